Context: an optimization exercise on an open-source flow, tuned for small area. The choices shown serve that exercise and are no tape-out recipe.
RTL that was checked went through simulation tests only; none was proved equivalent to the original.
The runs stand in the order in which they began. Some may have run side by side, so a run need not build on the results above it, and the first need not be the original design.
Some runs may be left out. An edit can pass the tests and still lose a function that they never use.
The RTL of runs 7 and 8 was laid out without a check of its function.

`flow/config.mk`:
```
export PLATFORM = sky130hd
export DESIGN_NAME = foc_svpwm
export DESIGN_NICKNAME = foc_svpwm
export VERILOG_FILES = /design/flow/design.v
export SDC_FILE = /design/flow/constraint.sdc
export NUM_CORES = 4
export LEC_CHECK = 0
export CAP_MARGIN = 20
export CORE_MARGIN = 2
export CORE_UTILIZATION = 40
export SLEW_MARGIN = 20
```
`flow/constraint.sdc`:
```
create_clock -name core_clock -period 10.0 [get_ports {clk}]
set_input_delay 2.0000 -clock core_clock [delete_from_list [all_inputs] [get_ports {clk}]]
set_output_delay 2.0000 -clock core_clock [all_outputs]
set_load 0.01 [all_outputs]
```
`flow/design.v`:
```
`timescale 1ns / 1ps
module CORDIC_Top (
        input clk,
        input rst,
        input [16:0] x_i,
        input [16:0] y_i,
        input [16:0] theta_i,
        output [16:0] x_o,
        output [16:0] y_o,
        output [16:0] theta_o
    );
    localparam ITERATIONS = 16;
    function [16:0] tanangle;
        input [3:0] i;
        begin
            case (i)
                4'b0000: tanangle = 17'd25736;  
                4'b0001: tanangle = 17'd15193;  
                4'b0010: tanangle = 17'd8027;  
                4'b0011: tanangle = 17'd4075;  
                4'b0100: tanangle = 17'd2045;  
                4'b0101: tanangle = 17'd1024;  
                4'b0110: tanangle = 17'd512;  
                4'b0111: tanangle = 17'd256;  
                4'b1000: tanangle = 17'd128;  
                4'b1001: tanangle = 17'd64;  
                4'b1010: tanangle = 17'd32;  
                4'b1011: tanangle = 17'd16;  
                4'b1100: tanangle = 17'd8;  
                4'b1101: tanangle = 17'd4;  
                4'b1110: tanangle = 17'd2;  
                default: tanangle = 17'd1;  
            endcase
        end
    endfunction
    reg signed [16:0] x [ITERATIONS:1];
    reg signed [16:0] y [ITERATIONS:1];
    reg signed [16:0] z [ITERATIONS:1];
    wire signed [16:0] x_in [ITERATIONS-1:0];
    wire signed [16:0] y_in [ITERATIONS-1:0];
    wire signed [16:0] z_in [ITERATIONS-1:0];
    assign x_in[0] = x_i;
    assign y_in[0] = y_i;
    assign z_in[0] = theta_i;
    genvar gi;
    generate
        for (gi = 1; gi < ITERATIONS; gi = gi + 1) begin: link_genloop
            assign x_in[gi] = x[gi];
            assign y_in[gi] = y[gi];
            assign z_in[gi] = z[gi];
        end
        for (gi = 0; gi < ITERATIONS; gi = gi + 1) begin: stage_genloop
            wire signed [16:0] x_sh = x_in[gi] >>> gi;
            wire signed [16:0] y_sh = y_in[gi] >>> gi;
            wire neg = z_in[gi][16];
            always @(posedge clk or posedge rst) begin
                if (rst) begin
                    x[gi+1] <= 0;
                    y[gi+1] <= 0;
                    z[gi+1] <= 0;
                end
                else begin
                    if (neg) begin
                        x[gi+1] <= x_in[gi] + y_sh;
                        y[gi+1] <= y_in[gi] - x_sh;
                        z[gi+1] <= z_in[gi] + tanangle(gi);
                    end
                    else begin
                        x[gi+1] <= x_in[gi] - y_sh;
                        y[gi+1] <= y_in[gi] + x_sh;
                        z[gi+1] <= z_in[gi] - tanangle(gi);
                    end
                end
            end
        end
    endgenerate
    assign x_o = x[ITERATIONS];
    assign y_o = y[ITERATIONS];
    assign theta_o = z[ITERATIONS];
endmodule
`timescale 1ns / 1ps
module sin_cos (
        input clk,
        input rstn,
        input signed [17:0] theta_tdata,
        input theta_tvalid,
        output [17*2-1:0] sin_cos_tdata,
        output sin_cos_tvalid
    );
    localparam ITERATION = 17;
    localparam FARCTIONAL_BITS = 15;
    localparam FARCTIONAL_SHIFT = (2 ** FARCTIONAL_BITS);
    localparam [16:0] x_i = 19898;  
    localparam [16:0] y_i = 0;
    localparam signed [17:0] PI_BY_2 = 51471;  
    localparam signed [17:0] PI = 102943;  
    reg [ITERATION-1:0] tvalid_delay;
    wire signed [16:0] sin_o;
    wire signed [16:0] cos_o;
    reg [ITERATION-1:0] quadrant;
    reg [16:0] cordic_core_thera_in;
    assign sin_cos_tvalid = tvalid_delay[ITERATION-1];
    assign sin_cos_tdata = {sin_o, quadrant[ITERATION-1] ? -cos_o : cos_o};
    always @(posedge clk or negedge rstn) begin
        if (!rstn) begin
            tvalid_delay <= 0;
            cordic_core_thera_in <= 0;
            quadrant <= 0;
        end
        else begin
            tvalid_delay <= tvalid_delay << 1 | theta_tvalid;
            if (theta_tvalid) begin
                if (theta_tdata > PI_BY_2) begin
                    cordic_core_thera_in <= -theta_tdata + PI;
                    quadrant <= quadrant << 1 | 1'b1;
                end
                else if (theta_tdata < -PI_BY_2) begin
                    cordic_core_thera_in <= -theta_tdata - PI;
                    quadrant <= quadrant << 1 | 1'b1;
                end
                else begin
                    cordic_core_thera_in <= theta_tdata;
                    quadrant <= quadrant << 1;
                end
            end else begin
                cordic_core_thera_in <= 0;
                quadrant <= quadrant << 1;
            end
        end
    end
    CORDIC_Top cordic_core (
                   .clk(clk),   
                   .rst(~rstn),   
                   .x_i(x_i),   
                   .y_i(y_i),   
                   .theta_i(cordic_core_thera_in),   
                   .x_o(cos_o),   
                   .y_o(sin_o)   
               );
endmodule
`timescale 1ns / 1ps
module SVPWM #(
        parameter integer PWM_WIDTH = 16
    ) (
        input clk,
        input rstn,
        input [PWM_WIDTH*2-1:0] alpha_beat_tdata,
        input alpha_beat_tvalid,
        output [PWM_WIDTH*3-1:0] pwm_out_tdata,
        output pwm_out_tvalid
    );
    localparam signed [PWM_WIDTH/2+1:0] SQRT3_BY_2 = 221;  
    reg signed [PWM_WIDTH:0] alpha_tmp;
    reg signed [PWM_WIDTH:0] va[2:0];
    reg signed [PWM_WIDTH:0] vb[2:0];
    reg signed [PWM_WIDTH:0] vc[2:0];
    reg signed [PWM_WIDTH:0] mux;
    reg signed [PWM_WIDTH:0] vmax;
    reg signed [PWM_WIDTH:0] vmin;
    reg signed [PWM_WIDTH:0] vcom;
    reg [PWM_WIDTH-1:0] pwm_u;
    reg [PWM_WIDTH-1:0] pwm_v;
    reg [PWM_WIDTH-1:0] pwm_w;
    reg [4:0] valid_delay;
    wire signed [PWM_WIDTH:0] alpha = {
             alpha_beat_tdata[PWM_WIDTH*2-1], alpha_beat_tdata[PWM_WIDTH*2-1:PWM_WIDTH]
         };
    wire signed [PWM_WIDTH/2-1:0] beta = {alpha_beat_tdata[PWM_WIDTH-1:PWM_WIDTH/2]};
    assign pwm_out_tdata  = {pwm_u, pwm_v, pwm_w};
    assign pwm_out_tvalid = valid_delay[4];
    function signed [PWM_WIDTH:0] MAX;
        input signed [PWM_WIDTH:0] a;
        input signed [PWM_WIDTH:0] b;
        begin
            if (a > b)
                MAX = a;
            else
                MAX = b;
        end
    endfunction
    function signed [PWM_WIDTH:0] MIN;
        input signed [PWM_WIDTH:0] a;
        input signed [PWM_WIDTH:0] b;
        begin
            if (a < b)
                MIN = a;
            else
                MIN = b;
        end
    endfunction
    always @(posedge clk) begin
        if (!rstn) begin
            alpha_tmp <= 0;
            va[0] <= 0;
            vb[0] <= 0;
            vc[0] <= 0;
            va[1] <= 0;
            vb[1] <= 0;
            vc[1] <= 0;
            va[2] <= 0;
            vb[2] <= 0;
            vc[2] <= 0;
            mux <= 0;
            vmax <= 0;
            vmin <= 0;
            vcom <= 0;
            pwm_u <= 0;
            pwm_v <= 0;
            pwm_w <= 0;
            valid_delay <= 0;
        end
        else begin
            valid_delay <= valid_delay << 1 | alpha_beat_tvalid;
            mux <= beta * SQRT3_BY_2;
            alpha_tmp <= alpha;
            va[0] <= alpha_tmp;
            vb[0] <= -alpha_tmp / $signed(3'd2) + mux;
            vc[0] <= -alpha_tmp / $signed(3'd2) - mux;
            vmax <= MAX(va[0], MAX(vb[0], vc[0]));
            vmin <= MIN(va[0], MIN(vb[0], vc[0]));
            va[1] <= va[0] * $signed(3'd2);
            vb[1] <= vb[0] * $signed(3'd2);
            vc[1] <= vc[0] * $signed(3'd2);
            vcom <= vmax + vmin;
            va[2] <= va[1] + (2'd2 ** (PWM_WIDTH - 1));
            vb[2] <= vb[1] + (2'd2 ** (PWM_WIDTH - 1));
            vc[2] <= vc[1] + (2'd2 ** (PWM_WIDTH - 1));
            pwm_u <= vcom - va[2];
            pwm_v <= vcom - vb[2];
            pwm_w <= vcom - vc[2];
        end
    end
endmodule
`timescale 1ns / 1ps
module PWM_Conv #(
        parameter integer PWM_CHANNEL_NUM = 3,
        parameter integer PWM_WIDTH = 16,
        parameter [PWM_WIDTH-1:0] PWM_RELOAD = 5000
    ) (
        input clk,
        input rstn,
        input [PWM_CHANNEL_NUM*PWM_WIDTH-1:0] axis_tdata,
        input axis_tvalid,
        output [PWM_CHANNEL_NUM*PWM_WIDTH-1:0] comp1,
        output [PWM_CHANNEL_NUM*PWM_WIDTH-1:0] comp2
    );
    localparam signed [PWM_WIDTH-1:0] RESIZE =  PWM_RELOAD / 4;  
    integer i;
    function [PWM_WIDTH-1:0] perunit_to_unsigned;
        input [PWM_WIDTH-1:0] D;
        begin
            perunit_to_unsigned = D * RESIZE / (2 ** (PWM_WIDTH - 1));
        end
    endfunction
    reg  [PWM_WIDTH-1:0] comp1_array[PWM_CHANNEL_NUM-1:0];
    reg  [PWM_WIDTH-1:0] comp2_array[PWM_CHANNEL_NUM-1:0];
    wire [PWM_WIDTH-1:0] pwm_array  [PWM_CHANNEL_NUM-1:0];
    genvar gi;
    generate
        for (gi = 0; gi < PWM_CHANNEL_NUM; gi = gi + 1) begin: comp_genloop
            assign pwm_array[gi] = perunit_to_unsigned(axis_tdata[(gi+1)*PWM_WIDTH-1:gi*PWM_WIDTH]);
            assign comp1[(gi+1)*PWM_WIDTH-1:gi*PWM_WIDTH] = comp1_array[gi];
            assign comp2[(gi+1)*PWM_WIDTH-1:gi*PWM_WIDTH] = comp2_array[gi];
        end
    endgenerate
    always @(posedge clk) begin
        if (!rstn) begin
            for (i = 0; i < PWM_CHANNEL_NUM; i = i + 1) begin
                comp1_array[i] <= 0;
                comp2_array[i] <= 0;
            end
        end
        else begin
            if (axis_tvalid) begin
                for (i = 0; i < PWM_CHANNEL_NUM; i = i + 1) begin
                    comp1_array[i] <= (PWM_RELOAD / $signed(3'd2)) - pwm_array[i];  
                    comp2_array[i] <= (PWM_RELOAD / $signed(3'd2)) + pwm_array[i];  
                end
            end
        end
    end
endmodule
`timescale 1ns / 1ps
module foc_svpwm (
        input clk,
        input rst,
        input [17:0] theta,
        input theta_valid,
        output [47:0] comp1,
        output [47:0] comp2,
        output comp_valid
    );
    wire rstn = ~rst;
    wire [33:0] sin_cos_tdata;
    wire sin_cos_tvalid;
    wire [47:0] pwm_out_tdata;
    wire pwm_out_tvalid;
    reg comp_valid_reg;
    sin_cos sin_cos_i (
                .clk(clk),
                .rstn(rstn),
                .theta_tdata(theta),
                .theta_tvalid(theta_valid),
                .sin_cos_tdata(sin_cos_tdata),
                .sin_cos_tvalid(sin_cos_tvalid)
            );
    wire [15:0] alpha = sin_cos_tdata[33:33-15];
    wire [15:0] beat = sin_cos_tdata[16:1];
    wire alpha_beat_tvalid = sin_cos_tvalid;
    SVPWM svpwm(
              .clk(clk),
              .rstn(rstn),
              .alpha_beat_tdata({alpha, beat}),
              .alpha_beat_tvalid(alpha_beat_tvalid),
              .pwm_out_tdata(pwm_out_tdata),
              .pwm_out_tvalid(pwm_out_tvalid)
          );
    PWM_Conv #(
                 .PWM_CHANNEL_NUM(3),
                 .PWM_WIDTH(16),
                 .PWM_RELOAD(4999)  
             ) pwm_conv_0 (
                 .clk(clk),
                 .rstn(rstn),
                 .axis_tdata(pwm_out_tdata),
                 .axis_tvalid(pwm_out_tvalid),
                 .comp1(comp1),
                 .comp2(comp2)
             );
    always @(posedge clk) begin
        if (!rstn)
            comp_valid_reg <= 0;
        else
            comp_valid_reg <= pwm_out_tvalid;
    end
    assign comp_valid = comp_valid_reg;
endmodule
```
`flow/run.sh`:
```
#!/bin/bash
# synth_recipe.tcl (not shown) runs the flow's synth.tcl, then flattens the netlist and writes it again
# the make line also repeats each setting of config.mk as NAME=value (left out here)
make -C /OpenROAD-flow-scripts/flow DESIGN_CONFIG=/design/flow/config.mk WORK_HOME=/design/flow/orfs CLKGATE_MAP_FILE= SYNTH_SCRIPT=/design/flow/synth_recipe.tcl finish
```
==> results of run 1 <==
[worst min path at each step]
stage | slack (ns) | cells past startpoint | end
2_1_floorplan | 0.33 | 0 | sin_cos_i.cordic_core.z[10][1]$_DFF_PP0_
6_report | 0.31 | 0 | sin_cos_i.quadrant[8]$_DFF_PP0_
5_1_grt | 0.32 | 0 | sin_cos_i.quadrant[8]$_DFF_PP0_
4_1_cts | 0.31 | 0 | sin_cos_i.quadrant[8]$_DFF_PP0_
3_3_place_gp | 0.33 | 0 | sin_cos_i.tvalid_delay[15]$_DFF_PP0_
3_5_place_dp | 0.33 | 0 | sin_cos_i.cordic_core.z[14][1]$_DFF_PP0_
[layout make-up]
cell class	count	area (um2)
fillers	18900	110000
multi-input cells	6202	48400
flip-flops and latches	1135	26700
clock buffers	193	3840
inverters	926	3480
well taps	2640	3300
repair buffers	134	1320
clock inverters	54	698
diodes	1	2.50
[layout by cell type (no fill, tap or decap), drive strengths merged, types with 193 or more instances in the layout]
master,instances
clkbuf,193
nor2b,193
xor2,283
o21ai,279
a21oi,627
nand3,231
inv,931
dfxtp,344
ha,1095
nor2,700
xnor2,641
nor3,270
nand2,304
dfrtp,791
[logic make-up (layout without fill, tap and decap cells)]
family	Yosys count	in the layout	share of synthesized area, %
AND/OR/NAND/NOR	2062	2062	12.6
AO/OA/AOI/OAI	1842	1842	15.2
flip-flops	1135	1135	33.6
XOR/XNOR	925	925	10.3
multiplexers	98	98	1.28
adder cells (fa/ha/maj)	1265	1265	21.6
buffers and inverters	1123	1307	5.46
other	2	11	0.00947
[metrics by stage]
step / hold slack (ns) / TNS (ns) / util (%) / worst slack [ns] / instances
after floorplan: 0.331 / -2324.16 / - / -6.26 / 8460
after global placement: 0.333 / 0 / 42.2 / 3.52 / 11000
after detailed placement: 0.335 / 0 / 42.2 / 3.51 / 11000
after CTS: 0.310 / 0 / 44.5 / 3.47 / 11300
after global routing: 0.323 / 0 / 44.5 / 2.96 / 11300
final: 0.310 / 0 / 44.5 / 3.51 / 11300
[metal layers]
metal / share of wire, % / track usage (%) / up-vias
li1: - / - / 29400
met5: 0.017 / 0 / -
met1: 45 / 22.9 / 27900
met4: 4.1 / 7.29 / 6
met3: 3.5 / 2.51 / 357
met2: 47 / 30.0 / 943
==> results.txt, run 1 <==
status timing/DRC/antenna clean; Worst Tran Pin Value between 1 and 1.5 ns; total CTS buffers ~140; crit-path cells nor4_1 -> nand3_1 -> or3_1 -> o31ai_1 -> xnor2_1 -> inv_1 -> fa_1 -> inv_1 -> ha_1 -> inv_1 -> fa_1 -> fa_1 -> inv_1 -> ha_1 -> a21oi_1 -> o21bai_1 -> a21oi_1 -> o21bai_1 -> a21oi_1 -> o21bai_1 -> a2111oi_0 -> o21ai_0 -> nor3b_1; CTS tree done; gr usage total roughly 18%; CTS Sinks approximately 1100; R2R depth 23; Syn Inst Count ~8500; top cells by count, synth ha_1, inv_1, dfrtp_1; reg2reg start sin_cos_i.cordic_core.x[16][5]$_DFF_PP0_; largest net degree at the start of global routing roughly 180; Largest regs sin_cos_i.cordic_core.y: 256 flops, sin_cos_i.cordic_core.x: 255 flops, sin_cos_i.cordic_core.z: 229 flops; Vias just under 60000; Clock transition at path regs 0.06 ns; Nets between 9000 and 10000; initial antenna violation count 4; most common cell in the netlist ha_1; asr flop ratio synth 69.7%; WP depth 23; register area share after synthesis ~34%; Max Fclk roughly 150 MHz; clock latency on the worst-skew pair ~0.78 ns; Post-Syn Area between 70000 and 80000 um2; leading area contributor after synthesis dfrtp_1; Syn Area/Cell approximately 9.4 um2; post-CTS setup buffer count 0; hold_sp sin_cos_i.quadrant[7]$_DFF_PP0_; Cell Rows between 150 and 200; Clock Path Buffers 3; RSZ-0062 raised after global routing no; first-pass GRT wire length 298000 um; number of global-route vias before repair between 50000 and 60000; Data required, critical path around 11 ns; hpwl dp 142000 um; Max stage delay on crit path about 0.57 ns; EDFF count, synth 0; Worst Hold Class reg2reg; ys flop type dfrtp_1; Congestion Overflow GR 0; Syn. warnings 13; Root Driver clkbuf_16; post-route cell area roughly 90000 um2; remaining antenna violation count 0; max-cap viol count 0; critical path fanouts, max 4; placed cell area 83200 um2; WL final 180000 um; initial drt markers between 2000 and 3000; top cells by area, synth dfrtp_1, ha_1, dfxtp_1, xnor2_1, inv_1; Die Y-Extent between 400 and 500 um; R2R Path End svpwm.mux[15]$_SDFF_PP0_; slew margin rel. around a quarter; CP max stage cell a2111oi_0; Final setup violation count 0; DRC viols 0; Die ar. between 200000 and 250000 um2; Critical Path Source sin_cos_i.cordic_core.x[16][5]$_DFF_PP0_; Synth cell types between 100 and 150; drt first pass iters 6; Final period util between 60% and 70%; Slew Limit Fails 0; Final Hold Viols 0; number of port buffers 108; H-tree levels 4; Setup crit end kind register; Final Wtd Congestion approximately 0.86; Critical Path AT 7.10 ns; Area growth syn-to-layout 10.5%; most used cell, CP inv_1; post_cts resized 0; Tmin final roughly 6.5 ns; startpoint types register; max FFs per register ~260; Top delay family on crit path adder cells; post-synth top area share 24.9%; clock skew 0.0466 ns; Largest Register sin_cos_i.cordic_core.y; CORE AREA between 150000 and 200000 um2; DR vias/cell 5.19; R2R Setup Slk roughly 3.5 ns; hold_buf cts 0; Crit Path Category reg2reg; CP Capture Point svpwm.mux[15]$_SDFF_PP0_; Yosys reg bits 1135; WP buf/inv 4; boundary pin count between 100 and 150; layout cells sized above 1 a little over 4%; WL/cell about 16 um; Initial Util around two fifths; die width 449 um
Power of run 1 is not shown: default switching activity piles up to over one toggle a cycle in this logic, so the estimate is an artifact.
==> run 2: changes to the inputs <==
==> flow/design.v (replaced) <==
`timescale 1ns / 1ps
module foc_svpwm (
        input clk,
        input rst,
        input [17:0] theta,
        input theta_valid,
        output [47:0] comp1,
        output [47:0] comp2,
        output comp_valid
    );
    wire signed [17:0] th = theta;
    wire qa = th > 18'sd51471;
    wire qb = th < -18'sd51471;
    wire [16:0] z0 = qa ? (17'd102943 - theta[16:0]) : qb ? (-theta[16:0] - 17'd102943) : theta[16:0];
    wire n0 = z0[16];
    wire [15:0] z1 = n0 ? z0[15:0] + 16'd25736 : z0[15:0] - 16'd25736;
    wire n1 = z1[15];
    wire [14:0] z2 = n1 ? z1[14:0] + 15'd15193 : z1[14:0] - 15'd15193;
    reg qA; reg [1:0] pA; reg [14:0] z2A;
    always @(posedge clk) begin qA <= qa | qb; pA <= {n0, n1}; z2A <= z2; end
    wire n2 = z2A[14];
    wire [13:0] z3 = n2 ? z2A[13:0] + 14'd8027 : z2A[13:0] - 14'd8027;
    wire n3 = z3[13];
    wire [12:0] z4 = n3 ? z3[12:0] + 13'd4075 : z3[12:0] - 13'd4075;
    wire n4 = z4[12];
    wire [11:0] z5 = n4 ? z4[11:0] + 12'd2045 : z4[11:0] - 12'd2045;
    reg [16:0] x5t, y5t;
    always @(*) begin
        case ({pA, n2, n3, n4})
            5'd1: begin x5t = 17'd487; y5t = 17'd32743; end
            5'd2: begin x5t = 17'd4528; y5t = 17'd32431; end
            5'd3: begin x5t = 17'd8530; y5t = 17'd31615; end
            5'd4: begin x5t = 17'd12144; y5t = 17'd30410; end
            5'd5: begin x5t = 17'd15836; y5t = 17'd28662; end
            5'd6: begin x5t = 17'd19256; y5t = 17'd26485; end
            5'd7: begin x5t = 17'd22404; y5t = 17'd23883; end
            5'd8: begin x5t = 17'd23883; y5t = 17'd22404; end
            5'd9: begin x5t = 17'd26485; y5t = 17'd19256; end
            5'd10: begin x5t = 17'd28662; y5t = 17'd15836; end
            5'd11: begin x5t = 17'd30410; y5t = 17'd12144; end
            5'd12: begin x5t = 17'd31615; y5t = 17'd8530; end
            5'd13: begin x5t = 17'd32431; y5t = 17'd4528; end
            5'd14: begin x5t = 17'd32743; y5t = 17'd487; end
            5'd17: begin x5t = 17'd32743; y5t = 17'd130585; end
            5'd18: begin x5t = 17'd32433; y5t = 17'd126544; end
            5'd19: begin x5t = 17'd31615; y5t = 17'd122542; end
            5'd20: begin x5t = 17'd30411; y5t = 17'd118927; end
            5'd21: begin x5t = 17'd28661; y5t = 17'd115235; end
            5'd22: begin x5t = 17'd26484; y5t = 17'd111816; end
            5'd23: begin x5t = 17'd23880; y5t = 17'd108670; end
            5'd24: begin x5t = 17'd22405; y5t = 17'd107189; end
            5'd25: begin x5t = 17'd19257; y5t = 17'd104587; end
            5'd26: begin x5t = 17'd15837; y5t = 17'd102410; end
            5'd27: begin x5t = 17'd12145; y5t = 17'd100662; end
            5'd28: begin x5t = 17'd8531; y5t = 17'd99456; end
            5'd29: begin x5t = 17'd4527; y5t = 17'd98640; end
            5'd30: begin x5t = 17'd486; y5t = 17'd98330; end
            default: begin x5t = 17'bx; y5t = 17'bx; end
        endcase
    end
    reg qS0; reg [10:0] bS0; reg [16:0] x5, y5;
    always @(posedge clk) begin qS0 <= qA; bS0 <= {~z5[11], z5[10:1]}; x5 <= x5t; y5 <= y5t; end
    wire u5 = bS0[10];
    wire d5 = ~bS0[10];
    wire [16:0] tx5 = $signed(x5) >>> 5;
    wire [16:0] ty5 = $signed(y5) >>> 5;
    wire [16:0] x6w, y6w;
    rca #(17) ax5 (x5, ~(ty5 ^ {17{d5}}), u5, x6w);
    rca #(17) ay5 (y5, ~(tx5 ^ {17{u5}}), d5, y6w);
    reg qS1; reg [16:0] x6r, y6r; reg [10:0] bS1;
    always @(posedge clk) begin qS1 <= qS0; x6r <= x6w; y6r <= y6w; bS1 <= bS0; end
    wire u6 = bS1[9];
    wire d6 = ~bS1[9];
    wire [16:0] tx6 = $signed(x6r) >>> 6;
    wire [16:0] ty6 = $signed(y6r) >>> 6;
    wire [16:0] x7w, y7w;
    rca #(17) ax6 (x6r, ~(ty6 ^ {17{d6}}), u6, x7w);
    rca #(17) ay6 (y6r, ~(tx6 ^ {17{u6}}), d6, y7w);
    reg qS2; reg [16:0] x7r, y7r; reg [10:0] bS2;
    always @(posedge clk) begin qS2 <= qS1; x7r <= x7w; y7r <= y7w; bS2 <= bS1; end
    wire u7 = bS2[8];
    wire d7 = ~bS2[8];
    wire [16:0] tx7 = $signed(x7r) >>> 7;
    wire [16:0] ty7 = $signed(y7r) >>> 7;
    wire [16:0] x8w, y8w;
    rca #(17) ax7 (x7r, ~(ty7 ^ {17{d7}}), u7, x8w);
    rca #(17) ay7 (y7r, ~(tx7 ^ {17{u7}}), d7, y8w);
    reg qS3; reg [16:0] x8r, y8r; reg [10:0] bS3;
    always @(posedge clk) begin qS3 <= qS2; x8r <= x8w; y8r <= y8w; bS3 <= bS2; end
    wire u8 = bS3[7];
    wire d8 = ~bS3[7];
    wire [16:0] tx8 = $signed(x8r) >>> 8;
    wire [16:0] ty8 = $signed(y8r) >>> 8;
    wire [16:0] x9w, y9w;
    rca #(17) ax8 (x8r, ~(ty8 ^ {17{d8}}), u8, x9w);
    rca #(17) ay8 (y8r, ~(tx8 ^ {17{u8}}), d8, y9w);
    reg qS4; reg [16:0] x9r, y9r; reg [10:0] bS4;
    always @(posedge clk) begin qS4 <= qS3; x9r <= x9w; y9r <= y9w; bS4 <= bS3; end
    wire u9 = bS4[6];
    wire d9 = ~bS4[6];
    wire [16:0] tx9 = $signed(x9r) >>> 9;
    wire [16:0] ty9 = $signed(y9r) >>> 9;
    wire [16:0] x10w, y10w;
    rca #(17) ax9 (x9r, ~(ty9 ^ {17{d9}}), u9, x10w);
    rca #(17) ay9 (y9r, ~(tx9 ^ {17{u9}}), d9, y10w);
    reg qS5; reg [16:0] x10r, y10r; reg [10:0] bS5;
    always @(posedge clk) begin qS5 <= qS4; x10r <= x10w; y10r <= y10w; bS5 <= bS4; end
    wire u10 = bS5[5];
    wire d10 = ~bS5[5];
    wire [16:0] tx10 = $signed(x10r) >>> 10;
    wire [16:0] ty10 = $signed(y10r) >>> 10;
    wire [16:0] x11w, y11w;
    rca #(17) ax10 (x10r, ~(ty10 ^ {17{d10}}), u10, x11w);
    rca #(17) ay10 (y10r, ~(tx10 ^ {17{u10}}), d10, y11w);
    reg qS6; reg [16:0] x11r, y11r; reg [10:0] bS6;
    always @(posedge clk) begin qS6 <= qS5; x11r <= x11w; y11r <= y11w; bS6 <= bS5; end
    wire u11 = bS6[4];
    wire d11 = ~bS6[4];
    wire [16:0] tx11 = $signed(x11r) >>> 11;
    wire [16:0] ty11 = $signed(y11r) >>> 11;
    wire [16:0] x12w, y12w;
    rca #(17) ax11 (x11r, ~(ty11 ^ {17{d11}}), u11, x12w);
    rca #(17) ay11 (y11r, ~(tx11 ^ {17{u11}}), d11, y12w);
    reg qS7; reg [16:0] x12r, y12r; reg [10:0] bS7;
    always @(posedge clk) begin qS7 <= qS6; x12r <= x12w; y12r <= y12w; bS7 <= bS6; end
    wire u12 = bS7[3];
    wire d12 = ~bS7[3];
    wire [16:0] tx12 = $signed(x12r) >>> 12;
    wire [16:0] ty12 = $signed(y12r) >>> 12;
    wire [16:0] x13w, y13w;
    rca #(17) ax12 (x12r, ~(ty12 ^ {17{d12}}), u12, x13w);
    rca #(17) ay12 (y12r, ~(tx12 ^ {17{u12}}), d12, y13w);
    reg qS8; reg [16:0] x13r, y13r; reg [10:0] bS8;
    always @(posedge clk) begin qS8 <= qS7; x13r <= x13w; y13r <= y13w; bS8 <= bS7; end
    wire u13 = bS8[2];
    wire d13 = ~bS8[2];
    wire [16:0] tx13 = $signed(x13r) >>> 13;
    wire [16:0] ty13 = $signed(y13r) >>> 13;
    wire [16:0] x14w, y14w;
    rca #(17) ax13 (x13r, ~(ty13 ^ {17{d13}}), u13, x14w);
    rca #(17) ay13 (y13r, ~(tx13 ^ {17{u13}}), d13, y14w);
    reg qS9; reg [16:0] x14r, y14r; reg [10:0] bS9;
    always @(posedge clk) begin qS9 <= qS8; x14r <= x14w; y14r <= y14w; bS9 <= bS8; end
    wire u14 = bS9[1];
    wire d14 = ~bS9[1];
    wire [16:0] tx14 = $signed(x14r) >>> 14;
    wire [16:0] ty14 = $signed(y14r) >>> 14;
    wire [16:0] x15w, y15w;
    rca #(17) ax14 (x14r, ~(ty14 ^ {17{d14}}), u14, x15w);
    rca #(17) ay14 (y14r, ~(tx14 ^ {17{u14}}), d14, y15w);
    reg qS10; reg [16:0] x15r, y15r; reg [10:0] bS10;
    always @(posedge clk) begin qS10 <= qS9; x15r <= x15w; y15r <= y15w; bS10 <= bS9; end
    wire u15 = bS10[0];
    wire d15 = ~bS10[0];
    wire [16:0] tx15 = $signed(x15r) >>> 15;
    wire [16:0] ty15 = $signed(y15r) >>> 15;
    wire [16:0] x16w, y16w;
    rca #(17) ax15 (x15r, ~(ty15 ^ {17{d15}}), u15, x16w);
    rca #(17) ay15 (y15r, ~(tx15 ^ {17{u15}}), d15, y16w);
    wire x16z = ~|x16w[8:0];
    wire [7:0] cneg;
    rca #(8) acn (~x16w[16:9], 8'd0, x16z, cneg);
    reg [15:0] alS; reg [7:0] beS;
    always @(posedge clk) begin alS <= y16w[16:1]; beS <= qS10 ? cneg : x16w[16:9]; end
    wire [16:0] a = {alS[15], alS};
    wire [17:0] a3;
    rca #(18) aa3 ({a[16], a}, {a, 1'b0}, a[16], a3);
    wire [16:0] g = a3[17:1];
    wire [16:0] b = {{9{beS[7]}}, beS};
    wire [16:0] mt1, mt2, m, m3;
    rca #(17) am1 ({b[8:0], 8'd0}, ~{b[11:0], 5'd0}, 1'b1, mt1);
    rca #(17) am2 (mt1, ~{b[14:0], 2'd0}, 1'b1, mt2);
    rca #(17) am3 (mt2, b, 1'b0, m);
    rca #(17) am4 (m, {m[15:0], 1'b0}, 1'b0, m3);
    reg [16:0] gS, mS, m3S;
    always @(posedge clk) begin gS <= g; mS <= m; m3S <= m3; end
    wire [16:0] s1, s2, gm3, gp3;
    rca #(17) as1 (gS, mS, 1'b0, s1);          
    rca #(17) as2 (gS, ~mS, 1'b1, s2);         
    rca #(17) ag1 (m3S, ~gS, 1'b1, gm3);       
    rca #(17) ag2 (gS, m3S, 1'b0, gp3);        
    wire amid = s2[16] ^ s1[16];
    wire bmid = ~amid & ~(s2[16] ^ mS[16]);
    wire cmid = ~amid & ~bmid;
    reg [16:0] nuS, nvS, swS;
    reg nviS;
    always @(posedge clk) begin
        nuS <= amid ? {gS[15:0], 1'b0} : bmid ? s1 : s2;
        nvS <= amid ? {mS[15:0], 1'b0} : bmid ? gm3 : ~s2;
        nviS <= cmid;
        swS <= amid ? {mS[15:0], 1'b0} : bmid ? s1 : gp3;
    end
    wire [11:0] cu, cv, cw;
    cmul mu (nuS, 1'b0, cu);
    cmul mv (nvS, nviS, cv);
    cmul mw (~swS, 1'b1, cw);
    reg [11:0] cuS, cvS, cwS;
    always @(posedge clk) begin cuS <= cu; cvS <= cv; cwS <= cw; end
    wire [12:0] du, dv, dw;
    rca #(13) adu (13'd4998, ~{1'b0, cuS}, 1'b1, du);
    rca #(13) adv (13'd4998, ~{1'b0, cvS}, 1'b1, dv);
    rca #(13) adw (13'd4998, ~{1'b0, cwS}, 1'b1, dw);
    assign comp1 = {4'd0, cuS, 4'd0, cvS, 4'd0, cwS};
    assign comp2 = {3'd0, du, 3'd0, dv, 3'd0, dw};
    reg [15:0] vS;
    always @(posedge clk or posedge rst)
        if (rst) vS <= 16'd0;
        else vS <= {vS[14:0], theta_valid};
    assign comp_valid = vS[15];
endmodule
module rca #(parameter W = 8) (
        input [W-1:0] a,
        input [W-1:0] b,
        input ci,
        output [W-1:0] s
    );
    wire [W:0] c;
    assign c[0] = ci;
    genvar j;
    generate
        for (j = 0; j < W; j = j + 1) begin : bit_
            assign s[j] = a[j] ^ b[j] ^ c[j];
            assign c[j+1] = (a[j] & b[j]) | (c[j] & (a[j] ^ b[j]));
        end
    endgenerate
endmodule
module cmul (
        input [16:0] w,
        input inc,
        output [11:0] c
    );
    wire [16:0] wo = w ^ 17'h10000;
    wire [26:0] p0 = {wo, 10'd0};
    wire [26:0] p1 = {2'd0, wo, 8'd0};
    wire [26:0] p2 = {5'd0, ~wo, 5'd0};
    wire [26:0] p3 = {10'd0, wo};
    wire [26:0] k = inc ? 27'd89163008 : 27'd89161759;
    wire [26:0] sa = p0 ^ p1 ^ p2;
    wire [26:0] ca = {(p0[25:0] & p1[25:0]) | (p0[25:0] & p2[25:0]) | (p1[25:0] & p2[25:0]), 1'b0};
    wire [26:0] sb = sa ^ ca ^ p3;
    wire [26:0] cb = {(sa[25:0] & ca[25:0]) | (sa[25:0] & p3[25:0]) | (ca[25:0] & p3[25:0]), 1'b0};
    wire [26:0] sc = sb ^ cb ^ k;
    wire [26:0] cc = {(sb[25:0] & cb[25:0]) | (sb[25:0] & k[25:0]) | (cb[25:0] & k[25:0]), 1'b0};
    wire [26:0] t;
    rca #(27) af (sc, cc, 1'b0, t);
    assign c = t[26:15];
endmodule
==> run 2 against run 1 <==
Against the previous run:
- setup slack lost 2.4 ns
- critical path type unchanged
- clock skew shrank 0.030 ns
- worst hold slack gained 0.011 ns
- still clean
- flip-flop and latch count shrank 492
- critical path depth shrank 1
==> results.txt, run 2 <==
status timing/DRC/antenna clean; Clock Path Buffers 3; Final setup violation count 0; largest net degree at the start of global routing 56; Final Hold Viols 0; post-synth top area share approximately a third; hpwl dp a little over 50000 um; leading area contributor after synthesis dfxtp_1; Congestion Overflow GR 0; clock skew 0.0162 ns; CTS tree done; Setup crit end kind register; Crit Path Category reg2reg; first-pass GRT wire length 106000 um; compound-gate portion of the synthesized area around 7.5%; Critical Path AT 9.35 ns; H-tree levels 3; CORE AREA around 90000 um2; Syn Inst Count slightly below 3000; slew margin rel. approximately a third; total CTS buffers 73; simple-gate share of the synthesized area 4.21%; commonest non-fill, non-tap cell in the layout dfxtp_1; post-CTS setup buffer count 0; remaining antenna violation count 0; RSZ-0062 raised after global routing no; post_cts resized 0; Slew Limit Fails 0; top cells by area, synth dfxtp_1, fa_1, ha_1, inv_1, xnor2_1; DRC viols 0; number of global-route vias before repair around 21000; critical path fanouts, max 26; Area growth syn-to-layout 13.5%; # fillers around 8200; Synth Area in XOR/XNOR between 6 and 7%; Post-Syn Area approximately 36000 um2; Cell Rows 110; asr flop ratio synth around 2.5%; Initial Util 40.2%; drt first pass iters 6; WL/cell between 10 and 15 um; Data required, critical path between 10 and 15 ns; die width a little over 300 um; Worst Hold Class reg2reg; max-cap viol count 0; DR vias/cell ~4.6; Tmin final between 8 and 9 ns; Vias about 20000; ys flop type dfxtp_1; Die Y-Extent around 300 um; Root Driver clkbuf_16; Nets slightly below 4000; layout cells sized above 1 approximately 6.4%; most frequent cells in the layout dfxtp_1, fa_1, inv_1; initial antenna violation count 0; register area share after synthesis between 30% and 40%; Yosys reg bits 643; Antenna Cells 0; most common cell in the netlist dfxtp_1; boundary pin count about 120; hold_buf cts 0; clock latency on the worst-skew pair between 0.6 and 0.7 ns; Worst Hold Slack 0.321 ns; Final Wtd Congestion ~0.9; mux share of post-synthesis cell area less than 1%; Syn Area/Cell between 10 and 15 um2; setup TNS 0 ns; adder-cell share of the synthesized area around two fifths; gr usage total roughly 14%; Synth cell types 95; main combinational cell family by area after synthesis adder cells; Syn. warnings 1; Worst Tran Pin Value about 0.99 ns; startpoint types register; WL final 62300 um; Max Fclk 113 MHz; CTS Sinks ~640; Clock transition at path regs 0.06 ns; initial drt markers 880; number of port buffers between 90 and 100; EDFF count, synth 0; Die ar. just over 90000 um2; top cells by count, synth dfxtp_1, fa_1, inv_1; Final period util between 80% and 90%
==> run 2: critical path: stages, from the launching register on <==
cell,delay (ns)
dfxtp_1,0.33
ha_1,0.20
inv_1,0.10
fa_1,0.18
inv_1,0.05
fa_1,0.40
fa_1,0.39
fa_1,0.39
fa_1,0.40
fa_1,0.39
fa_1,0.39
fa_1,0.40
fa_1,0.39
fa_1,0.40
fa_1,0.39
fa_1,0.40
fa_1,0.39
fa_1,0.39
fa_1,0.74
nand2_1,0.44
o21a_1,0.69
clkinv_1,0.50
a221oi_1,0.41
==> run 2: kinds of logic (layout without fill, tap and decap cells) <==
kind of cell               count (synthesis)  in the layout
xor gates and xnor gates                 262            262
other                                      1             21
muxes                                     19             19
buffers and inverters                    496            659
AOI/OAI and AO/OA                        404            404
and+or+nand+nor                          329            329
DFF                                      643            643
adders and majority gates                817            817
==> run 2: worst paths after layout <==
kind                                start               end  slack (ns)  cells after the start
min in group asynchronous             rst   vS[5]$_DFF_PP0_        1.76                      2
hold / removal             bS1[6]$_DFF_P_    bS2[6]$_DFF_P_        0.32                      0
setup / recovery           m3S[0]$_DFF_P_    nvS[2]$_DFF_P_        1.15                     22
max in group asynchronous             rst  vS[14]$_DFF_PP0_        7.85                      2
hold reg to reg            bS1[6]$_DFF_P_    bS2[6]$_DFF_P_        0.32                      0
setup reg to reg           m3S[0]$_DFF_P_    nvS[2]$_DFF_P_        1.15                     22
==> run 2: layout make-up <==
type / count / area [um2] / area share, %
flip-flops and latches: 643 / 13000 / 31.7
clock inverters: 34 / 420 / 1.03
multi-input cells: 1852 / 21200 / 51.8
well taps: 1176 / 1470 / 3.60
inverters: 402 / 1510 / 3.69
clock buffers: 98 / 2150 / 5.25
repair buffers: 125 / 1180 / 2.89
==> run 2: per-stage QoR <==
step	cell area [um2]	util [%]	worst slack, ns	cells
2_1_floorplan	36100	-	2.03	2991
3_3_place_gp	38300	42.7	1.32	4198
3_5_place_dp	38300	42.7	1.20	4198
4_1_cts	40800	45.6	1.18	4330
5_1_grt	40800	45.6	0.619	4330
6_report	40800	45.6	1.15	4330
==> run 2: per-layer routing <==
metal  wire, um  vias to the layer above  GRT usage (%)
met5          0                        -              0
met4       1460                        0           4.15
met3       2170                       94           2.20
met2      33300                      344           26.5
met1      25400                     9916           16.7
li1           -                     9771              -
Power of run 2 is left out for the same reason.
==> run 3: changes to the inputs <==
--- a/flow/config.mk
+++ b/flow/config.mk
@@ -7,5 +7,6 @@
 export LEC_CHECK = 0
 export CAP_MARGIN = 20
 export CORE_MARGIN = 2
-export CORE_UTILIZATION = 40
+export CORE_UTILIZATION = 70
+export CTS_BUF_LIST = sky130_fd_sc_hd__clkbuf_4
 export SLEW_MARGIN = 20
==> run 3 against run 2 <==
Against the previous run:
- sequential share of layout area grew 0.94 points
- critical endpoint is now nuS[15]$_DFF_P_
- critical path depth grew 2
- worst hold slack lost 0.026 ns
- still clean
==> results.txt, run 3 <==
H-tree levels 4; most frequent cells in the layout dfxtp_1, fa_1, inv_1; Critical Path AT between 9 and 10 ns; Clock Path Buffers 3; hpwl dp between 50000 and 60000 um; EDFF count, synth 0; WL final between 70000 and 80000 um; boundary pin count 118; final setup margin approximately 0.93 ns; status timing/DRC/antenna clean; Syn Area/Cell roughly 12 um2; Data required, critical path 10.91 ns; clock skew between 0.07 and 0.08 ns; Area growth syn-to-layout 10.2%; Root Driver clkbuf_4; Congestion Overflow GR 0; register area share after synthesis a little over a third; hold_buf cts 0; WL/cell 18.1 um; most common cell in the netlist dfxtp_1; Max Fclk 110 MHz; Initial Util ~70%; DRC viols 0; number of global-route vias before repair approximately 24000; Worst Hold Slack ~0.30 ns; drt first pass iters 5; initial antenna violation count 2; Die ar. 53300 um2; DR vias/cell 5.38; layout cells sized above 1 under 10%; initial drt markers between 1000 and 1500; CTS Sinks between 600 and 700; commonest non-fill, non-tap cell in the layout dfxtp_1; Yosys reg bits about 640; asr flop ratio synth under 10%; Nets 4019; RSZ-0062 raised after global routing no; Final period util roughly 91%; Crit Path Category reg2reg; Vias between 20000 and 25000; Tmin final 9.07 ns; Syn Inst Count around 3000; Clock transition at path regs ~0.07 ns; Slew Limit Fails 0; remaining antenna violation count 0; largest net degree at the start of global routing 56; post-synth top area share 34.9%; Synth cell types 95; Post-Syn Area 36000 um2; CORE AREA between 50000 and 60000 um2; startpoint types register; gr usage total around 29%; CTS tree done; leading area contributor after synthesis dfxtp_1; Cell Rows 83; die width between 200 and 250 um; top cells by count, synth dfxtp_1, fa_1, inv_1; Setup crit end kind register; clock latency on the worst-skew pair 1.03 ns; Syn. warnings 1; dpl ws approximately 1 ns; Final setup violation count 0; Worst Tran Pin Value ~0.94 ns; first-pass GRT wire length 119000 um; top cells by area, synth dfxtp_1, fa_1, ha_1, inv_1, xnor2_1; setup TNS 0 ns; post-CTS setup buffer count 0; Final Wtd Congestion slightly above 0.9; slew margin rel. ~37%; max-cap viol count 0; number of port buffers 96; ys flop type dfxtp_1; critical path fanouts, max 26; post_cts resized 0; Die Y-Extent 231 um; Final Hold Viols 0; total CTS buffers 159; Worst Hold Class reg2reg
[run 3: changes by cell type in the layout (fill, tap and decap cells not counted), moves of 2 or more]
cell / delta
clkbuf_8: -14
diode_2: +4
xnor2_2: -2
clkinvlp_4: -3
clkinv_1: +31
inv_8: +3
bufinv_16: -3
clkbuf_1: -7
clkbuf_4: +212
clkbuf_16: -77
[run 3: area by class of cell]
cell class / count / area [um2]
clock buffer: 212 / 1590
timing repair buffer: 124 / 1170
clock inverter: 60 / 414
sequential: 643 / 13000
inverter: 402 / 1510
fill: 3088 / 11400
multi-input combinational: 1852 / 21200
antenna: 4 / 10.0
tap: 680 / 851
[run 3: worst paths after layout]
kind	from	end	slack [ns]	depth (start not counted)
min in group asynchronous	rst	vS[0]$_DFF_PP0_	1.37	2
max in group asynchronous	rst	vS[6]$_DFF_PP0_	8.24	2
min reg2reg	bS4[2]$_DFF_P_	bS5[2]$_DFF_P_	0.30	0
max reg2reg	m3S[0]$_DFF_P_	nuS[15]$_DFF_P_	0.93	24
min	bS4[2]$_DFF_P_	bS5[2]$_DFF_P_	0.30	0
max	m3S[0]$_DFF_P_	nuS[15]$_DFF_P_	0.93	24
[run 3: per-layer routing]
metal  up-vias  GRT usage, %  wire length (um)
li1      10000             -                 -
met1     10700          33.4             28100
met2       499          52.2             38700
met3       176          5.50              2900
met4         0          11.7              2410
met5         -             0                 0
[run 3: worst max-delay path: stages (launching register included)]
cell      delay [ns]
dfxtp_1         0.35
ha_1            0.22
inv_1           0.11
fa_1            0.19
inv_1           0.05
fa_1            0.40
fa_1            0.41
fa_1            0.39
fa_1            0.39
fa_1            0.39
fa_1            0.38
fa_1            0.38
fa_1            0.39
fa_1            0.38
fa_1            0.39
fa_1            0.39
fa_1            0.38
fa_1            0.38
fa_1            0.75
nand2_1         0.45
o21a_1          0.77
clkinv_1        0.59
nand2_1         0.22
o21ai_0         0.13
nor2_1          0.12
[run 3: stage by stage]
| stage | instance area (um2) | cells | util (%) |
|---|---|---|---|
| global route | 39700 | 3977 | 77.7 |
| global placement | 37600 | 3701 | 73.7 |
| floorplan | 36100 | 2991 | - |
| CTS | 39700 | 3973 | 77.6 |
| finish | 39700 | 3977 | 77.7 |
| detailed placement | 37600 | 3701 | 73.7 |
[run 3: logic make-up after synthesis]
logic type | share of synthesized area (%)
other cells | 0.0104
fa+ha+maj | 39.8
flops | 36.0
compound gates | 7.47
buf+inv | 5.47
xor+xnor | 6.48
mux | 0.594
simple gates | 4.21
Power of run 3 is left out for the same reason.
==> run 4: changes to the inputs <==
--- a/flow/config.mk
+++ b/flow/config.mk
@@ -7,6 +7,6 @@
 export LEC_CHECK = 0
 export CAP_MARGIN = 20
 export CORE_MARGIN = 2
-export CORE_UTILIZATION = 70
-export CTS_BUF_LIST = sky130_fd_sc_hd__clkbuf_4
+export CORE_UTILIZATION = 60
+export CTS_BUF_LIST = sky130_fd_sc_hd__clkbuf_2 sky130_fd_sc_hd__clkbuf_4 sky130_fd_sc_hd__clkbuf_8
 export SLEW_MARGIN = 20
==> run 4 against run 3 <==
Against the previous run:
- final cell count grew 0.18%
- clock skew down 0.017 ns
- critical endpoint is now nvS[5]$_DFF_P_
- maximum frequency rose by 6.3%
- critical path depth fell by 1
- wire length decreased by 9.9%
- register-to-register slack better by 0.54 ns
- largest cell class unchanged
- still clean
- first-iteration DRC count is 28% lower
==> results.txt, run 4 <==
R2R Setup Slk around 1.5 ns; crit-path cells ha_1 -> inv_1 -> fa_1 -> inv_1 -> fa_1 -> fa_1 -> fa_1 -> fa_1 -> fa_1 -> fa_1 -> fa_1 -> fa_1 -> fa_1 -> fa_1 -> fa_1 -> fa_1 -> fa_1 -> fa_1 -> nand2_1 -> o21a_1 -> buf_4 -> clkinv_1 -> a221oi_1; DR vias/cell 5.12; max-cap viol count 0; Data required, critical path around 11 ns; hpwl dp around 53000 um; Area growth syn-to-layout 11.5%; Synth cell types between 90 and 100; final setup margin 1.47 ns; H-tree levels 3; RSZ-0062 raised after global routing no; drt first pass iters 5; ys flop type dfxtp_1; WP buf/inv 4; Slew Limit Fails 0; Root Driver clkbuf_8; Hold Path Stages 0; CP max stage cell fa_1; remaining antenna violation count 0; Crit Path Category reg2reg; post-route cell area 40100 um2; Worst Tran Pin Value between 0.9 and 1 ns; reg2reg start m3S[0]$_DFF_P_; clock skew 0.0622 ns; asr flop ratio synth between 2 and 2.5%; dpl cells roughly 3800; Setup crit end kind register; commonest non-fill, non-tap cell in the layout dfxtp_1; Congestion Overflow GR 0; Max stage delay on crit path roughly 0.75 ns; hold_sp bS3[0]$_DFF_P_; Final period util 85.3%; clock latency on the worst-skew pair about 0.7 ns; CTS Sinks 643; Syn Inst Count just under 3000; die width roughly 250 um; Post-Syn Area about 36000 um2; gr usage total ~22%; Initial Util between 60 and 70%; critical path fanouts, max 26; Die Y-Extent approximately 250 um; Top delay family on crit path adder cells; Clock Path Buffers 3; CTS tree done; startpoint types register; post-synth top area share 34.9%; Critical Path AT ~9.1 ns; post-CTS setup buffer count 0; # fillers between 4000 and 5000; top cells by area, synth dfxtp_1, fa_1, ha_1, inv_1, xnor2_1; Nets 3962; total CTS buffers between 100 and 150; hold_buf cts 0; first-pass GRT wire length ~110000 um; setup TNS 0 ns; Final Wtd Congestion roughly 0.90; Yosys reg bits about 640; register area share after synthesis about 36%; Tmin final 8.53 ns; largest net degree at the start of global routing 56; status timing/DRC/antenna clean; dpl ws 1.26 ns; Max Fclk ~120 MHz; hold endpoint bS4[0]$_DFF_P_; Die ar. 62000 um2; Syn Area/Cell between 10 and 15 um2; Final setup violation count 0; WL final 65000 um; WP depth 23; most used cell, CP fa_1; DRC viols 0; most frequent cells in the layout dfxtp_1, fa_1, inv_1; WL/cell ~16 um; Vias between 20000 and 25000; Syn. warnings 1; post_cts resized 0; R2R depth 23; most common cell in the netlist dfxtp_1; layout cells sized above 1 under 10%; CORE AREA between 50000 and 60000 um2; Final Hold Viols 0; EDFF count, synth 0; Clock transition at path regs ~0.06 ns; initial drt markers between 800 and 900; number of port buffers 96; placed cell area ~38000 um2; boundary pin count 118; Worst Hold Class reg2reg; initial antenna violation count 1; R2R Path End nvS[5]$_DFF_P_; leading area contributor after synthesis dfxtp_1; Cell Rows between 80 and 90; fin cells roughly 4000; slew margin rel. 35.1%; number of global-route vias before repair ~23000; top cells by count, synth dfxtp_1, fa_1, inv_1
## run 4: cell counts after synthesis
No cell type changed its count.
## run 4: layout make-up
| cell class | count | area, um2 | share of cell area (%) |
|---|---|---|---|
| Clock inverter | 36 | 482 | 1.20 |
| Multi-Input combinational cell | 1852 | 21200 | 52.8 |
| Timing Repair Buffer | 124 | 1170 | 2.92 |
| Sequential cell | 643 | 13000 | 32.3 |
| Clock buffer | 148 | 1870 | 4.65 |
| Inverter | 402 | 1510 | 3.76 |
| Tap cell | 773 | 967 | 2.41 |
| Antenna cell | 6 | 15.0 | 0.0374 |
## run 4: worst register-to-register path, delay by kind of cell, from the launching register on
kind	cells	cell delay [ns]
adders and majority gates	16	6.20
DFF	1	0.34
AOI/OAI and AO/OA	2	0.58
buffers and inverters	4	0.81
and+or+nand+nor	1	0.47
## run 4: layer usage
metal  vias to the layer above  share of wire, %  track usage [%]  wire length (um)
met5                         -                 0                0                 0
met4                         0               2.5             6.96              1640
met3                       123               3.0             3.40              1930
met2                       315                51             39.3             33300
met1                     10100                43             28.2             28200
li1                       9843                 -                -                 -
## run 4: worst max path at each step
stage	start	end	slack, ns
finish	m3S[0]$_DFF_P_	nvS[5]$_DFF_P_	1.47
global route	m3S[0]$_DFF_P_	nuS[15]$_DFF_P_	1.02
CTS	m3S[0]$_DFF_P_	nvS[5]$_DFF_P_	1.48
detailed placement	theta[6]	z2A[14]$_DFF_P_	1.26
global placement	theta[3]	z2A[14]$_DFF_P_	1.45
floorplan	bS2[8]$_DFF_P_	y8r[16]$_DFF_P_	2.03
## run 4: per-stage QoR
step	hold WS [ns]	utilization (%)
3_3_place_gp	0.312	63.9
5_1_grt	0.293	67.9
6_report	0.282	67.9
2_1_floorplan	0.310	-
3_5_place_dp	0.312	63.9
4_1_cts	0.262	67.9
## run 4: kinds of logic (layout without fill, tap and decap cells)
logic type	after synthesis	in the layout	share of synthesized area, %
flip-flops	643	643	36.0
other	1	27	0.0104
multiplexers	19	19	0.594
adder cells (fa/ha/maj)	817	817	39.8
buffers and inverters	496	710	5.47
AND/OR/NAND/NOR	329	329	4.21
XOR/XNOR	262	262	6.48
AO/OA/AOI/OAI	404	404	7.47
Power of run 4 is left out for the same reason.
==> run 5: changes to the inputs <==
==> flow/design.v (replaced) <==
`timescale 1ns / 1ps
module foc_svpwm (
        input clk,
        input rst,
        input [17:0] theta,
        input theta_valid,
        output [47:0] comp1,
        output [47:0] comp2,
        output comp_valid
    );
    wire signed [17:0] th = theta;
    wire qa = th > 18'sd51471;
    wire qb = th < -18'sd51471;
    wire [16:0] z0 = qa ? (17'd102943 - theta[16:0]) : qb ? (-theta[16:0] - 17'd102943) : theta[16:0];
    wire n0 = z0[16];
    wire [15:0] z1 = n0 ? z0[15:0] + 16'd25736 : z0[15:0] - 16'd25736;
    wire n1 = z1[15];
    wire [14:0] z2 = n1 ? z1[14:0] + 15'd15193 : z1[14:0] - 15'd15193;
    reg qA; reg [1:0] pA; reg [14:0] z2A;
    always @(posedge clk) begin qA <= qa | qb; pA <= {n0, n1}; z2A <= z2; end
    wire n2 = z2A[14];
    wire [13:0] z3 = n2 ? z2A[13:0] + 14'd8027 : z2A[13:0] - 14'd8027;
    wire n3 = z3[13];
    wire [12:0] z4 = n3 ? z3[12:0] + 13'd4075 : z3[12:0] - 13'd4075;
    wire n4 = z4[12];
    wire [11:0] z5 = n4 ? z4[11:0] + 12'd2045 : z4[11:0] - 12'd2045;
    reg [16:0] x5t, y5t;
    always @(*) begin
        case ({pA, n2, n3, n4})
            5'd1: begin x5t = 17'd487; y5t = 17'd32743; end
            5'd2: begin x5t = 17'd4528; y5t = 17'd32431; end
            5'd3: begin x5t = 17'd8530; y5t = 17'd31615; end
            5'd4: begin x5t = 17'd12144; y5t = 17'd30410; end
            5'd5: begin x5t = 17'd15836; y5t = 17'd28662; end
            5'd6: begin x5t = 17'd19256; y5t = 17'd26485; end
            5'd7: begin x5t = 17'd22404; y5t = 17'd23883; end
            5'd8: begin x5t = 17'd23883; y5t = 17'd22404; end
            5'd9: begin x5t = 17'd26485; y5t = 17'd19256; end
            5'd10: begin x5t = 17'd28662; y5t = 17'd15836; end
            5'd11: begin x5t = 17'd30410; y5t = 17'd12144; end
            5'd12: begin x5t = 17'd31615; y5t = 17'd8530; end
            5'd13: begin x5t = 17'd32431; y5t = 17'd4528; end
            5'd14: begin x5t = 17'd32743; y5t = 17'd487; end
            5'd17: begin x5t = 17'd32743; y5t = 17'd130585; end
            5'd18: begin x5t = 17'd32433; y5t = 17'd126544; end
            5'd19: begin x5t = 17'd31615; y5t = 17'd122542; end
            5'd20: begin x5t = 17'd30411; y5t = 17'd118927; end
            5'd21: begin x5t = 17'd28661; y5t = 17'd115235; end
            5'd22: begin x5t = 17'd26484; y5t = 17'd111816; end
            5'd23: begin x5t = 17'd23880; y5t = 17'd108670; end
            5'd24: begin x5t = 17'd22405; y5t = 17'd107189; end
            5'd25: begin x5t = 17'd19257; y5t = 17'd104587; end
            5'd26: begin x5t = 17'd15837; y5t = 17'd102410; end
            5'd27: begin x5t = 17'd12145; y5t = 17'd100662; end
            5'd28: begin x5t = 17'd8531; y5t = 17'd99456; end
            5'd29: begin x5t = 17'd4527; y5t = 17'd98640; end
            5'd30: begin x5t = 17'd486; y5t = 17'd98330; end
            default: begin x5t = 17'bx; y5t = 17'bx; end
        endcase
    end
    reg qS0; reg [10:0] bS0; reg [16:0] x5, y5;
    always @(posedge clk) begin qS0 <= qA; bS0 <= {~z5[11], z5[10:1]}; x5 <= x5t; y5 <= y5t; end
    wire w_x5_0 = x5[0];
    wire w_y5_0 = y5[0];
    wire w_x5_1 = x5[1];
    wire w_y5_1 = y5[1];
    wire w_x5_2 = x5[2];
    wire w_y5_2 = y5[2];
    wire w_x5_3 = x5[3];
    wire w_y5_3 = y5[3];
    wire w_x5_4 = x5[4];
    wire w_y5_4 = y5[4];
    wire w_x5_5 = x5[5];
    wire w_y5_5 = y5[5];
    wire w_x5_6 = x5[6];
    wire w_y5_6 = y5[6];
    wire w_x5_7 = x5[7];
    wire w_y5_7 = y5[7];
    wire w_x5_8 = x5[8];
    wire w_y5_8 = y5[8];
    wire w_x5_9 = x5[9];
    wire w_y5_9 = y5[9];
    wire w_x5_10 = x5[10];
    wire w_y5_10 = y5[10];
    wire w_x5_11 = x5[11];
    wire w_y5_11 = y5[11];
    wire w_x5_12 = x5[12];
    wire w_y5_12 = y5[12];
    wire w_x5_13 = x5[13];
    wire w_y5_13 = y5[13];
    wire w_x5_14 = x5[14];
    wire w_y5_14 = y5[14];
    wire w_x5_15 = x5[15];
    wire w_y5_15 = y5[15];
    wire w_x5_16 = x5[16];
    wire w_y5_16 = y5[16];
    wire w_u5 = bS0[10];
    wire w_u6 = bS0[9];
    wire w_u7 = bS0[8];
    wire w_u8 = bS0[7];
    wire w_u9 = bS0[6];
    wire w_u10 = bS0[5];
    wire w_u11 = bS0[4];
    wire w_u12 = bS0[3];
    wire w_u13 = bS0[2];
    wire w_u14 = bS0[1];
    wire w_u15 = bS0[0];
    wire w_q = qS0;
    wire w_x6_0, w_cx5_1; fa f_x5_0 (w_x5_0, ~(w_y5_5 ^ ~w_u5), w_u5, w_x6_0, w_cx5_1);   
    wire w_x6_1, w_cx5_2; fa f_x5_1 (w_x5_1, ~(w_y5_6 ^ ~w_u5), w_cx5_1, w_x6_1, w_cx5_2);   
    wire w_x6_2, w_cx5_3; fa f_x5_2 (w_x5_2, ~(w_y5_7 ^ ~w_u5), w_cx5_2, w_x6_2, w_cx5_3);   
    wire w_x6_3, w_cx5_4; fa f_x5_3 (w_x5_3, ~(w_y5_8 ^ ~w_u5), w_cx5_3, w_x6_3, w_cx5_4);   
    wire w_x6_4, w_cx5_5; fa f_x5_4 (w_x5_4, ~(w_y5_9 ^ ~w_u5), w_cx5_4, w_x6_4, w_cx5_5);   
    wire w_x6_5, w_cx5_6; fa f_x5_5 (w_x5_5, ~(w_y5_10 ^ ~w_u5), w_cx5_5, w_x6_5, w_cx5_6);   
    wire w_x6_6, w_cx5_7; fa f_x5_6 (w_x5_6, ~(w_y5_11 ^ ~w_u5), w_cx5_6, w_x6_6, w_cx5_7);   
    wire w_x6_7, w_cx5_8; fa f_x5_7 (w_x5_7, ~(w_y5_12 ^ ~w_u5), w_cx5_7, w_x6_7, w_cx5_8);   
    wire w_x6_8, w_cx5_9; fa f_x5_8 (w_x5_8, ~(w_y5_13 ^ ~w_u5), w_cx5_8, w_x6_8, w_cx5_9);   
    wire w_x6_9, w_cx5_10; fa f_x5_9 (w_x5_9, ~(w_y5_14 ^ ~w_u5), w_cx5_9, w_x6_9, w_cx5_10);   
    wire w_x6_10, w_cx5_11; fa f_x5_10 (w_x5_10, ~(w_y5_15 ^ ~w_u5), w_cx5_10, w_x6_10, w_cx5_11);   
    wire w_x6_11, w_cx5_12; fa f_x5_11 (w_x5_11, ~(w_y5_16 ^ ~w_u5), w_cx5_11, w_x6_11, w_cx5_12);   
    wire w_x6_12, w_cx5_13; fa f_x5_12 (w_x5_12, ~(w_y5_16 ^ ~w_u5), w_cx5_12, w_x6_12, w_cx5_13);   
    wire w_x6_13, w_cx5_14; fa f_x5_13 (w_x5_13, ~(w_y5_16 ^ ~w_u5), w_cx5_13, w_x6_13, w_cx5_14);   
    wire w_x6_14, w_cx5_15; fa f_x5_14 (w_x5_14, ~(w_y5_16 ^ ~w_u5), w_cx5_14, w_x6_14, w_cx5_15);   
    wire w_x6_15, w_cx5_16; fa f_x5_15 (w_x5_15, ~(w_y5_16 ^ ~w_u5), w_cx5_15, w_x6_15, w_cx5_16);   
    wire w_x6_16, w_cx5_17; fa f_x5_16 (w_x5_16, ~(w_y5_16 ^ ~w_u5), w_cx5_16, w_x6_16, w_cx5_17);   
    wire w_y6_0, w_cy5_1; fa f_y5_0 (w_y5_0, ~(w_x5_5 ^ w_u5), ~w_u5, w_y6_0, w_cy5_1);   
    wire w_y6_1, w_cy5_2; fa f_y5_1 (w_y5_1, ~(w_x5_6 ^ w_u5), w_cy5_1, w_y6_1, w_cy5_2);   
    wire w_y6_2, w_cy5_3; fa f_y5_2 (w_y5_2, ~(w_x5_7 ^ w_u5), w_cy5_2, w_y6_2, w_cy5_3);   
    wire w_y6_3, w_cy5_4; fa f_y5_3 (w_y5_3, ~(w_x5_8 ^ w_u5), w_cy5_3, w_y6_3, w_cy5_4);   
    wire w_y6_4, w_cy5_5; fa f_y5_4 (w_y5_4, ~(w_x5_9 ^ w_u5), w_cy5_4, w_y6_4, w_cy5_5);   
    wire w_y6_5, w_cy5_6; fa f_y5_5 (w_y5_5, ~(w_x5_10 ^ w_u5), w_cy5_5, w_y6_5, w_cy5_6);   
    wire w_y6_6, w_cy5_7; fa f_y5_6 (w_y5_6, ~(w_x5_11 ^ w_u5), w_cy5_6, w_y6_6, w_cy5_7);   
    wire w_y6_7, w_cy5_8; fa f_y5_7 (w_y5_7, ~(w_x5_12 ^ w_u5), w_cy5_7, w_y6_7, w_cy5_8);   
    wire w_y6_8, w_cy5_9; fa f_y5_8 (w_y5_8, ~(w_x5_13 ^ w_u5), w_cy5_8, w_y6_8, w_cy5_9);   
    wire w_y6_9, w_cy5_10; fa f_y5_9 (w_y5_9, ~(w_x5_14 ^ w_u5), w_cy5_9, w_y6_9, w_cy5_10);   
    wire w_y6_10, w_cy5_11; fa f_y5_10 (w_y5_10, ~(w_x5_15 ^ w_u5), w_cy5_10, w_y6_10, w_cy5_11);   
    wire w_y6_11, w_cy5_12; fa f_y5_11 (w_y5_11, ~(w_x5_16 ^ w_u5), w_cy5_11, w_y6_11, w_cy5_12);   
    wire w_y6_12, w_cy5_13; fa f_y5_12 (w_y5_12, ~(w_x5_16 ^ w_u5), w_cy5_12, w_y6_12, w_cy5_13);   
    wire w_y6_13, w_cy5_14; fa f_y5_13 (w_y5_13, ~(w_x5_16 ^ w_u5), w_cy5_13, w_y6_13, w_cy5_14);   
    wire w_y6_14, w_cy5_15; fa f_y5_14 (w_y5_14, ~(w_x5_16 ^ w_u5), w_cy5_14, w_y6_14, w_cy5_15);   
    wire w_y6_15, w_cy5_16; fa f_y5_15 (w_y5_15, ~(w_x5_16 ^ w_u5), w_cy5_15, w_y6_15, w_cy5_16);   
    wire w_y6_16, w_cy5_17; fa f_y5_16 (w_y5_16, ~(w_x5_16 ^ w_u5), w_cy5_16, w_y6_16, w_cy5_17);   
    wire w_x7_0, w_cx6_1; fa f_x6_0 (w_x6_0, ~(w_y6_6 ^ ~w_u6), w_u6, w_x7_0, w_cx6_1);   
    wire w_x7_1, w_cx6_2; fa f_x6_1 (w_x6_1, ~(w_y6_7 ^ ~w_u6), w_cx6_1, w_x7_1, w_cx6_2);   
    wire w_x7_2, w_cx6_3; fa f_x6_2 (w_x6_2, ~(w_y6_8 ^ ~w_u6), w_cx6_2, w_x7_2, w_cx6_3);   
    wire w_x7_3, w_cx6_4; fa f_x6_3 (w_x6_3, ~(w_y6_9 ^ ~w_u6), w_cx6_3, w_x7_3, w_cx6_4);   
    wire w_x7_4, w_cx6_5; fa f_x6_4 (w_x6_4, ~(w_y6_10 ^ ~w_u6), w_cx6_4, w_x7_4, w_cx6_5);   
    wire w_x7_5, w_cx6_6; fa f_x6_5 (w_x6_5, ~(w_y6_11 ^ ~w_u6), w_cx6_5, w_x7_5, w_cx6_6);   
    wire w_x7_6, w_cx6_7; fa f_x6_6 (w_x6_6, ~(w_y6_12 ^ ~w_u6), w_cx6_6, w_x7_6, w_cx6_7);   
    wire w_x7_7, w_cx6_8; fa f_x6_7 (w_x6_7, ~(w_y6_13 ^ ~w_u6), w_cx6_7, w_x7_7, w_cx6_8);   
    wire w_x7_8, w_cx6_9; fa f_x6_8 (w_x6_8, ~(w_y6_14 ^ ~w_u6), w_cx6_8, w_x7_8, w_cx6_9);   
    wire w_x7_9, w_cx6_10; fa f_x6_9 (w_x6_9, ~(w_y6_15 ^ ~w_u6), w_cx6_9, w_x7_9, w_cx6_10);   
    wire w_x7_10, w_cx6_11; fa f_x6_10 (r1_x6_10, ~(r1_y6_16 ^ ~r1_u6), r1_cx6_10, w_x7_10, w_cx6_11);   
    wire w_x7_11, w_cx6_12; fa f_x6_11 (r1_x6_11, ~(r1_y6_16 ^ ~r1_u6), w_cx6_11, w_x7_11, w_cx6_12);   
    wire w_x7_12, w_cx6_13; fa f_x6_12 (r1_x6_12, ~(r1_y6_16 ^ ~r1_u6), w_cx6_12, w_x7_12, w_cx6_13);   
    wire w_x7_13, w_cx6_14; fa f_x6_13 (r1_x6_13, ~(r1_y6_16 ^ ~r1_u6), w_cx6_13, w_x7_13, w_cx6_14);   
    wire w_x7_14, w_cx6_15; fa f_x6_14 (r1_x6_14, ~(r1_y6_16 ^ ~r1_u6), w_cx6_14, w_x7_14, w_cx6_15);   
    wire w_x7_15, w_cx6_16; fa f_x6_15 (r1_x6_15, ~(r1_y6_16 ^ ~r1_u6), w_cx6_15, w_x7_15, w_cx6_16);   
    wire w_x7_16, w_cx6_17; fa f_x6_16 (r1_x6_16, ~(r1_y6_16 ^ ~r1_u6), w_cx6_16, w_x7_16, w_cx6_17);   
    wire w_y7_0, w_cy6_1; fa f_y6_0 (w_y6_0, ~(w_x6_6 ^ w_u6), ~w_u6, w_y7_0, w_cy6_1);   
    wire w_y7_1, w_cy6_2; fa f_y6_1 (w_y6_1, ~(w_x6_7 ^ w_u6), w_cy6_1, w_y7_1, w_cy6_2);   
    wire w_y7_2, w_cy6_3; fa f_y6_2 (w_y6_2, ~(w_x6_8 ^ w_u6), w_cy6_2, w_y7_2, w_cy6_3);   
    wire w_y7_3, w_cy6_4; fa f_y6_3 (w_y6_3, ~(w_x6_9 ^ w_u6), w_cy6_3, w_y7_3, w_cy6_4);   
    wire w_y7_4, w_cy6_5; fa f_y6_4 (w_y6_4, ~(w_x6_10 ^ w_u6), w_cy6_4, w_y7_4, w_cy6_5);   
    wire w_y7_5, w_cy6_6; fa f_y6_5 (w_y6_5, ~(w_x6_11 ^ w_u6), w_cy6_5, w_y7_5, w_cy6_6);   
    wire w_y7_6, w_cy6_7; fa f_y6_6 (w_y6_6, ~(w_x6_12 ^ w_u6), w_cy6_6, w_y7_6, w_cy6_7);   
    wire w_y7_7, w_cy6_8; fa f_y6_7 (w_y6_7, ~(w_x6_13 ^ w_u6), w_cy6_7, w_y7_7, w_cy6_8);   
    wire w_y7_8, w_cy6_9; fa f_y6_8 (w_y6_8, ~(w_x6_14 ^ w_u6), w_cy6_8, w_y7_8, w_cy6_9);   
    wire w_y7_9, w_cy6_10; fa f_y6_9 (w_y6_9, ~(w_x6_15 ^ w_u6), w_cy6_9, w_y7_9, w_cy6_10);   
    wire w_y7_10, w_cy6_11; fa f_y6_10 (r1_y6_10, ~(r1_x6_16 ^ r1_u6), r1_cy6_10, w_y7_10, w_cy6_11);   
    wire w_y7_11, w_cy6_12; fa f_y6_11 (r1_y6_11, ~(r1_x6_16 ^ r1_u6), w_cy6_11, w_y7_11, w_cy6_12);   
    wire w_y7_12, w_cy6_13; fa f_y6_12 (r1_y6_12, ~(r1_x6_16 ^ r1_u6), w_cy6_12, w_y7_12, w_cy6_13);   
    wire w_y7_13, w_cy6_14; fa f_y6_13 (r1_y6_13, ~(r1_x6_16 ^ r1_u6), w_cy6_13, w_y7_13, w_cy6_14);   
    wire w_y7_14, w_cy6_15; fa f_y6_14 (r1_y6_14, ~(r1_x6_16 ^ r1_u6), w_cy6_14, w_y7_14, w_cy6_15);   
    wire w_y7_15, w_cy6_16; fa f_y6_15 (r1_y6_15, ~(r1_x6_16 ^ r1_u6), w_cy6_15, w_y7_15, w_cy6_16);   
    wire w_y7_16, w_cy6_17; fa f_y6_16 (r1_y6_16, ~(r1_x6_16 ^ r1_u6), w_cy6_16, w_y7_16, w_cy6_17);   
    wire w_x8_0, w_cx7_1; fa f_x7_0 (w_x7_0, ~(w_y7_7 ^ ~w_u7), w_u7, w_x8_0, w_cx7_1);   
    wire w_x8_1, w_cx7_2; fa f_x7_1 (r1_x7_1, ~(r1_y7_8 ^ ~r1_u7), r1_cx7_1, w_x8_1, w_cx7_2);   
    wire w_x8_2, w_cx7_3; fa f_x7_2 (r1_x7_2, ~(r1_y7_9 ^ ~r1_u7), w_cx7_2, w_x8_2, w_cx7_3);   
    wire w_x8_3, w_cx7_4; fa f_x7_3 (r1_x7_3, ~(w_y7_10 ^ ~r1_u7), w_cx7_3, w_x8_3, w_cx7_4);   
    wire w_x8_4, w_cx7_5; fa f_x7_4 (r1_x7_4, ~(w_y7_11 ^ ~r1_u7), w_cx7_4, w_x8_4, w_cx7_5);   
    wire w_x8_5, w_cx7_6; fa f_x7_5 (r1_x7_5, ~(w_y7_12 ^ ~r1_u7), w_cx7_5, w_x8_5, w_cx7_6);   
    wire w_x8_6, w_cx7_7; fa f_x7_6 (r1_x7_6, ~(w_y7_13 ^ ~r1_u7), w_cx7_6, w_x8_6, w_cx7_7);   
    wire w_x8_7, w_cx7_8; fa f_x7_7 (r1_x7_7, ~(w_y7_14 ^ ~r1_u7), w_cx7_7, w_x8_7, w_cx7_8);   
    wire w_x8_8, w_cx7_9; fa f_x7_8 (r1_x7_8, ~(w_y7_15 ^ ~r1_u7), w_cx7_8, w_x8_8, w_cx7_9);   
    wire w_x8_9, w_cx7_10; fa f_x7_9 (r1_x7_9, ~(w_y7_16 ^ ~r1_u7), w_cx7_9, w_x8_9, w_cx7_10);   
    wire w_x8_10, w_cx7_11; fa f_x7_10 (w_x7_10, ~(w_y7_16 ^ ~r1_u7), w_cx7_10, w_x8_10, w_cx7_11);   
    wire w_x8_11, w_cx7_12; fa f_x7_11 (w_x7_11, ~(w_y7_16 ^ ~r1_u7), w_cx7_11, w_x8_11, w_cx7_12);   
    wire w_x8_12, w_cx7_13; fa f_x7_12 (w_x7_12, ~(w_y7_16 ^ ~r1_u7), w_cx7_12, w_x8_12, w_cx7_13);   
    wire w_x8_13, w_cx7_14; fa f_x7_13 (w_x7_13, ~(w_y7_16 ^ ~r1_u7), w_cx7_13, w_x8_13, w_cx7_14);   
    wire w_x8_14, w_cx7_15; fa f_x7_14 (w_x7_14, ~(w_y7_16 ^ ~r1_u7), w_cx7_14, w_x8_14, w_cx7_15);   
    wire w_x8_15, w_cx7_16; fa f_x7_15 (w_x7_15, ~(w_y7_16 ^ ~r1_u7), w_cx7_15, w_x8_15, w_cx7_16);   
    wire w_x8_16, w_cx7_17; fa f_x7_16 (w_x7_16, ~(w_y7_16 ^ ~r1_u7), w_cx7_16, w_x8_16, w_cx7_17);   
    wire w_y8_0, w_cy7_1; fa f_y7_0 (w_y7_0, ~(w_x7_7 ^ w_u7), ~w_u7, w_y8_0, w_cy7_1);   
    wire w_y8_1, w_cy7_2; fa f_y7_1 (r1_y7_1, ~(r1_x7_8 ^ r1_u7), r1_cy7_1, w_y8_1, w_cy7_2);   
    wire w_y8_2, w_cy7_3; fa f_y7_2 (r1_y7_2, ~(r1_x7_9 ^ r1_u7), w_cy7_2, w_y8_2, w_cy7_3);   
    wire w_y8_3, w_cy7_4; fa f_y7_3 (r1_y7_3, ~(w_x7_10 ^ r1_u7), w_cy7_3, w_y8_3, w_cy7_4);   
    wire w_y8_4, w_cy7_5; fa f_y7_4 (r1_y7_4, ~(w_x7_11 ^ r1_u7), w_cy7_4, w_y8_4, w_cy7_5);   
    wire w_y8_5, w_cy7_6; fa f_y7_5 (r1_y7_5, ~(w_x7_12 ^ r1_u7), w_cy7_5, w_y8_5, w_cy7_6);   
    wire w_y8_6, w_cy7_7; fa f_y7_6 (r1_y7_6, ~(w_x7_13 ^ r1_u7), w_cy7_6, w_y8_6, w_cy7_7);   
    wire w_y8_7, w_cy7_8; fa f_y7_7 (r1_y7_7, ~(w_x7_14 ^ r1_u7), w_cy7_7, w_y8_7, w_cy7_8);   
    wire w_y8_8, w_cy7_9; fa f_y7_8 (r1_y7_8, ~(w_x7_15 ^ r1_u7), w_cy7_8, w_y8_8, w_cy7_9);   
    wire w_y8_9, w_cy7_10; fa f_y7_9 (r1_y7_9, ~(w_x7_16 ^ r1_u7), w_cy7_9, w_y8_9, w_cy7_10);   
    wire w_y8_10, w_cy7_11; fa f_y7_10 (w_y7_10, ~(w_x7_16 ^ r1_u7), w_cy7_10, w_y8_10, w_cy7_11);   
    wire w_y8_11, w_cy7_12; fa f_y7_11 (w_y7_11, ~(w_x7_16 ^ r1_u7), w_cy7_11, w_y8_11, w_cy7_12);   
    wire w_y8_12, w_cy7_13; fa f_y7_12 (w_y7_12, ~(w_x7_16 ^ r1_u7), w_cy7_12, w_y8_12, w_cy7_13);   
    wire w_y8_13, w_cy7_14; fa f_y7_13 (w_y7_13, ~(w_x7_16 ^ r1_u7), w_cy7_13, w_y8_13, w_cy7_14);   
    wire w_y8_14, w_cy7_15; fa f_y7_14 (w_y7_14, ~(w_x7_16 ^ r1_u7), w_cy7_14, w_y8_14, w_cy7_15);   
    wire w_y8_15, w_cy7_16; fa f_y7_15 (w_y7_15, ~(w_x7_16 ^ r1_u7), w_cy7_15, w_y8_15, w_cy7_16);   
    wire w_y8_16, w_cy7_17; fa f_y7_16 (w_y7_16, ~(w_x7_16 ^ r1_u7), w_cy7_16, w_y8_16, w_cy7_17);   
    wire w_x9_0, w_cx8_1; fa f_x8_0 (r1_x8_0, ~(w_y8_8 ^ ~r1_u8), r1_u8, w_x9_0, w_cx8_1);   
    wire w_x9_1, w_cx8_2; fa f_x8_1 (w_x8_1, ~(w_y8_9 ^ ~r1_u8), w_cx8_1, w_x9_1, w_cx8_2);   
    wire w_x9_2, w_cx8_3; fa f_x8_2 (w_x8_2, ~(w_y8_10 ^ ~r1_u8), w_cx8_2, w_x9_2, w_cx8_3);   
    wire w_x9_3, w_cx8_4; fa f_x8_3 (w_x8_3, ~(w_y8_11 ^ ~r1_u8), w_cx8_3, w_x9_3, w_cx8_4);   
    wire w_x9_4, w_cx8_5; fa f_x8_4 (w_x8_4, ~(w_y8_12 ^ ~r1_u8), w_cx8_4, w_x9_4, w_cx8_5);   
    wire w_x9_5, w_cx8_6; fa f_x8_5 (w_x8_5, ~(w_y8_13 ^ ~r1_u8), w_cx8_5, w_x9_5, w_cx8_6);   
    wire w_x9_6, w_cx8_7; fa f_x8_6 (w_x8_6, ~(w_y8_14 ^ ~r1_u8), w_cx8_6, w_x9_6, w_cx8_7);   
    wire w_x9_7, w_cx8_8; fa f_x8_7 (w_x8_7, ~(w_y8_15 ^ ~r1_u8), w_cx8_7, w_x9_7, w_cx8_8);   
    wire w_x9_8, w_cx8_9; fa f_x8_8 (w_x8_8, ~(w_y8_16 ^ ~r1_u8), w_cx8_8, w_x9_8, w_cx8_9);   
    wire w_x9_9, w_cx8_10; fa f_x8_9 (r2_x8_9, ~(r2_y8_16 ^ ~r2_u8), r2_cx8_9, w_x9_9, w_cx8_10);   
    wire w_x9_10, w_cx8_11; fa f_x8_10 (r2_x8_10, ~(r2_y8_16 ^ ~r2_u8), w_cx8_10, w_x9_10, w_cx8_11);   
    wire w_x9_11, w_cx8_12; fa f_x8_11 (r2_x8_11, ~(r2_y8_16 ^ ~r2_u8), w_cx8_11, w_x9_11, w_cx8_12);   
    wire w_x9_12, w_cx8_13; fa f_x8_12 (r2_x8_12, ~(r2_y8_16 ^ ~r2_u8), w_cx8_12, w_x9_12, w_cx8_13);   
    wire w_x9_13, w_cx8_14; fa f_x8_13 (r2_x8_13, ~(r2_y8_16 ^ ~r2_u8), w_cx8_13, w_x9_13, w_cx8_14);   
    wire w_x9_14, w_cx8_15; fa f_x8_14 (r2_x8_14, ~(r2_y8_16 ^ ~r2_u8), w_cx8_14, w_x9_14, w_cx8_15);   
    wire w_x9_15, w_cx8_16; fa f_x8_15 (r2_x8_15, ~(r2_y8_16 ^ ~r2_u8), w_cx8_15, w_x9_15, w_cx8_16);   
    wire w_x9_16, w_cx8_17; fa f_x8_16 (r2_x8_16, ~(r2_y8_16 ^ ~r2_u8), w_cx8_16, w_x9_16, w_cx8_17);   
    wire w_y9_0, w_cy8_1; fa f_y8_0 (r1_y8_0, ~(w_x8_8 ^ r1_u8), ~r1_u8, w_y9_0, w_cy8_1);   
    wire w_y9_1, w_cy8_2; fa f_y8_1 (w_y8_1, ~(w_x8_9 ^ r1_u8), w_cy8_1, w_y9_1, w_cy8_2);   
    wire w_y9_2, w_cy8_3; fa f_y8_2 (w_y8_2, ~(w_x8_10 ^ r1_u8), w_cy8_2, w_y9_2, w_cy8_3);   
    wire w_y9_3, w_cy8_4; fa f_y8_3 (w_y8_3, ~(w_x8_11 ^ r1_u8), w_cy8_3, w_y9_3, w_cy8_4);   
    wire w_y9_4, w_cy8_5; fa f_y8_4 (w_y8_4, ~(w_x8_12 ^ r1_u8), w_cy8_4, w_y9_4, w_cy8_5);   
    wire w_y9_5, w_cy8_6; fa f_y8_5 (w_y8_5, ~(w_x8_13 ^ r1_u8), w_cy8_5, w_y9_5, w_cy8_6);   
    wire w_y9_6, w_cy8_7; fa f_y8_6 (w_y8_6, ~(w_x8_14 ^ r1_u8), w_cy8_6, w_y9_6, w_cy8_7);   
    wire w_y9_7, w_cy8_8; fa f_y8_7 (w_y8_7, ~(w_x8_15 ^ r1_u8), w_cy8_7, w_y9_7, w_cy8_8);   
    wire w_y9_8, w_cy8_9; fa f_y8_8 (w_y8_8, ~(w_x8_16 ^ r1_u8), w_cy8_8, w_y9_8, w_cy8_9);   
    wire w_y9_9, w_cy8_10; fa f_y8_9 (r2_y8_9, ~(r2_x8_16 ^ r2_u8), r2_cy8_9, w_y9_9, w_cy8_10);   
    wire w_y9_10, w_cy8_11; fa f_y8_10 (r2_y8_10, ~(r2_x8_16 ^ r2_u8), w_cy8_10, w_y9_10, w_cy8_11);   
    wire w_y9_11, w_cy8_12; fa f_y8_11 (r2_y8_11, ~(r2_x8_16 ^ r2_u8), w_cy8_11, w_y9_11, w_cy8_12);   
    wire w_y9_12, w_cy8_13; fa f_y8_12 (r2_y8_12, ~(r2_x8_16 ^ r2_u8), w_cy8_12, w_y9_12, w_cy8_13);   
    wire w_y9_13, w_cy8_14; fa f_y8_13 (r2_y8_13, ~(r2_x8_16 ^ r2_u8), w_cy8_13, w_y9_13, w_cy8_14);   
    wire w_y9_14, w_cy8_15; fa f_y8_14 (r2_y8_14, ~(r2_x8_16 ^ r2_u8), w_cy8_14, w_y9_14, w_cy8_15);   
    wire w_y9_15, w_cy8_16; fa f_y8_15 (r2_y8_15, ~(r2_x8_16 ^ r2_u8), w_cy8_15, w_y9_15, w_cy8_16);   
    wire w_y9_16, w_cy8_17; fa f_y8_16 (r2_y8_16, ~(r2_x8_16 ^ r2_u8), w_cy8_16, w_y9_16, w_cy8_17);   
    wire w_x10_0, w_cx9_1; fa f_x9_0 (r2_x9_0, ~(w_y9_9 ^ ~r2_u9), r2_u9, w_x10_0, w_cx9_1);   
    wire w_x10_1, w_cx9_2; fa f_x9_1 (r2_x9_1, ~(w_y9_10 ^ ~r2_u9), w_cx9_1, w_x10_1, w_cx9_2);   
    wire w_x10_2, w_cx9_3; fa f_x9_2 (r2_x9_2, ~(w_y9_11 ^ ~r2_u9), w_cx9_2, w_x10_2, w_cx9_3);   
    wire w_x10_3, w_cx9_4; fa f_x9_3 (r2_x9_3, ~(w_y9_12 ^ ~r2_u9), w_cx9_3, w_x10_3, w_cx9_4);   
    wire w_x10_4, w_cx9_5; fa f_x9_4 (r2_x9_4, ~(w_y9_13 ^ ~r2_u9), w_cx9_4, w_x10_4, w_cx9_5);   
    wire w_x10_5, w_cx9_6; fa f_x9_5 (r2_x9_5, ~(w_y9_14 ^ ~r2_u9), w_cx9_5, w_x10_5, w_cx9_6);   
    wire w_x10_6, w_cx9_7; fa f_x9_6 (r2_x9_6, ~(w_y9_15 ^ ~r2_u9), w_cx9_6, w_x10_6, w_cx9_7);   
    wire w_x10_7, w_cx9_8; fa f_x9_7 (r2_x9_7, ~(w_y9_16 ^ ~r2_u9), w_cx9_7, w_x10_7, w_cx9_8);   
    wire w_x10_8, w_cx9_9; fa f_x9_8 (r2_x9_8, ~(w_y9_16 ^ ~r2_u9), w_cx9_8, w_x10_8, w_cx9_9);   
    wire w_x10_9, w_cx9_10; fa f_x9_9 (w_x9_9, ~(w_y9_16 ^ ~r2_u9), w_cx9_9, w_x10_9, w_cx9_10);   
    wire w_x10_10, w_cx9_11; fa f_x9_10 (w_x9_10, ~(w_y9_16 ^ ~r2_u9), w_cx9_10, w_x10_10, w_cx9_11);   
    wire w_x10_11, w_cx9_12; fa f_x9_11 (w_x9_11, ~(w_y9_16 ^ ~r2_u9), w_cx9_11, w_x10_11, w_cx9_12);   
    wire w_x10_12, w_cx9_13; fa f_x9_12 (w_x9_12, ~(w_y9_16 ^ ~r2_u9), w_cx9_12, w_x10_12, w_cx9_13);   
    wire w_x10_13, w_cx9_14; fa f_x9_13 (w_x9_13, ~(w_y9_16 ^ ~r2_u9), w_cx9_13, w_x10_13, w_cx9_14);   
    wire w_x10_14, w_cx9_15; fa f_x9_14 (w_x9_14, ~(w_y9_16 ^ ~r2_u9), w_cx9_14, w_x10_14, w_cx9_15);   
    wire w_x10_15, w_cx9_16; fa f_x9_15 (w_x9_15, ~(w_y9_16 ^ ~r2_u9), w_cx9_15, w_x10_15, w_cx9_16);   
    wire w_x10_16, w_cx9_17; fa f_x9_16 (r3_x9_16, ~(r3_y9_16 ^ ~r3_u9), r3_cx9_16, w_x10_16, w_cx9_17);   
    wire w_y10_0, w_cy9_1; fa f_y9_0 (r2_y9_0, ~(w_x9_9 ^ r2_u9), ~r2_u9, w_y10_0, w_cy9_1);   
    wire w_y10_1, w_cy9_2; fa f_y9_1 (r2_y9_1, ~(w_x9_10 ^ r2_u9), w_cy9_1, w_y10_1, w_cy9_2);   
    wire w_y10_2, w_cy9_3; fa f_y9_2 (r2_y9_2, ~(w_x9_11 ^ r2_u9), w_cy9_2, w_y10_2, w_cy9_3);   
    wire w_y10_3, w_cy9_4; fa f_y9_3 (r2_y9_3, ~(w_x9_12 ^ r2_u9), w_cy9_3, w_y10_3, w_cy9_4);   
    wire w_y10_4, w_cy9_5; fa f_y9_4 (r2_y9_4, ~(w_x9_13 ^ r2_u9), w_cy9_4, w_y10_4, w_cy9_5);   
    wire w_y10_5, w_cy9_6; fa f_y9_5 (r2_y9_5, ~(w_x9_14 ^ r2_u9), w_cy9_5, w_y10_5, w_cy9_6);   
    wire w_y10_6, w_cy9_7; fa f_y9_6 (r2_y9_6, ~(w_x9_15 ^ r2_u9), w_cy9_6, w_y10_6, w_cy9_7);   
    wire w_y10_7, w_cy9_8; fa f_y9_7 (r2_y9_7, ~(w_x9_16 ^ r2_u9), w_cy9_7, w_y10_7, w_cy9_8);   
    wire w_y10_8, w_cy9_9; fa f_y9_8 (r2_y9_8, ~(w_x9_16 ^ r2_u9), w_cy9_8, w_y10_8, w_cy9_9);   
    wire w_y10_9, w_cy9_10; fa f_y9_9 (w_y9_9, ~(w_x9_16 ^ r2_u9), w_cy9_9, w_y10_9, w_cy9_10);   
    wire w_y10_10, w_cy9_11; fa f_y9_10 (w_y9_10, ~(w_x9_16 ^ r2_u9), w_cy9_10, w_y10_10, w_cy9_11);   
    wire w_y10_11, w_cy9_12; fa f_y9_11 (w_y9_11, ~(w_x9_16 ^ r2_u9), w_cy9_11, w_y10_11, w_cy9_12);   
    wire w_y10_12, w_cy9_13; fa f_y9_12 (w_y9_12, ~(w_x9_16 ^ r2_u9), w_cy9_12, w_y10_12, w_cy9_13);   
    wire w_y10_13, w_cy9_14; fa f_y9_13 (w_y9_13, ~(w_x9_16 ^ r2_u9), w_cy9_13, w_y10_13, w_cy9_14);   
    wire w_y10_14, w_cy9_15; fa f_y9_14 (w_y9_14, ~(w_x9_16 ^ r2_u9), w_cy9_14, w_y10_14, w_cy9_15);   
    wire w_y10_15, w_cy9_16; fa f_y9_15 (w_y9_15, ~(w_x9_16 ^ r2_u9), w_cy9_15, w_y10_15, w_cy9_16);   
    wire w_y10_16, w_cy9_17; fa f_y9_16 (r3_y9_16, ~(r3_x9_16 ^ r3_u9), r3_cy9_16, w_y10_16, w_cy9_17);   
    wire w_x11_0, w_cx10_1; fa f_x10_0 (w_x10_0, ~(w_y10_10 ^ ~r2_u10), r2_u10, w_x11_0, w_cx10_1);   
    wire w_x11_1, w_cx10_2; fa f_x10_1 (w_x10_1, ~(w_y10_11 ^ ~r2_u10), w_cx10_1, w_x11_1, w_cx10_2);   
    wire w_x11_2, w_cx10_3; fa f_x10_2 (w_x10_2, ~(w_y10_12 ^ ~r2_u10), w_cx10_2, w_x11_2, w_cx10_3);   
    wire w_x11_3, w_cx10_4; fa f_x10_3 (w_x10_3, ~(w_y10_13 ^ ~r2_u10), w_cx10_3, w_x11_3, w_cx10_4);   
    wire w_x11_4, w_cx10_5; fa f_x10_4 (r3_x10_4, ~(r3_y10_14 ^ ~r3_u10), r3_cx10_4, w_x11_4, w_cx10_5);   
    wire w_x11_5, w_cx10_6; fa f_x10_5 (r3_x10_5, ~(r3_y10_15 ^ ~r3_u10), w_cx10_5, w_x11_5, w_cx10_6);   
    wire w_x11_6, w_cx10_7; fa f_x10_6 (r3_x10_6, ~(w_y10_16 ^ ~r3_u10), w_cx10_6, w_x11_6, w_cx10_7);   
    wire w_x11_7, w_cx10_8; fa f_x10_7 (r3_x10_7, ~(w_y10_16 ^ ~r3_u10), w_cx10_7, w_x11_7, w_cx10_8);   
    wire w_x11_8, w_cx10_9; fa f_x10_8 (r3_x10_8, ~(w_y10_16 ^ ~r3_u10), w_cx10_8, w_x11_8, w_cx10_9);   
    wire w_x11_9, w_cx10_10; fa f_x10_9 (r3_x10_9, ~(w_y10_16 ^ ~r3_u10), w_cx10_9, w_x11_9, w_cx10_10);   
    wire w_x11_10, w_cx10_11; fa f_x10_10 (r3_x10_10, ~(w_y10_16 ^ ~r3_u10), w_cx10_10, w_x11_10, w_cx10_11);   
    wire w_x11_11, w_cx10_12; fa f_x10_11 (r3_x10_11, ~(w_y10_16 ^ ~r3_u10), w_cx10_11, w_x11_11, w_cx10_12);   
    wire w_x11_12, w_cx10_13; fa f_x10_12 (r3_x10_12, ~(w_y10_16 ^ ~r3_u10), w_cx10_12, w_x11_12, w_cx10_13);   
    wire w_x11_13, w_cx10_14; fa f_x10_13 (r3_x10_13, ~(w_y10_16 ^ ~r3_u10), w_cx10_13, w_x11_13, w_cx10_14);   
    wire w_x11_14, w_cx10_15; fa f_x10_14 (r3_x10_14, ~(w_y10_16 ^ ~r3_u10), w_cx10_14, w_x11_14, w_cx10_15);   
    wire w_x11_15, w_cx10_16; fa f_x10_15 (r3_x10_15, ~(w_y10_16 ^ ~r3_u10), w_cx10_15, w_x11_15, w_cx10_16);   
    wire w_x11_16, w_cx10_17; fa f_x10_16 (w_x10_16, ~(w_y10_16 ^ ~r3_u10), w_cx10_16, w_x11_16, w_cx10_17);   
    wire w_y11_0, w_cy10_1; fa f_y10_0 (w_y10_0, ~(w_x10_10 ^ r2_u10), ~r2_u10, w_y11_0, w_cy10_1);   
    wire w_y11_1, w_cy10_2; fa f_y10_1 (w_y10_1, ~(w_x10_11 ^ r2_u10), w_cy10_1, w_y11_1, w_cy10_2);   
    wire w_y11_2, w_cy10_3; fa f_y10_2 (w_y10_2, ~(w_x10_12 ^ r2_u10), w_cy10_2, w_y11_2, w_cy10_3);   
    wire w_y11_3, w_cy10_4; fa f_y10_3 (w_y10_3, ~(w_x10_13 ^ r2_u10), w_cy10_3, w_y11_3, w_cy10_4);   
    wire w_y11_4, w_cy10_5; fa f_y10_4 (r3_y10_4, ~(r3_x10_14 ^ r3_u10), r3_cy10_4, w_y11_4, w_cy10_5);   
    wire w_y11_5, w_cy10_6; fa f_y10_5 (r3_y10_5, ~(r3_x10_15 ^ r3_u10), w_cy10_5, w_y11_5, w_cy10_6);   
    wire w_y11_6, w_cy10_7; fa f_y10_6 (r3_y10_6, ~(w_x10_16 ^ r3_u10), w_cy10_6, w_y11_6, w_cy10_7);   
    wire w_y11_7, w_cy10_8; fa f_y10_7 (r3_y10_7, ~(w_x10_16 ^ r3_u10), w_cy10_7, w_y11_7, w_cy10_8);   
    wire w_y11_8, w_cy10_9; fa f_y10_8 (r3_y10_8, ~(w_x10_16 ^ r3_u10), w_cy10_8, w_y11_8, w_cy10_9);   
    wire w_y11_9, w_cy10_10; fa f_y10_9 (r3_y10_9, ~(w_x10_16 ^ r3_u10), w_cy10_9, w_y11_9, w_cy10_10);   
    wire w_y11_10, w_cy10_11; fa f_y10_10 (r3_y10_10, ~(w_x10_16 ^ r3_u10), w_cy10_10, w_y11_10, w_cy10_11);   
    wire w_y11_11, w_cy10_12; fa f_y10_11 (r3_y10_11, ~(w_x10_16 ^ r3_u10), w_cy10_11, w_y11_11, w_cy10_12);   
    wire w_y11_12, w_cy10_13; fa f_y10_12 (r3_y10_12, ~(w_x10_16 ^ r3_u10), w_cy10_12, w_y11_12, w_cy10_13);   
    wire w_y11_13, w_cy10_14; fa f_y10_13 (r3_y10_13, ~(w_x10_16 ^ r3_u10), w_cy10_13, w_y11_13, w_cy10_14);   
    wire w_y11_14, w_cy10_15; fa f_y10_14 (r3_y10_14, ~(w_x10_16 ^ r3_u10), w_cy10_14, w_y11_14, w_cy10_15);   
    wire w_y11_15, w_cy10_16; fa f_y10_15 (r3_y10_15, ~(w_x10_16 ^ r3_u10), w_cy10_15, w_y11_15, w_cy10_16);   
    wire w_y11_16, w_cy10_17; fa f_y10_16 (w_y10_16, ~(w_x10_16 ^ r3_u10), w_cy10_16, w_y11_16, w_cy10_17);   
    wire w_x12_0, w_cx11_1; fa f_x11_0 (r3_x11_0, ~(w_y11_11 ^ ~r3_u11), r3_u11, w_x12_0, w_cx11_1);   
    wire w_x12_1, w_cx11_2; fa f_x11_1 (r3_x11_1, ~(w_y11_12 ^ ~r3_u11), w_cx11_1, w_x12_1, w_cx11_2);   
    wire w_x12_2, w_cx11_3; fa f_x11_2 (r3_x11_2, ~(w_y11_13 ^ ~r3_u11), w_cx11_2, w_x12_2, w_cx11_3);   
    wire w_x12_3, w_cx11_4; fa f_x11_3 (r3_x11_3, ~(w_y11_14 ^ ~r3_u11), w_cx11_3, w_x12_3, w_cx11_4);   
    wire w_x12_4, w_cx11_5; fa f_x11_4 (w_x11_4, ~(w_y11_15 ^ ~r3_u11), w_cx11_4, w_x12_4, w_cx11_5);   
    wire w_x12_5, w_cx11_6; fa f_x11_5 (w_x11_5, ~(w_y11_16 ^ ~r3_u11), w_cx11_5, w_x12_5, w_cx11_6);   
    wire w_x12_6, w_cx11_7; fa f_x11_6 (w_x11_6, ~(w_y11_16 ^ ~r3_u11), w_cx11_6, w_x12_6, w_cx11_7);   
    wire w_x12_7, w_cx11_8; fa f_x11_7 (w_x11_7, ~(w_y11_16 ^ ~r3_u11), w_cx11_7, w_x12_7, w_cx11_8);   
    wire w_x12_8, w_cx11_9; fa f_x11_8 (w_x11_8, ~(w_y11_16 ^ ~r3_u11), w_cx11_8, w_x12_8, w_cx11_9);   
    wire w_x12_9, w_cx11_10; fa f_x11_9 (r4_x11_9, ~(r4_y11_16 ^ ~r4_u11), r4_cx11_9, w_x12_9, w_cx11_10);   
    wire w_x12_10, w_cx11_11; fa f_x11_10 (r4_x11_10, ~(r4_y11_16 ^ ~r4_u11), w_cx11_10, w_x12_10, w_cx11_11);   
    wire w_x12_11, w_cx11_12; fa f_x11_11 (r4_x11_11, ~(r4_y11_16 ^ ~r4_u11), w_cx11_11, w_x12_11, w_cx11_12);   
    wire w_x12_12, w_cx11_13; fa f_x11_12 (r4_x11_12, ~(r4_y11_16 ^ ~r4_u11), w_cx11_12, w_x12_12, w_cx11_13);   
    wire w_x12_13, w_cx11_14; fa f_x11_13 (r4_x11_13, ~(r4_y11_16 ^ ~r4_u11), w_cx11_13, w_x12_13, w_cx11_14);   
    wire w_x12_14, w_cx11_15; fa f_x11_14 (r4_x11_14, ~(r4_y11_16 ^ ~r4_u11), w_cx11_14, w_x12_14, w_cx11_15);   
    wire w_x12_15, w_cx11_16; fa f_x11_15 (r4_x11_15, ~(r4_y11_16 ^ ~r4_u11), w_cx11_15, w_x12_15, w_cx11_16);   
    wire w_x12_16, w_cx11_17; fa f_x11_16 (r4_x11_16, ~(r4_y11_16 ^ ~r4_u11), w_cx11_16, w_x12_16, w_cx11_17);   
    wire w_y12_0, w_cy11_1; fa f_y11_0 (r3_y11_0, ~(w_x11_11 ^ r3_u11), ~r3_u11, w_y12_0, w_cy11_1);   
    wire w_y12_1, w_cy11_2; fa f_y11_1 (r3_y11_1, ~(w_x11_12 ^ r3_u11), w_cy11_1, w_y12_1, w_cy11_2);   
    wire w_y12_2, w_cy11_3; fa f_y11_2 (r3_y11_2, ~(w_x11_13 ^ r3_u11), w_cy11_2, w_y12_2, w_cy11_3);   
    wire w_y12_3, w_cy11_4; fa f_y11_3 (r3_y11_3, ~(w_x11_14 ^ r3_u11), w_cy11_3, w_y12_3, w_cy11_4);   
    wire w_y12_4, w_cy11_5; fa f_y11_4 (w_y11_4, ~(w_x11_15 ^ r3_u11), w_cy11_4, w_y12_4, w_cy11_5);   
    wire w_y12_5, w_cy11_6; fa f_y11_5 (w_y11_5, ~(w_x11_16 ^ r3_u11), w_cy11_5, w_y12_5, w_cy11_6);   
    wire w_y12_6, w_cy11_7; fa f_y11_6 (w_y11_6, ~(w_x11_16 ^ r3_u11), w_cy11_6, w_y12_6, w_cy11_7);   
    wire w_y12_7, w_cy11_8; fa f_y11_7 (w_y11_7, ~(w_x11_16 ^ r3_u11), w_cy11_7, w_y12_7, w_cy11_8);   
    wire w_y12_8, w_cy11_9; fa f_y11_8 (w_y11_8, ~(w_x11_16 ^ r3_u11), w_cy11_8, w_y12_8, w_cy11_9);   
    wire w_y12_9, w_cy11_10; fa f_y11_9 (r4_y11_9, ~(r4_x11_16 ^ r4_u11), r4_cy11_9, w_y12_9, w_cy11_10);   
    wire w_y12_10, w_cy11_11; fa f_y11_10 (r4_y11_10, ~(r4_x11_16 ^ r4_u11), w_cy11_10, w_y12_10, w_cy11_11);   
    wire w_y12_11, w_cy11_12; fa f_y11_11 (r4_y11_11, ~(r4_x11_16 ^ r4_u11), w_cy11_11, w_y12_11, w_cy11_12);   
    wire w_y12_12, w_cy11_13; fa f_y11_12 (r4_y11_12, ~(r4_x11_16 ^ r4_u11), w_cy11_12, w_y12_12, w_cy11_13);   
    wire w_y12_13, w_cy11_14; fa f_y11_13 (r4_y11_13, ~(r4_x11_16 ^ r4_u11), w_cy11_13, w_y12_13, w_cy11_14);   
    wire w_y12_14, w_cy11_15; fa f_y11_14 (r4_y11_14, ~(r4_x11_16 ^ r4_u11), w_cy11_14, w_y12_14, w_cy11_15);   
    wire w_y12_15, w_cy11_16; fa f_y11_15 (r4_y11_15, ~(r4_x11_16 ^ r4_u11), w_cy11_15, w_y12_15, w_cy11_16);   
    wire w_y12_16, w_cy11_17; fa f_y11_16 (r4_y11_16, ~(r4_x11_16 ^ r4_u11), w_cy11_16, w_y12_16, w_cy11_17);   
    wire w_x13_0, w_cx12_1; fa f_x12_0 (r4_x12_0, ~(w_y12_12 ^ ~r4_u12), r4_u12, w_x13_0, w_cx12_1);   
    wire w_x13_1, w_cx12_2; fa f_x12_1 (r4_x12_1, ~(w_y12_13 ^ ~r4_u12), w_cx12_1, w_x13_1, w_cx12_2);   
    wire w_x13_2, w_cx12_3; fa f_x12_2 (r4_x12_2, ~(w_y12_14 ^ ~r4_u12), w_cx12_2, w_x13_2, w_cx12_3);   
    wire w_x13_3, w_cx12_4; fa f_x12_3 (r4_x12_3, ~(w_y12_15 ^ ~r4_u12), w_cx12_3, w_x13_3, w_cx12_4);   
    wire w_x13_4, w_cx12_5; fa f_x12_4 (r4_x12_4, ~(w_y12_16 ^ ~r4_u12), w_cx12_4, w_x13_4, w_cx12_5);   
    wire w_x13_5, w_cx12_6; fa f_x12_5 (r4_x12_5, ~(w_y12_16 ^ ~r4_u12), w_cx12_5, w_x13_5, w_cx12_6);   
    wire w_x13_6, w_cx12_7; fa f_x12_6 (r4_x12_6, ~(w_y12_16 ^ ~r4_u12), w_cx12_6, w_x13_6, w_cx12_7);   
    wire w_x13_7, w_cx12_8; fa f_x12_7 (r4_x12_7, ~(w_y12_16 ^ ~r4_u12), w_cx12_7, w_x13_7, w_cx12_8);   
    wire w_x13_8, w_cx12_9; fa f_x12_8 (r4_x12_8, ~(w_y12_16 ^ ~r4_u12), w_cx12_8, w_x13_8, w_cx12_9);   
    wire w_x13_9, w_cx12_10; fa f_x12_9 (w_x12_9, ~(w_y12_16 ^ ~r4_u12), w_cx12_9, w_x13_9, w_cx12_10);   
    wire w_x13_10, w_cx12_11; fa f_x12_10 (w_x12_10, ~(w_y12_16 ^ ~r4_u12), w_cx12_10, w_x13_10, w_cx12_11);   
    wire w_x13_11, w_cx12_12; fa f_x12_11 (w_x12_11, ~(w_y12_16 ^ ~r4_u12), w_cx12_11, w_x13_11, w_cx12_12);   
    wire w_x13_12, w_cx12_13; fa f_x12_12 (w_x12_12, ~(w_y12_16 ^ ~r4_u12), w_cx12_12, w_x13_12, w_cx12_13);   
    wire w_x13_13, w_cx12_14; fa f_x12_13 (r5_x12_13, ~(r5_y12_16 ^ ~r5_u12), r5_cx12_13, w_x13_13, w_cx12_14);   
    wire w_x13_14, w_cx12_15; fa f_x12_14 (r5_x12_14, ~(r5_y12_16 ^ ~r5_u12), w_cx12_14, w_x13_14, w_cx12_15);   
    wire w_x13_15, w_cx12_16; fa f_x12_15 (r5_x12_15, ~(r5_y12_16 ^ ~r5_u12), w_cx12_15, w_x13_15, w_cx12_16);   
    wire w_x13_16, w_cx12_17; fa f_x12_16 (r5_x12_16, ~(r5_y12_16 ^ ~r5_u12), w_cx12_16, w_x13_16, w_cx12_17);   
    wire w_y13_0, w_cy12_1; fa f_y12_0 (r4_y12_0, ~(w_x12_12 ^ r4_u12), ~r4_u12, w_y13_0, w_cy12_1);   
    wire w_y13_1, w_cy12_2; fa f_y12_1 (r4_y12_1, ~(w_x12_13 ^ r4_u12), w_cy12_1, w_y13_1, w_cy12_2);   
    wire w_y13_2, w_cy12_3; fa f_y12_2 (r4_y12_2, ~(w_x12_14 ^ r4_u12), w_cy12_2, w_y13_2, w_cy12_3);   
    wire w_y13_3, w_cy12_4; fa f_y12_3 (r4_y12_3, ~(w_x12_15 ^ r4_u12), w_cy12_3, w_y13_3, w_cy12_4);   
    wire w_y13_4, w_cy12_5; fa f_y12_4 (r4_y12_4, ~(w_x12_16 ^ r4_u12), w_cy12_4, w_y13_4, w_cy12_5);   
    wire w_y13_5, w_cy12_6; fa f_y12_5 (r4_y12_5, ~(w_x12_16 ^ r4_u12), w_cy12_5, w_y13_5, w_cy12_6);   
    wire w_y13_6, w_cy12_7; fa f_y12_6 (r4_y12_6, ~(w_x12_16 ^ r4_u12), w_cy12_6, w_y13_6, w_cy12_7);   
    wire w_y13_7, w_cy12_8; fa f_y12_7 (r4_y12_7, ~(w_x12_16 ^ r4_u12), w_cy12_7, w_y13_7, w_cy12_8);   
    wire w_y13_8, w_cy12_9; fa f_y12_8 (r4_y12_8, ~(w_x12_16 ^ r4_u12), w_cy12_8, w_y13_8, w_cy12_9);   
    wire w_y13_9, w_cy12_10; fa f_y12_9 (w_y12_9, ~(w_x12_16 ^ r4_u12), w_cy12_9, w_y13_9, w_cy12_10);   
    wire w_y13_10, w_cy12_11; fa f_y12_10 (w_y12_10, ~(w_x12_16 ^ r4_u12), w_cy12_10, w_y13_10, w_cy12_11);   
    wire w_y13_11, w_cy12_12; fa f_y12_11 (w_y12_11, ~(w_x12_16 ^ r4_u12), w_cy12_11, w_y13_11, w_cy12_12);   
    wire w_y13_12, w_cy12_13; fa f_y12_12 (w_y12_12, ~(w_x12_16 ^ r4_u12), w_cy12_12, w_y13_12, w_cy12_13);   
    wire w_y13_13, w_cy12_14; fa f_y12_13 (r5_y12_13, ~(r5_x12_16 ^ r5_u12), r5_cy12_13, w_y13_13, w_cy12_14);   
    wire w_y13_14, w_cy12_15; fa f_y12_14 (r5_y12_14, ~(r5_x12_16 ^ r5_u12), w_cy12_14, w_y13_14, w_cy12_15);   
    wire w_y13_15, w_cy12_16; fa f_y12_15 (r5_y12_15, ~(r5_x12_16 ^ r5_u12), w_cy12_15, w_y13_15, w_cy12_16);   
    wire w_y13_16, w_cy12_17; fa f_y12_16 (r5_y12_16, ~(r5_x12_16 ^ r5_u12), w_cy12_16, w_y13_16, w_cy12_17);   
    wire w_x14_0, w_cx13_1; fa f_x13_0 (r5_x13_0, ~(w_y13_13 ^ ~r5_u13), r5_u13, w_x14_0, w_cx13_1);   
    wire w_x14_1, w_cx13_2; fa f_x13_1 (r5_x13_1, ~(w_y13_14 ^ ~r5_u13), w_cx13_1, w_x14_1, w_cx13_2);   
    wire w_x14_2, w_cx13_3; fa f_x13_2 (r5_x13_2, ~(w_y13_15 ^ ~r5_u13), w_cx13_2, w_x14_2, w_cx13_3);   
    wire w_x14_3, w_cx13_4; fa f_x13_3 (r5_x13_3, ~(w_y13_16 ^ ~r5_u13), w_cx13_3, w_x14_3, w_cx13_4);   
    wire w_x14_4, w_cx13_5; fa f_x13_4 (r5_x13_4, ~(w_y13_16 ^ ~r5_u13), w_cx13_4, w_x14_4, w_cx13_5);   
    wire w_x14_5, w_cx13_6; fa f_x13_5 (r5_x13_5, ~(w_y13_16 ^ ~r5_u13), w_cx13_5, w_x14_5, w_cx13_6);   
    wire w_x14_6, w_cx13_7; fa f_x13_6 (r5_x13_6, ~(w_y13_16 ^ ~r5_u13), w_cx13_6, w_x14_6, w_cx13_7);   
    wire w_x14_7, w_cx13_8; fa f_x13_7 (r5_x13_7, ~(w_y13_16 ^ ~r5_u13), w_cx13_7, w_x14_7, w_cx13_8);   
    wire w_x14_8, w_cx13_9; fa f_x13_8 (r5_x13_8, ~(w_y13_16 ^ ~r5_u13), w_cx13_8, w_x14_8, w_cx13_9);   
    wire w_x14_9, w_cx13_10; fa f_x13_9 (r5_x13_9, ~(w_y13_16 ^ ~r5_u13), w_cx13_9, w_x14_9, w_cx13_10);   
    wire w_x14_10, w_cx13_11; fa f_x13_10 (r5_x13_10, ~(w_y13_16 ^ ~r5_u13), w_cx13_10, w_x14_10, w_cx13_11);   
    wire w_x14_11, w_cx13_12; fa f_x13_11 (r5_x13_11, ~(w_y13_16 ^ ~r5_u13), w_cx13_11, w_x14_11, w_cx13_12);   
    wire w_x14_12, w_cx13_13; fa f_x13_12 (r5_x13_12, ~(w_y13_16 ^ ~r5_u13), w_cx13_12, w_x14_12, w_cx13_13);   
    wire w_x14_13, w_cx13_14; fa f_x13_13 (w_x13_13, ~(w_y13_16 ^ ~r5_u13), w_cx13_13, w_x14_13, w_cx13_14);   
    wire w_x14_14, w_cx13_15; fa f_x13_14 (w_x13_14, ~(w_y13_16 ^ ~r5_u13), w_cx13_14, w_x14_14, w_cx13_15);   
    wire w_x14_15, w_cx13_16; fa f_x13_15 (w_x13_15, ~(w_y13_16 ^ ~r5_u13), w_cx13_15, w_x14_15, w_cx13_16);   
    wire w_x14_16, w_cx13_17; fa f_x13_16 (r6_x13_16, ~(r6_y13_16 ^ ~r6_u13), r6_cx13_16, w_x14_16, w_cx13_17);   
    wire w_y14_0, w_cy13_1; fa f_y13_0 (r5_y13_0, ~(w_x13_13 ^ r5_u13), ~r5_u13, w_y14_0, w_cy13_1);   
    wire w_y14_1, w_cy13_2; fa f_y13_1 (r5_y13_1, ~(w_x13_14 ^ r5_u13), w_cy13_1, w_y14_1, w_cy13_2);   
    wire w_y14_2, w_cy13_3; fa f_y13_2 (r5_y13_2, ~(w_x13_15 ^ r5_u13), w_cy13_2, w_y14_2, w_cy13_3);   
    wire w_y14_3, w_cy13_4; fa f_y13_3 (r5_y13_3, ~(w_x13_16 ^ r5_u13), w_cy13_3, w_y14_3, w_cy13_4);   
    wire w_y14_4, w_cy13_5; fa f_y13_4 (r5_y13_4, ~(w_x13_16 ^ r5_u13), w_cy13_4, w_y14_4, w_cy13_5);   
    wire w_y14_5, w_cy13_6; fa f_y13_5 (r5_y13_5, ~(w_x13_16 ^ r5_u13), w_cy13_5, w_y14_5, w_cy13_6);   
    wire w_y14_6, w_cy13_7; fa f_y13_6 (r5_y13_6, ~(w_x13_16 ^ r5_u13), w_cy13_6, w_y14_6, w_cy13_7);   
    wire w_y14_7, w_cy13_8; fa f_y13_7 (r5_y13_7, ~(w_x13_16 ^ r5_u13), w_cy13_7, w_y14_7, w_cy13_8);   
    wire w_y14_8, w_cy13_9; fa f_y13_8 (r5_y13_8, ~(w_x13_16 ^ r5_u13), w_cy13_8, w_y14_8, w_cy13_9);   
    wire w_y14_9, w_cy13_10; fa f_y13_9 (r5_y13_9, ~(w_x13_16 ^ r5_u13), w_cy13_9, w_y14_9, w_cy13_10);   
    wire w_y14_10, w_cy13_11; fa f_y13_10 (r5_y13_10, ~(w_x13_16 ^ r5_u13), w_cy13_10, w_y14_10, w_cy13_11);   
    wire w_y14_11, w_cy13_12; fa f_y13_11 (r5_y13_11, ~(w_x13_16 ^ r5_u13), w_cy13_11, w_y14_11, w_cy13_12);   
    wire w_y14_12, w_cy13_13; fa f_y13_12 (r5_y13_12, ~(w_x13_16 ^ r5_u13), w_cy13_12, w_y14_12, w_cy13_13);   
    wire w_y14_13, w_cy13_14; fa f_y13_13 (w_y13_13, ~(w_x13_16 ^ r5_u13), w_cy13_13, w_y14_13, w_cy13_14);   
    wire w_y14_14, w_cy13_15; fa f_y13_14 (w_y13_14, ~(w_x13_16 ^ r5_u13), w_cy13_14, w_y14_14, w_cy13_15);   
    wire w_y14_15, w_cy13_16; fa f_y13_15 (w_y13_15, ~(w_x13_16 ^ r5_u13), w_cy13_15, w_y14_15, w_cy13_16);   
    wire w_y14_16, w_cy13_17; fa f_y13_16 (r6_y13_16, ~(r6_x13_16 ^ r6_u13), r6_cy13_16, w_y14_16, w_cy13_17);   
    wire w_x15_0, w_cx14_1; fa f_x14_0 (r6_x14_0, ~(r6_y14_14 ^ ~r6_u14), r6_u14, w_x15_0, w_cx14_1);   
    wire w_x15_1, w_cx14_2; fa f_x14_1 (r6_x14_1, ~(r6_y14_15 ^ ~r6_u14), w_cx14_1, w_x15_1, w_cx14_2);   
    wire w_x15_2, w_cx14_3; fa f_x14_2 (r6_x14_2, ~(w_y14_16 ^ ~r6_u14), w_cx14_2, w_x15_2, w_cx14_3);   
    wire w_x15_3, w_cx14_4; fa f_x14_3 (r6_x14_3, ~(w_y14_16 ^ ~r6_u14), w_cx14_3, w_x15_3, w_cx14_4);   
    wire w_x15_4, w_cx14_5; fa f_x14_4 (r6_x14_4, ~(w_y14_16 ^ ~r6_u14), w_cx14_4, w_x15_4, w_cx14_5);   
    wire w_x15_5, w_cx14_6; fa f_x14_5 (r6_x14_5, ~(w_y14_16 ^ ~r6_u14), w_cx14_5, w_x15_5, w_cx14_6);   
    wire w_x15_6, w_cx14_7; fa f_x14_6 (r6_x14_6, ~(w_y14_16 ^ ~r6_u14), w_cx14_6, w_x15_6, w_cx14_7);   
    wire w_x15_7, w_cx14_8; fa f_x14_7 (r6_x14_7, ~(w_y14_16 ^ ~r6_u14), w_cx14_7, w_x15_7, w_cx14_8);   
    wire w_x15_8, w_cx14_9; fa f_x14_8 (r6_x14_8, ~(w_y14_16 ^ ~r6_u14), w_cx14_8, w_x15_8, w_cx14_9);   
    wire w_x15_9, w_cx14_10; fa f_x14_9 (r6_x14_9, ~(w_y14_16 ^ ~r6_u14), w_cx14_9, w_x15_9, w_cx14_10);   
    wire w_x15_10, w_cx14_11; fa f_x14_10 (r6_x14_10, ~(w_y14_16 ^ ~r6_u14), w_cx14_10, w_x15_10, w_cx14_11);   
    wire w_x15_11, w_cx14_12; fa f_x14_11 (r6_x14_11, ~(w_y14_16 ^ ~r6_u14), w_cx14_11, w_x15_11, w_cx14_12);   
    wire w_x15_12, w_cx14_13; fa f_x14_12 (r6_x14_12, ~(w_y14_16 ^ ~r6_u14), w_cx14_12, w_x15_12, w_cx14_13);   
    wire w_x15_13, w_cx14_14; fa f_x14_13 (r6_x14_13, ~(w_y14_16 ^ ~r6_u14), w_cx14_13, w_x15_13, w_cx14_14);   
    wire w_x15_14, w_cx14_15; fa f_x14_14 (r6_x14_14, ~(w_y14_16 ^ ~r6_u14), w_cx14_14, w_x15_14, w_cx14_15);   
    wire w_x15_15, w_cx14_16; fa f_x14_15 (r6_x14_15, ~(w_y14_16 ^ ~r6_u14), w_cx14_15, w_x15_15, w_cx14_16);   
    wire w_x15_16, w_cx14_17; fa f_x14_16 (w_x14_16, ~(w_y14_16 ^ ~r6_u14), w_cx14_16, w_x15_16, w_cx14_17);   
    wire w_y15_0, w_cy14_1; fa f_y14_0 (r6_y14_0, ~(r6_x14_14 ^ r6_u14), ~r6_u14, w_y15_0, w_cy14_1);   
    wire w_y15_1, w_cy14_2; fa f_y14_1 (r6_y14_1, ~(r6_x14_15 ^ r6_u14), w_cy14_1, w_y15_1, w_cy14_2);   
    wire w_y15_2, w_cy14_3; fa f_y14_2 (r6_y14_2, ~(w_x14_16 ^ r6_u14), w_cy14_2, w_y15_2, w_cy14_3);   
    wire w_y15_3, w_cy14_4; fa f_y14_3 (r6_y14_3, ~(w_x14_16 ^ r6_u14), w_cy14_3, w_y15_3, w_cy14_4);   
    wire w_y15_4, w_cy14_5; fa f_y14_4 (r6_y14_4, ~(w_x14_16 ^ r6_u14), w_cy14_4, w_y15_4, w_cy14_5);   
    wire w_y15_5, w_cy14_6; fa f_y14_5 (r6_y14_5, ~(w_x14_16 ^ r6_u14), w_cy14_5, w_y15_5, w_cy14_6);   
    wire w_y15_6, w_cy14_7; fa f_y14_6 (r6_y14_6, ~(w_x14_16 ^ r6_u14), w_cy14_6, w_y15_6, w_cy14_7);   
    wire w_y15_7, w_cy14_8; fa f_y14_7 (r6_y14_7, ~(w_x14_16 ^ r6_u14), w_cy14_7, w_y15_7, w_cy14_8);   
    wire w_y15_8, w_cy14_9; fa f_y14_8 (r6_y14_8, ~(w_x14_16 ^ r6_u14), w_cy14_8, w_y15_8, w_cy14_9);   
    wire w_y15_9, w_cy14_10; fa f_y14_9 (r6_y14_9, ~(w_x14_16 ^ r6_u14), w_cy14_9, w_y15_9, w_cy14_10);   
    wire w_y15_10, w_cy14_11; fa f_y14_10 (r6_y14_10, ~(w_x14_16 ^ r6_u14), w_cy14_10, w_y15_10, w_cy14_11);   
    wire w_y15_11, w_cy14_12; fa f_y14_11 (r6_y14_11, ~(w_x14_16 ^ r6_u14), w_cy14_11, w_y15_11, w_cy14_12);   
    wire w_y15_12, w_cy14_13; fa f_y14_12 (r6_y14_12, ~(w_x14_16 ^ r6_u14), w_cy14_12, w_y15_12, w_cy14_13);   
    wire w_y15_13, w_cy14_14; fa f_y14_13 (r6_y14_13, ~(w_x14_16 ^ r6_u14), w_cy14_13, w_y15_13, w_cy14_14);   
    wire w_y15_14, w_cy14_15; fa f_y14_14 (r6_y14_14, ~(w_x14_16 ^ r6_u14), w_cy14_14, w_y15_14, w_cy14_15);   
    wire w_y15_15, w_cy14_16; fa f_y14_15 (r6_y14_15, ~(w_x14_16 ^ r6_u14), w_cy14_15, w_y15_15, w_cy14_16);   
    wire w_y15_16, w_cy14_17; fa f_y14_16 (w_y14_16, ~(w_x14_16 ^ r6_u14), w_cy14_16, w_y15_16, w_cy14_17);   
    wire w_x16_0, w_cx15_1; fa f_x15_0 (w_x15_0, ~(w_y15_15 ^ ~r6_u15), r6_u15, w_x16_0, w_cx15_1);   
    wire w_x16_1, w_cx15_2; fa f_x15_1 (r7_x15_1, ~(r7_y15_16 ^ ~r7_u15), r7_cx15_1, w_x16_1, w_cx15_2);   
    wire w_x16_2, w_cx15_3; fa f_x15_2 (r7_x15_2, ~(r7_y15_16 ^ ~r7_u15), w_cx15_2, w_x16_2, w_cx15_3);   
    wire w_x16_3, w_cx15_4; fa f_x15_3 (r7_x15_3, ~(r7_y15_16 ^ ~r7_u15), w_cx15_3, w_x16_3, w_cx15_4);   
    wire w_x16_4, w_cx15_5; fa f_x15_4 (r7_x15_4, ~(r7_y15_16 ^ ~r7_u15), w_cx15_4, w_x16_4, w_cx15_5);   
    wire w_x16_5, w_cx15_6; fa f_x15_5 (r7_x15_5, ~(r7_y15_16 ^ ~r7_u15), w_cx15_5, w_x16_5, w_cx15_6);   
    wire w_x16_6, w_cx15_7; fa f_x15_6 (r7_x15_6, ~(r7_y15_16 ^ ~r7_u15), w_cx15_6, w_x16_6, w_cx15_7);   
    wire w_x16_7, w_cx15_8; fa f_x15_7 (r7_x15_7, ~(r7_y15_16 ^ ~r7_u15), w_cx15_7, w_x16_7, w_cx15_8);   
    wire w_x16_8, w_cx15_9; fa f_x15_8 (r7_x15_8, ~(r7_y15_16 ^ ~r7_u15), w_cx15_8, w_x16_8, w_cx15_9);   
    wire w_x16_9, w_cx15_10; fa f_x15_9 (r7_x15_9, ~(r7_y15_16 ^ ~r7_u15), w_cx15_9, w_x16_9, w_cx15_10);   
    wire w_x16_10, w_cx15_11; fa f_x15_10 (r7_x15_10, ~(r7_y15_16 ^ ~r7_u15), w_cx15_10, w_x16_10, w_cx15_11);   
    wire w_x16_11, w_cx15_12; fa f_x15_11 (r7_x15_11, ~(r7_y15_16 ^ ~r7_u15), w_cx15_11, w_x16_11, w_cx15_12);   
    wire w_x16_12, w_cx15_13; fa f_x15_12 (r7_x15_12, ~(r7_y15_16 ^ ~r7_u15), w_cx15_12, w_x16_12, w_cx15_13);   
    wire w_x16_13, w_cx15_14; fa f_x15_13 (r7_x15_13, ~(r7_y15_16 ^ ~r7_u15), w_cx15_13, w_x16_13, w_cx15_14);   
    wire w_x16_14, w_cx15_15; fa f_x15_14 (r7_x15_14, ~(r7_y15_16 ^ ~r7_u15), w_cx15_14, w_x16_14, w_cx15_15);   
    wire w_x16_15, w_cx15_16; fa f_x15_15 (r7_x15_15, ~(r7_y15_16 ^ ~r7_u15), w_cx15_15, w_x16_15, w_cx15_16);   
    wire w_x16_16, w_cx15_17; fa f_x15_16 (r7_x15_16, ~(r7_y15_16 ^ ~r7_u15), w_cx15_16, w_x16_16, w_cx15_17);   
    wire w_y16_0, w_cy15_1; fa f_y15_0 (w_y15_0, ~(w_x15_15 ^ r6_u15), ~r6_u15, w_y16_0, w_cy15_1);   
    wire w_y16_1, w_cy15_2; fa f_y15_1 (r7_y15_1, ~(r7_x15_16 ^ r7_u15), r7_cy15_1, w_y16_1, w_cy15_2);   
    wire w_y16_2, w_cy15_3; fa f_y15_2 (r7_y15_2, ~(r7_x15_16 ^ r7_u15), w_cy15_2, w_y16_2, w_cy15_3);   
    wire w_y16_3, w_cy15_4; fa f_y15_3 (r7_y15_3, ~(r7_x15_16 ^ r7_u15), w_cy15_3, w_y16_3, w_cy15_4);   
    wire w_y16_4, w_cy15_5; fa f_y15_4 (r7_y15_4, ~(r7_x15_16 ^ r7_u15), w_cy15_4, w_y16_4, w_cy15_5);   
    wire w_y16_5, w_cy15_6; fa f_y15_5 (r7_y15_5, ~(r7_x15_16 ^ r7_u15), w_cy15_5, w_y16_5, w_cy15_6);   
    wire w_y16_6, w_cy15_7; fa f_y15_6 (r7_y15_6, ~(r7_x15_16 ^ r7_u15), w_cy15_6, w_y16_6, w_cy15_7);   
    wire w_y16_7, w_cy15_8; fa f_y15_7 (r7_y15_7, ~(r7_x15_16 ^ r7_u15), w_cy15_7, w_y16_7, w_cy15_8);   
    wire w_y16_8, w_cy15_9; fa f_y15_8 (r7_y15_8, ~(r7_x15_16 ^ r7_u15), w_cy15_8, w_y16_8, w_cy15_9);   
    wire w_y16_9, w_cy15_10; fa f_y15_9 (r7_y15_9, ~(r7_x15_16 ^ r7_u15), w_cy15_9, w_y16_9, w_cy15_10);   
    wire w_y16_10, w_cy15_11; fa f_y15_10 (r7_y15_10, ~(r7_x15_16 ^ r7_u15), w_cy15_10, w_y16_10, w_cy15_11);   
    wire w_y16_11, w_cy15_12; fa f_y15_11 (r7_y15_11, ~(r7_x15_16 ^ r7_u15), w_cy15_11, w_y16_11, w_cy15_12);   
    wire w_y16_12, w_cy15_13; fa f_y15_12 (r7_y15_12, ~(r7_x15_16 ^ r7_u15), w_cy15_12, w_y16_12, w_cy15_13);   
    wire w_y16_13, w_cy15_14; fa f_y15_13 (r7_y15_13, ~(r7_x15_16 ^ r7_u15), w_cy15_13, w_y16_13, w_cy15_14);   
    wire w_y16_14, w_cy15_15; fa f_y15_14 (r7_y15_14, ~(r7_x15_16 ^ r7_u15), w_cy15_14, w_y16_14, w_cy15_15);   
    wire w_y16_15, w_cy15_16; fa f_y15_15 (r7_y15_15, ~(r7_x15_16 ^ r7_u15), w_cy15_15, w_y16_15, w_cy15_16);   
    wire w_y16_16, w_cy15_17; fa f_y15_16 (r7_y15_16, ~(r7_x15_16 ^ r7_u15), w_cy15_16, w_y16_16, w_cy15_17);   
    wire w_zz = ~|{r7_x16_0, w_x16_1, w_x16_2, w_x16_3, w_x16_4, w_x16_5, w_x16_6, w_x16_7, w_x16_8};
    reg r1_u6, r1_u7, r1_u8, r2_u8, r1_u9, r2_u9, r3_u9, r1_u10, r2_u10, r3_u10, r1_u11, r2_u11, r3_u11, r4_u11, r1_u12, r2_u12, r3_u12, r4_u12, r5_u12, r1_u13, r2_u13, r3_u13, r4_u13, r5_u13, r6_u13, r1_u14, r2_u14, r3_u14, r4_u14, r5_u14, r6_u14, r1_u15, r2_u15, r3_u15, r4_u15, r5_u15, r6_u15, r7_u15, r1_q, r2_q, r3_q, r4_q, r5_q, r6_q, r7_q, r8_q, r1_x6_10, r1_x6_11, r1_x6_12, r1_x6_13, r1_x6_14, r1_x6_15, r1_x6_16, r1_y6_10, r1_y6_11, r1_y6_12, r1_y6_13, r1_y6_14, r1_y6_15, r1_y6_16, r1_x7_1, r1_x7_2, r1_x7_3, r1_x7_4, r1_x7_5, r1_x7_6, r1_x7_7, r1_x7_8, r1_x7_9, r1_cx6_10, r1_y7_1, r1_y7_2, r1_y7_3, r1_y7_4, r1_y7_5, r1_y7_6, r1_y7_7, r1_y7_8, r1_y7_9, r1_cy6_10, r1_x8_0, r1_cx7_1, r2_x8_9, r2_x8_10, r2_x8_11, r2_x8_12, r2_x8_13, r2_x8_14, r2_x8_15, r2_x8_16, r1_y8_0, r1_cy7_1, r2_y8_9, r2_y8_10, r2_y8_11, r2_y8_12, r2_y8_13, r2_y8_14, r2_y8_15, r2_y8_16, r2_x9_0, r2_x9_1, r2_x9_2, r2_x9_3, r2_x9_4, r2_x9_5, r2_x9_6, r2_x9_7, r2_x9_8, r2_cx8_9, r3_x9_16, r2_y9_0, r2_y9_1, r2_y9_2, r2_y9_3, r2_y9_4, r2_y9_5, r2_y9_6, r2_y9_7, r2_y9_8, r2_cy8_9, r3_y9_16, r3_x10_4, r3_x10_5, r3_x10_6, r3_x10_7, r3_x10_8, r3_x10_9, r3_x10_10, r3_x10_11, r3_x10_12, r3_x10_13, r3_x10_14, r3_x10_15, r3_cx9_16, r3_y10_4, r3_y10_5, r3_y10_6, r3_y10_7, r3_y10_8, r3_y10_9, r3_y10_10, r3_y10_11, r3_y10_12, r3_y10_13, r3_y10_14, r3_y10_15, r3_cy9_16, r3_x11_0, r3_x11_1, r3_x11_2, r3_x11_3, r3_cx10_4, r4_x11_9, r4_x11_10, r4_x11_11, r4_x11_12, r4_x11_13, r4_x11_14, r4_x11_15, r4_x11_16, r3_y11_0, r3_y11_1, r3_y11_2, r3_y11_3, r3_cy10_4, r4_y11_9, r4_y11_10, r4_y11_11, r4_y11_12, r4_y11_13, r4_y11_14, r4_y11_15, r4_y11_16, r4_x12_0, r4_x12_1, r4_x12_2, r4_x12_3, r4_x12_4, r4_x12_5, r4_x12_6, r4_x12_7, r4_x12_8, r4_cx11_9, r5_x12_13, r5_x12_14, r5_x12_15, r5_x12_16, r4_y12_0, r4_y12_1, r4_y12_2, r4_y12_3, r4_y12_4, r4_y12_5, r4_y12_6, r4_y12_7, r4_y12_8, r4_cy11_9, r5_y12_13, r5_y12_14, r5_y12_15, r5_y12_16, r5_x13_0, r5_x13_1, r5_x13_2, r5_x13_3, r5_x13_4, r5_x13_5, r5_x13_6, r5_x13_7, r5_x13_8, r5_x13_9, r5_x13_10, r5_x13_11, r5_x13_12, r5_cx12_13, r6_x13_16, r5_y13_0, r5_y13_1, r5_y13_2, r5_y13_3, r5_y13_4, r5_y13_5, r5_y13_6, r5_y13_7, r5_y13_8, r5_y13_9, r5_y13_10, r5_y13_11, r5_y13_12, r5_cy12_13, r6_y13_16, r6_x14_0, r6_x14_1, r6_x14_2, r6_x14_3, r6_x14_4, r6_x14_5, r6_x14_6, r6_x14_7, r6_x14_8, r6_x14_9, r6_x14_10, r6_x14_11, r6_x14_12, r6_x14_13, r6_x14_14, r6_x14_15, r6_cx13_16, r6_y14_0, r6_y14_1, r6_y14_2, r6_y14_3, r6_y14_4, r6_y14_5, r6_y14_6, r6_y14_7, r6_y14_8, r6_y14_9, r6_y14_10, r6_y14_11, r6_y14_12, r6_y14_13, r6_y14_14, r6_y14_15, r6_cy13_16, r7_x15_1, r7_x15_2, r7_x15_3, r7_x15_4, r7_x15_5, r7_x15_6, r7_x15_7, r7_x15_8, r7_x15_9, r7_x15_10, r7_x15_11, r7_x15_12, r7_x15_13, r7_x15_14, r7_x15_15, r7_x15_16, r7_y15_1, r7_y15_2, r7_y15_3, r7_y15_4, r7_y15_5, r7_y15_6, r7_y15_7, r7_y15_8, r7_y15_9, r7_y15_10, r7_y15_11, r7_y15_12, r7_y15_13, r7_y15_14, r7_y15_15, r7_y15_16, r7_x16_0, r7_cx15_1, r8_x16_9, r8_x16_10, r8_x16_11, r8_x16_12, r8_x16_13, r8_x16_14, r8_x16_15, r8_x16_16, r7_cy15_1, r8_y16_1, r8_y16_2, r8_y16_3, r8_y16_4, r8_y16_5, r8_y16_6, r8_y16_7, r8_y16_8, r8_y16_9, r8_y16_10, r8_y16_11, r8_y16_12, r8_y16_13, r8_y16_14, r8_y16_15, r8_y16_16, r8_zz;
    always @(posedge clk) begin
        r1_u6 <= w_u6;
        r1_u7 <= w_u7;
        r1_u8 <= w_u8;
        r2_u8 <= r1_u8;
        r1_u9 <= w_u9;
        r2_u9 <= r1_u9;
        r3_u9 <= r2_u9;
        r1_u10 <= w_u10;
        r2_u10 <= r1_u10;
        r3_u10 <= r2_u10;
        r1_u11 <= w_u11;
        r2_u11 <= r1_u11;
        r3_u11 <= r2_u11;
        r4_u11 <= r3_u11;
        r1_u12 <= w_u12;
        r2_u12 <= r1_u12;
        r3_u12 <= r2_u12;
        r4_u12 <= r3_u12;
        r5_u12 <= r4_u12;
        r1_u13 <= w_u13;
        r2_u13 <= r1_u13;
        r3_u13 <= r2_u13;
        r4_u13 <= r3_u13;
        r5_u13 <= r4_u13;
        r6_u13 <= r5_u13;
        r1_u14 <= w_u14;
        r2_u14 <= r1_u14;
        r3_u14 <= r2_u14;
        r4_u14 <= r3_u14;
        r5_u14 <= r4_u14;
        r6_u14 <= r5_u14;
        r1_u15 <= w_u15;
        r2_u15 <= r1_u15;
        r3_u15 <= r2_u15;
        r4_u15 <= r3_u15;
        r5_u15 <= r4_u15;
        r6_u15 <= r5_u15;
        r7_u15 <= r6_u15;
        r1_q <= w_q;
        r2_q <= r1_q;
        r3_q <= r2_q;
        r4_q <= r3_q;
        r5_q <= r4_q;
        r6_q <= r5_q;
        r7_q <= r6_q;
        r8_q <= r7_q;
        r1_x6_10 <= w_x6_10;
        r1_x6_11 <= w_x6_11;
        r1_x6_12 <= w_x6_12;
        r1_x6_13 <= w_x6_13;
        r1_x6_14 <= w_x6_14;
        r1_x6_15 <= w_x6_15;
        r1_x6_16 <= w_x6_16;
        r1_y6_10 <= w_y6_10;
        r1_y6_11 <= w_y6_11;
        r1_y6_12 <= w_y6_12;
        r1_y6_13 <= w_y6_13;
        r1_y6_14 <= w_y6_14;
        r1_y6_15 <= w_y6_15;
        r1_y6_16 <= w_y6_16;
        r1_x7_1 <= w_x7_1;
        r1_x7_2 <= w_x7_2;
        r1_x7_3 <= w_x7_3;
        r1_x7_4 <= w_x7_4;
        r1_x7_5 <= w_x7_5;
        r1_x7_6 <= w_x7_6;
        r1_x7_7 <= w_x7_7;
        r1_x7_8 <= w_x7_8;
        r1_x7_9 <= w_x7_9;
        r1_cx6_10 <= w_cx6_10;
        r1_y7_1 <= w_y7_1;
        r1_y7_2 <= w_y7_2;
        r1_y7_3 <= w_y7_3;
        r1_y7_4 <= w_y7_4;
        r1_y7_5 <= w_y7_5;
        r1_y7_6 <= w_y7_6;
        r1_y7_7 <= w_y7_7;
        r1_y7_8 <= w_y7_8;
        r1_y7_9 <= w_y7_9;
        r1_cy6_10 <= w_cy6_10;
        r1_x8_0 <= w_x8_0;
        r1_cx7_1 <= w_cx7_1;
        r2_x8_9 <= w_x8_9;
        r2_x8_10 <= w_x8_10;
        r2_x8_11 <= w_x8_11;
        r2_x8_12 <= w_x8_12;
        r2_x8_13 <= w_x8_13;
        r2_x8_14 <= w_x8_14;
        r2_x8_15 <= w_x8_15;
        r2_x8_16 <= w_x8_16;
        r1_y8_0 <= w_y8_0;
        r1_cy7_1 <= w_cy7_1;
        r2_y8_9 <= w_y8_9;
        r2_y8_10 <= w_y8_10;
        r2_y8_11 <= w_y8_11;
        r2_y8_12 <= w_y8_12;
        r2_y8_13 <= w_y8_13;
        r2_y8_14 <= w_y8_14;
        r2_y8_15 <= w_y8_15;
        r2_y8_16 <= w_y8_16;
        r2_x9_0 <= w_x9_0;
        r2_x9_1 <= w_x9_1;
        r2_x9_2 <= w_x9_2;
        r2_x9_3 <= w_x9_3;
        r2_x9_4 <= w_x9_4;
        r2_x9_5 <= w_x9_5;
        r2_x9_6 <= w_x9_6;
        r2_x9_7 <= w_x9_7;
        r2_x9_8 <= w_x9_8;
        r2_cx8_9 <= w_cx8_9;
        r3_x9_16 <= w_x9_16;
        r2_y9_0 <= w_y9_0;
        r2_y9_1 <= w_y9_1;
        r2_y9_2 <= w_y9_2;
        r2_y9_3 <= w_y9_3;
        r2_y9_4 <= w_y9_4;
        r2_y9_5 <= w_y9_5;
        r2_y9_6 <= w_y9_6;
        r2_y9_7 <= w_y9_7;
        r2_y9_8 <= w_y9_8;
        r2_cy8_9 <= w_cy8_9;
        r3_y9_16 <= w_y9_16;
        r3_x10_4 <= w_x10_4;
        r3_x10_5 <= w_x10_5;
        r3_x10_6 <= w_x10_6;
        r3_x10_7 <= w_x10_7;
        r3_x10_8 <= w_x10_8;
        r3_x10_9 <= w_x10_9;
        r3_x10_10 <= w_x10_10;
        r3_x10_11 <= w_x10_11;
        r3_x10_12 <= w_x10_12;
        r3_x10_13 <= w_x10_13;
        r3_x10_14 <= w_x10_14;
        r3_x10_15 <= w_x10_15;
        r3_cx9_16 <= w_cx9_16;
        r3_y10_4 <= w_y10_4;
        r3_y10_5 <= w_y10_5;
        r3_y10_6 <= w_y10_6;
        r3_y10_7 <= w_y10_7;
        r3_y10_8 <= w_y10_8;
        r3_y10_9 <= w_y10_9;
        r3_y10_10 <= w_y10_10;
        r3_y10_11 <= w_y10_11;
        r3_y10_12 <= w_y10_12;
        r3_y10_13 <= w_y10_13;
        r3_y10_14 <= w_y10_14;
        r3_y10_15 <= w_y10_15;
        r3_cy9_16 <= w_cy9_16;
        r3_x11_0 <= w_x11_0;
        r3_x11_1 <= w_x11_1;
        r3_x11_2 <= w_x11_2;
        r3_x11_3 <= w_x11_3;
        r3_cx10_4 <= w_cx10_4;
        r4_x11_9 <= w_x11_9;
        r4_x11_10 <= w_x11_10;
        r4_x11_11 <= w_x11_11;
        r4_x11_12 <= w_x11_12;
        r4_x11_13 <= w_x11_13;
        r4_x11_14 <= w_x11_14;
        r4_x11_15 <= w_x11_15;
        r4_x11_16 <= w_x11_16;
        r3_y11_0 <= w_y11_0;
        r3_y11_1 <= w_y11_1;
        r3_y11_2 <= w_y11_2;
        r3_y11_3 <= w_y11_3;
        r3_cy10_4 <= w_cy10_4;
        r4_y11_9 <= w_y11_9;
        r4_y11_10 <= w_y11_10;
        r4_y11_11 <= w_y11_11;
        r4_y11_12 <= w_y11_12;
        r4_y11_13 <= w_y11_13;
        r4_y11_14 <= w_y11_14;
        r4_y11_15 <= w_y11_15;
        r4_y11_16 <= w_y11_16;
        r4_x12_0 <= w_x12_0;
        r4_x12_1 <= w_x12_1;
        r4_x12_2 <= w_x12_2;
        r4_x12_3 <= w_x12_3;
        r4_x12_4 <= w_x12_4;
        r4_x12_5 <= w_x12_5;
        r4_x12_6 <= w_x12_6;
        r4_x12_7 <= w_x12_7;
        r4_x12_8 <= w_x12_8;
        r4_cx11_9 <= w_cx11_9;
        r5_x12_13 <= w_x12_13;
        r5_x12_14 <= w_x12_14;
        r5_x12_15 <= w_x12_15;
        r5_x12_16 <= w_x12_16;
        r4_y12_0 <= w_y12_0;
        r4_y12_1 <= w_y12_1;
        r4_y12_2 <= w_y12_2;
        r4_y12_3 <= w_y12_3;
        r4_y12_4 <= w_y12_4;
        r4_y12_5 <= w_y12_5;
        r4_y12_6 <= w_y12_6;
        r4_y12_7 <= w_y12_7;
        r4_y12_8 <= w_y12_8;
        r4_cy11_9 <= w_cy11_9;
        r5_y12_13 <= w_y12_13;
        r5_y12_14 <= w_y12_14;
        r5_y12_15 <= w_y12_15;
        r5_y12_16 <= w_y12_16;
        r5_x13_0 <= w_x13_0;
        r5_x13_1 <= w_x13_1;
        r5_x13_2 <= w_x13_2;
        r5_x13_3 <= w_x13_3;
        r5_x13_4 <= w_x13_4;
        r5_x13_5 <= w_x13_5;
        r5_x13_6 <= w_x13_6;
        r5_x13_7 <= w_x13_7;
        r5_x13_8 <= w_x13_8;
        r5_x13_9 <= w_x13_9;
        r5_x13_10 <= w_x13_10;
        r5_x13_11 <= w_x13_11;
        r5_x13_12 <= w_x13_12;
        r5_cx12_13 <= w_cx12_13;
        r6_x13_16 <= w_x13_16;
        r5_y13_0 <= w_y13_0;
        r5_y13_1 <= w_y13_1;
        r5_y13_2 <= w_y13_2;
        r5_y13_3 <= w_y13_3;
        r5_y13_4 <= w_y13_4;
        r5_y13_5 <= w_y13_5;
        r5_y13_6 <= w_y13_6;
        r5_y13_7 <= w_y13_7;
        r5_y13_8 <= w_y13_8;
        r5_y13_9 <= w_y13_9;
        r5_y13_10 <= w_y13_10;
        r5_y13_11 <= w_y13_11;
        r5_y13_12 <= w_y13_12;
        r5_cy12_13 <= w_cy12_13;
        r6_y13_16 <= w_y13_16;
        r6_x14_0 <= w_x14_0;
        r6_x14_1 <= w_x14_1;
        r6_x14_2 <= w_x14_2;
        r6_x14_3 <= w_x14_3;
        r6_x14_4 <= w_x14_4;
        r6_x14_5 <= w_x14_5;
        r6_x14_6 <= w_x14_6;
        r6_x14_7 <= w_x14_7;
        r6_x14_8 <= w_x14_8;
        r6_x14_9 <= w_x14_9;
        r6_x14_10 <= w_x14_10;
        r6_x14_11 <= w_x14_11;
        r6_x14_12 <= w_x14_12;
        r6_x14_13 <= w_x14_13;
        r6_x14_14 <= w_x14_14;
        r6_x14_15 <= w_x14_15;
        r6_cx13_16 <= w_cx13_16;
        r6_y14_0 <= w_y14_0;
        r6_y14_1 <= w_y14_1;
        r6_y14_2 <= w_y14_2;
        r6_y14_3 <= w_y14_3;
        r6_y14_4 <= w_y14_4;
        r6_y14_5 <= w_y14_5;
        r6_y14_6 <= w_y14_6;
        r6_y14_7 <= w_y14_7;
        r6_y14_8 <= w_y14_8;
        r6_y14_9 <= w_y14_9;
        r6_y14_10 <= w_y14_10;
        r6_y14_11 <= w_y14_11;
        r6_y14_12 <= w_y14_12;
        r6_y14_13 <= w_y14_13;
        r6_y14_14 <= w_y14_14;
        r6_y14_15 <= w_y14_15;
        r6_cy13_16 <= w_cy13_16;
        r7_x15_1 <= w_x15_1;
        r7_x15_2 <= w_x15_2;
        r7_x15_3 <= w_x15_3;
        r7_x15_4 <= w_x15_4;
        r7_x15_5 <= w_x15_5;
        r7_x15_6 <= w_x15_6;
        r7_x15_7 <= w_x15_7;
        r7_x15_8 <= w_x15_8;
        r7_x15_9 <= w_x15_9;
        r7_x15_10 <= w_x15_10;
        r7_x15_11 <= w_x15_11;
        r7_x15_12 <= w_x15_12;
        r7_x15_13 <= w_x15_13;
        r7_x15_14 <= w_x15_14;
        r7_x15_15 <= w_x15_15;
        r7_x15_16 <= w_x15_16;
        r7_y15_1 <= w_y15_1;
        r7_y15_2 <= w_y15_2;
        r7_y15_3 <= w_y15_3;
        r7_y15_4 <= w_y15_4;
        r7_y15_5 <= w_y15_5;
        r7_y15_6 <= w_y15_6;
        r7_y15_7 <= w_y15_7;
        r7_y15_8 <= w_y15_8;
        r7_y15_9 <= w_y15_9;
        r7_y15_10 <= w_y15_10;
        r7_y15_11 <= w_y15_11;
        r7_y15_12 <= w_y15_12;
        r7_y15_13 <= w_y15_13;
        r7_y15_14 <= w_y15_14;
        r7_y15_15 <= w_y15_15;
        r7_y15_16 <= w_y15_16;
        r7_x16_0 <= w_x16_0;
        r7_cx15_1 <= w_cx15_1;
        r8_x16_9 <= w_x16_9;
        r8_x16_10 <= w_x16_10;
        r8_x16_11 <= w_x16_11;
        r8_x16_12 <= w_x16_12;
        r8_x16_13 <= w_x16_13;
        r8_x16_14 <= w_x16_14;
        r8_x16_15 <= w_x16_15;
        r8_x16_16 <= w_x16_16;
        r7_cy15_1 <= w_cy15_1;
        r8_y16_1 <= w_y16_1;
        r8_y16_2 <= w_y16_2;
        r8_y16_3 <= w_y16_3;
        r8_y16_4 <= w_y16_4;
        r8_y16_5 <= w_y16_5;
        r8_y16_6 <= w_y16_6;
        r8_y16_7 <= w_y16_7;
        r8_y16_8 <= w_y16_8;
        r8_y16_9 <= w_y16_9;
        r8_y16_10 <= w_y16_10;
        r8_y16_11 <= w_y16_11;
        r8_y16_12 <= w_y16_12;
        r8_y16_13 <= w_y16_13;
        r8_y16_14 <= w_y16_14;
        r8_y16_15 <= w_y16_15;
        r8_y16_16 <= w_y16_16;
        r8_zz <= w_zz;
    end
    wire [15:0] alS = {r8_y16_16, r8_y16_15, r8_y16_14, r8_y16_13, r8_y16_12, r8_y16_11, r8_y16_10, r8_y16_9, r8_y16_8, r8_y16_7, r8_y16_6, r8_y16_5, r8_y16_4, r8_y16_3, r8_y16_2, r8_y16_1};
    wire [7:0] bxS = {r8_x16_16, r8_x16_15, r8_x16_14, r8_x16_13, r8_x16_12, r8_x16_11, r8_x16_10, r8_x16_9};
    wire zzS = r8_zz;
    wire qF = r8_q;
    wire [7:0] beS;
    rca #(8) abe (bxS ^ {8{qF}}, 8'd0, qF & zzS, beS);
    wire [16:0] b = {{9{beS[7]}}, beS};
    wire [16:0] mt1, mt2, m, m3;
    rca #(17) am1 ({b[8:0], 8'd0}, ~{b[11:0], 5'd0}, 1'b1, mt1);
    rca #(17) am2 (mt1, ~{b[14:0], 2'd0}, 1'b1, mt2);
    rca #(17) am3 (mt2, b, 1'b0, m);
    rca #(17) am4 (m, {m[15:0], 1'b0}, 1'b0, m3);
    wire [16:0] a = {alS[15], alS};
    wire [17:0] a3;
    rca #(18) aa3 ({a[16], a}, {a, 1'b0}, a[16], a3);
    wire [16:0] g = a3[17:1];
    reg [16:0] gS, mS, m3S;
    always @(posedge clk) begin gS <= g; mS <= m; m3S <= m3; end
    wire [16:0] s1, s2, gm3, gp3;
    rca #(17) as1 (gS, mS, 1'b0, s1);          
    rca #(17) as2 (gS, ~mS, 1'b1, s2);         
    rca #(17) ag1 (m3S, ~gS, 1'b1, gm3);       
    rca #(17) ag2 (gS, m3S, 1'b0, gp3);        
    wire amid = s2[16] ^ s1[16];
    wire bmid = ~amid & ~(s2[16] ^ mS[16]);
    wire cmid = ~amid & ~bmid;
    reg [16:0] sS, nwS;
    reg nwiS, amidS, bmidS, cmidS;
    always @(posedge clk) begin
        sS <= amid ? {mS[15:0], 1'b0} : bmid ? s1 : s2;
        nwS <= amid ? {gS[15:0], 1'b0} : bmid ? gm3 : ~gp3;
        nwiS <= cmid;
        amidS <= amid; bmidS <= bmid; cmidS <= cmid;
    end
    wire [11:0] yn, ym;
    cmul ms (sS, 1'b0, yn);
    cmul mm (nwS, nwiS, ym);
    reg [11:0] ynS, ymS;
    reg amidT, bmidT, cmidT;
    always @(posedge clk) begin ynS <= yn; ymS <= ym; amidT <= amidS; bmidT <= bmidS; cmidT <= cmidS; end
    wire [11:0] yp;
    rca #(12) ayp (12'd2501, ~ynS, 1'b1, yp);
    wire [11:0] cu = amidT ? ymS : ynS;
    wire [11:0] cv = amidT ? ynS : bmidT ? ymS : yp;
    wire [11:0] cw = cmidT ? ymS : yp;
    wire [12:0] du, dv, dw;
    rca #(13) adu (13'd4998, ~{1'b0, cu}, 1'b1, du);
    rca #(13) adv (13'd4998, ~{1'b0, cv}, 1'b1, dv);
    rca #(13) adw (13'd4998, ~{1'b0, cw}, 1'b1, dw);
    assign comp1 = {4'd0, cu, 4'd0, cv, 4'd0, cw};
    assign comp2 = {3'd0, du, 3'd0, dv, 3'd0, dw};
    reg [12:0] vS;
    always @(posedge clk or posedge rst)
        if (rst) vS <= 13'd0;
        else vS <= {vS[11:0], theta_valid};
    assign comp_valid = vS[12];
endmodule
module fa (
        input a,
        input b,
        input c,
        output s,
        output co
    );
    assign s = a ^ b ^ c;
    assign co = (a & b) | (c & (a ^ b));
endmodule
module rca #(parameter W = 8) (
        input [W-1:0] a,
        input [W-1:0] b,
        input ci,
        output [W-1:0] s
    );
    wire [W:0] c;
    assign c[0] = ci;
    genvar j;
    generate
        for (j = 0; j < W; j = j + 1) begin : bit_
            assign s[j] = a[j] ^ b[j] ^ c[j];
            assign c[j+1] = (a[j] & b[j]) | (c[j] & (a[j] ^ b[j]));
        end
    endgenerate
endmodule
module cmul (
        input [16:0] w,
        input inc,
        output [11:0] c
    );
    wire [16:0] wo = w ^ 17'h10000;
    wire [26:0] p0 = {wo, 10'd0};
    wire [26:0] p1 = {2'd0, wo, 8'd0};
    wire [26:0] p2 = {5'd0, ~wo, 5'd0};
    wire [26:0] p3 = {10'd0, wo};
    wire [26:0] k = inc ? 27'd89163008 : 27'd89161759;
    wire [26:0] sa = p0 ^ p1 ^ p2;
    wire [26:0] ca = {(p0[25:0] & p1[25:0]) | (p0[25:0] & p2[25:0]) | (p1[25:0] & p2[25:0]), 1'b0};
    wire [26:0] sb = sa ^ ca ^ p3;
    wire [26:0] cb = {(sa[25:0] & ca[25:0]) | (sa[25:0] & p3[25:0]) | (ca[25:0] & p3[25:0]), 1'b0};
    wire [26:0] sc = sb ^ cb ^ k;
    wire [26:0] cc = {(sb[25:0] & cb[25:0]) | (sb[25:0] & k[25:0]) | (cb[25:0] & k[25:0]), 1'b0};
    wire [26:0] t;
    rca #(27) af (sc, cc, 1'b0, t);
    assign c = t[26:15];
endmodule
--- a/flow/config.mk
+++ b/flow/config.mk
@@ -7,6 +7,7 @@
 export LEC_CHECK = 0
 export CAP_MARGIN = 20
 export CORE_MARGIN = 2
-export CORE_UTILIZATION = 60
-export CTS_BUF_LIST = sky130_fd_sc_hd__clkbuf_2 sky130_fd_sc_hd__clkbuf_4 sky130_fd_sc_hd__clkbuf_8
+export CORE_UTILIZATION = 75
+export CTS_BUF_LIST = sky130_fd_sc_hd__clkbuf_8
+export CTS_CLUSTER_SIZE = 20
 export SLEW_MARGIN = 20
==> run 5 against run 4 <==
Against the previous run:
- wire length increased by 14%
- non-clock buffer count decreased by 5
- count of clock-buffer cells in the layout decreased by 53
- flip-flop and latch count decreased by 129
- final cell count decreased by 4.6%
- utilization increased by 15 points
- die area decreased by 26%
- global-route usage increased by 12 points
- register-to-register slack got worse by 0.42 ns
- synthesized area decreased by 7.6%
- clock skew decreased by 0.028 ns
- maximum frequency decreased by 4.7%
- critical endpoint is now m3S[16]$_DFF_P_
==> results.txt, run 5 <==
Clock Path Buffers 3; CTS tree done; WL final ~74000 um; first-pass GRT wire length about 120000 um; ys flop type dfxtp_1; Die ar. between 40000 and 50000 um2; Final Hold Viols 0; R2R Path End m3S[16]$_DFF_P_; Critical Path AT roughly 9.6 ns; layout cells sized above 1 roughly 6.1%; DR vias/cell about 5.6; drt first pass iters 5; Clock transition at path regs 0.07 ns; Worst Tran Pin Value between 1 and 1.5 ns; number of global-route vias before repair about 24000; Yosys reg bits between 500 and 600; Die Y-Extent about 210 um; Data required, critical path between 10 and 15 ns; Area growth syn-to-layout 9.77%; Nets roughly 3900; post-CTS setup buffer count 0; remaining antenna violation count 0; hold_buf cts 0; Post-Syn Area ~33000 um2; boundary pin count roughly 120; reg2reg start r8_q$_DFF_P_; Crit Path Category reg2reg; Root Driver clkbuf_8; CTS Sinks 514; initial drt markers about 1300; Setup crit end kind register; Hold Path Stages 0; Syn Area/Cell approximately 11 um2; largest net degree at the start of global routing 51; top cells by count, synth inv_1, fa_1, dfxtp_1; hpwl dp ~56000 um; Initial Util 75.6%; WL/cell roughly 20 um; startpoint types register; hold endpoint r5_u15$_DFF_P_; Worst Hold Class reg2reg; Congestion Overflow GR 0; max-cap viol count 0; top cells by area, synth fa_1, dfxtp_1, ha_1, inv_1, xnor2_1; H-tree levels 3; initial antenna violation count 1; slew margin rel. a little over a quarter; critical path fanouts, max 9; setup TNS 0 ns; CORE AREA around 44000 um2; Cell Rows 77; Final Wtd Congestion approximately 0.89; leading area contributor after synthesis fa_1; post-synth top area share 31.0%; Vias approximately 21000; R2R depth 21; Syn. warnings 1; gr usage total 34.3%; EDFF count, synth 0; Max Fclk ~110 MHz; total CTS buffers 83; clock skew approximately 0.034 ns; Final period util between 80 and 90%; Syn Inst Count 3020; commonest non-fill, non-tap cell in the layout inv_1; Slew Limit Fails 0; number of port buffers 96; Synth cell types just over 80; asr flop ratio synth under 10%; status timing/DRC/antenna clean; die width 215 um; post_cts resized 0; Final setup violation count 0; most frequent cells in the layout inv_1, fa_1, dfxtp_1; DRC viols 0; R2R Setup Slk approximately 1.1 ns; Tmin final 8.95 ns; hold_sp r4_u15$_DFF_P_; register area share after synthesis between 30% and 40%; RSZ-0062 raised after global routing no; clock latency on the worst-skew pair about 0.67 ns; most common cell in the netlist inv_1
[run 5: changes by cell type after synthesis, sizes merged, moves of 9 or more]
cell	change
o221ai	-16
dfxtp	-126
nor2	-11
a211oi	+14
nand2	+43
inv	+212
nand3	-9
fa	-31
o21ai	+19
o22ai	-33
ha	-36
mux2	+18
[run 5: worst max-delay path: stages (launching register included)]
cell and delay (ns):
dfxtp_1 0.63, xor2_1 0.14, ha_1 0.22, ha_1 0.19, ha_1 0.36, ha_1 0.25
fa_1 0.57, fa_1 0.47, fa_1 0.48, fa_1 0.47, fa_1 0.48, fa_1 0.48
fa_1 0.47, fa_1 0.46, fa_1 0.46, fa_1 0.46, fa_1 0.48, fa_1 0.48
fa_1 0.47, fa_1 0.45, xor2_1 0.25, xnor2_1 0.15
[run 5: worst max-delay path by stage]
stage                 endpoint  cells after the start  slack (ns)     startpoint
2_1_floorplan  m3S[16]$_DFF_P_                     24        1.34   r8_q$_DFF_P_
3_3_place_gp   m3S[16]$_DFF_P_                     21        1.40   r8_q$_DFF_P_
3_5_place_dp   r2_y9_8$_DFF_P_                     22        1.17  r1_u6$_DFF_P_
4_1_cts        m3S[16]$_DFF_P_                     21        1.03   r8_q$_DFF_P_
5_1_grt        m3S[16]$_DFF_P_                     21        0.75   r8_q$_DFF_P_
6_report       m3S[16]$_DFF_P_                     21        1.05   r8_q$_DFF_P_
[run 5: routing by layer]
layer	vias to the layer above	wire length (um)	GRT usage [%]
met5	-	0	0
met4	0	3170	15.3
met3	248	3940	5.59
met2	750	39300	62.1
met1	10700	27700	40.1
li1	9609	-	-
[run 5: logic make-up (layout without fill, tap and decap cells)]
group,after synthesis,after routing,synth area share [%]
AND/OR/NAND/NOR,341,341,4.58
AO/OA/AOI/OAI,390,390,7.48
flip-flops,514,514,31.1
XOR/XNOR,275,275,7.33
other,1,22,0.0113
adder cells (fa/ha/maj),749,749,39.8
multiplexers,41,41,1.34
buffers and inverters,709,877,8.34
[run 5: area by class of cell]
type / instances / area, um2
timing repair buffer: 119 / 1130
fill: 2374 / 7510
antenna: 1 / 2.50
sequential: 514 / 10400
clock buffer: 95 / 1310
tap: 592 / 741
clock inverter: 50 / 448
inverter: 613 / 2300
multi-input combinational: 1817 / 20200
[run 5: stage by stage]
step	cell area, um2	setup WS, ns	utilization, %	hold WS, ns	cells
3_5_place_dp	34800	1.17	78.9	0.312	3655
4_1_cts	36500	1.03	82.9	0.308	3800
6_report	36500	1.05	82.9	0.315	3801
5_1_grt	36500	0.752	82.9	0.321	3800
3_3_place_gp	34800	1.40	78.9	0.310	3655
2_1_floorplan	33300	1.34	-	0.310	3040
Power of run 5 is left out for the same reason.
==> run 6: changes to the inputs <==
--- a/flow/config.mk
+++ b/flow/config.mk
@@ -8,6 +8,7 @@
 export CAP_MARGIN = 20
 export CORE_MARGIN = 2
 export CORE_UTILIZATION = 75
-export CTS_BUF_LIST = sky130_fd_sc_hd__clkbuf_8
-export CTS_CLUSTER_SIZE = 20
+export CTS_BUF_LIST = sky130_fd_sc_hd__clkbuf_4 sky130_fd_sc_hd__clkbuf_8
+export CTS_CLUSTER_DIAMETER = 50
+export CTS_CLUSTER_SIZE = 16
 export SLEW_MARGIN = 20
==> run 6 against run 5 <==
Against the previous run:
- still clean on timing, DRC and antenna
- maximum frequency increased by 1.0%
- wire length shrank 6.1%
- synthesized cell count did not move
- setup slack improved by 0.091 ns
- die area unchanged
- synthesized area is the same
- design area fell by 1.6%
- worst hold slack gained 0.0010 ns
- largest cell class unchanged
- highest routed layer is now met5
==> results.txt, run 6 <==
hold_buf cts 0; top cells by area, synth fa_1, dfxtp_1, ha_1, inv_1, xnor2_1; commonest non-fill, non-tap cell in the layout inv_1; DRC viols 0; initial drt markers between 1000 and 1500; DR vias/cell 5.54; WP buf/inv 3; Final setup violation count 0; most common cell in the netlist inv_1; Hold Path Stages 0; R2R Path End r2_y9_8$_DFF_P_; number of global-route vias before repair around 23000; post-CTS setup buffer count 0; Setup crit end kind register; Yosys reg bits slightly above 500; CTS tree done; compound-gate portion of the synthesized area 7.48%; layout cells sized above 1 5.01%; remaining antenna violation count 0; main combinational cell family by area after synthesis adder cells; Clock Path Buffers 3; Root Driver clkbuf_8; WL final between 60000 and 70000 um; R2R depth 22; Initial Util about three quarters; critical path fanouts, max 5; clock latency on the worst-skew pair ~0.66 ns; Max stage delay on crit path around 0.69 ns; simple-gate share of the synthesized area under 10%; Slew Limit Fails 0; max-cap viol count 0; CP max stage cell fa_1; EDFF count, synth 0; Congestion Overflow GR 0; RSZ-0062 raised after global routing no; Synth cell types 81; Synth Area in XOR/XNOR 7.33%; Die ar. about 46000 um2; CTS Sinks about 500; Final period util ~89%; CORE AREA between 40000 and 50000 um2; Max Fclk approximately 110 MHz; initial antenna violation count 2; WP depth 22; Crit Path Category reg2reg; drt first pass iters 5; WL/cell ~19 um; Syn Inst Count between 3000 and 4000; post_cts resized 0; boundary pin count between 100 and 150; leading area contributor after synthesis fa_1; reg2reg start r1_u6$_DFF_P_; largest net degree at the start of global routing 51; adder-cell share of the synthesized area approximately two fifths; post-route cell area between 30000 and 40000 um2; Vias between 20000 and 25000; hpwl dp ~56000 um; first-pass GRT wire length between 100000 and 150000 um; most used cell, CP fa_1; Final Wtd Congestion 0.887; top cells by count, synth inv_1, fa_1, dfxtp_1; Syn. warnings 1; number of port buffers 96; Final Hold Viols 0; Data required, critical path between 10 and 15 ns; hold endpoint r5_u15$_DFF_P_; Cell Rows 77; Critical Path AT 9.40 ns; Worst Hold Class reg2reg; Area growth syn-to-layout 7.98%; ys flop type dfxtp_1; crit-path cells xor2_1 -> inv_1 -> fa_1 -> xnor2_1 -> fa_1 -> fa_1 -> fa_1 -> fa_1 -> fa_1 -> fa_1 -> inv_1 -> fa_1 -> xor2_1 -> fa_1 -> fa_1 -> fa_1 -> fa_1 -> fa_1 -> fa_1 -> fa_1 -> inv_1 -> fa_1; post-synth top area share between 30% and 40%; gr usage total 32.0%; placed cell area ~35000 um2; hold_sp r4_u15$_DFF_P_; Clock transition at path regs ~0.090 ns; register area share after synthesis ~31%; most frequent cells in the layout inv_1, fa_1, dfxtp_1; Worst Tran Pin Value just over 1 ns; Post-Syn Area roughly 33000 um2; Nets roughly 3900; R2R Setup Slk about 1.1 ns; asr flop ratio synth 2.53%; status timing/DRC/antenna clean; setup TNS 0 ns; slew margin rel. between 30% and 40%; Syn Area/Cell between 10 and 15 um2; startpoint types register; total CTS buffers between 50 and 60; Die Y-Extent ~210 um; H-tree levels 2; Top delay family on crit path adder cells; Tmin final approximately 9 ns; clock skew ~0.031 ns; mux share of post-synthesis cell area about 1.3%; die width roughly 210 um
-- run 6: how the worst max path moves through the flow --
stage	slack [ns]	startpoint	endpoint
final	1.15	r1_u6$_DFF_P_	r2_y9_8$_DFF_P_
after global routing	0.74	r5_u12$_DFF_P_	r6_x14_15$_DFF_P_
after CTS	1.10	r5_u12$_DFF_P_	r6_x14_15$_DFF_P_
after detailed placement	1.17	r1_u6$_DFF_P_	r2_y9_8$_DFF_P_
after global placement	1.40	r8_q$_DFF_P_	m3S[16]$_DFF_P_
after floorplan	1.34	r8_q$_DFF_P_	m3S[16]$_DFF_P_
-- run 6: final cells by class --
| cell class | instances | area, um2 |
|---|---|---|
| tap | 592 | 741 |
| antenna | 1 | 2.50 |
| clock inverter | 28 | 373 |
| multi-input combinational | 1817 | 20200 |
| timing repair buffer | 119 | 1130 |
| inverter | 613 | 2300 |
| fill | 2505 | 8110 |
| clock buffer | 60 | 788 |
| sequential | 514 | 10400 |
-- run 6: stage by stage --
stage               instances  setup slack (ns)  hold slack [ns]  utilization, %
detailed placement       3655              1.17            0.312            78.9
CTS                      3743              1.10            0.320            81.6
floorplan                3040              1.34            0.310               -
global placement         3655              1.40            0.310            78.9
global route             3744             0.740            0.319            81.6
finish                   3744              1.15            0.316            81.6
-- run 6: layer usage --
metal  vias up  GRT usage [%]  routed length, um
met2       608           57.7              36900
li1       9527              -                  -
met1     10400           39.0              26800
met3       183           4.89               3170
met5         -              0                 13
met4         2           12.2               2770
-- run 6: logic make-up (layout without fill, tap and decap cells) --
group | count (synthesis) | in the layout
AO/OA/AOI/OAI | 390 | 390
XOR/XNOR | 275 | 275
adder cells (fa/ha/maj) | 749 | 749
buffers and inverters | 709 | 820
flip-flops | 514 | 514
multiplexers | 41 | 41
other | 1 | 22
AND/OR/NAND/NOR | 341 | 341
Power of run 6 is left out for the same reason.
==> run 7: changes to the inputs <==
==> flow/design.v (replaced) <==
`timescale 1ns / 1ps
module foc_svpwm (
        input clk,
        input rst,
        input [17:0] theta,
        input theta_valid,
        output [47:0] comp1,
        output [47:0] comp2,
        output comp_valid
    );
    wire signed [17:0] th = theta;
    wire qa = th > 18'sd51471;
    wire qb = th < -18'sd51471;
    wire [16:0] z0 = qa ? (17'd102943 - theta[16:0]) : qb ? (-theta[16:0] - 17'd102943) : theta[16:0];
    wire n0 = z0[16];
    wire [15:0] z1 = n0 ? z0[15:0] + 16'd25736 : z0[15:0] - 16'd25736;
    wire n1 = z1[15];
    wire [14:0] z2 = n1 ? z1[14:0] + 15'd15193 : z1[14:0] - 15'd15193;
    reg qA; reg [1:0] pA; reg [14:0] z2A;
    always @(posedge clk) begin qA <= qa | qb; pA <= {n0, n1}; z2A <= z2; end
    wire n2 = z2A[14];
    wire [13:0] z3 = n2 ? z2A[13:0] + 14'd8027 : z2A[13:0] - 14'd8027;
    wire n3 = z3[13];
    wire [12:0] z4 = n3 ? z3[12:0] + 13'd4075 : z3[12:0] - 13'd4075;
    wire n4 = z4[12];
    wire [11:0] z5 = n4 ? z4[11:0] + 12'd2045 : z4[11:0] - 12'd2045;
    reg [16:0] x5t, y5t;
    always @(*) begin
        case ({pA, n2, n3, n4})
            5'd1: begin x5t = 17'd487; y5t = 17'd32743; end
            5'd2: begin x5t = 17'd4528; y5t = 17'd32431; end
            5'd3: begin x5t = 17'd8530; y5t = 17'd31615; end
            5'd4: begin x5t = 17'd12144; y5t = 17'd30410; end
            5'd5: begin x5t = 17'd15836; y5t = 17'd28662; end
            5'd6: begin x5t = 17'd19256; y5t = 17'd26485; end
            5'd7: begin x5t = 17'd22404; y5t = 17'd23883; end
            5'd8: begin x5t = 17'd23883; y5t = 17'd22404; end
            5'd9: begin x5t = 17'd26485; y5t = 17'd19256; end
            5'd10: begin x5t = 17'd28662; y5t = 17'd15836; end
            5'd11: begin x5t = 17'd30410; y5t = 17'd12144; end
            5'd12: begin x5t = 17'd31615; y5t = 17'd8530; end
            5'd13: begin x5t = 17'd32431; y5t = 17'd4528; end
            5'd14: begin x5t = 17'd32743; y5t = 17'd487; end
            5'd17: begin x5t = 17'd32743; y5t = 17'd130585; end
            5'd18: begin x5t = 17'd32433; y5t = 17'd126544; end
            5'd19: begin x5t = 17'd31615; y5t = 17'd122542; end
            5'd20: begin x5t = 17'd30411; y5t = 17'd118927; end
            5'd21: begin x5t = 17'd28661; y5t = 17'd115235; end
            5'd22: begin x5t = 17'd26484; y5t = 17'd111816; end
            5'd23: begin x5t = 17'd23880; y5t = 17'd108670; end
            5'd24: begin x5t = 17'd22405; y5t = 17'd107189; end
            5'd25: begin x5t = 17'd19257; y5t = 17'd104587; end
            5'd26: begin x5t = 17'd15837; y5t = 17'd102410; end
            5'd27: begin x5t = 17'd12145; y5t = 17'd100662; end
            5'd28: begin x5t = 17'd8531; y5t = 17'd99456; end
            5'd29: begin x5t = 17'd4527; y5t = 17'd98640; end
            5'd30: begin x5t = 17'd486; y5t = 17'd98330; end
            default: begin x5t = 17'bx; y5t = 17'bx; end
        endcase
    end
    wire [10:0] bS0 = {~z5[11], z5[10:1]};
    wire [16:0] x5 = x5t, y5 = y5t;
    wire qS0 = qA;
    wire w_x5_0 = x5[0];
    wire w_y5_0 = y5[0];
    wire w_x5_1 = x5[1];
    wire w_y5_1 = y5[1];
    wire w_x5_2 = x5[2];
    wire w_y5_2 = y5[2];
    wire w_x5_3 = x5[3];
    wire w_y5_3 = y5[3];
    wire w_x5_4 = x5[4];
    wire w_y5_4 = y5[4];
    wire w_x5_5 = x5[5];
    wire w_y5_5 = y5[5];
    wire w_x5_6 = x5[6];
    wire w_y5_6 = y5[6];
    wire w_x5_7 = x5[7];
    wire w_y5_7 = y5[7];
    wire w_x5_8 = x5[8];
    wire w_y5_8 = y5[8];
    wire w_x5_9 = x5[9];
    wire w_y5_9 = y5[9];
    wire w_x5_10 = x5[10];
    wire w_y5_10 = y5[10];
    wire w_x5_11 = x5[11];
    wire w_y5_11 = y5[11];
    wire w_x5_12 = x5[12];
    wire w_y5_12 = y5[12];
    wire w_x5_13 = x5[13];
    wire w_y5_13 = y5[13];
    wire w_x5_14 = x5[14];
    wire w_y5_14 = y5[14];
    wire w_x5_15 = x5[15];
    wire w_y5_15 = y5[15];
    wire w_x5_16 = x5[16];
    wire w_y5_16 = y5[16];
    wire w_u5 = bS0[10];
    wire w_u6 = bS0[9];
    wire w_u7 = bS0[8];
    wire w_u8 = bS0[7];
    wire w_u9 = bS0[6];
    wire w_u10 = bS0[5];
    wire w_u11 = bS0[4];
    wire w_u12 = bS0[3];
    wire w_u13 = bS0[2];
    wire w_u14 = bS0[1];
    wire w_u15 = bS0[0];
    wire w_q = qS0;
    wire w_x6_0, w_cx5_1; fa f_x5_0 (w_x5_0, ~(w_y5_5 ^ ~w_u5), w_u5, w_x6_0, w_cx5_1);   
    wire w_x6_1, w_cx5_2; fa f_x5_1 (w_x5_1, ~(w_y5_6 ^ ~w_u5), w_cx5_1, w_x6_1, w_cx5_2);   
    wire w_x6_2, w_cx5_3; fa f_x5_2 (w_x5_2, ~(w_y5_7 ^ ~w_u5), w_cx5_2, w_x6_2, w_cx5_3);   
    wire w_x6_3, w_cx5_4; fa f_x5_3 (w_x5_3, ~(w_y5_8 ^ ~w_u5), w_cx5_3, w_x6_3, w_cx5_4);   
    wire w_x6_4, w_cx5_5; fa f_x5_4 (r1_x5_4, ~(r1_y5_9 ^ ~r1_u5), r1_cx5_4, w_x6_4, w_cx5_5);   
    wire w_x6_5, w_cx5_6; fa f_x5_5 (r1_x5_5, ~(r1_y5_10 ^ ~r1_u5), w_cx5_5, w_x6_5, w_cx5_6);   
    wire w_x6_6, w_cx5_7; fa f_x5_6 (r1_x5_6, ~(r1_y5_11 ^ ~r1_u5), w_cx5_6, w_x6_6, w_cx5_7);   
    wire w_x6_7, w_cx5_8; fa f_x5_7 (r1_x5_7, ~(r1_y5_12 ^ ~r1_u5), w_cx5_7, w_x6_7, w_cx5_8);   
    wire w_x6_8, w_cx5_9; fa f_x5_8 (r1_x5_8, ~(r1_y5_13 ^ ~r1_u5), w_cx5_8, w_x6_8, w_cx5_9);   
    wire w_x6_9, w_cx5_10; fa f_x5_9 (r1_x5_9, ~(r1_y5_14 ^ ~r1_u5), w_cx5_9, w_x6_9, w_cx5_10);   
    wire w_x6_10, w_cx5_11; fa f_x5_10 (r1_x5_10, ~(r1_y5_15 ^ ~r1_u5), w_cx5_10, w_x6_10, w_cx5_11);   
    wire w_x6_11, w_cx5_12; fa f_x5_11 (r1_x5_11, ~(r1_y5_16 ^ ~r1_u5), w_cx5_11, w_x6_11, w_cx5_12);   
    wire w_x6_12, w_cx5_13; fa f_x5_12 (r1_x5_12, ~(r1_y5_16 ^ ~r1_u5), w_cx5_12, w_x6_12, w_cx5_13);   
    wire w_x6_13, w_cx5_14; fa f_x5_13 (r1_x5_13, ~(r1_y5_16 ^ ~r1_u5), w_cx5_13, w_x6_13, w_cx5_14);   
    wire w_x6_14, w_cx5_15; fa f_x5_14 (r1_x5_14, ~(r1_y5_16 ^ ~r1_u5), w_cx5_14, w_x6_14, w_cx5_15);   
    wire w_x6_15, w_cx5_16; fa f_x5_15 (r1_x5_15, ~(r1_y5_16 ^ ~r1_u5), w_cx5_15, w_x6_15, w_cx5_16);   
    wire w_x6_16, w_cx5_17; fa f_x5_16 (r1_x5_16, ~(r1_y5_16 ^ ~r1_u5), w_cx5_16, w_x6_16, w_cx5_17);   
    wire w_y6_0, w_cy5_1; fa f_y5_0 (w_y5_0, ~(w_x5_5 ^ w_u5), ~w_u5, w_y6_0, w_cy5_1);   
    wire w_y6_1, w_cy5_2; fa f_y5_1 (w_y5_1, ~(w_x5_6 ^ w_u5), w_cy5_1, w_y6_1, w_cy5_2);   
    wire w_y6_2, w_cy5_3; fa f_y5_2 (w_y5_2, ~(w_x5_7 ^ w_u5), w_cy5_2, w_y6_2, w_cy5_3);   
    wire w_y6_3, w_cy5_4; fa f_y5_3 (w_y5_3, ~(w_x5_8 ^ w_u5), w_cy5_3, w_y6_3, w_cy5_4);   
    wire w_y6_4, w_cy5_5; fa f_y5_4 (r1_y5_4, ~(r1_x5_9 ^ r1_u5), r1_cy5_4, w_y6_4, w_cy5_5);   
    wire w_y6_5, w_cy5_6; fa f_y5_5 (r1_y5_5, ~(r1_x5_10 ^ r1_u5), w_cy5_5, w_y6_5, w_cy5_6);   
    wire w_y6_6, w_cy5_7; fa f_y5_6 (r1_y5_6, ~(r1_x5_11 ^ r1_u5), w_cy5_6, w_y6_6, w_cy5_7);   
    wire w_y6_7, w_cy5_8; fa f_y5_7 (r1_y5_7, ~(r1_x5_12 ^ r1_u5), w_cy5_7, w_y6_7, w_cy5_8);   
    wire w_y6_8, w_cy5_9; fa f_y5_8 (r1_y5_8, ~(r1_x5_13 ^ r1_u5), w_cy5_8, w_y6_8, w_cy5_9);   
    wire w_y6_9, w_cy5_10; fa f_y5_9 (r1_y5_9, ~(r1_x5_14 ^ r1_u5), w_cy5_9, w_y6_9, w_cy5_10);   
    wire w_y6_10, w_cy5_11; fa f_y5_10 (r1_y5_10, ~(r1_x5_15 ^ r1_u5), w_cy5_10, w_y6_10, w_cy5_11);   
    wire w_y6_11, w_cy5_12; fa f_y5_11 (r1_y5_11, ~(r1_x5_16 ^ r1_u5), w_cy5_11, w_y6_11, w_cy5_12);   
    wire w_y6_12, w_cy5_13; fa f_y5_12 (r1_y5_12, ~(r1_x5_16 ^ r1_u5), w_cy5_12, w_y6_12, w_cy5_13);   
    wire w_y6_13, w_cy5_14; fa f_y5_13 (r1_y5_13, ~(r1_x5_16 ^ r1_u5), w_cy5_13, w_y6_13, w_cy5_14);   
    wire w_y6_14, w_cy5_15; fa f_y5_14 (r1_y5_14, ~(r1_x5_16 ^ r1_u5), w_cy5_14, w_y6_14, w_cy5_15);   
    wire w_y6_15, w_cy5_16; fa f_y5_15 (r1_y5_15, ~(r1_x5_16 ^ r1_u5), w_cy5_15, w_y6_15, w_cy5_16);   
    wire w_y6_16, w_cy5_17; fa f_y5_16 (r1_y5_16, ~(r1_x5_16 ^ r1_u5), w_cy5_16, w_y6_16, w_cy5_17);   
    wire w_x7_0, w_cx6_1; fa f_x6_0 (r1_x6_0, ~(w_y6_6 ^ ~r1_u6), r1_u6, w_x7_0, w_cx6_1);   
    wire w_x7_1, w_cx6_2; fa f_x6_1 (r1_x6_1, ~(w_y6_7 ^ ~r1_u6), w_cx6_1, w_x7_1, w_cx6_2);   
    wire w_x7_2, w_cx6_3; fa f_x6_2 (r1_x6_2, ~(w_y6_8 ^ ~r1_u6), w_cx6_2, w_x7_2, w_cx6_3);   
    wire w_x7_3, w_cx6_4; fa f_x6_3 (r1_x6_3, ~(w_y6_9 ^ ~r1_u6), w_cx6_3, w_x7_3, w_cx6_4);   
    wire w_x7_4, w_cx6_5; fa f_x6_4 (w_x6_4, ~(w_y6_10 ^ ~r1_u6), w_cx6_4, w_x7_4, w_cx6_5);   
    wire w_x7_5, w_cx6_6; fa f_x6_5 (w_x6_5, ~(w_y6_11 ^ ~r1_u6), w_cx6_5, w_x7_5, w_cx6_6);   
    wire w_x7_6, w_cx6_7; fa f_x6_6 (w_x6_6, ~(w_y6_12 ^ ~r1_u6), w_cx6_6, w_x7_6, w_cx6_7);   
    wire w_x7_7, w_cx6_8; fa f_x6_7 (w_x6_7, ~(w_y6_13 ^ ~r1_u6), w_cx6_7, w_x7_7, w_cx6_8);   
    wire w_x7_8, w_cx6_9; fa f_x6_8 (w_x6_8, ~(w_y6_14 ^ ~r1_u6), w_cx6_8, w_x7_8, w_cx6_9);   
    wire w_x7_9, w_cx6_10; fa f_x6_9 (w_x6_9, ~(w_y6_15 ^ ~r1_u6), w_cx6_9, w_x7_9, w_cx6_10);   
    wire w_x7_10, w_cx6_11; fa f_x6_10 (w_x6_10, ~(w_y6_16 ^ ~r1_u6), w_cx6_10, w_x7_10, w_cx6_11);   
    wire w_x7_11, w_cx6_12; fa f_x6_11 (w_x6_11, ~(w_y6_16 ^ ~r1_u6), w_cx6_11, w_x7_11, w_cx6_12);   
    wire w_x7_12, w_cx6_13; fa f_x6_12 (w_x6_12, ~(w_y6_16 ^ ~r1_u6), w_cx6_12, w_x7_12, w_cx6_13);   
    wire w_x7_13, w_cx6_14; fa f_x6_13 (w_x6_13, ~(w_y6_16 ^ ~r1_u6), w_cx6_13, w_x7_13, w_cx6_14);   
    wire w_x7_14, w_cx6_15; fa f_x6_14 (w_x6_14, ~(w_y6_16 ^ ~r1_u6), w_cx6_14, w_x7_14, w_cx6_15);   
    wire w_x7_15, w_cx6_16; fa f_x6_15 (w_x6_15, ~(w_y6_16 ^ ~r1_u6), w_cx6_15, w_x7_15, w_cx6_16);   
    wire w_x7_16, w_cx6_17; fa f_x6_16 (r2_x6_16, ~(r2_y6_16 ^ ~r2_u6), r2_cx6_16, w_x7_16, w_cx6_17);   
    wire w_y7_0, w_cy6_1; fa f_y6_0 (r1_y6_0, ~(w_x6_6 ^ r1_u6), ~r1_u6, w_y7_0, w_cy6_1);   
    wire w_y7_1, w_cy6_2; fa f_y6_1 (r1_y6_1, ~(w_x6_7 ^ r1_u6), w_cy6_1, w_y7_1, w_cy6_2);   
    wire w_y7_2, w_cy6_3; fa f_y6_2 (r1_y6_2, ~(w_x6_8 ^ r1_u6), w_cy6_2, w_y7_2, w_cy6_3);   
    wire w_y7_3, w_cy6_4; fa f_y6_3 (r1_y6_3, ~(w_x6_9 ^ r1_u6), w_cy6_3, w_y7_3, w_cy6_4);   
    wire w_y7_4, w_cy6_5; fa f_y6_4 (w_y6_4, ~(w_x6_10 ^ r1_u6), w_cy6_4, w_y7_4, w_cy6_5);   
    wire w_y7_5, w_cy6_6; fa f_y6_5 (w_y6_5, ~(w_x6_11 ^ r1_u6), w_cy6_5, w_y7_5, w_cy6_6);   
    wire w_y7_6, w_cy6_7; fa f_y6_6 (w_y6_6, ~(w_x6_12 ^ r1_u6), w_cy6_6, w_y7_6, w_cy6_7);   
    wire w_y7_7, w_cy6_8; fa f_y6_7 (w_y6_7, ~(w_x6_13 ^ r1_u6), w_cy6_7, w_y7_7, w_cy6_8);   
    wire w_y7_8, w_cy6_9; fa f_y6_8 (w_y6_8, ~(w_x6_14 ^ r1_u6), w_cy6_8, w_y7_8, w_cy6_9);   
    wire w_y7_9, w_cy6_10; fa f_y6_9 (w_y6_9, ~(w_x6_15 ^ r1_u6), w_cy6_9, w_y7_9, w_cy6_10);   
    wire w_y7_10, w_cy6_11; fa f_y6_10 (w_y6_10, ~(w_x6_16 ^ r1_u6), w_cy6_10, w_y7_10, w_cy6_11);   
    wire w_y7_11, w_cy6_12; fa f_y6_11 (w_y6_11, ~(w_x6_16 ^ r1_u6), w_cy6_11, w_y7_11, w_cy6_12);   
    wire w_y7_12, w_cy6_13; fa f_y6_12 (w_y6_12, ~(w_x6_16 ^ r1_u6), w_cy6_12, w_y7_12, w_cy6_13);   
    wire w_y7_13, w_cy6_14; fa f_y6_13 (w_y6_13, ~(w_x6_16 ^ r1_u6), w_cy6_13, w_y7_13, w_cy6_14);   
    wire w_y7_14, w_cy6_15; fa f_y6_14 (w_y6_14, ~(w_x6_16 ^ r1_u6), w_cy6_14, w_y7_14, w_cy6_15);   
    wire w_y7_15, w_cy6_16; fa f_y6_15 (w_y6_15, ~(w_x6_16 ^ r1_u6), w_cy6_15, w_y7_15, w_cy6_16);   
    wire w_y7_16, w_cy6_17; fa f_y6_16 (r2_y6_16, ~(r2_x6_16 ^ r2_u6), r2_cy6_16, w_y7_16, w_cy6_17);   
    wire w_x8_0, w_cx7_1; fa f_x7_0 (w_x7_0, ~(w_y7_7 ^ ~r1_u7), r1_u7, w_x8_0, w_cx7_1);   
    wire w_x8_1, w_cx7_2; fa f_x7_1 (w_x7_1, ~(w_y7_8 ^ ~r1_u7), w_cx7_1, w_x8_1, w_cx7_2);   
    wire w_x8_2, w_cx7_3; fa f_x7_2 (w_x7_2, ~(w_y7_9 ^ ~r1_u7), w_cx7_2, w_x8_2, w_cx7_3);   
    wire w_x8_3, w_cx7_4; fa f_x7_3 (w_x7_3, ~(w_y7_10 ^ ~r1_u7), w_cx7_3, w_x8_3, w_cx7_4);   
    wire w_x8_4, w_cx7_5; fa f_x7_4 (w_x7_4, ~(w_y7_11 ^ ~r1_u7), w_cx7_4, w_x8_4, w_cx7_5);   
    wire w_x8_5, w_cx7_6; fa f_x7_5 (w_x7_5, ~(w_y7_12 ^ ~r1_u7), w_cx7_5, w_x8_5, w_cx7_6);   
    wire w_x8_6, w_cx7_7; fa f_x7_6 (w_x7_6, ~(w_y7_13 ^ ~r1_u7), w_cx7_6, w_x8_6, w_cx7_7);   
    wire w_x8_7, w_cx7_8; fa f_x7_7 (r2_x7_7, ~(r2_y7_14 ^ ~r2_u7), r2_cx7_7, w_x8_7, w_cx7_8);   
    wire w_x8_8, w_cx7_9; fa f_x7_8 (r2_x7_8, ~(r2_y7_15 ^ ~r2_u7), w_cx7_8, w_x8_8, w_cx7_9);   
    wire w_x8_9, w_cx7_10; fa f_x7_9 (r2_x7_9, ~(w_y7_16 ^ ~r2_u7), w_cx7_9, w_x8_9, w_cx7_10);   
    wire w_x8_10, w_cx7_11; fa f_x7_10 (r2_x7_10, ~(w_y7_16 ^ ~r2_u7), w_cx7_10, w_x8_10, w_cx7_11);   
    wire w_x8_11, w_cx7_12; fa f_x7_11 (r2_x7_11, ~(w_y7_16 ^ ~r2_u7), w_cx7_11, w_x8_11, w_cx7_12);   
    wire w_x8_12, w_cx7_13; fa f_x7_12 (r2_x7_12, ~(w_y7_16 ^ ~r2_u7), w_cx7_12, w_x8_12, w_cx7_13);   
    wire w_x8_13, w_cx7_14; fa f_x7_13 (r2_x7_13, ~(w_y7_16 ^ ~r2_u7), w_cx7_13, w_x8_13, w_cx7_14);   
    wire w_x8_14, w_cx7_15; fa f_x7_14 (r2_x7_14, ~(w_y7_16 ^ ~r2_u7), w_cx7_14, w_x8_14, w_cx7_15);   
    wire w_x8_15, w_cx7_16; fa f_x7_15 (r2_x7_15, ~(w_y7_16 ^ ~r2_u7), w_cx7_15, w_x8_15, w_cx7_16);   
    wire w_x8_16, w_cx7_17; fa f_x7_16 (w_x7_16, ~(w_y7_16 ^ ~r2_u7), w_cx7_16, w_x8_16, w_cx7_17);   
    wire w_y8_0, w_cy7_1; fa f_y7_0 (w_y7_0, ~(w_x7_7 ^ r1_u7), ~r1_u7, w_y8_0, w_cy7_1);   
    wire w_y8_1, w_cy7_2; fa f_y7_1 (w_y7_1, ~(w_x7_8 ^ r1_u7), w_cy7_1, w_y8_1, w_cy7_2);   
    wire w_y8_2, w_cy7_3; fa f_y7_2 (w_y7_2, ~(w_x7_9 ^ r1_u7), w_cy7_2, w_y8_2, w_cy7_3);   
    wire w_y8_3, w_cy7_4; fa f_y7_3 (w_y7_3, ~(w_x7_10 ^ r1_u7), w_cy7_3, w_y8_3, w_cy7_4);   
    wire w_y8_4, w_cy7_5; fa f_y7_4 (w_y7_4, ~(w_x7_11 ^ r1_u7), w_cy7_4, w_y8_4, w_cy7_5);   
    wire w_y8_5, w_cy7_6; fa f_y7_5 (w_y7_5, ~(w_x7_12 ^ r1_u7), w_cy7_5, w_y8_5, w_cy7_6);   
    wire w_y8_6, w_cy7_7; fa f_y7_6 (w_y7_6, ~(w_x7_13 ^ r1_u7), w_cy7_6, w_y8_6, w_cy7_7);   
    wire w_y8_7, w_cy7_8; fa f_y7_7 (r2_y7_7, ~(r2_x7_14 ^ r2_u7), r2_cy7_7, w_y8_7, w_cy7_8);   
    wire w_y8_8, w_cy7_9; fa f_y7_8 (r2_y7_8, ~(r2_x7_15 ^ r2_u7), w_cy7_8, w_y8_8, w_cy7_9);   
    wire w_y8_9, w_cy7_10; fa f_y7_9 (r2_y7_9, ~(w_x7_16 ^ r2_u7), w_cy7_9, w_y8_9, w_cy7_10);   
    wire w_y8_10, w_cy7_11; fa f_y7_10 (r2_y7_10, ~(w_x7_16 ^ r2_u7), w_cy7_10, w_y8_10, w_cy7_11);   
    wire w_y8_11, w_cy7_12; fa f_y7_11 (r2_y7_11, ~(w_x7_16 ^ r2_u7), w_cy7_11, w_y8_11, w_cy7_12);   
    wire w_y8_12, w_cy7_13; fa f_y7_12 (r2_y7_12, ~(w_x7_16 ^ r2_u7), w_cy7_12, w_y8_12, w_cy7_13);   
    wire w_y8_13, w_cy7_14; fa f_y7_13 (r2_y7_13, ~(w_x7_16 ^ r2_u7), w_cy7_13, w_y8_13, w_cy7_14);   
    wire w_y8_14, w_cy7_15; fa f_y7_14 (r2_y7_14, ~(w_x7_16 ^ r2_u7), w_cy7_14, w_y8_14, w_cy7_15);   
    wire w_y8_15, w_cy7_16; fa f_y7_15 (r2_y7_15, ~(w_x7_16 ^ r2_u7), w_cy7_15, w_y8_15, w_cy7_16);   
    wire w_y8_16, w_cy7_17; fa f_y7_16 (w_y7_16, ~(w_x7_16 ^ r2_u7), w_cy7_16, w_y8_16, w_cy7_17);   
    wire w_x9_0, w_cx8_1; fa f_x8_0 (r2_x8_0, ~(w_y8_8 ^ ~r2_u8), r2_u8, w_x9_0, w_cx8_1);   
    wire w_x9_1, w_cx8_2; fa f_x8_1 (r2_x8_1, ~(w_y8_9 ^ ~r2_u8), w_cx8_1, w_x9_1, w_cx8_2);   
    wire w_x9_2, w_cx8_3; fa f_x8_2 (r2_x8_2, ~(w_y8_10 ^ ~r2_u8), w_cx8_2, w_x9_2, w_cx8_3);   
    wire w_x9_3, w_cx8_4; fa f_x8_3 (r2_x8_3, ~(w_y8_11 ^ ~r2_u8), w_cx8_3, w_x9_3, w_cx8_4);   
    wire w_x9_4, w_cx8_5; fa f_x8_4 (r2_x8_4, ~(w_y8_12 ^ ~r2_u8), w_cx8_4, w_x9_4, w_cx8_5);   
    wire w_x9_5, w_cx8_6; fa f_x8_5 (r2_x8_5, ~(w_y8_13 ^ ~r2_u8), w_cx8_5, w_x9_5, w_cx8_6);   
    wire w_x9_6, w_cx8_7; fa f_x8_6 (r2_x8_6, ~(w_y8_14 ^ ~r2_u8), w_cx8_6, w_x9_6, w_cx8_7);   
    wire w_x9_7, w_cx8_8; fa f_x8_7 (w_x8_7, ~(w_y8_15 ^ ~r2_u8), w_cx8_7, w_x9_7, w_cx8_8);   
    wire w_x9_8, w_cx8_9; fa f_x8_8 (w_x8_8, ~(w_y8_16 ^ ~r2_u8), w_cx8_8, w_x9_8, w_cx8_9);   
    wire w_x9_9, w_cx8_10; fa f_x8_9 (w_x8_9, ~(w_y8_16 ^ ~r2_u8), w_cx8_9, w_x9_9, w_cx8_10);   
    wire w_x9_10, w_cx8_11; fa f_x8_10 (w_x8_10, ~(w_y8_16 ^ ~r2_u8), w_cx8_10, w_x9_10, w_cx8_11);   
    wire w_x9_11, w_cx8_12; fa f_x8_11 (w_x8_11, ~(w_y8_16 ^ ~r2_u8), w_cx8_11, w_x9_11, w_cx8_12);   
    wire w_x9_12, w_cx8_13; fa f_x8_12 (w_x8_12, ~(w_y8_16 ^ ~r2_u8), w_cx8_12, w_x9_12, w_cx8_13);   
    wire w_x9_13, w_cx8_14; fa f_x8_13 (w_x8_13, ~(w_y8_16 ^ ~r2_u8), w_cx8_13, w_x9_13, w_cx8_14);   
    wire w_x9_14, w_cx8_15; fa f_x8_14 (w_x8_14, ~(w_y8_16 ^ ~r2_u8), w_cx8_14, w_x9_14, w_cx8_15);   
    wire w_x9_15, w_cx8_16; fa f_x8_15 (w_x8_15, ~(w_y8_16 ^ ~r2_u8), w_cx8_15, w_x9_15, w_cx8_16);   
    wire w_x9_16, w_cx8_17; fa f_x8_16 (w_x8_16, ~(w_y8_16 ^ ~r2_u8), w_cx8_16, w_x9_16, w_cx8_17);   
    wire w_y9_0, w_cy8_1; fa f_y8_0 (r2_y8_0, ~(w_x8_8 ^ r2_u8), ~r2_u8, w_y9_0, w_cy8_1);   
    wire w_y9_1, w_cy8_2; fa f_y8_1 (r2_y8_1, ~(w_x8_9 ^ r2_u8), w_cy8_1, w_y9_1, w_cy8_2);   
    wire w_y9_2, w_cy8_3; fa f_y8_2 (r2_y8_2, ~(w_x8_10 ^ r2_u8), w_cy8_2, w_y9_2, w_cy8_3);   
    wire w_y9_3, w_cy8_4; fa f_y8_3 (r2_y8_3, ~(w_x8_11 ^ r2_u8), w_cy8_3, w_y9_3, w_cy8_4);   
    wire w_y9_4, w_cy8_5; fa f_y8_4 (r2_y8_4, ~(w_x8_12 ^ r2_u8), w_cy8_4, w_y9_4, w_cy8_5);   
    wire w_y9_5, w_cy8_6; fa f_y8_5 (r2_y8_5, ~(w_x8_13 ^ r2_u8), w_cy8_5, w_y9_5, w_cy8_6);   
    wire w_y9_6, w_cy8_7; fa f_y8_6 (r2_y8_6, ~(w_x8_14 ^ r2_u8), w_cy8_6, w_y9_6, w_cy8_7);   
    wire w_y9_7, w_cy8_8; fa f_y8_7 (w_y8_7, ~(w_x8_15 ^ r2_u8), w_cy8_7, w_y9_7, w_cy8_8);   
    wire w_y9_8, w_cy8_9; fa f_y8_8 (w_y8_8, ~(w_x8_16 ^ r2_u8), w_cy8_8, w_y9_8, w_cy8_9);   
    wire w_y9_9, w_cy8_10; fa f_y8_9 (w_y8_9, ~(w_x8_16 ^ r2_u8), w_cy8_9, w_y9_9, w_cy8_10);   
    wire w_y9_10, w_cy8_11; fa f_y8_10 (w_y8_10, ~(w_x8_16 ^ r2_u8), w_cy8_10, w_y9_10, w_cy8_11);   
    wire w_y9_11, w_cy8_12; fa f_y8_11 (w_y8_11, ~(w_x8_16 ^ r2_u8), w_cy8_11, w_y9_11, w_cy8_12);   
    wire w_y9_12, w_cy8_13; fa f_y8_12 (w_y8_12, ~(w_x8_16 ^ r2_u8), w_cy8_12, w_y9_12, w_cy8_13);   
    wire w_y9_13, w_cy8_14; fa f_y8_13 (w_y8_13, ~(w_x8_16 ^ r2_u8), w_cy8_13, w_y9_13, w_cy8_14);   
    wire w_y9_14, w_cy8_15; fa f_y8_14 (w_y8_14, ~(w_x8_16 ^ r2_u8), w_cy8_14, w_y9_14, w_cy8_15);   
    wire w_y9_15, w_cy8_16; fa f_y8_15 (w_y8_15, ~(w_x8_16 ^ r2_u8), w_cy8_15, w_y9_15, w_cy8_16);   
    wire w_y9_16, w_cy8_17; fa f_y8_16 (w_y8_16, ~(w_x8_16 ^ r2_u8), w_cy8_16, w_y9_16, w_cy8_17);   
    wire w_x10_0, w_cx9_1; fa f_x9_0 (w_x9_0, ~(w_y9_9 ^ ~r2_u9), r2_u9, w_x10_0, w_cx9_1);   
    wire w_x10_1, w_cx9_2; fa f_x9_1 (w_x9_1, ~(w_y9_10 ^ ~r2_u9), w_cx9_1, w_x10_1, w_cx9_2);   
    wire w_x10_2, w_cx9_3; fa f_x9_2 (w_x9_2, ~(w_y9_11 ^ ~r2_u9), w_cx9_2, w_x10_2, w_cx9_3);   
    wire w_x10_3, w_cx9_4; fa f_x9_3 (w_x9_3, ~(w_y9_12 ^ ~r2_u9), w_cx9_3, w_x10_3, w_cx9_4);   
    wire w_x10_4, w_cx9_5; fa f_x9_4 (w_x9_4, ~(w_y9_13 ^ ~r2_u9), w_cx9_4, w_x10_4, w_cx9_5);   
    wire w_x10_5, w_cx9_6; fa f_x9_5 (w_x9_5, ~(w_y9_14 ^ ~r2_u9), w_cx9_5, w_x10_5, w_cx9_6);   
    wire w_x10_6, w_cx9_7; fa f_x9_6 (r3_x9_6, ~(r3_y9_15 ^ ~r3_u9), r3_cx9_6, w_x10_6, w_cx9_7);   
    wire w_x10_7, w_cx9_8; fa f_x9_7 (r3_x9_7, ~(r3_y9_16 ^ ~r3_u9), w_cx9_7, w_x10_7, w_cx9_8);   
    wire w_x10_8, w_cx9_9; fa f_x9_8 (r3_x9_8, ~(r3_y9_16 ^ ~r3_u9), w_cx9_8, w_x10_8, w_cx9_9);   
    wire w_x10_9, w_cx9_10; fa f_x9_9 (r3_x9_9, ~(r3_y9_16 ^ ~r3_u9), w_cx9_9, w_x10_9, w_cx9_10);   
    wire w_x10_10, w_cx9_11; fa f_x9_10 (r3_x9_10, ~(r3_y9_16 ^ ~r3_u9), w_cx9_10, w_x10_10, w_cx9_11);   
    wire w_x10_11, w_cx9_12; fa f_x9_11 (r3_x9_11, ~(r3_y9_16 ^ ~r3_u9), w_cx9_11, w_x10_11, w_cx9_12);   
    wire w_x10_12, w_cx9_13; fa f_x9_12 (r3_x9_12, ~(r3_y9_16 ^ ~r3_u9), w_cx9_12, w_x10_12, w_cx9_13);   
    wire w_x10_13, w_cx9_14; fa f_x9_13 (r3_x9_13, ~(r3_y9_16 ^ ~r3_u9), w_cx9_13, w_x10_13, w_cx9_14);   
    wire w_x10_14, w_cx9_15; fa f_x9_14 (r3_x9_14, ~(r3_y9_16 ^ ~r3_u9), w_cx9_14, w_x10_14, w_cx9_15);   
    wire w_x10_15, w_cx9_16; fa f_x9_15 (r3_x9_15, ~(r3_y9_16 ^ ~r3_u9), w_cx9_15, w_x10_15, w_cx9_16);   
    wire w_x10_16, w_cx9_17; fa f_x9_16 (r3_x9_16, ~(r3_y9_16 ^ ~r3_u9), w_cx9_16, w_x10_16, w_cx9_17);   
    wire w_y10_0, w_cy9_1; fa f_y9_0 (w_y9_0, ~(w_x9_9 ^ r2_u9), ~r2_u9, w_y10_0, w_cy9_1);   
    wire w_y10_1, w_cy9_2; fa f_y9_1 (w_y9_1, ~(w_x9_10 ^ r2_u9), w_cy9_1, w_y10_1, w_cy9_2);   
    wire w_y10_2, w_cy9_3; fa f_y9_2 (w_y9_2, ~(w_x9_11 ^ r2_u9), w_cy9_2, w_y10_2, w_cy9_3);   
    wire w_y10_3, w_cy9_4; fa f_y9_3 (w_y9_3, ~(w_x9_12 ^ r2_u9), w_cy9_3, w_y10_3, w_cy9_4);   
    wire w_y10_4, w_cy9_5; fa f_y9_4 (w_y9_4, ~(w_x9_13 ^ r2_u9), w_cy9_4, w_y10_4, w_cy9_5);   
    wire w_y10_5, w_cy9_6; fa f_y9_5 (w_y9_5, ~(w_x9_14 ^ r2_u9), w_cy9_5, w_y10_5, w_cy9_6);   
    wire w_y10_6, w_cy9_7; fa f_y9_6 (r3_y9_6, ~(r3_x9_15 ^ r3_u9), r3_cy9_6, w_y10_6, w_cy9_7);   
    wire w_y10_7, w_cy9_8; fa f_y9_7 (r3_y9_7, ~(r3_x9_16 ^ r3_u9), w_cy9_7, w_y10_7, w_cy9_8);   
    wire w_y10_8, w_cy9_9; fa f_y9_8 (r3_y9_8, ~(r3_x9_16 ^ r3_u9), w_cy9_8, w_y10_8, w_cy9_9);   
    wire w_y10_9, w_cy9_10; fa f_y9_9 (r3_y9_9, ~(r3_x9_16 ^ r3_u9), w_cy9_9, w_y10_9, w_cy9_10);   
    wire w_y10_10, w_cy9_11; fa f_y9_10 (r3_y9_10, ~(r3_x9_16 ^ r3_u9), w_cy9_10, w_y10_10, w_cy9_11);   
    wire w_y10_11, w_cy9_12; fa f_y9_11 (r3_y9_11, ~(r3_x9_16 ^ r3_u9), w_cy9_11, w_y10_11, w_cy9_12);   
    wire w_y10_12, w_cy9_13; fa f_y9_12 (r3_y9_12, ~(r3_x9_16 ^ r3_u9), w_cy9_12, w_y10_12, w_cy9_13);   
    wire w_y10_13, w_cy9_14; fa f_y9_13 (r3_y9_13, ~(r3_x9_16 ^ r3_u9), w_cy9_13, w_y10_13, w_cy9_14);   
    wire w_y10_14, w_cy9_15; fa f_y9_14 (r3_y9_14, ~(r3_x9_16 ^ r3_u9), w_cy9_14, w_y10_14, w_cy9_15);   
    wire w_y10_15, w_cy9_16; fa f_y9_15 (r3_y9_15, ~(r3_x9_16 ^ r3_u9), w_cy9_15, w_y10_15, w_cy9_16);   
    wire w_y10_16, w_cy9_17; fa f_y9_16 (r3_y9_16, ~(r3_x9_16 ^ r3_u9), w_cy9_16, w_y10_16, w_cy9_17);   
    wire w_x11_0, w_cx10_1; fa f_x10_0 (r3_x10_0, ~(w_y10_10 ^ ~r3_u10), r3_u10, w_x11_0, w_cx10_1);   
    wire w_x11_1, w_cx10_2; fa f_x10_1 (r3_x10_1, ~(w_y10_11 ^ ~r3_u10), w_cx10_1, w_x11_1, w_cx10_2);   
    wire w_x11_2, w_cx10_3; fa f_x10_2 (r3_x10_2, ~(w_y10_12 ^ ~r3_u10), w_cx10_2, w_x11_2, w_cx10_3);   
    wire w_x11_3, w_cx10_4; fa f_x10_3 (r3_x10_3, ~(w_y10_13 ^ ~r3_u10), w_cx10_3, w_x11_3, w_cx10_4);   
    wire w_x11_4, w_cx10_5; fa f_x10_4 (r3_x10_4, ~(w_y10_14 ^ ~r3_u10), w_cx10_4, w_x11_4, w_cx10_5);   
    wire w_x11_5, w_cx10_6; fa f_x10_5 (r3_x10_5, ~(w_y10_15 ^ ~r3_u10), w_cx10_5, w_x11_5, w_cx10_6);   
    wire w_x11_6, w_cx10_7; fa f_x10_6 (w_x10_6, ~(w_y10_16 ^ ~r3_u10), w_cx10_6, w_x11_6, w_cx10_7);   
    wire w_x11_7, w_cx10_8; fa f_x10_7 (w_x10_7, ~(w_y10_16 ^ ~r3_u10), w_cx10_7, w_x11_7, w_cx10_8);   
    wire w_x11_8, w_cx10_9; fa f_x10_8 (w_x10_8, ~(w_y10_16 ^ ~r3_u10), w_cx10_8, w_x11_8, w_cx10_9);   
    wire w_x11_9, w_cx10_10; fa f_x10_9 (w_x10_9, ~(w_y10_16 ^ ~r3_u10), w_cx10_9, w_x11_9, w_cx10_10);   
    wire w_x11_10, w_cx10_11; fa f_x10_10 (w_x10_10, ~(w_y10_16 ^ ~r3_u10), w_cx10_10, w_x11_10, w_cx10_11);   
    wire w_x11_11, w_cx10_12; fa f_x10_11 (w_x10_11, ~(w_y10_16 ^ ~r3_u10), w_cx10_11, w_x11_11, w_cx10_12);   
    wire w_x11_12, w_cx10_13; fa f_x10_12 (w_x10_12, ~(w_y10_16 ^ ~r3_u10), w_cx10_12, w_x11_12, w_cx10_13);   
    wire w_x11_13, w_cx10_14; fa f_x10_13 (w_x10_13, ~(w_y10_16 ^ ~r3_u10), w_cx10_13, w_x11_13, w_cx10_14);   
    wire w_x11_14, w_cx10_15; fa f_x10_14 (r4_x10_14, ~(r4_y10_16 ^ ~r4_u10), r4_cx10_14, w_x11_14, w_cx10_15);   
    wire w_x11_15, w_cx10_16; fa f_x10_15 (r4_x10_15, ~(r4_y10_16 ^ ~r4_u10), w_cx10_15, w_x11_15, w_cx10_16);   
    wire w_x11_16, w_cx10_17; fa f_x10_16 (r4_x10_16, ~(r4_y10_16 ^ ~r4_u10), w_cx10_16, w_x11_16, w_cx10_17);   
    wire w_y11_0, w_cy10_1; fa f_y10_0 (r3_y10_0, ~(w_x10_10 ^ r3_u10), ~r3_u10, w_y11_0, w_cy10_1);   
    wire w_y11_1, w_cy10_2; fa f_y10_1 (r3_y10_1, ~(w_x10_11 ^ r3_u10), w_cy10_1, w_y11_1, w_cy10_2);   
    wire w_y11_2, w_cy10_3; fa f_y10_2 (r3_y10_2, ~(w_x10_12 ^ r3_u10), w_cy10_2, w_y11_2, w_cy10_3);   
    wire w_y11_3, w_cy10_4; fa f_y10_3 (r3_y10_3, ~(w_x10_13 ^ r3_u10), w_cy10_3, w_y11_3, w_cy10_4);   
    wire w_y11_4, w_cy10_5; fa f_y10_4 (r3_y10_4, ~(w_x10_14 ^ r3_u10), w_cy10_4, w_y11_4, w_cy10_5);   
    wire w_y11_5, w_cy10_6; fa f_y10_5 (r3_y10_5, ~(w_x10_15 ^ r3_u10), w_cy10_5, w_y11_5, w_cy10_6);   
    wire w_y11_6, w_cy10_7; fa f_y10_6 (w_y10_6, ~(w_x10_16 ^ r3_u10), w_cy10_6, w_y11_6, w_cy10_7);   
    wire w_y11_7, w_cy10_8; fa f_y10_7 (w_y10_7, ~(w_x10_16 ^ r3_u10), w_cy10_7, w_y11_7, w_cy10_8);   
    wire w_y11_8, w_cy10_9; fa f_y10_8 (w_y10_8, ~(w_x10_16 ^ r3_u10), w_cy10_8, w_y11_8, w_cy10_9);   
    wire w_y11_9, w_cy10_10; fa f_y10_9 (w_y10_9, ~(w_x10_16 ^ r3_u10), w_cy10_9, w_y11_9, w_cy10_10);   
    wire w_y11_10, w_cy10_11; fa f_y10_10 (w_y10_10, ~(w_x10_16 ^ r3_u10), w_cy10_10, w_y11_10, w_cy10_11);   
    wire w_y11_11, w_cy10_12; fa f_y10_11 (w_y10_11, ~(w_x10_16 ^ r3_u10), w_cy10_11, w_y11_11, w_cy10_12);   
    wire w_y11_12, w_cy10_13; fa f_y10_12 (w_y10_12, ~(w_x10_16 ^ r3_u10), w_cy10_12, w_y11_12, w_cy10_13);   
    wire w_y11_13, w_cy10_14; fa f_y10_13 (w_y10_13, ~(w_x10_16 ^ r3_u10), w_cy10_13, w_y11_13, w_cy10_14);   
    wire w_y11_14, w_cy10_15; fa f_y10_14 (r4_y10_14, ~(r4_x10_16 ^ r4_u10), r4_cy10_14, w_y11_14, w_cy10_15);   
    wire w_y11_15, w_cy10_16; fa f_y10_15 (r4_y10_15, ~(r4_x10_16 ^ r4_u10), w_cy10_15, w_y11_15, w_cy10_16);   
    wire w_y11_16, w_cy10_17; fa f_y10_16 (r4_y10_16, ~(r4_x10_16 ^ r4_u10), w_cy10_16, w_y11_16, w_cy10_17);   
    wire w_x12_0, w_cx11_1; fa f_x11_0 (w_x11_0, ~(w_y11_11 ^ ~r3_u11), r3_u11, w_x12_0, w_cx11_1);   
    wire w_x12_1, w_cx11_2; fa f_x11_1 (r4_x11_1, ~(r4_y11_12 ^ ~r4_u11), r4_cx11_1, w_x12_1, w_cx11_2);   
    wire w_x12_2, w_cx11_3; fa f_x11_2 (r4_x11_2, ~(r4_y11_13 ^ ~r4_u11), w_cx11_2, w_x12_2, w_cx11_3);   
    wire w_x12_3, w_cx11_4; fa f_x11_3 (r4_x11_3, ~(w_y11_14 ^ ~r4_u11), w_cx11_3, w_x12_3, w_cx11_4);   
    wire w_x12_4, w_cx11_5; fa f_x11_4 (r4_x11_4, ~(w_y11_15 ^ ~r4_u11), w_cx11_4, w_x12_4, w_cx11_5);   
    wire w_x12_5, w_cx11_6; fa f_x11_5 (r4_x11_5, ~(w_y11_16 ^ ~r4_u11), w_cx11_5, w_x12_5, w_cx11_6);   
    wire w_x12_6, w_cx11_7; fa f_x11_6 (r4_x11_6, ~(w_y11_16 ^ ~r4_u11), w_cx11_6, w_x12_6, w_cx11_7);   
    wire w_x12_7, w_cx11_8; fa f_x11_7 (r4_x11_7, ~(w_y11_16 ^ ~r4_u11), w_cx11_7, w_x12_7, w_cx11_8);   
    wire w_x12_8, w_cx11_9; fa f_x11_8 (r4_x11_8, ~(w_y11_16 ^ ~r4_u11), w_cx11_8, w_x12_8, w_cx11_9);   
    wire w_x12_9, w_cx11_10; fa f_x11_9 (r4_x11_9, ~(w_y11_16 ^ ~r4_u11), w_cx11_9, w_x12_9, w_cx11_10);   
    wire w_x12_10, w_cx11_11; fa f_x11_10 (r4_x11_10, ~(w_y11_16 ^ ~r4_u11), w_cx11_10, w_x12_10, w_cx11_11);   
    wire w_x12_11, w_cx11_12; fa f_x11_11 (r4_x11_11, ~(w_y11_16 ^ ~r4_u11), w_cx11_11, w_x12_11, w_cx11_12);   
    wire w_x12_12, w_cx11_13; fa f_x11_12 (r4_x11_12, ~(w_y11_16 ^ ~r4_u11), w_cx11_12, w_x12_12, w_cx11_13);   
    wire w_x12_13, w_cx11_14; fa f_x11_13 (r4_x11_13, ~(w_y11_16 ^ ~r4_u11), w_cx11_13, w_x12_13, w_cx11_14);   
    wire w_x12_14, w_cx11_15; fa f_x11_14 (w_x11_14, ~(w_y11_16 ^ ~r4_u11), w_cx11_14, w_x12_14, w_cx11_15);   
    wire w_x12_15, w_cx11_16; fa f_x11_15 (w_x11_15, ~(w_y11_16 ^ ~r4_u11), w_cx11_15, w_x12_15, w_cx11_16);   
    wire w_x12_16, w_cx11_17; fa f_x11_16 (w_x11_16, ~(w_y11_16 ^ ~r4_u11), w_cx11_16, w_x12_16, w_cx11_17);   
    wire w_y12_0, w_cy11_1; fa f_y11_0 (w_y11_0, ~(w_x11_11 ^ r3_u11), ~r3_u11, w_y12_0, w_cy11_1);   
    wire w_y12_1, w_cy11_2; fa f_y11_1 (r4_y11_1, ~(r4_x11_12 ^ r4_u11), r4_cy11_1, w_y12_1, w_cy11_2);   
    wire w_y12_2, w_cy11_3; fa f_y11_2 (r4_y11_2, ~(r4_x11_13 ^ r4_u11), w_cy11_2, w_y12_2, w_cy11_3);   
    wire w_y12_3, w_cy11_4; fa f_y11_3 (r4_y11_3, ~(w_x11_14 ^ r4_u11), w_cy11_3, w_y12_3, w_cy11_4);   
    wire w_y12_4, w_cy11_5; fa f_y11_4 (r4_y11_4, ~(w_x11_15 ^ r4_u11), w_cy11_4, w_y12_4, w_cy11_5);   
    wire w_y12_5, w_cy11_6; fa f_y11_5 (r4_y11_5, ~(w_x11_16 ^ r4_u11), w_cy11_5, w_y12_5, w_cy11_6);   
    wire w_y12_6, w_cy11_7; fa f_y11_6 (r4_y11_6, ~(w_x11_16 ^ r4_u11), w_cy11_6, w_y12_6, w_cy11_7);   
    wire w_y12_7, w_cy11_8; fa f_y11_7 (r4_y11_7, ~(w_x11_16 ^ r4_u11), w_cy11_7, w_y12_7, w_cy11_8);   
    wire w_y12_8, w_cy11_9; fa f_y11_8 (r4_y11_8, ~(w_x11_16 ^ r4_u11), w_cy11_8, w_y12_8, w_cy11_9);   
    wire w_y12_9, w_cy11_10; fa f_y11_9 (r4_y11_9, ~(w_x11_16 ^ r4_u11), w_cy11_9, w_y12_9, w_cy11_10);   
    wire w_y12_10, w_cy11_11; fa f_y11_10 (r4_y11_10, ~(w_x11_16 ^ r4_u11), w_cy11_10, w_y12_10, w_cy11_11);   
    wire w_y12_11, w_cy11_12; fa f_y11_11 (r4_y11_11, ~(w_x11_16 ^ r4_u11), w_cy11_11, w_y12_11, w_cy11_12);   
    wire w_y12_12, w_cy11_13; fa f_y11_12 (r4_y11_12, ~(w_x11_16 ^ r4_u11), w_cy11_12, w_y12_12, w_cy11_13);   
    wire w_y12_13, w_cy11_14; fa f_y11_13 (r4_y11_13, ~(w_x11_16 ^ r4_u11), w_cy11_13, w_y12_13, w_cy11_14);   
    wire w_y12_14, w_cy11_15; fa f_y11_14 (w_y11_14, ~(w_x11_16 ^ r4_u11), w_cy11_14, w_y12_14, w_cy11_15);   
    wire w_y12_15, w_cy11_16; fa f_y11_15 (w_y11_15, ~(w_x11_16 ^ r4_u11), w_cy11_15, w_y12_15, w_cy11_16);   
    wire w_y12_16, w_cy11_17; fa f_y11_16 (w_y11_16, ~(w_x11_16 ^ r4_u11), w_cy11_16, w_y12_16, w_cy11_17);   
    wire w_x13_0, w_cx12_1; fa f_x12_0 (r4_x12_0, ~(w_y12_12 ^ ~r4_u12), r4_u12, w_x13_0, w_cx12_1);   
    wire w_x13_1, w_cx12_2; fa f_x12_1 (w_x12_1, ~(w_y12_13 ^ ~r4_u12), w_cx12_1, w_x13_1, w_cx12_2);   
    wire w_x13_2, w_cx12_3; fa f_x12_2 (w_x12_2, ~(w_y12_14 ^ ~r4_u12), w_cx12_2, w_x13_2, w_cx12_3);   
    wire w_x13_3, w_cx12_4; fa f_x12_3 (w_x12_3, ~(w_y12_15 ^ ~r4_u12), w_cx12_3, w_x13_3, w_cx12_4);   
    wire w_x13_4, w_cx12_5; fa f_x12_4 (w_x12_4, ~(w_y12_16 ^ ~r4_u12), w_cx12_4, w_x13_4, w_cx12_5);   
    wire w_x13_5, w_cx12_6; fa f_x12_5 (w_x12_5, ~(w_y12_16 ^ ~r4_u12), w_cx12_5, w_x13_5, w_cx12_6);   
    wire w_x13_6, w_cx12_7; fa f_x12_6 (w_x12_6, ~(w_y12_16 ^ ~r4_u12), w_cx12_6, w_x13_6, w_cx12_7);   
    wire w_x13_7, w_cx12_8; fa f_x12_7 (r5_x12_7, ~(r5_y12_16 ^ ~r5_u12), r5_cx12_7, w_x13_7, w_cx12_8);   
    wire w_x13_8, w_cx12_9; fa f_x12_8 (r5_x12_8, ~(r5_y12_16 ^ ~r5_u12), w_cx12_8, w_x13_8, w_cx12_9);   
    wire w_x13_9, w_cx12_10; fa f_x12_9 (r5_x12_9, ~(r5_y12_16 ^ ~r5_u12), w_cx12_9, w_x13_9, w_cx12_10);   
    wire w_x13_10, w_cx12_11; fa f_x12_10 (r5_x12_10, ~(r5_y12_16 ^ ~r5_u12), w_cx12_10, w_x13_10, w_cx12_11);   
    wire w_x13_11, w_cx12_12; fa f_x12_11 (r5_x12_11, ~(r5_y12_16 ^ ~r5_u12), w_cx12_11, w_x13_11, w_cx12_12);   
    wire w_x13_12, w_cx12_13; fa f_x12_12 (r5_x12_12, ~(r5_y12_16 ^ ~r5_u12), w_cx12_12, w_x13_12, w_cx12_13);   
    wire w_x13_13, w_cx12_14; fa f_x12_13 (r5_x12_13, ~(r5_y12_16 ^ ~r5_u12), w_cx12_13, w_x13_13, w_cx12_14);   
    wire w_x13_14, w_cx12_15; fa f_x12_14 (r5_x12_14, ~(r5_y12_16 ^ ~r5_u12), w_cx12_14, w_x13_14, w_cx12_15);   
    wire w_x13_15, w_cx12_16; fa f_x12_15 (r5_x12_15, ~(r5_y12_16 ^ ~r5_u12), w_cx12_15, w_x13_15, w_cx12_16);   
    wire w_x13_16, w_cx12_17; fa f_x12_16 (r5_x12_16, ~(r5_y12_16 ^ ~r5_u12), w_cx12_16, w_x13_16, w_cx12_17);   
    wire w_y13_0, w_cy12_1; fa f_y12_0 (r4_y12_0, ~(w_x12_12 ^ r4_u12), ~r4_u12, w_y13_0, w_cy12_1);   
    wire w_y13_1, w_cy12_2; fa f_y12_1 (w_y12_1, ~(w_x12_13 ^ r4_u12), w_cy12_1, w_y13_1, w_cy12_2);   
    wire w_y13_2, w_cy12_3; fa f_y12_2 (w_y12_2, ~(w_x12_14 ^ r4_u12), w_cy12_2, w_y13_2, w_cy12_3);   
    wire w_y13_3, w_cy12_4; fa f_y12_3 (w_y12_3, ~(w_x12_15 ^ r4_u12), w_cy12_3, w_y13_3, w_cy12_4);   
    wire w_y13_4, w_cy12_5; fa f_y12_4 (w_y12_4, ~(w_x12_16 ^ r4_u12), w_cy12_4, w_y13_4, w_cy12_5);   
    wire w_y13_5, w_cy12_6; fa f_y12_5 (w_y12_5, ~(w_x12_16 ^ r4_u12), w_cy12_5, w_y13_5, w_cy12_6);   
    wire w_y13_6, w_cy12_7; fa f_y12_6 (w_y12_6, ~(w_x12_16 ^ r4_u12), w_cy12_6, w_y13_6, w_cy12_7);   
    wire w_y13_7, w_cy12_8; fa f_y12_7 (r5_y12_7, ~(r5_x12_16 ^ r5_u12), r5_cy12_7, w_y13_7, w_cy12_8);   
    wire w_y13_8, w_cy12_9; fa f_y12_8 (r5_y12_8, ~(r5_x12_16 ^ r5_u12), w_cy12_8, w_y13_8, w_cy12_9);   
    wire w_y13_9, w_cy12_10; fa f_y12_9 (r5_y12_9, ~(r5_x12_16 ^ r5_u12), w_cy12_9, w_y13_9, w_cy12_10);   
    wire w_y13_10, w_cy12_11; fa f_y12_10 (r5_y12_10, ~(r5_x12_16 ^ r5_u12), w_cy12_10, w_y13_10, w_cy12_11);   
    wire w_y13_11, w_cy12_12; fa f_y12_11 (r5_y12_11, ~(r5_x12_16 ^ r5_u12), w_cy12_11, w_y13_11, w_cy12_12);   
    wire w_y13_12, w_cy12_13; fa f_y12_12 (r5_y12_12, ~(r5_x12_16 ^ r5_u12), w_cy12_12, w_y13_12, w_cy12_13);   
    wire w_y13_13, w_cy12_14; fa f_y12_13 (r5_y12_13, ~(r5_x12_16 ^ r5_u12), w_cy12_13, w_y13_13, w_cy12_14);   
    wire w_y13_14, w_cy12_15; fa f_y12_14 (r5_y12_14, ~(r5_x12_16 ^ r5_u12), w_cy12_14, w_y13_14, w_cy12_15);   
    wire w_y13_15, w_cy12_16; fa f_y12_15 (r5_y12_15, ~(r5_x12_16 ^ r5_u12), w_cy12_15, w_y13_15, w_cy12_16);   
    wire w_y13_16, w_cy12_17; fa f_y12_16 (r5_y12_16, ~(r5_x12_16 ^ r5_u12), w_cy12_16, w_y13_16, w_cy12_17);   
    wire w_x14_0, w_cx13_1; fa f_x13_0 (r5_x13_0, ~(w_y13_13 ^ ~r5_u13), r5_u13, w_x14_0, w_cx13_1);   
    wire w_x14_1, w_cx13_2; fa f_x13_1 (r5_x13_1, ~(w_y13_14 ^ ~r5_u13), w_cx13_1, w_x14_1, w_cx13_2);   
    wire w_x14_2, w_cx13_3; fa f_x13_2 (r5_x13_2, ~(w_y13_15 ^ ~r5_u13), w_cx13_2, w_x14_2, w_cx13_3);   
    wire w_x14_3, w_cx13_4; fa f_x13_3 (r5_x13_3, ~(w_y13_16 ^ ~r5_u13), w_cx13_3, w_x14_3, w_cx13_4);   
    wire w_x14_4, w_cx13_5; fa f_x13_4 (r5_x13_4, ~(w_y13_16 ^ ~r5_u13), w_cx13_4, w_x14_4, w_cx13_5);   
    wire w_x14_5, w_cx13_6; fa f_x13_5 (r5_x13_5, ~(w_y13_16 ^ ~r5_u13), w_cx13_5, w_x14_5, w_cx13_6);   
    wire w_x14_6, w_cx13_7; fa f_x13_6 (r5_x13_6, ~(w_y13_16 ^ ~r5_u13), w_cx13_6, w_x14_6, w_cx13_7);   
    wire w_x14_7, w_cx13_8; fa f_x13_7 (w_x13_7, ~(w_y13_16 ^ ~r5_u13), w_cx13_7, w_x14_7, w_cx13_8);   
    wire w_x14_8, w_cx13_9; fa f_x13_8 (w_x13_8, ~(w_y13_16 ^ ~r5_u13), w_cx13_8, w_x14_8, w_cx13_9);   
    wire w_x14_9, w_cx13_10; fa f_x13_9 (w_x13_9, ~(w_y13_16 ^ ~r5_u13), w_cx13_9, w_x14_9, w_cx13_10);   
    wire w_x14_10, w_cx13_11; fa f_x13_10 (w_x13_10, ~(w_y13_16 ^ ~r5_u13), w_cx13_10, w_x14_10, w_cx13_11);   
    wire w_x14_11, w_cx13_12; fa f_x13_11 (w_x13_11, ~(w_y13_16 ^ ~r5_u13), w_cx13_11, w_x14_11, w_cx13_12);   
    wire w_x14_12, w_cx13_13; fa f_x13_12 (r6_x13_12, ~(r6_y13_16 ^ ~r6_u13), r6_cx13_12, w_x14_12, w_cx13_13);   
    wire w_x14_13, w_cx13_14; fa f_x13_13 (r6_x13_13, ~(r6_y13_16 ^ ~r6_u13), w_cx13_13, w_x14_13, w_cx13_14);   
    wire w_x14_14, w_cx13_15; fa f_x13_14 (r6_x13_14, ~(r6_y13_16 ^ ~r6_u13), w_cx13_14, w_x14_14, w_cx13_15);   
    wire w_x14_15, w_cx13_16; fa f_x13_15 (r6_x13_15, ~(r6_y13_16 ^ ~r6_u13), w_cx13_15, w_x14_15, w_cx13_16);   
    wire w_x14_16, w_cx13_17; fa f_x13_16 (r6_x13_16, ~(r6_y13_16 ^ ~r6_u13), w_cx13_16, w_x14_16, w_cx13_17);   
    wire w_y14_0, w_cy13_1; fa f_y13_0 (r5_y13_0, ~(w_x13_13 ^ r5_u13), ~r5_u13, w_y14_0, w_cy13_1);   
    wire w_y14_1, w_cy13_2; fa f_y13_1 (r5_y13_1, ~(w_x13_14 ^ r5_u13), w_cy13_1, w_y14_1, w_cy13_2);   
    wire w_y14_2, w_cy13_3; fa f_y13_2 (r5_y13_2, ~(w_x13_15 ^ r5_u13), w_cy13_2, w_y14_2, w_cy13_3);   
    wire w_y14_3, w_cy13_4; fa f_y13_3 (r5_y13_3, ~(w_x13_16 ^ r5_u13), w_cy13_3, w_y14_3, w_cy13_4);   
    wire w_y14_4, w_cy13_5; fa f_y13_4 (r5_y13_4, ~(w_x13_16 ^ r5_u13), w_cy13_4, w_y14_4, w_cy13_5);   
    wire w_y14_5, w_cy13_6; fa f_y13_5 (r5_y13_5, ~(w_x13_16 ^ r5_u13), w_cy13_5, w_y14_5, w_cy13_6);   
    wire w_y14_6, w_cy13_7; fa f_y13_6 (r5_y13_6, ~(w_x13_16 ^ r5_u13), w_cy13_6, w_y14_6, w_cy13_7);   
    wire w_y14_7, w_cy13_8; fa f_y13_7 (w_y13_7, ~(w_x13_16 ^ r5_u13), w_cy13_7, w_y14_7, w_cy13_8);   
    wire w_y14_8, w_cy13_9; fa f_y13_8 (w_y13_8, ~(w_x13_16 ^ r5_u13), w_cy13_8, w_y14_8, w_cy13_9);   
    wire w_y14_9, w_cy13_10; fa f_y13_9 (w_y13_9, ~(w_x13_16 ^ r5_u13), w_cy13_9, w_y14_9, w_cy13_10);   
    wire w_y14_10, w_cy13_11; fa f_y13_10 (w_y13_10, ~(w_x13_16 ^ r5_u13), w_cy13_10, w_y14_10, w_cy13_11);   
    wire w_y14_11, w_cy13_12; fa f_y13_11 (w_y13_11, ~(w_x13_16 ^ r5_u13), w_cy13_11, w_y14_11, w_cy13_12);   
    wire w_y14_12, w_cy13_13; fa f_y13_12 (r6_y13_12, ~(r6_x13_16 ^ r6_u13), r6_cy13_12, w_y14_12, w_cy13_13);   
    wire w_y14_13, w_cy13_14; fa f_y13_13 (r6_y13_13, ~(r6_x13_16 ^ r6_u13), w_cy13_13, w_y14_13, w_cy13_14);   
    wire w_y14_14, w_cy13_15; fa f_y13_14 (r6_y13_14, ~(r6_x13_16 ^ r6_u13), w_cy13_14, w_y14_14, w_cy13_15);   
    wire w_y14_15, w_cy13_16; fa f_y13_15 (r6_y13_15, ~(r6_x13_16 ^ r6_u13), w_cy13_15, w_y14_15, w_cy13_16);   
    wire w_y14_16, w_cy13_17; fa f_y13_16 (r6_y13_16, ~(r6_x13_16 ^ r6_u13), w_cy13_16, w_y14_16, w_cy13_17);   
    wire w_x15_0, w_cx14_1; fa f_x14_0 (r6_x14_0, ~(w_y14_14 ^ ~r6_u14), r6_u14, w_x15_0, w_cx14_1);   
    wire w_x15_1, w_cx14_2; fa f_x14_1 (r6_x14_1, ~(w_y14_15 ^ ~r6_u14), w_cx14_1, w_x15_1, w_cx14_2);   
    wire w_x15_2, w_cx14_3; fa f_x14_2 (r6_x14_2, ~(w_y14_16 ^ ~r6_u14), w_cx14_2, w_x15_2, w_cx14_3);   
    wire w_x15_3, w_cx14_4; fa f_x14_3 (r6_x14_3, ~(w_y14_16 ^ ~r6_u14), w_cx14_3, w_x15_3, w_cx14_4);   
    wire w_x15_4, w_cx14_5; fa f_x14_4 (r6_x14_4, ~(w_y14_16 ^ ~r6_u14), w_cx14_4, w_x15_4, w_cx14_5);   
    wire w_x15_5, w_cx14_6; fa f_x14_5 (r6_x14_5, ~(w_y14_16 ^ ~r6_u14), w_cx14_5, w_x15_5, w_cx14_6);   
    wire w_x15_6, w_cx14_7; fa f_x14_6 (r6_x14_6, ~(w_y14_16 ^ ~r6_u14), w_cx14_6, w_x15_6, w_cx14_7);   
    wire w_x15_7, w_cx14_8; fa f_x14_7 (r6_x14_7, ~(w_y14_16 ^ ~r6_u14), w_cx14_7, w_x15_7, w_cx14_8);   
    wire w_x15_8, w_cx14_9; fa f_x14_8 (r6_x14_8, ~(w_y14_16 ^ ~r6_u14), w_cx14_8, w_x15_8, w_cx14_9);   
    wire w_x15_9, w_cx14_10; fa f_x14_9 (r6_x14_9, ~(w_y14_16 ^ ~r6_u14), w_cx14_9, w_x15_9, w_cx14_10);   
    wire w_x15_10, w_cx14_11; fa f_x14_10 (r6_x14_10, ~(w_y14_16 ^ ~r6_u14), w_cx14_10, w_x15_10, w_cx14_11);   
    wire w_x15_11, w_cx14_12; fa f_x14_11 (r6_x14_11, ~(w_y14_16 ^ ~r6_u14), w_cx14_11, w_x15_11, w_cx14_12);   
    wire w_x15_12, w_cx14_13; fa f_x14_12 (w_x14_12, ~(w_y14_16 ^ ~r6_u14), w_cx14_12, w_x15_12, w_cx14_13);   
    wire w_x15_13, w_cx14_14; fa f_x14_13 (w_x14_13, ~(w_y14_16 ^ ~r6_u14), w_cx14_13, w_x15_13, w_cx14_14);   
    wire w_x15_14, w_cx14_15; fa f_x14_14 (w_x14_14, ~(w_y14_16 ^ ~r6_u14), w_cx14_14, w_x15_14, w_cx14_15);   
    wire w_x15_15, w_cx14_16; fa f_x14_15 (w_x14_15, ~(w_y14_16 ^ ~r6_u14), w_cx14_15, w_x15_15, w_cx14_16);   
    wire w_x15_16, w_cx14_17; fa f_x14_16 (r7_x14_16, ~(r7_y14_16 ^ ~r7_u14), r7_cx14_16, w_x15_16, w_cx14_17);   
    wire w_y15_0, w_cy14_1; fa f_y14_0 (r6_y14_0, ~(w_x14_14 ^ r6_u14), ~r6_u14, w_y15_0, w_cy14_1);   
    wire w_y15_1, w_cy14_2; fa f_y14_1 (r6_y14_1, ~(w_x14_15 ^ r6_u14), w_cy14_1, w_y15_1, w_cy14_2);   
    wire w_y15_2, w_cy14_3; fa f_y14_2 (r6_y14_2, ~(w_x14_16 ^ r6_u14), w_cy14_2, w_y15_2, w_cy14_3);   
    wire w_y15_3, w_cy14_4; fa f_y14_3 (r6_y14_3, ~(w_x14_16 ^ r6_u14), w_cy14_3, w_y15_3, w_cy14_4);   
    wire w_y15_4, w_cy14_5; fa f_y14_4 (r6_y14_4, ~(w_x14_16 ^ r6_u14), w_cy14_4, w_y15_4, w_cy14_5);   
    wire w_y15_5, w_cy14_6; fa f_y14_5 (r6_y14_5, ~(w_x14_16 ^ r6_u14), w_cy14_5, w_y15_5, w_cy14_6);   
    wire w_y15_6, w_cy14_7; fa f_y14_6 (r6_y14_6, ~(w_x14_16 ^ r6_u14), w_cy14_6, w_y15_6, w_cy14_7);   
    wire w_y15_7, w_cy14_8; fa f_y14_7 (r6_y14_7, ~(w_x14_16 ^ r6_u14), w_cy14_7, w_y15_7, w_cy14_8);   
    wire w_y15_8, w_cy14_9; fa f_y14_8 (r6_y14_8, ~(w_x14_16 ^ r6_u14), w_cy14_8, w_y15_8, w_cy14_9);   
    wire w_y15_9, w_cy14_10; fa f_y14_9 (r6_y14_9, ~(w_x14_16 ^ r6_u14), w_cy14_9, w_y15_9, w_cy14_10);   
    wire w_y15_10, w_cy14_11; fa f_y14_10 (r6_y14_10, ~(w_x14_16 ^ r6_u14), w_cy14_10, w_y15_10, w_cy14_11);   
    wire w_y15_11, w_cy14_12; fa f_y14_11 (r6_y14_11, ~(w_x14_16 ^ r6_u14), w_cy14_11, w_y15_11, w_cy14_12);   
    wire w_y15_12, w_cy14_13; fa f_y14_12 (w_y14_12, ~(w_x14_16 ^ r6_u14), w_cy14_12, w_y15_12, w_cy14_13);   
    wire w_y15_13, w_cy14_14; fa f_y14_13 (w_y14_13, ~(w_x14_16 ^ r6_u14), w_cy14_13, w_y15_13, w_cy14_14);   
    wire w_y15_14, w_cy14_15; fa f_y14_14 (w_y14_14, ~(w_x14_16 ^ r6_u14), w_cy14_14, w_y15_14, w_cy14_15);   
    wire w_y15_15, w_cy14_16; fa f_y14_15 (w_y14_15, ~(w_x14_16 ^ r6_u14), w_cy14_15, w_y15_15, w_cy14_16);   
    wire w_y15_16, w_cy14_17; fa f_y14_16 (r7_y14_16, ~(r7_x14_16 ^ r7_u14), r7_cy14_16, w_y15_16, w_cy14_17);   
    wire w_x16_0, w_cx15_1; fa f_x15_0 (r7_x15_0, ~(r7_y15_15 ^ ~r7_u15), r7_u15, w_x16_0, w_cx15_1);   
    wire w_x16_1, w_cx15_2; fa f_x15_1 (r7_x15_1, ~(w_y15_16 ^ ~r7_u15), w_cx15_1, w_x16_1, w_cx15_2);   
    wire w_x16_2, w_cx15_3; fa f_x15_2 (r7_x15_2, ~(w_y15_16 ^ ~r7_u15), w_cx15_2, w_x16_2, w_cx15_3);   
    wire w_x16_3, w_cx15_4; fa f_x15_3 (r7_x15_3, ~(w_y15_16 ^ ~r7_u15), w_cx15_3, w_x16_3, w_cx15_4);   
    wire w_x16_4, w_cx15_5; fa f_x15_4 (r7_x15_4, ~(w_y15_16 ^ ~r7_u15), w_cx15_4, w_x16_4, w_cx15_5);   
    wire w_x16_5, w_cx15_6; fa f_x15_5 (r7_x15_5, ~(w_y15_16 ^ ~r7_u15), w_cx15_5, w_x16_5, w_cx15_6);   
    wire w_x16_6, w_cx15_7; fa f_x15_6 (r7_x15_6, ~(w_y15_16 ^ ~r7_u15), w_cx15_6, w_x16_6, w_cx15_7);   
    wire w_x16_7, w_cx15_8; fa f_x15_7 (r7_x15_7, ~(w_y15_16 ^ ~r7_u15), w_cx15_7, w_x16_7, w_cx15_8);   
    wire w_x16_8, w_cx15_9; fa f_x15_8 (r7_x15_8, ~(w_y15_16 ^ ~r7_u15), w_cx15_8, w_x16_8, w_cx15_9);   
    wire w_x16_9, w_cx15_10; fa f_x15_9 (r7_x15_9, ~(w_y15_16 ^ ~r7_u15), w_cx15_9, w_x16_9, w_cx15_10);   
    wire w_x16_10, w_cx15_11; fa f_x15_10 (r7_x15_10, ~(w_y15_16 ^ ~r7_u15), w_cx15_10, w_x16_10, w_cx15_11);   
    wire w_x16_11, w_cx15_12; fa f_x15_11 (r7_x15_11, ~(w_y15_16 ^ ~r7_u15), w_cx15_11, w_x16_11, w_cx15_12);   
    wire w_x16_12, w_cx15_13; fa f_x15_12 (r7_x15_12, ~(w_y15_16 ^ ~r7_u15), w_cx15_12, w_x16_12, w_cx15_13);   
    wire w_x16_13, w_cx15_14; fa f_x15_13 (r7_x15_13, ~(w_y15_16 ^ ~r7_u15), w_cx15_13, w_x16_13, w_cx15_14);   
    wire w_x16_14, w_cx15_15; fa f_x15_14 (r7_x15_14, ~(w_y15_16 ^ ~r7_u15), w_cx15_14, w_x16_14, w_cx15_15);   
    wire w_x16_15, w_cx15_16; fa f_x15_15 (r7_x15_15, ~(w_y15_16 ^ ~r7_u15), w_cx15_15, w_x16_15, w_cx15_16);   
    wire w_x16_16, w_cx15_17; fa f_x15_16 (w_x15_16, ~(w_y15_16 ^ ~r7_u15), w_cx15_16, w_x16_16, w_cx15_17);   
    wire w_y16_0, w_cy15_1; fa f_y15_0 (r7_y15_0, ~(r7_x15_15 ^ r7_u15), ~r7_u15, w_y16_0, w_cy15_1);   
    wire w_y16_1, w_cy15_2; fa f_y15_1 (r7_y15_1, ~(w_x15_16 ^ r7_u15), w_cy15_1, w_y16_1, w_cy15_2);   
    wire w_y16_2, w_cy15_3; fa f_y15_2 (r7_y15_2, ~(w_x15_16 ^ r7_u15), w_cy15_2, w_y16_2, w_cy15_3);   
    wire w_y16_3, w_cy15_4; fa f_y15_3 (r7_y15_3, ~(w_x15_16 ^ r7_u15), w_cy15_3, w_y16_3, w_cy15_4);   
    wire w_y16_4, w_cy15_5; fa f_y15_4 (r7_y15_4, ~(w_x15_16 ^ r7_u15), w_cy15_4, w_y16_4, w_cy15_5);   
    wire w_y16_5, w_cy15_6; fa f_y15_5 (r7_y15_5, ~(w_x15_16 ^ r7_u15), w_cy15_5, w_y16_5, w_cy15_6);   
    wire w_y16_6, w_cy15_7; fa f_y15_6 (r7_y15_6, ~(w_x15_16 ^ r7_u15), w_cy15_6, w_y16_6, w_cy15_7);   
    wire w_y16_7, w_cy15_8; fa f_y15_7 (r7_y15_7, ~(w_x15_16 ^ r7_u15), w_cy15_7, w_y16_7, w_cy15_8);   
    wire w_y16_8, w_cy15_9; fa f_y15_8 (r7_y15_8, ~(w_x15_16 ^ r7_u15), w_cy15_8, w_y16_8, w_cy15_9);   
    wire w_y16_9, w_cy15_10; fa f_y15_9 (r7_y15_9, ~(w_x15_16 ^ r7_u15), w_cy15_9, w_y16_9, w_cy15_10);   
    wire w_y16_10, w_cy15_11; fa f_y15_10 (r7_y15_10, ~(w_x15_16 ^ r7_u15), w_cy15_10, w_y16_10, w_cy15_11);   
    wire w_y16_11, w_cy15_12; fa f_y15_11 (r7_y15_11, ~(w_x15_16 ^ r7_u15), w_cy15_11, w_y16_11, w_cy15_12);   
    wire w_y16_12, w_cy15_13; fa f_y15_12 (r7_y15_12, ~(w_x15_16 ^ r7_u15), w_cy15_12, w_y16_12, w_cy15_13);   
    wire w_y16_13, w_cy15_14; fa f_y15_13 (r7_y15_13, ~(w_x15_16 ^ r7_u15), w_cy15_13, w_y16_13, w_cy15_14);   
    wire w_y16_14, w_cy15_15; fa f_y15_14 (r7_y15_14, ~(w_x15_16 ^ r7_u15), w_cy15_14, w_y16_14, w_cy15_15);   
    wire w_y16_15, w_cy15_16; fa f_y15_15 (r7_y15_15, ~(w_x15_16 ^ r7_u15), w_cy15_15, w_y16_15, w_cy15_16);   
    wire w_y16_16, w_cy15_17; fa f_y15_16 (w_y15_16, ~(w_x15_16 ^ r7_u15), w_cy15_16, w_y16_16, w_cy15_17);   
    wire w_zz = ~|{w_x16_0, w_x16_1, w_x16_2, w_x16_3, w_x16_4, w_x16_5, w_x16_6, w_x16_7, w_x16_8};
    reg r1_x5_4, r1_y5_4, r1_x5_5, r1_y5_5, r1_x5_6, r1_y5_6, r1_x5_7, r1_y5_7, r1_x5_8, r1_y5_8, r1_x5_9, r1_y5_9, r1_x5_10, r1_y5_10, r1_x5_11, r1_y5_11, r1_x5_12, r1_y5_12, r1_x5_13, r1_y5_13, r1_x5_14, r1_y5_14, r1_x5_15, r1_y5_15, r1_x5_16, r1_y5_16, r1_u5, r1_u6, r2_u6, r1_u7, r2_u7, r1_u8, r2_u8, r1_u9, r2_u9, r3_u9, r1_u10, r2_u10, r3_u10, r4_u10, r1_u11, r2_u11, r3_u11, r4_u11, r1_u12, r2_u12, r3_u12, r4_u12, r5_u12, r1_u13, r2_u13, r3_u13, r4_u13, r5_u13, r6_u13, r1_u14, r2_u14, r3_u14, r4_u14, r5_u14, r6_u14, r7_u14, r1_u15, r2_u15, r3_u15, r4_u15, r5_u15, r6_u15, r7_u15, r1_q, r2_q, r3_q, r4_q, r5_q, r6_q, r7_q, r8_q, r1_x6_0, r1_x6_1, r1_x6_2, r1_x6_3, r1_cx5_4, r2_x6_16, r1_y6_0, r1_y6_1, r1_y6_2, r1_y6_3, r1_cy5_4, r2_y6_16, r2_x7_7, r2_x7_8, r2_x7_9, r2_x7_10, r2_x7_11, r2_x7_12, r2_x7_13, r2_x7_14, r2_x7_15, r2_cx6_16, r2_y7_7, r2_y7_8, r2_y7_9, r2_y7_10, r2_y7_11, r2_y7_12, r2_y7_13, r2_y7_14, r2_y7_15, r2_cy6_16, r2_x8_0, r2_x8_1, r2_x8_2, r2_x8_3, r2_x8_4, r2_x8_5, r2_x8_6, r2_cx7_7, r2_y8_0, r2_y8_1, r2_y8_2, r2_y8_3, r2_y8_4, r2_y8_5, r2_y8_6, r2_cy7_7, r3_x9_6, r3_x9_7, r3_x9_8, r3_x9_9, r3_x9_10, r3_x9_11, r3_x9_12, r3_x9_13, r3_x9_14, r3_x9_15, r3_x9_16, r3_y9_6, r3_y9_7, r3_y9_8, r3_y9_9, r3_y9_10, r3_y9_11, r3_y9_12, r3_y9_13, r3_y9_14, r3_y9_15, r3_y9_16, r3_x10_0, r3_x10_1, r3_x10_2, r3_x10_3, r3_x10_4, r3_x10_5, r3_cx9_6, r4_x10_14, r4_x10_15, r4_x10_16, r3_y10_0, r3_y10_1, r3_y10_2, r3_y10_3, r3_y10_4, r3_y10_5, r3_cy9_6, r4_y10_14, r4_y10_15, r4_y10_16, r4_x11_1, r4_x11_2, r4_x11_3, r4_x11_4, r4_x11_5, r4_x11_6, r4_x11_7, r4_x11_8, r4_x11_9, r4_x11_10, r4_x11_11, r4_x11_12, r4_x11_13, r4_cx10_14, r4_y11_1, r4_y11_2, r4_y11_3, r4_y11_4, r4_y11_5, r4_y11_6, r4_y11_7, r4_y11_8, r4_y11_9, r4_y11_10, r4_y11_11, r4_y11_12, r4_y11_13, r4_cy10_14, r4_x12_0, r4_cx11_1, r5_x12_7, r5_x12_8, r5_x12_9, r5_x12_10, r5_x12_11, r5_x12_12, r5_x12_13, r5_x12_14, r5_x12_15, r5_x12_16, r4_y12_0, r4_cy11_1, r5_y12_7, r5_y12_8, r5_y12_9, r5_y12_10, r5_y12_11, r5_y12_12, r5_y12_13, r5_y12_14, r5_y12_15, r5_y12_16, r5_x13_0, r5_x13_1, r5_x13_2, r5_x13_3, r5_x13_4, r5_x13_5, r5_x13_6, r5_cx12_7, r6_x13_12, r6_x13_13, r6_x13_14, r6_x13_15, r6_x13_16, r5_y13_0, r5_y13_1, r5_y13_2, r5_y13_3, r5_y13_4, r5_y13_5, r5_y13_6, r5_cy12_7, r6_y13_12, r6_y13_13, r6_y13_14, r6_y13_15, r6_y13_16, r6_x14_0, r6_x14_1, r6_x14_2, r6_x14_3, r6_x14_4, r6_x14_5, r6_x14_6, r6_x14_7, r6_x14_8, r6_x14_9, r6_x14_10, r6_x14_11, r6_cx13_12, r7_x14_16, r6_y14_0, r6_y14_1, r6_y14_2, r6_y14_3, r6_y14_4, r6_y14_5, r6_y14_6, r6_y14_7, r6_y14_8, r6_y14_9, r6_y14_10, r6_y14_11, r6_cy13_12, r7_y14_16, r7_x15_0, r7_x15_1, r7_x15_2, r7_x15_3, r7_x15_4, r7_x15_5, r7_x15_6, r7_x15_7, r7_x15_8, r7_x15_9, r7_x15_10, r7_x15_11, r7_x15_12, r7_x15_13, r7_x15_14, r7_x15_15, r7_cx14_16, r7_y15_0, r7_y15_1, r7_y15_2, r7_y15_3, r7_y15_4, r7_y15_5, r7_y15_6, r7_y15_7, r7_y15_8, r7_y15_9, r7_y15_10, r7_y15_11, r7_y15_12, r7_y15_13, r7_y15_14, r7_y15_15, r7_cy14_16, r8_x16_9, r8_x16_10, r8_x16_11, r8_x16_12, r8_x16_13, r8_x16_14, r8_x16_15, r8_x16_16, r8_y16_1, r8_y16_2, r8_y16_3, r8_y16_4, r8_y16_5, r8_y16_6, r8_y16_7, r8_y16_8, r8_y16_9, r8_y16_10, r8_y16_11, r8_y16_12, r8_y16_13, r8_y16_14, r8_y16_15, r8_y16_16, r8_zz;
    always @(posedge clk) begin
        r1_x5_4 <= w_x5_4;
        r1_y5_4 <= w_y5_4;
        r1_x5_5 <= w_x5_5;
        r1_y5_5 <= w_y5_5;
        r1_x5_6 <= w_x5_6;
        r1_y5_6 <= w_y5_6;
        r1_x5_7 <= w_x5_7;
        r1_y5_7 <= w_y5_7;
        r1_x5_8 <= w_x5_8;
        r1_y5_8 <= w_y5_8;
        r1_x5_9 <= w_x5_9;
        r1_y5_9 <= w_y5_9;
        r1_x5_10 <= w_x5_10;
        r1_y5_10 <= w_y5_10;
        r1_x5_11 <= w_x5_11;
        r1_y5_11 <= w_y5_11;
        r1_x5_12 <= w_x5_12;
        r1_y5_12 <= w_y5_12;
        r1_x5_13 <= w_x5_13;
        r1_y5_13 <= w_y5_13;
        r1_x5_14 <= w_x5_14;
        r1_y5_14 <= w_y5_14;
        r1_x5_15 <= w_x5_15;
        r1_y5_15 <= w_y5_15;
        r1_x5_16 <= w_x5_16;
        r1_y5_16 <= w_y5_16;
        r1_u5 <= w_u5;
        r1_u6 <= w_u6;
        r2_u6 <= r1_u6;
        r1_u7 <= w_u7;
        r2_u7 <= r1_u7;
        r1_u8 <= w_u8;
        r2_u8 <= r1_u8;
        r1_u9 <= w_u9;
        r2_u9 <= r1_u9;
        r3_u9 <= r2_u9;
        r1_u10 <= w_u10;
        r2_u10 <= r1_u10;
        r3_u10 <= r2_u10;
        r4_u10 <= r3_u10;
        r1_u11 <= w_u11;
        r2_u11 <= r1_u11;
        r3_u11 <= r2_u11;
        r4_u11 <= r3_u11;
        r1_u12 <= w_u12;
        r2_u12 <= r1_u12;
        r3_u12 <= r2_u12;
        r4_u12 <= r3_u12;
        r5_u12 <= r4_u12;
        r1_u13 <= w_u13;
        r2_u13 <= r1_u13;
        r3_u13 <= r2_u13;
        r4_u13 <= r3_u13;
        r5_u13 <= r4_u13;
        r6_u13 <= r5_u13;
        r1_u14 <= w_u14;
        r2_u14 <= r1_u14;
        r3_u14 <= r2_u14;
        r4_u14 <= r3_u14;
        r5_u14 <= r4_u14;
        r6_u14 <= r5_u14;
        r7_u14 <= r6_u14;
        r1_u15 <= w_u15;
        r2_u15 <= r1_u15;
        r3_u15 <= r2_u15;
        r4_u15 <= r3_u15;
        r5_u15 <= r4_u15;
        r6_u15 <= r5_u15;
        r7_u15 <= r6_u15;
        r1_q <= w_q;
        r2_q <= r1_q;
        r3_q <= r2_q;
        r4_q <= r3_q;
        r5_q <= r4_q;
        r6_q <= r5_q;
        r7_q <= r6_q;
        r8_q <= r7_q;
        r1_x6_0 <= w_x6_0;
        r1_x6_1 <= w_x6_1;
        r1_x6_2 <= w_x6_2;
        r1_x6_3 <= w_x6_3;
        r1_cx5_4 <= w_cx5_4;
        r2_x6_16 <= w_x6_16;
        r1_y6_0 <= w_y6_0;
        r1_y6_1 <= w_y6_1;
        r1_y6_2 <= w_y6_2;
        r1_y6_3 <= w_y6_3;
        r1_cy5_4 <= w_cy5_4;
        r2_y6_16 <= w_y6_16;
        r2_x7_7 <= w_x7_7;
        r2_x7_8 <= w_x7_8;
        r2_x7_9 <= w_x7_9;
        r2_x7_10 <= w_x7_10;
        r2_x7_11 <= w_x7_11;
        r2_x7_12 <= w_x7_12;
        r2_x7_13 <= w_x7_13;
        r2_x7_14 <= w_x7_14;
        r2_x7_15 <= w_x7_15;
        r2_cx6_16 <= w_cx6_16;
        r2_y7_7 <= w_y7_7;
        r2_y7_8 <= w_y7_8;
        r2_y7_9 <= w_y7_9;
        r2_y7_10 <= w_y7_10;
        r2_y7_11 <= w_y7_11;
        r2_y7_12 <= w_y7_12;
        r2_y7_13 <= w_y7_13;
        r2_y7_14 <= w_y7_14;
        r2_y7_15 <= w_y7_15;
        r2_cy6_16 <= w_cy6_16;
        r2_x8_0 <= w_x8_0;
        r2_x8_1 <= w_x8_1;
        r2_x8_2 <= w_x8_2;
        r2_x8_3 <= w_x8_3;
        r2_x8_4 <= w_x8_4;
        r2_x8_5 <= w_x8_5;
        r2_x8_6 <= w_x8_6;
        r2_cx7_7 <= w_cx7_7;
        r2_y8_0 <= w_y8_0;
        r2_y8_1 <= w_y8_1;
        r2_y8_2 <= w_y8_2;
        r2_y8_3 <= w_y8_3;
        r2_y8_4 <= w_y8_4;
        r2_y8_5 <= w_y8_5;
        r2_y8_6 <= w_y8_6;
        r2_cy7_7 <= w_cy7_7;
        r3_x9_6 <= w_x9_6;
        r3_x9_7 <= w_x9_7;
        r3_x9_8 <= w_x9_8;
        r3_x9_9 <= w_x9_9;
        r3_x9_10 <= w_x9_10;
        r3_x9_11 <= w_x9_11;
        r3_x9_12 <= w_x9_12;
        r3_x9_13 <= w_x9_13;
        r3_x9_14 <= w_x9_14;
        r3_x9_15 <= w_x9_15;
        r3_x9_16 <= w_x9_16;
        r3_y9_6 <= w_y9_6;
        r3_y9_7 <= w_y9_7;
        r3_y9_8 <= w_y9_8;
        r3_y9_9 <= w_y9_9;
        r3_y9_10 <= w_y9_10;
        r3_y9_11 <= w_y9_11;
        r3_y9_12 <= w_y9_12;
        r3_y9_13 <= w_y9_13;
        r3_y9_14 <= w_y9_14;
        r3_y9_15 <= w_y9_15;
        r3_y9_16 <= w_y9_16;
        r3_x10_0 <= w_x10_0;
        r3_x10_1 <= w_x10_1;
        r3_x10_2 <= w_x10_2;
        r3_x10_3 <= w_x10_3;
        r3_x10_4 <= w_x10_4;
        r3_x10_5 <= w_x10_5;
        r3_cx9_6 <= w_cx9_6;
        r4_x10_14 <= w_x10_14;
        r4_x10_15 <= w_x10_15;
        r4_x10_16 <= w_x10_16;
        r3_y10_0 <= w_y10_0;
        r3_y10_1 <= w_y10_1;
        r3_y10_2 <= w_y10_2;
        r3_y10_3 <= w_y10_3;
        r3_y10_4 <= w_y10_4;
        r3_y10_5 <= w_y10_5;
        r3_cy9_6 <= w_cy9_6;
        r4_y10_14 <= w_y10_14;
        r4_y10_15 <= w_y10_15;
        r4_y10_16 <= w_y10_16;
        r4_x11_1 <= w_x11_1;
        r4_x11_2 <= w_x11_2;
        r4_x11_3 <= w_x11_3;
        r4_x11_4 <= w_x11_4;
        r4_x11_5 <= w_x11_5;
        r4_x11_6 <= w_x11_6;
        r4_x11_7 <= w_x11_7;
        r4_x11_8 <= w_x11_8;
        r4_x11_9 <= w_x11_9;
        r4_x11_10 <= w_x11_10;
        r4_x11_11 <= w_x11_11;
        r4_x11_12 <= w_x11_12;
        r4_x11_13 <= w_x11_13;
        r4_cx10_14 <= w_cx10_14;
        r4_y11_1 <= w_y11_1;
        r4_y11_2 <= w_y11_2;
        r4_y11_3 <= w_y11_3;
        r4_y11_4 <= w_y11_4;
        r4_y11_5 <= w_y11_5;
        r4_y11_6 <= w_y11_6;
        r4_y11_7 <= w_y11_7;
        r4_y11_8 <= w_y11_8;
        r4_y11_9 <= w_y11_9;
        r4_y11_10 <= w_y11_10;
        r4_y11_11 <= w_y11_11;
        r4_y11_12 <= w_y11_12;
        r4_y11_13 <= w_y11_13;
        r4_cy10_14 <= w_cy10_14;
        r4_x12_0 <= w_x12_0;
        r4_cx11_1 <= w_cx11_1;
        r5_x12_7 <= w_x12_7;
        r5_x12_8 <= w_x12_8;
        r5_x12_9 <= w_x12_9;
        r5_x12_10 <= w_x12_10;
        r5_x12_11 <= w_x12_11;
        r5_x12_12 <= w_x12_12;
        r5_x12_13 <= w_x12_13;
        r5_x12_14 <= w_x12_14;
        r5_x12_15 <= w_x12_15;
        r5_x12_16 <= w_x12_16;
        r4_y12_0 <= w_y12_0;
        r4_cy11_1 <= w_cy11_1;
        r5_y12_7 <= w_y12_7;
        r5_y12_8 <= w_y12_8;
        r5_y12_9 <= w_y12_9;
        r5_y12_10 <= w_y12_10;
        r5_y12_11 <= w_y12_11;
        r5_y12_12 <= w_y12_12;
        r5_y12_13 <= w_y12_13;
        r5_y12_14 <= w_y12_14;
        r5_y12_15 <= w_y12_15;
        r5_y12_16 <= w_y12_16;
        r5_x13_0 <= w_x13_0;
        r5_x13_1 <= w_x13_1;
        r5_x13_2 <= w_x13_2;
        r5_x13_3 <= w_x13_3;
        r5_x13_4 <= w_x13_4;
        r5_x13_5 <= w_x13_5;
        r5_x13_6 <= w_x13_6;
        r5_cx12_7 <= w_cx12_7;
        r6_x13_12 <= w_x13_12;
        r6_x13_13 <= w_x13_13;
        r6_x13_14 <= w_x13_14;
        r6_x13_15 <= w_x13_15;
        r6_x13_16 <= w_x13_16;
        r5_y13_0 <= w_y13_0;
        r5_y13_1 <= w_y13_1;
        r5_y13_2 <= w_y13_2;
        r5_y13_3 <= w_y13_3;
        r5_y13_4 <= w_y13_4;
        r5_y13_5 <= w_y13_5;
        r5_y13_6 <= w_y13_6;
        r5_cy12_7 <= w_cy12_7;
        r6_y13_12 <= w_y13_12;
        r6_y13_13 <= w_y13_13;
        r6_y13_14 <= w_y13_14;
        r6_y13_15 <= w_y13_15;
        r6_y13_16 <= w_y13_16;
        r6_x14_0 <= w_x14_0;
        r6_x14_1 <= w_x14_1;
        r6_x14_2 <= w_x14_2;
        r6_x14_3 <= w_x14_3;
        r6_x14_4 <= w_x14_4;
        r6_x14_5 <= w_x14_5;
        r6_x14_6 <= w_x14_6;
        r6_x14_7 <= w_x14_7;
        r6_x14_8 <= w_x14_8;
        r6_x14_9 <= w_x14_9;
        r6_x14_10 <= w_x14_10;
        r6_x14_11 <= w_x14_11;
        r6_cx13_12 <= w_cx13_12;
        r7_x14_16 <= w_x14_16;
        r6_y14_0 <= w_y14_0;
        r6_y14_1 <= w_y14_1;
        r6_y14_2 <= w_y14_2;
        r6_y14_3 <= w_y14_3;
        r6_y14_4 <= w_y14_4;
        r6_y14_5 <= w_y14_5;
        r6_y14_6 <= w_y14_6;
        r6_y14_7 <= w_y14_7;
        r6_y14_8 <= w_y14_8;
        r6_y14_9 <= w_y14_9;
        r6_y14_10 <= w_y14_10;
        r6_y14_11 <= w_y14_11;
        r6_cy13_12 <= w_cy13_12;
        r7_y14_16 <= w_y14_16;
        r7_x15_0 <= w_x15_0;
        r7_x15_1 <= w_x15_1;
        r7_x15_2 <= w_x15_2;
        r7_x15_3 <= w_x15_3;
        r7_x15_4 <= w_x15_4;
        r7_x15_5 <= w_x15_5;
        r7_x15_6 <= w_x15_6;
        r7_x15_7 <= w_x15_7;
        r7_x15_8 <= w_x15_8;
        r7_x15_9 <= w_x15_9;
        r7_x15_10 <= w_x15_10;
        r7_x15_11 <= w_x15_11;
        r7_x15_12 <= w_x15_12;
        r7_x15_13 <= w_x15_13;
        r7_x15_14 <= w_x15_14;
        r7_x15_15 <= w_x15_15;
        r7_cx14_16 <= w_cx14_16;
        r7_y15_0 <= w_y15_0;
        r7_y15_1 <= w_y15_1;
        r7_y15_2 <= w_y15_2;
        r7_y15_3 <= w_y15_3;
        r7_y15_4 <= w_y15_4;
        r7_y15_5 <= w_y15_5;
        r7_y15_6 <= w_y15_6;
        r7_y15_7 <= w_y15_7;
        r7_y15_8 <= w_y15_8;
        r7_y15_9 <= w_y15_9;
        r7_y15_10 <= w_y15_10;
        r7_y15_11 <= w_y15_11;
        r7_y15_12 <= w_y15_12;
        r7_y15_13 <= w_y15_13;
        r7_y15_14 <= w_y15_14;
        r7_y15_15 <= w_y15_15;
        r7_cy14_16 <= w_cy14_16;
        r8_x16_9 <= w_x16_9;
        r8_x16_10 <= w_x16_10;
        r8_x16_11 <= w_x16_11;
        r8_x16_12 <= w_x16_12;
        r8_x16_13 <= w_x16_13;
        r8_x16_14 <= w_x16_14;
        r8_x16_15 <= w_x16_15;
        r8_x16_16 <= w_x16_16;
        r8_y16_1 <= w_y16_1;
        r8_y16_2 <= w_y16_2;
        r8_y16_3 <= w_y16_3;
        r8_y16_4 <= w_y16_4;
        r8_y16_5 <= w_y16_5;
        r8_y16_6 <= w_y16_6;
        r8_y16_7 <= w_y16_7;
        r8_y16_8 <= w_y16_8;
        r8_y16_9 <= w_y16_9;
        r8_y16_10 <= w_y16_10;
        r8_y16_11 <= w_y16_11;
        r8_y16_12 <= w_y16_12;
        r8_y16_13 <= w_y16_13;
        r8_y16_14 <= w_y16_14;
        r8_y16_15 <= w_y16_15;
        r8_y16_16 <= w_y16_16;
        r8_zz <= w_zz;
    end
    wire [15:0] alS = {r8_y16_16, r8_y16_15, r8_y16_14, r8_y16_13, r8_y16_12, r8_y16_11, r8_y16_10, r8_y16_9, r8_y16_8, r8_y16_7, r8_y16_6, r8_y16_5, r8_y16_4, r8_y16_3, r8_y16_2, r8_y16_1};
    wire [7:0] bxS = {r8_x16_16, r8_x16_15, r8_x16_14, r8_x16_13, r8_x16_12, r8_x16_11, r8_x16_10, r8_x16_9};
    wire zzS = r8_zz;
    wire qF = r8_q;
    wire [7:0] beS;
    rca #(8) abe (bxS ^ {8{qF}}, 8'd0, qF & zzS, beS);
    wire [15:0] b = {{8{beS[7]}}, beS};
    wire [15:0] mt1, mt2, m;
    rca #(16) am1 ({b[7:0], 8'd0}, ~{b[10:0], 5'd0}, 1'b1, mt1);
    rca #(16) am2 (mt1, ~{b[13:0], 2'd0}, 1'b1, mt2);
    rca #(16) am3 (mt2, b, 1'b0, m);
    wire [15:0] a = alS;
    wire [16:0] a3;
    rca #(17) aa3 ({a[15], a}, {a, 1'b0}, a[15], a3);
    wire [15:0] g = a3[16:1];
    reg [15:0] gS, mS;
    always @(posedge clk) begin gS <= g; mS <= m; end
    wire [15:0] m3S, s1, s2, gm3, gp3;
    rca #(16) am4 (mS, {mS[14:0], 1'b0}, 1'b0, m3S);
    rca #(16) as1 (gS, mS, 1'b0, s1);          
    rca #(16) as2 (gS, ~mS, 1'b1, s2);         
    rca #(16) ag1 (m3S, ~gS, 1'b1, gm3);       
    rca #(16) ag2 (gS, m3S, 1'b0, gp3);        
    wire amid = s2[15] ^ s1[15];
    wire bmid = ~amid & ~(s2[15] ^ mS[15]);
    reg [15:0] sS, nwS;
    reg amidS, bmidS;
    always @(posedge clk) begin
        sS <= amid ? {mS[14:0], 1'b0} : bmid ? s1 : s2;
        nwS <= amid ? {gS[14:0], 1'b0} : bmid ? gm3 : ~gp3;
        amidS <= amid; bmidS <= bmid;
    end
    wire cmidS = ~amidS & ~bmidS;
    wire [11:0] yn, ym;
    cmuln ms (sS, 1'b0, yn);
    cmuli mm (nwS, cmidS, ym);
    reg [11:0] ynS, ymS;
    reg amidT, bmidT;
    always @(posedge clk) begin ynS <= yn; ymS <= ym; amidT <= amidS; bmidT <= bmidS; end
    wire cmidT = ~amidT & ~bmidT;
    wire [11:0] yp;
    rca #(12) ayp (12'd2501, ~ynS, 1'b1, yp);
    wire [11:0] cu = amidT ? ymS : ynS;
    wire [11:0] cv = amidT ? ynS : bmidT ? ymS : yp;
    wire [11:0] cw = cmidT ? ymS : yp;
    wire [12:0] du, dv, dw;
    rca #(13) adu (13'd4998, ~{1'b0, cu}, 1'b1, du);
    rca #(13) adv (13'd4998, ~{1'b0, cv}, 1'b1, dv);
    rca #(13) adw (13'd4998, ~{1'b0, cw}, 1'b1, dw);
    assign comp1 = {4'd0, cu, 4'd0, cv, 4'd0, cw};
    assign comp2 = {3'd0, du, 3'd0, dv, 3'd0, dw};
    reg [11:0] vS;
    always @(posedge clk or posedge rst)
        if (rst) vS <= 12'd0;
        else vS <= {vS[10:0], theta_valid};
    assign comp_valid = vS[11];
endmodule
module fa (
        input a,
        input b,
        input c,
        output s,
        output co
    );
    assign s = a ^ b ^ c;
    assign co = (a & b) | (c & (a ^ b));
endmodule
module rca #(parameter W = 8) (
        input [W-1:0] a,
        input [W-1:0] b,
        input ci,
        output [W-1:0] s
    );
    wire [W:0] c;
    assign c[0] = ci;
    genvar j;
    generate
        for (j = 0; j < W; j = j + 1) begin : bit_
            assign s[j] = a[j] ^ b[j] ^ c[j];
            assign c[j+1] = (a[j] & b[j]) | (c[j] & (a[j] ^ b[j]));
        end
    endgenerate
endmodule
module cmuln (
        input [15:0] w,
        input unused,
        output [11:0] c
    );
    wire [15:0] wo = w ^ 16'h8000;
    wire [26:0] p0 = {1'b1, wo, 5'd0, 5'b11111};
    wire [26:0] p1 = {3'd0, wo, 8'd0};
    wire [26:0] p2 = {6'd0, ~wo, 5'd0};
    wire [26:0] p3 = {1'b0, 5'b11111, 4'd0, 1'b1, wo};
    wire [26:0] sa = p0 ^ p1 ^ p2;
    wire [26:0] ca = {(p0[25:0] & p1[25:0]) | (p0[25:0] & p2[25:0]) | (p1[25:0] & p2[25:0]), 1'b0};
    wire [26:0] sb = sa ^ ca ^ p3;
    wire [26:0] cb = {(sa[25:0] & ca[25:0]) | (sa[25:0] & p3[25:0]) | (ca[25:0] & p3[25:0]), 1'b0};
    wire [26:0] t;
    rca #(27) af (sb, cb, 1'b0, t);
    assign c = t[26:15];
endmodule
module cmuli (
        input [15:0] w,
        input inc,
        output [11:0] c
    );
    wire [15:0] wo = w ^ 16'h8000;
    wire [26:0] p0 = {1'b0, wo, 10'd0};
    wire [26:0] p1 = {3'd0, wo, 8'd0};
    wire [26:0] p2 = {6'd0, ~wo, 5'd0};
    wire [26:0] p3 = {11'd0, wo};
    wire [26:0] k = inc ? 27'd132187392 : 27'd132186143;
    wire [26:0] sa = p0 ^ p1 ^ p2;
    wire [26:0] ca = {(p0[25:0] & p1[25:0]) | (p0[25:0] & p2[25:0]) | (p1[25:0] & p2[25:0]), 1'b0};
    wire [26:0] sb = sa ^ ca ^ p3;
    wire [26:0] cb = {(sa[25:0] & ca[25:0]) | (sa[25:0] & p3[25:0]) | (ca[25:0] & p3[25:0]), 1'b0};
    wire [26:0] sc = sb ^ cb ^ k;
    wire [26:0] cc = {(sb[25:0] & cb[25:0]) | (sb[25:0] & k[25:0]) | (cb[25:0] & k[25:0]), 1'b0};
    wire [26:0] t;
    rca #(27) af (sc, cc, 1'b0, t);
    assign c = t[26:15];
endmodule
==> run 7 against run 6 <==
Against the previous run:
- non-clock buffer count is 3 lower
- register-to-register slack worse by 0.35 ns
- maximum frequency shrank 3.8%
- via count fell by 5.2%
- wire length is 6.1% lower
- final cell count fell by 4.6%
- setup slack got worse by 0.35 ns
- global-route usage shrank 0.35 points
- synthesized area shrank 5.3%
==> results.txt, run 7 <==
Antenna Cells 0; most common cell in the netlist inv_1; Area growth syn-to-layout 7.62%; Clock transition at path regs approximately 0.09 ns; Root Driver clkbuf_8; final setup margin 0.794 ns; clock skew slightly below 0.05 ns; startpoint types register; Yosys reg bits 451; hold endpoint r5_q$_DFF_P_; Data required, critical path 10.51 ns; Tmin final slightly above 9 ns; Slew Limit Fails 0; die width about 210 um; Multi-input gate area 19700 um2; reg2reg start r1_u5$_DFF_P_; top cells by area, synth fa_1, dfxtp_1, ha_1, inv_1, xnor2_1; layout cells sized above 1 under 10%; Die ar. 43700 um2; R2R Path End r2_x8_6$_DFF_P_; Syn. warnings 1; post_cts resized 0; Worst Tran Pin Value ~0.94 ns; initial drt markers roughly 1300; Critical Path AT a little under 10 ns; Die Y-Extent around 210 um; largest net degree at the start of global routing 64; most used cell, CP fa_1; Setup crit end kind register; gr usage total 31.7%; top cells by count, synth inv_1, fa_1, dfxtp_1; initial antenna violation count 0; hold_sp r4_q$_DFF_P_; Max stage delay on crit path 0.59 ns; boundary pin count between 100 and 150; Post-Syn Area roughly 32000 um2; Syn Inst Count between 2000 and 3000; crit-path cells inv_1 -> ha_1 -> inv_1 -> fa_1 -> inv_1 -> fa_1 -> fa_1 -> fa_1 -> fa_1 -> fa_1 -> fa_1 -> fa_1 -> fa_1 -> fa_1 -> xor2_1 -> fa_1 -> xnor2_1 -> fa_1 -> fa_1 -> fa_1 -> fa_1 -> fa_1 -> inv_1 -> fa_1; post-synth top area share 32.0%; CP max stage cell fa_1; R2R Setup Slk between 0.7 and 0.8 ns; RSZ-0062 raised after global routing no; CTS tree done; remaining antenna violation count 0; Congestion Overflow GR 0; Clock Path Buffers 3; Syn Area/Cell about 11 um2; # fillers ~2400; commonest non-fill, non-tap cell in the layout inv_1; DR vias/cell 5.51; ys flop type dfxtp_1; hold_buf cts 0; number of global-route vias before repair between 20000 and 25000; hpwl dp 51800 um; Crit Path Category reg2reg; total CTS buffers between 40 and 50; Hold Path Stages 0; register area between 9000 and 10000 um2; status timing/DRC/antenna clean; first-pass GRT wire length roughly 110000 um; Cell Rows 75; CTS Sinks approximately 450; Final Hold Viols 0; WL/cell ~18 um; critical path fanouts, max 12; DRC viols 0; asr flop ratio synth 2.66%; H-tree levels 2; max-cap viol count 0; Worst Hold Class reg2reg; leading area contributor after synthesis fa_1; drt first pass iters 7; Final period util slightly above 90%; Max Fclk about 110 MHz; Final setup violation count 0; R2R depth 24; most frequent cells in the layout inv_1, fa_1, dfxtp_1; dpl ws ~0.77 ns; Final Wtd Congestion approximately 0.88; register area share after synthesis 28.8%; CORE AREA around 42000 um2; WL final approximately 65000 um; setup TNS 0 ns; Initial Util around three quarters; EDFF count, synth 0; post-CTS setup buffer count 0; Nets 3752; number of port buffers 96; Vias between 15000 and 20000; Synth cell types 82; clock latency on the worst-skew pair 0.66 ns; slew margin rel. between 30 and 40%
[run 7: cell count changes in the layout (fill, tap and decap cells not counted), sizes merged, moves of 14 or more]
cell,delta
inv,+16
xor2,-16
nand2,-43
dfxtp,-62
nor2,+24
o21ai,-39
a211oi,-14
a21oi,+38
[run 7: how the worst max path moves through the flow]
stage / startpoint / endpoint / cells after the start / slack, ns
after global placement: theta[8] / z2A[14]$_DFF_P_ / 27 / 1.02
after global routing: r6_u13$_DFF_P_ / r7_x15_15$_DFF_P_ / 26 / 0.31
after detailed placement: theta[8] / z2A[14]$_DFF_P_ / 27 / 0.77
after floorplan: r1_u5$_DFF_P_ / r2_x8_6$_DFF_P_ / 25 / 1.16
final: r1_u5$_DFF_P_ / r2_x8_6$_DFF_P_ / 24 / 0.79
after CTS: r1_u5$_DFF_P_ / r2_x8_6$_DFF_P_ / 24 / 0.74
[run 7: final cells by class]
class / count / share of cell area [%]
clock buffer: 47 / 1.85
clock inverter: 23 / 0.944
inverter: 630 / 6.97
multi-input combinational: 1765 / 58.2
sequential: 451 / 26.8
tap: 539 / 1.99
timing repair buffer: 116 / 3.28
[run 7: per-stage QoR]
step                cells  utilization [%]  hold WS (ns)  instance area, um2
floorplan            2942                -         0.310               31600
global placement     3501             78.9         0.311               32900
detailed placement   3501             78.9         0.312               32900
CTS                  3571             81.2         0.312               33900
global route         3571             81.2         0.311               33900
finish               3571             81.2         0.311               33900
[run 7: kinds of logic (layout without fill, tap and decap cells)]
group | count (synthesis) | count (layout) | synth area share [%]
buf+inv | 726 | 816 | 9.00
fa+ha+maj | 725 | 725 | 40.8
flops | 451 | 451 | 28.8
compound gates | 366 | 366 | 7.50
simple gates | 338 | 338 | 4.81
xor+xnor | 271 | 271 | 7.55
mux | 44 | 44 | 1.50
other cells | 1 | 21 | 0.0119
[run 7: critical path: cells and delay by family, from the launching register on]
kind / cells / cell delay [ns]
flip-flops: 1 / 0.57
adder cells (fa/ha/maj): 18 / 7.55
XOR/XNOR: 2 / 0.38
buffers and inverters: 4 / 0.59
[run 7: routing by layer]
layer,track usage [%],share of wire [%],up-vias
met2,59.9,56,496
met3,3.89,3.4,169
li1,-,-,9128
met4,11.8,3.8,0
met5,0,0,-
met1,36.8,37,9874
Power of run 7 is left out for the same reason.
==> run 8: changes to the inputs <==
--- a/flow/design.v
+++ b/flow/design.v
@@ -13,20 +13,51 @@
     wire qb = th < -18'sd51471;
     wire [16:0] z0 = qa ? (17'd102943 - theta[16:0]) : qb ? (-theta[16:0] - 17'd102943) : theta[16:0];
     wire n0 = z0[16];
-    wire [15:0] z1 = n0 ? z0[15:0] + 16'd25736 : z0[15:0] - 16'd25736;
-    wire n1 = z1[15];
-    wire [14:0] z2 = n1 ? z1[14:0] + 15'd15193 : z1[14:0] - 15'd15193;
-    reg qA; reg [1:0] pA; reg [14:0] z2A;
-    always @(posedge clk) begin qA <= qa | qb; pA <= {n0, n1}; z2A <= z2; end
-    wire n2 = z2A[14];
-    wire [13:0] z3 = n2 ? z2A[13:0] + 14'd8027 : z2A[13:0] - 14'd8027;
-    wire n3 = z3[13];
-    wire [12:0] z4 = n3 ? z3[12:0] + 13'd4075 : z3[12:0] - 13'd4075;
-    wire n4 = z4[12];
-    wire [11:0] z5 = n4 ? z4[11:0] + 12'd2045 : z4[11:0] - 12'd2045;
+    wire signed [16:0] z0s = z0;
+    wire n1 = n0 ? (z0s < -17'sd25736) : (z0s < 17'sd25736);
+    reg signed [16:0] t2;
+    always @(*) begin
+        case ({n0, n1})
+            2'b00: t2 = 17'sd40929;
+            2'b01: t2 = 17'sd10543;
+            2'b10: t2 = -17'sd10543;
+            default: t2 = -17'sd40929;
+        endcase
+    end
+    wire n2 = z0s < t2;
+    wire [14:0] z2 = z0[14:0] - t2[14:0];
+    reg qA; reg [2:0] pA; reg [14:0] z2A;
+    always @(posedge clk) begin qA <= qa | qb; pA <= {n0, n1, n2}; z2A <= z2; end
+    wire signed [14:0] z2s = z2A;
+    wire n3 = pA[0] ? (z2s < -15'sd8027) : (z2s < 15'sd8027);
+    reg signed [14:0] t4;
+    always @(*) begin
+        case ({pA[0], n3})
+            2'b00: t4 = 15'sd12102;
+            2'b01: t4 = 15'sd3952;
+            2'b10: t4 = -15'sd3952;
+            default: t4 = -15'sd12102;
+        endcase
+    end
+    wire n4 = z2s < t4;
+    reg [11:0] t5;
+    always @(*) begin
+        case ({pA[0], n3, n4})
+            3'b000: t5 = 12'd1859;
+            3'b001: t5 = 12'd1865;
+            3'b010: t5 = 12'd1901;
+            3'b011: t5 = 12'd1907;
+            3'b100: t5 = 12'd2189;
+            3'b101: t5 = 12'd2195;
+            3'b110: t5 = 12'd2231;
+            3'b111: t5 = 12'd2237;
+            default: t5 = 12'd0;
+        endcase
+    end
+    wire [11:0] z5 = z2A[11:0] - t5;
     reg [16:0] x5t, y5t;
     always @(*) begin
-        case ({pA, n2, n3, n4})
+        case ({pA, n3, n4})
             5'd1: begin x5t = 17'd487; y5t = 17'd32743; end
             5'd2: begin x5t = 17'd4528; y5t = 17'd32431; end
             5'd3: begin x5t = 17'd8530; y5t = 17'd31615; end
--- a/flow/config.mk
+++ b/flow/config.mk
@@ -5,6 +5,7 @@
 export SDC_FILE = /design/flow/constraint.sdc
 export NUM_CORES = 4
 export LEC_CHECK = 0
+export ABC_AREA = 1
 export CAP_MARGIN = 20
 export CORE_MARGIN = 2
 export CORE_UTILIZATION = 75
==> run 8 against run 7 <==
Against the previous run:
- maximum frequency shrank 1.5%
- critical path type unchanged
- register-to-register slack worse by 0.14 ns
- critical path depth increased by 2
- synthesized area is 2.9% lower
- highest routed layer unchanged
- still clean
==> results.txt, run 8 <==
RSZ-0062 raised after global routing no; max-cap viol count 0; Vias ~19000; CORE AREA 40600 um2; CTS Sinks roughly 450; asr flop ratio synth about 2.7%; layout cells sized above 1 around 4.4%; met3 Use GR around 5%; WL/cell around 18 um; remaining antenna violation count 0; Syn. warnings 1; Tmin final 9.34 ns; Cell Rows 74; Synth cell types 58; Setup crit end kind register; critical path fanouts, max 7; Max stage delay on crit path between 0.8 and 0.9 ns; Yosys reg bits approximately 450; Die Y-Extent around 210 um; # fillers 2319; Final Wtd Congestion 0.923; ys flop type dfxtp_1; Congestion Overflow GR 0; hold endpoint r8_q$_DFF_P_; Worst Tran Pin Value between 1 and 1.5 ns; post-route cell area about 33000 um2; Max Fclk approximately 110 MHz; CP max stage cell xor2_1; clock latency on the worst-skew pair approximately 0.65 ns; Critical Path AT 9.88 ns; hpwl dp between 50000 and 60000 um; total CTS buffers 43; Final setup violation count 0; leading area contributor after synthesis fa_1; setup TNS 0 ns; most used cell, CP fa_1; Hold Path Stages 0; DRC viols 0; most frequent cells in the layout inv_1, fa_1, dfxtp_1; largest net degree at the start of global routing 57; top cells by count, synth inv_1, fa_1, dfxtp_1; drt first pass iters 7; EDFF count, synth 0; initial antenna violation count 0; Slew Limit Fails 0; Data required, critical path roughly 11 ns; WL final between 60000 and 70000 um; Final Hold Viols 0; final core occ a little over 80%; Syn Inst Count about 3000; DR vias/cell between 5 and 6; R2R Setup Slk ~0.66 ns; Worst Hold Class reg2reg; die width approximately 200 um; post_cts resized 0; Clock transition at path regs 0.10 ns; Crit Path Category reg2reg; R2R depth 26; hold_sp r7_q$_DFF_P_; Post-Syn Area 30600 um2; status timing/DRC/antenna clean; startpoint types register; initial drt markers roughly 1100; reg2reg start r2_u7$_DFF_P_; commonest non-fill, non-tap cell in the layout inv_1; Die ar. between 40000 and 50000 um2; Root Driver clkbuf_8; clock skew ~0.021 ns; most common cell in the netlist inv_1; CTS tree done; top cells by area, synth fa_1, dfxtp_1, inv_1, ha_1, xor2_1; Antenna Cells 0; gr usage total between 30% and 40%; Clock Path Buffers 3; number of port buffers 96; number of global-route vias before repair about 22000; Most Crowded Layer GR met2; slew margin rel. between 30% and 40%; met1 GRT Util between 30% and 40%; placed cell area between 30000 and 40000 um2; Initial Util between 70 and 80%; first-pass GRT wire length 105000 um; boundary pin count around 120; Final period util between 90% and 100%; register area share after synthesis between 20% and 30%; Nets roughly 3800; Area growth syn-to-layout 7.77%; M2 GR Usage 59.7%; hold_buf cts 0; R2R Path End r3_x10_5$_DFF_P_; post-CTS setup buffer count 0; Syn Area/Cell 10.3 um2; H-tree levels 2; post-synth top area share 33.0%
[run 8: changes by cell type after synthesis, moves of 30 or more]
cell,before,now
nand2_1,101,300
inv_1,627,736
nor2_1,129,73
a21oi_1,115,64
xnor2_1,153,103
nand3_1,14,57
o21ai_0,82,118
ha_1,221,191
[run 8: cell type report]
cell class | instances | area [um2] | share of cell area, %
Inverter | 745 | 2800 | 8.48
Sequential cell | 452 | 9110 | 27.6
Tap cell | 532 | 666 | 2.02
Multi-Input combinational cell | 1710 | 18400 | 55.6
Clock buffer | 52 | 697 | 2.11
Clock inverter | 22 | 312 | 0.944
Timing Repair Buffer | 109 | 1060 | 3.21
[run 8: how the worst max path moves through the flow]
stage	start	end	depth (start not counted)
after floorplan	r1_u5$_DFF_P_	r2_x8_6$_DFF_P_	24
after global placement	r1_u5$_DFF_P_	r2_x8_6$_DFF_P_	24
after detailed placement	r1_u5$_DFF_P_	r2_x8_6$_DFF_P_	24
after CTS	r2_u7$_DFF_P_	r3_x10_5$_DFF_P_	26
after global routing	r2_u7$_DFF_P_	r3_x10_5$_DFF_P_	26
final	r2_u7$_DFF_P_	r3_x10_5$_DFF_P_	26
[run 8: cell families after synthesis]
kind of cell | after synthesis | share of synthesized area, %
compound gates | 272 | 5.09
mux | 4 | 0.139
buf+inv | 830 | 10.6
flops | 452 | 29.8
fa+ha+maj | 696 | 40.8
simple gates | 476 | 6.62
xor+xnor | 241 | 6.92
other cells | 1 | 0.0122
[run 8: worst max-delay path: cells and delay by family, from the launching register on]
| kind | cells | cell delay, ns |
|---|---|---|
| xor gates and xnor gates | 4 | 1.35 |
| adders and majority gates | 17 | 6.78 |
| buffers and inverters | 5 | 0.59 |
| DFF | 1 | 0.51 |
[run 8: stage by stage]
stage                     setup WS, ns  instances  hold WS [ns]
after global placement            1.05       3548         0.311
after detailed placement         0.753       3548         0.313
after floorplan                   1.15       2992         0.310
after CTS                        0.578       3622         0.324
after global routing             0.208       3622         0.328
final                            0.656       3622         0.322
[run 8: per-layer routing]
| layer | up-vias | part of all wire [%] |
|---|---|---|
| met4 | 0 | 5.1 |
| li1 | 8929 | - |
| met2 | 466 | 55 |
| met3 | 217 | 4.0 |
| met1 | 9577 | 36 |
| met5 | - | 0 |
Power of run 8 is left out for the same reason.
==> run 9: changes to the inputs <==
--- a/flow/design.v
+++ b/flow/design.v
@@ -853,24 +853,124 @@
     wire zzS = r8_zz;
     wire qF = r8_q;
     wire [7:0] beS;
-    rca #(8) abe (bxS ^ {8{qF}}, 8'd0, qF & zzS, beS);
+    wire [7:0] abe_a = bxS ^ {8{qF}};
+    wire [7:0] abe_b = 8'd0;
+    wire [8:0] abe_c;
+    assign abe_c[0] = qF & zzS;
+    genvar abe_j;
+    generate
+        for (abe_j = 0; abe_j < 8; abe_j = abe_j + 1) begin : abe_bit
+            assign beS[abe_j] = abe_a[abe_j] ^ abe_b[abe_j] ^ abe_c[abe_j];
+            assign abe_c[abe_j+1] = (abe_a[abe_j] & abe_b[abe_j]) | (abe_c[abe_j] & (abe_a[abe_j] ^ abe_b[abe_j]));
+        end
+    endgenerate
     wire [15:0] b = {{8{beS[7]}}, beS};
     wire [15:0] mt1, mt2, m;
-    rca #(16) am1 ({b[7:0], 8'd0}, ~{b[10:0], 5'd0}, 1'b1, mt1);
-    rca #(16) am2 (mt1, ~{b[13:0], 2'd0}, 1'b1, mt2);
-    rca #(16) am3 (mt2, b, 1'b0, m);
+    wire [15:0] am1_a = {b[7:0], 8'd0};
+    wire [15:0] am1_b = ~{b[10:0], 5'd0};
+    wire [16:0] am1_c;
+    assign am1_c[0] = 1'b1;
+    genvar am1_j;
+    generate
+        for (am1_j = 0; am1_j < 16; am1_j = am1_j + 1) begin : am1_bit
+            assign mt1[am1_j] = am1_a[am1_j] ^ am1_b[am1_j] ^ am1_c[am1_j];
+            assign am1_c[am1_j+1] = (am1_a[am1_j] & am1_b[am1_j]) | (am1_c[am1_j] & (am1_a[am1_j] ^ am1_b[am1_j]));
+        end
+    endgenerate
+    wire [15:0] am2_a = mt1;
+    wire [15:0] am2_b = ~{b[13:0], 2'd0};
+    wire [16:0] am2_c;
+    assign am2_c[0] = 1'b1;
+    genvar am2_j;
+    generate
+        for (am2_j = 0; am2_j < 16; am2_j = am2_j + 1) begin : am2_bit
+            assign mt2[am2_j] = am2_a[am2_j] ^ am2_b[am2_j] ^ am2_c[am2_j];
+            assign am2_c[am2_j+1] = (am2_a[am2_j] & am2_b[am2_j]) | (am2_c[am2_j] & (am2_a[am2_j] ^ am2_b[am2_j]));
+        end
+    endgenerate
+    wire [15:0] am3_a = mt2;
+    wire [15:0] am3_b = b;
+    wire [16:0] am3_c;
+    assign am3_c[0] = 1'b0;
+    genvar am3_j;
+    generate
+        for (am3_j = 0; am3_j < 16; am3_j = am3_j + 1) begin : am3_bit
+            assign m[am3_j] = am3_a[am3_j] ^ am3_b[am3_j] ^ am3_c[am3_j];
+            assign am3_c[am3_j+1] = (am3_a[am3_j] & am3_b[am3_j]) | (am3_c[am3_j] & (am3_a[am3_j] ^ am3_b[am3_j]));
+        end
+    endgenerate
     wire [15:0] a = alS;
     wire [16:0] a3;
-    rca #(17) aa3 ({a[15], a}, {a, 1'b0}, a[15], a3);
+    wire [16:0] aa3_a = {a[15], a};
+    wire [16:0] aa3_b = {a, 1'b0};
+    wire [17:0] aa3_c;
+    assign aa3_c[0] = a[15];
+    genvar aa3_j;
+    generate
+        for (aa3_j = 0; aa3_j < 17; aa3_j = aa3_j + 1) begin : aa3_bit
+            assign a3[aa3_j] = aa3_a[aa3_j] ^ aa3_b[aa3_j] ^ aa3_c[aa3_j];
+            assign aa3_c[aa3_j+1] = (aa3_a[aa3_j] & aa3_b[aa3_j]) | (aa3_c[aa3_j] & (aa3_a[aa3_j] ^ aa3_b[aa3_j]));
+        end
+    endgenerate
     wire [15:0] g = a3[16:1];
     reg [15:0] gS, mS;
     always @(posedge clk) begin gS <= g; mS <= m; end
     wire [15:0] m3S, s1, s2, gm3, gp3;
-    rca #(16) am4 (mS, {mS[14:0], 1'b0}, 1'b0, m3S);
-    rca #(16) as1 (gS, mS, 1'b0, s1);          
-    rca #(16) as2 (gS, ~mS, 1'b1, s2);         
-    rca #(16) ag1 (m3S, ~gS, 1'b1, gm3);       
-    rca #(16) ag2 (gS, m3S, 1'b0, gp3);        
+    wire [15:0] am4_a = mS;
+    wire [15:0] am4_b = {mS[14:0], 1'b0};
+    wire [16:0] am4_c;
+    assign am4_c[0] = 1'b0;
+    genvar am4_j;
+    generate
+        for (am4_j = 0; am4_j < 16; am4_j = am4_j + 1) begin : am4_bit
+            assign m3S[am4_j] = am4_a[am4_j] ^ am4_b[am4_j] ^ am4_c[am4_j];
+            assign am4_c[am4_j+1] = (am4_a[am4_j] & am4_b[am4_j]) | (am4_c[am4_j] & (am4_a[am4_j] ^ am4_b[am4_j]));
+        end
+    endgenerate
+    wire [15:0] as1_a = gS;
+    wire [15:0] as1_b = mS;
+    wire [16:0] as1_c;
+    assign as1_c[0] = 1'b0;
+    genvar as1_j;
+    generate
+        for (as1_j = 0; as1_j < 16; as1_j = as1_j + 1) begin : as1_bit
+            assign s1[as1_j] = as1_a[as1_j] ^ as1_b[as1_j] ^ as1_c[as1_j];
+            assign as1_c[as1_j+1] = (as1_a[as1_j] & as1_b[as1_j]) | (as1_c[as1_j] & (as1_a[as1_j] ^ as1_b[as1_j]));
+        end
+    endgenerate
+    wire [15:0] as2_a = gS;
+    wire [15:0] as2_b = ~mS;
+    wire [16:0] as2_c;
+    assign as2_c[0] = 1'b1;
+    genvar as2_j;
+    generate
+        for (as2_j = 0; as2_j < 16; as2_j = as2_j + 1) begin : as2_bit
+            assign s2[as2_j] = as2_a[as2_j] ^ as2_b[as2_j] ^ as2_c[as2_j];
+            assign as2_c[as2_j+1] = (as2_a[as2_j] & as2_b[as2_j]) | (as2_c[as2_j] & (as2_a[as2_j] ^ as2_b[as2_j]));
+        end
+    endgenerate
+    wire [15:0] ag1_a = m3S;
+    wire [15:0] ag1_b = ~gS;
+    wire [16:0] ag1_c;
+    assign ag1_c[0] = 1'b1;
+    genvar ag1_j;
+    generate
+        for (ag1_j = 0; ag1_j < 16; ag1_j = ag1_j + 1) begin : ag1_bit
+            assign gm3[ag1_j] = ag1_a[ag1_j] ^ ag1_b[ag1_j] ^ ag1_c[ag1_j];
+            assign ag1_c[ag1_j+1] = (ag1_a[ag1_j] & ag1_b[ag1_j]) | (ag1_c[ag1_j] & (ag1_a[ag1_j] ^ ag1_b[ag1_j]));
+        end
+    endgenerate
+    wire [15:0] ag2_a = gS;
+    wire [15:0] ag2_b = m3S;
+    wire [16:0] ag2_c;
+    assign ag2_c[0] = 1'b0;
+    genvar ag2_j;
+    generate
+        for (ag2_j = 0; ag2_j < 16; ag2_j = ag2_j + 1) begin : ag2_bit
+            assign gp3[ag2_j] = ag2_a[ag2_j] ^ ag2_b[ag2_j] ^ ag2_c[ag2_j];
+            assign ag2_c[ag2_j+1] = (ag2_a[ag2_j] & ag2_b[ag2_j]) | (ag2_c[ag2_j] & (ag2_a[ag2_j] ^ ag2_b[ag2_j]));
+        end
+    endgenerate
     wire amid = s2[15] ^ s1[15];
     wire bmid = ~amid & ~(s2[15] ^ mS[15]);
     reg [15:0] sS, nwS;
@@ -882,21 +982,116 @@
     end
     wire cmidS = ~amidS & ~bmidS;
     wire [11:0] yn, ym;
-    cmuln ms (sS, 1'b0, yn);
-    cmuli mm (nwS, cmidS, ym);
+    wire [15:0] ms_w = sS;
+    wire ms_inc = 1'b0;
+    wire ms_unused = 1'b0;
+    wire [11:0] ms_c;
+    wire [15:0] ms_wo = ms_w ^ 16'h8000;
+    wire [26:0] ms_p0 = {1'b1, ms_wo, 5'd0, 5'b11111};
+    wire [26:0] ms_p1 = {3'd0, ms_wo, 8'd0};
+    wire [26:0] ms_p2 = {6'd0, ~ms_wo, 5'd0};
+    wire [26:0] ms_p3 = {1'b0, 5'b11111, 4'd0, 1'b1, ms_wo};
+    wire [26:0] ms_sa = ms_p0 ^ ms_p1 ^ ms_p2;
+    wire [26:0] ms_ca = {(ms_p0[25:0] & ms_p1[25:0]) | (ms_p0[25:0] & ms_p2[25:0]) | (ms_p1[25:0] & ms_p2[25:0]), 1'b0};
+    wire [26:0] ms_sb = ms_sa ^ ms_ca ^ ms_p3;
+    wire [26:0] ms_cb = {(ms_sa[25:0] & ms_ca[25:0]) | (ms_sa[25:0] & ms_p3[25:0]) | (ms_ca[25:0] & ms_p3[25:0]), 1'b0};
+    wire [26:0] ms_t;
+    wire [26:0] ms_af_a = ms_sb;
+    wire [26:0] ms_af_b = ms_cb;
+    wire [27:0] ms_af_c;
+    assign ms_af_c[0] = 1'b0;
+    genvar ms_af_j;
+    generate
+        for (ms_af_j = 0; ms_af_j < 27; ms_af_j = ms_af_j + 1) begin : ms_af_bit
+            assign ms_t[ms_af_j] = ms_af_a[ms_af_j] ^ ms_af_b[ms_af_j] ^ ms_af_c[ms_af_j];
+            assign ms_af_c[ms_af_j+1] = (ms_af_a[ms_af_j] & ms_af_b[ms_af_j]) | (ms_af_c[ms_af_j] & (ms_af_a[ms_af_j] ^ ms_af_b[ms_af_j]));
+        end
+    endgenerate
+    assign ms_c = ms_t[26:15];
+    assign yn = ms_c;
+    wire [15:0] mm_w = nwS;
+    wire mm_inc = cmidS;
+    wire mm_unused = 1'b0;
+    wire [11:0] mm_c;
+    wire [15:0] mm_wo = mm_w ^ 16'h8000;
+    wire [26:0] mm_p0 = {1'b0, mm_wo, 10'd0};
+    wire [26:0] mm_p1 = {3'd0, mm_wo, 8'd0};
+    wire [26:0] mm_p2 = {6'd0, ~mm_wo, 5'd0};
+    wire [26:0] mm_p3 = {11'd0, mm_wo};
+    wire [26:0] mm_k = mm_inc ? 27'd132187392 : 27'd132186143;
+    wire [26:0] mm_sa = mm_p0 ^ mm_p1 ^ mm_p2;
+    wire [26:0] mm_ca = {(mm_p0[25:0] & mm_p1[25:0]) | (mm_p0[25:0] & mm_p2[25:0]) | (mm_p1[25:0] & mm_p2[25:0]), 1'b0};
+    wire [26:0] mm_sb = mm_sa ^ mm_ca ^ mm_p3;
+    wire [26:0] mm_cb = {(mm_sa[25:0] & mm_ca[25:0]) | (mm_sa[25:0] & mm_p3[25:0]) | (mm_ca[25:0] & mm_p3[25:0]), 1'b0};
+    wire [26:0] mm_sc = mm_sb ^ mm_cb ^ mm_k;
+    wire [26:0] mm_cc = {(mm_sb[25:0] & mm_cb[25:0]) | (mm_sb[25:0] & mm_k[25:0]) | (mm_cb[25:0] & mm_k[25:0]), 1'b0};
+    wire [26:0] mm_t;
+    wire [26:0] mm_af_a = mm_sc;
+    wire [26:0] mm_af_b = mm_cc;
+    wire [27:0] mm_af_c;
+    assign mm_af_c[0] = 1'b0;
+    genvar mm_af_j;
+    generate
+        for (mm_af_j = 0; mm_af_j < 27; mm_af_j = mm_af_j + 1) begin : mm_af_bit
+            assign mm_t[mm_af_j] = mm_af_a[mm_af_j] ^ mm_af_b[mm_af_j] ^ mm_af_c[mm_af_j];
+            assign mm_af_c[mm_af_j+1] = (mm_af_a[mm_af_j] & mm_af_b[mm_af_j]) | (mm_af_c[mm_af_j] & (mm_af_a[mm_af_j] ^ mm_af_b[mm_af_j]));
+        end
+    endgenerate
+    assign mm_c = mm_t[26:15];
+    assign ym = mm_c;
     reg [11:0] ynS, ymS;
     reg amidT, bmidT;
     always @(posedge clk) begin ynS <= yn; ymS <= ym; amidT <= amidS; bmidT <= bmidS; end
     wire cmidT = ~amidT & ~bmidT;
     wire [11:0] yp;
-    rca #(12) ayp (12'd2501, ~ynS, 1'b1, yp);
+    wire [11:0] ayp_a = 12'd2501;
+    wire [11:0] ayp_b = ~ynS;
+    wire [12:0] ayp_c;
+    assign ayp_c[0] = 1'b1;
+    genvar ayp_j;
+    generate
+        for (ayp_j = 0; ayp_j < 12; ayp_j = ayp_j + 1) begin : ayp_bit
+            assign yp[ayp_j] = ayp_a[ayp_j] ^ ayp_b[ayp_j] ^ ayp_c[ayp_j];
+            assign ayp_c[ayp_j+1] = (ayp_a[ayp_j] & ayp_b[ayp_j]) | (ayp_c[ayp_j] & (ayp_a[ayp_j] ^ ayp_b[ayp_j]));
+        end
+    endgenerate
     wire [11:0] cu = amidT ? ymS : ynS;
     wire [11:0] cv = amidT ? ynS : bmidT ? ymS : yp;
     wire [11:0] cw = cmidT ? ymS : yp;
     wire [12:0] du, dv, dw;
-    rca #(13) adu (13'd4998, ~{1'b0, cu}, 1'b1, du);
-    rca #(13) adv (13'd4998, ~{1'b0, cv}, 1'b1, dv);
-    rca #(13) adw (13'd4998, ~{1'b0, cw}, 1'b1, dw);
+    wire [12:0] adu_a = 13'd4998;
+    wire [12:0] adu_b = ~{1'b0, cu};
+    wire [13:0] adu_c;
+    assign adu_c[0] = 1'b1;
+    genvar adu_j;
+    generate
+        for (adu_j = 0; adu_j < 13; adu_j = adu_j + 1) begin : adu_bit
+            assign du[adu_j] = adu_a[adu_j] ^ adu_b[adu_j] ^ adu_c[adu_j];
+            assign adu_c[adu_j+1] = (adu_a[adu_j] & adu_b[adu_j]) | (adu_c[adu_j] & (adu_a[adu_j] ^ adu_b[adu_j]));
+        end
+    endgenerate
+    wire [12:0] adv_a = 13'd4998;
+    wire [12:0] adv_b = ~{1'b0, cv};
+    wire [13:0] adv_c;
+    assign adv_c[0] = 1'b1;
+    genvar adv_j;
+    generate
+        for (adv_j = 0; adv_j < 13; adv_j = adv_j + 1) begin : adv_bit
+            assign dv[adv_j] = adv_a[adv_j] ^ adv_b[adv_j] ^ adv_c[adv_j];
+            assign adv_c[adv_j+1] = (adv_a[adv_j] & adv_b[adv_j]) | (adv_c[adv_j] & (adv_a[adv_j] ^ adv_b[adv_j]));
+        end
+    endgenerate
+    wire [12:0] adw_a = 13'd4998;
+    wire [12:0] adw_b = ~{1'b0, cw};
+    wire [13:0] adw_c;
+    assign adw_c[0] = 1'b1;
+    genvar adw_j;
+    generate
+        for (adw_j = 0; adw_j < 13; adw_j = adw_j + 1) begin : adw_bit
+            assign dw[adw_j] = adw_a[adw_j] ^ adw_b[adw_j] ^ adw_c[adw_j];
+            assign adw_c[adw_j+1] = (adw_a[adw_j] & adw_b[adw_j]) | (adw_c[adw_j] & (adw_a[adw_j] ^ adw_b[adw_j]));
+        end
+    endgenerate
     assign comp1 = {4'd0, cu, 4'd0, cv, 4'd0, cw};
     assign comp2 = {3'd0, du, 3'd0, dv, 3'd0, dw};
     reg [11:0] vS;
@@ -915,58 +1110,3 @@
     assign s = a ^ b ^ c;
     assign co = (a & b) | (c & (a ^ b));
 endmodule
-module rca #(parameter W = 8) (
-        input [W-1:0] a,
-        input [W-1:0] b,
-        input ci,
-        output [W-1:0] s
-    );
-    wire [W:0] c;
-    assign c[0] = ci;
-    genvar j;
-    generate
-        for (j = 0; j < W; j = j + 1) begin : bit_
-            assign s[j] = a[j] ^ b[j] ^ c[j];
-            assign c[j+1] = (a[j] & b[j]) | (c[j] & (a[j] ^ b[j]));
-        end
-    endgenerate
-endmodule
-module cmuln (
-        input [15:0] w,
-        input unused,
-        output [11:0] c
-    );
-    wire [15:0] wo = w ^ 16'h8000;
-    wire [26:0] p0 = {1'b1, wo, 5'd0, 5'b11111};
-    wire [26:0] p1 = {3'd0, wo, 8'd0};
-    wire [26:0] p2 = {6'd0, ~wo, 5'd0};
-    wire [26:0] p3 = {1'b0, 5'b11111, 4'd0, 1'b1, wo};
-    wire [26:0] sa = p0 ^ p1 ^ p2;
-    wire [26:0] ca = {(p0[25:0] & p1[25:0]) | (p0[25:0] & p2[25:0]) | (p1[25:0] & p2[25:0]), 1'b0};
-    wire [26:0] sb = sa ^ ca ^ p3;
-    wire [26:0] cb = {(sa[25:0] & ca[25:0]) | (sa[25:0] & p3[25:0]) | (ca[25:0] & p3[25:0]), 1'b0};
-    wire [26:0] t;
-    rca #(27) af (sb, cb, 1'b0, t);
-    assign c = t[26:15];
-endmodule
-module cmuli (
-        input [15:0] w,
-        input inc,
-        output [11:0] c
-    );
-    wire [15:0] wo = w ^ 16'h8000;
-    wire [26:0] p0 = {1'b0, wo, 10'd0};
-    wire [26:0] p1 = {3'd0, wo, 8'd0};
-    wire [26:0] p2 = {6'd0, ~wo, 5'd0};
-    wire [26:0] p3 = {11'd0, wo};
-    wire [26:0] k = inc ? 27'd132187392 : 27'd132186143;
-    wire [26:0] sa = p0 ^ p1 ^ p2;
-    wire [26:0] ca = {(p0[25:0] & p1[25:0]) | (p0[25:0] & p2[25:0]) | (p1[25:0] & p2[25:0]), 1'b0};
-    wire [26:0] sb = sa ^ ca ^ p3;
-    wire [26:0] cb = {(sa[25:0] & ca[25:0]) | (sa[25:0] & p3[25:0]) | (ca[25:0] & p3[25:0]), 1'b0};
-    wire [26:0] sc = sb ^ cb ^ k;
-    wire [26:0] cc = {(sb[25:0] & cb[25:0]) | (sb[25:0] & k[25:0]) | (cb[25:0] & k[25:0]), 1'b0};
-    wire [26:0] t;
-    rca #(27) af (sc, cc, 1'b0, t);
-    assign c = t[26:15];
-endmodule
--- a/flow/config.mk
+++ b/flow/config.mk
@@ -13,3 +13,5 @@
 export CTS_CLUSTER_DIAMETER = 50
 export CTS_CLUSTER_SIZE = 16
 export SLEW_MARGIN = 20
+export SYNTH_HIERARCHICAL = 1
+export SYNTH_MINIMUM_KEEP_SIZE = 0
==> run 9 against run 8 <==
Against the previous run:
- critical path depth fell by 5
- first-iteration DRC count up 6.1%
- maximum frequency down 1.7%
- still clean on timing, DRC and antenna
- global-route usage rose by 1.6 points
- highest routed layer unchanged
- final cell count decreased by 9.7%
- clock skew grew 0.055 ns
- design area decreased by 2.1%
- die area down 2.6%
- synthesized area is 2.7% lower
- flip-flop and latch count is the same
- wire length increased by 3.5%
==> results.txt, run 9 <==
Final Wtd Congestion approximately 0.9; most frequent cells in the layout fa_1, dfxtp_1, inv_1; Worst Hold Class reg2reg; Yosys reg bits between 400 and 500; hold_buf cts 0; Vias 18200; RSZ-0062 raised after global routing no; commonest non-fill, non-tap cell in the layout fa_1; first-pass GRT wire length approximately 110000 um; leading area contributor after synthesis fa_1; slew margin rel. about 33%; DRC viols 0; Slew Limit Fails 0; # fillers 2068; Die ar. approximately 41000 um2; Tmin final between 9 and 10 ns; Initial Util roughly 76%; clock skew 0.0768 ns; post_cts resized 0; Clock Path Buffers 3; Setup crit end kind register; ys flop type dfxtp_1; post-CTS setup buffer count 0; initial antenna violation count 1; Final setup violation count 0; CTS tree done; WL/cell 20.3 um; Worst Hold Slack 0.273 ns; Nets 3477; CTS Sinks ~450; remaining antenna violation count 0; Multi-input gate area approximately 19000 um2; Root Driver clkbuf_8; gr usage total between 30% and 40%; die width 203 um; H-tree levels 2; boundary pin count about 120; clock latency on the worst-skew pair between 0.6 and 0.7 ns; WL final roughly 66000 um; layout cells sized above 1 under 10%; Cell Rows 73; DR vias/cell around 5.6; status timing/DRC/antenna clean; Final period util between 90% and 100%; Critical Path AT about 10 ns; Crit Path Category reg2reg; top cells by count, synth fa_1, dfxtp_1, inv_1; number of port buffers 96; asr flop ratio synth under 10%; Area growth syn-to-layout 8.39%; startpoint types register; max-cap viol count 0; initial drt markers 1145; register area between 9000 and 10000 um2; register area share after synthesis between 30% and 40%; EDFF count, synth 0; number of global-route vias before repair roughly 21000; Clock transition at path regs ~0.1 ns; Congestion Overflow GR 0; post-synth top area share 36.9%; Die Y-Extent roughly 200 um; Syn Inst Count 2608; critical path fanouts, max 12; Max Fclk between 100 and 150 MHz; top cells by area, synth fa_1, dfxtp_1, ha_1, inv_1, nand2_1; Post-Syn Area 29800 um2; setup TNS 0 ns; most common cell in the netlist fa_1; CORE AREA 39500 um2; Syn. warnings 7; Antenna Cells 0; Syn Area/Cell 11.4 um2; Synth cell types 59; final core occ approximately four fifths; Final Hold Viols 0; Worst Tran Pin Value just over 1 ns; largest net degree at the start of global routing 33; total CTS buffers between 40 and 50; Data required, critical path between 10 and 15 ns; hpwl dp 52600 um; drt first pass iters 8
-- run 9: path summary, 6_finish.rpt --
path,endpoint,startpoint,slack [ns],cells past startpoint
worst min-delay path,r2_u15$_DFF_P_,r1_u15$_DFF_P_,0.27,0
worst max-delay path,r5_y13_6$_DFF_P_,r4_x10_16$_DFF_P_,0.50,21
max in group asynchronous,vS[0]$_DFF_PP0_,rst,8.00,2
worst max register to register,r5_y13_6$_DFF_P_,r4_x10_16$_DFF_P_,0.50,21
worst min register to register,r2_u15$_DFF_P_,r1_u15$_DFF_P_,0.27,0
min in group asynchronous,vS[8]$_DFF_PP0_,rst,1.69,2
-- run 9: final cells by class --
class	count	share of cell area [%]
clock inverter	20	0.767
multi-input combinational	1670	58.2
tap	525	2.03
clock buffer	55	2.27
timing repair buffer	123	3.60
inverter	427	4.96
sequential	452	28.2
-- run 9: critical path, cell delays in order, from the launching register on --
cell     delay, ns
dfxtp_1       0.36
xnor2_1       0.29
fa_1          0.49
fa_1          0.46
fa_1          0.68
xor2_2        0.36
fa_1          0.55
fa_1          0.43
fa_1          0.41
fa_1          0.39
fa_1          0.43
fa_1          0.40
fa_1          0.39
fa_1          0.41
fa_1          0.40
fa_1          0.40
fa_1          0.39
fa_1          0.49
xnor2_1       0.25
fa_1          0.51
fa_1          0.40
fa_1          0.44
-- run 9: stage by stage --
step                      worst slack [ns]  cell area (um2)  std cells
after floorplan                      0.725            29900       2630
after global placement               0.996            31300       3197
after detailed placement             0.654            31300       3197
after CTS                            0.595            32300       3272
after global routing                 0.211            32300       3272
final                                0.497            32300       3272
-- run 9: cells by family (layout without fill, tap and decap cells) --
logic type | Yosys count | after routing | share of synthesized area [%]
XOR/XNOR | 212 | 212 | 6.26
AO/OA/AOI/OAI | 247 | 247 | 4.93
flip-flops | 452 | 452 | 30.6
adder cells (fa/ha/maj) | 738 | 738 | 44.8
other | 1 | 23 | 0.0126
multiplexers | 2 | 2 | 0.109
AND/OR/NAND/NOR | 448 | 448 | 6.41
buffers and inverters | 508 | 625 | 6.88
-- run 9: per-module statistics from Yosys (local to each module, per instance) --
| module | flip-flops and latches | cells | copies in the design |
|---|---|---|---|
| fa | 0 | 1 | 374 |
| foc_svpwm | 452 | 2234 | 1 |
-- run 9: layer usage --
metal / share of wire, % / vias to the layer above / GRT usage, %
met5: 0 / - / 0
met4: 4.6 / 0 / 15.2
met3: 4.3 / 231 / 4.73
met2: 55 / 586 / 62.3
met1: 36 / 9213 / 39.0
li1: - / 8137 / -
Power of run 9 is left out for the same reason.
==> run 10: changes to the inputs <==
==> flow/config.mk (replaced) <==
export PLATFORM = sky130hd
export DESIGN_NAME = foc_svpwm
export DESIGN_NICKNAME = foc_svpwm
export VERILOG_FILES = /design/flow/design.v
export SDC_FILE = /design/flow/constraint.sdc
export NUM_CORES = 4
export LEC_CHECK = 0
export CAP_MARGIN = 20
export CORE_MARGIN = 2
export CORE_UTILIZATION = 75
export CTS_BUF_LIST = sky130_fd_sc_hd__clkbuf_2 sky130_fd_sc_hd__clkbuf_4 sky130_fd_sc_hd__clkbuf_8
export CTS_CLUSTER_DIAMETER = 40
export CTS_CLUSTER_SIZE = 12
export SLEW_MARGIN = 20
export SYNTH_HIERARCHICAL = 1
export SYNTH_MINIMUM_KEEP_SIZE = 0
==> run 10 against run 9 <==
Against the previous run:
- global-route usage is 1.6 points higher
- utilization up 1.7 points
- design area grew 0.50%
- still clean
==> results.txt, run 10 <==
number of port buffers between 90 and 100; clock skew ~0.045 ns; Max Fclk 102 MHz; Worst Hold Class reg2reg; Post-Syn Area between 20000 and 30000 um2; Initial Util approximately 76%; Final Wtd Congestion 0.907; layout cells sized above 1 under 10%; remaining antenna violation count 0; Die ar. just over 40000 um2; status timing/DRC/antenna clean; DRC viols 0; Die Y-Extent 203 um; register area share after synthesis roughly 31%; Vias 17900; Cell Rows 72; fin cells 3117; largest net degree at the start of global routing 55; commonest non-fill, non-tap cell in the layout fa_1; hpwl dp between 50000 and 60000 um; Slew Limit Fails 0; Final period util 98.1%; Area growth syn-to-layout 9.29%; Yosys reg bits 452; Multi-input gate area approximately 19000 um2; Syn. warnings 7; Data required, critical path around 11 ns; Crit Path Category reg2reg; setup TNS 0 ns; CTS tree done; Nets approximately 3300; Clock Path Buffers 3; register area between 9000 and 10000 um2; Congestion Overflow GR 0; Critical Path AT a little over 10 ns; most frequent cells in the layout fa_1, dfxtp_1, inv_1; critical path fanouts, max 10; post-CTS setup buffer count 0; Worst Hold Slack around 0.30 ns; WL final between 60000 and 70000 um; top cells by area, synth fa_1, dfxtp_1, ha_1, inv_1, xnor2_1; dpl cells about 3000; Tmin final ~9.8 ns; Clock transition at path regs 0.08 ns; H-tree levels 2; CORE AREA around 39000 um2; boundary pin count about 120; CTS Sinks 452; total CTS buffers 56; post-synth top area share ~37%; most common cell in the netlist fa_1; asr flop ratio synth between 2 and 3%; R2R depth 21; initial drt markers roughly 1100; final core occ between 80% and 90%; gr usage total a little over a third; first-pass GRT wire length 110000 um; DR vias/cell 5.76; Syn Inst Count about 2500; clock latency on the worst-skew pair ~0.67 ns; Antenna Cells 0; # fillers between 2000 and 2500; initial antenna violation count 0; ys flop type dfxtp_1; Root Driver clkbuf_8; Worst Tran Pin Value around 1.1 ns; max-cap viol count 0; Synth cell types between 80 and 90; hold_buf cts 0; die width around 200 um; RSZ-0062 raised after global routing no; slew margin rel. between 20% and 30%; Hold Path Stages 0; leading area contributor after synthesis fa_1; Final Hold Viols 0; post_cts resized 0; drt first pass iters 5; EDFF count, synth 0; number of global-route vias before repair between 20000 and 25000; Setup crit end kind register; Final setup violation count 0; WL/cell 21.7 um; Syn Area/Cell 12.1 um2; top cells by count, synth fa_1, dfxtp_1, inv_1; startpoint types register
## run 10: cell count changes after synthesis, moves of 15 or more
cell,before,now
a21oi_1,50,73
inv_1,413,322
mux2i_1,1,16
nand2_1,285,134
nand3_1,39,9
o211ai_1,33,7
o21ai_0,100,117
xnor2_1,91,123
xor2_1,120,90
## run 10: cell families after synthesis
| family | synth area share [%] |
|---|---|
| adders and majority gates | 45.0 |
| DFF | 30.7 |
| buffers and inverters | 5.84 |
| AOI/OAI and AO/OA | 6.63 |
| and+or+nand+nor | 4.39 |
| xor gates and xnor gates | 6.28 |
| muxes | 1.18 |
| other | 0.0126 |
## run 10: per-module statistics from Yosys, one instance, submodules excluded
module / cells inside / area, um2 / times used / flip-flops and latches
fa: 1 / 20.0 / 374 / 0
foc_svpwm: 2082 / 22200 / 1 / 452
## run 10: routing by layer
layer | wire, um | global-route usage [%] | share of wire, % | up-vias
met5 | 0 | 0 | 0 | -
met1 | 24200 | 40.8 | 36 | 9171
met2 | 36100 | 64.3 | 53 | 641
met3 | 3610 | 5.01 | 5.3 | 234
met4 | 3880 | 18.3 | 5.7 | 0
li1 | - | - | - | 7901
## run 10: final cells by class
cell class | count | area share (%)
Inverter | 324 | 3.75
Tap cell | 518 | 2.00
Clock inverter | 26 | 1.12
Clock buffer | 67 | 2.78
Timing Repair Buffer | 127 | 3.68
Multi-Input combinational cell | 1603 | 58.6
Sequential cell | 452 | 28.1
## run 10: path summary, 6_finish.rpt
| check | from | slack (ns) | endpoint |
|---|---|---|---|
| max in group asynchronous | rst | 7.99 | vS[0]$_DFF_PP0_ |
| worst min register to register | r1_u12$_DFF_P_ | 0.30 | r2_u12$_DFF_P_ |
| worst max-delay path | r4_u11$_DFF_P_ | 0.19 | r5_y13_6$_DFF_P_ |
| worst min-delay path | r1_u12$_DFF_P_ | 0.30 | r2_u12$_DFF_P_ |
| worst max register to register | r4_u11$_DFF_P_ | 0.19 | r5_y13_6$_DFF_P_ |
| min in group asynchronous | rst | 1.69 | vS[11]$_DFF_PP0_ |
## run 10: through the flow
step / setup WS (ns) / area, um2
after floorplan: 0.725 / 29800
after global placement: 1.11 / 31200
after global routing: 0.00880 / 32500
final: 0.193 / 32500
after CTS: 0.227 / 32400
after detailed placement: 0.625 / 31200
## run 10: worst max-delay path: stages, from the launching register on
cell     delay, ns
dfxtp_1       0.76
xor2_1        0.23
fa_1          0.48
fa_1          0.42
fa_1          0.44
fa_1          0.46
fa_1          0.40
fa_1          0.39
fa_1          0.41
fa_1          0.41
fa_1          0.45
fa_1          0.44
fa_1          0.43
fa_1          0.45
fa_1          0.44
fa_1          0.45
fa_1          0.41
fa_1          0.53
xnor2_1       0.29
fa_1          0.50
fa_1          0.42
fa_1          0.46
Power of run 10 is left out for the same reason.
==> run 11: changes to the inputs <==
==> flow/config.mk (replaced) <==
export PLATFORM = sky130hd
export DESIGN_NAME = foc_svpwm
export DESIGN_NICKNAME = foc_svpwm
export VERILOG_FILES = /design/flow/design.v
export SDC_FILE = /design/flow/constraint.sdc
export NUM_CORES = 4
export LEC_CHECK = 0
export CAP_MARGIN = 20
export CORE_MARGIN = 2
export CORE_UTILIZATION = 75
export CTS_BUF_LIST = sky130_fd_sc_hd__clkbuf_8
export CTS_CLUSTER_DIAMETER = 50
export CTS_CLUSTER_SIZE = 16
export SLEW_MARGIN = 20
export SYNTH_HIERARCHICAL = 1
export SYNTH_MINIMUM_KEEP_SIZE = 0
==> run 11 against run 10 <==
Against the previous run:
- design area fell by 1.1%
- critical path depth did not move
- wire length down 7.2%
- critical endpoint is now r2_x8_6$_DFF_P_
- largest cell class unchanged
- highest routed layer unchanged
==> results.txt, run 11 <==
status timing/DRC/antenna clean; top cells by area, synth fa_1, dfxtp_1, ha_1, inv_1, xnor2_1; hold_buf cts 0; critical path fanouts, max 6; largest net degree at the start of global routing 55; Tmin final roughly 9.4 ns; post-CTS setup buffer count 0; EDFF count, synth 0; Multi-input gate area ~19000 um2; Clock transition at path regs 0.09 ns; most common cell in the netlist fa_1; Synth cell types between 80 and 90; clock skew between 0.06 and 0.07 ns; CP max stage cell xnor2_1; Final Wtd Congestion about 0.9; Final Hold Viols 0; Final period util between 90% and 100%; post_cts resized 0; register area share after synthesis between 30% and 40%; placed cell area around 31000 um2; asr flop ratio synth about 2.7%; initial drt markers ~1000; CORE AREA between 30000 and 40000 um2; leading area contributor after synthesis fa_1; reg2reg start r1_y5_9$_DFF_P_; H-tree levels 2; initial antenna violation count 0; total CTS buffers between 40 and 50; final core occ 82.7%; RSZ-0062 raised after global routing no; WL/cell a little over 20 um; commonest non-fill, non-tap cell in the layout fa_1; Antenna Cells 0; setup TNS 0 ns; most used cell, CP fa_1; Post-Syn Area 29700 um2; Syn Inst Count 2456; Worst Hold Class reg2reg; Nets 3310; Critical Path Source r1_y5_9$_DFF_P_; crit-path cells xor2_1 -> fa_1 -> fa_1 -> fa_1 -> fa_1 -> fa_1 -> fa_1 -> fa_1 -> fa_1 -> fa_1 -> fa_1 -> fa_1 -> fa_1 -> fa_1 -> xnor2_1 -> fa_1 -> xor2_1 -> fa_1 -> fa_1 -> fa_1 -> fa_1; Final setup violation count 0; layout cells sized above 1 5.59%; # fillers 2140; Die ar. 41200 um2; top cells by count, synth fa_1, dfxtp_1, inv_1; DR vias/cell ~5.7; slew margin rel. 33.1%; Max stage delay on crit path approximately 0.79 ns; hpwl dp between 50000 and 60000 um; WL final between 60000 and 70000 um; Crit Path Category reg2reg; Root Driver clkbuf_8; number of port buffers 96; startpoint types register; most frequent cells in the layout fa_1, dfxtp_1, inv_1; first-pass GRT wire length ~100000 um; Setup crit end kind register; gr usage total roughly a third; die width 203 um; Yosys reg bits about 450; max-cap viol count 0; Data required, critical path between 10 and 15 ns; Congestion Overflow GR 0; boundary pin count about 120; Slew Limit Fails 0; register area a little over 9000 um2; Cell Rows between 70 and 80; Syn Area/Cell 12.1 um2; remaining antenna violation count 0; hold_sp r1_u12$_DFF_P_; Area growth syn-to-layout 8.10%; Syn. warnings 7; Die Y-Extent between 200 and 250 um; Critical Path AT between 9 and 10 ns; post-synth top area share 37.1%; Vias roughly 18000; Worst Tran Pin Value ~1.0 ns; DRC viols 0; Max Fclk about 110 MHz; Initial Util 76.5%; clock latency on the worst-skew pair 0.65 ns; drt first pass iters 5; ys flop type dfxtp_1; CTS Sinks 452; post-route cell area roughly 32000 um2; Clock Path Buffers 3; number of global-route vias before repair 19600; CTS tree done
-- run 11: layout make-up --
| class | instances | area share [%] |
|---|---|---|
| Inverter | 324 | 3.79 |
| Tap cell | 518 | 2.02 |
| Timing Repair Buffer | 127 | 3.72 |
| Clock inverter | 27 | 0.955 |
| Multi-Input combinational cell | 1603 | 59.3 |
| Sequential cell | 452 | 28.4 |
| Clock buffer | 44 | 1.89 |
-- run 11: metrics by stage --
| step | std cells | hold slack [ns] | worst slack (ns) |
|---|---|---|---|
| 3_5_place_dp | 3024 | 0.312 | 0.625 |
| 5_1_grt | 3095 | 0.312 | 0.333 |
| 6_report | 3095 | 0.304 | 0.583 |
| 4_1_cts | 3095 | 0.298 | 0.590 |
| 3_3_place_gp | 3024 | 0.310 | 1.11 |
| 2_1_floorplan | 2478 | 0.310 | 0.725 |
-- run 11: Yosys stat by module (local to each module, per instance) --
module     copies in the design  cell area [um2]  cells
foc_svpwm                     1            22200   2082
fa                          374             20.0      1
-- run 11: logic make-up after synthesis --
logic type	Yosys count	synth area share, %
AND/OR/NAND/NOR	292	4.39
AO/OA/AOI/OAI	308	6.63
flip-flops	452	30.7
other	1	0.0126
buffers and inverters	423	5.84
XOR/XNOR	213	6.28
adder cells (fa/ha/maj)	738	45.0
multiplexers	29	1.18
-- run 11: final timing paths --
kind                       slack (ns)              end  depth (start not counted)
setup / recovery                 0.58  r2_x8_6$_DFF_P_                         21
hold / removal                   0.30   r2_u12$_DFF_P_                          0
setup reg to reg                 0.58  r2_x8_6$_DFF_P_                         21
hold reg to reg                  0.30   r2_u12$_DFF_P_                          0
max in group asynchronous        7.98  vS[0]$_DFF_PP0_                          2
min in group asynchronous        1.69  vS[6]$_DFF_PP0_                          2
-- run 11: layer usage --
layer	wire length, um	track usage [%]	up-vias	share of wire (%)
met5	0	0	-	0
met4	2810	14.2	0	4.5
met3	2490	3.93	157	4.0
met2	33600	59.7	506	53
met1	24000	39.5	8995	38
li1	-	-	7859	-
-- run 11: worst max-delay path: cells and delay by family (launching register included) --
kind / cells / cell delay [ns]
adder cells (fa/ha/maj): 18 / 7.79
XOR/XNOR: 3 / 1.15
flip-flops: 1 / 0.35
Power of run 11 is left out for the same reason.
==> run 12: changes to the inputs <==
--- a/flow/config.mk
+++ b/flow/config.mk
@@ -9,8 +9,8 @@
 export CORE_MARGIN = 2
 export CORE_UTILIZATION = 75
 export CTS_BUF_LIST = sky130_fd_sc_hd__clkbuf_8
-export CTS_CLUSTER_DIAMETER = 50
-export CTS_CLUSTER_SIZE = 16
+export CTS_CLUSTER_DIAMETER = 55
+export CTS_CLUSTER_SIZE = 18
 export SLEW_MARGIN = 20
 export SYNTH_HIERARCHICAL = 1
 export SYNTH_MINIMUM_KEEP_SIZE = 0
==> run 12 against run 11 <==
Against the previous run:
- die area is the same
- final cell count down 0.13%
- flip-flop and latch count is the same
- global-route usage is 1.0 points higher
- utilization down 0.21 points
- worst hold slack gained 0.021 ns
- sequential share of layout area grew 0.072 points
==> results.txt, run 12 <==
startpoint types register; Data required, critical path around 11 ns; max-cap viol count 0; drt first pass iters 5; Max stage delay on crit path 0.75 ns; Syn Area/Cell ~12 um2; Final Hold Viols 0; slew margin rel. approximately a third; Slew Limit Fails 0; initial drt markers 1034; die width 203 um; register area share after synthesis between 30% and 40%; met3 Use GR ~5.0%; asr flop ratio synth around 2.7%; Vias 17500; Root Driver clkbuf_8; clock latency on the worst-skew pair around 0.65 ns; Final Wtd Congestion between 0.9 and 1; WL final roughly 65000 um; first-pass GRT wire length about 110000 um; Syn Inst Count ~2500; Area growth syn-to-layout 7.82%; CTS Sinks between 400 and 500; post-synth top area share between 30% and 40%; number of port buffers between 90 and 100; Final setup violation count 0; EDFF count, synth 0; top cells by count, synth fa_1, dfxtp_1, inv_1; crit-path cells xnor2_1 -> fa_1 -> fa_1 -> fa_2 -> xor2_4 -> fa_1 -> fa_1 -> fa_1 -> fa_1 -> fa_1 -> fa_1 -> fa_1 -> fa_1 -> fa_1 -> fa_1 -> fa_1 -> fa_1 -> xnor2_1 -> fa_1 -> fa_1 -> fa_1; status timing/DRC/antenna clean; boundary pin count approximately 120; RSZ-0062 raised after global routing no; Die Y-Extent between 200 and 250 um; CORE AREA between 30000 and 40000 um2; H-tree levels 2; CP max stage cell fa_2; Setup crit end kind register; Worst Hold Class reg2reg; largest net degree at the start of global routing 55; M2 GR Usage 61.9%; Post-Syn Area slightly below 30000 um2; Initial Util 76.5%; DRC viols 0; Tmin final around 9.7 ns; Congestion Overflow GR 0; total CTS buffers 38; Crit Path Category reg2reg; ys flop type dfxtp_1; hpwl dp between 50000 and 60000 um; Cell Rows between 70 and 80; clock skew 0.0478 ns; Antenna Cells 0; number of global-route vias before repair about 20000; Yosys reg bits 452; WL/cell 21.1 um; setup TNS 0 ns; Critical Path AT 10.22 ns; Nets approximately 3300; Clock Path Buffers 3; remaining antenna violation count 0; gr usage total 33.8%; Worst Tran Pin Value ~1 ns; initial antenna violation count 0; met1 GRT Util between 30% and 40%; most common cell in the netlist fa_1; top cells by area, synth fa_1, dfxtp_1, ha_1, inv_1, xnor2_1; DR vias/cell 5.68; leading area contributor after synthesis fa_1; Synth cell types 86; Max Fclk between 100 and 150 MHz; commonest non-fill, non-tap cell in the layout fa_1; Syn. warnings 7; most used cell, CP fa_1; Clock transition at path regs roughly 0.11 ns; Die ar. 41200 um2; CTS tree done; most frequent cells in the layout fa_1, dfxtp_1, inv_1; Most Crowded Layer GR met2; critical path fanouts, max 12; Final period util 96.9%; layout cells sized above 1 under 10%
## run 12: cells by family after synthesis
family                   Yosys count  synth area share [%]
multiplexers                      29                  1.18
adder cells (fa/ha/maj)          738                  45.0
AND/OR/NAND/NOR                  292                  4.39
AO/OA/AOI/OAI                    308                  6.63
other                              1                0.0126
XOR/XNOR                         213                  6.28
buffers and inverters            423                  5.84
flip-flops                       452                  30.7
## run 12: worst max-delay path: cells and delay by family, from the launching register on
| kind | cells | cell delay, ns |
|---|---|---|
| fa+ha+maj | 18 | 8.30 |
| xor+xnor | 3 | 0.89 |
| flops | 1 | 0.35 |
## run 12: what timing repair did
item                       4_1_cts  5_1_grt
resized for setup                1        1
hold buffers                     0        0
buffers inserted                 0        0
setup endpoints to repair        1        2
## run 12: worst paths after layout
path / start / slack, ns / endpoint / cells after the start
setup / recovery: r4_x10_16$_DFF_P_ / 0.31 / r5_y13_6$_DFF_P_ / 21
hold reg to reg: r5_q$_DFF_P_ / 0.33 / r6_q$_DFF_P_ / 0
hold / removal: r5_q$_DFF_P_ / 0.33 / r6_q$_DFF_P_ / 0
setup reg to reg: r4_x10_16$_DFF_P_ / 0.31 / r5_y13_6$_DFF_P_ / 21
min in group asynchronous: rst / 1.69 / vS[6]$_DFF_PP0_ / 2
max in group asynchronous: rst / 8.00 / vS[3]$_DFF_PP0_ / 2
## run 12: metrics by stage
step	instances	setup slack, ns	hold slack (ns)	cell area (um2)	util [%]
2_1_floorplan	2478	0.725	0.310	29800	-
6_report	3091	0.309	0.325	32000	82.5
4_1_cts	3091	0.0895	0.329	32000	82.4
5_1_grt	3091	0.0271	0.337	32000	82.5
3_5_place_dp	3024	0.625	0.312	31200	80.3
3_3_place_gp	3024	1.11	0.310	31200	80.3
## run 12: Yosys stat by module, one instance, submodules excluded
module | flip-flops and latches | area, um2 | cells | copies in the design
foc_svpwm | 452 | 22200 | 2082 | 1
fa | 0 | 20.0 | 1 | 374
## run 12: layout make-up
class                           instances  area [um2]
Clock buffer                           41         564
Fill cell                            2157        6800
Clock inverter                         26         253
Timing Repair Buffer                  127        1190
Multi-Input combinational cell       1603       19000
Sequential cell                       452        9110
Inverter                              324        1220
Tap cell                              518         648
## run 12: layer usage
| layer | part of all wire, % | wire length [um] |
|---|---|---|
| met4 | 4.6 | 2970 |
| met3 | 4.4 | 2870 |
| met2 | 54 | 35000 |
| met5 | 0 | 0 |
| met1 | 37 | 24400 |
Power of run 12 is left out for the same reason.

re-timing with driven ports:
How much do the figures lean on ideal ports? The routed layouts below were timed once more, with nothing changed but the port constraints. Step 1: set_driving_cell puts a clkbuf_16 on clk and a buf_2 on each other input, an assumption about the parent block. Step 2, shift: input delay + t, output delay - t, t = (earliest + latest rising clock arrival at the registers) / 2. This alone moves slack from input paths to output paths. a / b / c = no drivers / after step 1 / after step 2; a / b = the first two.
run | t, ns | slack for setup (ns) | clock arrival spread, ns | pins driven straight from the clock port
run 1 | 0.838 | 3.509 / 3.509 / 3.509 | 0.052 / 0.052 | 1
run 2 | 0.667 | 1.147 / 1.147 / 1.147 | 0.019 / 0.019 | 1
run 3 | 1.046 | 0.932 / 0.932 / 0.932 | 0.086 / 0.086 | 1
run 4 | 0.731 | 1.472 / 1.472 / 1.185 | 0.062 / 0.062 | 1
run 5 | 0.717 | 1.054 / 1.054 / 1.054 | 0.040 / 0.040 | 1
run 6 | 0.712 | 1.145 / 1.145 / 1.145 | 0.038 / 0.037 | 1
run 7 | 0.684 | 0.794 / 0.794 / 0.628 | 0.049 / 0.049 | 1
run 8 | 0.690 | 0.656 / 0.656 / 0.656 | 0.026 / 0.026 | 1
run 9 | 0.677 | 0.497 / 0.497 / 0.497 | 0.079 / 0.079 | 1
run 10 | 0.702 | 0.193 / 0.193 / 0.193 | 0.051 / 0.051 | 1
run 11 | 0.678 | 0.583 / 0.583 / 0.583 | 0.067 / 0.066 | 1
run 12 | 0.674 | 0.309 / 0.309 / 0.309 | 0.057 / 0.057 | 1
After both steps every run listed still meets setup and hold. For run 4, which loses most, drivers alone change the setup slack by 0.000 ns; drivers and shift together by -0.287 ns.
